Context: an optimization exercise on an open-source flow, tuned for small area. The choices shown serve that exercise and are no tape-out recipe.
Where RTL was checked, it was by simulation tests only, not by an equivalence proof against the original.
Order is by start time. A run may have started before the one above it ended, and the first run may already hold edits.
Not every run is shown, and edits may drop behaviour that the tests do not exercise.
No functional check of the RTL was part of runs 1, 7 to 10 and 20.
Power figures rest on the tool's default switching activity, not on a simulated workload. The flow treats the clock pin as an ideal source, which a real chip does not have.

`design.v`:
```
module EQComparator_16bit#(
    parameter WORD_WIDTH = 16
)(
    input logic             [WORD_WIDTH-1:0]    inA,
    input logic             [WORD_WIDTH-1:0]    inB,
    output logic                                out
);
    assign out = (inA == inB) ? 1 : 0;
endmodule
`timescale 1ns / 1ps
module QTU_FMB #(
    parameter MEM_DEPTH = 2048,
    parameter MEM_WIDTH = 8,
    parameter WORD_WIDTH = 16
)(
    input logic                             clk,
    input logic                             nrst,
    input logic                             en,
    input logic                             iAmDestination,
    input logic                             HB_Reset,
    input logic         [WORD_WIDTH-1:0]    fSourceID,
    input logic         [WORD_WIDTH-1:0]    fSourceHops,
    input logic         [WORD_WIDTH-1:0]    fQValue,
    input logic         [WORD_WIDTH-1:0]    fEnergyLeft,
    input logic         [WORD_WIDTH-1:0]    fHopsFromCH,
    input logic         [WORD_WIDTH-1:0]    fChosenCH,
    input logic         [WORD_WIDTH-1:0]    chosenCH,
    input logic         [WORD_WIDTH-1:0]    hopsFromCH,
    input logic         [WORD_WIDTH-1:0]    myQValue,
    output logic        [WORD_WIDTH-1:0]    nodeID,
    output logic        [WORD_WIDTH-1:0]    nodeHops,
    output logic        [WORD_WIDTH-1:0]    nodeEnergy,
    output logic        [WORD_WIDTH-1:0]    nodeQValue,
    output logic        [4:0]               neighborIndex,  
    output logic        [WORD_WIDTH-1:0]    chosenHop,
    output logic        [4:0]               neighborCount,
    output logic                            QTUFMB_done
);
logic                                   neighbors_valid [31:0];
logic               [WORD_WIDTH-1:0]    neighbors_neighborID [31:0];
    logic               [1:0]               state;
    logic               [WORD_WIDTH-1:0]    hopsNeeded;  
    logic               [WORD_WIDTH-1:0]    maxQValue; 
    logic               [WORD_WIDTH-1:0]    bestNeighbor;
    logic               [31:0]              oneHotIndex;
    logic               [5:0]               encoder_out;
    logic               [WORD_WIDTH-1:0]    nextHop;
    logic               [WORD_WIDTH-1:0]    nextHopCount;
    parameter s_idle = 2'b00;
    parameter s_process = 2'b01;
    parameter s_output = 2'b10;
    parameter s_HBreset = 2'b11;
    always@(posedge clk or negedge nrst) begin
        if(!nrst) begin
            state <= s_idle;
        end
        else begin
            case(state)
                s_idle: begin
                    if(en && !HB_Reset) begin     
                        state <= s_process;
                    end
                    else if(HB_Reset) begin
                        state <= s_HBreset;
                    end
                    else begin
                        state <= s_idle;
                    end
                end
                s_process: begin
                    if(fChosenCH == chosenCH) begin
                        state <= s_output;
                    end
                    else begin
                        state <= s_idle;
                    end
                end
                s_output: begin
                    state <= s_idle;
                end
                s_HBreset: begin
                    state <= s_idle;
                end
                default: state <= state;
            endcase
        end
    end
    always@(posedge clk or negedge nrst) begin
        if(!nrst) begin
            for(int i = 0; i < 32; i++) begin
                neighbors_valid[i] <= 0;
            end
        end
        else begin
            case(state)
                s_output: begin
                    if((encoder_out == 6'h20 || (!neighbors_valid[neighborIndex])) && (fChosenCH == chosenCH)) begin
                        neighbors_valid[neighborIndex] <= 1;
                    end
                end
                s_HBreset: begin
                    for(int i = 0; i < 32; i++) begin
                        if(neighbors_valid[i] != 0) begin
                            neighbors_valid[i] <= 0;
                        end
                        else begin
                            neighbors_valid[i] <= neighbors_valid[i];
                        end
                    end
                end
                default: begin
                    neighbors_valid[neighborIndex] <= neighbors_valid[neighborIndex];
                end
            endcase
        end
    end
    always@(posedge clk or negedge nrst)  begin
        if(!nrst) begin
            neighborCount <= 0;
        end
        else begin
            case(state)
                s_output: begin
                    if((fChosenCH == chosenCH) && ((!neighbors_valid[neighborIndex]) || encoder_out == 6'h20)) begin
                        neighborCount <= neighborCount + 1;
                    end
                    else begin
                        neighborCount <= neighborCount;
                    end
                end
                s_HBreset: begin
                    neighborCount <= 0;
                end
                default: neighborCount <= neighborCount;
            endcase
        end
    end
    always@(posedge clk or negedge nrst) begin
        if(!nrst) begin
            nodeID <= 16'h0;
        end
        else begin
            case(state)
                s_output: begin
                    nodeID <= fSourceID;
                end
                default: nodeID <= nodeID; 
            endcase
        end
    end
    always@(posedge clk or negedge nrst) begin
        if(!nrst) begin
            nodeHops <= 16'hFFFF;
        end
        else begin
            case(state)
                s_output: begin
                    nodeHops <= fSourceHops;
                end
                default: nodeHops <= nodeHops; 
            endcase
        end
    end
    always@(posedge clk or negedge nrst) begin
        if(!nrst) begin
            nodeEnergy <= 16'h0;
        end
        else begin
            case(state)
                s_output: begin
                    nodeEnergy <= fEnergyLeft;
                end
                default: nodeEnergy <= nodeEnergy; 
            endcase
        end
    end
    always@(posedge clk or negedge nrst) begin
        if(!nrst) begin
            nodeQValue <= 16'h0;
        end
        else begin
            case(state)
                s_output: begin
                    nodeQValue <= fQValue;
                end
                default: nodeQValue <= nodeQValue; 
            endcase
        end
    end
    always@(posedge clk or negedge nrst) begin
        if(!nrst) begin
            QTUFMB_done <= 0;
        end
        else begin
            case(state)
                s_output: begin
                    QTUFMB_done <= 1;
                end
                default: begin 
                    QTUFMB_done <= 0;
                end
            endcase
        end
    end
    always@(posedge clk or negedge nrst) begin
        if(!nrst) begin
            hopsNeeded <= 16'hFFFF;
        end
        else begin
            if(HB_Reset) begin
                hopsNeeded <= 16'hFFFF;
            end
            else begin
                hopsNeeded <= hopsFromCH - 1;
            end
        end
    end
    always@(posedge clk or negedge nrst) begin
        if(!nrst) begin
            maxQValue <= 0;
        end
        else begin
            case(state) 
                s_output: begin
                    if(iAmDestination) begin
                        if(fHopsFromCH == hopsNeeded) begin
                            if(fQValue > maxQValue) begin
                                maxQValue <= fQValue;
                            end
                            else begin
                                maxQValue <= maxQValue;
                            end
                        end
                    end
                    else begin
                        maxQValue <= maxQValue;
                    end
                end
                s_HBreset: begin
                    maxQValue <= 0;
                end
                default: maxQValue <= maxQValue;
            endcase
        end
    end
    always@(posedge clk or negedge nrst) begin
        if(!nrst) begin
            bestNeighbor <= 16'hFFFF;
        end
        else begin
            case(state)
                s_output: begin
                    if(iAmDestination) begin
                        if(hopsNeeded == 0) begin
                            bestNeighbor <= chosenCH;
                        end
                        else if(fHopsFromCH == hopsNeeded) begin
                            if(fQValue > maxQValue) begin
                                bestNeighbor <= fSourceID;
                            end
                            else if(fQValue == maxQValue) begin
                                if(fSourceID < bestNeighbor) begin
                                    bestNeighbor <= fSourceID;
                                end
                                else begin
                                    bestNeighbor <= bestNeighbor;
                                end
                            end
                            else begin
                                bestNeighbor <= bestNeighbor;
                            end
                        end
                        else begin
                            bestNeighbor <= bestNeighbor;
                        end
                    end
                    else begin
                        bestNeighbor <= bestNeighbor;
                    end
                end
                s_HBreset: begin
                    bestNeighbor <= 16'hFFFF;
                end
                default: begin
                    bestNeighbor <= bestNeighbor;
                end
            endcase
        end
    end
    always@(posedge clk or negedge nrst) begin
        if(!nrst) begin
            nextHop <= 16'hffff;
        end
        else begin
            case(state)
                s_output: begin
                    nextHop <= bestNeighbor;
                end
                default: begin
                    if(!HB_Reset) begin
                        nextHop <= nextHop;
                    end
                    else begin
                        nextHop <= 16'hffff;
                    end
                end
            endcase
        end
    end
    always@(posedge clk or negedge nrst) begin
        if(!nrst) begin
            nextHopCount <= 16'hFFFF;
        end
        else begin
            case(state)
                s_output: begin
                    if((fChosenCH == chosenCH) && (encoder_out == 6'h20 || (!neighbors_valid[neighborIndex]))) begin
                        nextHopCount <= hopsNeeded;
                    end
                    else begin
                        nextHopCount <= nextHopCount;
                    end
                end
                default: begin
                    if(!HB_Reset) begin
                        nextHopCount <= nextHopCount;
                    end
                    else begin
                        nextHopCount <= 16'hFFFF;
                    end
                end
            endcase
        end
    end
    always_comb begin
        case(oneHotIndex)
            32'b00000000000000000000000000000001: encoder_out <= 6'd0;
            32'b00000000000000000000000000000010: encoder_out <= 6'd1;
            32'b00000000000000000000000000000100: encoder_out <= 6'd2;
            32'b00000000000000000000000000001000: encoder_out <= 6'd3;
            32'b00000000000000000000000000010000: encoder_out <= 6'd4;
            32'b00000000000000000000000000100000: encoder_out <= 6'd5;
            32'b00000000000000000000000001000000: encoder_out <= 6'd6;
            32'b00000000000000000000000010000000: encoder_out <= 6'd7;
            32'b00000000000000000000000100000000: encoder_out <= 6'd8;
            32'b00000000000000000000001000000000: encoder_out <= 6'd9;
            32'b00000000000000000000010000000000: encoder_out <= 6'd10;
            32'b00000000000000000000100000000000: encoder_out <= 6'd11;
            32'b00000000000000000001000000000000: encoder_out <= 6'd12;
            32'b00000000000000000010000000000000: encoder_out <= 6'd13;
            32'b00000000000000000100000000000000: encoder_out <= 6'd14;
            32'b00000000000000001000000000000000: encoder_out <= 6'd15;
            32'b00000000000000010000000000000000: encoder_out <= 6'd16;
            32'b00000000000000100000000000000000: encoder_out <= 6'd17;
            32'b00000000000001000000000000000000: encoder_out <= 6'd18;
            32'b00000000000010000000000000000000: encoder_out <= 6'd19;
            32'b00000000000100000000000000000000: encoder_out <= 6'd20;
            32'b00000000001000000000000000000000: encoder_out <= 6'd21;
            32'b00000000010000000000000000000000: encoder_out <= 6'd22;
            32'b00000000100000000000000000000000: encoder_out <= 6'd23;
            32'b00000001000000000000000000000000: encoder_out <= 6'd24;
            32'b00000010000000000000000000000000: encoder_out <= 6'd25;
            32'b00000100000000000000000000000000: encoder_out <= 6'd26;
            32'b00001000000000000000000000000000: encoder_out <= 6'd27;
            32'b00010000000000000000000000000000: encoder_out <= 6'd28;
            32'b00100000000000000000000000000000: encoder_out <= 6'd29;
            32'b01000000000000000000000000000000: encoder_out <= 6'd30;
            32'b10000000000000000000000000000000: encoder_out <= 6'd31;
            default: encoder_out <= 6'd32;
        endcase
    end
    EQComparator_16bit C0    (.inA(fSourceID), 
                            .inB(neighbors_neighborID[0]),
                            .out(oneHotIndex[0])
    );
    EQComparator_16bit C1    (.inA(fSourceID), 
                            .inB(neighbors_neighborID[1]),
                            .out(oneHotIndex[1])
    );
    EQComparator_16bit C2    (.inA(fSourceID), 
                            .inB(neighbors_neighborID[2]),
                            .out(oneHotIndex[2])
    );
    EQComparator_16bit C3    (.inA(fSourceID), 
                            .inB(neighbors_neighborID[3]),
                            .out(oneHotIndex[3])
    );
    EQComparator_16bit C4    (.inA(fSourceID), 
                            .inB(neighbors_neighborID[4]),
                            .out(oneHotIndex[4])
    );
    EQComparator_16bit C5    (.inA(fSourceID), 
                            .inB(neighbors_neighborID[5]),
                            .out(oneHotIndex[5])
    );
    EQComparator_16bit C6    (.inA(fSourceID), 
                            .inB(neighbors_neighborID[6]),
                            .out(oneHotIndex[6])
    );
    EQComparator_16bit C7    (.inA(fSourceID), 
                            .inB(neighbors_neighborID[7]),
                            .out(oneHotIndex[7])
    );
    EQComparator_16bit C8    (.inA(fSourceID), 
                            .inB(neighbors_neighborID[8]),
                            .out(oneHotIndex[8])
    );
    EQComparator_16bit C9    (.inA(fSourceID), 
                            .inB(neighbors_neighborID[9]),
                            .out(oneHotIndex[9])
    );
    EQComparator_16bit C10   (.inA(fSourceID), 
                            .inB(neighbors_neighborID[10]),
                            .out(oneHotIndex[10])
    );
    EQComparator_16bit C11   (.inA(fSourceID), 
                            .inB(neighbors_neighborID[11]),
                            .out(oneHotIndex[11])
    );
    EQComparator_16bit C12   (.inA(fSourceID), 
                            .inB(neighbors_neighborID[12]),
                            .out(oneHotIndex[12])
    );
    EQComparator_16bit C13   (.inA(fSourceID), 
                            .inB(neighbors_neighborID[13]),
                            .out(oneHotIndex[13])
    );
    EQComparator_16bit C14   (.inA(fSourceID), 
                            .inB(neighbors_neighborID[14]),
                            .out(oneHotIndex[14])
    );
    EQComparator_16bit C15   (.inA(fSourceID), 
                            .inB(neighbors_neighborID[15]),
                            .out(oneHotIndex[15])
    );
    EQComparator_16bit C16   (.inA(fSourceID), 
                            .inB(neighbors_neighborID[16]),
                            .out(oneHotIndex[16])
    );
    EQComparator_16bit C17   (.inA(fSourceID), 
                            .inB(neighbors_neighborID[17]),
                            .out(oneHotIndex[17])
    );
    EQComparator_16bit C18   (.inA(fSourceID), 
                            .inB(neighbors_neighborID[18]),
                            .out(oneHotIndex[18])
    );
    EQComparator_16bit C19   (.inA(fSourceID), 
                            .inB(neighbors_neighborID[19]),
                            .out(oneHotIndex[19])
    );
    EQComparator_16bit C20   (.inA(fSourceID), 
                            .inB(neighbors_neighborID[20]),
                            .out(oneHotIndex[20])
    );
    EQComparator_16bit C21   (.inA(fSourceID), 
                            .inB(neighbors_neighborID[21]),
                            .out(oneHotIndex[21])
    );
    EQComparator_16bit C22   (.inA(fSourceID), 
                            .inB(neighbors_neighborID[22]),
                            .out(oneHotIndex[22])
    );
    EQComparator_16bit C23   (.inA(fSourceID), 
                            .inB(neighbors_neighborID[23]),
                            .out(oneHotIndex[23])
    );
    EQComparator_16bit C24   (.inA(fSourceID), 
                            .inB(neighbors_neighborID[24]),
                            .out(oneHotIndex[24])
    );
    EQComparator_16bit C25   (.inA(fSourceID), 
                            .inB(neighbors_neighborID[25]),
                            .out(oneHotIndex[25])
    );
    EQComparator_16bit C26   (.inA(fSourceID), 
                            .inB(neighbors_neighborID[26]),
                            .out(oneHotIndex[26])
    );
    EQComparator_16bit C27   (.inA(fSourceID), 
                            .inB(neighbors_neighborID[27]),
                            .out(oneHotIndex[27])
    );
    EQComparator_16bit C28   (.inA(fSourceID), 
                            .inB(neighbors_neighborID[28]),
                            .out(oneHotIndex[28])
    );
    EQComparator_16bit C29   (.inA(fSourceID), 
                            .inB(neighbors_neighborID[29]),
                            .out(oneHotIndex[29])
    );
    EQComparator_16bit C30   (.inA(fSourceID), 
                            .inB(neighbors_neighborID[30]),
                            .out(oneHotIndex[30])
    );
    EQComparator_16bit C31   (.inA(fSourceID), 
                            .inB(neighbors_neighborID[31]),
                            .out(oneHotIndex[31])
    );
    always@(posedge clk or negedge nrst) begin
        if(!nrst) begin
            for(int i = 0; i < 32; i++) begin
                neighbors_neighborID[i] <= 0;
            end
        end
        else begin
            case(state)
                s_output: begin
                    if((encoder_out == 6'h20 || (!neighbors_valid[neighborIndex])) && (fChosenCH == chosenCH)) begin
                        neighbors_neighborID[neighborIndex] <= fSourceID;
                    end
                    else begin
                        neighbors_neighborID[neighborIndex] <= neighbors_neighborID[neighborIndex];
                    end
                end
                default: begin
                    neighbors_neighborID[neighborIndex] <= neighbors_neighborID[neighborIndex];
                end
            endcase
        end
    end
    always@(posedge clk or negedge nrst) begin
        if(!nrst) begin
            neighborIndex <= 0;
        end
        else begin
            case(state) 
                s_process: begin
                    if((encoder_out == 6'h20 || (!neighbors_valid[neighborIndex])) && (fChosenCH == chosenCH)) begin
                        neighborIndex <= neighborCount;
                    end
                    else begin
                        neighborIndex <= encoder_out;
                    end
                end
                default: begin
                    neighborIndex <= neighborIndex;
                end
            endcase
        end
    end
assign chosenHop = bestNeighbor;
endmodule
```
`constraint.sdc`:
```
create_clock -name core_clock -period 10.0 [get_ports {clk}]
set_input_delay 2.0000 -clock core_clock [delete_from_list [all_inputs] [get_ports {clk}]]
set_output_delay 2.0000 -clock core_clock [all_outputs]
set_load 0.01 [all_outputs]
```
`run.sh`:
```
#!/bin/bash
# synth_recipe.tcl (not shown) runs the flow's synth.tcl, then flattens the netlist and writes it again
# the make line also repeats each setting of config.mk as NAME=value (left out here)
make -C /OpenROAD-flow-scripts/flow DESIGN_CONFIG=/design/flow/config.mk WORK_HOME=/design/flow/orfs CLKGATE_MAP_FILE= SYNTH_SCRIPT=/design/flow/synth_recipe.tcl finish
```
`config.mk`:
```
export PLATFORM = sky130hd
export DESIGN_NAME = QTU_FMB
export DESIGN_NICKNAME = QTU_FMB
export VERILOG_FILES = /design/flow/design.v
export SDC_FILE = /design/flow/constraint.sdc
export NUM_CORES = 4
export LEC_CHECK = 0
export CAP_MARGIN = 20
export CORE_MARGIN = 2
export CORE_UTILIZATION = 40
export SLEW_MARGIN = 20
```
==> results of run 1 <==
-- power by group through the flow --
stage | clock network [W] | registers (W) | logic, W
after global placement | 0 | 0.00348 | 0.00160
after detailed placement | 0 | 0.00349 | 0.00162
after CTS | 0.00298 | 0.00344 | 0.00162
after floorplan | 0 | 0.00350 | 0.000805
final | 0.00295 | 0.00345 | 0.00162
after global routing | 0.00310 | 0.00350 | 0.00177
-- state kept, by name (all words and copies together), names as in the netlist --
name / flops
neighborCount: 5
neighbors_valid: 32
nodeHops: 16
nodeEnergy: 16
neighborIndex: 5
nodeQValue: 16
hopsNeeded: 16
maxQValue: 16
bestNeighbor: 16
QTUFMB_done: 1
neighbors_neighborID: 512
nodeID: 16
state: 2
-- final cells by class --
cell class                      instances  area (um2)
Clock buffer                          126        2410
Inverter                               44         165
Fill cell                            8925       49600
Sequential cell                       669       16800
Multi-Input combinational cell       2863       19300
Tap cell                             1254        1570
Antenna cell                            2        5.00
Timing Repair Buffer                  351        3160
Clock inverter                         14         191
-- critical path, cell delays in order --
cell and delay, ps:
sky130_fd_sc_hd__buf_2 440, sky130_fd_sc_hd__buf_4 330, sky130_fd_sc_hd__xnor2_1 140, sky130_fd_sc_hd__nand4_1 430, sky130_fd_sc_hd__nor4_2 1040, sky130_fd_sc_hd__nor4_1 290, sky130_fd_sc_hd__nand4_1 660, sky130_fd_sc_hd__nor2_1 340
sky130_fd_sc_hd__o41ai_4 490, sky130_fd_sc_hd__and2_2 880, sky130_fd_sc_hd__mux2i_4 820, sky130_fd_sc_hd__buf_4 330, sky130_fd_sc_hd__o21ai_1 80
-- kinds of logic after synthesis --
| group | after synthesis | share of synthesized area (%) |
|---|---|---|
| AOI/OAI and AO/OA | 807 | 13.8 |
| xor gates and xnor gates | 568 | 13.3 |
| adders and majority gates | 33 | 1.10 |
| buffers and inverters | 337 | 4.50 |
| DFF | 669 | 44.8 |
| muxes | 235 | 6.93 |
| and+or+nand+nor | 1220 | 15.7 |
-- layout by cell type (no fill, tap or decap), drive strengths merged, types with 13 or more instances in the layout --
cell type        n
nand2          633
dfrtp          621
xnor2          400
o21ai          310
a22oi          219
clkdlybuf4s50  206
mux2           184
nor2           176
a21oi          174
xor2           168
buf            145
nand4          135
clkbuf         126
nor4            95
mux2i           51
dfstp           48
inv             46
nand3           39
ha              33
nor3            25
nand2b          23
nor2b           18
a21o            16
and3            15
a221oi          13
-- path summary, 6_finish.rpt --
path                                                           from                                  endpoint  depth (start not counted)
setup / recovery                                      fSourceID[12]  neighbors_neighborID[18][14]$_DFFE_PN0P_                         13
hold / removal                             nodeHops[11]$_DFFE_PN1P_                  nodeHops[11]$_DFFE_PN1P_                          2
setup reg to reg           neighbors_neighborID[21][12]$_DFFE_PN0P_  neighbors_neighborID[18][14]$_DFFE_PN0P_                         11
hold reg to reg                            nodeHops[11]$_DFFE_PN1P_                  nodeHops[11]$_DFFE_PN1P_                          2
max in group asynchronous                                      nrst              neighborCount[0]$_DFFE_PN0P_                          3
min in group asynchronous                                      nrst  neighbors_neighborID[17][12]$_DFFE_PN0P_                          1
-- metal layers --
layer  track usage, %  wire [um]
met5                0         28
met4             14.8       8320
met3             8.02      14900
met2             46.3      64700
met1             41.3      60200
-- through the flow --
step | utilization (%) | instance area (um2)
global route | 46.7 | 43600
detailed placement | 44.0 | 41000
CTS | 46.7 | 43600
global placement | 44.0 | 41000
finish | 46.8 | 43600
floorplan | - | 37500
==> results.txt, run 1 <==
CTS:
- Clock-pin slew was measured on the worst setup and hold paths at 60 ps.
- TritonCTS built the clock tree.
- The clock tree root driver cell is sky130_fd_sc_hd__clkbuf_16.
- The clock latency on the worst-skew pair is 660 ps.
- TritonCTS created 78 clock buffers.
- The H-tree generated during clock tree synthesis spans 3 levels.
- In this run the deepest clock path goes through 3 buffers.
- The total clock sinks is 669.
- In this run the post-CTS setup repair buffer count came out at 0.
- After clock tree synthesis, the repair step resized 0 gates.
- The hold buffer count at CTS is 0.

Drt:
- In this run, the number of DRC markers left after iteration 0 of detailed routing was 3629.
- The post-detailed-routing wire length is 148 mm.
- The remaining antenna violation count after routing is 0.
- In the routed layout, each cell is associated on average with a via count of 5.82.
- The detailed-route via count is 31000.
- The DRC violations left is 0.
- The length of the first detailed-routing pass in iterations is 6.
- The wire length per cell is 27.8 um.

Synth:
- The register bit total from synthesis is 669.
- Among all flip-flop cells after synthesis, the most frequent one is sky130_fd_sc_hd__dfrtp_1.
- After technology mapping, the gate count stands at 3869.
- The warning count from the yosys run is 5.
- The post-synthesis cell type count is 77.
- By area the synthesized netlist is led by sky130_fd_sc_hd__dfrtp_1 41%, sky130_fd_sc_hd__xnor2_1 9.3%, sky130_fd_sc_hd__nand2_1 6.3%.
- Counting instances in the post-synthesis netlist gives the leading cell types as 633 x sky130_fd_sc_hd__nand2_1, 621 x sky130_fd_sc_hd__dfrtp_1, 400 x sky130_fd_sc_hd__xnor2_1.
- The most common cell in the synthesized netlist is sky130_fd_sc_hd__nand2_1.
- Of all flip-flops after synthesis, the portion carrying an async set or reset was 100%.
- Summing every instance area after synthesis gives 37500 um2.
- Of the synthesized area, sequential elements account for 44.8%.
- Of the post-synthesis cell area, the dominant cell type holds 41.4%.
- In this run the mean area of a mapped cell was 9.70 um2.
- The cell taking the most area after synthesis is sky130_fd_sc_hd__dfrtp_1.
- The count of flip-flops with a built-in enable after synthesis is 0.

Placed design:
- The cell count after placement is 5181.
- At the end of routability-driven placement, the weighted congestion stood at 1.00.
- The worst slack at placement is 1780 ps.
- The quantity of I/O buffers inserted on ports is 223.
- Detailed placement ended at an HPWL of 104 mm.

Setup path:
- STA classifies the critical path endpoint as a flop.
- The maximum fanout count along the critical path is 15.
- Across all register-to-register paths, the minimum setup slack is 3690 ps.
- The critical path is of the input pin to flop type.
- For the worst setup path, the data required time is 10490 ps.
- The signal arrival time at the worst endpoint is 8330 ps.
- The startpoint type of the worst setup path is an input pin.

Global route:
- The total overflow left after global routing is 0.
- Global routing used 30.8% of the available tracks.
- The first global-routing pass estimated 214 mm of wire.
- The number of antenna violations at the first check in global routing is 6.
- The via count of the first global-routing pass is 29600.
- The largest net degree at the start of global routing is 144.

Timing:
- The smallest hold slack is 455 ps.
- Across the routed clock network, the largest skew measured is 32.9 ps.
- The final count of negative-setup-slack endpoints is 0.
- The final max-slew violation count was 0.
- The clock period minus worst slack is 7850 ps.
- The maximum achievable frequency is 127 MHz.
- In this run the tightest slew margin relative to its limit is 15.7%.
- The accumulated negative setup slack is 0 ps.
- The total count of hold-check failures in the final report is 0.
- Setup repair after global routing left no endpoint under its margin.
- The share of the clock period used by the worst path after layout is 78.5%.
- Setup slack closes at 2150 ps.
- For the pin with the worst max-slew slack, the measured transition is 1250 ps.

Outcome:
- The run finished with no timing, DRC or antenna violations.

Floorplanning:
- The die is 310 um wide.
- The count of pins on the block boundary is 240.
- The core region is 93200 um2.
- The number of placement rows is 112.
- The die area is 96300 um2.
- The die extent in y is 310 um.
- The initial utilization of the core area, before any placement, comes to 40.3%.

Power:
- The design draws 0.00802 W.
- The combinational group share of total power is 20.2%.
- Summed over all cells, the static leakage comes to 18.8 nW.
- Internal power comes to 0.00566 W.
- The sequential group share of total power is 43.0%.
- The clock network power share is 36.8%.
- The net switching power is 0.00236 W.
- For this design the ratio of total power to cell area is 184 nW/um2.
- The maximum resistive drop on vdd is 125 uV.
- The switching part of the total is 29.4%.

Finish:
- The post-route netlist has 15.6% of its cells at a drive strength greater than 1.
- The signed area change from the synthesized netlist to the final layout is 16.1%.
- The filler-free cell count of the finished design is 5323.
- The number of nets in the layout is 4189.

Min path:
- The type of the tightest min-delay check is flop to flop.

Job:
- Across the run, the number of max-cap violations was 0.
==> run 2, diff against run 1 <==
==> design.v (replaced) <==
module EQComparator_16bit#(
    parameter WORD_WIDTH = 16
)(
    input logic             [WORD_WIDTH-1:0]    inA,
    input logic             [WORD_WIDTH-1:0]    inB,
    output logic                                out
);
    assign out = (inA == inB);
endmodule
`timescale 1ns / 1ps
module QTU_FMB #(
    parameter MEM_DEPTH = 2048,
    parameter MEM_WIDTH = 8,
    parameter WORD_WIDTH = 16
)(
    input logic                             clk,
    input logic                             nrst,
    input logic                             en,
    input logic                             iAmDestination,
    input logic                             HB_Reset,
    input logic         [WORD_WIDTH-1:0]    fSourceID,
    input logic         [WORD_WIDTH-1:0]    fSourceHops,
    input logic         [WORD_WIDTH-1:0]    fQValue,
    input logic         [WORD_WIDTH-1:0]    fEnergyLeft,
    input logic         [WORD_WIDTH-1:0]    fHopsFromCH,
    input logic         [WORD_WIDTH-1:0]    fChosenCH,
    input logic         [WORD_WIDTH-1:0]    chosenCH,
    input logic         [WORD_WIDTH-1:0]    hopsFromCH,
    input logic         [WORD_WIDTH-1:0]    myQValue,
    output logic        [WORD_WIDTH-1:0]    nodeID,
    output logic        [WORD_WIDTH-1:0]    nodeHops,
    output logic        [WORD_WIDTH-1:0]    nodeEnergy,
    output logic        [WORD_WIDTH-1:0]    nodeQValue,
    output logic        [4:0]               neighborIndex,
    output logic        [WORD_WIDTH-1:0]    chosenHop,
    output logic        [4:0]               neighborCount,
    output logic                            QTUFMB_done
);
    localparam logic [1:0] s_idle    = 2'b00;
    localparam logic [1:0] s_process = 2'b01;
    localparam logic [1:0] s_output  = 2'b10;
    localparam logic [1:0] s_HBreset = 2'b11;
    logic [1:0]            state;
    logic [31:0]           valid;
    logic [31:0]           written;
    logic [WORD_WIDTH-1:0] ids [31:0];
    logic [WORD_WIDTH-1:0] hopsNeeded;
    logic [WORD_WIDTH-1:0] maxQValue;
    logic [WORD_WIDTH-1:0] bestNeighbor;
    logic [31:0] hit;
    logic        fzero;
    assign fzero = (fSourceID == '0);
    genvar g;
    generate
        for (g = 0; g < 32; g++) begin : cam
            logic eq;
            EQComparator_16bit C (.inA(fSourceID), .inB(ids[g]), .out(eq));
            assign hit[g] = written[g] ? eq : fzero;
        end
    endgenerate
    logic       one;
    logic [4:0] idx;
    always_comb begin
        logic [15:0] a1, m1;
        logic [7:0]  a2, m2;
        logic [3:0]  a3, m3;
        logic [1:0]  a4, m4;
        for (int i = 0; i < 16; i++) begin
            a1[i] = hit[2*i] | hit[2*i+1];
            m1[i] = hit[2*i] & hit[2*i+1];
        end
        for (int i = 0; i < 8; i++) begin
            a2[i] = a1[2*i] | a1[2*i+1];
            m2[i] = m1[2*i] | m1[2*i+1] | (a1[2*i] & a1[2*i+1]);
        end
        for (int i = 0; i < 4; i++) begin
            a3[i] = a2[2*i] | a2[2*i+1];
            m3[i] = m2[2*i] | m2[2*i+1] | (a2[2*i] & a2[2*i+1]);
        end
        for (int i = 0; i < 2; i++) begin
            a4[i] = a3[2*i] | a3[2*i+1];
            m4[i] = m3[2*i] | m3[2*i+1] | (a3[2*i] & a3[2*i+1]);
        end
        one = (a4[0] | a4[1]) & ~(m4[0] | m4[1] | (a4[0] & a4[1]));
        idx = '0;
        for (int i = 0; i < 32; i++)
            if (hit[i]) idx = idx | 5'(i);
    end
    logic same, newEntry;
    assign same     = (fChosenCH == chosenCH);
    assign newEntry = same & (~one | ~valid[neighborIndex]);
    logic wr;
    assign wr = (state == s_output) & newEntry;
    always_ff @(posedge clk or negedge nrst) begin
        if (!nrst) state <= s_idle;
        else case (state)
            s_idle:    state <= HB_Reset ? s_HBreset : (en ? s_process : s_idle);
            s_process: state <= same ? s_output : s_idle;
            default:   state <= s_idle;
        endcase
    end
    always_ff @(posedge clk or negedge nrst) begin
        if (!nrst) begin
            valid   <= '0;
            written <= '0;
        end else begin
            for (int i = 0; i < 32; i++) begin
                if (wr && neighborIndex == 5'(i)) begin
                    valid[i]   <= 1'b1;
                    written[i] <= 1'b1;
                end else if (state == s_HBreset) begin
                    valid[i]   <= 1'b0;
                end
            end
        end
    end
    always_ff @(posedge clk) begin
        for (int i = 0; i < 32; i++)
            if (wr && neighborIndex == 5'(i))
                ids[i] <= fSourceID;
    end
    always_ff @(posedge clk or negedge nrst) begin
        if (!nrst) neighborCount <= '0;
        else if (state == s_HBreset) neighborCount <= '0;
        else if (wr) neighborCount <= neighborCount + 5'd1;
    end
    always_ff @(posedge clk or negedge nrst) begin
        if (!nrst) neighborIndex <= '0;
        else if (state == s_process)
            neighborIndex <= newEntry ? neighborCount : (one ? idx : 5'd0);
    end
    always_ff @(posedge clk or negedge nrst) begin
        if (!nrst) begin
            nodeID     <= 16'h0000;
            nodeHops   <= 16'hFFFF;
            nodeEnergy <= 16'h0000;
            nodeQValue <= 16'h0000;
        end else if (state == s_output) begin
            nodeID     <= fSourceID;
            nodeHops   <= fSourceHops;
            nodeEnergy <= fEnergyLeft;
            nodeQValue <= fQValue;
        end
    end
    always_ff @(posedge clk or negedge nrst) begin
        if (!nrst) QTUFMB_done <= 1'b0;
        else QTUFMB_done <= (state == s_output);
    end
    always_ff @(posedge clk or negedge nrst) begin
        if (!nrst) hopsNeeded <= 16'hFFFF;
        else hopsNeeded <= HB_Reset ? 16'hFFFF : hopsFromCH - 16'd1;
    end
    logic hopMatch, qGreater, qEqual;
    assign hopMatch = (fHopsFromCH == hopsNeeded);
    assign qGreater = (fQValue > maxQValue);
    assign qEqual   = (fQValue == maxQValue);
    always_ff @(posedge clk or negedge nrst) begin
        if (!nrst) begin
            maxQValue    <= 16'h0000;
            bestNeighbor <= 16'hFFFF;
        end else if (state == s_HBreset) begin
            maxQValue    <= 16'h0000;
            bestNeighbor <= 16'hFFFF;
        end else if (state == s_output && iAmDestination) begin
            if (hopMatch && qGreater) maxQValue <= fQValue;
            if (hopsNeeded == 16'h0000) bestNeighbor <= chosenCH;
            else if (hopMatch && (qGreater || (qEqual && fSourceID < bestNeighbor)))
                bestNeighbor <= fSourceID;
        end
    end
    assign chosenHop = bestNeighbor;
endmodule
==> results.txt, run 2 <==
Synth:
- The warning count from the yosys run is 3.
- After synthesis, the share of flip-flops with an asynchronous set or reset is 27.0%.
- The share of Yosys cell area claimed by the top area cell type is 48.4%.
- After synthesis, flip-flops and latches occupy 63.5% of the total area.
- The post-synthesis cell type count is 68.
- Sorting the synthesized cells by area gives the leading types as sky130_fd_sc_hd__edfxtp_1 48%, sky130_fd_sc_hd__xor2_1 14%, sky130_fd_sc_hd__dfrtp_1 11%.
- The fraction of the mapped netlist area in compound gates is 2.42%.
- By area, the combinational part of the netlist is dominated by XOR/XNOR gates.
- The library cell with the highest instance count after synthesis is sky130_fd_sc_hd__edfxtp_1.
- By count the netlist is led by 512 x sky130_fd_sc_hd__edfxtp_1, 498 x sky130_fd_sc_hd__xor2_1, 242 x sky130_fd_sc_hd__nand2_1.
- The register bit total from synthesis is 701.
- After Yosys synthesis, XOR and XNOR cells account for 15.3% of the synthesized area.
- For this run, the leading register cell type out of synthesis is sky130_fd_sc_hd__edfxtp_1.
- Of the total synthesized cell area, the portion taken by full adders, half adders and majority gates is 1.34%.
- After Yosys synthesis, and, or, nand and nor cells account for 10.6% of the synthesized area.
- The post-synthesis cell count is 2244.
- The mean cell area of the mapped netlist is 14.1 um2.
- The synthesized area is 31700 um2.
- The cell taking the most area after synthesis is sky130_fd_sc_hd__edfxtp_1.
- The count of flip-flops with a built-in enable after synthesis is 512.
- The mux share of post-synthesis cell area is 3.38%.

CTS:
- The later pin in the worst-skew pair is clocked with a latency of 620 ps.
- Post-CTS timing repair inserted 0 buffers for setup.
- For this design, the CTS-stage hold fixing added 0 buffers.
- The number of gates resized after cts is 0.
- The TritonCTS clock tree is built.
- The largest buffer count on any clock path is 3.
- The tree is rooted in a sky130_fd_sc_hd__clkbuf_16.
- The total clock sinks is 701.
- The number of buffers inserted during clock tree synthesis is 76.
- The clock transition at the registers of the reported paths is 60 ps.
- The maximum level of the CTS H-tree is 3.

Setup path:
- For this run, the slowest stage of the critical path takes 840 ps.
- The worst setup path is captured at a flop.
- Traced cell by cell, the critical path runs through buf_4 > buf_4 > xor2_1 > nor4_1 > nand4_1 > mux2i_1 > nor4_4 > and4b_1 > nor3_1 > a21o_1 > o31a_4 > and3_1.
- The signal arrival time at the worst endpoint is 6490 ps.
- By instance count, the cell type seen most on the critical path is sky130_fd_sc_hd__buf_4.
- In this run the critical register-to-register path is captured at ids[4][3]$_DFFE_PP_.
- For the worst flop-to-flop path, the logic depth is 6.
- The startpoint of the most critical register-to-register path is neighborIndex[0]$_DFFE_PN0P_.
- The critical path contains buffers and inverters numbering 2 combined.
- For the worst setup path, the data required time is 10230 ps.
- For this design, the slowest cell found on the critical path is sky130_fd_sc_hd__and3_1.
- The kind of cell adding the most delay to the critical path is simple AND/OR/NAND/NOR gates.
- The worst setup path is launched from an input pin.
- The critical path in this run is classified as input pin to flop.
- The number of cells on the critical path is 12.
- The critical path capture point is ids[4][3]$_DFFE_PP_.
- The launch point of the worst path is fSourceID[10].
- Of all nets on the critical path, the largest fanout is 40.
- The reg2reg setup slack is 5780 ps.

Timing:
- The total count of hold-check failures in the final report is 0.
- Setup violations remaining at the end of the flow were counted as 0.
- Setup repair after global routing left no endpoint under its margin.
- The transition time at the pin with the least slew margin is 1060 ps.
- For the final database, setup skew stands at 18.8 ps.
- The final max-slew violation count is 0.
- The clock period minus worst slack is 6270 ps.
- Headroom to the max-slew limit came out at 29.1%.
- In the final timing run, aggregate negative setup slack is 0 ps.
- The share of the clock period used by the worst path after layout is 62.7%.
- Static timing analysis puts the maximum clock frequency at 160 MHz.
- The smallest hold slack is 457 ps.

Drt:
- In the routed design, unresolved DRC markers number 0.
- The post-detailed-routing wire length is 75.0 mm.
- The first TritonRoute pass finished after 6 iterations.
- The wire length per cell is 20.9 um.
- The count of nets left with antenna violations once routing finished came out at 0.
- The number of DRC violations after detailed-routing iteration 0 is 1157.
- The mean number of vias per cell is 5.11.
- The detailed-route via count is 18300.

Power:
- The cell leakage power is 14.2 nW.
- The ratio of total power to cell area is 200 nW/um2.
- IR analysis of the VDD net gives a maximum drop of 175 uV.

Finish:
- The register with the most flip-flops in the layout has 512 of them.
- Summing all flip-flop and latch instances after layout gives 20200 um2.
- In the final layout, the multi-input gates occupy 10500 um2.
- Excluding fillers, the count of instances in the completed layout stands at 3586.
- The signed area change from the synthesized netlist to the final layout is 16.6%.
- Of the cells placed in the final design, the portion with a size suffix greater than 1 is 10.6%.
- The largest registers in the layout are ids x512, valid x32, written x32.
- Leaving out fill and tap cells, the most frequent cell in the layout is sky130_fd_sc_hd__edfxtp_1.
- The top cell types in the final layout, fill and taps aside, are 512 x sky130_fd_sc_hd__edfxtp_1, 498 x sky130_fd_sc_hd__xor2_1, 241 x sky130_fd_sc_hd__nand2_1.
- The layout has 6836 filler cells.
- The register with the highest flop count is ids.
- The number of nets in the layout is 2655.

Global route:
- The largest net degree at the start of global routing is 123.
- Summed over all layers, the global routing overflow is 0.
- The via count of the first global-routing pass is 19200.
- The global router's overall resource usage is 18.5%.
- The number of antenna violations at the first check in global routing was 1.
- The first global-routing pass estimated 116 mm of wire.

Job:
- The number of max-capacitance violations reported is 0.

Placed design:
- Once detailed placement completed, the half-perimeter wirelength came to 46.2 mm.
- The cell count after placement is 3445.
- The congestion estimate from routability-driven global placement came to 0.873.
- The quantity of I/O buffers inserted on ports is 223.

Min path:
- The path class of the tightest hold or removal check is flop to flop.

Floorplanning:
- The initial core utilization is 40.3%.
- The die is 286 um wide.
- The die covers 81600 um2.
- The core region is 78700 um2.
- The floorplan has 103 rows.
- The count of pins on the block boundary is 240.
- The floorplan step set the die height to 286 um.

Outcome:
- The flow ran to the end and the layout has no timing, DRC or antenna violations.
[run 2: cells by family (layout without fill, tap and decap cells)]
family / Yosys count / after routing
xor gates and xnor gates: 555 / 555
DFF: 701 / 701
buffers and inverters: 143 / 433
adders and majority gates: 34 / 34
and+or+nand+nor: 614 / 614
other: 0 / 2
AOI/OAI and AO/OA: 106 / 106
muxes: 91 / 91
[run 2: power breakdown]
| part | total (W) | switching (W) | internal [W] |
|---|---|---|---|
| Clock | 0.00268 | 0.00112 | 0.00157 |
| Combinational | 0.00119 | 0.000617 | 0.000577 |
| Sequential | 0.00352 | 0.000136 | 0.00339 |
[run 2: final cells by class]
class,count,area share [%]
Clock buffer,101,5.62
Antenna cell,2,0.0135
Sequential cell,701,54.5
Timing Repair Buffer,256,6.70
Inverter,38,0.385
Multi-Input combinational cell,1400,28.4
Tap cell,1050,3.55
Clock inverter,38,0.822
[run 2: metrics by stage]
step	area [um2]	power [W]	util, %	setup WS, ps
floorplan	31700	0.00414	-	5050
global placement	34600	0.00475	44.0	3220
detailed placement	34600	0.00478	44.0	3050
CTS	37000	0.00749	47.0	3700
global route	37000	0.00773	47.0	3420
finish	37000	0.00740	47.0	3730
[run 2: worst reg2reg max path: stages, from the launching register on]
cell and delay, ps:
sky130_fd_sc_hd__dfrtp_1 950, sky130_fd_sc_hd__mux4_2 640, sky130_fd_sc_hd__mux4_2 530, sky130_fd_sc_hd__mux2_2 280, sky130_fd_sc_hd__inv_1 140, sky130_fd_sc_hd__o31a_4 430
sky130_fd_sc_hd__and3_1 850
[run 2: metal layers]
layer	part of all wire [%]	GRT usage, %	wire length (um)
met5	0.016	0	12
met4	2.2	5.27	1620
met3	6.1	4.40	4580
met2	48	31.0	36100
met1	44	24.0	32700
[run 2: how the worst min path moves through the flow]
stage,startpoint,endpoint,slack [ps],depth (start not counted)
finish,nodeHops[9]$_DFFE_PN1P_,nodeHops[9]$_DFFE_PN1P_,460,2
global route,nodeHops[0]$_DFFE_PN1P_,nodeHops[0]$_DFFE_PN1P_,470,2
CTS,nodeHops[5]$_DFFE_PN1P_,nodeHops[5]$_DFFE_PN1P_,460,2
detailed placement,nodeHops[9]$_DFFE_PN1P_,nodeHops[9]$_DFFE_PN1P_,450,2
global placement,nodeHops[8]$_DFFE_PN1P_,nodeHops[8]$_DFFE_PN1P_,450,2
floorplan,valid[10]$_DFFE_PN0P_,valid[10]$_DFFE_PN0P_,440,1
==> run 3, diff against run 2 <==
--- a/config.mk
+++ b/config.mk
@@ -8,4 +8,5 @@
 export CAP_MARGIN = 20
 export CORE_MARGIN = 2
 export CORE_UTILIZATION = 40
+export CTS_BUF_LIST = sky130_fd_sc_hd__clkbuf_4
 export SLEW_MARGIN = 20
==> results.txt, run 3 <==
Outcome:
- The run finished with no timing, DRC or antenna violations.

Timing:
- The setup clock skew after layout is 74.4 ps.
- For the final routed database, the setup TNS stands at 0 ps.
- At the pin with the least slew margin, the transition time is 1090 ps.
- After layout, the worst path uses 58.8% of the clock period.
- Based on the critical path, the design can be clocked at up to 170 MHz.
- The final count of negative-setup-slack endpoints is 0.
- Setup repair after global routing left no endpoint under its margin.
- The clock period minus worst slack is 5880 ps.
- The least setup slack across all paths after layout is 4120 ps.
- The final max-slew violation count was 0.
- Measured against its own limit, the worst slew margin works out to 26.9%.
- The total count of hold-check failures in the final report is 0.

Global route:
- Entering global routing, the biggest net connects 123 pins.
- The global router's overall resource usage is 18.9%.
- The via count of the first global-routing pass is 20000.
- The number of antenna violations at the first check in global routing is 3.
- The wire length of the first global-routing pass is 117 mm.
- The overflow left after global routing is 0.

Synth:
- The commonest cells after synthesis are 512 x sky130_fd_sc_hd__edfxtp_1, 498 x sky130_fd_sc_hd__xor2_1, 242 x sky130_fd_sc_hd__nand2_1.
- After synthesis, the mean cell area works out to 14.1 um2.
- The most common cell in the synthesized netlist is sky130_fd_sc_hd__edfxtp_1.
- By area the synthesized netlist is led by sky130_fd_sc_hd__edfxtp_1 48%, sky130_fd_sc_hd__xor2_1 14%, sky130_fd_sc_hd__dfrtp_1 11%.
- The Yosys step of the flow raised 3 warnings.
- The synthesized design devotes to its leading area cell type 48.4% of total area.
- The register bit total from synthesis is 701.
- The post-synthesis cell type count is 68.
- Summed over all instances, the cell type with the most area after synthesis is sky130_fd_sc_hd__edfxtp_1.
- The flip-flop cell with the highest count after synthesis is sky130_fd_sc_hd__edfxtp_1.
- The synthesized netlist occupies a cell area of 31700 um2.
- The count of flip-flops with a built-in enable after synthesis is 512.
- The post-synthesis cell count is 2244.
- The post-synthesis sequential area ratio is 63.5%.
- The fraction of registers with async set/reset is 27.0%.

Floorplanning:
- The die is 286 um tall.
- Measured along the x axis, the die boundary spans 286 um.
- The die area is 81600 um2.
- The core region area is 78700 um2.
- The number of placement rows is 103.
- The count of pins on the block boundary is 240.
- Once the floorplan was initialized, standard cells occupied 40.3% of the core.

Setup path:
- STA classifies the critical path endpoint as a flop.
- The slowest stage of the critical path is the sky130_fd_sc_hd__and3_1 cell.
- The signal arrival time at the worst endpoint is 6500 ps.
- Setup slack on the worst reg-to-reg path comes out at 5790 ps.
- The largest stage delay on the critical path is 820 ps.
- The critical path required time is 10610 ps.
- Counting stages on the worst path, the most repeated cell is sky130_fd_sc_hd__buf_4.
- The signal on the critical path passes through buf_4 > buf_4 > xor2_1 > nor4_1 > nand4_1 > mux2i_1 > nor4_4 > and4b_1 > nor3_1 > a21o_1 > o31a_4 > and3_1.
- The kind of cell adding the most delay to the critical path is simple AND/OR/NAND/NOR gates.
- The critical path contains buffers and inverters numbering 2 combined.
- The startpoint-to-endpoint class of the critical path is input pin to flop.
- In this run the worst path has a maximum fanout of 40.
- The worst setup path is launched from an input pin.

Finish:
- The signed area change from the synthesized netlist to the final layout is 16.8%.
- The flip-flop count of the largest register after layout is 512.
- The commonest non-fill, non-tap cell in the layout is sky130_fd_sc_hd__edfxtp_1.
- Leaving out fill and tap cells, the most frequent cells in the layout are 512 x sky130_fd_sc_hd__edfxtp_1, 498 x sky130_fd_sc_hd__xor2_1, 280 x sky130_fd_sc_hd__clkbuf_4.
- After the last flow step, the layout net total stands at 2757.
- The register with the most flip-flops in the final layout is ids.
- The post-route netlist has 16.9% of its cells at a drive strength greater than 1.
- In the final layout, the registers with the most flip-flops are ids x512, valid x32, written x32.

Power:
- The internal power contribution is 0.00538 W.
- The maximum resistive drop on vdd is 134 uV.
- The clock network power share is 35.3%.
- Per report_power, the combinational group accounts for 16.4% of the total.
- Per report_power, the sequential group accounts for 48.3% of the total.
- In this run the power spent charging and discharging nets is 0.00190 W.
- Net switching is 26.1% of the power.
- For this design the static power due to leakage is 14.5 nW.
- The ratio of total power to cell area is 197 nW/um2.

Placed design:
- Port buffering added 223 buffers.
- The estimated wirelength of the detail-placed design is 46.2 mm.
- Timing analysis after detailed placement gives a worst setup slack of 3050 ps.
- The final RePlAce weighted congestion is 0.873.

Drt:
- The wire length per cell is 20.2 um.
- The DRC violations left is 0.
- Across all layers, the routed design uses 19000 vias.
- Wires add up to 76.1 mm.
- The number of DRC violations after detailed-routing iteration 0 is 1192.
- The count of nets left with antenna violations once routing finished came out at 0.
- Before antenna repair, the detailed router went through 6 iterations.
- Dividing the detail-routed via count by the number of cells gives 5.03.

CTS:
- The clock latency on the worst-skew pair is 1040 ps.
- Post-CTS repair changed the size of 0 cells.
- The maximum level of the CTS H-tree is 4.
- For this design, the sink count on the clock tree is 701.
- The post-CTS setup buffer count is 0.
- Counting along the longest clock path gives a buffer depth of 3.
- The clock tree root driver cell is sky130_fd_sc_hd__clkbuf_4.
- The clock transition at the registers of the reported paths is 60 ps.
- The number of buffers inserted during clock tree synthesis is 178.
- The hold buffer count at CTS is 0.
- TritonCTS built the clock tree.

Min path:
- The type of the tightest min-delay check is flop to flop.

Job:
- The number of max-capacitance violations reported is 0.
## run 3: cell counts after synthesis
Identical to the previous run, type by type.
## run 3: stage by stage
stage | power (W) | utilization [%] | area [um2] | hold WS [ps] | cells
after floorplan | 0.00414 | - | 31700 | 444 | 2244
final | 0.00729 | 47.1 | 37100 | 459 | 3772
after CTS | 0.00738 | 47.1 | 37100 | 460 | 3766
after global placement | 0.00475 | 44.0 | 34600 | 449 | 3445
after global routing | 0.00767 | 47.1 | 37100 | 472 | 3771
after detailed placement | 0.00478 | 44.0 | 34600 | 450 | 3445
## run 3: layer usage
metal  global-route usage, %  vias to the layer above  part of all wire [%]
li1                        -                     8804                     -
met1                    23.8                     9490                    43
met2                    30.9                      526                    48
met3                    5.89                      135                   6.2
met4                    6.66                        2                   2.5
met5                       0                        -                 0.016
## run 3: logic make-up (layout without fill, tap and decap cells)
kind of cell / after synthesis / in the layout / synth area share (%)
muxes: 91 / 91 / 3.38
xor gates and xnor gates: 555 / 555 / 15.3
other: 0 / 6 / 0
buffers and inverters: 143 / 615 / 3.38
AOI/OAI and AO/OA: 106 / 106 / 2.42
DFF: 701 / 701 / 63.5
and+or+nand+nor: 614 / 614 / 10.6
adders and majority gates: 34 / 34 / 1.34
## run 3: worst min-delay path: cells and delay by family (launching register included)
kind / cells / cell delay [ps]
flip-flops: 1 / 370
AND/OR/NAND/NOR: 2 / 90
## run 3: layout make-up
class / instances / area (um2)
antenna: 6 / 15.0
clock buffer: 280 / 2100
clock inverter: 41 / 342
fill: 6950 / 41700
inverter: 38 / 143
multi-input combinational: 1400 / 10500
sequential: 701 / 20200
tap: 1050 / 1310
timing repair buffer: 256 / 2480
## run 3: power groups by stage
stage	registers [W]	logic (W)	clock network, W
floorplan	0.00363	0.000502	0
global placement	0.00356	0.00119	0
detailed placement	0.00357	0.00121	0
CTS	0.00352	0.00121	0.00265
global route	0.00354	0.00132	0.00281
finish	0.00352	0.00119	0.00257
## run 3: worst paths after layout
check	startpoint	endpoint	depth (start not counted)
setup / recovery	fSourceID[10]	ids[4][4]$_DFFE_PP_	12
hold / removal	nodeHops[9]$_DFFE_PN1P_	nodeHops[9]$_DFFE_PN1P_	2
setup reg to reg	neighborIndex[0]$_DFFE_PN0P_	ids[4][4]$_DFFE_PP_	6
hold reg to reg	nodeHops[9]$_DFFE_PN1P_	nodeHops[9]$_DFFE_PN1P_	2
max in group asynchronous	nrst	written[23]$_DFFE_PN0P_	2
min in group asynchronous	nrst	nodeID[6]$_DFFE_PN0P_	1
==> run 4, diff against run 3 <==
--- a/config.mk
+++ b/config.mk
@@ -8,5 +8,7 @@
 export CAP_MARGIN = 20
 export CORE_MARGIN = 2
 export CORE_UTILIZATION = 40
-export CTS_BUF_LIST = sky130_fd_sc_hd__clkbuf_4
+export CTS_BUF_LIST = sky130_fd_sc_hd__clkbuf_8
+export CTS_CLUSTER_DIAMETER = 50
+export CTS_CLUSTER_SIZE = 20
 export SLEW_MARGIN = 20
==> results.txt, run 4 <==
Floorplanning:
- The initial core utilization is 40.3%.
- In this run the count of I/O pins placed on the die edge is 240.
- The die extent in y is 286 um.
- The floorplan step set the die width to 286 um.
- The core region area is 78700 um2.
- The die area is 81600 um2.
- The number of placement rows is 103.

Timing:
- The final max-slew violation count is 0.
- The final count of negative-setup-slack endpoints is 0.
- Setup total negative slack on the finished layout was measured at 0 ps.
- The setup clock skew after layout is 41.8 ps.
- After layout, the minimum clock period comes to 6170 ps.
- Setup repair after global routing left no endpoint under its margin.
- The total count of hold-check failures in the final report is 0.
- The transition time at the pin with the least slew margin is 1070 ps.
- The final critical path takes up 61.7% of the cycle.
- The worst pin sits at a relative slew slack of 28.4%.
- Timing would allow up to 162 MHz.

Setup path:
- The most critical setup path has its startpoint at fSourceID[10].
- The reg2reg setup slack is 5780 ps.
- The worst setup path is captured at a flop.
- The cell family contributing the most delay on the critical path is simple AND/OR/NAND/NOR gates.
- The worst setup path is launched from an input pin.
- The critical-path cell with the highest stage delay is sky130_fd_sc_hd__and3_1.
- The number of buffer and inverter instances along the worst setup path is 2.
- Traced cell by cell, the critical path runs through buf_4 > buf_4 > xor2_1 > nor4_1 > nand4_1 > mux2i_1 > nor4_4 > and4b_1 > nor3_1 > a21o_1 > o31a_4 > and3_1.
- The critical path required time is 10310 ps.
- The maximum fanout count along the critical path is 40.
- Counting stages on the worst path, the most repeated cell is sky130_fd_sc_hd__buf_4.
- In this design, the stage delay of the slowest critical-path cell is 830 ps.
- The startpoint of the most critical register-to-register path is neighborIndex[0]$_DFFE_PN0P_.
- STA puts the critical path data arrival time at 6480 ps.
- The startpoint-to-endpoint class of the critical path is input pin to flop.

Synth:
- The synthesized-area fraction occupied by adder cells is 1.34%.
- The synthesized design spends more area on one cell type than any other, namely sky130_fd_sc_hd__edfxtp_1.
- The dominant combinational cell family by area after synthesis is XOR/XNOR gates.
- In the synthesized netlist the async set-or-reset flop fraction comes to 27.0%.
- Synthesis handed over a netlist of 2244 instances.
- Yosys mapped a number of flops with a built-in enable equal to 512.
- Of the total synthesized cell area, the portion taken by XOR and XNOR cells is 15.3%.
- After synthesis, the netlist uses 68 different library cells.
- The register bit total from synthesis is 701.
- The share of Yosys cell area claimed by the top area cell type is 48.4%.
- The synthesized area is 31700 um2.
- After synthesis, the cell types taking the most area are sky130_fd_sc_hd__edfxtp_1 48%, sky130_fd_sc_hd__xor2_1 14%, sky130_fd_sc_hd__dfrtp_1 11%.
- Of the synthesized area, sequential elements account for 63.5%.
- Of the post-synthesis cell area, the part taken by muxes is 3.38%.
- In the synthesized netlist, the cells that appear most often are 512 x sky130_fd_sc_hd__edfxtp_1, 498 x sky130_fd_sc_hd__xor2_1, 242 x sky130_fd_sc_hd__nand2_1.
- Among all cell types in the netlist, the one instantiated most often is sky130_fd_sc_hd__edfxtp_1.
- The fraction of the mapped netlist area in compound gates is 2.42%.
- For this run, the number of Yosys warnings is 3.
- The average instance in the mapped netlist occupies 14.1 um2.
- After Yosys synthesis, and, or, nand and nor cells account for 10.6% of the synthesized area.
- In the synthesized netlist the dominant register cell turns out to be sky130_fd_sc_hd__edfxtp_1.

CTS:
- The number of hold buffers added after CTS was 0.
- The largest buffer count on any clock path is 3.
- Post-CTS timing repair inserted 0 buffers for setup.
- The clock transition at the registers of the reported paths is 90 ps.
- The total clock sinks is 701.
- TritonCTS built the clock tree.
- The clock latency on the worst-skew pair is 700 ps.
- The number of buffers inserted during clock tree synthesis is 76.
- The clock tree root driver cell is sky130_fd_sc_hd__clkbuf_8.
- The maximum level of the CTS H-tree is 3.
- Once the clock tree was built, the resizer swapped 0 gates to a different size.

Power:
- The completed layout was analyzed and its total power is 0.00685 W.
- In this run, the combinational gates consume 17.4% of the power.
- The cell leakage power is 13.9 nW.
- The clock network power share is 31.3%.
- The internal power contribution is 0.00492 W.
- In this run the power density over the cells is 188 nW/um2.
- VDD sags by at most 135 uV.
- In this run switching power makes up 28.2% of total power.
- In this run the power spent charging and discharging nets is 0.00193 W.
- The sequential group share of total power is 51.3%.

Finish:
- Relative to the synthesized area, the layout overhead comes to 14.7%.
- In the final layout, the registers with the most flip-flops are ids x512, valid x32, written x32.
- The footprint of the multi-input gates is 10500 um2.
- ids holds more flip-flops than any other register.
- The commonest non-fill, non-tap cell in the layout is sky130_fd_sc_hd__edfxtp_1.
- The flip-flop count of the largest register after layout is 512.
- At the end of the flow, the number of nets in the layout was 2655.
- Leaving out fill and tap cells, the most frequent cells in the layout are 512 x sky130_fd_sc_hd__edfxtp_1, 498 x sky130_fd_sc_hd__xor2_1, 241 x sky130_fd_sc_hd__nand2_1.
- The area taken by flip-flops and latches is 20200 um2.
- Measured on the finished design, the core utilization comes to 46.2%.
- The post-route netlist has 11.7% of its cells at a drive strength greater than 1.
- After filler insertion, the fill cell instance count of the layout stands at 6899.

Drt:
- The mean number of vias per cell is 5.11.
- The pre-antenna-repair detailed-routing pass consisted of 6 iterations.
- The post-detailed-routing wire length is 74.9 mm.
- For this block, the via count after detailed routing is 18300.
- After detailed routing, the average wire length per cell comes to 20.9 um.
- In the routed design, unresolved DRC markers number 0.
- The detailed router finished its first iteration with 1199 violations.
- In this run the remaining antenna-violating nets after routing total 0.

Global route:
- The wire length of the first global-routing pass is 115 mm.
- The via count of the first global-routing pass is 19100.
- Entering global routing, the biggest net connects 123 pins.
- Summed over all layers, the global routing overflow is 0.
- The global router's overall resource usage is 18.4%.
- The number of antenna violations at the first check in global routing was 2.

Outcome:
- The flow ran to the end and the layout has no timing, DRC or antenna violations.

Min path:
- The hold path startpoint is nodeHops[9]$_DFFE_PN1P_.
- The type of the tightest min-delay check is flop to flop.

Job:
- Across the run, the number of max-cap violations was 0.

Placed design:
- The congestion estimate from routability-driven global placement came to 0.873.
- The HPWL after detailed placement is 46.2 mm.
- In this run the tool buffered the top-level ports with 223 buffer cells.
-- run 4: changes by cell type in the layout (fill, tap and decap cells not counted), moves of 4 or more --
| cell | before | now |
|---|---|---|
| sky130_fd_sc_hd__clkinv_1 | 25 | 3 |
| sky130_fd_sc_hd__inv_1 | 37 | 41 |
| sky130_fd_sc_hd__clkbuf_4 | 280 | 0 |
| sky130_fd_sc_hd__clkbuf_8 | 1 | 80 |
| sky130_fd_sc_hd__inv_8 | 0 | 11 |
| sky130_fd_sc_hd__inv_6 | 1 | 15 |
| sky130_fd_sc_hd__clkinv_4 | 2 | 6 |
| sky130_fd_sc_hd__clkinv_8 | 0 | 8 |
-- run 4: area by class of cell --
type                       count  share of cell area (%)
inverter                      38                   0.392
timing repair buffer         256                    6.81
antenna                        3                  0.0206
clock inverter                62                    1.90
multi-input combinational   1400                    28.9
clock buffer                  79                    2.99
tap                         1050                    3.61
sequential                   701                    55.4
-- run 4: worst min-delay path: stages (launching register included) --
cell and delay (ps):
sky130_fd_sc_hd__dfstp_2 370, sky130_fd_sc_hd__nand2_1 50, sky130_fd_sc_hd__nand2_1 40
-- run 4: metal layers --
metal / wire length [um] / track usage (%) / up-vias
met4: 1750 / 5.59 / 2
li1: - / - / 8472
met2: 36000 / 30.8 / 479
met1: 32700 / 24.0 / 9268
met3: 4470 / 4.08 / 107
met5: 12 / 0 / -
-- run 4: kinds of logic (layout without fill, tap and decap cells) --
group | after synthesis | count (layout)
flops | 701 | 701
buf+inv | 143 | 435
mux | 91 | 91
compound gates | 106 | 106
fa+ha+maj | 34 | 34
xor+xnor | 555 | 555
other cells | 0 | 3
simple gates | 614 | 614
-- run 4: power groups by stage --
stage / sequential (W) / clock (W) / combinational [W]
detailed placement: 0.00357 / 0 / 0.00121
global route: 0.00354 / 0.00232 / 0.00132
global placement: 0.00356 / 0 / 0.00119
finish: 0.00352 / 0.00214 / 0.00119
CTS: 0.00352 / 0.00221 / 0.00121
floorplan: 0.00363 / 0 / 0.000502
-- run 4: path summary, 6_finish.rpt --
check | to | cells past startpoint
max | ids[4][4]$_DFFE_PP_ | 12
min | nodeHops[9]$_DFFE_PN1P_ | 2
max reg2reg | ids[4][4]$_DFFE_PP_ | 6
min reg2reg | nodeHops[9]$_DFFE_PN1P_ | 2
max in group asynchronous | valid[25]$_DFFE_PN0P_ | 2
min in group asynchronous | maxQValue[3]$_DFFE_PN0P_ | 1
-- run 4: stage by stage --
stage / setup WS (ps) / cells / hold WS, ps / area, um2
2_1_floorplan: 5050 / 2244 / 444 / 31700
4_1_cts: 3810 / 3586 / 463 / 36400
5_1_grt: 3500 / 3588 / 474 / 36400
6_report: 3830 / 3589 / 461 / 36400
3_3_place_gp: 3220 / 3445 / 449 / 34600
3_5_place_dp: 3050 / 3445 / 450 / 34600
==> run 5, diff against run 4 <==
--- a/config.mk
+++ b/config.mk
@@ -8,7 +8,6 @@
 export CAP_MARGIN = 20
 export CORE_MARGIN = 2
 export CORE_UTILIZATION = 40
-export CTS_BUF_LIST = sky130_fd_sc_hd__clkbuf_8
-export CTS_CLUSTER_DIAMETER = 50
-export CTS_CLUSTER_SIZE = 20
+export CTS_CLUSTER_DIAMETER = 60
+export CTS_CLUSTER_SIZE = 30
 export SLEW_MARGIN = 20
==> results.txt, run 5 <==
Outcome:
- The flow ran to the end and the layout has no timing, DRC or antenna violations.

Finish:
- In the layout the commonest cells are 512 x sky130_fd_sc_hd__edfxtp_1, 498 x sky130_fd_sc_hd__xor2_1, 241 x sky130_fd_sc_hd__nand2_1.
- The commonest non-fill, non-tap cell in the layout is sky130_fd_sc_hd__edfxtp_1.
- The flip-flop count of the largest register after layout is 512.
- Once layout is complete, the utilization of the core stands at 46.0%.
- After the last flow step, the layout net total stands at 2626.
- The signed area change from the synthesized netlist to the final layout is 14.2%.
- The register with the highest flop count is ids.
- The largest registers in the layout are ids x512, valid x32, written x32.
- The ratio of cells with drive above 1 in the final layout is 9.71%.

Timing:
- The accumulated negative setup slack is 0 ps.
- The total count of hold-check failures in the final report came to 0.
- At the pin with the least slew margin, the transition time is 1070 ps.
- Setup repair after global routing left no endpoint under its margin.
- The final count of negative-setup-slack endpoints is 0.
- The worst relative slew slack is 28.2%.
- The maximum achievable frequency is 160 MHz.
- The worst path uses 62.7% of the clock period.
- The clock period could shrink to 6270 ps.
- The final max-slew violation count was 0.
- The setup clock skew after layout is 37.9 ps.

Power:
- The maximum resistive drop on vdd is 187 uV.
- The total power consumption of the routed design is 0.00679 W.
- Power spread over the standard cell area amounts to 187 nW/um2.
- The cell leakage power is 13.8 nW.

Floorplanning:
- Measured along the y axis, the die boundary spans 286 um.
- The core region area is 78700 um2.
- Measured along the x axis, the die boundary spans 286 um.
- In this run the core area contains 103 standard-cell rows.
- The die area is 81600 um2.
- The initial core utilization is 40.3%.
- The count of pins on the block boundary is 240.

CTS:
- After clock tree synthesis, the clock-pin slew on the worst setup and hold paths is 90 ps.
- The number of gates resized after cts is 0.
- The clock passes through at most 3 buffers.
- The hold buffer count at CTS is 0.
- The clock tree root driver cell is sky130_fd_sc_hd__clkbuf_16.
- The clock latency on the worst-skew pair is 620 ps.
- Once the clock tree was built, the setup fixing pass inserted 0 buffers.
- The TritonCTS clock tree is built.
- The total clock sinks is 701.
- The number of buffers inserted during clock tree synthesis is 47.
- The maximum level of the CTS H-tree is 2.

Setup path:
- The startpoint type of the worst setup path is an input pin.
- The dominant cell type by count on the critical path is sky130_fd_sc_hd__buf_4.
- The reg-to-reg critical path endpoint is ids[4][3]$_DFFE_PP_.
- In this design, the largest share of critical-path delay is due to simple AND/OR/NAND/NOR gates.
- The largest stage delay on the critical path is 820 ps.
- The critical-path cell with the highest stage delay is sky130_fd_sc_hd__and3_1.
- The type of element capturing the critical path is a flop.
- The startpoint of the most critical register-to-register path is neighborIndex[0]$_DFFE_PN0P_.
- The depth of the worst register-to-register path is 6.
- The number of buffer and inverter instances along the worst setup path is 2.
- In this run the register-to-register setup slack is 5830 ps.
- The critical path goes through buf_4 > buf_4 > xor2_1 > nor4_1 > nand4_1 > mux2i_1 > nor4_4 > and4b_1 > nor3_1 > a21o_1 > o31a_4 > and3_1.
- The startpoint-to-endpoint class of the critical path is input pin to flop.
- In this run the worst path has a maximum fanout of 40.
- Data on the critical path arrives at its endpoint at 6510 ps.
- The critical path required time is 10240 ps.

Drt:
- The mean number of vias per cell is 5.10.
- The wire length per cell is 21.0 um.
- After detailed routing, the number of remaining DRC violations is 0.
- In this run the remaining antenna-violating nets after routing total 0.
- The length of the first detailed-routing pass in iterations is 5.
- Summed over all layers, the routed wires come to 74.3 mm.
- The first routing iteration left 1235 violations.
- The detailed-route via count is 18000.

Placed design:
- The quantity of I/O buffers inserted on ports is 223.
- At the end of routability-driven placement, the weighted congestion stood at 0.873.
- The estimated wirelength of the detail-placed design is 46.2 mm.

Synth:
- The warning count from the yosys run is 3.
- The synthesized area is 31700 um2.
- After synthesis, the largest family of logic cells by area is XOR/XNOR gates.
- The library cell with the highest instance count after synthesis is sky130_fd_sc_hd__edfxtp_1.
- After synthesis, the share of flip-flops with an asynchronous set or reset is 27.0%.
- In this run, distinct cell masters in the synthesized netlist total 68.
- The post-synthesis sequential area ratio is 63.5%.
- Ranked by total cell area, the synthesized netlist is headed by sky130_fd_sc_hd__edfxtp_1 48%, sky130_fd_sc_hd__xor2_1 14%, sky130_fd_sc_hd__dfrtp_1 11%.
- Summing the areas of all xor and xnor instances in the mapped netlist gives 15.3% of the synthesized area.
- The register bit total from synthesis is 701.
- A synthesized cell averages 14.1 um2.
- In the synthesized netlist, mux cells make up 3.38% of the area.
- The biggest area contributor in the post-synthesis netlist is sky130_fd_sc_hd__edfxtp_1.
- The post-synthesis cell count is 2244.
- The synthesized netlist devotes 2.42% of its cell area to compound gates.
- For this run, the leading register cell type out of synthesis is sky130_fd_sc_hd__edfxtp_1.
- The post-synthesis share of cell area spent on and, or, nand and nor gates is 10.6%.
- By count the netlist is led by 512 x sky130_fd_sc_hd__edfxtp_1, 498 x sky130_fd_sc_hd__xor2_1, 242 x sky130_fd_sc_hd__nand2_1.
- The synthesized design contains 512 enable-type register cells.
- Of the total synthesized cell area, the portion taken by full adders, half adders and majority gates is 1.34%.
- In this run the biggest area consumer among cell types represents 48.4% of the synthesized area.

Min path:
- The end point of the most critical hold path is nodeHops[9]$_DFFE_PN1P_.
- The worst hold path belongs to the class flop to flop.
- The startpoint identified for the worst hold timing path is nodeHops[9]$_DFFE_PN1P_.
- The worst hold path passes through 2 cells.

Global route:
- For this run the aggregate overflow at the end of global routing stands at 0.
- The number of antenna violations at the first check in global routing is 1.
- The wire length of the first global-routing pass is 114 mm.
- The largest net degree at the start of global routing is 123.
- The via count of the first global-routing pass is 18800.
- Global routing consumed, over all layers together, 18.3% of the routing resources.

Job:
- The number of max-capacitance violations reported is 0.
-- run 5: through the flow --
step	cell area, um2	hold WS, ps	instances	setup WS [ps]
after floorplan	31700	444	2244	5050
after global placement	34600	449	3445	3220
after detailed placement	34600	450	3445	3050
after CTS	36300	463	3532	3700
after global routing	36300	474	3532	3410
final	36300	460	3533	3730
-- run 5: final cells by class --
cell class                 count  area [um2]
antenna                        1        2.50
clock buffer                  54        1240
clock inverter                33         385
fill                        6905       42500
inverter                      38         143
multi-input combinational   1400       10500
sequential                   701       20200
tap                         1050        1310
timing repair buffer         256        2480
-- run 5: logic make-up after synthesis --
family / Yosys count
adders and majority gates: 34
xor gates and xnor gates: 555
buffers and inverters: 143
and+or+nand+nor: 614
muxes: 91
DFF: 701
AOI/OAI and AO/OA: 106
-- run 5: worst min-delay path: stages, from the launching register on --
cell	delay (ps)
sky130_fd_sc_hd__dfstp_2	370
sky130_fd_sc_hd__nand2_1	50
sky130_fd_sc_hd__nand2_1	40
-- run 5: layer usage --
| layer | wire (um) | track usage [%] | share of wire [%] | vias to the layer above |
|---|---|---|---|---|
| met4 | 1570 | 4.45 | 2.1 | 2 |
| met3 | 4110 | 3.89 | 5.5 | 86 |
| li1 | - | - | - | 8389 |
| met5 | 12 | 0 | 0.016 | - |
| met1 | 32600 | 24.0 | 44 | 9135 |
| met2 | 35900 | 30.9 | 48 | 411 |
-- run 5: worst max path at each step --
| stage | from | end | slack (ps) | depth (start not counted) |
|---|---|---|---|---|
| after floorplan | fSourceID[13] | ids[24][0]$_DFFE_PP_ | 5050 | 12 |
| after global placement | fSourceID[10] | ids[9][11]$_DFFE_PP_ | 3220 | 12 |
| after detailed placement | fSourceID[10] | ids[9][8]$_DFFE_PP_ | 3050 | 12 |
| after CTS | fSourceID[10] | ids[9][3]$_DFFE_PP_ | 3700 | 12 |
| after global routing | fSourceID[10] | ids[9][3]$_DFFE_PP_ | 3410 | 12 |
| final | fSourceID[10] | ids[4][3]$_DFFE_PP_ | 3730 | 12 |
-- run 5: where the power goes --
| part | total (W) | internal, W | switching, W | leakage [nW] |
|---|---|---|---|---|
| Clock | 0.00208 | 0.00104 | 0.00104 | 0.792 |
| Sequential | 0.00352 | 0.00338 | 0.000136 | 6.93 |
| Combinational | 0.00119 | 0.000577 | 0.000617 | 6.11 |
==> run 6, diff against run 5 <==
--- a/config.mk
+++ b/config.mk
@@ -8,6 +8,6 @@
 export CAP_MARGIN = 20
 export CORE_MARGIN = 2
 export CORE_UTILIZATION = 40
-export CTS_CLUSTER_DIAMETER = 60
+export CTS_CLUSTER_DIAMETER = 90
 export CTS_CLUSTER_SIZE = 30
 export SLEW_MARGIN = 20
==> results.txt, run 6 <==
Synth:
- After synthesis the cells add up to 31700 um2.
- For this run, the leading register cell type out of synthesis is sky130_fd_sc_hd__edfxtp_1.
- The mean cell area of the mapped netlist is 14.1 um2.
- During synthesis, Yosys emitted a total of 3 warnings.
- The mux share of post-synthesis cell area is 3.38%.
- After synthesis, the largest family of logic cells by area is XOR/XNOR gates.
- The post-synthesis cell type count is 68.
- The synthesized netlist devotes 2.42% of its cell area to compound gates.
- The synthesized design spends more area on one cell type than any other, namely sky130_fd_sc_hd__edfxtp_1.
- Summed over its instances, the top area cell type makes up 48.4% of the synthesized netlist area.
- After synthesis, the cell types taking the most area are sky130_fd_sc_hd__edfxtp_1 48%, sky130_fd_sc_hd__xor2_1 14%, sky130_fd_sc_hd__dfrtp_1 11%.
- The synthesized netlist devotes 1.34% of its cell area to adder and majority cells.
- Among all cell types in the netlist, the one instantiated most often is sky130_fd_sc_hd__edfxtp_1.
- The register bit total from synthesis is 701.
- The post-synthesis cell count is 2244.
- Yosys mapped a number of flops with a built-in enable equal to 512.
- The XOR/XNOR share of the synthesized area is 15.3%.
- After synthesis, the most frequently instantiated cells are 512 x sky130_fd_sc_hd__edfxtp_1, 498 x sky130_fd_sc_hd__xor2_1, 242 x sky130_fd_sc_hd__nand2_1.
- The synthesized netlist devotes 10.6% of its cell area to simple gates.
- Summing the sequential cell areas from Yosys gives 63.5% of the chip area.
- The fraction of registers with async set/reset is 27.0%.

CTS:
- Hold repair after CTS inserted 0 buffers.
- The total clock sinks is 701.
- The number of setup buffers added after CTS is 0.
- The number of buffers inserted during clock tree synthesis is 30.
- After clock tree synthesis, the clock-pin slew on the worst setup and hold paths is 110 ps.
- The number of gates resized after CTS was 0.
- In this run the number of H-tree levels came out at 1.
- The clock latency on the worst-skew pair is 630 ps.
- TritonCTS built the clock tree.
- The root buffer cell chosen for the clock tree is sky130_fd_sc_hd__clkbuf_16.
- The largest buffer count on any clock path is 3.

Placed design:
- Detailed placement ended at an HPWL of 46.2 mm.
- The quantity of I/O buffers inserted on ports is 223.
- The cell count after placement is 3445.
- The final RePlAce weighted congestion is 0.873.

Drt:
- The length of the first detailed-routing pass in iterations is 6.
- The remaining antenna violation count after routing is 0.
- The post-detailed-routing wire length is 73.8 mm.
- The detailed router finished its first iteration with 1146 violations.
- For this block, the via count after detailed routing is 18000.
- The mean number of vias per cell is 5.14.
- In the final routed layout, each cell accounts on average for 21.1 um.
- The DRC violations left is 0.

Finish:
- Leaving out fill and tap cells, the most frequent cell in the layout is sky130_fd_sc_hd__edfxtp_1.
- The register with the highest flop count is ids.
- The filler-free cell count of the finished design is 3502.
- The signed area change from the synthesized netlist to the final layout is 12.1%.
- The library cells used most frequently in the layout, excluding fill and tap cells, are 512 x sky130_fd_sc_hd__edfxtp_1, 498 x sky130_fd_sc_hd__xor2_1, 241 x sky130_fd_sc_hd__nand2_1.
- At the end of the flow the core is filled with cells to 45.2%.
- The number of nets in the layout is 2609.
- In the final layout, the share of cells above drive strength 1 is 8.49%.
- The flip-flop count of the largest register after layout is 512.
- In the final layout, the registers with the most flip-flops are ids x512, valid x32, written x32.

Setup path:
- The startpoint type of the worst setup path is an input pin.
- The critical-path cell with the highest stage delay is sky130_fd_sc_hd__and3_1.
- Among the stages of the critical path, the cell type that occurs most often is sky130_fd_sc_hd__buf_4.
- The type of element capturing the critical path is a flop.
- The startpoint-to-endpoint class of the critical path is input pin to flop.
- The kind of cell with the highest combined delay along the critical path is simple AND/OR/NAND/NOR gates.
- The maximum fanout count along the critical path is 40.
- STA puts the critical path data arrival time at 6530 ps.
- Together, buffers and inverters on the worst path number 2.
- The largest stage delay on the critical path is 850 ps.
- Walking the worst path, the cells encountered are buf_4 > buf_4 > xor2_1 > nor4_1 > nand4_1 > mux2i_1 > nor4_4 > and4b_1 > nor3_1 > a21o_1 > o31a_4 > and3_1.
- The critical path required time is 10260 ps.

Timing:
- Setup violations remaining at the end of the flow were counted as 0.
- The worst relative slew slack is 28.2%.
- The final max-slew violation count is 0.
- The worst path uses 62.6% of the clock period.
- The smallest hold slack is 464 ps.
- For the finished layout, the period the worst path requires is 6260 ps.
- The transition time at the pin with the least slew margin is 1070 ps.
- The maximum achievable frequency is 160 MHz.
- Setup repair after global routing left no endpoint under its margin.
- The total count of hold-check failures in the final report is 0.
- The setup clock skew after layout is 24.2 ps.
- The accumulated negative setup slack is 0 ps.

Floorplanning:
- The width of the die is 286 um.
- 240 I/O pins were placed.
- The floorplan step defined a die boundary enclosing 81600 um2.
- The number of placement rows is 103.
- For this configuration, the core starts out at a cell density of 40.3%.
- The floorplan step defined a core boundary enclosing 78700 um2.
- The floorplan step set the die height to 286 um.

Job:
- The tool flagged a number of max-cap violations equal to 0.

Outcome:
- The flow ran to the end and the layout has no timing, DRC or antenna violations.

Power:
- The analysis attributes to cell leakage a power of 13.5 nW.
- Power spread over the standard cell area amounts to 175 nW/um2.
- The maximum resistive drop on vdd is 135 uV.

Global route:
- The number of antenna violations at the first check in global routing is 1.
- Across every metal layer, demand over resource in global routing totals 18.0%.
- The largest net degree at the start of global routing is 123.
- The first global-routing pass estimated 114 mm of wire.
- The via count of the first global-routing pass is 18600.
- Summed over all layers, the global routing overflow is 0.

Min path:
- The path class of the tightest hold or removal check is flop to flop.
==> run 6: cell counts after synthesis <==
Identical to the previous run, type by type.
==> run 6: area by class of cell <==
cell class | count | area, um2
diodes | 1 | 2.50
clock buffers | 43 | 831
clock inverters | 13 | 134
fillers | 6956 | 43200
inverters | 38 | 143
multi-input cells | 1400 | 10500
flip-flops and latches | 701 | 20200
well taps | 1050 | 1310
repair buffers | 256 | 2480
==> run 6: kinds of logic (layout without fill, tap and decap cells) <==
| kind of cell | count (synthesis) | after routing |
|---|---|---|
| other cells | 0 | 1 |
| simple gates | 614 | 614 |
| fa+ha+maj | 34 | 34 |
| xor+xnor | 555 | 555 |
| compound gates | 106 | 106 |
| mux | 91 | 91 |
| buf+inv | 143 | 350 |
| flops | 701 | 701 |
==> run 6: stage by stage <==
step | area (um2) | worst slack (ps) | total power [W]
detailed placement | 34600 | 3050 | 0.00478
finish | 35600 | 3740 | 0.00623
global route | 35600 | 3470 | 0.00654
floorplan | 31700 | 5050 | 0.00414
CTS | 35600 | 3730 | 0.00630
global placement | 34600 | 3220 | 0.00475
==> run 6: power by group <==
part	leakage [nW]	switching, W	total [W]	internal [W]
clock	0.474	0.000913	0.00152	0.000611
combinational	6.11	0.000617	0.00119	0.000577
sequential	6.93	0.000136	0.00351	0.00338
total	13.5	0.00167	0.00623	0.00457
==> run 6: metal layers <==
metal / part of all wire, % / vias up / track usage (%)
met1: 44 / 9179 / 24.0
met4: 1.7 / 2 / 3.51
li1: - / 8326 / -
met3: 6.0 / 71 / 3.55
met5: 0.016 / - / 0
met2: 48 / 426 / 30.7
==> run 6: final timing paths <==
check / from / endpoint / slack [ps] / cells after the start
worst max-delay path: fSourceID[10] / ids[9][4]$_DFFE_PP_ / 3740 / 12
worst min-delay path: nodeHops[9]$_DFFE_PN1P_ / nodeHops[9]$_DFFE_PN1P_ / 460 / 2
worst max register to register: neighborIndex[0]$_DFFE_PN0P_ / ids[9][4]$_DFFE_PP_ / 5790 / 6
worst min register to register: nodeHops[9]$_DFFE_PN1P_ / nodeHops[9]$_DFFE_PN1P_ / 460 / 2
max in group asynchronous: nrst / written[26]$_DFFE_PN0P_ / 6960 / 2
min in group asynchronous: nrst / maxQValue[1]$_DFFE_PN0P_ / 1550 / 1
==> run 6: worst register-to-register path, delay by kind of cell (launching register included) <==
kind | cells | cell delay, ps
mux | 3 | 1450
flops | 1 | 960
simple gates | 1 | 860
compound gates | 1 | 430
buf+inv | 1 | 140
==> run 7, diff against run 6 <==
--- a/design.v
+++ b/design.v
@@ -150,9 +150,16 @@
         if (!nrst) hopsNeeded <= 16'hFFFF;
         else hopsNeeded <= HB_Reset ? 16'hFFFF : hopsFromCH - 16'd1;
     end
+    function automatic logic gt16(input logic [15:0] a, input logic [15:0] b);
+        logic g;
+        g = 1'b0;
+        for (int i = 0; i < 16; i++)
+            g = (a[i] & ~b[i]) | (~(a[i] ^ b[i]) & g);
+        gt16 = g;
+    endfunction
     logic hopMatch, qGreater, qEqual;
     assign hopMatch = (fHopsFromCH == hopsNeeded);
-    assign qGreater = (fQValue > maxQValue);
+    assign qGreater = gt16(fQValue, maxQValue);
     assign qEqual   = (fQValue == maxQValue);
     always_ff @(posedge clk or negedge nrst) begin
         if (!nrst) begin
@@ -164,7 +171,7 @@
         end else if (state == s_output && iAmDestination) begin
             if (hopMatch && qGreater) maxQValue <= fQValue;
             if (hopsNeeded == 16'h0000) bestNeighbor <= chosenCH;
-            else if (hopMatch && (qGreater || (qEqual && fSourceID < bestNeighbor)))
+            else if (hopMatch && (qGreater || (qEqual && gt16(bestNeighbor, fSourceID))))
                 bestNeighbor <= fSourceID;
         end
     end
==> flow/run.sh (new file) <==
#!/bin/bash
export BUFFER_PORTS_ARGS="-buffer_cell sky130_fd_sc_hd__buf_1"
export RECOVER_POWER=100
bash standard.sh > standard.log 2>&1
==> standard.sh (new file) <==
#!/bin/bash
# synth_recipe.tcl (not shown) runs the flow's synth.tcl, then flattens the netlist and writes it again
# the make line also repeats each setting of config.mk as NAME=value (left out here)
make -C /OpenROAD-flow-scripts/flow DESIGN_CONFIG=/design/flow/config.mk WORK_HOME=/design/flow/orfs CLKGATE_MAP_FILE= SYNTH_SCRIPT=/design/flow/synth_recipe.tcl "${@:-finish}"
--- a/config.mk
+++ b/config.mk
@@ -8,6 +8,6 @@
 export CAP_MARGIN = 20
 export CORE_MARGIN = 2
 export CORE_UTILIZATION = 40
-export CTS_CLUSTER_DIAMETER = 90
+export CTS_CLUSTER_DIAMETER = 60
 export CTS_CLUSTER_SIZE = 30
 export SLEW_MARGIN = 20
removed: run.sh
==> results.txt, run 7 <==
Global route:
- In the global route stage, met1 resource usage came out at 25.1%.
- The largest net degree at the start of global routing is 82.
- The global router's overall resource usage is 18.2%.
- The via count of the first global-routing pass is 18800.
- The number of antenna violations at the first check in global routing is 2.
- For this run, global-route usage on met3 was measured as 2.55%.
- The layer with the highest usage after global routing is met2.
- The overflow left after global routing is 0.
- The first global-routing pass estimated 115 mm of wire.
- Global routing used 30.7% of the available met2 tracks.

Floorplanning:
- The core region is 78600 um2.
- The die area is 81200 um2.
- The initial utilization of the core area, before any placement, comes to 40.2%.
- The die extent in y is 285 um.
- 240 I/O pins were placed.
- The width of the die is 285 um.
- The floorplan has 103 rows.

Power:
- Cell internal power was estimated by the tool at 0.00467 W.
- The total power consumption of the routed design is 0.00650 W.
- The cell leakage power is 13.0 nW.
- The analysis attributes to net switching a power of 0.00184 W.
- Sequential cells account for 53.4% of the total power.
- The switching part of the total is 28.2%.
- The worst-case IR drop observed on VDD is 134 uV.
- Combinational cells account for 13.6% of the total power.
- In this run the power density over the cells is 187 nW/um2.
- The clock network power share is 33.0%.

CTS:
- In this run the deepest clock path goes through 3 buffers.
- The clock latency on the worst-skew pair is 630 ps.
- For this design, the CTS-stage hold fixing added 0 buffers.
- The TritonCTS clock tree is built.
- CTS placed an instance of sky130_fd_sc_hd__clkbuf_16 at the clock tree root.
- For this design, the sink count on the clock tree is 701.
- The clock transition at the registers of the reported paths is 90 ps.
- The number of gates resized after CTS was 0.
- TritonCTS created 47 clock buffers.
- The maximum level of the CTS H-tree is 2.
- After clock tree synthesis, the setup repair step added 0 buffers.

Synth:
- In the synthesized netlist, the cells that appear most often are 512 x sky130_fd_sc_hd__edfxtp_1, 417 x sky130_fd_sc_hd__xor2_1, 201 x sky130_fd_sc_hd__nand2_1.
- After synthesis, the mean cell area works out to 14.1 um2.
- The register bit total from synthesis is 701.
- The most used flip-flop cell after synthesis is sky130_fd_sc_hd__edfxtp_1.
- For this run, the number of Yosys warnings is 3.
- The synthesized area is 31600 um2.
- The fraction of registers with async set/reset is 27.0%.
- The post-synthesis cell count is 2231.
- The post-synthesis sequential area ratio is 63.9%.
- The post-synthesis cell type count is 76.
- Yosys instantiated no cell more often than sky130_fd_sc_hd__edfxtp_1.
- In this run, synthesis inferred 512 flip-flops with an integrated enable.
- By area the synthesized netlist is led by sky130_fd_sc_hd__edfxtp_1 49%, sky130_fd_sc_hd__xor2_1 12%, sky130_fd_sc_hd__dfrtp_1 11%.
- The synthesized design spends more area on one cell type than any other, namely sky130_fd_sc_hd__edfxtp_1.
- The share of Yosys cell area claimed by the top area cell type is 48.7%.

Finish:
- The post-route netlist has 7.93% of its cells at a drive strength greater than 1.
- Leaving out fill and tap cells, the most frequent cells in the layout are 512 x sky130_fd_sc_hd__edfxtp_1, 417 x sky130_fd_sc_hd__xor2_1, 203 x sky130_fd_sc_hd__buf_1.
- The register with the most flip-flops in the layout has 512 of them.
- In the final layout, the registers with the most flip-flops are ids x512, valid x32, written x32.
- The number of nets in the layout is 2616.
- Compared with the post-synthesis result, the final layout area differs by 9.96%.
- The commonest non-fill, non-tap cell in the layout is sky130_fd_sc_hd__edfxtp_1.
- Ranked by flip-flop count, first place goes to ids.

Drt:
- The DRC violations left is 0.
- The number of DRC violations after detailed-routing iteration 0 is 1298.
- Dividing the detail-routed via count by the number of cells gives 5.17.
- The routed layout has 18200 vias.
- The remaining antenna violation count after routing is 0.
- The post-detailed-routing wire length is 74.7 mm.
- The length of the first detailed-routing pass in iterations is 5.
- After detailed routing, the average wire length per cell comes to 21.2 um.

Setup path:
- The worst setup path is captured at a flop.
- The critical-path cell with the highest stage delay is sky130_fd_sc_hd__clkbuf_1.
- The startpoint-to-endpoint class of the critical path is input pin to flop.
- On the critical path the largest part of the delay comes from buffers and inverters.
- The startpoint of the most critical register-to-register path is state[0]$_DFF_PN0_.
- Along the worst path, the maximum fanout reaches 39.
- The signal arrival time at the worst endpoint is 8600 ps.
- The critical path required time is 10250 ps.
- STA classifies the critical path startpoint as an input pin.
- The launch point of the worst path is fSourceID[12].
- The signal on the critical path passes through clkbuf_1 > buf_4 > xor2_1 > nor4_1 > nand4_1 > mux2i_1 > nor4_1 > and4bb_2 > xnor2_1 > o211a_4 > a311oi_4 > buf_4 > and3_1.
- On the worst path, the slowest cell contributes a delay of 1750 ps.
- The number of buffer and inverter instances along the worst setup path is 3.

Timing:
- The setup clock skew after layout is 33.8 ps.
- The final max-slew violation count was 857.
- Setup repair after global routing left no endpoint under its margin.
- Hold is met by 461 ps.
- The total count of hold-check failures in the final report is 0.
- The final count of negative-setup-slack endpoints is 0.
- The smallest clock period supported by the final layout is computed as 8350 ps.
- The transition time at the pin with the least slew margin is 3930 ps.
- The worst relative slew slack is -162%.
- The share of the clock period used by the worst path after layout is 83.5%.
- The maximum achievable frequency is 120 MHz.
- After routing, the total negative slack on setup checks comes to 0 ps.

Placed design:
- Detailed placement finished with a half-perimeter wire length of 47.5 mm.
- At the end of routability-driven placement, the weighted congestion stood at 0.936.
- Input and output buffers added on the ports amount to 223.

Min path:
- The hold path startpoint is nodeHops[13]$_DFFE_PN1P_.
- The worst hold path belongs to the class flop to flop.

Job:
- The tool flagged a number of max-cap violations equal to 23.

Outcome:
- The layout checks failed on capacitance limit, slew limit.
- The run finished, with violations left.
## run 7: metrics by stage
stage | utilization, % | area [um2] | std cells | setup slack, ps
floorplan | - | 31600 | 2231 | 4730
finish | 44.2 | 34700 | 3524 | 1650
global placement | 42.2 | 33100 | 3434 | 2250
global route | 44.2 | 34700 | 3523 | 1350
detailed placement | 42.2 | 33100 | 3434 | 2130
CTS | 44.4 | 34900 | 3521 | 2790
## run 7: path summary, 6_finish.rpt
check	endpoint	slack, ps	depth (start not counted)
max	ids[20][0]$_DFFE_PP_	1650	13
min	nodeHops[13]$_DFFE_PN1P_	460	2
max reg2reg	nodeEnergy[0]$_DFFE_PN0P_	4740	7
min reg2reg	nodeHops[13]$_DFFE_PN1P_	460	2
max in group asynchronous	nodeID[8]$_DFFE_PN0P_	2480	2
min in group asynchronous	maxQValue[6]$_DFFE_PN0P_	2520	1
## run 7: worst reg2reg max path, stage by stage (launching register included)
cell                       delay [ps]
sky130_fd_sc_hd__dfrtp_1          450
sky130_fd_sc_hd__inv_1            130
sky130_fd_sc_hd__nand2_1          180
sky130_fd_sc_hd__clkbuf_1        2290
sky130_fd_sc_hd__clkinv_1         530
sky130_fd_sc_hd__clkbuf_1         990
sky130_fd_sc_hd__nand2_1          500
sky130_fd_sc_hd__nand2_1           80
## run 7: kinds of logic after synthesis
kind of cell	Yosys count	synth area share, %
AOI/OAI and AO/OA	145	3.19
xor gates and xnor gates	555	15.4
adders and majority gates	35	1.37
buffers and inverters	142	3.35
DFF	701	63.9
muxes	65	2.53
and+or+nand+nor	588	10.3
## run 7: power groups by stage
stage	Sequential, W	Clock (W)	Combinational (W)
after floorplan	0.00361	0	0.000458
after global placement	0.00354	0	0.000871
after detailed placement	0.00354	0	0.000896
after CTS	0.00348	0.00220	0.000903
after global routing	0.00350	0.00230	0.000988
final	0.00347	0.00215	0.000885
## run 7: layer usage
metal	part of all wire [%]	vias up	wire (um)
met5	0.013	-	10
met1	46	9414	34200
met3	3.7	86	2780
li1	-	8394	-
met4	1.8	2	1360
met2	49	339	36300
## run 7: layout make-up
type                       count  area [um2]
timing repair buffer         258        1080
inverter                      38         143
clock buffer                  49        1230
fill                        7123       43900
sequential                   701       20200
tap                         1050        1310
antenna                        2        5.00
multi-input combinational   1388       10300
clock inverter                38         497
==> run 8, diff against run 7 <==
--- a/design.v
+++ b/design.v
@@ -146,10 +146,8 @@
         if (!nrst) QTUFMB_done <= 1'b0;
         else QTUFMB_done <= (state == s_output);
     end
-    always_ff @(posedge clk or negedge nrst) begin
-        if (!nrst) hopsNeeded <= 16'hFFFF;
-        else hopsNeeded <= HB_Reset ? 16'hFFFF : hopsFromCH - 16'd1;
-    end
+    always_ff @(posedge clk)
+        hopsNeeded <= HB_Reset ? 16'hFFFF : hopsFromCH - 16'd1;
     function automatic logic gt16(input logic [15:0] a, input logic [15:0] b);
         logic g;
         g = 1'b0;
==> flow/run.sh (replaced) <==
#!/bin/bash
export BUFFER_PORTS_ARGS="-buffer_cell sky130_fd_sc_hd__buf_1"
export CTS_ARGS="-sink_clustering_enable -repair_clock_nets -sink_clustering_size 30 -sink_clustering_max_diameter 100 -dont_use_dummy_load"
bash standard.sh > standard.log 2>&1
--- a/config.mk
+++ b/config.mk
@@ -8,6 +8,4 @@
 export CAP_MARGIN = 20
 export CORE_MARGIN = 2
 export CORE_UTILIZATION = 40
-export CTS_CLUSTER_DIAMETER = 60
-export CTS_CLUSTER_SIZE = 30
 export SLEW_MARGIN = 20
==> results.txt, run 8 <==
CTS:
- The number of gates resized after cts is 0.
- The total clock sinks is 701.
- The clock transition at the registers of the reported paths is 100 ps.
- The maximum level of the CTS H-tree is 1.
- The clock reaches the later pin of the worst-skew pair after 640 ps.
- In this run the post-CTS setup repair buffer count came out at 0.
- The TritonCTS clock tree is built.
- The number of clock buffers added by TritonCTS is 29.
- The largest buffer count on any clock path is 3.
- In this run the clock root is driven by a sky130_fd_sc_hd__clkbuf_16.
- For this design, the CTS-stage hold fixing added 0 buffers.

Setup path:
- The critical path required time is 10360 ps.
- The critical path crosses 14 cells after its start point.
- The startpoint-to-endpoint class of the critical path is input pin to flop.
- The signal arrival time at the worst endpoint is 7580 ps.
- The kind of cell adding the most delay to the critical path is compound AO/OA/AOI/OAI gates.
- The critical path goes through clkbuf_4 > buf_4 > nor4_1 > nand4_2 > nor2_1 > a21oi_1 > nand4_1 > nor4_1 > a21boi_0 > o21ai_1 > o21ai_4 > buf_4 > nor3_2 > buf_6.
- The startpoint type of the worst setup path is an input pin.
- The worst register-to-register path has a setup slack of 4920 ps.
- The type of element capturing the critical path is a flop.
- The number of cells on the worst reg-to-reg path is 12.
- The largest stage delay on the critical path is 710 ps.
- The worst register-to-register path ends at ids[22][7]$_DFFE_PP_.
- The number of buffer and inverter instances along the worst setup path is 4.
- The maximum fanout count along the critical path is 39.
- The critical path capture point is ids[22][7]$_DFFE_PP_.
- The slowest stage of the critical path belongs to the cell sky130_fd_sc_hd__o21ai_4.
- The startpoint of the most critical register-to-register path is ids[19][6]$_DFFE_PP_.
- The launch point of the worst path is fSourceID[8].

Synth:
- The library cell with the highest instance count after synthesis is sky130_fd_sc_hd__xnor2_1.
- The synthesized area is 31800 um2.
- The warning count from the yosys run is 3.
- The cell taking the most area after synthesis is sky130_fd_sc_hd__edfxtp_1.
- In the synthesized netlist, the number of instances is 2353.
- The count of flip-flops with a built-in enable after synthesis is 512.
- The fraction of registers with async set/reset is 24.7%.
- The post-synthesis cell type count is 63.
- The most used flip-flop cell after synthesis is sky130_fd_sc_hd__edfxtp_1.
- Counting instances in the post-synthesis netlist gives the leading cell types as 528 x sky130_fd_sc_hd__xnor2_1, 512 x sky130_fd_sc_hd__edfxtp_1, 255 x sky130_fd_sc_hd__nand2_1.
- The post-synthesis sequential area ratio is 63.1%.
- The register bit total from synthesis is 701.
- After synthesis, the cell types taking the most area are sky130_fd_sc_hd__edfxtp_1 48%, sky130_fd_sc_hd__xnor2_1 15%, sky130_fd_sc_hd__dfrtp_1 11%.
- The average instance in the mapped netlist occupies 13.5 um2.
- Summed over its instances, the top area cell type makes up 48.3% of the synthesized netlist area.

Outcome:
- The flow ran to the end and the layout has no timing, DRC or antenna violations.

Power:
- The total power consumption of the routed design is 0.00585 W.
- The sequential group share of total power is 60.0%.
- Power spread over the standard cell area amounts to 169 nW/um2.
- The combinational group share of total power is 16.6%.
- The internal power contribution is 0.00426 W.
- The maximum resistive drop on vdd is 90.7 uV.
- The switching part of the total is 27.2%.
- The net switching power is 0.00159 W.
- The analysis attributes to cell leakage a power of 12.1 nW.
- The clock network power share is 23.3%.

Drt:
- In this run the remaining antenna-violating nets after routing total 0.
- For this run, design rule violations remaining after detail routing come to 0.
- The length of the first detailed-routing pass in iterations is 6.
- In the routed layout, each cell is associated on average with a via count of 5.26.
- The detailed router finished its first iteration with 1308 violations.
- The post-detailed-routing wire length is 75.2 mm.
- The wire length per cell is 20.9 um.
- The detailed-route via count is 18900.

Timing:
- The tightest hold path in the finished design has a slack of 463 ps.
- The final max-slew violation count is 0.
- The total count of hold-check failures in the final report is 0.
- Static timing analysis puts the maximum clock frequency at 139 MHz.
- The share of the clock period used by the worst path after layout is 72.1%.
- The setup clock skew after layout is 59.6 ps.
- The transition time at the pin with the least slew margin is 1170 ps.
- The final count of negative-setup-slack endpoints is 0.
- The worst relative slew slack is 21.4%.
- The accumulated negative setup slack is 0 ps.
- The clock period could shrink to 7210 ps.
- Setup repair after global routing left no endpoint under its margin.

Finish:
- The flip-flop count of the largest register after layout is 512.
- The number of inserted diodes is 0.
- The library cell used most frequently in the layout, excluding fill and tap cells, is sky130_fd_sc_hd__xnor2_1.
- The register with the highest flop count is ids.
- In the layout the commonest cells are 528 x sky130_fd_sc_hd__xnor2_1, 512 x sky130_fd_sc_hd__edfxtp_1, 254 x sky130_fd_sc_hd__nand2_1.
- The post-route netlist has 9.24% of its cells at a drive strength greater than 1.
- In the final layout, the registers with the most flip-flops are ids x512, valid x32, written x32.
- From synthesis to final layout, the design area changed by 8.93%.
- The final layout contains 2728 nets.

Global route:
- The largest net degree at the start of global routing is 83.
- The overflow left after global routing is 0.
- Global routing used 18.2% of the available tracks across all layers.
- The number of antenna violations at the first check in global routing is 0.
- The via count of the first global-routing pass is 19200.
- The first global-routing pass estimated 117 mm of wire.

Floorplanning:
- The initialized floorplan defines 103 standard-cell rows.
- The total area inside the core boundary comes to 78900 um2.
- From bottom edge to top edge, the die measures 286 um.
- From left edge to right edge, the die measures 286 um.
- For this configuration, the core starts out at a cell density of 40.3%.
- In this run the count of I/O pins placed on the die edge is 240.
- The die covers 81800 um2.

Placed design:
- The quantity of I/O buffers inserted on ports is 223.
- Summed over all nets, the half-perimeter wirelength after detailed placement is 48.9 mm.
- The final RePlAce weighted congestion is 0.867.

Job:
- The tool flagged a number of max-cap violations equal to 0.

Min path:
- The worst hold path belongs to the class flop to flop.
## run 8: cell count changes after synthesis, moves of 15 or more
| cell | change |
|---|---|
| sky130_fd_sc_hd__a21oi_2 | +15 |
| sky130_fd_sc_hd__and3_4 | -25 |
| sky130_fd_sc_hd__dfstp_2 | -16 |
| sky130_fd_sc_hd__dfxtp_1 | +16 |
| sky130_fd_sc_hd__nand2_1 | +54 |
| sky130_fd_sc_hd__nand3_1 | -27 |
| sky130_fd_sc_hd__nand4_1 | +91 |
| sky130_fd_sc_hd__nor2_1 | +50 |
| sky130_fd_sc_hd__nor3_1 | +23 |
| sky130_fd_sc_hd__nor4_1 | -64 |
| sky130_fd_sc_hd__o31ai_1 | +31 |
| sky130_fd_sc_hd__or2_1 | -25 |
| sky130_fd_sc_hd__xnor2_1 | +390 |
| sky130_fd_sc_hd__xor2_1 | -390 |
## run 8: kinds of logic (layout without fill, tap and decap cells)
logic type | after synthesis | after routing | synth area share (%)
flip-flops | 701 | 701 | 63.1
AND/OR/NAND/NOR | 645 | 645 | 9.96
XOR/XNOR | 555 | 555 | 15.3
AO/OA/AOI/OAI | 189 | 189 | 4.24
buffers and inverters | 168 | 359 | 3.76
multiplexers | 62 | 62 | 2.41
adder cells (fa/ha/maj) | 33 | 33 | 1.30
## run 8: layer usage
metal	GRT usage [%]	up-vias	part of all wire, %
met5	0	-	0
met3	1.75	65	4.5
met4	2.93	0	1.4
li1	-	8726	-
met2	30.2	449	48
met1	26.3	9674	46
## run 8: metrics by stage
stage               instance area (um2)  setup slack, ps  utilization (%)  instances
floorplan                         31800             3910                -       2353
global placement                  33700             2530             42.7       3561
detailed placement                33700             2370             42.8       3562
CTS                               34500             3010             43.7       3591
global route                      34700             2450             43.9       3594
finish                            34700             2790             43.9       3594
## run 8: power groups by stage
stage | combinational [W] | sequential (W) | clock [W]
finish | 0.000973 | 0.00351 | 0.00136
global route | 0.00109 | 0.00354 | 0.00150
CTS | 0.000981 | 0.00351 | 0.00141
detailed placement | 0.000978 | 0.00358 | 0
global placement | 0.000957 | 0.00357 | 0
floorplan | 0.000517 | 0.00364 | 0
## run 8: worst min-delay path, stage by stage, from the launching register on
cell                      delay, ps
sky130_fd_sc_hd__dfstp_2        380
sky130_fd_sc_hd__nand2_1         50
sky130_fd_sc_hd__nand2_1         40
## run 8: how the worst min path moves through the flow
| stage | start | end | cells past startpoint |
|---|---|---|---|
| 6_report | nodeHops[15]$_DFFE_PN1P_ | nodeHops[15]$_DFFE_PN1P_ | 2 |
| 2_1_floorplan | valid[10]$_DFFE_PN0P_ | valid[10]$_DFFE_PN0P_ | 2 |
| 3_5_place_dp | nodeHops[15]$_DFFE_PN1P_ | nodeHops[15]$_DFFE_PN1P_ | 2 |
| 5_1_grt | nodeHops[2]$_DFFE_PN1P_ | nodeHops[2]$_DFFE_PN1P_ | 2 |
| 3_3_place_gp | nodeHops[4]$_DFFE_PN1P_ | nodeHops[4]$_DFFE_PN1P_ | 2 |
| 4_1_cts | nodeHops[15]$_DFFE_PN1P_ | nodeHops[15]$_DFFE_PN1P_ | 2 |
## run 8: final cells by class
cell class / instances / area (um2)
Clock buffer: 29 / 726
Tap cell: 1050 / 1310
Fill cell: 7201 / 44200
Inverter: 42 / 158
Multi-Input combinational cell: 1484 / 10900
Timing Repair Buffer: 288 / 1490
Sequential cell: 701 / 20100
==> run 9, diff against run 8 <==
--- a/design.v
+++ b/design.v
@@ -146,8 +146,10 @@
         if (!nrst) QTUFMB_done <= 1'b0;
         else QTUFMB_done <= (state == s_output);
     end
-    always_ff @(posedge clk)
-        hopsNeeded <= HB_Reset ? 16'hFFFF : hopsFromCH - 16'd1;
+    always_ff @(posedge clk or negedge nrst) begin
+        if (!nrst) hopsNeeded <= 16'hFFFF;
+        else hopsNeeded <= HB_Reset ? 16'hFFFF : hopsFromCH - 16'd1;
+    end
     function automatic logic gt16(input logic [15:0] a, input logic [15:0] b);
         logic g;
         g = 1'b0;
==> results.txt, run 9 <==
Outcome:
- The flow ran to the end and the layout has no timing, DRC or antenna violations.

Synth:
- The library cell with the highest instance count after synthesis is sky130_fd_sc_hd__edfxtp_1.
- The warning count from the yosys run is 3.
- In this run, synthesis produced a sequential element count of 701.
- The synthesized design devotes to its leading area cell type 48.7% of total area.
- The post-synthesis cell count is 2231.
- The synthesized area is 31600 um2.
- By area the synthesized netlist is led by sky130_fd_sc_hd__edfxtp_1 49%, sky130_fd_sc_hd__xor2_1 12%, sky130_fd_sc_hd__dfrtp_1 11%.
- The mean cell area of the mapped netlist is 14.1 um2.
- By count the netlist is led by 512 x sky130_fd_sc_hd__edfxtp_1, 417 x sky130_fd_sc_hd__xor2_1, 201 x sky130_fd_sc_hd__nand2_1.
- The post-synthesis cell type count is 76.
- Among all flip-flop cells after synthesis, the most frequent one is sky130_fd_sc_hd__edfxtp_1.
- Summing the sequential cell areas from Yosys gives 63.9% of the chip area.
- Counting flops with a built-in enable in the synthesized netlist gives 512.
- The cell taking the most area after synthesis is sky130_fd_sc_hd__edfxtp_1.
- Counting flops with an async set or reset pin after synthesis yields a share of 27.0%.

CTS:
- Once the clock tree was built, the setup fixing pass inserted 0 buffers.
- The clock tree root driver cell is sky130_fd_sc_hd__clkbuf_16.
- The clock latency on the worst-skew pair is 620 ps.
- For this design, the CTS-stage hold fixing added 0 buffers.
- The largest buffer count on any clock path is 3.
- Clock tree synthesis found a total of 701 sinks.
- In this run, post-CTS repair resized a total of 0 instances.
- The clock transition at the registers of the reported paths is 110 ps.
- The TritonCTS clock tree is built.
- The maximum level of the CTS H-tree is 1.
- Buffers inserted during clock tree synthesis total 28.

Setup path:
- The critical path required time is 10240 ps.
- The critical path is of the input pin to flop type.
- The depth of the worst register-to-register path is 10.
- Data on the critical path arrives at its endpoint at 7200 ps.
- The reg2reg setup slack is 5180 ps.
- The worst setup path is launched from an input pin.
- The type of element capturing the critical path is a flop.
- The maximum fanout count along the critical path is 35.

Floorplanning:
- The width of the die is 285 um.
- In this run the standard cell core region covers 78600 um2.
- For this design the top-level I/O count stands at 240.
- The die extent in y is 285 um.
- The die area is 81200 um2.
- Row generation in the floorplan step produced 103 rows.
- For this configuration, the core starts out at a cell density of 40.2%.

Finish:
- In the final layout, the registers with the most flip-flops are ids x512, valid x32, written x32.
- The library cell used most frequently in the layout, excluding fill and tap cells, is sky130_fd_sc_hd__edfxtp_1.
- Of the cells placed in the final design, the portion with a size suffix greater than 1 is 8.50%.
- The finished cells cover 33900 um2.
- The library cells used most frequently in the layout, excluding fill and tap cells, are 512 x sky130_fd_sc_hd__edfxtp_1, 417 x sky130_fd_sc_hd__xor2_1, 206 x sky130_fd_sc_hd__buf_1.
- The register with the highest flop count is ids.
- After the flow finishes, the layout carries non-filler instances totaling 3464.
- Relative to the synthesized area, the layout overhead comes to 7.32%.
- The flip-flop count of the largest register after layout is 512.
- The net count of the finished layout is 2597.

Power:
- The internal power contribution is 0.00417 W.
- The sequential group share of total power is 61.0%.
- In this run the power spent charging and discharging nets is 0.00153 W.
- The combinational group share of total power is 15.6%.
- Of the total power, the clock network draws 23.4%.
- The ratio of total power to cell area is 168 nW/um2.
- The total power consumption of the routed design is 0.00570 W.
- In this run switching power makes up 26.8% of total power.
- The analysis attributes to cell leakage a power of 12.6 nW.
- The worst-case IR drop observed on VDD is 110 uV.

Placed design:
- The worst slack at placement is 2130 ps.
- The placed instances occupy a cell area of 33100 um2.
- The quantity of I/O buffers inserted on ports is 223.
- The estimated wirelength of the detail-placed design is 47.5 mm.
- The congestion estimate from routability-driven global placement came to 0.936.
- Counting tap cells, the placed design contains a total of 3434 instances.

Min path:
- In this run the worst hold path is classified as flop to flop.
- Counting instances, the worst hold path has a depth of 2.

Drt:
- The detailed-route via count is 18000.
- The DRC violations left is 0.
- The first detailed-routing pass took 5 iterations.
- The wire length per cell is 21.4 um.
- Dividing the detail-routed via count by the number of cells gives 5.19.
- The number of DRC violations after detailed-routing iteration 0 is 1189.
- The post-detailed-routing wire length is 74.0 mm.
- The count of nets left with antenna violations once routing finished came out at 0.

Timing:
- Of the available clock period, the critical path in the final layout requires 69.7%.
- The clock period minus worst slack is 6970 ps.
- Setup repair after global routing left no endpoint under its margin.
- The worst relative slew slack is 28.4%.
- The final count of negative-setup-slack endpoints is 0.
- Across the routed clock network, the largest skew measured is 60.0 ps.
- For the pin with the worst max-slew slack, the measured transition is 1070 ps.
- The final max-slew violation count is 0.
- The total count of hold-check failures in the final report is 0.
- Adding up every negative setup slack in the final design gives 0 ps.
- Static timing analysis puts the maximum clock frequency at 144 MHz.
- The least setup slack across all paths after layout is 3030 ps.

Global route:
- Global routing used 17.9% of the available tracks across all layers.
- After global routing the overflow that remains totals 0.
- The largest net degree at the start of global routing is 82.
- The via count of the first global-routing pass is 18500.
- The number of antenna violations at the first check in global routing came to 2.
- The wire length of the first global-routing pass is 113 mm.

Job:
- The number of max-capacitance violations reported is 0.
## run 9: critical path, cell delays in order
cell,delay (ps)
sky130_fd_sc_hd__clkbuf_4,530
sky130_fd_sc_hd__buf_4,610
sky130_fd_sc_hd__xor2_1,140
sky130_fd_sc_hd__nor4_1,370
sky130_fd_sc_hd__nand4_1,220
sky130_fd_sc_hd__mux2i_1,480
sky130_fd_sc_hd__nand4bb_1,270
sky130_fd_sc_hd__and4bb_2,290
sky130_fd_sc_hd__xnor2_1,150
sky130_fd_sc_hd__o211a_4,160
sky130_fd_sc_hd__a311oi_4,940
sky130_fd_sc_hd__and3_1,920
## run 9: cells by family (layout without fill, tap and decap cells)
family,count (synthesis),in the layout,synth area share (%)
compound gates,145,145,3.19
xor+xnor,555,555,15.4
fa+ha+maj,35,35,1.37
buf+inv,142,324,3.35
flops,701,701,63.9
mux,65,65,2.53
other cells,0,1,0
simple gates,588,588,10.3
## run 9: layout make-up
| class | instances | area [um2] |
|---|---|---|
| inverters | 38 | 143 |
| clock buffers | 28 | 701 |
| repair buffers | 258 | 1200 |
| well taps | 1050 | 1310 |
| flip-flops and latches | 701 | 20200 |
| multi-input cells | 1388 | 10400 |
| fillers | 7176 | 44700 |
| diodes | 1 | 2.50 |
## run 9: per-stage QoR
| step | util, % | hold WS [ps] |
|---|---|---|
| finish | 43.1 | 465 |
| global placement | 42.2 | 449 |
| floorplan | - | 444 |
| CTS | 43.1 | 466 |
| detailed placement | 42.2 | 448 |
| global route | 43.1 | 475 |
## run 9: final timing paths
| path | from | end |
|---|---|---|
| hold reg to reg | nodeHops[13]$_DFFE_PN1P_ | nodeHops[13]$_DFFE_PN1P_ |
| max in group asynchronous | nrst | nodeID[9]$_DFFE_PN0P_ |
| min in group asynchronous | nrst | state[0]$_DFF_PN0_ |
| setup / recovery | fSourceID[7] | ids[28][13]$_DFFE_PP_ |
| setup reg to reg | ids[17][15]$_DFFE_PP_ | ids[28][13]$_DFFE_PP_ |
| hold / removal | nodeHops[13]$_DFFE_PN1P_ | nodeHops[13]$_DFFE_PN1P_ |
## run 9: power groups by stage
stage	logic [W]	registers, W	clock network, W
after floorplan	0.000458	0.00361	0
after global placement	0.000871	0.00354	0
after detailed placement	0.000896	0.00354	0
after CTS	0.000901	0.00348	0.00137
after global routing	0.000988	0.00351	0.00146
final	0.000886	0.00348	0.00133
## run 9: routing by layer
metal / track usage [%] / part of all wire [%] / vias up / wire length, um
met5: 0 / 0.031 / - / 23
met4: 3.69 / 1.7 / 4 / 1280
met3: 1.87 / 3.5 / 83 / 2570
met2: 30.5 / 49 / 336 / 35900
met1: 24.9 / 46 / 9268 / 34200
li1: - / - / 8286 / -
==> run 10, diff against run 9 <==
--- a/design.v
+++ b/design.v
@@ -43,19 +43,21 @@
     logic [1:0]            state;
     logic [31:0]           valid;
     logic [31:0]           written;
-    logic [WORD_WIDTH-1:0] ids [31:0];
+    logic                  wr;
     logic [WORD_WIDTH-1:0] hopsNeeded;
     logic [WORD_WIDTH-1:0] maxQValue;
     logic [WORD_WIDTH-1:0] bestNeighbor;
     logic [31:0] hit;
+    logic [31:0] we, weN;
     logic        fzero;
     assign fzero = (fSourceID == '0);
     genvar g;
     generate
         for (g = 0; g < 32; g++) begin : cam
-            logic eq;
-            EQComparator_16bit C (.inA(fSourceID), .inB(ids[g]), .out(eq));
-            assign hit[g] = written[g] ? eq : fzero;
+            assign we[g]  = wr & (neighborIndex == 5'(g));
+            assign weN[g] = ~we[g];
+            QTU_cam_entry e (.clk(clk), .we(we[g]), .weN(weN[g]), .f(fSourceID),
+                             .fzero(fzero), .written(written[g]), .hit(hit[g]));
         end
     endgenerate
     logic       one;
@@ -89,7 +91,6 @@
     logic same, newEntry;
     assign same     = (fChosenCH == chosenCH);
     assign newEntry = same & (~one | ~valid[neighborIndex]);
-    logic wr;
     assign wr = (state == s_output) & newEntry;
     always_ff @(posedge clk or negedge nrst) begin
         if (!nrst) state <= s_idle;
@@ -105,7 +106,7 @@
             written <= '0;
         end else begin
             for (int i = 0; i < 32; i++) begin
-                if (wr && neighborIndex == 5'(i)) begin
+                if (we[i]) begin
                     valid[i]   <= 1'b1;
                     written[i] <= 1'b1;
                 end else if (state == s_HBreset) begin
@@ -113,11 +114,6 @@
                 end
             end
         end
-    end
-    always_ff @(posedge clk) begin
-        for (int i = 0; i < 32; i++)
-            if (wr && neighborIndex == 5'(i))
-                ids[i] <= fSourceID;
     end
     always_ff @(posedge clk or negedge nrst) begin
         if (!nrst) neighborCount <= '0;
@@ -146,10 +142,8 @@
         if (!nrst) QTUFMB_done <= 1'b0;
         else QTUFMB_done <= (state == s_output);
     end
-    always_ff @(posedge clk or negedge nrst) begin
-        if (!nrst) hopsNeeded <= 16'hFFFF;
-        else hopsNeeded <= HB_Reset ? 16'hFFFF : hopsFromCH - 16'd1;
-    end
+    always_ff @(posedge clk)
+        hopsNeeded <= HB_Reset ? 16'hFFFF : hopsFromCH - 16'd1;
     function automatic logic gt16(input logic [15:0] a, input logic [15:0] b);
         logic g;
         g = 1'b0;
@@ -177,3 +171,17 @@
     end
     assign chosenHop = bestNeighbor;
 endmodule
+module QTU_cam_entry (
+    input  logic        clk,
+    input  logic        we,
+    input  logic        weN,
+    input  logic [15:0] f,
+    input  logic        fzero,
+    input  logic        written,
+    output logic        hit
+);
+    logic [15:0] id;
+    always_ff @(posedge clk)
+        id <= ({16{we}} & f) | ({16{weN}} & id);
+    assign hit = written ? (id == f) : fzero;
+endmodule
--- a/config.mk
+++ b/config.mk
@@ -9,3 +9,4 @@
 export CORE_MARGIN = 2
 export CORE_UTILIZATION = 40
 export SLEW_MARGIN = 20
+export SYNTH_HIERARCHICAL = 1
==> results.txt, run 10 <==
Setup path:
- The critical path required time is 10470 ps.
- The most critical setup path has its startpoint at fSourceID[5].
- The startpoint type of the worst setup path is an input pin.
- The reg2reg setup slack is 5210 ps.
- The slowest stage of the critical path is the sky130_fd_sc_hd__a2111oi_4 cell.
- Counting cells, the worst reg-to-reg path comes to 12.
- Among the stages of the critical path, the cell type that occurs most often is sky130_fd_sc_hd__nor4_1.
- The signal arrival time at the worst endpoint is 7580 ps.
- The critical path ends at cam[22].e.id[3]$_DFF_P_.
- The worst setup path is captured at a flop.
- The signal on the critical path passes through clkbuf_4 > buf_4 > xnor2_1 > nand4_1 > nor4_1 > mux2_2 > or4_1 > nor4_1 > xor2_1 > nor4_1 > a2111oi_4 > buf_4 > nand3_1 > a22o_1.
- In this run the worst path has a maximum fanout of 41.
- On the worst path, the slowest cell contributes a delay of 880 ps.
- The startpoint identified for the worst register-to-register timing path is cam[0].e.id[13]$_DFF_P_.
- The critical path is of the input pin to flop type.
- The endpoint identified for the worst register-to-register timing path is cam[22].e.id[3]$_DFF_P_.

Timing:
- Setup repair after global routing left no endpoint under its margin.
- The transition time at the pin with the least slew margin is 1090 ps.
- The clock period minus worst slack is 7110 ps.
- On the final layout, the worst hold slack is 483 ps.
- The total count of hold-check failures in the final report is 0.
- The setup clock skew after layout is 76.2 ps.
- Setup violations remaining at the end of the flow were counted as 0.
- Summed over all failing endpoints, the final setup total negative slack is 0 ps.
- The worst path uses 71.1% of the clock period.
- For this run, the top clock speed supported by timing is 141 MHz.
- The final max-slew violation count is 0.
- In this run the tightest slew margin relative to its limit is 26.9%.

Finish:
- The register with the most flip-flops in the layout has 512 of them.
- The number of fill cells is 7271.
- The number of nets in the layout is 3077.
- The multi-input combinational cells in the finished layout cover a total of 15200 um2.
- In the final layout, the registers with the most flip-flops are cam.e.id x512, valid x32, written x32.
- The area taken by flip-flops and latches is 14900 um2.
- Relative to the synthesized area, the layout overhead comes to 8.92%.
- The number of inserted diodes is 0.
- The filler-free cell count of the finished design is 3933.
- Once layout is done, the placed cells without fillers occupy 33800 um2.
- The register with the highest flop count is cam.e.id.
- The post-route core utilization is 43.9%.
- The top cell types in the final layout, fill and taps aside, are 536 x sky130_fd_sc_hd__xnor2_1, 528 x sky130_fd_sc_hd__dfxtp_1, 482 x sky130_fd_sc_hd__a22o_1.
- The commonest non-fill, non-tap cell in the layout is sky130_fd_sc_hd__xnor2_1.
- In the final layout, the share of cells above drive strength 1 is 10.5%.

Synth:
- By area the synthesized netlist is led by sky130_fd_sc_hd__dfxtp_1 34%, sky130_fd_sc_hd__xnor2_1 15%, sky130_fd_sc_hd__a22o_1 14%.
- The synthesized design contains 0 enable-type register cells.
- The library cell with the highest instance count after synthesis is sky130_fd_sc_hd__xnor2_1.
- The cell taking the most area after synthesis is sky130_fd_sc_hd__dfxtp_1.
- The post-synthesis cell type count is 62.
- Each instance of the synthesized netlist takes up on average 11.3 um2.
- The warning count from the yosys run is 8.
- The fraction of registers with async set/reset is 24.7%.
- The share of Yosys cell area claimed by the top area cell type is 34.1%.
- The register bit total from synthesis is 701.
- In the synthesized netlist the dominant register cell turns out to be sky130_fd_sc_hd__dfxtp_1.
- The synthesized area is 31000 um2.
- The post-synthesis sequential area ratio is 48.1%.
- The commonest cells after synthesis are 536 x sky130_fd_sc_hd__xnor2_1, 528 x sky130_fd_sc_hd__dfxtp_1, 482 x sky130_fd_sc_hd__a22o_1.
- After technology mapping, the gate count stands at 2756.

Placed design:
- Once placement completed, the tool counted placed cells totaling 3901.
- The HPWL after detailed placement is 55.5 mm.
- The count of buffers added on input and output ports is 223.
- At the end of routability-driven placement, the weighted congestion stood at 0.879.
- In this run the cell area measured after placement is 33000 um2.

Power:
- Power spread over the standard cell area amounts to 161 nW/um2.
- The cell leakage power is 12.2 nW.
- VDD sags by at most 159 uV.

Global route:
- The wire length of the first global-routing pass is 133 mm.
- The via count of the first global-routing pass is 22700.
- The number of antenna violations at the first check in global routing is 2.
- Entering global routing, the biggest net connects 73 pins.
- Global routing used 21.1% of the available tracks.
- The overflow left after global routing is 0.

Floorplanning:
- Once the floorplan was initialized, standard cells occupied 40.3% of the core.
- The floorplan step defined a die boundary enclosing 79800 um2.
- From bottom edge to top edge, the die measures 283 um.
- The number of placement rows is 102.
- 240 I/O pins were placed.
- The width of the die is 283 um.
- The core region area is 77100 um2.

Drt:
- In the routed design, unresolved DRC markers number 0.
- The post-detailed-routing wire length is 85.3 mm.
- The detailed-route via count is 22500.
- The length of the first detailed-routing pass in iterations is 5.
- The first routing iteration left 1398 violations.
- The wire length per cell is 21.7 um.
- After detailed routing, the number of vias per cell comes to 5.72.
- The count of nets left with antenna violations once routing finished came out at 0.

Outcome:
- The flow ran to the end and the layout has no timing, DRC or antenna violations.

CTS:
- TritonCTS created 31 clock buffers.
- TritonCTS built the clock tree.
- The cell sitting at the root of the clock tree is a sky130_fd_sc_hd__clkbuf_16.
- Hold repair after CTS inserted 0 buffers.
- The total clock sinks is 701.
- In this run the number of H-tree levels came out at 1.
- The clock transition at the registers of the reported paths is 100 ps.
- The post-CTS setup buffer count is 0.
- At the later pin of the worst-skew pair, clock insertion delay measures 650 ps.
- Once the clock tree was built, the resizer swapped 0 gates to a different size.
- The clock passes through at most 3 buffers.

Job:
- The number of max-capacitance violations reported is 0.

Min path:
- The type of the tightest min-delay check is flop to flop.
-- run 10: stage by stage --
stage               total power (W)  setup WS, ps
CTS                         0.00549          2950
detailed placement          0.00408          2320
global route                0.00569          2620
global placement            0.00405          2380
floorplan                   0.00368          4050
finish                      0.00544          2890
-- run 10: area by class of cell --
| cell class | instances | area share (%) |
|---|---|---|
| inverters | 39 | 0.433 |
| multi-input cells | 1829 | 44.9 |
| clock buffers | 31 | 2.29 |
| well taps | 1040 | 3.85 |
| repair buffers | 293 | 4.35 |
| flip-flops and latches | 701 | 44.2 |
-- run 10: worst min path at each step --
stage                     depth (start not counted)                       to                     from  slack [ps]
after detailed placement                          1  written[24]$_DFFE_PN0P_  written[24]$_DFFE_PN0P_         460
final                                             1  written[24]$_DFFE_PN0P_  written[24]$_DFFE_PN0P_         480
after global placement                            1  written[22]$_DFFE_PN0P_  written[22]$_DFFE_PN0P_         460
after global routing                              1  written[23]$_DFFE_PN0P_  written[23]$_DFFE_PN0P_         500
after CTS                                         1  written[24]$_DFFE_PN0P_  written[24]$_DFFE_PN0P_         490
after floorplan                                   1   written[0]$_DFFE_PN0P_   written[0]$_DFFE_PN0P_         450
-- run 10: kinds of logic (layout without fill, tap and decap cells) --
logic type | Yosys count | in the layout | synth area share (%)
AO/OA/AOI/OAI | 658 | 658 | 18.4
buffers and inverters | 226 | 363 | 3.14
adder cells (fa/ha/maj) | 33 | 33 | 1.33
multiplexers | 147 | 147 | 5.37
flip-flops | 701 | 701 | 48.1
XOR/XNOR | 558 | 558 | 15.7
AND/OR/NAND/NOR | 433 | 433 | 7.92
-- run 10: Yosys stat by module (local to each module, per instance) --
module / times used / cell area (um2)
QTU_cam_entry: 32 / 662
QTU_FMB: 1 / 9860
-- run 10: worst max-delay path, delay by kind of cell --
kind	cells	cell delay (ps)
AND/OR/NAND/NOR	6	1900
buffers and inverters	3	1560
AO/OA/AOI/OAI	2	1300
multiplexers	1	340
XOR/XNOR	2	410
-- run 10: where the power goes --
part / total, W / internal [W] / switching (W) / leakage, nW
sequential: 0.00315 / 0.00303 / 0.000120 / 6.42
combinational: 0.000864 / 0.000353 / 0.000511 / 5.39
clock: 0.00142 / 0.000553 / 0.000870 / 0.382
-- run 10: routing by layer --
| layer | track usage [%] | routed length (um) | up-vias |
|---|---|---|---|
| li1 | - | - | 10500 |
| met1 | 28.4 | 38300 | 11300 |
| met2 | 34.8 | 39500 | 644 |
| met3 | 3.93 | 5380 | 103 |
| met4 | 5.07 | 2120 | 2 |
| met5 | 0 | 12 | - |
==> run 11, diff against run 10 <==
==> design.v (replaced) <==
module EQComparator_16bit#(
    parameter WORD_WIDTH = 16
)(
    input logic             [WORD_WIDTH-1:0]    inA,
    input logic             [WORD_WIDTH-1:0]    inB,
    output logic                                out
);
    assign out = (inA == inB);
endmodule
`timescale 1ns / 1ps
module QTU_FMB #(
    parameter MEM_DEPTH = 2048,
    parameter MEM_WIDTH = 8,
    parameter WORD_WIDTH = 16
)(
    input logic                             clk,
    input logic                             nrst,
    input logic                             en,
    input logic                             iAmDestination,
    input logic                             HB_Reset,
    input logic         [WORD_WIDTH-1:0]    fSourceID,
    input logic         [WORD_WIDTH-1:0]    fSourceHops,
    input logic         [WORD_WIDTH-1:0]    fQValue,
    input logic         [WORD_WIDTH-1:0]    fEnergyLeft,
    input logic         [WORD_WIDTH-1:0]    fHopsFromCH,
    input logic         [WORD_WIDTH-1:0]    fChosenCH,
    input logic         [WORD_WIDTH-1:0]    chosenCH,
    input logic         [WORD_WIDTH-1:0]    hopsFromCH,
    input logic         [WORD_WIDTH-1:0]    myQValue,
    output logic        [WORD_WIDTH-1:0]    nodeID,
    output logic        [WORD_WIDTH-1:0]    nodeHops,
    output logic        [WORD_WIDTH-1:0]    nodeEnergy,
    output logic        [WORD_WIDTH-1:0]    nodeQValue,
    output logic        [4:0]               neighborIndex,
    output logic        [WORD_WIDTH-1:0]    chosenHop,
    output logic        [4:0]               neighborCount,
    output logic                            QTUFMB_done
);
    localparam logic [1:0] s_idle    = 2'b00;
    localparam logic [1:0] s_process = 2'b01;
    localparam logic [1:0] s_output  = 2'b10;
    localparam logic [1:0] s_HBreset = 2'b11;
    logic [1:0]            state;
    logic                  clr;
    logic [31:0]           valid;
    logic                  wr;
    logic [WORD_WIDTH-1:0] hopsNeeded;
    logic [WORD_WIDTH-1:0] maxQValue;
    logic [WORD_WIDTH-1:0] bestNeighbor;
    always_ff @(posedge clk or negedge nrst) begin
        if (!nrst) clr <= 1'b1;
        else clr <= 1'b0;
    end
    logic [31:0] hit;
    logic [31:0] we, keep;
    genvar g;
    generate
        for (g = 0; g < 32; g++) begin : cam
            assign we[g]   = wr & (neighborIndex == 5'(g));
            assign keep[g] = ~(we[g] | clr);
            QTU_cam_entry e (.clk(clk), .we(we[g]), .keep(keep[g]), .f(fSourceID), .hit(hit[g]));
        end
    endgenerate
    logic       one;
    logic [4:0] idx, nidx;
    always_comb begin
        for (int k = 0; k < 5; k++) begin
            idx[k]  = 1'b0;
            nidx[k] = 1'b0;
            for (int i = 0; i < 32; i++) begin
                if (i & (1 << k)) idx[k]  = idx[k]  | hit[i];
                else              nidx[k] = nidx[k] | hit[i];
            end
        end
        one = (idx[0] | nidx[0]) & ~|(idx & nidx);
    end
    logic same, newEntry;
    EQComparator_16bit c_same (.inA(fChosenCH), .inB(chosenCH), .out(same));
    assign newEntry = same & (~one | ~valid[neighborIndex]);
    assign wr = (state == s_output) & newEntry;
    always_ff @(posedge clk or negedge nrst) begin
        if (!nrst) state <= s_idle;
        else case (state)
            s_idle:    state <= HB_Reset ? s_HBreset : (en ? s_process : s_idle);
            s_process: state <= same ? s_output : s_idle;
            default:   state <= s_idle;
        endcase
    end
    logic hbr;
    assign hbr = (state == s_HBreset);
    always_ff @(posedge clk) begin
        for (int i = 0; i < 32; i++)
            valid[i] <= ~(hbr | clr) & (we[i] | valid[i]);
    end
    always_ff @(posedge clk or negedge nrst) begin
        if (!nrst) neighborCount <= '0;
        else if (hbr) neighborCount <= '0;
        else if (wr) neighborCount <= neighborCount + 5'd1;
    end
    always_ff @(posedge clk or negedge nrst) begin
        if (!nrst) neighborIndex <= '0;
        else if (state == s_process)
            neighborIndex <= newEntry ? neighborCount : (one ? idx : 5'd0);
    end
    logic outEn, outEnN;
    assign outEn  = (state == s_output);
    assign outEnN = ~outEn;
    QTU_ereg #(.RV(16'h0000)) r_nodeID     (.clk(clk), .nrst(nrst), .en(outEn), .enN(outEnN), .d(fSourceID),   .q(nodeID));
    QTU_ereg #(.RV(16'hFFFF)) r_nodeHops   (.clk(clk), .nrst(nrst), .en(outEn), .enN(outEnN), .d(fSourceHops), .q(nodeHops));
    QTU_ereg #(.RV(16'h0000)) r_nodeEnergy (.clk(clk), .nrst(nrst), .en(outEn), .enN(outEnN), .d(fEnergyLeft), .q(nodeEnergy));
    QTU_ereg #(.RV(16'h0000)) r_nodeQValue (.clk(clk), .nrst(nrst), .en(outEn), .enN(outEnN), .d(fQValue),     .q(nodeQValue));
    always_ff @(posedge clk or negedge nrst) begin
        if (!nrst) QTUFMB_done <= 1'b0;
        else QTUFMB_done <= outEn;
    end
    always_ff @(posedge clk)
        hopsNeeded <= HB_Reset ? 16'hFFFF : hopsFromCH - 16'd1;
    function automatic logic gt16(input logic [15:0] a, input logic [15:0] b);
        logic g;
        g = 1'b0;
        for (int i = 0; i < 16; i++)
            g = (a[i] & ~b[i]) | (~(a[i] ^ b[i]) & g);
        gt16 = g;
    endfunction
    logic hopMatch, qGreater, qEqual, fmb;
    assign hopMatch = (fHopsFromCH == hopsNeeded);
    assign qGreater = gt16(fQValue, maxQValue);
    assign qEqual   = (fQValue == maxQValue);
    assign fmb      = outEn & iAmDestination;
    always_ff @(posedge clk) begin
        if (hbr || clr) maxQValue <= 16'h0000;
        else if (fmb && hopMatch && qGreater) maxQValue <= fQValue;
    end
    always_ff @(posedge clk or negedge nrst) begin
        if (!nrst) bestNeighbor <= 16'hFFFF;
        else if (hbr) bestNeighbor <= 16'hFFFF;
        else if (fmb) begin
            if (hopsNeeded == 16'h0000) bestNeighbor <= chosenCH;
            else if (hopMatch && (qGreater || (qEqual && gt16(bestNeighbor, fSourceID))))
                bestNeighbor <= fSourceID;
        end
    end
    assign chosenHop = bestNeighbor;
endmodule
module QTU_cam_entry (
    input  logic        clk,
    input  logic        we,
    input  logic        keep,
    input  logic [15:0] f,
    output logic        hit
);
    logic [15:0] id;
    always_ff @(posedge clk)
        id <= ({16{we}} & f) | ({16{keep}} & id);
    EQComparator_16bit c (.inA(f), .inB(id), .out(hit));
endmodule
module QTU_ereg #(
    parameter logic [15:0] RV = 16'h0000
)(
    input  logic        clk,
    input  logic        nrst,
    input  logic        en,
    input  logic        enN,
    input  logic [15:0] d,
    output logic [15:0] q
);
    always_ff @(posedge clk or negedge nrst)
        if (!nrst) q <= RV;
        else       q <= ({16{en}} & d) | ({16{enN}} & q);
endmodule
--- a/config.mk
+++ b/config.mk
@@ -5,8 +5,9 @@
 export SDC_FILE = /design/flow/constraint.sdc
 export NUM_CORES = 4
 export LEC_CHECK = 0
-export CAP_MARGIN = 20
+export CAP_MARGIN = 5
 export CORE_MARGIN = 2
 export CORE_UTILIZATION = 40
-export SLEW_MARGIN = 20
+export GPL_TIMING_DRIVEN = 0
+export SLEW_MARGIN = 5
 export SYNTH_HIERARCHICAL = 1
==> results.txt, run 11 <==
Synth:
- Sequential cells were found to cover 45.7% of the synthesized design area.
- Among all flip-flop cells after synthesis, the most frequent one is sky130_fd_sc_hd__dfxtp_1.
- The synthesized area is 30500 um2.
- Of the post-synthesis cell area, the dominant cell type holds 37.8%.
- The synthesized design contains 0 enable-type register cells.
- The fraction of registers with async set/reset is 14.0%.
- The commonest cells after synthesis are 576 x sky130_fd_sc_hd__a22o_1, 576 x sky130_fd_sc_hd__dfxtp_1, 553 x sky130_fd_sc_hd__xnor2_1.
- The cell taking the most area after synthesis is sky130_fd_sc_hd__dfxtp_1.
- Sorting the synthesized cells by area gives the leading types as sky130_fd_sc_hd__dfxtp_1 38%, sky130_fd_sc_hd__a22o_1 17%, sky130_fd_sc_hd__xnor2_1 16%.
- Dividing the synthesized area by the synthesized cell count gives 11.3 um2.
- For this run, the number of Yosys warnings is 10.
- Counting flops and latches in the post-synthesis netlist gives 670.
- The post-synthesis cell type count is 60.
- Synthesis produced a netlist whose cell count is 2692.

Timing:
- The final critical path takes up 63.8% of the cycle.
- The clock period minus worst slack is 6380 ps.
- The total count of hold-check failures in the final report came to 0.
- The final max-slew violation count is 0.
- The final count of negative-setup-slack endpoints is 0.
- The setup clock skew after layout is 51.7 ps.
- For the pin with the worst max-slew slack, the measured transition is 1280 ps.
- The worst relative slew slack is 14.7%.
- Hold timing on the final database bottoms out at a slack of 464 ps.
- Setup repair after global routing left no endpoint under its margin.
- Timing would allow up to 157 MHz.
- Setup total negative slack on the finished layout was measured at 0 ps.

Outcome:
- The run finished with no timing, DRC or antenna violations.

Finish:
- The register with the most flip-flops in the final layout is cam.e.id.
- The number of nets in the layout is 3163.
- Cells with a size suffix above 1 make up 11.4% of the layout.
- Leaving out fill and tap cells, the most frequent cells in the layout are 576 x sky130_fd_sc_hd__a22o_1, 576 x sky130_fd_sc_hd__dfxtp_1, 553 x sky130_fd_sc_hd__xnor2_1.
- The signed area change from the synthesized netlist to the final layout is 11.6%.
- The flip-flop count of the largest register after layout is 512.
- The number of inserted diodes is 0.
- The filler-free cell count of the finished design is 3957.
- In the final layout, the registers with the most flip-flops are cam.e.id x512, valid x32.

Setup path:
- The signal arrival time at the worst endpoint is 6950 ps.
- The critical path required time is 10570 ps.
- The depth of the worst register-to-register path is 13.
- In this design, the largest share of critical-path delay is due to simple AND/OR/NAND/NOR gates.
- STA classifies the critical path startpoint as an input pin.
- Walking the worst path, the cells encountered are buf_2 > buf_12 > buf_16 > xnor2_1 > nand4_1 > nor4_2 > nor4_1 > nand4_1 > a22oi_1 > o2111a_1 > a211oi_2 > nand2_1 > nor3_1 > buf_6 > buf_6 > a22o_1.
- The worst setup path is captured at a flop.
- The critical path crosses 16 cells after its start point.
- Together, buffers and inverters on the worst path number 5.
- In this design, the stage delay of the slowest critical-path cell is 710 ps.
- By startpoint and endpoint, the worst setup path is classified as input pin to flop.
- Of all nets on the critical path, the largest fanout is 26.
- The critical-path cell with the highest stage delay is sky130_fd_sc_hd__nor4_2.

Min path:
- The worst hold path stage count is 2.
- The path class of the tightest hold or removal check is flop to flop.

Global route:
- The largest net degree at the start of global routing is 41.
- The via count of the first global-routing pass was 22400.
- The first global-routing pass estimated 134 mm of wire.
- The number of antenna violations at the first check in global routing came to 0.
- The overflow left after global routing is 0.
- The global router's overall resource usage is 21.6%.

Power:
- Of the total power, the clock network draws 26.0%.
- The sequential group share of total power is 56.6%.
- Across the VDD grid, the largest voltage drop is 119 uV.
- For this design the total switching power over the nets is 0.00150 W.
- The ratio of total power to cell area is 155 nW/um2.
- The switching part of the total is 28.5%.
- The internal power contribution is 0.00378 W.
- The share of total power dissipated in combinational logic is 17.3%.
- The cell leakage power is 11.9 nW.

CTS:
- After clock tree synthesis, the clock-pin slew on the worst setup and hold paths is 100 ps.
- The clock net in this run drives a total of 670 sinks.
- Once the clock tree was built, the setup fixing pass inserted 0 buffers.
- The number of gates resized after cts is 0.
- The clock tree root driver cell is sky130_fd_sc_hd__clkbuf_16.
- The TritonCTS clock tree is built.
- The maximum level of the CTS H-tree is 1.
- Counting the buffers created by CTS gives 30.
- The largest buffer count on any clock path is 3.
- The clock latency on the worst-skew pair is 640 ps.
- Buffers inserted to repair hold after CTS numbered 0.

Drt:
- The length of the first detailed-routing pass in iterations is 5.
- The mean number of vias per cell is 5.61.
- The post-detailed-routing wire length is 86.7 mm.
- The wire length per cell is 21.9 um.
- The detailed router finished its first iteration with 1302 violations.
- The final route contains 22200 vias.
- Once detail routing completed, the nets flagged for antenna violations numbered 0.
- After detailed routing, the number of remaining DRC violations is 0.

Placed design:
- The number of placed instances, taps included, is 3927.
- In this run the tool buffered the top-level ports with 223 buffer cells.
- The estimated wirelength of the detail-placed design is 62.5 mm.
- The final RePlAce weighted congestion is 0.910.

Floorplanning:
- For this design the top-level I/O count stands at 240.
- The die area is 78400 um2.
- Measured along the x axis, the die boundary spans 280 um.
- The region available for standard cell placement spans 75700 um2.
- Row generation in the floorplan step produced 101 rows.
- The initial utilization of the core area, before any placement, comes to 40.3%.
- The die extent in y is 280 um.

Job:
- The number of max-capacitance violations reported is 0.
run 11: changes by cell type in the layout (fill, tap and decap cells not counted), sizes merged, moves of 17 or more:
cell / before / now
dfrtp: 141 / 61
a32o: 32 / 0
dfxtp: 528 / 576
a22o: 514 / 576
mux2: 97 / 3
buf: 276 / 412
a31o: 33 / 0
nor2: 19 / 84
xnor2: 536 / 553
xor2: 22 / 4
mux2i: 44 / 27
run 11: final timing paths:
path	start	to	slack [ps]
setup / recovery	fSourceID[1]	cam[15].e.id[5]$_DFF_P_	3620
hold / removal	valid[0]$_DFF_P_	valid[0]$_DFF_P_	460
setup reg to reg	cam[29].e.id[14]$_DFF_P_	cam[15].e.id[5]$_DFF_P_	5790
hold reg to reg	valid[0]$_DFF_P_	valid[0]$_DFF_P_	460
max in group asynchronous	nrst	bestNeighbor[8]$_DFFE_PN1P_	7720
min in group asynchronous	nrst	r_nodeQValue.q[14]$_DFF_PN0_	1500
run 11: stage by stage:
step	util, %	setup WS, ps	cell area (um2)	power, W
finish	44.9	3620	34000	0.00528
global route	44.9	3510	34000	0.00552
CTS	44.9	3710	34000	0.00534
detailed placement	43.9	3050	33300	0.00397
global placement	43.0	256	32500	0.00395
floorplan	-	5410	30500	0.00353
run 11: layout make-up:
| class | instances | area [um2] |
|---|---|---|
| clock buffer | 30 | 751 |
| sequential | 670 | 13900 |
| multi-input combinational | 1797 | 14600 |
| buffer | 185 | 1800 |
| inverter | 40 | 150 |
| fill | 7010 | 41700 |
| timing repair buffer | 257 | 1550 |
| tap | 978 | 1220 |
run 11: worst reg2reg max path, delay by kind of cell, from the launching register on:
kind	cells	cell delay, ps
flops	1	340
buf+inv	2	330
compound gates	3	920
xor+xnor	2	380
simple gates	6	2190
run 11: modules after synthesis (local to each module, per instance), excerpt:
| module | area [um2] | cells inside | times used | flip-flops and latches |
|---|---|---|---|---|
| QTU_cam_entry | 505 | 36 | 32 | 16 |
| EQComparator_16bit | 178 | 21 | 33 | 0 |
| QTU_FMB | 6090 | 703 | 1 | 94 |
run 11: cells by family after synthesis:
family / Yosys count / share of synthesized area (%)
AO/OA/AOI/OAI: 687 / 19.7
XOR/XNOR: 557 / 16.0
adder cells (fa/ha/maj): 33 / 1.35
buffers and inverters: 225 / 6.39
flip-flops: 670 / 45.7
multiplexers: 34 / 1.29
other: 1 / 0.0123
AND/OR/NAND/NOR: 485 / 9.60
run 11: power by group through the flow:
stage                     Clock (W)  Sequential (W)  Combinational [W]
after floorplan                   0         0.00310           0.000430
after global placement            0         0.00304           0.000908
after detailed placement          0         0.00304           0.000925
after CTS                   0.00142         0.00299           0.000926
after global routing        0.00151         0.00301           0.000993
final                       0.00138         0.00299           0.000915
run 11: routing by layer:
metal | routed length (um) | vias up | share of wire (%) | track usage, %
met3 | 3870 | 74 | 4.5 | 2.81
met2 | 41300 | 504 | 48 | 37.1
met1 | 40300 | 11100 | 46 | 29.5
met4 | 1210 | 0 | 1.4 | 3.14
li1 | - | 10500 | - | -
met5 | 0 | - | 0 | 0
==> run 12, diff against run 11 <==
--- a/config.mk
+++ b/config.mk
@@ -5,9 +5,8 @@
 export SDC_FILE = /design/flow/constraint.sdc
 export NUM_CORES = 4
 export LEC_CHECK = 0
-export CAP_MARGIN = 5
+export CAP_MARGIN = 20
 export CORE_MARGIN = 2
 export CORE_UTILIZATION = 40
-export GPL_TIMING_DRIVEN = 0
-export SLEW_MARGIN = 5
+export SLEW_MARGIN = 20
 export SYNTH_HIERARCHICAL = 1
==> results.txt, run 12 <==
Outcome:
- The run finished with no timing, DRC or antenna violations.

Setup path:
- The largest individual stage delay along the critical path comes from the cell sky130_fd_sc_hd__nor4_4.
- The maximum fanout count along the critical path is 41.
- Walking the worst path, the cells encountered are clkbuf_4 > buf_4 > xnor2_1 > nand4_1 > nor4_2 > nor4_1 > nand4_1 > xor2_1 > o2111a_1 > a211o_2 > nor4_4 > nor2_1 > a22o_1.
- The dominant cell type by count on the critical path is sky130_fd_sc_hd__nand4_1.
- The reg2reg setup slack is 5060 ps.
- The number of buffer and inverter instances along the worst setup path is 2.
- For the worst flop-to-flop path, the logic depth is 11.
- The startpoint type of the worst setup path is an input pin.
- In this design, the stage delay of the slowest critical-path cell is 920 ps.
- STA classifies the critical path endpoint as a flop.
- The endpoint identified for the worst register-to-register timing path is cam[24].e.id[3]$_DFF_P_.
- The critical path required time is 10500 ps.
- Counting buffers and inverters, the worst setup path is 13 cells deep.
- The kind of cell with the highest combined delay along the critical path is simple AND/OR/NAND/NOR gates.
- The worst register-to-register path begins at cam[13].e.id[9]$_DFF_P_.
- STA puts the critical path data arrival time at 7670 ps.
- The critical path in this run is classified as input pin to flop.

CTS:
- The clock transition at the registers of the reported paths is 100 ps.
- The hold buffer count at CTS is 0.
- The tree is rooted in a sky130_fd_sc_hd__clkbuf_16.
- The post-CTS setup buffer count is 0.
- The number of gates resized after cts is 0.
- The total clock sinks is 670.
- The clock latency on the worst-skew pair is 630 ps.
- TritonCTS built the clock tree.
- The number of clock buffers added by TritonCTS is 29.
- The largest buffer count on any clock path is 3.
- The maximum level of the CTS H-tree is 1.

Drt:
- For this run, design rule violations remaining after detail routing come to 0.
- The routed design has 81.9 mm of wire.
- In this run the remaining antenna-violating nets after routing total 0.
- The detailed router finished its first iteration with 1478 violations.
- Dividing the detail-routed via count by the number of cells gives 5.74.
- The routed layout has 21800 vias.
- The wire length per cell is 21.6 um.
- The length of the first detailed-routing pass in iterations is 5.

Power:
- Power spread over the standard cell area amounts to 161 nW/um2.
- The net switching power is 0.00146 W.
- The combinational group share of total power is 15.8%.
- Of the total power, registers draw 58.0%.
- IR analysis of the VDD net gives a maximum drop of 118 uV.
- The clock network power share is 26.1%.
- Of the total power, the share spent switching nets is 28.3%.
- The cell leakage power is 10.9 nW.
- Cell internal power was estimated by the tool at 0.00370 W.

Synth:
- sky130_fd_sc_hd__dfxtp_1 takes more of the synthesized area than any other cell.
- Synthesis inferred 670 register bits.
- The synthesized area is 30500 um2.
- A synthesized cell averages 11.3 um2.
- The synthesized design contains 0 enable-type register cells.
- The flip-flop cell with the highest count after synthesis is sky130_fd_sc_hd__dfxtp_1.
- The post-synthesis cell type count is 60.
- The fraction of registers with async set/reset is 14.0%.
- The post-synthesis cell count is 2692.
- The post-synthesis sequential area ratio is 45.7%.
- By count the netlist is led by 576 x sky130_fd_sc_hd__a22o_1, 576 x sky130_fd_sc_hd__dfxtp_1, 553 x sky130_fd_sc_hd__xnor2_1.
- By area the synthesized netlist is led by sky130_fd_sc_hd__dfxtp_1 38%, sky130_fd_sc_hd__a22o_1 17%, sky130_fd_sc_hd__xnor2_1 16%.
- The warning count from the yosys run is 10.
- After synthesis, the largest area contributor takes up 37.8% of total cell area.

Timing:
- The least setup slack across all paths after layout is 2830 ps.
- Derived from the worst setup path, the maximum achievable clock frequency is 139 MHz.
- The final count of negative-setup-slack endpoints is 0.
- The share of the clock period used by the worst path after layout is 71.7%.
- The final max-slew violation count is 0.
- The setup clock skew after layout is 66.5 ps.
- Summed over all failing endpoints, the final setup total negative slack is 0 ps.
- The transition time at the pin with the least slew margin is 1120 ps.
- The worst relative slew slack is 24.9%.
- The clock period minus worst slack is 7170 ps.
- Setup repair after global routing left no endpoint under its margin.
- The total count of hold-check failures in the final report is 0.

Finish:
- Of the cells placed in the final design, the portion with a size suffix greater than 1 is 8.21%.
- The flip-flop count of the largest register after layout is 512.
- The net count of the finished layout is 2996.
- The library cells used most frequently in the layout, excluding fill and tap cells, are 576 x sky130_fd_sc_hd__a22o_1, 576 x sky130_fd_sc_hd__dfxtp_1, 553 x sky130_fd_sc_hd__xnor2_1.
- From synthesis to final layout, the design area changed by 4.99%.
- The largest registers in the layout are cam.e.id x512, valid x32.
- The register with the highest flop count is cam.e.id.
- The number of inserted diodes is 0.

Min path:
- The type of the tightest min-delay check is flop to flop.
- The hold path startpoint is valid[30]$_DFF_P_.
- For hold timing, the worst endpoint is valid[30]$_DFF_P_.
- The worst hold path stage count is 2.

Global route:
- The via count of the first global-routing pass is 22000.
- The number of antenna violations at the first check in global routing is 0.
- Entering global routing, the biggest net connects 68 pins.
- The first global-routing pass estimated 127 mm of wire.
- Global routing used 20.2% of the available tracks.
- The overflow left after global routing is 0.

Floorplanning:
- The die area is 78400 um2.
- Measured along the x axis, the die boundary spans 280 um.
- During I/O placement, the number of pins put on the boundary was 240.
- The core region area is 75700 um2.
- The initial core utilization is 40.3%.
- The floorplan has 101 rows.
- The die is 280 um tall.

Placed design:
- OpenSTA, run right after detailed placement, puts the worst setup slack at 2290 ps.
- The final RePlAce weighted congestion is 0.900.
- During placement, the flow inserted port buffers numbering 223.
- Detailed placement ended at an HPWL of 53.0 mm.

Job:
- The number of max-capacitance violations reported is 0.
run 12: logic make-up after synthesis:
group                    after synthesis  synth area share (%)
adder cells (fa/ha/maj)               33                  1.35
XOR/XNOR                             557                  16.0
other                                  1                0.0123
multiplexers                          34                  1.29
AO/OA/AOI/OAI                        687                  19.7
buffers and inverters                225                  6.39
flip-flops                           670                  45.7
AND/OR/NAND/NOR                      485                  9.60
run 12: worst max-delay path by stage:
stage	from	end
floorplan	fSourceID[5]	cam[17].e.id[10]$_DFF_P_
global placement	fSourceID[11]	cam[7].e.id[12]$_DFF_P_
detailed placement	fSourceID[11]	cam[8].e.id[8]$_DFF_P_
CTS	fSourceID[11]	cam[8].e.id[8]$_DFF_P_
global route	fSourceID[14]	cam[24].e.id[9]$_DFF_P_
finish	fSourceID[14]	cam[24].e.id[3]$_DFF_P_
run 12: routing by layer:
metal	GRT usage, %	up-vias	wire (um)
met5	0	-	0
met4	5.17	0	2030
met3	3.72	107	5010
met2	33.8	638	38100
met1	26.8	10900	36700
li1	-	10100	-
run 12: cell type report:
cell class                      count  area, um2
Tap cell                          978       1220
Fill cell                        7085      43700
Inverter                           40        150
Multi-Input combinational cell   1797      14700
Sequential cell                   670      13900
Clock buffer                       29        726
Timing Repair Buffer              276       1300
run 12: power groups by stage:
stage / combinational, W / sequential [W] / clock (W)
after floorplan: 0.000430 / 0.00310 / 0
after global placement: 0.000811 / 0.00305 / 0
after detailed placement: 0.000827 / 0.00305 / 0
after CTS: 0.000825 / 0.00299 / 0.00139
after global routing: 0.000890 / 0.00302 / 0.00148
final: 0.000817 / 0.00300 / 0.00135
run 12: tightest hold or removal path, cell delays in order (launching register included):
cell and delay (ps):
sky130_fd_sc_hd__dfxtp_1 340, sky130_fd_sc_hd__nand2_1 50, sky130_fd_sc_hd__o41ai_1 50
run 12: per-module statistics from Yosys (local to each module, per instance), a selection:
| module | copies in the design | flip-flops and latches | cells inside | cell area, um2 |
|---|---|---|---|---|
| QTU_cam_entry | 32 | 16 | 36 | 505 |
| QTU_FMB | 1 | 94 | 703 | 6090 |
| EQComparator_16bit | 33 | 0 | 21 | 178 |
run 12: metrics by stage:
step / cell area, um2 / utilization [%] / std cells / hold WS [ps] / total power, W
floorplan: 30500 / - / 2692 / 414 / 0.00353
global placement: 31200 / 41.2 / 3759 / 426 / 0.00386
detailed placement: 31200 / 41.3 / 3760 / 431 / 0.00387
CTS: 32000 / 42.2 / 3789 / 457 / 0.00521
global route: 32000 / 42.3 / 3790 / 487 / 0.00539
finish: 32000 / 42.3 / 3790 / 460 / 0.00516
==> run 13, diff against run 12 <==
--- a/design.v
+++ b/design.v
@@ -115,17 +115,11 @@
     end
     always_ff @(posedge clk)
         hopsNeeded <= HB_Reset ? 16'hFFFF : hopsFromCH - 16'd1;
-    function automatic logic gt16(input logic [15:0] a, input logic [15:0] b);
-        logic g;
-        g = 1'b0;
-        for (int i = 0; i < 16; i++)
-            g = (a[i] & ~b[i]) | (~(a[i] ^ b[i]) & g);
-        gt16 = g;
-    endfunction
-    logic hopMatch, qGreater, qEqual, fmb;
-    assign hopMatch = (fHopsFromCH == hopsNeeded);
-    assign qGreater = gt16(fQValue, maxQValue);
-    assign qEqual   = (fQValue == maxQValue);
+    logic hopMatch, qGreater, qEqual, idLess, fmb;
+    EQComparator_16bit c_hop (.inA(fHopsFromCH), .inB(hopsNeeded), .out(hopMatch));
+    EQComparator_16bit c_qeq (.inA(fQValue), .inB(maxQValue), .out(qEqual));
+    QTU_gt16 c_qgt (.a(fQValue), .b(maxQValue), .gt(qGreater));
+    QTU_gt16 c_idlt (.a(bestNeighbor), .b(fSourceID), .gt(idLess));
     assign fmb      = outEn & iAmDestination;
     always_ff @(posedge clk) begin
         if (hbr || clr) maxQValue <= 16'h0000;
@@ -136,7 +130,7 @@
         else if (hbr) bestNeighbor <= 16'hFFFF;
         else if (fmb) begin
             if (hopsNeeded == 16'h0000) bestNeighbor <= chosenCH;
-            else if (hopMatch && (qGreater || (qEqual && gt16(bestNeighbor, fSourceID))))
+            else if (hopMatch && (qGreater || (qEqual && idLess)))
                 bestNeighbor <= fSourceID;
         end
     end
@@ -168,3 +162,17 @@
         if (!nrst) q <= RV;
         else       q <= ({16{en}} & d) | ({16{enN}} & q);
 endmodule
+module QTU_gt16 (
+    input  logic [15:0] a,
+    input  logic [15:0] b,
+    output logic        gt
+);
+    logic [16:0] c;
+    assign c[0] = 1'b0;
+    for (genvar i = 0; i < 16; i++) begin : g
+        logic bn;
+        assign bn = ~b[i];
+        assign c[i+1] = (a[i] & bn) | (a[i] & c[i]) | (bn & c[i]);
+    end
+    assign gt = c[16];
+endmodule
==> flow/run.sh (replaced) <==
#!/bin/bash
export REMOVE_ABC_BUFFERS=1
export BUFFER_PORTS_ARGS="-buffer_cell sky130_fd_sc_hd__buf_1"
export CTS_ARGS="-sink_clustering_enable -repair_clock_nets -sink_clustering_size 30 -sink_clustering_max_diameter 100 -dont_use_dummy_load"
bash standard.sh > standard.log 2>&1
--- a/config.mk
+++ b/config.mk
@@ -8,5 +8,6 @@
 export CAP_MARGIN = 20
 export CORE_MARGIN = 2
 export CORE_UTILIZATION = 40
+export GPL_TIMING_DRIVEN = 0
 export SLEW_MARGIN = 20
 export SYNTH_HIERARCHICAL = 1
==> results.txt, run 13 <==
Global route:
- The largest net degree at the start of global routing is 67.
- The number of antenna violations at the first check in global routing came to 1.
- The first global-routing pass estimated 130 mm of wire.
- The global router's overall resource usage is 20.7%.
- After global routing the overflow that remains totals 0.
- The via count of the first global-routing pass is 22300.

Drt:
- The wire length per cell is 21.9 um.
- For this block, the routed nets add up to 83.4 mm of wire.
- After detailed routing, the number of remaining DRC violations is 0.
- The remaining antenna violation count after routing is 0.
- Using the TritonRoute via totals, the vias-per-cell ratio works out to 5.76.
- The first detailed-routing pass ran for 5 iterations.
- The met3 wire length is 3.00 mm.
- The detailed-route via count is 22000.
- The detailed router finished its first iteration with 1431 violations.
- In the detailed route, the total length drawn on met2 is 40.3 mm.
- The highest metal layer used by the detailed router is met4.
- After detailed routing, the wire length on met1 is 38.4 mm.

Synth:
- The register bit total from synthesis is 670.
- The flip-flop cell with the highest count after synthesis is sky130_fd_sc_hd__dfxtp_1.
- In the synthesized netlist, the cells that appear most often are 597 x sky130_fd_sc_hd__a22o_1, 576 x sky130_fd_sc_hd__dfxtp_1, 568 x sky130_fd_sc_hd__xnor2_1.
- The library cell with the highest instance count after synthesis is sky130_fd_sc_hd__a22o_1.
- In the post-synthesis netlist, the biggest area contributors are sky130_fd_sc_hd__dfxtp_1 38%, sky130_fd_sc_hd__a22o_1 17%, sky130_fd_sc_hd__xnor2_1 16%.
- The fraction of registers with async set/reset is 14.0%.
- Counting flops with a built-in enable in the synthesized netlist gives 0.
- The mean cell area of the mapped netlist is 11.2 um2.
- After synthesis the cells add up to 30400 um2.
- Counting distinct cell types in the post-synthesis netlist gives 64.
- The share of Yosys cell area claimed by the top area cell type is 38.0%.
- The post-synthesis sequential area ratio is 45.8%.
- The cell taking the most area after synthesis is sky130_fd_sc_hd__dfxtp_1.
- The post-synthesis cell count is 2707.
- The warning count from the yosys run is 10.

Power:
- The design draws 0.00522 W.
- The ratio of total power to cell area is 159 nW/um2.
- In this run the static leakage power is 11.2 nW.
- IR analysis of the VDD net gives a maximum drop of 143 uV.

CTS:
- The clock net in this run drives a total of 670 sinks.
- The post-CTS setup buffer count is 0.
- The hold buffer count at CTS is 0.
- The maximum level of the CTS H-tree is 1.
- The clock tree root driver cell is sky130_fd_sc_hd__clkbuf_16.
- The clock transition at the registers of the reported paths is 120 ps.
- Buffers inserted during clock tree synthesis total 27.
- The clock latency on the worst-skew pair is 620 ps.
- The number of gates resized after cts is 0.
- No sink is reached through more buffers than the 3 on the longest clock path.
- The TritonCTS clock tree is built.

Setup path:
- The reg2reg setup slack is 5510 ps.
- The largest individual stage delay along the critical path comes from the cell sky130_fd_sc_hd__nor2_1.
- The critical path required time is 10570 ps.
- Along the worst path, the maximum fanout reaches 25.
- The startpoint-to-endpoint class of the critical path is input pin to flop.
- On the worst path, the slowest cell contributes a delay of 1040 ps.
- The startpoint type of the worst setup path is an input pin.
- STA puts the critical path data arrival time at 7160 ps.
- The critical path goes through buf_2 > buf_12 > buf_12 > xnor2_1 > nand4_1 > nor4_2 > nor4_4 > nand4_1 > a31oi_1 > o211ai_2 > o21bai_4 > nand3_1 > nor2_1 > a22o_1.
- The type of element capturing the critical path is a flop.
- The number of buffer and inverter instances along the worst setup path is 3.
- The kind of cell adding the most delay to the critical path is simple AND/OR/NAND/NOR gates.

Finish:
- In the final layout, the registers with the most flip-flops are cam.e.id x512, valid x32.
- In the final layout, the multi-input gates occupy 14800 um2.
- For this run, the post-layout net count is 2990.
- The post-route netlist has 9.55% of its cells at a drive strength greater than 1.
- The filler-free cell count of the finished design is 3816.
- The library cells used most frequently in the layout, excluding fill and tap cells, are 597 x sky130_fd_sc_hd__a22o_1, 576 x sky130_fd_sc_hd__dfxtp_1, 568 x sky130_fd_sc_hd__xnor2_1.
- The library cell used most frequently in the layout, excluding fill and tap cells, is sky130_fd_sc_hd__a22o_1.
- The number of fill cells is 7130.
- The area growth from synthesis to layout is 8.03%.
- The area taken by flip-flops and latches is 13900 um2.
- The flip-flop count of the largest register after layout is 512.
- More flip-flops sit in one register than any other, and that register is cam.e.id.

Timing:
- The final max-slew violation count came to 0.
- Summed over all failing endpoints, the final setup total negative slack is 0 ps.
- For the pin with the worst max-slew slack, the measured transition is 1140 ps.
- Setup violations remaining at the end of the flow were counted as 0.
- The share of the clock period used by the worst path after layout is 65.9%.
- The setup clock skew after layout is 33.8 ps.
- The worst relative slew slack is 23.9%.
- The clock period minus worst slack is 6590 ps.
- Timing would allow up to 152 MHz.
- The total count of hold-check failures in the final report is 0.
- Setup repair after global routing left no endpoint under its margin.

Placed design:
- After legalization and detailed placement, the total HPWL measured 59.0 mm.
- At the end of routability-driven placement, the weighted congestion stood at 0.885.
- The cell count after placement is 3788.
- The quantity of I/O buffers inserted on ports is 223.

Floorplanning:
- In this run the count of I/O pins placed on the die edge is 240.
- The die area is 78200 um2.
- The die is 280 um tall.
- Row generation in the floorplan step produced 101 rows.
- The core region area is 75600 um2.
- The initial core utilization is 40.2%.
- The die is 280 um wide.

Job:
- Max-cap violations in this run came to 0.

Min path:
- The min-delay analysis places its worst path in the category flop to flop.

Outcome:
- The run finished with no timing, DRC or antenna violations.
## run 13: worst paths after layout
check / from / end / depth (start not counted)
worst max-delay path: fSourceID[5] / cam[18].e.id[10]$_DFF_P_ / 14
worst min-delay path: valid[13]$_DFF_P_ / valid[13]$_DFF_P_ / 2
worst max register to register: cam[25].e.id[11]$_DFF_P_ / cam[18].e.id[10]$_DFF_P_ / 11
worst min register to register: valid[13]$_DFF_P_ / valid[13]$_DFF_P_ / 2
max in group asynchronous: nrst / r_nodeHops.q[3]$_DFF_PN1_ / 3
min in group asynchronous: nrst / r_nodeQValue.q[0]$_DFF_PN0_ / 1
## run 13: metrics by stage
stage / instance area, um2 / setup WS, ps / util, % / hold slack [ps]
6_report: 32800 / 3410 / 43.4 / 458
5_1_grt: 32800 / 3180 / 43.4 / 476
4_1_cts: 32700 / 3550 / 43.3 / 456
3_5_place_dp: 32000 / 2900 / 42.4 / 441
3_3_place_gp: 30600 / -1380 / 40.5 / 433
2_1_floorplan: 28600 / 4510 / - / 424
## run 13: cell type report
| class | count | area share (%) |
|---|---|---|
| multi-input cells | 1817 | 45.1 |
| flip-flops and latches | 670 | 42.5 |
| repair buffers | 290 | 6.21 |
| well taps | 978 | 3.73 |
| clock buffers | 27 | 2.06 |
| inverters | 33 | 0.393 |
| diodes | 1 | 0.00763 |
## run 13: kinds of logic (layout without fill, tap and decap cells)
logic type | after synthesis | in the layout | share of synthesized area (%)
AOI/OAI and AO/OA | 745 | 745 | 20.3
xor gates and xnor gates | 572 | 572 | 16.5
adders and majority gates | 12 | 12 | 0.420
buffers and inverters | 220 | 350 | 6.36
DFF | 670 | 670 | 45.8
muxes | 36 | 36 | 1.19
other | 1 | 2 | 0.0123
and+or+nand+nor | 451 | 451 | 9.35
## run 13: tightest hold or removal path, delay by kind of cell (launching register included)
family	cells	cell delay (ps)
flops	1	320
compound gates	1	50
simple gates	1	50
## run 13: layer usage
| layer | vias up | track usage [%] |
|---|---|---|
| met1 | 11100 | 28.0 |
| met3 | 114 | 1.75 |
| met4 | 0 | 4.68 |
| li1 | 10200 | - |
| met2 | 520 | 35.8 |
| met5 | - | 0 |
## run 13: where the power goes
| group | leakage, nW | internal [W] | switching, W |
|---|---|---|---|
| sequential | 5.75 | 0.00289 | 0.000128 |
| clock | 0.333 | 0.000486 | 0.000821 |
| combinational | 5.14 | 0.000358 | 0.000540 |
## run 13: modules after synthesis (local to each module, per instance), excerpt
module,flip-flops and latches,cell area [um2],times used,cells inside
QTU_FMB,94,5010,1,586
QTU_cam_entry,16,505,32,36
QTU_gt16,0,305,2,45
EQComparator_16bit,0,178,35,21
==> run 14, diff against run 13 <==
==> flow/run.sh (replaced) <==
#!/bin/bash
export BUFFER_PORTS_ARGS="-buffer_cell sky130_fd_sc_hd__buf_1"
export CTS_ARGS="-sink_clustering_enable -repair_clock_nets -sink_clustering_size 30 -sink_clustering_max_diameter 100 -dont_use_dummy_load"
bash standard.sh > standard.log 2>&1
--- a/config.mk
+++ b/config.mk
@@ -8,6 +8,5 @@
 export CAP_MARGIN = 20
 export CORE_MARGIN = 2
 export CORE_UTILIZATION = 40
-export GPL_TIMING_DRIVEN = 0
 export SLEW_MARGIN = 20
 export SYNTH_HIERARCHICAL = 1
==> results.txt, run 14 <==
Timing:
- The clock period minus worst slack is 6900 ps.
- The share of the clock period used by the worst path after layout is 69.0%.
- The final max-slew violation count came to 0.
- The accumulated negative setup slack is 0 ps.
- The maximum achievable frequency is 145 MHz.
- The final count of negative-setup-slack endpoints is 0.
- The total count of hold-check failures in the final report is 0.
- For the final database, setup skew stands at 73.5 ps.
- Setup repair after global routing left no endpoint under its margin.
- The worst relative slew slack is 26.9%.
- The transition time at the pin with the least slew margin is 1090 ps.
- Across all setup checks in the final design, the least slack found is 3100 ps.

Setup path:
- The kind of cell adding the most delay to the critical path is simple AND/OR/NAND/NOR gates.
- The slowest stage of the critical path is the sky130_fd_sc_hd__nor2_1 cell.
- The type of element capturing the critical path is a flop.
- The startpoint-to-endpoint class of the critical path is input pin to flop.
- The number of buffer and inverter instances along the worst setup path is 2.
- In this run the register-to-register setup slack is 5360 ps.
- Traced cell by cell, the critical path runs through clkbuf_4 > buf_4 > xnor2_1 > nand4_1 > nor4_2 > nor4_4 > nand4_1 > a31oi_1 > o211ai_2 > o21bai_4 > nand3_1 > nor2_1 > a22o_1.
- The reg-to-reg critical path endpoint is cam[16].e.id[6]$_DFF_P_.
- The most numerous cell type found on the critical path is sky130_fd_sc_hd__nand4_1.
- The maximum fanout count along the critical path is 45.
- The largest stage delay on the critical path is 1090 ps.
- The critical path required time is 10550 ps.
- The signal arrival time at the worst endpoint is 7450 ps.
- The depth of the worst register-to-register path is 11.
- The startpoint type of the worst setup path is an input pin.
- The startpoint of the most critical register-to-register path is cam[29].e.id[10]$_DFF_P_.

Finish:
- In the layout the commonest cells are 597 x sky130_fd_sc_hd__a22o_1, 576 x sky130_fd_sc_hd__dfxtp_1, 568 x sky130_fd_sc_hd__xnor2_1.
- The flip-flop count of the largest register after layout is 512.
- The commonest non-fill, non-tap cell in the layout is sky130_fd_sc_hd__a22o_1.
- The number of fill cells is 7225.
- In the final layout, the registers with the most flip-flops are cam.e.id x512, valid x32.
- Compared with the post-synthesis result, the final layout area differs by 5.39%.
- The ratio of cells with drive above 1 in the final layout is 8.29%.
- The register with the highest flop count is cam.e.id.
- 0 antenna diodes ended up in the layout.
- Excluding fillers, the count of instances in the completed layout stands at 3813.
- In the final design database the tool counted 2988 nets.

Synth:
- Among all cell types in the netlist, the one instantiated most often is sky130_fd_sc_hd__a22o_1.
- The Yosys step of the flow raised 10 warnings.
- The register bit total from synthesis is 670.
- The synthesized netlist devotes 20.3% of its cell area to compound gates.
- Ranked by total cell area, the synthesized netlist is headed by sky130_fd_sc_hd__dfxtp_1 38%, sky130_fd_sc_hd__a22o_1 17%, sky130_fd_sc_hd__xnor2_1 16%.
- The synthesized area is 30400 um2.
- In this run, synthesis inferred 0 flip-flops with an integrated enable.
- Summed over all instances, the cell type with the most area after synthesis is sky130_fd_sc_hd__dfxtp_1.
- The share of the Yosys chip area taken by registers is 45.8%.
- The synthesized-area fraction occupied by adder cells is 0.420%.
- The dominant combinational cell family by area after synthesis is compound AO/OA/AOI/OAI gates.
- The post-synthesis share of cell area spent on and, or, nand and nor gates is 9.35%.
- In the synthesized netlist, the number of instances is 2707.
- The fraction of registers with async set/reset is 14.0%.
- The commonest cells after synthesis are 597 x sky130_fd_sc_hd__a22o_1, 576 x sky130_fd_sc_hd__dfxtp_1, 568 x sky130_fd_sc_hd__xnor2_1.
- The mux share of post-synthesis cell area is 1.19%.
- The post-synthesis cell type count is 64.
- The share of Yosys cell area claimed by the top area cell type is 38.0%.
- The most used flip-flop cell after synthesis is sky130_fd_sc_hd__dfxtp_1.
- The XOR/XNOR share of the synthesized area is 16.5%.
- The mean cell area of the mapped netlist is 11.2 um2.

Min path:
- For hold timing, the worst endpoint is valid[28]$_DFF_P_.
- The type of the tightest min-delay check is flop to flop.
- The hold path startpoint is valid[28]$_DFF_P_.
- Counting instances, the worst hold path has a depth of 2.

Drt:
- The number of DRC violations after detailed-routing iteration 0 is 1673.
- After detailed routing, the total wire length is 83.2 mm.
- After detailed routing, the number of vias per cell comes to 5.76.
- The wire length per cell is 21.8 um.
- The first detailed-routing pass ran for 5 iterations.
- The DRC violations left is 0.
- The detail route stage leaves a number of antenna-violating nets equal to 0.
- The detailed-route via count is 22000.

Placed design:
- Counting tap cells, the placed design contains a total of 3783 instances.
- Routability-driven placement finished with a final weighted congestion of 0.850.
- The worst slack at placement is 2480 ps.
- The estimated wirelength of the detail-placed design is 54.1 mm.
- The quantity of I/O buffers inserted on ports is 223.

Power:
- The maximum resistive drop on vdd is 141 uV.
- The ratio of total power to cell area is 162 nW/um2.
- The analysis attributes to cell leakage a power of 11.0 nW.

CTS:
- The number of buffers inserted during clock tree synthesis is 28.
- In this run the deepest clock path goes through 3 buffers.
- The hold buffer count at CTS is 0.
- After clock tree synthesis, the clock-pin slew on the worst setup and hold paths is 110 ps.
- TritonCTS built the clock tree.
- The total clock sinks is 670.
- The clock tree root driver cell is sky130_fd_sc_hd__clkbuf_16.
- The later pin in the worst-skew pair is clocked with a latency of 630 ps.
- The maximum level of the CTS H-tree is 1.
- Post-CTS repair changed the size of 0 cells.
- The number of setup buffers added after CTS is 0.

Floorplanning:
- The number of placement rows is 101.
- The count of pins on the block boundary is 240.
- The initial utilization of the core area, before any placement, comes to 40.2%.
- In this run the standard cell core region covers 75600 um2.
- The die is 280 um tall.
- The width of the die is 280 um.
- The die area is 78200 um2.

Global route:
- For this run the aggregate overflow at the end of global routing stands at 0.
- Global routing used 20.7% of the available tracks across all layers.
- The via count of the first global-routing pass is 21900.
- The number of antenna violations at the first check in global routing is 0.
- The first global-routing pass estimated 129 mm of wire.
- Entering global routing, the biggest net connects 70 pins.

Job:
- The number of max-capacitance violations reported is 0.

Outcome:
- The flow ran to the end and the layout has no timing, DRC or antenna violations.
## run 14: kinds of logic after synthesis
logic type               count (synthesis)
adder cells (fa/ha/maj)                 12
AO/OA/AOI/OAI                          745
XOR/XNOR                               572
buffers and inverters                  220
flip-flops                             670
multiplexers                            36
AND/OR/NAND/NOR                        451
other                                    1
## run 14: metrics by stage
step / util, % / hold WS [ps] / cell area (um2) / power (W)
2_1_floorplan: - / 424 / 30400 / 0.00356
3_3_place_gp: 41.3 / 435 / 31200 / 0.00390
3_5_place_dp: 41.3 / 441 / 31200 / 0.00392
4_1_cts: 42.2 / 458 / 31900 / 0.00524
5_1_grt: 42.4 / 477 / 32000 / 0.00541
6_report: 42.4 / 459 / 32000 / 0.00519
## run 14: power breakdown
group	switching, W	internal [W]	leakage [nW]	total, W
combinational	0.000527	0.000320	4.86	0.000847
clock	0.000827	0.000503	0.345	0.00133
sequential	0.000130	0.00289	5.76	0.00302
total	0.00148	0.00371	11.0	0.00519
## run 14: layout make-up
class                      count  area, um2  area share (%)
timing repair buffer         287       1380            4.31
inverter                      33        129           0.403
sequential                   670      13900            43.5
clock buffer                  28        701            2.19
tap                          978       1220            3.82
multi-input combinational   1817      14700            45.8
## run 14: worst max-delay path by stage
| stage | startpoint | end | slack, ps | cells past startpoint |
|---|---|---|---|---|
| floorplan | fSourceID[10] | cam[7].e.id[10]$_DFF_P_ | 5540 | 13 |
| global placement | fSourceID[10] | cam[31].e.id[10]$_DFF_P_ | 2640 | 12 |
| detailed placement | fSourceID[6] | cam[13].e.id[3]$_DFF_P_ | 2480 | 13 |
| CTS | fSourceID[6] | cam[13].e.id[7]$_DFF_P_ | 3110 | 13 |
| global route | fSourceID[6] | cam[3].e.id[15]$_DFF_P_ | 2890 | 13 |
| finish | fSourceID[5] | cam[16].e.id[6]$_DFF_P_ | 3100 | 13 |
## run 14: worst register-to-register path, stage by stage, from the launching register on
cell and delay, ps:
sky130_fd_sc_hd__dfxtp_1 340, sky130_fd_sc_hd__xnor2_1 180, sky130_fd_sc_hd__nand4_1 140, sky130_fd_sc_hd__nor4_2 770
sky130_fd_sc_hd__nor4_1 150, sky130_fd_sc_hd__and2_1 230, sky130_fd_sc_hd__and4_1 160, sky130_fd_sc_hd__o211ai_2 240
sky130_fd_sc_hd__o21bai_4 290, sky130_fd_sc_hd__nand3_1 690, sky130_fd_sc_hd__nor2_1 1090, sky130_fd_sc_hd__a22o_1 300
## run 14: per-module statistics from Yosys (local to each module, per instance), a selection
module              area [um2]  flops+latches  cells inside
EQComparator_16bit         178              0            21
QTU_FMB                   5010             94           586
QTU_gt16                   305              0            45
QTU_cam_entry              505             16            36
## run 14: metal layers
| metal | GRT usage [%] | up-vias | wire (um) |
|---|---|---|---|
| met3 | 2.69 | 96 | 4670 |
| met1 | 28.7 | 11100 | 38500 |
| li1 | - | 10200 | - |
| met4 | 4.37 | 0 | 1440 |
| met2 | 34.4 | 615 | 38700 |
| met5 | 0 | - | 0 |
==> run 15, diff against run 14 <==
==> flow/run.sh (replaced) <==
#!/bin/bash
export BUFFER_PORTS_ARGS="-buffer_cell sky130_fd_sc_hd__buf_1"
export PRE_RESIZE_TCL="$(pwd)/flow/downsize.tcl"
export CTS_ARGS="-sink_clustering_enable -repair_clock_nets -sink_clustering_size 30 -sink_clustering_max_diameter 100 -dont_use_dummy_load"
bash standard.sh > standard.log 2>&1
==> flow/downsize.tcl (new file) <==
# Before the resizer's repair_design (3_4): swap every combinational cell to
# the smallest cell of its family (same function and pins, e.g. nor4_2 to
# nor4_1); repair_design then fixes any slew or capacitance this breaks.
set db [ord::get_db]
set n 0
foreach inst [[ord::get_db_block] getInsts] {
  set m [$inst getMaster]
  set name [$m getName]
  if {![regexp {^(sky130_fd_sc_hd__[a-z0-9]+)_([0-9]+)$} $name -> base drive]} { continue }
  if {[regexp {__(df|edf|sdf|sedf|dl|tap|fill|decap|conb)} $name]} { continue }
  set best $m
  set barea [expr {[$m getWidth] * [$m getHeight]}]
  foreach d {0 1 2 3 4 6 8 12 16} {
    set c [$db findMaster ${base}_$d]
    if {$c eq "NULL" || $c eq ""} { continue }
    set a [expr {[$c getWidth] * [$c getHeight]}]
    if {$a < $barea} { set best $c; set barea $a }
  }
  if {$best ne $m} {
    $inst swapMaster $best
    incr n
  }
}
puts "downsize.tcl: swapped $n instances to a smaller cell"
==> results.txt, run 15 <==
Outcome:
- The run finished with no timing, DRC or antenna violations.

Timing:
- For the final database, setup skew stands at 66.4 ps.
- The total count of hold-check failures in the final report is 0.
- Setup repair after global routing left no endpoint under its margin.
- Setup slack on the critical path of the routed design comes to 2350 ps.
- The worst relative slew slack is 22.0%.
- The clock period minus worst slack is 7650 ps.
- The final critical path takes up 76.5% of the cycle.
- The transition time at the pin with the least slew margin is 1160 ps.
- The final max-slew violation count was 0.
- The accumulated negative setup slack is 0 ps.
- The tightest hold path in the finished design has a slack of 464 ps.
- Setup violations remaining at the end of the flow were counted as 0.
- The maximum achievable frequency is 131 MHz.

Setup path:
- The signal arrival time at the worst endpoint is 8210 ps.
- The maximum fanout count along the critical path is 25.
- STA classifies the critical path startpoint as an input pin.
- The startpoint-to-endpoint class of the critical path is input pin to flop.
- The critical path required time is 10560 ps.
- STA classifies the critical path endpoint as a flop.

Synth:
- A synthesized cell averages 11.2 um2.
- The count of flip-flops with a built-in enable after synthesis is 0.
- The post-synthesis cell type count is 64.
- sky130_fd_sc_hd__dfxtp_1 takes more of the synthesized area than any other cell.
- Sorting the synthesized cells by how often they occur yields 597 x sky130_fd_sc_hd__a22o_1, 576 x sky130_fd_sc_hd__dfxtp_1, 568 x sky130_fd_sc_hd__xnor2_1.
- Yosys attributes the largest share of cell area to sky130_fd_sc_hd__dfxtp_1 38%, sky130_fd_sc_hd__a22o_1 17%, sky130_fd_sc_hd__xnor2_1 16%.
- After synthesis the netlist holds a flip-flop and latch count of 670.
- The post-synthesis cell count is 2707.
- The fraction of registers with async set/reset is 14.0%.
- sky130_fd_sc_hd__a22o_1 is the most common cell in the netlist.
- Of the post-synthesis cell area, the dominant cell type holds 38.0%.
- Among all flip-flop cells after synthesis, the most frequent one is sky130_fd_sc_hd__dfxtp_1.
- After synthesis the cells add up to 30400 um2.
- Of the synthesized area, sequential elements account for 45.8%.
- The warning count from the yosys run is 10.

Finish:
- The area taken by flip-flops and latches is 13900 um2.
- The final layout contains 3014 nets.
- The largest registers in the layout are cam.e.id x512, valid x32.
- The number of inserted diodes is 0.
- The register with the highest flop count is cam.e.id.
- The ratio of cells with drive above 1 in the final layout is 6.33%.
- The number of fill cells is 7139.
- In the layout the commonest cells are 597 x sky130_fd_sc_hd__a22o_1, 576 x sky130_fd_sc_hd__dfxtp_1, 568 x sky130_fd_sc_hd__xnor2_1.
- The footprint of the multi-input gates is 14300 um2.
- The library cell used most frequently in the layout, excluding fill and tap cells, is sky130_fd_sc_hd__a22o_1.
- The count of cells in the finished layout, fillers not included, comes to 3839.
- The flip-flop count of the largest register after layout is 512.
- The signed area change from the synthesized netlist to the final layout is 5.26%.

Drt:
- The number of DRC violations after detailed-routing iteration 0 is 1460.
- The post-detailed-routing wire length is 83.5 mm.
- In this run the remaining antenna-violating nets after routing total 0.
- Dividing the detail-routed wire length by the instance count gives 21.8 um.
- For this run, design rule violations remaining after detail routing come to 0.
- Before antenna repair, the detailed router went through 5 iterations.
- The detailed-route via count is 22100.
- The mean number of vias per cell is 5.75.

Placed design:
- The wire-length estimate of the detail-placed layout is 56.7 mm.
- The quantity of I/O buffers inserted on ports is 223.
- The worst slack at placement is 1560 ps.
- The cell count after placement is 3811.
- At the end of routability-driven placement, the weighted congestion stood at 0.850.

CTS:
- The longest clock path from root to sink contains 3 buffers.
- The clock transition at the registers of the reported paths is 110 ps.
- The clock tree root driver cell is sky130_fd_sc_hd__clkbuf_16.
- TritonCTS built the clock tree.
- The post-CTS setup buffer count is 0.
- CTS built an H-tree with a depth of 1.
- Counting the buffers created by CTS gives 28.
- The clock latency on the worst-skew pair is 630 ps.
- The hold buffer count at CTS is 0.
- The number of gates resized after cts is 0.
- The total clock sinks is 670.

Power:
- The total power consumption of the routed design is 0.00520 W.
- The clock network accounts for 25.7% of the total power.
- Of the total power, the share spent switching nets is 28.5%.
- Combinational cells account for 16.5% of the total power.
- The maximum resistive drop on vdd is 135 uV.
- The analysis attributes to net switching a power of 0.00148 W.
- The ratio of total power to cell area is 163 nW/um2.
- Summed over all cells, the static leakage comes to 11.0 nW.
- The sequential group share of total power is 57.9%.
- Internal power comes to 0.00372 W.

Floorplanning:
- The width of the die is 280 um.
- The count of pins on the block boundary is 240.
- The initial core utilization is 40.2%.
- The core region area is 75600 um2.
- The die covers 78200 um2.
- The die extent in y is 280 um.
- The number of placement rows is 101.

Global route:
- The via count of the first global-routing pass is 22100.
- Entering global routing, the biggest net connects 70 pins.
- The global router's overall resource usage is 20.9%.
- The number of antenna violations at the first check in global routing came to 0.
- The total overflow left after global routing is 0.
- The first global-routing pass estimated 130 mm of wire.

Min path:
- The type of the tightest min-delay check is flop to flop.

Job:
- The number of max-capacitance violations reported is 0.
==> run 15: path summary, 6_finish.rpt <==
check	startpoint	end	slack, ps	cells past startpoint
worst max-delay path	fSourceID[4]	cam[30].e.id[3]$_DFF_P_	2350	14
worst min-delay path	valid[15]$_DFF_P_	valid[15]$_DFF_P_	460	2
worst max register to register	cam[30].e.id[10]$_DFF_P_	cam[30].e.id[3]$_DFF_P_	4750	13
worst min register to register	valid[15]$_DFF_P_	valid[15]$_DFF_P_	460	2
max in group asynchronous	nrst	bestNeighbor[3]$_DFFE_PN1P_	7580	4
min in group asynchronous	nrst	r_nodeID.q[1]$_DFF_PN0_	1280	1
==> run 15: layout make-up <==
cell class	count	area share [%]
clock buffer	28	2.19
tap	978	3.83
sequential	670	43.5
multi-input combinational	1817	44.7
inverter	33	0.403
timing repair buffer	313	5.32
==> run 15: cells by family (layout without fill, tap and decap cells) <==
family / count (synthesis) / count (layout) / share of synthesized area [%]
other: 1 / 1 / 0.0123
XOR/XNOR: 572 / 572 / 16.5
AO/OA/AOI/OAI: 745 / 745 / 20.3
flip-flops: 670 / 670 / 45.8
AND/OR/NAND/NOR: 451 / 451 / 9.35
adder cells (fa/ha/maj): 12 / 12 / 0.420
multiplexers: 36 / 36 / 1.19
buffers and inverters: 220 / 374 / 6.36
==> run 15: power by group through the flow <==
| stage | registers, W | clock network, W | logic, W |
|---|---|---|---|
| after CTS | 0.00301 | 0.00138 | 0.000866 |
| after global routing | 0.00304 | 0.00146 | 0.000928 |
| after detailed placement | 0.00306 | 0 | 0.000866 |
| after global placement | 0.00306 | 0 | 0.000838 |
| final | 0.00301 | 0.00134 | 0.000856 |
| after floorplan | 0.00312 | 0 | 0.000433 |
==> run 15: worst max-delay path, cell delays in order <==
cell and delay [ps]:
sky130_fd_sc_hd__clkbuf_1 640, sky130_fd_sc_hd__buf_2 760, sky130_fd_sc_hd__xnor2_1 190, sky130_fd_sc_hd__nand4_1 150, sky130_fd_sc_hd__nor4_1 910, sky130_fd_sc_hd__nor4_1 250
sky130_fd_sc_hd__and4_1 260, sky130_fd_sc_hd__o211ai_1 370, sky130_fd_sc_hd__o21bai_2 390, sky130_fd_sc_hd__nand2_1 540, sky130_fd_sc_hd__buf_1 420, sky130_fd_sc_hd__nor3_1 410
sky130_fd_sc_hd__buf_1 610, sky130_fd_sc_hd__a22o_1 250
==> run 15: modules after synthesis, one instance, submodules excluded, a selection <==
module	cells inside	flops+latches
EQComparator_16bit	21	0
QTU_cam_entry	36	16
QTU_FMB	586	94
QTU_gt16	45	0
==> run 15: through the flow <==
step	utilization, %	instance area [um2]
final	42.3	32000
after floorplan	-	30400
after global placement	41.3	31200
after detailed placement	41.3	31200
after global routing	42.3	32000
after CTS	42.2	31900
==> run 15: routing by layer <==
layer,track usage (%),up-vias,share of wire (%)
met5,0,-,0
met2,34.6,653,46
met4,4.70,0,2.3
li1,-,10200,-
met3,2.88,122,5.4
met1,28.9,11000,46
==> run 16, diff against run 15 <==
==> flow/run.sh (replaced) <==
#!/bin/bash
export BUFFER_PORTS_ARGS="-buffer_cell sky130_fd_sc_hd__buf_1"
export CTS_ARGS="-sink_clustering_enable -repair_clock_nets -sink_clustering_size 30 -sink_clustering_max_diameter 100 -dont_use_dummy_load"
bash standard.sh > standard.log 2>&1
--- a/config.mk
+++ b/config.mk
@@ -5,8 +5,8 @@
 export SDC_FILE = /design/flow/constraint.sdc
 export NUM_CORES = 4
 export LEC_CHECK = 0
-export CAP_MARGIN = 20
+export CAP_MARGIN = 0
 export CORE_MARGIN = 2
 export CORE_UTILIZATION = 40
-export SLEW_MARGIN = 20
+export SLEW_MARGIN = 0
 export SYNTH_HIERARCHICAL = 1
removed: flow/downsize.tcl
==> results.txt, run 16 <==
Synth:
- The fraction of registers with async set/reset is 14.0%.
- In the synthesized netlist the dominant register cell turns out to be sky130_fd_sc_hd__dfxtp_1.
- The post-synthesis cell type count is 64.
- By area, the combinational part of the netlist is dominated by compound AO/OA/AOI/OAI gates.
- Of the post-synthesis cell area, the dominant cell type holds 38.0%.
- The synthesized area is 30400 um2.
- The synthesized-area fraction occupied by adder cells is 0.420%.
- sky130_fd_sc_hd__dfxtp_1 takes more of the synthesized area than any other cell.
- The mean cell area of the mapped netlist is 11.2 um2.
- Of the total synthesized cell area, the portion taken by XOR and XNOR cells is 16.5%.
- The register bit total from synthesis is 670.
- The count of flip-flops with a built-in enable after synthesis is 0.
- Counting instances in the post-synthesis netlist gives the leading cell types as 597 x sky130_fd_sc_hd__a22o_1, 576 x sky130_fd_sc_hd__dfxtp_1, 568 x sky130_fd_sc_hd__xnor2_1.
- The mux share of post-synthesis cell area is 1.19%.
- Summing the areas of all and, or, nand and nor instances in the mapped netlist gives 9.35% of the synthesized area.
- The cell count after synthesis came out at 2707.
- In the post-synthesis netlist, the biggest area contributors are sky130_fd_sc_hd__dfxtp_1 38%, sky130_fd_sc_hd__a22o_1 17%, sky130_fd_sc_hd__xnor2_1 16%.
- The post-synthesis sequential area ratio is 45.8%.
- The warning count from the yosys run is 10.
- Summing the areas of all compound-gate instances in the mapped netlist gives 20.3% of the synthesized area.
- The library cell with the highest instance count after synthesis is sky130_fd_sc_hd__a22o_1.

CTS:
- The total clock sinks is 670.
- TritonCTS built the clock tree.
- The clock latency on the worst-skew pair is 630 ps.
- The number of gates resized after cts is 0.
- The largest buffer count on any clock path is 3.
- The maximum level of the CTS H-tree is 1.
- The hold buffer count at CTS is 0.
- The clock transition at the registers of the reported paths is 110 ps.
- The tree is rooted in a sky130_fd_sc_hd__clkbuf_16.
- The number of buffers inserted during clock tree synthesis is 27.
- The post-CTS setup buffer count is 0.

Timing:
- Between clock sinks in the finished design, the worst skew comes to 65.2 ps.
- The final critical path takes up 69.8% of the cycle.
- Setup repair after global routing left no endpoint under its margin.
- The worst path in the final design needs a cycle of 6980 ps, including I/O delays and setup.
- The final count of negative-setup-slack endpoints is 0.
- The total count of hold-check failures in the final report is 0.
- For the pin with the worst max-slew slack, the measured transition is 1360 ps.
- The worst relative slew slack is 9.09%.
- The final max-slew violation count is 0.
- The maximum achievable frequency is 143 MHz.
- For the final routed database, the setup TNS stands at 0 ps.

Drt:
- For this run, design rule violations remaining after detail routing come to 0.
- In this run, the number of DRC markers left after iteration 0 of detailed routing was 1451.
- The final layout contains routed wiring with a total length of 83.0 mm.
- In the routed layout, each cell is associated on average with a via count of 5.74.
- In the final routed layout, each cell accounts on average for 21.8 um.
- Before antenna repair, the detailed router went through 5 iterations.
- The count of nets left with antenna violations once routing finished came out at 0.
- The final route contains 21900 vias.

Floorplanning:
- The initial utilization of the core area, before any placement, comes to 40.2%.
- The die extent in y is 280 um.
- The floorplan has 101 rows.
- The core region area is 75600 um2.
- The floorplan step set the die width to 280 um.
- The count of pins on the block boundary is 240.
- The die area is 78200 um2.

Finish:
- The number of nets in the layout is 2985.
- The number of fill cells is 7163.
- The sequential cells in the finished layout cover a total of 13900 um2.
- The largest registers in the layout are cam.e.id x512, valid x32.
- In the final layout, the multi-input gates occupy 14600 um2.
- The number of antenna diodes in the final layout is 0.
- The signed area change from the synthesized netlist to the final layout is 4.94%.
- The commonest non-fill, non-tap cell in the layout is sky130_fd_sc_hd__a22o_1.
- For this run, the share of the core covered by cells in the final layout is 42.2%.
- The top cell types in the final layout, fill and taps aside, are 597 x sky130_fd_sc_hd__a22o_1, 576 x sky130_fd_sc_hd__dfxtp_1, 568 x sky130_fd_sc_hd__xnor2_1.
- The register with the highest flop count is cam.e.id.
- Of the cells placed in the final design, the portion with a size suffix greater than 1 is 7.31%.
- The flip-flop count of the largest register after layout is 512.

Power:
- Across the VDD grid, the largest voltage drop is 115 uV.
- The cell leakage power is 10.9 nW.
- In this run the power density over the cells is 162 nW/um2.

Setup path:
- The startpoint type of the worst setup path is an input pin.
- The number of buffer and inverter instances along the worst setup path is 2.
- Data on the critical path arrives at its endpoint at 7460 ps.
- Traced cell by cell, the critical path runs through clkbuf_4 > buf_4 > xnor2_1 > nand4_1 > nor4_2 > nor4_4 > nand4_1 > a31oi_1 > o211ai_2 > o21bai_4 > nor3b_2 > a21oi_1 > a22o_1.
- The largest single stage delay on the critical path is 1010 ps.
- The startpoint-to-endpoint class of the critical path is input pin to flop.
- The dominant cell type by count on the critical path is sky130_fd_sc_hd__nand4_1.
- The critical path required time is 10480 ps.
- STA classifies the critical path endpoint as a flop.
- In this run the worst path has a maximum fanout of 45.
- The kind of cell with the highest combined delay along the critical path is simple AND/OR/NAND/NOR gates.
- The critical-path cell with the highest stage delay is sky130_fd_sc_hd__nor3b_2.

Global route:
- The via count of the first global-routing pass is 21900.
- The largest net degree at the start of global routing is 70.
- The number of antenna violations at the first check in global routing is 1.
- The global router's overall resource usage is 20.7%.
- The wire length of the first global-routing pass is 128 mm.
- The total overflow left after global routing is 0.

Min path:
- The worst hold path belongs to the class flop to flop.

Job:
- The number of max-capacitance violations reported is 0.

Placed design:
- Once detailed placement completed, the half-perimeter wirelength came to 54.0 mm.
- The final RePlAce weighted congestion is 0.850.
- Port buffering added 223 buffers.

Outcome:
- The flow ran to the end and the layout has no timing, DRC or antenna violations.
-- run 16: changes by cell type in the layout (fill, tap and decap cells not counted), moves of 6 or more --
cell	before	now
sky130_fd_sc_hd__nor2_2	8	1
sky130_fd_sc_hd__nor4_1	59	23
sky130_fd_sc_hd__clkbuf_2	6	0
sky130_fd_sc_hd__clkbuf_4	11	17
sky130_fd_sc_hd__buf_2	27	0
sky130_fd_sc_hd__nor4_2	7	39
sky130_fd_sc_hd__nor2_1	29	36
sky130_fd_sc_hd__a21oi_2	18	0
sky130_fd_sc_hd__buf_12	15	0
sky130_fd_sc_hd__buf_16	7	0
sky130_fd_sc_hd__a21oi_1	45	63
sky130_fd_sc_hd__buf_4	5	62
sky130_fd_sc_hd__buf_1	239	206
-- run 16: cells by family after synthesis --
kind of cell / Yosys count
other: 1
AOI/OAI and AO/OA: 745
DFF: 670
muxes: 36
buffers and inverters: 220
adders and majority gates: 12
and+or+nand+nor: 451
xor gates and xnor gates: 572
-- run 16: per-layer routing --
layer	part of all wire, %	up-vias	GRT usage, %	wire (um)
met1	45	11000	27.9	37400
met4	2.8	2	5.72	2340
li1	-	10100	-	-
met5	0.018	-	0	15
met3	6.2	137	3.66	5170
met2	46	628	34.1	38100
-- run 16: worst register-to-register path, cell delays in order, from the launching register on --
cell and delay (ps):
sky130_fd_sc_hd__dfrtp_1 530, sky130_fd_sc_hd__nand2b_2 250, sky130_fd_sc_hd__buf_4 350, sky130_fd_sc_hd__inv_2 1070
sky130_fd_sc_hd__nand2_1 460, sky130_fd_sc_hd__nor3b_2 1050, sky130_fd_sc_hd__a21oi_1 650, sky130_fd_sc_hd__a22o_1 390
-- run 16: modules after synthesis (local to each module, per instance), a selection --
module	cell area, um2	cells inside	flops+latches
QTU_FMB	5010	586	94
QTU_gt16	305	45	0
QTU_cam_entry	505	36	16
EQComparator_16bit	178	21	0
-- run 16: path summary, 6_finish.rpt --
check	startpoint	end	slack (ps)	cells after the start
worst max-delay path	fSourceID[5]	cam[31].e.id[11]$_DFF_P_	3020	13
worst min-delay path	valid[28]$_DFF_P_	valid[28]$_DFF_P_	460	2
worst max register to register	state[0]$_DFF_PN0_	cam[31].e.id[11]$_DFF_P_	5140	7
worst min register to register	valid[28]$_DFF_P_	valid[28]$_DFF_P_	460	2
max in group asynchronous	nrst	neighborCount[3]$_DFFE_PN0P_	7400	2
min in group asynchronous	nrst	r_nodeEnergy.q[7]$_DFF_PN0_	1380	1
-- run 16: layout make-up --
cell class                      count  area share [%]
Multi-Input combinational cell   1817            45.7
Sequential cell                   670            43.7
Timing Repair Buffer              285            4.29
Tap cell                          978            3.84
Clock buffer                       27            2.12
Inverter                           33           0.396
-- run 16: through the flow --
step                      worst slack (ps)  cell area (um2)  hold slack [ps]  std cells  total power (W)
after floorplan                       5540            30400              424       2707          0.00356
after global placement                2640            31200              435       3781          0.00390
after detailed placement              2480            31200              441       3781          0.00392
after CTS                             3110            31900              457       3808          0.00521
after global routing                  2600            31900              489       3810          0.00539
final                                 3020            31900              458       3810          0.00517
-- run 16: power by group --
| part | total [W] | leakage [nW] | internal [W] | switching [W] |
|---|---|---|---|---|
| clock | 0.00131 | 0.333 | 0.000487 | 0.000822 |
| sequential | 0.00301 | 5.76 | 0.00289 | 0.000128 |
| combinational | 0.000847 | 4.85 | 0.000320 | 0.000528 |
==> run 17, diff against run 16 <==
==> flow/run.sh (replaced) <==
#!/bin/bash
export BUFFER_PORTS_ARGS="-buffer_cell sky130_fd_sc_hd__buf_1"
export CTS_ARGS="-sink_clustering_enable -repair_clock_nets -sink_clustering_size 30 -sink_clustering_max_diameter 100 -dont_use_dummy_load -buf_list {sky130_fd_sc_hd__clkbuf_4 sky130_fd_sc_hd__clkbuf_8 sky130_fd_sc_hd__clkbuf_16}"
bash standard.sh > standard.log 2>&1
--- a/config.mk
+++ b/config.mk
@@ -5,8 +5,8 @@
 export SDC_FILE = /design/flow/constraint.sdc
 export NUM_CORES = 4
 export LEC_CHECK = 0
-export CAP_MARGIN = 0
+export CAP_MARGIN = 20
 export CORE_MARGIN = 2
 export CORE_UTILIZATION = 40
-export SLEW_MARGIN = 0
+export SLEW_MARGIN = 20
 export SYNTH_HIERARCHICAL = 1
==> results.txt, run 17 <==
Synth:
- sky130_fd_sc_hd__a22o_1 is the most common cell in the netlist.
- Summing the sequential cell areas from Yosys gives 45.8% of the chip area.
- Synthesis handed over a netlist of 2707 instances.
- The biggest area contributor in the post-synthesis netlist is sky130_fd_sc_hd__dfxtp_1.
- Yosys mapped the design onto 64 distinct sky130hd cell types.
- In this run the cell area of the synthesized design comes to 30400 um2.
- After synthesis the netlist holds a flip-flop and latch count of 670.
- The mean cell area of the mapped netlist is 11.2 um2.
- For this run, the leading register cell type out of synthesis is sky130_fd_sc_hd__dfxtp_1.
- The synthesized design contains 0 enable-type register cells.
- The warning count from the yosys run is 10.
- By count the netlist is led by 597 x sky130_fd_sc_hd__a22o_1, 576 x sky130_fd_sc_hd__dfxtp_1, 568 x sky130_fd_sc_hd__xnor2_1.
- In this run the biggest area consumer among cell types represents 38.0% of the synthesized area.
- The fraction of registers with async set/reset is 14.0%.
- Yosys attributes the largest share of cell area to sky130_fd_sc_hd__dfxtp_1 38%, sky130_fd_sc_hd__a22o_1 17%, sky130_fd_sc_hd__xnor2_1 16%.

Setup path:
- The startpoint of the most critical register-to-register path is cam[29].e.id[10]$_DFF_P_.
- The cell that appears most often on the critical path is sky130_fd_sc_hd__nand4_1.
- The critical path required time is 10550 ps.
- The endpoint identified for the worst register-to-register timing path is cam[16].e.id[6]$_DFF_P_.
- On the critical path the largest part of the delay comes from simple AND/OR/NAND/NOR gates.
- The largest stage delay on the critical path is 1090 ps.
- The startpoint-to-endpoint class of the critical path is input pin to flop.
- The number of buffer and inverter instances along the worst setup path is 2.
- In this run the register-to-register setup slack is 5360 ps.
- STA classifies the critical path startpoint as an input pin.
- The largest individual stage delay along the critical path comes from the cell sky130_fd_sc_hd__nor2_1.
- The type of element capturing the critical path is a flop.
- The depth of the worst register-to-register path is 11.
- At the worst endpoint, the arrival time is 7450 ps.
- Of all nets on the critical path, the largest fanout is 45.
- The signal on the critical path passes through clkbuf_4 > buf_4 > xnor2_1 > nand4_1 > nor4_2 > nor4_4 > nand4_1 > a31oi_1 > o211ai_2 > o21bai_4 > nand3_1 > nor2_1 > a22o_1.

Timing:
- The accumulated negative setup slack is 0 ps.
- Setup violations remaining at the end of the flow were counted as 0.
- The smallest hold slack is 459 ps.
- The final max-slew violation count is 0.
- The setup clock skew after layout is 73.5 ps.
- In this run the tightest slew margin relative to its limit is 26.9%.
- The share of the clock period used by the worst path after layout is 69.0%.
- The total count of hold-check failures in the final report is 0.
- The least setup slack across all paths after layout is 3100 ps.
- Timing would allow up to 145 MHz.
- Setup repair after global routing left no endpoint under its margin.
- The clock period minus worst slack is 6900 ps.
- For the pin with the worst max-slew slack, the measured transition is 1090 ps.

CTS:
- The clock latency on the worst-skew pair is 630 ps.
- The TritonCTS clock tree is built.
- The clock tree root driver cell is sky130_fd_sc_hd__clkbuf_16.
- The hold buffer count at CTS is 0.
- The post-CTS setup buffer count is 0.
- In this run the number of H-tree levels came out at 1.
- The clock transition at the registers of the reported paths is 110 ps.
- The largest buffer count on any clock path is 3.
- Counting the buffers created by CTS gives 28.
- The number of gates resized after cts is 0.
- The total clock sinks is 670.

Floorplanning:
- The number of placement rows is 101.
- Once the floorplan was initialized, standard cells occupied 40.2% of the core.
- The core region area is 75600 um2.
- 240 I/O pins were placed.
- Measured along the x axis, the die boundary spans 280 um.
- The die area is 78200 um2.
- The die is 280 um tall.

Finish:
- Leaving out fill and tap cells, the most frequent cell in the layout is sky130_fd_sc_hd__a22o_1.
- The largest registers in the layout are cam.e.id x512, valid x32.
- Cells fill 42.4% of the core in the end.
- The library cells used most frequently in the layout, excluding fill and tap cells, are 597 x sky130_fd_sc_hd__a22o_1, 576 x sky130_fd_sc_hd__dfxtp_1, 568 x sky130_fd_sc_hd__xnor2_1.
- The register with the highest flop count is cam.e.id.
- Relative to the synthesized area, the layout overhead comes to 5.39%.
- The number of fill cells is 7225.
- For this run, the post-layout net count is 2988.
- The area taken by flip-flops and latches is 13900 um2.
- The register with the most flip-flops in the layout has 512 of them.
- The ratio of cells with drive above 1 in the final layout is 8.29%.
- The repair_antennas step left the layout with diodes totalling 0.
- The footprint of the multi-input gates is 14700 um2.

Outcome:
- The flow ran to the end and the layout has no timing, DRC or antenna violations.

Drt:
- The number of DRC violations after detailed-routing iteration 0 is 1673.
- The wire length per cell is 21.8 um.
- The mean number of vias per cell is 5.76.
- The detailed-route via count is 22000.
- The first TritonRoute pass finished after 5 iterations.
- For this block, the routed nets add up to 83.2 mm of wire.
- The DRC violations left is 0.
- The remaining antenna violation count after routing is 0.

Min path:
- The type of the tightest min-delay check is flop to flop.
- The startpoint identified for the worst hold timing path is valid[28]$_DFF_P_.
- The worst hold path stage count is 2.
- The end point of the most critical hold path is valid[28]$_DFF_P_.

Global route:
- The global router's overall resource usage is 20.7%.
- The number of antenna violations at the first check in global routing was 0.
- The wire length of the first global-routing pass is 129 mm.
- The largest net degree at the start of global routing is 70.
- The via count of the first global-routing pass is 21900.
- Global routing finished with a remaining overflow of 0.

Placed design:
- The final RePlAce weighted congestion is 0.850.
- Port buffering added 223 buffers.
- The estimated wirelength of the detail-placed design is 54.1 mm.
- The worst slack at placement is 2480 ps.

Job:
- The tool flagged a number of max-cap violations equal to 0.

Power:
- The cell leakage power is 11.0 nW.
- The worst-case IR drop observed on VDD is 141 uV.
- The ratio of total power to cell area is 162 nW/um2.
run 17: cell types whose count changed in the layout (fill, tap and decap cells not counted), sizes merged:
cell	change
clkbuf	+1
buf	+2
run 17: cell type report:
cell class	count	share of cell area [%]
Clock buffer	28	2.19
Inverter	33	0.403
Multi-Input combinational cell	1817	45.8
Sequential cell	670	43.5
Tap cell	978	3.82
Timing Repair Buffer	287	4.31
run 17: worst register-to-register path: stages (launching register included):
cell and delay, ps:
sky130_fd_sc_hd__dfxtp_1 340, sky130_fd_sc_hd__xnor2_1 180, sky130_fd_sc_hd__nand4_1 140, sky130_fd_sc_hd__nor4_2 770
sky130_fd_sc_hd__nor4_1 150, sky130_fd_sc_hd__and2_1 230, sky130_fd_sc_hd__and4_1 160, sky130_fd_sc_hd__o211ai_2 240
sky130_fd_sc_hd__o21bai_4 290, sky130_fd_sc_hd__nand3_1 690, sky130_fd_sc_hd__nor2_1 1090, sky130_fd_sc_hd__a22o_1 300
run 17: per-module statistics from Yosys, one instance, submodules excluded, a selection:
| module | area (um2) | times used | cells inside | flops+latches |
|---|---|---|---|---|
| EQComparator_16bit | 178 | 35 | 21 | 0 |
| QTU_FMB | 5010 | 1 | 586 | 94 |
| QTU_cam_entry | 505 | 32 | 36 | 16 |
| QTU_gt16 | 305 | 2 | 45 | 0 |
run 17: worst max-delay path by stage:
stage,depth (start not counted),slack [ps],from,to
6_report,13,3100,fSourceID[5],cam[16].e.id[6]$_DFF_P_
5_1_grt,13,2890,fSourceID[6],cam[3].e.id[15]$_DFF_P_
4_1_cts,13,3110,fSourceID[6],cam[13].e.id[7]$_DFF_P_
3_5_place_dp,13,2480,fSourceID[6],cam[13].e.id[3]$_DFF_P_
3_3_place_gp,12,2640,fSourceID[10],cam[31].e.id[10]$_DFF_P_
2_1_floorplan,13,5540,fSourceID[10],cam[7].e.id[10]$_DFF_P_
run 17: cells by family after synthesis:
family | synth area share (%)
AO/OA/AOI/OAI | 20.3
adder cells (fa/ha/maj) | 0.420
XOR/XNOR | 16.5
AND/OR/NAND/NOR | 9.35
other | 0.0123
multiplexers | 1.19
flip-flops | 45.8
buffers and inverters | 6.36
run 17: per-layer routing:
layer | track usage [%] | wire length (um)
met1 | 28.7 | 38500
met2 | 34.4 | 38700
met3 | 2.69 | 4670
met4 | 4.37 | 1440
met5 | 0 | 0
run 17: per-stage QoR:
| stage | instance area (um2) | std cells | total power (W) |
|---|---|---|---|
| 2_1_floorplan | 30400 | 2707 | 0.00356 |
| 3_3_place_gp | 31200 | 3781 | 0.00390 |
| 3_5_place_dp | 31200 | 3783 | 0.00392 |
| 4_1_cts | 31900 | 3811 | 0.00524 |
| 5_1_grt | 32000 | 3813 | 0.00541 |
| 6_report | 32000 | 3813 | 0.00519 |
run 17: where the power goes:
part | internal, W | switching [W]
Clock | 0.000503 | 0.000827
Sequential | 0.00289 | 0.000130
Combinational | 0.000320 | 0.000527
Total | 0.00371 | 0.00148
==> run 18, diff against run 17 <==
==> flow/run.sh (replaced) <==
#!/bin/bash
export BUFFER_PORTS_ARGS="-buffer_cell sky130_fd_sc_hd__buf_1"
export CTS_ARGS="-sink_clustering_enable -repair_clock_nets -sink_clustering_size 30 -sink_clustering_max_diameter 100 -dont_use_dummy_load"
bash standard.sh > standard.log 2>&1
==> config.mk (replaced) <==
export PLATFORM = sky130hd
export DESIGN_NAME = QTU_FMB
export DESIGN_NICKNAME = QTU_FMB
export VERILOG_FILES = /design/flow/design.v
export SDC_FILE = /design/flow/constraint.sdc
export NUM_CORES = 4
export LEC_CHECK = 0
export CAP_MARGIN = 0
export CORE_MARGIN = 2
export CORE_UTILIZATION = 65
export PLACE_DENSITY = 0.75
export SLEW_MARGIN = 0
export SYNTH_HIERARCHICAL = 1
==> results.txt, run 18 <==
Timing:
- The least setup slack across all paths after layout is 3220 ps.
- The setup clock skew after layout is 46.2 ps.
- Setup violations remaining at the end of the flow were counted as 0.
- The share of the clock period used by the worst path after layout is 67.8%.
- For the final routed database, the setup TNS stands at 0 ps.
- The total count of hold-check failures in the final report came to 0.
- The tightest hold path in the finished design has a slack of 455 ps.
- The worst relative slew slack is 7.88%.
- Derived from the worst setup path, the maximum achievable clock frequency is 148 MHz.
- The clock period minus worst slack is 6780 ps.
- Setup repair after global routing left no endpoint under its margin.
- The final max-slew violation count is 0.
- At the pin with the least slew margin, the transition time is 1380 ps.

Drt:
- The DRC violations left is 0.
- The detailed router finished its first iteration with 1807 violations.
- Once detail routing completed, the nets flagged for antenna violations numbered 0.
- For this run, the detailed router's first-pass iteration total came to 5.
- The detailed-route via count is 21900.
- The post-detailed-routing wire length is 74.7 mm.
- In the routed layout, each cell is associated on average with a via count of 6.38.
- The wire length per cell is 21.8 um.

Floorplanning:
- The core region is 46400 um2.
- The initial core utilization is 65.5%.
- The floorplan step set the die height to 220 um.
- For this design the top-level I/O count stands at 240.
- The die area is 48500 um2.
- The number of placement rows is 79.
- The width of the die is 220 um.

Outcome:
- The flow ran to the end and the layout has no timing, DRC or antenna violations.

Global route:
- The number of antenna violations at the first check in global routing was 0.
- The largest net degree at the start of global routing is 70.
- For this run, the total global-route usage over all layers was measured as 30.2%.
- Summed over all layers, the global routing overflow is 0.
- The via count of the first global-routing pass is 21000.
- The first global-routing pass estimated 117 mm of wire.

Synth:
- The register bit total from synthesis is 670.
- The mean cell area of the mapped netlist is 11.2 um2.
- The post-synthesis cell type count is 64.
- sky130_fd_sc_hd__dfxtp_1 takes more of the synthesized area than any other cell.
- The share of synthesized area in the top cell type comes to 38.0%.
- Counting flops with an async set or reset pin after synthesis yields a share of 14.0%.
- The commonest cells after synthesis are 597 x sky130_fd_sc_hd__a22o_1, 576 x sky130_fd_sc_hd__dfxtp_1, 568 x sky130_fd_sc_hd__xnor2_1.
- After synthesis, the cell types taking the most area are sky130_fd_sc_hd__dfxtp_1 38%, sky130_fd_sc_hd__a22o_1 17%, sky130_fd_sc_hd__xnor2_1 16%.
- For this run, the register share of the synthesized area comes to 45.8%.
- The cell count after synthesis came out at 2707.
- The flip-flop cell with the highest count after synthesis is sky130_fd_sc_hd__dfxtp_1.
- Among all cell types in the netlist, the one instantiated most often is sky130_fd_sc_hd__a22o_1.
- The warning count from the yosys run is 10.
- The synthesized design contains 0 enable-type register cells.
- The synthesized area is 30400 um2.

Finish:
- In the layout the commonest cells are 597 x sky130_fd_sc_hd__a22o_1, 576 x sky130_fd_sc_hd__dfxtp_1, 568 x sky130_fd_sc_hd__xnor2_1.
- After the last flow step, the layout net total stands at 2974.
- More flip-flops sit in one register than any other, and that register is cam.e.id.
- In the final layout, the registers with the most flip-flops are cam.e.id x512, valid x32.
- The flip-flop count of the largest register after layout is 512.
- The library cell used most frequently in the layout, excluding fill and tap cells, is sky130_fd_sc_hd__a22o_1.
- The post-route core utilization is 67.6%.
- The ratio of cells with drive above 1 in the final layout is 6.98%.
- The signed area change from the synthesized netlist to the final layout is 3.10%.
- The number of inserted diodes is 0.

CTS:
- The tree is rooted in a sky130_fd_sc_hd__clkbuf_16.
- The clock transition at the registers of the reported paths is 110 ps.
- The clock net in this run drives a total of 670 sinks.
- The number of gates resized after cts is 0.
- The post-CTS setup buffer count is 0.
- For this design, the CTS-stage hold fixing added 0 buffers.
- The clock latency on the worst-skew pair is 610 ps.
- The maximum level of the CTS H-tree is 1.
- TritonCTS built the clock tree.
- The longest clock path from root to sink contains 3 buffers.
- In this run, CTS created clock tree buffers numbering 26.

Placed design:
- In this run the tool buffered the top-level ports with 223 buffer cells.
- The estimated wirelength of the detail-placed design is 48.1 mm.
- The final RePlAce weighted congestion is 0.982.
- The worst slack at placement is 2760 ps.

Setup path:
- STA classifies the critical path startpoint as an input pin.
- The signal arrival time at the worst endpoint is 7310 ps.
- The type of element capturing the critical path is a flop.
- The maximum fanout count along the critical path is 43.
- By startpoint and endpoint, the worst setup path is classified as input pin to flop.
- The critical path required time is 10540 ps.

Power:
- In this run the power density over the cells is 163 nW/um2.
- IR analysis of the VDD net gives a maximum drop of 153 uV.
- The cell leakage power is 10.9 nW.

Min path:
- The tightest min-delay check is of the flop to flop type.

Job:
- Across the run, the number of max-cap violations was 0.
==> run 18: power breakdown <==
part           leakage (nW)  internal, W  switching [W]  total, W
clock                 0.320     0.000470       0.000797   0.00127
sequential             5.76      0.00289       0.000124   0.00301
combinational          4.80     0.000317       0.000500  0.000817
total                  10.9      0.00367        0.00142   0.00509
==> run 18: stage by stage <==
| stage | instances | power (W) | area, um2 |
|---|---|---|---|
| final | 3428 | 0.00509 | 31300 |
| after global routing | 3428 | 0.00528 | 31300 |
| after CTS | 3428 | 0.00511 | 31300 |
| after detailed placement | 3402 | 0.00388 | 30700 |
| after global placement | 3402 | 0.00386 | 30700 |
| after floorplan | 2707 | 0.00356 | 30400 |
==> run 18: logic make-up after synthesis <==
logic type	synth area share (%)
DFF	45.8
adders and majority gates	0.420
and+or+nand+nor	9.35
muxes	1.19
buffers and inverters	6.36
xor gates and xnor gates	16.5
AOI/OAI and AO/OA	20.3
other	0.0123
==> run 18: metal layers <==
layer / wire length (um) / share of wire, % / vias up / global-route usage [%]
met5: 0 / 0 / - / 0
met4: 1460 / 2.0 / 0 / 7.25
met3: 4610 / 6.2 / 97 / 3.77
met2: 35800 / 48 / 647 / 50.6
met1: 32800 / 44 / 11000 / 41.6
li1: - / - / 10100 / -
==> run 18: layout make-up <==
class,count,area (um2)
sequential,670,13900
fill,3556,15000
inverter,33,126
timing repair buffer,275,1290
tap,607,759
clock buffer,26,651
multi-input combinational,1817,14600
==> run 18: worst max-delay path, stage by stage <==
cell	delay, ps
sky130_fd_sc_hd__clkbuf_4	610
sky130_fd_sc_hd__buf_4	550
sky130_fd_sc_hd__xnor2_1	190
sky130_fd_sc_hd__nand4_1	160
sky130_fd_sc_hd__nor4_2	580
sky130_fd_sc_hd__nor4_1	180
sky130_fd_sc_hd__and2_1	190
sky130_fd_sc_hd__and4_1	160
sky130_fd_sc_hd__o211ai_2	280
sky130_fd_sc_hd__o21bai_4	300
sky130_fd_sc_hd__nand3_1	590
sky130_fd_sc_hd__nor2_1	1140
sky130_fd_sc_hd__a22o_1	290
==> run 18: final timing paths <==
| check | slack (ps) | end | cells past startpoint | start |
|---|---|---|---|---|
| hold reg to reg | 450 | valid[13]$_DFF_P_ | 2 | valid[13]$_DFF_P_ |
| setup reg to reg | 5430 | cam[19].e.id[10]$_DFF_P_ | 11 | cam[15].e.id[10]$_DFF_P_ |
| max in group asynchronous | 7480 | bestNeighbor[6]$_DFFE_PN1P_ | 2 | nrst |
| hold / removal | 450 | valid[13]$_DFF_P_ | 2 | valid[13]$_DFF_P_ |
| min in group asynchronous | 1410 | r_nodeEnergy.q[12]$_DFF_PN0_ | 1 | nrst |
| setup / recovery | 3220 | cam[19].e.id[10]$_DFF_P_ | 13 | fSourceID[10] |
==> run 18: Yosys stat by module, one instance, submodules excluded, a selection <==
module              copies in the design  cells inside  cell area (um2)  flip-flops and latches
EQComparator_16bit                    35            21              178                       0
QTU_gt16                               2            45              305                       0
QTU_cam_entry                         32            36              505                      16
QTU_FMB                                1           586             5010                      94
==> run 19, diff against run 18 <==
==> flow/run.sh (replaced) <==
#!/bin/bash
export BUFFER_PORTS_ARGS="-buffer_cell sky130_fd_sc_hd__buf_1"
export PRE_RESIZE_TCL="$(pwd)/flow/downsize.tcl"
export CTS_ARGS="-sink_clustering_enable -repair_clock_nets -sink_clustering_size 30 -sink_clustering_max_diameter 100 -dont_use_dummy_load"
bash standard.sh > standard.log 2>&1
==> flow/downsize.tcl (new file) <==
# Before the resizer's repair_design (3_4): swap every combinational cell to
# the smallest cell of its family (same function and pins, e.g. nor4_2 to
# nor4_1); repair_design then fixes any slew or capacitance this breaks.
set db [ord::get_db]
set n 0
foreach inst [[ord::get_db_block] getInsts] {
  set m [$inst getMaster]
  set name [$m getName]
  if {![regexp {^(sky130_fd_sc_hd__[a-z0-9]+)_([0-9]+)$} $name -> base drive]} { continue }
  if {[regexp {__(df|edf|sdf|sedf|dl|tap|fill|decap|conb)} $name]} { continue }
  set best $m
  set barea [expr {[$m getWidth] * [$m getHeight]}]
  foreach d {0 1 2 3 4 6 8 12 16} {
    set c [$db findMaster ${base}_$d]
    if {$c eq "NULL" || $c eq ""} { continue }
    set a [expr {[$c getWidth] * [$c getHeight]}]
    if {$a < $barea} { set best $c; set barea $a }
  }
  if {$best ne $m} {
    $inst swapMaster $best
    incr n
  }
}
puts "downsize.tcl: swapped $n instances to a smaller cell"
==> results.txt, run 19 <==
Floorplanning:
- The die covers 48500 um2.
- The die is 220 um wide.
- The number of placement rows is 79.
- The total area inside the core boundary comes to 46400 um2.
- 240 I/O pins were placed.
- In this run the vertical extent of the chip is 220 um.
- The initial core utilization is 65.5%.

Finish:
- The post-route core utilization is 67.1%.
- The number of nets in the layout is 2993.
- In the final layout, the registers with the most flip-flops are cam.e.id x512, valid x32.
- The register with the most flip-flops in the layout has 512 of them.
- The repair_antennas step left the layout with diodes totalling 0.
- Leaving out fill and tap cells, the most frequent cells in the layout are 597 x sky130_fd_sc_hd__a22o_1, 576 x sky130_fd_sc_hd__dfxtp_1, 568 x sky130_fd_sc_hd__xnor2_1.
- The ratio of cells with drive above 1 in the final layout is 4.54%.
- The register with the highest flop count is cam.e.id.
- The signed area change from the synthesized netlist to the final layout is 2.34%.
- The library cell used most frequently in the layout, excluding fill and tap cells, is sky130_fd_sc_hd__a22o_1.

Drt:
- The mean number of vias per cell is 6.36.
- The number of DRC violations after detailed-routing iteration 0 is 1749.
- Detailed routing inserted a total of 21900 vias.
- The count of nets left with antenna violations once routing finished came out at 0.
- The length of the first detailed-routing pass in iterations is 5.
- Dividing the detail-routed wire length by the instance count gives 21.6 um.
- For this run, design rule violations remaining after detail routing come to 0.
- The final layout contains routed wiring with a total length of 74.5 mm.

Timing:
- Setup repair after global routing left no endpoint under its margin.
- The worst path in the final design needs a cycle of 8190 ps, including I/O delays and setup.
- The total count of hold-check failures in the final report is 0.
- The transition time at the pin with the least slew margin is 1420 ps.
- The share of the clock period used by the worst path after layout is 81.9%.
- Setup total negative slack on the finished layout was measured at 0 ps.
- The final max-slew violation count is 0.
- The setup clock skew after layout is 36.0 ps.
- Headroom to the max-slew limit came out at 5.50%.
- The maximum achievable frequency is 122 MHz.
- Setup violations remaining at the end of the flow were counted as 0.

Min path:
- The worst hold path passes through 2 cells.
- The worst hold path belongs to the class flop to flop.

Synth:
- The count of flip-flops with a built-in enable after synthesis is 0.
- Of all flip-flops after synthesis, the portion carrying an async set or reset was 14.0%.
- In this run, synthesis produced a sequential element count of 670.
- Yosys instantiated no cell more often than sky130_fd_sc_hd__a22o_1.
- The synthesized area is 30400 um2.
- Dividing the synthesized area by the synthesized cell count gives 11.2 um2.
- In the synthesized netlist the dominant register cell turns out to be sky130_fd_sc_hd__dfxtp_1.
- The post-synthesis cell count is 2707.
- The synthesized design spends more area on one cell type than any other, namely sky130_fd_sc_hd__dfxtp_1.
- The post-synthesis sequential area ratio is 45.8%.
- The warning count from the yosys run is 10.
- The synthesized design devotes to its leading area cell type 38.0% of total area.
- Ranked by total cell area, the synthesized netlist is headed by sky130_fd_sc_hd__dfxtp_1 38%, sky130_fd_sc_hd__a22o_1 17%, sky130_fd_sc_hd__xnor2_1 16%.
- By count the netlist is led by 597 x sky130_fd_sc_hd__a22o_1, 576 x sky130_fd_sc_hd__dfxtp_1, 568 x sky130_fd_sc_hd__xnor2_1.
- The netlist uses 64 different library cells.

Setup path:
- Data arrives at the worst endpoint at 8720 ps.
- For this run, the slowest stage of the critical path takes 940 ps.
- Together, buffers and inverters on the worst path number 5.
- The kind of cell adding the most delay to the critical path is simple AND/OR/NAND/NOR gates.
- The setup path with the least slack is of type input pin to flop.
- The signal on the critical path passes through clkbuf_2 > buf_12 > buf_2 > xnor2_1 > nand4_1 > nor4_1 > nor4_1 > nand4_1 > a31oi_1 > o211ai_1 > o21bai_1 > nand2_1 > buf_1 > nor3_1 > buf_1 > a22o_1.
- STA classifies the critical path endpoint as a flop.
- STA puts the critical path data required time at 10530 ps.
- STA classifies the critical path startpoint as an input pin.
- Along the worst path, the maximum fanout reaches 29.
- The depth of the worst register-to-register path is 12.
- The critical-path cell with the highest stage delay is sky130_fd_sc_hd__nor4_1.
- Counting buffers and inverters, the worst setup path is 16 cells deep.

CTS:
- Buffers added to address setup during post-CTS repair amount to 0.
- TritonCTS built the clock tree.
- The later pin in the worst-skew pair is clocked with a latency of 610 ps.
- Clock tree synthesis inserted a total of 26 buffers.
- The maximum level of the CTS H-tree is 1.
- Clock tree synthesis found a total of 670 sinks.
- Counting along the longest clock path gives a buffer depth of 3.
- In this run the clock root is driven by a sky130_fd_sc_hd__clkbuf_16.
- Buffers inserted to repair hold after CTS numbered 0.
- The number of gates resized after cts is 0.
- After clock tree synthesis, the clock-pin slew on the worst setup and hold paths is 110 ps.

Global route:
- For this run, global-route usage on met3 was measured as 3.99%.
- Entering global routing, the biggest net connects 70 pins.
- The via count of the first global-routing pass was 21300.
- The number of antenna violations at the first check in global routing is 0.
- Global routing finished with a remaining overflow of 0.
- The global router's overall resource usage is 30.3%.
- For met1 alone, demand over resource in global routing was 41.4%.
- The global-route track usage on met2 is 50.8%.
- After global routing, the most crowded layer is met2.
- The first global-routing pass estimated 117 mm of wire.

Placed design:
- The estimated wirelength of the detail-placed design is 49.8 mm.
- The quantity of I/O buffers inserted on ports is 223.
- At the end of routability-driven placement, the weighted congestion stood at 0.982.

Outcome:
- The run finished with no timing, DRC or antenna violations.

Power:
- For this design the static power due to leakage is 10.9 nW.
- The ratio of total power to cell area is 164 nW/um2.
- The worst-case IR drop observed on VDD is 197 uV.

Job:
- Max-cap violations in this run came to 0.
## run 19: cell types whose count changed in the layout (fill, tap and decap cells not counted), moves of 3 or more
cell,previous run,this run
sky130_fd_sc_hd__buf_1,206,237
sky130_fd_sc_hd__buf_16,0,3
sky130_fd_sc_hd__buf_4,52,2
sky130_fd_sc_hd__buf_2,0,16
sky130_fd_sc_hd__clkbuf_4,17,4
sky130_fd_sc_hd__buf_12,0,14
sky130_fd_sc_hd__clkbuf_2,0,18
sky130_fd_sc_hd__nor4_2,39,1
sky130_fd_sc_hd__nor4_4,4,0
sky130_fd_sc_hd__nor4_1,23,65
## run 19: worst register-to-register path: stages (launching register included)
cell and delay [ps]:
sky130_fd_sc_hd__dfxtp_1 340, sky130_fd_sc_hd__xnor2_1 190, sky130_fd_sc_hd__nand4_1 160, sky130_fd_sc_hd__nor4_1 1080, sky130_fd_sc_hd__nor4_1 190, sky130_fd_sc_hd__and4_1 280, sky130_fd_sc_hd__o211ai_1 420, sky130_fd_sc_hd__o21bai_1 560
sky130_fd_sc_hd__nand2_1 730, sky130_fd_sc_hd__buf_1 440, sky130_fd_sc_hd__nor3_1 380, sky130_fd_sc_hd__buf_1 610, sky130_fd_sc_hd__a22o_1 260
## run 19: area by class of cell
cell class | instances | area [um2]
tap | 607 | 759
inverter | 33 | 126
clock buffer | 26 | 651
timing repair buffer | 294 | 1470
multi-input combinational | 1817 | 14200
fill | 3602 | 15300
sequential | 670 | 13900
## run 19: cells by family after synthesis
family / share of synthesized area, %
AO/OA/AOI/OAI: 20.3
XOR/XNOR: 16.5
adder cells (fa/ha/maj): 0.420
buffers and inverters: 6.36
flip-flops: 45.8
multiplexers: 1.19
other: 0.0123
AND/OR/NAND/NOR: 9.35
## run 19: path summary, 6_finish.rpt
kind	from	end	slack, ps
setup / recovery	fSourceID[10]	cam[29].e.id[10]$_DFF_P_	1810
hold / removal	valid[14]$_DFF_P_	valid[14]$_DFF_P_	450
setup reg to reg	cam[7].e.id[0]$_DFF_P_	cam[29].e.id[10]$_DFF_P_	4320
hold reg to reg	valid[14]$_DFF_P_	valid[14]$_DFF_P_	450
max in group asynchronous	nrst	bestNeighbor[11]$_DFFE_PN1P_	7630
min in group asynchronous	nrst	r_nodeEnergy.q[6]$_DFF_PN0_	1200
## run 19: per-module statistics from Yosys, one instance, submodules excluded, excerpt
module / cells / area (um2) / times used
QTU_FMB: 586 / 5010 / 1
QTU_cam_entry: 36 / 505 / 32
QTU_gt16: 45 / 305 / 2
EQComparator_16bit: 21 / 178 / 35
## run 19: routing by layer
metal  vias up  routed length (um)
li1      10200                   -
met1     11000               33200
met2       599               35400
met3       116                4140
met4         0                1780
met5         -                   0
## run 19: power breakdown
| group | internal [W] | switching (W) |
|---|---|---|
| Clock | 0.000470 | 0.000802 |
| Sequential | 0.00289 | 0.000124 |
| Combinational | 0.000324 | 0.000494 |
| Total | 0.00368 | 0.00142 |
## run 19: stage by stage
step / setup slack [ps] / power [W] / hold WS, ps / cell area (um2) / std cells
floorplan: 5540 / 0.00356 / 424 / 30400 / 2707
global placement: 2880 / 0.00386 / 435 / 30700 / 3402
detailed placement: 1070 / 0.00388 / 440 / 30400 / 3420
CTS: 1680 / 0.00512 / 454 / 31100 / 3446
global route: 1500 / 0.00529 / 468 / 31100 / 3447
finish: 1810 / 0.00510 / 454 / 31100 / 3447
==> run 20, diff against run 19 <==
--- a/design.v
+++ b/design.v
@@ -121,19 +121,17 @@
     QTU_gt16 c_qgt (.a(fQValue), .b(maxQValue), .gt(qGreater));
     QTU_gt16 c_idlt (.a(bestNeighbor), .b(fSourceID), .gt(idLess));
     assign fmb      = outEn & iAmDestination;
-    always_ff @(posedge clk) begin
-        if (hbr || clr) maxQValue <= 16'h0000;
-        else if (fmb && hopMatch && qGreater) maxQValue <= fQValue;
-    end
-    always_ff @(posedge clk or negedge nrst) begin
-        if (!nrst) bestNeighbor <= 16'hFFFF;
-        else if (hbr) bestNeighbor <= 16'hFFFF;
-        else if (fmb) begin
-            if (hopsNeeded == 16'h0000) bestNeighbor <= chosenCH;
-            else if (hopMatch && (qGreater || (qEqual && idLess)))
-                bestNeighbor <= fSourceID;
-        end
-    end
+    logic ldQ, keepQ;
+    assign ldQ   = fmb & hopMatch & qGreater;
+    assign keepQ = ~(ldQ | hbr | clr);
+    QTU_sreg r_maxQ (.clk(clk), .ld(ldQ), .keep(keepQ), .d(fQValue), .q(maxQValue));
+    logic hn0, selCH, selF, keepBN;
+    assign hn0    = (hopsNeeded == 16'h0000);
+    assign selCH  = fmb & hn0;
+    assign selF   = fmb & ~hn0 & hopMatch & (qGreater | (qEqual & idLess));
+    assign keepBN = ~(selCH | selF | hbr);
+    QTU_bnreg r_bestNeighbor (.clk(clk), .nrst(nrst), .set(hbr), .selA(selCH), .selB(selF),
+                              .keep(keepBN), .a(chosenCH), .b(fSourceID), .q(bestNeighbor));
     assign chosenHop = bestNeighbor;
 endmodule
 module QTU_cam_entry (
@@ -176,3 +174,28 @@
     end
     assign gt = c[16];
 endmodule
+module QTU_sreg (
+    input  logic        clk,
+    input  logic        ld,
+    input  logic        keep,
+    input  logic [15:0] d,
+    output logic [15:0] q
+);
+    always_ff @(posedge clk)
+        q <= ({16{ld}} & d) | ({16{keep}} & q);
+endmodule
+module QTU_bnreg (
+    input  logic        clk,
+    input  logic        nrst,
+    input  logic        set,
+    input  logic        selA,
+    input  logic        selB,
+    input  logic        keep,
+    input  logic [15:0] a,
+    input  logic [15:0] b,
+    output logic [15:0] q
+);
+    always_ff @(posedge clk or negedge nrst)
+        if (!nrst) q <= 16'hFFFF;
+        else       q <= {16{set}} | ({16{selA}} & a) | ({16{selB}} & b) | ({16{keep}} & q);
+endmodule
--- a/config.mk
+++ b/config.mk
@@ -7,7 +7,6 @@
 export LEC_CHECK = 0
 export CAP_MARGIN = 0
 export CORE_MARGIN = 2
-export CORE_UTILIZATION = 65
-export PLACE_DENSITY = 0.75
+export CORE_UTILIZATION = 40
 export SLEW_MARGIN = 0
 export SYNTH_HIERARCHICAL = 1
==> results.txt, run 20 <==
Timing:
- The final count of negative-setup-slack endpoints is 0.
- The final critical path takes up 76.8% of the cycle.
- The final max-slew violation count is 0.
- The worst relative slew slack is 8.84%.
- The total count of hold-check failures in the final report is 0.
- Setup repair after global routing left no endpoint under its margin.
- The transition time at the pin with the least slew margin is 1370 ps.
- The accumulated negative setup slack is 0 ps.
- Counting I/O delays and the setup requirement, the final critical path takes 7680 ps.
- In the post-route analysis, the smallest setup slack over all paths is 2320 ps.
- Derived from the worst setup path, the maximum achievable clock frequency is 130 MHz.
- The setup clock skew after layout is 60.0 ps.

Floorplanning:
- The die area is 78200 um2.
- The initial core utilization is 40.2%.
- The count of pins on the block boundary is 240.
- The width of the die is 280 um.
- The region available for standard cell placement spans 75600 um2.
- The floorplan has 101 rows.
- The die extent in y is 280 um.

CTS:
- Counting every sink on the clock net gives 670.
- CTS built an H-tree with a depth of 1.
- The clock tree root driver cell is sky130_fd_sc_hd__clkbuf_16.
- The TritonCTS clock tree is built.
- Post-CTS repair changed the size of 0 cells.
- The number of buffers inserted during clock tree synthesis is 29.
- Clock-pin slew was measured on the worst setup and hold paths at 120 ps.
- The clock passes through at most 3 buffers.
- After clock tree synthesis, the flow added hold-fix buffers numbering 0.
- At the later pin of the worst-skew pair, clock insertion delay measures 640 ps.
- Once the clock tree was built, the setup fixing pass inserted 0 buffers.

Drt:
- For this run, the detailed router's first-pass iteration total came to 5.
- Once detail routing completed, the nets flagged for antenna violations numbered 0.
- The detailed router placed 21800 vias in this run.
- The final layout contains routed wiring with a total length of 84.1 mm.
- The number of DRC violations after detailed-routing iteration 0 is 1601.
- The DRC violations left is 0.
- The mean number of vias per cell is 5.77.
- The wire length per cell is 22.3 um.

Setup path:
- The startpoint-to-endpoint class of the critical path is input pin to flop.
- STA classifies the critical path endpoint as a flop.
- The largest stage delay on the critical path is 1010 ps.
- Data on the critical path arrives at its endpoint at 8170 ps.
- Walking the worst path, the cells encountered are clkbuf_2 > buf_16 > buf_1 > xnor2_1 > nand4_1 > nor4_1 > nor4_1 > and4_1 > o22ai_1 > a21o_1 > o21a_1 > buf_1 > a21oi_1 > a22o_1.
- The critical-path cell with the highest stage delay is sky130_fd_sc_hd__nor4_1.
- Data on the critical path is required at its endpoint by 10480 ps.
- Of all nets on the critical path, the largest fanout is 22.
- The startpoint type of the worst setup path is an input pin.

Placed design:
- The HPWL after detailed placement is 57.2 mm.
- In this run the tool buffered the top-level ports with 223 buffer cells.
- Prior to clock tree synthesis, the placed netlist has a worst setup slack of 1730 ps.
- The final RePlAce weighted congestion is 0.877.
- After detailed placement, the total cell area comes to 30900 um2.

Global route:
- The overflow left after global routing is 0.
- The via count of the first global-routing pass is 21700.
- The largest net degree at the start of global routing is 57.
- The first global-routing pass estimated 130 mm of wire.
- Global routing used 20.9% of the available tracks across all layers.
- The number of antenna violations at the first check in global routing is 0.

Power:
- Across the VDD grid, the largest voltage drop is 138 uV.
- The design draws 0.00524 W.
- For this design the ratio of total power to cell area is 165 nW/um2.
- The cell leakage power is 10.8 nW.

Finish:
- The largest registers in the layout are cam.e.id x512, valid x32.
- The repair_antennas step left the layout with diodes totalling 0.
- Summing all non-filler instances in the final layout gives an area of 31700 um2.
- Relative to the synthesized area, the layout overhead comes to 4.22%.
- In the final layout, the share of cells above drive strength 1 is 5.43%.
- The commonest non-fill, non-tap cell in the layout is sky130_fd_sc_hd__a22o_1.
- Cells fill 41.9% of the core in the end.
- The flip-flop count of the largest register after layout is 512.
- The top cell types in the final layout, fill and taps aside, are 628 x sky130_fd_sc_hd__a22o_1, 576 x sky130_fd_sc_hd__dfxtp_1, 569 x sky130_fd_sc_hd__xnor2_1.
- Ranked by flip-flop count, first place goes to cam.e.id.
- The number of nets in the layout is 2954.

Job:
- The number of max-capacitance violations reported is 0.

Synth:
- For this run, the number of Yosys warnings is 12.
- The register bit total from synthesis is 670.
- In the synthesized netlist, the number of instances is 2664.
- sky130_fd_sc_hd__a22o_1 is the most common cell in the netlist.
- The post-synthesis sequential area ratio is 45.8%.
- The share of Yosys cell area claimed by the top area cell type is 37.9%.
- The fraction of registers with async set/reset is 14.0%.
- By area the synthesized netlist is led by sky130_fd_sc_hd__dfxtp_1 38%, sky130_fd_sc_hd__a22o_1 18%, sky130_fd_sc_hd__xnor2_1 16%.
- Among all flip-flop cells after synthesis, the most frequent one is sky130_fd_sc_hd__dfxtp_1.
- After synthesis, the most frequently instantiated cells are 628 x sky130_fd_sc_hd__a22o_1, 576 x sky130_fd_sc_hd__dfxtp_1, 569 x sky130_fd_sc_hd__xnor2_1.
- The post-synthesis cell type count is 69.
- In this run, synthesis inferred 0 flip-flops with an integrated enable.
- The cell taking the most area after synthesis is sky130_fd_sc_hd__dfxtp_1.
- The synthesized netlist occupies a cell area of 30400 um2.
- The mean cell area of the mapped netlist is 11.4 um2.

Outcome:
- The run finished with no timing, DRC or antenna violations.

Min path:
- The min-delay analysis places its worst path in the category flop to flop.
-- run 20: layer usage --
layer	global-route usage [%]	wire, um
met4	4.73	1730
met3	2.19	3110
met5	0	0
met2	35.7	40600
met1	28.4	38700
-- run 20: layout make-up --
class | instances | area [um2]
fill | 7100 | 43900
multi-input combinational | 1771 | 14100
sequential | 670 | 13900
timing repair buffer | 294 | 1590
tap | 978 | 1220
clock buffer | 29 | 726
inverter | 37 | 141
-- run 20: report_power, final --
part	internal (W)	switching [W]
clock	0.000520	0.000837
combinational	0.000329	0.000541
sequential	0.00289	0.000129
total	0.00374	0.00151
-- run 20: critical path: cells and delay by family --
kind	cells	cell delay, ps
AO/OA/AOI/OAI	5	1840
XOR/XNOR	1	210
buffers and inverters	4	2420
AND/OR/NAND/NOR	4	1650
-- run 20: per-stage QoR --
step,hold slack (ps),instances
final,493,3779
after global routing,508,3779
after CTS,495,3777
after detailed placement,463,3748
after global placement,462,3723
after floorplan,449,2664
-- run 20: cells by family after synthesis --
kind of cell	after synthesis	share of synthesized area (%)
multiplexers	23	0.757
XOR/XNOR	575	16.6
AND/OR/NAND/NOR	400	8.45
AO/OA/AOI/OAI	760	21.2
buffers and inverters	223	6.81
flip-flops	670	45.8
adder cells (fa/ha/maj)	12	0.420
other	1	0.0123
-- run 20: Yosys stat by module (local to each module, per instance), a selection --
module / times used / cells inside
QTU_FMB: 1 / 435
QTU_bnreg: 1 / 72
QTU_cam_entry: 32 / 36
QTU_sreg: 1 / 36
QTU_gt16: 2 / 45
EQComparator_16bit: 35 / 21
-- run 20: final timing paths --
check,start,end,slack (ps),depth (start not counted)
setup / recovery,fSourceID[15],cam[31].e.id[6]$_DFF_P_,2320,14
hold / removal,valid[10]$_DFF_P_,valid[10]$_DFF_P_,490,1
setup reg to reg,cam[26].e.id[6]$_DFF_P_,cam[31].e.id[6]$_DFF_P_,4900,12
hold reg to reg,valid[10]$_DFF_P_,valid[10]$_DFF_P_,490,1
max in group asynchronous,nrst,r_bestNeighbor.q[3]$_DFF_PN1_,7270,4
min in group asynchronous,nrst,r_nodeEnergy.q[4]$_DFF_PN0_,1370,1
==> run 21, diff against run 20 <==
--- a/design.v
+++ b/design.v
@@ -121,17 +121,19 @@
     QTU_gt16 c_qgt (.a(fQValue), .b(maxQValue), .gt(qGreater));
     QTU_gt16 c_idlt (.a(bestNeighbor), .b(fSourceID), .gt(idLess));
     assign fmb      = outEn & iAmDestination;
-    logic ldQ, keepQ;
-    assign ldQ   = fmb & hopMatch & qGreater;
-    assign keepQ = ~(ldQ | hbr | clr);
-    QTU_sreg r_maxQ (.clk(clk), .ld(ldQ), .keep(keepQ), .d(fQValue), .q(maxQValue));
-    logic hn0, selCH, selF, keepBN;
-    assign hn0    = (hopsNeeded == 16'h0000);
-    assign selCH  = fmb & hn0;
-    assign selF   = fmb & ~hn0 & hopMatch & (qGreater | (qEqual & idLess));
-    assign keepBN = ~(selCH | selF | hbr);
-    QTU_bnreg r_bestNeighbor (.clk(clk), .nrst(nrst), .set(hbr), .selA(selCH), .selB(selF),
-                              .keep(keepBN), .a(chosenCH), .b(fSourceID), .q(bestNeighbor));
+    always_ff @(posedge clk) begin
+        if (hbr || clr) maxQValue <= 16'h0000;
+        else if (fmb && hopMatch && qGreater) maxQValue <= fQValue;
+    end
+    always_ff @(posedge clk or negedge nrst) begin
+        if (!nrst) bestNeighbor <= 16'hFFFF;
+        else if (hbr) bestNeighbor <= 16'hFFFF;
+        else if (fmb) begin
+            if (hopsNeeded == 16'h0000) bestNeighbor <= chosenCH;
+            else if (hopMatch && (qGreater || (qEqual && idLess)))
+                bestNeighbor <= fSourceID;
+        end
+    end
     assign chosenHop = bestNeighbor;
 endmodule
 module QTU_cam_entry (
@@ -174,28 +176,3 @@
     end
     assign gt = c[16];
 endmodule
-module QTU_sreg (
-    input  logic        clk,
-    input  logic        ld,
-    input  logic        keep,
-    input  logic [15:0] d,
-    output logic [15:0] q
-);
-    always_ff @(posedge clk)
-        q <= ({16{ld}} & d) | ({16{keep}} & q);
-endmodule
-module QTU_bnreg (
-    input  logic        clk,
-    input  logic        nrst,
-    input  logic        set,
-    input  logic        selA,
-    input  logic        selB,
-    input  logic        keep,
-    input  logic [15:0] a,
-    input  logic [15:0] b,
-    output logic [15:0] q
-);
-    always_ff @(posedge clk or negedge nrst)
-        if (!nrst) q <= 16'hFFFF;
-        else       q <= {16{set}} | ({16{selA}} & a) | ({16{selB}} & b) | ({16{keep}} & q);
-endmodule
==> results.txt, run 21 <==
Outcome:
- The flow ran to the end and the layout has no timing, DRC or antenna violations.

Setup path:
- The critical path required time is 10560 ps.
- The startpoint type of the worst setup path is an input pin.
- The maximum fanout count along the critical path is 45.
- The worst register-to-register path ends at cam[30].e.id[5]$_DFF_P_.
- The startpoint-to-endpoint class of the critical path is input pin to flop.
- Counting cells, the worst reg-to-reg path comes to 13.
- The largest stage delay on the critical path is 1040 ps.
- The startpoint of the most critical register-to-register path is cam[29].e.id[10]$_DFF_P_.
- The signal arrival time at the worst endpoint is 8720 ps.
- The critical-path cell with the highest stage delay is sky130_fd_sc_hd__nor4_1.
- The reg2reg setup slack is 4340 ps.
- Traced cell by cell, the critical path runs through clkbuf_4 > buf_2 > xnor2_1 > nand4_1 > nor4_1 > nor4_1 > nand4_1 > a31oi_1 > o211ai_1 > o21bai_1 > nand2_1 > buf_1 > nor3_1 > buf_1 > a22o_1.
- The type of element capturing the critical path is a flop.
- Tracing the worst setup path back leads to its startpoint at fSourceID[5].

Timing:
- The setup clock skew after layout is 57.1 ps.
- The smallest hold slack is 458 ps.
- Headroom to the max-slew limit came out at 5.30%.
- Static timing analysis puts the maximum clock frequency at 123 MHz.
- Summed over all failing endpoints, the final setup total negative slack is 0 ps.
- Setup repair after global routing left no endpoint under its margin.
- The transition time at the pin with the least slew margin is 1420 ps.
- The share of the clock period used by the worst path after layout is 81.6%.
- The total count of hold-check failures in the final report is 0.
- The smallest clock period supported by the final layout is computed as 8160 ps.
- The final max-slew violation count is 0.
- Setup violations remaining at the end of the flow were counted as 0.

Synth:
- In this run the mean area of a mapped cell was 11.2 um2.
- The synthesized netlist devotes 0.420% of its cell area to adder and majority cells.
- Yosys printed 10 warnings.
- After synthesis, the share of flip-flops with an asynchronous set or reset is 14.0%.
- After Yosys synthesis, XOR and XNOR cells account for 16.5% of the synthesized area.
- The library cell with the highest instance count after synthesis is sky130_fd_sc_hd__a22o_1.
- After synthesis, the largest family of logic cells by area is compound AO/OA/AOI/OAI gates.
- In the synthesized netlist the dominant register cell turns out to be sky130_fd_sc_hd__dfxtp_1.
- Ranked by total cell area, the synthesized netlist is headed by sky130_fd_sc_hd__dfxtp_1 38%, sky130_fd_sc_hd__a22o_1 17%, sky130_fd_sc_hd__xnor2_1 16%.
- The synthesized design contains 0 enable-type register cells.
- Multiplexer cells account for 1.19% of the synthesized area.
- The post-synthesis cell count is 2707.
- Of all cell types, the one taking the most synthesized area is sky130_fd_sc_hd__dfxtp_1.
- By count the netlist is led by 597 x sky130_fd_sc_hd__a22o_1, 576 x sky130_fd_sc_hd__dfxtp_1, 568 x sky130_fd_sc_hd__xnor2_1.
- The post-synthesis cell type count is 64.
- The synthesized area is 30400 um2.
- The register bit total from synthesis is 670.
- Summing the areas of all compound-gate instances in the mapped netlist gives 20.3% of the synthesized area.
- Summing the sequential cell areas from Yosys gives 45.8% of the chip area.
- Of the total synthesized cell area, the portion taken by AND, OR, NAND and NOR gates is 9.35%.
- After synthesis, the largest area contributor takes up 38.0% of total cell area.

CTS:
- In this run the number of H-tree levels came out at 1.
- The TritonCTS clock tree is built.
- Gates resized during post-CTS repair numbered 0.
- The largest buffer count on any clock path is 3.
- Post-CTS timing repair inserted 0 buffers for setup.
- The clock tree root driver cell is sky130_fd_sc_hd__clkbuf_16.
- Clock-pin slew was measured on the worst setup and hold paths at 110 ps.
- The later pin in the worst-skew pair is clocked with a latency of 610 ps.
- In this run, CTS created clock tree buffers numbering 28.
- The total clock sinks is 670.
- The hold buffer count at CTS is 0.

Finish:
- The largest registers in the layout are cam.e.id x512, valid x32.
- The post-route core utilization is 41.7%.
- The flip-flop count of the largest register after layout is 512.
- The filler cells instantiated in the layout total 7244.
- Leaving out fill and tap cells, the most frequent cell in the layout is sky130_fd_sc_hd__a22o_1.
- The signed area change from the synthesized netlist to the final layout is 3.80%.
- In the final layout, flip-flops and latches occupy 13900 um2.
- Ranked by flip-flop count, first place goes to cam.e.id.
- The final layout contains 3000 nets.
- The footprint of the multi-input gates is 14200 um2.
- The number of inserted diodes is 0.
- The library cells used most frequently in the layout, excluding fill and tap cells, are 597 x sky130_fd_sc_hd__a22o_1, 576 x sky130_fd_sc_hd__dfxtp_1, 568 x sky130_fd_sc_hd__xnor2_1.
- Cells with a size suffix above 1 make up 4.53% of the layout.

Drt:
- The number of DRC violations after detailed-routing iteration 0 is 1504.
- The wire length per cell is 21.8 um.
- Using the TritonRoute via totals, the vias-per-cell ratio works out to 5.74.
- The detailed-route via count is 22000.
- After detailed routing, the number of remaining DRC violations is 0.
- The first TritonRoute pass finished after 5 iterations.
- In this run the remaining antenna-violating nets after routing total 0.
- After detailed routing, the total wire length is 83.2 mm.

Min path:
- For hold timing, the worst endpoint is valid[28]$_DFF_P_.
- The worst hold path stage count is 2.
- In this run the most critical hold path is launched from valid[28]$_DFF_P_.
- The min-delay analysis places its worst path in the category flop to flop.

Floorplanning:
- 240 I/O pins were placed.
- The initial utilization of the core area, before any placement, comes to 40.2%.
- The die area is 78200 um2.
- The width of the die is 280 um.
- In this run the standard cell core region covers 75600 um2.
- The number of placement rows is 101.
- In this run the vertical extent of the chip is 280 um.

Power:
- The ratio of total power to cell area is 164 nW/um2.
- The cell leakage power is 10.9 nW.
- After layout, the design draws a total of 0.00519 W.
- The maximum resistive drop on vdd is 142 uV.

Global route:
- The wire length of the first global-routing pass is 129 mm.
- The global router's overall resource usage is 20.7%.
- The overflow left after global routing is 0.
- The number of antenna violations at the first check in global routing came to 0.
- Entering global routing, the biggest net connects 70 pins.
- The via count of the first global-routing pass is 21900.

Placed design:
- The estimated wirelength of the detail-placed design is 55.2 mm.
- The congestion estimate from routability-driven global placement came to 0.850.
- Input and output buffers added on the ports amount to 223.

Job:
- Max-cap violations in this run came to 0.
## run 21: cell count changes after synthesis, sizes merged, moves of 14 or more
cell    delta
nand2     +35
a22o      -31
a21o      +15
a22oi     -14
clkbuf    +14
nand4     +14
## run 21: per-stage QoR
| step | setup WS [ps] | std cells | cell area (um2) |
|---|---|---|---|
| floorplan | 5540 | 2707 | 30400 |
| global placement | 2640 | 3781 | 31200 |
| detailed placement | 1110 | 3794 | 30800 |
| global route | 1430 | 3825 | 31500 |
| finish | 1840 | 3825 | 31500 |
| CTS | 1750 | 3822 | 31500 |
## run 21: cell families after synthesis
group | after synthesis
adder cells (fa/ha/maj) | 12
buffers and inverters | 220
flip-flops | 670
AO/OA/AOI/OAI | 745
other | 1
AND/OR/NAND/NOR | 451
XOR/XNOR | 572
multiplexers | 36
## run 21: worst max-delay path, delay by kind of cell
family          cells  cell delay, ps
simple gates        6            2680
buf+inv             4            2510
compound gates      4            1280
xor+xnor            1             200
## run 21: cell type report
cell class	instances	share of cell area (%)
well taps	978	3.88
inverters	33	0.401
repair buffers	299	4.43
multi-input cells	1817	44.9
clock buffers	28	2.22
flip-flops and latches	670	44.2
## run 21: report_power, final
| group | internal [W] | switching [W] | total (W) |
|---|---|---|---|
| clock network | 0.000503 | 0.000826 | 0.00133 |
| logic | 0.000320 | 0.000523 | 0.000843 |
| registers | 0.00289 | 0.000127 | 0.00301 |
## run 21: modules after synthesis, one instance, submodules excluded, excerpt
module | flip-flops and latches | cells inside | copies in the design | cell area, um2
EQComparator_16bit | 0 | 21 | 35 | 178
QTU_gt16 | 0 | 45 | 2 | 305
QTU_cam_entry | 16 | 36 | 32 | 505
QTU_FMB | 94 | 586 | 1 | 5010
## run 21: how the worst max path moves through the flow
stage / end / slack (ps) / depth (start not counted)
after floorplan: cam[7].e.id[10]$_DFF_P_ / 5540 / 13
after global placement: cam[31].e.id[10]$_DFF_P_ / 2640 / 12
after detailed placement: cam[30].e.id[9]$_DFF_P_ / 1110 / 15
after CTS: cam[30].e.id[5]$_DFF_P_ / 1750 / 15
after global routing: cam[30].e.id[10]$_DFF_P_ / 1430 / 15
final: cam[30].e.id[5]$_DFF_P_ / 1840 / 15
## run 21: metal layers
layer / part of all wire (%) / routed length, um / up-vias / GRT usage (%)
li1: - / - / 10200 / -
met1: 47 / 38800 / 11000 / 28.7
met2: 46 / 38400 / 649 / 34.3
met3: 5.4 / 4460 / 95 / 2.77
met4: 1.9 / 1570 / 0 / 4.43
met5: 0 / 0 / - / 0
==> run 22, diff against run 21 <==
--- a/design.v
+++ b/design.v
@@ -56,9 +56,9 @@
     genvar g;
     generate
         for (g = 0; g < 32; g++) begin : cam
-            assign we[g]   = wr & (neighborIndex == 5'(g));
+            assign we[g]   = wrd & (neighborIndex == 5'(g));
             assign keep[g] = ~(we[g] | clr);
-            QTU_cam_entry e (.clk(clk), .we(we[g]), .keep(keep[g]), .f(fSourceID), .hit(hit[g]));
+            QTU_cam_entry e (.clk(clk), .we(we[g]), .keep(keep[g]), .d(nodeID), .f(fSourceID), .hit(hit[g]));
         end
     endgenerate
     logic       one;
@@ -78,6 +78,11 @@
     EQComparator_16bit c_same (.inA(fChosenCH), .inB(chosenCH), .out(same));
     assign newEntry = same & (~one | ~valid[neighborIndex]);
     assign wr = (state == s_output) & newEntry;
+    logic wrd;
+    always_ff @(posedge clk or negedge nrst) begin
+        if (!nrst) wrd <= 1'b0;
+        else wrd <= wr;
+    end
     always_ff @(posedge clk or negedge nrst) begin
         if (!nrst) state <= s_idle;
         else case (state)
@@ -121,31 +126,30 @@
     QTU_gt16 c_qgt (.a(fQValue), .b(maxQValue), .gt(qGreater));
     QTU_gt16 c_idlt (.a(bestNeighbor), .b(fSourceID), .gt(idLess));
     assign fmb      = outEn & iAmDestination;
-    always_ff @(posedge clk) begin
-        if (hbr || clr) maxQValue <= 16'h0000;
-        else if (fmb && hopMatch && qGreater) maxQValue <= fQValue;
-    end
-    always_ff @(posedge clk or negedge nrst) begin
-        if (!nrst) bestNeighbor <= 16'hFFFF;
-        else if (hbr) bestNeighbor <= 16'hFFFF;
-        else if (fmb) begin
-            if (hopsNeeded == 16'h0000) bestNeighbor <= chosenCH;
-            else if (hopMatch && (qGreater || (qEqual && idLess)))
-                bestNeighbor <= fSourceID;
-        end
-    end
+    logic ldQ, keepQ;
+    assign ldQ   = fmb & hopMatch & qGreater;
+    assign keepQ = ~(ldQ | hbr | clr);
+    QTU_sreg r_maxQ (.clk(clk), .ld(ldQ), .keep(keepQ), .d(fQValue), .q(maxQValue));
+    logic hn0, selCH, selF, keepBN;
+    assign hn0    = (hopsNeeded == 16'h0000);
+    assign selCH  = fmb & hn0;
+    assign selF   = fmb & ~hn0 & hopMatch & (qGreater | (qEqual & idLess));
+    assign keepBN = ~(selCH | selF | hbr);
+    QTU_bnreg r_bestNeighbor (.clk(clk), .nrst(nrst), .set(hbr), .selA(selCH), .selB(selF),
+                              .keep(keepBN), .a(chosenCH), .b(fSourceID), .q(bestNeighbor));
     assign chosenHop = bestNeighbor;
 endmodule
 module QTU_cam_entry (
     input  logic        clk,
     input  logic        we,
     input  logic        keep,
+    input  logic [15:0] d,
     input  logic [15:0] f,
     output logic        hit
 );
     logic [15:0] id;
     always_ff @(posedge clk)
-        id <= ({16{we}} & f) | ({16{keep}} & id);
+        id <= ({16{we}} & d) | ({16{keep}} & id);
     EQComparator_16bit c (.inA(f), .inB(id), .out(hit));
 endmodule
 module QTU_ereg #(
@@ -176,3 +180,28 @@
     end
     assign gt = c[16];
 endmodule
+module QTU_sreg (
+    input  logic        clk,
+    input  logic        ld,
+    input  logic        keep,
+    input  logic [15:0] d,
+    output logic [15:0] q
+);
+    always_ff @(posedge clk)
+        q <= ({16{ld}} & d) | ({16{keep}} & q);
+endmodule
+module QTU_bnreg (
+    input  logic        clk,
+    input  logic        nrst,
+    input  logic        set,
+    input  logic        selA,
+    input  logic        selB,
+    input  logic        keep,
+    input  logic [15:0] a,
+    input  logic [15:0] b,
+    output logic [15:0] q
+);
+    always_ff @(posedge clk or negedge nrst)
+        if (!nrst) q <= 16'hFFFF;
+        else       q <= {16{set}} | ({16{selA}} & a) | ({16{selB}} & b) | ({16{keep}} & q);
+endmodule
--- a/config.mk
+++ b/config.mk
@@ -5,8 +5,8 @@
 export SDC_FILE = /design/flow/constraint.sdc
 export NUM_CORES = 4
 export LEC_CHECK = 0
-export CAP_MARGIN = 0
+export CAP_MARGIN = 10
 export CORE_MARGIN = 2
 export CORE_UTILIZATION = 40
-export SLEW_MARGIN = 0
+export SLEW_MARGIN = 10
 export SYNTH_HIERARCHICAL = 1
==> results.txt, run 22 <==
Synth:
- The flip-flop cell with the highest count after synthesis is sky130_fd_sc_hd__dfxtp_1.
- The library cell with the highest instance count after synthesis is sky130_fd_sc_hd__a22o_1.
- The synthesized-area fraction occupied by adder cells is 0.425%.
- The commonest cells after synthesis are 596 x sky130_fd_sc_hd__a22o_1, 576 x sky130_fd_sc_hd__dfxtp_1, 568 x sky130_fd_sc_hd__xnor2_1.
- The count of flip-flops with a built-in enable after synthesis is 0.
- The fraction of the mapped netlist area in compound gates is 20.7%.
- Synthesis inferred 671 register bits.
- The post-synthesis cell type count is 64.
- The cell taking the most area after synthesis is sky130_fd_sc_hd__dfxtp_1.
- The share of Yosys cell area claimed by the top area cell type is 38.4%.
- Of the post-synthesis cell area, the part taken by muxes is 0.700%.
- The XOR/XNOR share of the synthesized area is 16.7%.
- The post-synthesis cell count is 2623.
- The fraction of registers with async set/reset is 14.2%.
- The post-synthesis share of cell area spent on and, or, nand and nor gates is 8.49%.
- Sequential elements use 46.4% of the synthesized area.
- The synthesized area is 30000 um2.
- The average instance in the mapped netlist occupies 11.5 um2.
- By area, the combinational part of the netlist is dominated by compound AO/OA/AOI/OAI gates.
- During synthesis, Yosys emitted a total of 12 warnings.
- In the post-synthesis netlist, the biggest area contributors are sky130_fd_sc_hd__dfxtp_1 38%, sky130_fd_sc_hd__a22o_1 17%, sky130_fd_sc_hd__xnor2_1 17%.

CTS:
- The maximum level of the CTS H-tree is 1.
- The clock net in this run drives a total of 671 sinks.
- The TritonCTS clock tree is built.
- The hold buffer count at CTS is 0.
- The clock tree root driver cell is sky130_fd_sc_hd__clkbuf_16.
- The number of buffers inserted during clock tree synthesis is 28.
- The number of gates resized after cts is 0.
- Clock-pin slew was measured on the worst setup and hold paths at 110 ps.
- Once the clock tree was built, the setup fixing pass inserted 0 buffers.
- The clock passes through at most 3 buffers.
- For the worst-skew pair, the clock arrives at the later sink with an insertion delay of 670 ps.

Drt:
- The post-detailed-routing wire length is 93.7 mm.
- After detailed routing, the number of vias per cell comes to 5.88.
- The length of the first detailed-routing pass in iterations is 5.
- In the routed design, unresolved DRC markers number 0.
- For this block, the initial DRC count from the detailed router was 1872.
- The detailed-route via count is 22300.
- The highest metal layer used by the detailed router is met4.
- The routed length on met2 is 44.2 mm.
- Detailed routing placed a total of 6.21 mm of wire on met3.
- Once detail routing completed, the nets flagged for antenna violations numbered 0.
- The wire length per cell is 24.7 um.
- The met1 wire length is 39.8 mm.

Setup path:
- The maximum fanout count along the critical path is 15.
- The critical path is of the input pin to flop type.
- The worst setup path is launched from an input pin.
- The startpoint of the most critical register-to-register path is r_maxQ.q[5]$_DFF_P_.
- The most critical setup path has its startpoint at fSourceID[11].
- The signal arrival time at the worst endpoint is 6340 ps.
- The critical path required time is 10580 ps.
- The worst setup path is captured at a flop.

Power:
- The maximum resistive drop on vdd is 174 uV.
- In this run the power density over the cells is 188 nW/um2.
- The cell leakage power is 11.0 nW.

Finish:
- The commonest non-fill, non-tap cell in the layout is sky130_fd_sc_hd__a22o_1.
- At the end of the flow, the number of nets in the layout was 2974.
- Cells with a size suffix above 1 make up 6.10% of the layout.
- The register with the highest flop count is cam.e.id.
- In the final layout, the registers with the most flip-flops are cam.e.id x512, valid x32.
- The signed area change from the synthesized netlist to the final layout is 5.83%.
- Leaving out fill and tap cells, the most frequent cells in the layout are 596 x sky130_fd_sc_hd__a22o_1, 576 x sky130_fd_sc_hd__dfxtp_1, 568 x sky130_fd_sc_hd__xnor2_1.
- The repair_antennas step left the layout with diodes totalling 0.
- The flip-flop count of the largest register after layout is 512.

Floorplanning:
- The die is 278 um tall.
- The width of the die is 278 um.
- The die area is 77300 um2.
- Once the floorplan was initialized, standard cells occupied 40.4% of the core.
- The number of placement rows is 100.
- The core region is 74400 um2.
- The count of pins on the block boundary is 240.

Timing:
- Setup repair after global routing left no endpoint under its margin.
- The worst pin sits at a relative slew slack of 16.9%.
- At the pin with the least slew margin, the transition time is 1230 ps.
- For the final routed database, the setup TNS stands at 0 ps.
- Between clock sinks in the finished design, the worst skew comes to 144 ps.
- The final count of negative-setup-slack endpoints is 0.
- The total count of hold-check failures in the final report is 0.
- Derived from the worst setup path, the maximum achievable clock frequency is 174 MHz.
- The clock period minus worst slack is 5760 ps.
- The final max-slew violation count was 0.
- The share of the clock period used by the worst path after layout is 57.6%.
- The least setup slack across all paths after layout is 4240 ps.

Global route:
- Global routing used 23.4% of the available tracks.
- The via count of the first global-routing pass is 22300.
- The largest net degree at the start of global routing is 65.
- The number of antenna violations at the first check in global routing was 2.
- The first global-routing pass estimated 139 mm of wire.
- The overflow left after global routing is 0.

Outcome:
- The run finished with no timing, DRC or antenna violations.

Job:
- The number of max-capacitance violations reported is 0.

Placed design:
- The quantity of I/O buffers inserted on ports is 223.
- Prior to clock tree synthesis, the placed netlist has a worst setup slack of 3660 ps.
- The estimated wirelength of the detail-placed design is 61.9 mm.
- The congestion estimate from routability-driven global placement came to 0.884.

Min path:
- The startpoint identified for the worst hold timing path is valid[15]$_DFF_P_.
- The type of the tightest min-delay check is flop to flop.
-- run 22: changes by cell type after synthesis, sizes merged, moves of 15 or more --
cell / change
a21o: -16
a21oi: -36
a22oi: +18
clkbuf: -19
mux2i: -15
nand2: -40
nor2: +31
o21a: +32
o21ai: -16
-- run 22: worst paths after layout --
kind                                                  end  slack, ps  cells after the start
setup / recovery             neighborCount[1]$_DFFE_PN0P_       4240                     12
hold / removal                          valid[15]$_DFF_P_        480                      1
setup reg to reg                      r_maxQ.q[9]$_DFF_P_       6510                     11
hold reg to reg                         valid[15]$_DFF_P_        480                      1
max in group asynchronous  r_bestNeighbor.q[15]$_DFF_PN1_       7300                      3
min in group asynchronous         r_nodeID.q[6]$_DFF_PN0_       1410                      1
-- run 22: kinds of logic (layout without fill, tap and decap cells) --
family,count (synthesis),after routing
AO/OA/AOI/OAI,722,722
flip-flops,671,671
XOR/XNOR,573,573
AND/OR/NAND/NOR,416,416
buffers and inverters,207,405
multiplexers,21,21
adder cells (fa/ha/maj),12,12
other,1,1
-- run 22: layout make-up --
type / count / area (um2)
clock buffer: 28 / 701
fill: 6982 / 42600
inverter: 34 / 130
multi-input combinational: 1745 / 13800
sequential: 671 / 14000
tap: 969 / 1210
timing repair buffer: 343 / 1990
-- run 22: report_power, final --
group	total [W]	switching [W]	internal [W]
combinational	0.00155	0.00113	0.000427
sequential	0.00309	0.000190	0.00290
clock	0.00134	0.000840	0.000502
-- run 22: modules after synthesis, one instance, submodules excluded, a selection --
module / cells inside / copies in the design / flip-flops and latches / cell area [um2]
QTU_sreg: 36 / 1 / 16 / 505
QTU_FMB: 394 / 1 / 63 / 3360
QTU_gt16: 45 / 2 / 0 / 305
EQComparator_16bit: 21 / 35 / 0 / 178
QTU_cam_entry: 36 / 32 / 16 / 505
QTU_bnreg: 72 / 1 / 16 / 813
-- run 22: worst max-delay path: stages --
cell and delay [ps]:
sky130_fd_sc_hd__clkbuf_2 540, sky130_fd_sc_hd__buf_2 540, sky130_fd_sc_hd__buf_12 270, sky130_fd_sc_hd__xnor2_1 140, sky130_fd_sc_hd__nand4_1 110, sky130_fd_sc_hd__nor4_1 940
sky130_fd_sc_hd__nor4_1 250, sky130_fd_sc_hd__nand4b_1 220, sky130_fd_sc_hd__xor2_1 260, sky130_fd_sc_hd__o2111ai_1 210, sky130_fd_sc_hd__o211ai_1 580, sky130_fd_sc_hd__mux2i_1 250
-- run 22: metrics by stage --
step	area (um2)	cells	util [%]	hold slack, ps	total power, W
floorplan	30000	2623	-	440	0.00377
global placement	31000	3721	41.6	447	0.00460
detailed placement	31100	3762	41.8	453	0.00468
CTS	31800	3790	42.7	481	0.00600
global route	31800	3790	42.7	490	0.00618
finish	31800	3790	42.7	478	0.00598
-- run 22: per-layer routing --
metal  global-route usage [%]  up-vias
met2                     39.2      773
met4                     7.69        0
li1                         -    10000
met3                     3.47      211
met1                     30.8    11300
met5                        0        -
==> run 23, diff against run 22 <==
==> design.v: back to that of run 13 <==
==> flow/run.sh (replaced) <==
#!/bin/bash
export BUFFER_PORTS_ARGS="-buffer_cell sky130_fd_sc_hd__buf_1"
export PRE_GLOBAL_PLACE_TCL="$(pwd)/flow/nobig.tcl"
export PRE_RESIZE_TCL="$(pwd)/flow/pre_resize.tcl"
export PRE_GLOBAL_ROUTE_TCL="$(pwd)/flow/nobig.tcl"
export CTS_ARGS="-sink_clustering_enable -repair_clock_nets -sink_clustering_size 30 -sink_clustering_max_diameter 100 -dont_use_dummy_load"
bash standard.sh > standard.log 2>&1
==> flow/nobig.tcl (new file) <==
set big {}
foreach m [get_lib_cells {sky130_fd_sc_hd__*_8 sky130_fd_sc_hd__*_12 sky130_fd_sc_hd__*_16}] {
  set n [get_name $m]
  if {[regexp {clkbuf|clkinv|decap|fill|lpflow|probe} $n]} { continue }
  lappend big $n
}
set_dont_use $big
puts "nobig.tcl: $big"
==> flow/pre_resize.tcl (new file) <==
source [file join [file dirname [info script]] downsize.tcl]
source [file join [file dirname [info script]] nobig.tcl]
==> results.txt, run 23 <==
Finish:
- In the final layout, flip-flops and latches occupy 13900 um2.
- The number of fill cells is 7198.
- The register with the highest flop count is cam.e.id.
- Of the cells placed in the final design, the portion with a size suffix greater than 1 is 5.45%.
- In the final layout, the registers with the most flip-flops are cam.e.id x512, valid x32.
- The commonest non-fill, non-tap cell in the layout is sky130_fd_sc_hd__a22o_1.
- The footprint of the multi-input gates is 14200 um2.
- The top cell types in the final layout, fill and taps aside, are 597 x sky130_fd_sc_hd__a22o_1, 576 x sky130_fd_sc_hd__dfxtp_1, 568 x sky130_fd_sc_hd__xnor2_1.
- The register with the most flip-flops in the layout has 512 of them.
- The number of antenna diodes in the final layout is 0.
- The signed area change from the synthesized netlist to the final layout is 3.81%.
- The finished cells cover 31500 um2.
- In the final design database the tool counted 2999 nets.

Setup path:
- STA classifies the critical path startpoint as an input pin.
- The maximum fanout count along the critical path is 41.
- The largest stage delay on the critical path is 940 ps.
- For the worst setup path, the data arrival time is 8610 ps.
- The type of element capturing the critical path is a flop.
- The setup path with the least slack is of type input pin to flop.
- Counting both buffers and inverters, the worst setup path holds a total of 4.
- The kind of cell adding the most delay to the critical path is buffers and inverters.
- The critical-path cell with the highest stage delay is sky130_fd_sc_hd__buf_1.
- The setup check on the worst reg-to-reg path leaves a slack of 4350 ps.
- Traced cell by cell, the critical path runs through clkbuf_4 > buf_1 > xnor2_1 > nand4_1 > nor4_1 > nor4_1 > nand4_1 > a31oi_1 > o211ai_1 > o21bai_1 > nand2_1 > buf_1 > nor4_1 > buf_1 > a22o_1.
- Data on the critical path is required at its endpoint by 10550 ps.

Timing:
- The clock period minus worst slack is 8060 ps.
- Measured against its own limit, the worst slew margin works out to 15.3%.
- Timing would allow up to 124 MHz.
- Setup repair after global routing left no endpoint under its margin.
- The transition time at the pin with the least slew margin is 1270 ps.
- The total count of hold-check failures in the final report was 0.
- Setup violations remaining at the end of the flow were counted as 0.
- Between clock sinks in the finished design, the worst skew comes to 30.2 ps.
- After layout, the worst path uses 80.6% of the clock period.
- The final max-slew violation count is 0.
- The accumulated negative setup slack is 0 ps.

Drt:
- Dividing the detail-routed wire length by the instance count gives 21.5 um.
- The routed layout has 21900 vias.
- After detailed routing, the total wire length is 82.3 mm.
- The length of the first detailed-routing pass in iterations is 6.
- The number of DRC violations after detailed-routing iteration 0 is 1600.
- The remaining antenna violation count after routing is 0.
- The DRC violations left is 0.
- Dividing the detail-routed via count by the number of cells gives 5.74.

Global route:
- The wire length of the first global-routing pass is 128 mm.
- The number of antenna violations at the first check in global routing is 3.
- The via count of the first global-routing pass is 21600.
- The overflow left after global routing is 0.
- Global routing consumed, on the met1 layer, 28.7% of the routing resources.
- Entering global routing, the biggest net connects 57 pins.
- In the global route stage, overall resource usage came out at 20.4%.
- The met3 capacity usage during global routing is 2.53%.
- The layer with the highest usage after global routing is met2.
- The global-route track usage on met2 is 34.1%.

Min path:
- The type of the tightest min-delay check is flop to flop.

Synth:
- Each instance of the synthesized netlist takes up on average 11.2 um2.
- The post-synthesis cell type count is 64.
- Among all cell types in the netlist, the one instantiated most often is sky130_fd_sc_hd__a22o_1.
- Summing every instance area after synthesis gives 30400 um2.
- Summed over all instances, the cell type with the most area after synthesis is sky130_fd_sc_hd__dfxtp_1.
- In the synthesized netlist, the cells that appear most often are 597 x sky130_fd_sc_hd__a22o_1, 576 x sky130_fd_sc_hd__dfxtp_1, 568 x sky130_fd_sc_hd__xnor2_1.
- After synthesis the netlist holds a flip-flop and latch count of 670.
- Counting every instance in the synthesized netlist gives 2707.
- The warning count from the yosys run is 10.
- The post-synthesis sequential area ratio is 45.8%.
- For this run, the leading register cell type out of synthesis is sky130_fd_sc_hd__dfxtp_1.
- By area the synthesized netlist is led by sky130_fd_sc_hd__dfxtp_1 38%, sky130_fd_sc_hd__a22o_1 17%, sky130_fd_sc_hd__xnor2_1 16%.
- The count of flip-flops with a built-in enable after synthesis is 0.
- The fraction of registers with async set/reset is 14.0%.
- The share of Yosys cell area claimed by the top area cell type is 38.0%.

CTS:
- The clock reaches the later pin of the worst-skew pair after 620 ps.
- The tree is rooted in a sky130_fd_sc_hd__clkbuf_16.
- The maximum level of the CTS H-tree is 1.
- The largest buffer count on any clock path is 3.
- The total clock sinks is 670.
- Clock tree synthesis inserted a total of 26 buffers.
- Post-CTS timing repair inserted 0 buffers for setup.
- Clock-pin slew was measured on the worst setup and hold paths at 110 ps.
- In this run, post-CTS hold repair placed 0 buffers.
- The number of gates resized after CTS was 0.
- TritonCTS built the clock tree.

Outcome:
- The run finished with no timing, DRC or antenna violations.

Floorplanning:
- The count of pins on the block boundary is 240.
- The initial core utilization is 40.2%.
- The number of placement rows is 101.
- The total area inside the core boundary comes to 75600 um2.
- The die extent in y is 280 um.
- The floorplan step defined a die boundary enclosing 78200 um2.
- The width of the die is 280 um.

Power:
- Across the VDD grid, the largest voltage drop is 126 uV.
- The cell leakage power is 10.8 nW.
- Dividing total power by cell area gives a power density of 163 nW/um2.

Placed design:
- The final RePlAce weighted congestion is 0.874.
- The quantity of I/O buffers inserted on ports is 223.
- The total cell area at the placement stage is 30800 um2.
- Detailed placement ended at an HPWL of 56.2 mm.

Job:
- The number of max-capacitance violations reported is 0.
run 23: path summary, 6_finish.rpt:
kind                                     startpoint                           end  cells after the start
max reg2reg                cam[13].e.id[11]$_DFF_P_        cam[4].e.id[5]$_DFF_P_                     13
min                               valid[12]$_DFF_P_             valid[12]$_DFF_P_                      2
min in group asynchronous                      nrst  r_nodeEnergy.q[12]$_DFF_PN0_                      1
max in group asynchronous                      nrst                 clr$_DFF_PN1_                      3
min reg2reg                       valid[12]$_DFF_P_             valid[12]$_DFF_P_                      2
max                                   fSourceID[13]        cam[4].e.id[5]$_DFF_P_                     15
run 23: cell type report:
| cell class | instances | area share, % |
|---|---|---|
| Tap cell | 978 | 3.88 |
| Sequential cell | 670 | 44.2 |
| Clock buffer | 26 | 2.06 |
| Timing Repair Buffer | 300 | 4.32 |
| Multi-Input combinational cell | 1817 | 45.2 |
| Inverter | 33 | 0.401 |
run 23: layer usage:
| metal | vias up | routed length [um] |
|---|---|---|
| li1 | 10200 | - |
| met4 | 0 | 1090 |
| met5 | - | 0 |
| met2 | 614 | 38400 |
| met1 | 11100 | 38400 |
| met3 | 68 | 4400 |
run 23: kinds of logic after synthesis:
logic type	count (synthesis)	synth area share [%]
buffers and inverters	220	6.36
AND/OR/NAND/NOR	451	9.35
adder cells (fa/ha/maj)	12	0.420
multiplexers	36	1.19
AO/OA/AOI/OAI	745	20.3
other	1	0.0123
flip-flops	670	45.8
XOR/XNOR	572	16.5
run 23: worst reg2reg max path, delay by kind of cell, from the launching register on:
| family | cells | cell delay [ps] |
|---|---|---|
| xor gates and xnor gates | 1 | 200 |
| AOI/OAI and AO/OA | 3 | 1160 |
| DFF | 1 | 340 |
| and+or+nand+nor | 7 | 2810 |
| buffers and inverters | 2 | 1070 |
run 23: modules after synthesis, one instance, submodules excluded, excerpt:
module,flops+latches,cells inside
QTU_FMB,94,586
QTU_cam_entry,16,36
QTU_gt16,0,45
EQComparator_16bit,0,21
run 23: per-stage QoR:
| stage | util [%] | std cells | hold WS (ps) | power, W | setup slack, ps |
|---|---|---|---|---|---|
| 3_5_place_dp | 40.7 | 3796 | 443 | 0.00391 | 1430 |
| 3_3_place_gp | 41.1 | 3775 | 433 | 0.00389 | 2610 |
| 5_1_grt | 41.7 | 3824 | 490 | 0.00535 | 1610 |
| 4_1_cts | 41.6 | 3822 | 464 | 0.00518 | 2090 |
| 6_report | 41.7 | 3824 | 468 | 0.00515 | 1940 |
| 2_1_floorplan | - | 2707 | 424 | 0.00356 | 5540 |
run 23: power breakdown:
part           leakage, nW  internal (W)  switching [W]  total (W)
Sequential            5.76       0.00289       0.000130    0.00302
Clock                0.320      0.000470       0.000825    0.00129
Combinational         4.76      0.000317       0.000520   0.000837
Total                 10.8       0.00367        0.00148    0.00515
==> run 24, diff against run 23 <==
==> design.v: back to that of run 22 <==
==> results.txt, run 24 <==
Outcome:
- The run finished with no timing, DRC or antenna violations.

Finish:
- In the final layout, the registers with the most flip-flops are cam.e.id x512, valid x32.
- Leaving out fill and tap cells, the most frequent cells in the layout are 596 x sky130_fd_sc_hd__a22o_1, 576 x sky130_fd_sc_hd__dfxtp_1, 568 x sky130_fd_sc_hd__xnor2_1.
- The area growth from synthesis to layout is 4.10%.
- The area taken by flip-flops and latches is 14000 um2.
- Of the cells placed in the final design, the portion with a size suffix greater than 1 is 5.86%.
- In the final design database the tool counted 2953 nets.
- Leaving out fill and tap cells, the most frequent cell in the layout is sky130_fd_sc_hd__a22o_1.
- Summing all multi-input logic gate instances after layout gives 13800 um2.
- The filler-free cell count of the finished design is 3769.
- The register with the most flip-flops in the layout has 512 of them.
- cam.e.id holds more flip-flops than any other register.
- The number of fill cells is 7026.
- 0 antenna diodes ended up in the layout.
- Cells fill 42.0% of the core in the end.

CTS:
- The root buffer cell chosen for the clock tree is sky130_fd_sc_hd__clkbuf_16.
- The number of buffers inserted during clock tree synthesis is 29.
- After clock tree synthesis, the repair step resized 0 gates.
- The clock transition at the registers of the reported paths is 110 ps.
- Clock tree synthesis found a total of 671 sinks.
- For the worst-skew pair, the clock arrives at the later sink with an insertion delay of 650 ps.
- In this run the number of H-tree levels came out at 1.
- After clock tree synthesis, the flow added hold-fix buffers numbering 0.
- The TritonCTS clock tree is built.
- The clock passes through at most 3 buffers.
- The post-CTS setup buffer count is 0.

Floorplanning:
- The die extent in y is 278 um.
- For this design the top-level I/O count stands at 240.
- The die covers 77300 um2.
- Once the floorplan was initialized, standard cells occupied 40.4% of the core.
- The initialized floorplan defines 100 standard-cell rows.
- The width of the die is 278 um.
- The core region area is 74400 um2.

Synth:
- The average instance in the mapped netlist occupies 11.5 um2.
- After synthesis, flip-flops and latches occupy 46.4% of the total area.
- In the post-synthesis netlist, the cell with the most instances is sky130_fd_sc_hd__a22o_1.
- The register bit total from synthesis is 671.
- The count of flip-flops with a built-in enable after synthesis is 0.
- Sorting the synthesized cells by area gives the leading types as sky130_fd_sc_hd__dfxtp_1 38%, sky130_fd_sc_hd__a22o_1 17%, sky130_fd_sc_hd__xnor2_1 17%.
- The synthesized netlist occupies a cell area of 30000 um2.
- The post-synthesis cell count is 2623.
- In this run the biggest area consumer among cell types represents 38.4% of the synthesized area.
- Counting distinct cell types in the post-synthesis netlist gives 64.
- The fraction of registers with async set/reset is 14.2%.
- The warning count from the yosys run is 12.
- The synthesized design spends more area on one cell type than any other, namely sky130_fd_sc_hd__dfxtp_1.
- The commonest cells after synthesis are 596 x sky130_fd_sc_hd__a22o_1, 576 x sky130_fd_sc_hd__dfxtp_1, 568 x sky130_fd_sc_hd__xnor2_1.
- For this run, the leading register cell type out of synthesis is sky130_fd_sc_hd__dfxtp_1.

Drt:
- The remaining antenna violation count after routing is 0.
- The first routing iteration left 1592 violations.
- The length of the first detailed-routing pass in iterations is 6.
- The post-detailed-routing wire length is 91.2 mm.
- The detailed-route via count is 22100.
- The DRC violations left is 0.
- After detailed routing, the average wire length per cell comes to 24.2 um.
- The mean number of vias per cell is 5.85.

Min path:
- The startpoint identified for the worst hold timing path is valid[16]$_DFF_P_.
- The worst hold path stage count is 1.
- The type of the tightest min-delay check is flop to flop.
- For hold timing, the worst endpoint is valid[16]$_DFF_P_.

Setup path:
- STA puts the critical path data arrival time at 6480 ps.
- The worst register-to-register path ends at r_maxQ.q[1]$_DFF_P_.
- The reg2reg setup slack is 5930 ps.
- The number of cells on the worst reg-to-reg path is 10.
- The maximum fanout count along the critical path is 21.
- At the worst endpoint, the required time is 10580 ps.
- STA classifies the critical path startpoint as an input pin.
- The worst setup path is of the input pin to flop kind.
- In this run the critical register-to-register path is launched from state[1]$_DFF_PN0_.
- STA classifies the critical path endpoint as a flop.

Timing:
- Setup repair after global routing left no endpoint under its margin.
- The share of the clock period used by the worst path after layout is 59.0%.
- The clock period minus worst slack is 5900 ps.
- The transition time at the pin with the least slew margin is 1210 ps.
- The total count of hold-check failures in the final report is 0.
- The final max-slew violation count is 0.
- Setup violations remaining at the end of the flow were counted as 0.
- Headroom to the max-slew limit came out at 18.7%.
- Between clock sinks in the finished design, the worst skew comes to 131 ps.
- The accumulated negative setup slack is 0 ps.
- Timing would allow up to 169 MHz.

Global route:
- The via count of the first global-routing pass came to 22100.
- Global routing consumed, over all layers together, 22.8% of the routing resources.
- The first global-routing pass estimated 137 mm of wire.
- The number of antenna violations at the first check in global routing is 2.
- The overflow left after global routing is 0.
- The largest net degree at the start of global routing is 49.

Placed design:
- Routability-driven placement finished with a final weighted congestion of 0.907.
- The quantity of I/O buffers inserted on ports is 223.
- The cell count after placement is 3738.
- The estimated wirelength of the detail-placed design is 61.9 mm.

Power:
- In this run the static leakage power is 10.8 nW.
- Power spread over the standard cell area amounts to 187 nW/um2.
- VDD sags by at most 313 uV.

Job:
- The number of max-capacitance violations reported is 0.
run 24: cell types whose count changed after synthesis, moves of 9 or more:
cell	change
sky130_fd_sc_hd__nand2_1	-40
sky130_fd_sc_hd__a21oi_1	-36
sky130_fd_sc_hd__o21a_1	+32
sky130_fd_sc_hd__nor2_1	+31
sky130_fd_sc_hd__clkbuf_1	-19
sky130_fd_sc_hd__a21o_1	-16
sky130_fd_sc_hd__mux2i_1	-15
sky130_fd_sc_hd__a31oi_1	-10
sky130_fd_sc_hd__o21ai_0	-10
sky130_fd_sc_hd__a22oi_1	+9
sky130_fd_sc_hd__a22oi_2	+9
run 24: per-layer routing:
layer | vias up | track usage, % | wire (um)
met5 | - | 0 | 0
met4 | 0 | 8.00 | 3370
li1 | 9982 | - | -
met2 | 639 | 38.9 | 43300
met1 | 11300 | 29.4 | 39500
met3 | 145 | 3.30 | 4990
run 24: how the worst max path moves through the flow:
stage                             start                           end  depth (start not counted)
after floorplan            fSourceID[5]  neighborCount[0]$_DFFE_PN0P_                          9
after global placement     fSourceID[8]  neighborCount[4]$_DFFE_PN0P_                         11
after detailed placement  fSourceID[15]  neighborCount[3]$_DFFE_PN0P_                         12
after CTS                 fSourceID[15]  neighborCount[3]$_DFFE_PN0P_                         12
after global routing       fSourceID[2]  neighborCount[0]$_DFFE_PN0P_                         11
final                      fSourceID[0]  neighborCount[3]$_DFFE_PN0P_                         11
run 24: critical path: stages:
cell                        delay, ps
sky130_fd_sc_hd__buf_2            570
sky130_fd_sc_hd__buf_2            810
sky130_fd_sc_hd__xnor2_1          210
sky130_fd_sc_hd__nand4_1          130
sky130_fd_sc_hd__nor4_1           960
sky130_fd_sc_hd__nor4_1           240
sky130_fd_sc_hd__nand4b_1         230
sky130_fd_sc_hd__xor2_1           240
sky130_fd_sc_hd__o2111ai_1        230
sky130_fd_sc_hd__o211ai_1         580
sky130_fd_sc_hd__mux2i_1          240
run 24: modules after synthesis, one instance, submodules excluded, a selection:
module / times used / area, um2
EQComparator_16bit: 35 / 178
QTU_FMB: 1 / 3360
QTU_bnreg: 1 / 813
QTU_cam_entry: 32 / 505
QTU_gt16: 2 / 305
QTU_sreg: 1 / 505
run 24: area by class of cell:
| class | count | share of cell area (%) |
|---|---|---|
| tap | 969 | 3.88 |
| clock buffer | 29 | 2.32 |
| sequential | 671 | 44.7 |
| inverter | 34 | 0.416 |
| multi-input combinational | 1745 | 44.1 |
| timing repair buffer | 321 | 4.64 |
run 24: report_power, final:
group | leakage [nW] | internal [W] | switching, W
combinational | 4.66 | 0.000357 | 0.000925
sequential | 5.75 | 0.00289 | 0.000329
clock | 0.357 | 0.000518 | 0.000836
total | 10.8 | 0.00377 | 0.00209
run 24: metrics by stage:
stage	total power, W	worst slack [ps]	hold WS (ps)	cell area (um2)
final	0.00586	4100	473	31300
after global routing	0.00605	3880	489	31300
after CTS	0.00587	3840	477	31300
after detailed placement	0.00454	3160	452	30500
after global placement	0.00450	3950	447	30800
after floorplan	0.00377	5800	440	30000
run 24: cells by family (layout without fill, tap and decap cells):
kind of cell | Yosys count | count (layout) | synth area share [%]
AOI/OAI and AO/OA | 722 | 722 | 20.7
xor gates and xnor gates | 573 | 573 | 16.7
adders and majority gates | 12 | 12 | 0.425
buffers and inverters | 207 | 384 | 6.53
DFF | 671 | 671 | 46.4
muxes | 21 | 21 | 0.700
other | 1 | 1 | 0.0125
and+or+nand+nor | 416 | 416 | 8.49
==> run 25, diff against run 24 <==
==> flow/nobig.tcl (replaced) <==
set big {}
foreach m [get_lib_cells {sky130_fd_sc_hd__*_6 sky130_fd_sc_hd__*_8 sky130_fd_sc_hd__*_12 sky130_fd_sc_hd__*_16}] {
  set n [get_name $m]
  if {[regexp {clkbuf|clkinv|decap|fill|lpflow|probe} $n]} { continue }
  lappend big $n
}
set_dont_use $big
puts "nobig.tcl: $big"
==> results.txt, run 25 <==
CTS:
- The total clock sinks is 671.
- Once the clock tree was built, the resizer swapped 0 gates to a different size.
- CTS built an H-tree with a depth of 1.
- The post-CTS setup buffer count is 0.
- Hold repair after CTS inserted 0 buffers.
- TritonCTS built the clock tree.
- The clock tree root driver cell is sky130_fd_sc_hd__clkbuf_16.
- The number of buffers inserted during clock tree synthesis is 28.
- After clock tree synthesis, the clock-pin slew on the worst setup and hold paths is 110 ps.
- The clock passes through at most 3 buffers.
- At the later pin of the worst-skew pair, clock insertion delay measures 670 ps.

Finish:
- The area growth from synthesis to layout is 3.49%.
- In the final layout, the multi-input gates occupy 13800 um2.
- The commonest non-fill, non-tap cell in the layout is sky130_fd_sc_hd__a22o_1.
- The number of inserted diodes is 0.
- At the end of the flow the core is filled with cells to 41.8%.
- The count of cells in the finished layout, fillers not included, comes to 3760.
- The register with the most flip-flops in the final layout is cam.e.id.
- After filler insertion, the fill cell instance count of the layout stands at 7073.
- The ratio of cells with drive above 1 in the final layout is 5.37%.
- The largest registers in the layout are cam.e.id x512, valid x32.
- The area taken by flip-flops and latches is 14000 um2.
- The flip-flop count of the largest register after layout is 512.
- In the final design database the tool counted 2944 nets.
- In the layout the commonest cells are 596 x sky130_fd_sc_hd__a22o_1, 576 x sky130_fd_sc_hd__dfxtp_1, 568 x sky130_fd_sc_hd__xnor2_1.

Synth:
- By count the netlist is led by 596 x sky130_fd_sc_hd__a22o_1, 576 x sky130_fd_sc_hd__dfxtp_1, 568 x sky130_fd_sc_hd__xnor2_1.
- In the synthesized netlist the dominant register cell turns out to be sky130_fd_sc_hd__dfxtp_1.
- Ranked by total cell area, the synthesized netlist is headed by sky130_fd_sc_hd__dfxtp_1 38%, sky130_fd_sc_hd__a22o_1 17%, sky130_fd_sc_hd__xnor2_1 17%.
- After synthesis, the share of flip-flops with an asynchronous set or reset is 14.2%.
- The register bit total from synthesis is 671.
- Synthesis produced a netlist whose cell count is 2623.
- The synthesized area is 30000 um2.
- The library cell with the highest instance count after synthesis is sky130_fd_sc_hd__a22o_1.
- The synthesized design devotes to its leading area cell type 38.4% of total area.
- Sequential elements use 46.4% of the synthesized area.
- The mean cell area of the mapped netlist is 11.5 um2.
- Yosys printed 12 warnings.
- Counting distinct cell types in the post-synthesis netlist gives 64.
- Yosys mapped a number of flops with a built-in enable equal to 0.
- The largest total area in the synthesized netlist belongs to sky130_fd_sc_hd__dfxtp_1.

Outcome:
- The run finished with no timing, DRC or antenna violations.

Floorplanning:
- The count of pins on the block boundary is 240.
- The initialized floorplan defines 100 standard-cell rows.
- For this configuration, the core starts out at a cell density of 40.4%.
- The width of the die is 278 um.
- The die covers 77300 um2.
- In this run the vertical extent of the chip is 278 um.
- The core region area is 74400 um2.

Global route:
- The number of antenna violations at the first check in global routing came to 1.
- The via count of the first global-routing pass is 21900.
- For this run, the total global-route usage over all layers was measured as 22.7%.
- The overflow left after global routing is 0.
- The first global-routing pass estimated 137 mm of wire.
- Entering global routing, the biggest net connects 65 pins.

Timing:
- After layout, the worst path uses 59.4% of the clock period.
- The setup clock skew after layout is 161 ps.
- The total count of hold-check failures in the final report came to 0.
- Headroom to the max-slew limit came out at 11.2%.
- The maximum achievable frequency is 168 MHz.
- Setup repair after global routing left no endpoint under its margin.
- Setup total negative slack on the finished layout was measured at 0 ps.
- The clock period minus worst slack is 5940 ps.
- Setup violations remaining at the end of the flow were counted as 0.
- For the pin with the worst max-slew slack, the measured transition is 1330 ps.
- The final max-slew violation count came to 0.

Drt:
- The number of DRC violations after detailed-routing iteration 0 is 1681.
- After detailed routing, the average wire length per cell comes to 24.2 um.
- The remaining antenna violation count after routing is 0.
- After detailed routing, the number of remaining DRC violations is 0.
- The length of the first detailed-routing pass in iterations is 6.
- The mean number of vias per cell is 5.86.
- The detailed-route via count is 22000.
- The post-detailed-routing wire length is 91.0 mm.

Setup path:
- Data on the critical path is required at its endpoint by 10580 ps.
- The startpoint-to-endpoint class of the critical path is input pin to flop.
- STA classifies the critical path startpoint as an input pin.
- STA classifies the critical path endpoint as a flop.
- The maximum fanout count along the critical path is 20.
- The signal arrival time at the worst endpoint is 6520 ps.

Placed design:
- Counting tap cells, the placed design contains a total of 3732 instances.
- The estimated wirelength of the detail-placed design is 60.6 mm.
- The quantity of I/O buffers inserted on ports is 223.
- The congestion estimate from routability-driven global placement came to 0.915.

Power:
- The total power consumption of the routed design is 0.00582 W.
- Dividing total power by cell area gives a power density of 187 nW/um2.
- The cell leakage power is 10.7 nW.
- The maximum resistive drop on vdd is 196 uV.

Min path:
- The type of the tightest min-delay check is flop to flop.

Job:
- Across the run, the number of max-cap violations was 0.
run 25: per-layer routing:
layer / share of wire [%] / vias up / GRT usage [%]
li1: - / 9968 / -
met1: 43 / 11200 / 29.8
met2: 47 / 731 / 38.4
met3: 5.9 / 173 / 3.32
met4: 3.5 / 0 / 7.46
met5: 0 / - / 0
run 25: cells by family after synthesis:
logic type / after synthesis / synth area share [%]
and+or+nand+nor: 416 / 8.49
DFF: 671 / 46.4
buffers and inverters: 207 / 6.53
AOI/OAI and AO/OA: 722 / 20.7
adders and majority gates: 12 / 0.425
muxes: 21 / 0.700
xor gates and xnor gates: 573 / 16.7
other: 1 / 0.0125
run 25: power by group:
group	leakage [nW]	switching, W	total, W	internal [W]
clock network	0.345	0.000833	0.00134	0.000502
registers	5.75	0.000400	0.00329	0.00289
logic	4.58	0.000852	0.00119	0.000337
total	10.7	0.00208	0.00582	0.00373
run 25: area by class of cell:
| class | instances | area share [%] |
|---|---|---|
| clock buffers | 28 | 2.25 |
| inverters | 34 | 0.423 |
| well taps | 969 | 3.90 |
| flip-flops and latches | 671 | 44.9 |
| multi-input cells | 1745 | 44.3 |
| repair buffers | 313 | 4.18 |
run 25: modules after synthesis, one instance, submodules excluded, excerpt:
module              flip-flops and latches  area, um2
QTU_gt16                                 0        305
QTU_cam_entry                           16        505
QTU_bnreg                               16        813
EQComparator_16bit                       0        178
QTU_sreg                                16        505
QTU_FMB                                 63       3360
run 25: final timing paths:
check	start	endpoint	slack, ps	cells past startpoint
worst max register to register	state[1]$_DFF_PN0_	r_nodeQValue.q[11]$_DFF_PN0_	6060	7
worst min register to register	valid[14]$_DFF_P_	valid[14]$_DFF_P_	480	1
max in group asynchronous	nrst	r_nodeHops.q[10]$_DFF_PN1_	7030	3
worst min-delay path	valid[14]$_DFF_P_	valid[14]$_DFF_P_	480	1
min in group asynchronous	nrst	neighborCount[2]$_DFFE_PN0P_	1440	1
worst max-delay path	fSourceID[5]	neighborCount[1]$_DFFE_PN0P_	4060	11
run 25: metrics by stage:
stage	instance area [um2]	hold slack, ps	setup slack (ps)
2_1_floorplan	30000	440	5800
3_3_place_gp	30700	447	3800
3_5_place_dp	30400	453	3410
4_1_cts	31100	480	4090
5_1_grt	31100	492	3830
6_report	31100	476	4060
run 25: worst max-delay path: stages:
cell and delay (ps):
sky130_fd_sc_hd__buf_2 630, sky130_fd_sc_hd__buf_2 820, sky130_fd_sc_hd__xnor2_1 200, sky130_fd_sc_hd__nand4_1 110
sky130_fd_sc_hd__nor4_1 1020, sky130_fd_sc_hd__nor4_1 230, sky130_fd_sc_hd__nand4b_1 230, sky130_fd_sc_hd__xor2_1 250
sky130_fd_sc_hd__o2111ai_1 210, sky130_fd_sc_hd__o211ai_1 540, sky130_fd_sc_hd__mux2i_1 270
==> run 26, diff against run 25 <==
==> flow/nobig.tcl (replaced) <==
set big {}
foreach m [get_lib_cells {sky130_fd_sc_hd__*_4 sky130_fd_sc_hd__*_6 sky130_fd_sc_hd__*_8 sky130_fd_sc_hd__*_12 sky130_fd_sc_hd__*_16}] {
  set n [get_name $m]
  if {[regexp {clkbuf|clkinv|decap|fill|lpflow|probe} $n]} { continue }
  lappend big $n
}
set_dont_use $big
puts "nobig.tcl: $big"
==> results.txt, run 26 <==
Setup path:
- The signal arrival time at the worst endpoint is 6820 ps.
- The reg-to-reg critical path endpoint is neighborCount[3]$_DFFE_PN0P_.
- The type of element capturing the critical path is a flop.
- The worst register-to-register path has a setup slack of 6410 ps.
- The startpoint-to-endpoint class of the critical path is input pin to flop.
- The number of cells on the worst reg-to-reg path is 9.
- The critical path required time is 10560 ps.
- The startpoint of the most critical register-to-register path is cam[1].e.id[4]$_DFF_P_.
- The maximum fanout count along the critical path is 16.
- The startpoint type of the worst setup path is an input pin.

Synth:
- The library cell with the highest instance count after synthesis is sky130_fd_sc_hd__a22o_1.
- The synthesized area is 30000 um2.
- The post-synthesis cell type count is 64.
- The count of flip-flops with a built-in enable after synthesis is 0.
- After synthesis, the mean cell area works out to 11.5 um2.
- Summed over all instances, the cell type with the most area after synthesis is sky130_fd_sc_hd__dfxtp_1.
- In the synthesized netlist the dominant register cell turns out to be sky130_fd_sc_hd__dfxtp_1.
- After synthesis, flip-flops and latches occupy 46.4% of the total area.
- Summed over its instances, the top area cell type makes up 38.4% of the synthesized netlist area.
- After synthesis, the most frequently instantiated cells are 596 x sky130_fd_sc_hd__a22o_1, 576 x sky130_fd_sc_hd__dfxtp_1, 568 x sky130_fd_sc_hd__xnor2_1.
- The fraction of registers with async set/reset is 14.2%.
- The register bit total from synthesis is 671.
- Ranked by total cell area, the synthesized netlist is headed by sky130_fd_sc_hd__dfxtp_1 38%, sky130_fd_sc_hd__a22o_1 17%, sky130_fd_sc_hd__xnor2_1 17%.
- The post-synthesis cell count is 2623.
- During synthesis, Yosys emitted a total of 12 warnings.

Min path:
- In this run the most critical hold path is launched from valid[0]$_DFF_P_.
- The worst hold path terminates at valid[0]$_DFF_P_.
- The min-delay analysis places its worst path in the category flop to flop.
- Along the worst hold path, the cell count comes to 1.

Placed design:
- Timing analysis after detailed placement gives a worst setup slack of 3100 ps.
- The quantity of I/O buffers inserted on ports is 223.
- The estimated wirelength of the detail-placed design is 61.2 mm.
- The placed instances occupy a cell area of 30400 um2.
- Routability-driven placement finished with a final weighted congestion of 0.933.

Finish:
- The ratio of cells with drive above 1 in the final layout is 5.24%.
- Summing all non-filler instances in the final layout gives an area of 31100 um2.
- The number of fill cells is 7144.
- The footprint of the multi-input gates is 13800 um2.
- The register with the most flip-flops in the layout has 512 of them.
- The commonest non-fill, non-tap cell in the layout is sky130_fd_sc_hd__a22o_1.
- The post-route core utilization is 41.8%.
- The largest registers in the layout are cam.e.id x512, valid x32.
- The area taken by flip-flops and latches is 14000 um2.
- The number of nets in the layout is 2957.
- In the layout the commonest cells are 596 x sky130_fd_sc_hd__a22o_1, 576 x sky130_fd_sc_hd__dfxtp_1, 568 x sky130_fd_sc_hd__xnor2_1.
- The register with the highest flop count is cam.e.id.
- The signed area change from the synthesized netlist to the final layout is 3.47%.
- The number of inserted diodes is 0.

CTS:
- The clock tree root driver cell is sky130_fd_sc_hd__clkbuf_16.
- The clock latency on the worst-skew pair is 660 ps.
- The total clock sinks is 671.
- Buffers inserted during clock tree synthesis total 28.
- For this design, the CTS-stage hold fixing added 0 buffers.
- The number of gates resized after cts is 0.
- In this run the number of H-tree levels came out at 1.
- TritonCTS built the clock tree.
- The clock transition at the registers of the reported paths is 110 ps.
- Counting along the longest clock path gives a buffer depth of 3.
- The number of setup buffers added after CTS is 0.

Floorplanning:
- During I/O placement, the number of pins put on the boundary was 240.
- The width of the die is 278 um.
- The initial core utilization is 40.4%.
- The core region area is 74400 um2.
- The die extent in y is 278 um.
- The die area is 77300 um2.
- The number of placement rows is 100.

Drt:
- The length of the first detailed-routing pass in iterations is 5.
- The DRC violations left is 0.
- After detailed routing, the met3 layer carries 6.04 mm of wire.
- The highest metal layer used by the detailed router is met4.
- The wire length per cell is 24.7 um.
- The detail route stage leaves a number of antenna-violating nets equal to 0.
- The met1 wire length is 40.7 mm.
- The post-detailed-routing wire length is 93.3 mm.
- The detailed router finished its first iteration with 1920 violations.
- Summed over all nets, wire length on met2 after detailed routing comes to 43.5 mm.
- The mean number of vias per cell is 5.88.
- The detailed router placed 22200 vias in this run.

Power:
- The share of total power dissipated in sequential elements is 56.2%.
- The clock network power share is 22.9%.
- The cell leakage power is 10.7 nW.
- The net switching power is 0.00212 W.
- The total power consumption of the routed design is 0.00584 W.
- Across the VDD grid, the largest voltage drop is 154 uV.
- In this run the power density over the cells is 188 nW/um2.
- The internal power contribution is 0.00373 W.
- The switching part of the total is 36.2%.
- The combinational group share of total power is 20.9%.

Timing:
- The total count of hold-check failures in the final report is 0.
- The clock period minus worst slack is 6260 ps.
- The share of the clock period used by the worst path after layout is 62.6%.
- Setup repair after global routing left no endpoint under its margin.
- Setup violations remaining at the end of the flow were counted as 0.
- In this run the tightest slew margin relative to its limit is 13.9%.
- For the final routed database, the setup TNS stands at 0 ps.
- The final max-slew violation count is 0.
- The least setup slack across all paths after layout is 3740 ps.
- The transition time at the pin with the least slew margin is 1290 ps.
- The setup clock skew after layout is 134 ps.
- For this run, the top clock speed supported by timing is 160 MHz.

Global route:
- Global routing consumed, over all layers together, 23.4% of the routing resources.
- For this run the aggregate overflow at the end of global routing stands at 0.
- The number of antenna violations at the first check in global routing came to 2.
- The wire length of the first global-routing pass is 140 mm.
- The largest net degree at the start of global routing is 65.
- The via count of the first global-routing pass was 22100.

Outcome:
- The flow ran to the end and the layout has no timing, DRC or antenna violations.

Job:
- The number of max-capacitance violations reported is 0.
==> run 26: worst max path at each step <==
stage	cells after the start	slack (ps)	to	start
floorplan	9	5800	neighborCount[0]$_DFFE_PN0P_	fSourceID[5]
global placement	13	3640	r_bestNeighbor.q[14]$_DFF_PN1_	fSourceID[11]
detailed placement	12	3100	neighborCount[3]$_DFFE_PN0P_	fSourceID[14]
CTS	12	3780	neighborCount[3]$_DFFE_PN0P_	fSourceID[14]
global route	11	3560	neighborCount[4]$_DFFE_PN0P_	fSourceID[8]
finish	12	3740	neighborCount[3]$_DFFE_PN0P_	fSourceID[14]
==> run 26: cell families after synthesis <==
| group | count (synthesis) | synth area share, % |
|---|---|---|
| flip-flops | 671 | 46.4 |
| buffers and inverters | 207 | 6.53 |
| adder cells (fa/ha/maj) | 12 | 0.425 |
| AND/OR/NAND/NOR | 416 | 8.49 |
| other | 1 | 0.0125 |
| XOR/XNOR | 573 | 16.7 |
| AO/OA/AOI/OAI | 722 | 20.7 |
| multiplexers | 21 | 0.700 |
==> run 26: final cells by class <==
class                   instances  area share [%]
inverters                      34           0.423
clock buffers                  28            2.25
multi-input cells            1745            44.3
repair buffers                326            4.19
flip-flops and latches        671            44.9
well taps                     969            3.90
==> run 26: power groups by stage <==
stage | registers [W] | clock network, W | logic, W
floorplan | 0.00332 | 0 | 0.000445
global placement | 0.00333 | 0 | 0.00121
detailed placement | 0.00334 | 0 | 0.00121
CTS | 0.00328 | 0.00136 | 0.00121
global route | 0.00330 | 0.00145 | 0.00128
finish | 0.00328 | 0.00134 | 0.00122
==> run 26: metrics by stage <==
stage	std cells	hold WS, ps
final	3773	478
after global routing	3773	497
after CTS	3772	475
after detailed placement	3744	452
after global placement	3730	447
after floorplan	2623	440
==> run 26: critical path, stage by stage <==
cell and delay [ps]:
sky130_fd_sc_hd__buf_2 620, sky130_fd_sc_hd__buf_2 420, sky130_fd_sc_hd__buf_2 620, sky130_fd_sc_hd__xnor2_1 200, sky130_fd_sc_hd__nand4_1 150, sky130_fd_sc_hd__nor4_1 1040, sky130_fd_sc_hd__nor4_1 180, sky130_fd_sc_hd__nand4b_1 200
sky130_fd_sc_hd__xor2_1 260, sky130_fd_sc_hd__o2111ai_1 230, sky130_fd_sc_hd__o211ai_1 590, sky130_fd_sc_hd__mux2i_1 260
==> run 26: Yosys stat by module, one instance, submodules excluded, excerpt <==
module	copies in the design	flip-flops and latches	area, um2
QTU_FMB	1	63	3360
QTU_bnreg	1	16	813
QTU_cam_entry	32	16	505
QTU_sreg	1	16	505
QTU_gt16	2	0	305
EQComparator_16bit	35	0	178
==> run 26: routing by layer <==
layer | track usage [%] | up-vias
met2 | 38.8 | 743
met3 | 3.27 | 164
li1 | - | 10000
met4 | 7.03 | 0
met1 | 31.5 | 11300
met5 | 0 | -
==> run 27, diff against run 26 <==
==> flow/nobig.tcl (replaced) <==
set big {}
foreach m [get_lib_cells {sky130_fd_sc_hd__*_6 sky130_fd_sc_hd__*_8 sky130_fd_sc_hd__*_12 sky130_fd_sc_hd__*_16}] {
  set n [get_name $m]
  if {[regexp {clkbuf|clkinv|decap|fill|lpflow|probe} $n]} { continue }
  lappend big $n
}
set_dont_use $big
puts "nobig.tcl: $big"
--- a/config.mk
+++ b/config.mk
@@ -7,6 +7,7 @@
 export LEC_CHECK = 0
 export CAP_MARGIN = 10
 export CORE_MARGIN = 2
-export CORE_UTILIZATION = 40
+export CORE_UTILIZATION = 60
+export PLACE_DENSITY = 0.72
 export SLEW_MARGIN = 10
 export SYNTH_HIERARCHICAL = 1
==> results.txt, run 27 <==
Drt:
- The pre-antenna-repair detailed-routing pass consisted of 5 iterations.
- The final route contains 22400 vias.
- The number of DRC violations after detailed-routing iteration 0 is 2212.
- The remaining antenna violation count after routing is 0.
- The wire length per cell is 25.2 um.
- The post-detailed-routing wire length is 87.1 mm.
- In the routed layout, each cell is associated on average with a via count of 6.47.
- After detailed routing, the number of remaining DRC violations is 0.

Synth:
- The flip-flop cell with the highest count after synthesis is sky130_fd_sc_hd__dfxtp_1.
- The fraction of registers with async set/reset is 14.2%.
- After synthesis the cells add up to 30000 um2.
- The register bit total from synthesis is 671.
- The share of Yosys cell area claimed by the top area cell type is 38.4%.
- By area the synthesized netlist is led by sky130_fd_sc_hd__dfxtp_1 38%, sky130_fd_sc_hd__a22o_1 17%, sky130_fd_sc_hd__xnor2_1 17%.
- The count of flip-flops with a built-in enable after synthesis is 0.
- The post-synthesis cell count is 2623.
- By count the netlist is led by 596 x sky130_fd_sc_hd__a22o_1, 576 x sky130_fd_sc_hd__dfxtp_1, 568 x sky130_fd_sc_hd__xnor2_1.
- The post-synthesis sequential area ratio is 46.4%.
- Counting distinct cell types in the post-synthesis netlist gives 64.
- The warning count from the yosys run is 12.
- sky130_fd_sc_hd__dfxtp_1 takes more of the synthesized area than any other cell.
- sky130_fd_sc_hd__a22o_1 is the most common cell in the netlist.
- Averaged over all synthesized cells, the footprint is 11.5 um2.

Min path:
- The worst hold path belongs to the class flop to flop.
- The hold path startpoint is valid[7]$_DFF_P_.
- The path with the worst hold slack has its endpoint at valid[7]$_DFF_P_.
- The worst hold path stage count is 1.

Floorplanning:
- The core region area is 49800 um2.
- The floorplan step defined a die boundary enclosing 51900 um2.
- The number of placement rows is 82.
- The count of pins on the block boundary is 240.
- The die extent in y is 228 um.
- The width of the die is 228 um.
- For this configuration, the core starts out at a cell density of 60.4%.

Power:
- Net switching is 35.9% of the power.
- VDD sags by at most 160 uV.
- Of the total power, combinational logic draws 20.4%.
- Sequential cells burn 57.4% of the power.
- The ratio of total power to cell area is 188 nW/um2.
- In this run the static leakage power is 10.6 nW.
- Summed over all nets, the switching power comes to 0.00207 W.
- The clock network power share is 22.2%.
- Cell internal power was estimated by the tool at 0.00370 W.

Timing:
- Setup repair after global routing left no endpoint under its margin.
- The maximum achievable frequency is 155 MHz.
- The worst relative slew slack is 11.2%.
- The accumulated negative setup slack is 0 ps.
- The transition time at the pin with the least slew margin is 1330 ps.
- The total count of hold-check failures in the final report is 0.
- On the final layout, the worst clock skew is 52.8 ps.
- The final max-slew violation count is 0.
- Subtracting the final worst setup slack from the clock period gives 6440 ps.
- The share of the clock period used by the worst path after layout is 64.4%.
- Setup violations remaining at the end of the flow were counted as 0.

Setup path:
- For the worst setup path, the data required time is 10510 ps.
- Counting cells, the worst reg-to-reg path comes to 9.
- The startpoint of the most critical register-to-register path is cam[26].e.id[6]$_DFF_P_.
- The critical-path cell with the highest stage delay is sky130_fd_sc_hd__nor4_1.
- The endpoint identified for the worst register-to-register timing path is neighborCount[4]$_DFFE_PN0P_.
- STA classifies the critical path startpoint as an input pin.
- At the worst endpoint, the arrival time is 6940 ps.
- The worst setup path is captured at a flop.
- The largest stage delay on the critical path is 1010 ps.
- The reg2reg setup slack is 6430 ps.
- The maximum fanout count along the critical path is 18.
- Traced cell by cell, the critical path runs through clkbuf_1 > buf_2 > buf_4 > xnor2_1 > nand4_1 > nor4_1 > nor4_1 > nand4b_1 > xor2_1 > o2111ai_1 > o211ai_1 > mux2i_1.
- The number of buffer and inverter instances along the worst setup path is 3.
- The kind of cell adding the most delay to the critical path is buffers and inverters.
- The critical path is of the input pin to flop type.
- Counting stages on the worst path, the most repeated cell is sky130_fd_sc_hd__nor4_1.

Placed design:
- Routability-driven placement finished with a final weighted congestion of 0.941.
- Once detailed placement completed, the half-perimeter wirelength came to 56.6 mm.
- Once placement finished, the instance area stood at 30000 um2.
- The cell count after placement is 3434.
- Port buffering added 223 buffers.

Global route:
- The wire length of the first global-routing pass is 133 mm.
- The number of antenna violations at the first check in global routing was 5.
- For this run, the total global-route usage over all layers was measured as 32.5%.
- The largest net degree at the start of global routing is 65.
- Global routing finished with a remaining overflow of 0.
- The via count of the first global-routing pass is 21900.

Finish:
- The top cell types in the final layout, fill and taps aside, are 596 x sky130_fd_sc_hd__a22o_1, 576 x sky130_fd_sc_hd__dfxtp_1, 568 x sky130_fd_sc_hd__xnor2_1.
- The library cell used most frequently in the layout, excluding fill and tap cells, is sky130_fd_sc_hd__a22o_1.
- The largest registers in the layout are cam.e.id x512, valid x32.
- The layout has 4109 filler cells.
- At the end of the flow, the number of nets in the layout was 2943.
- Counting flops per register, the top entry is cam.e.id.
- The ratio of cells with drive above 1 in the final layout is 5.23%.
- The flip-flop count of the largest register after layout is 512.
- Summing all non-filler instances in the final layout gives an area of 30700 um2.
- From synthesis to final layout, the design area changed by 2.08%.
- Excluding fillers, the count of instances in the completed layout stands at 3463.

CTS:
- The root buffer cell chosen for the clock tree is sky130_fd_sc_hd__clkbuf_16.
- In this run the number of H-tree levels came out at 1.
- The TritonCTS clock tree is built.
- The hold buffer count at CTS is 0.
- The total clock sinks is 671.
- The number of gates resized after cts is 0.
- The number of buffers inserted during clock tree synthesis is 26.
- The clock latency on the worst-skew pair is 630 ps.
- Buffers added to address setup during post-CTS repair amount to 0.
- The largest buffer count on any clock path is 3.
- The clock transition at the registers of the reported paths is 110 ps.

Job:
- The number of max-capacitance violations reported is 0.

Outcome:
- The flow ran to the end and the layout has no timing, DRC or antenna violations.
==> run 27: cell counts after synthesis <==
Identical to the previous run, type by type.
==> run 27: worst reg2reg max path: stages (launching register included) <==
cell	delay [ps]
sky130_fd_sc_hd__dfxtp_1	340
sky130_fd_sc_hd__xnor2_1	180
sky130_fd_sc_hd__nand4_1	120
sky130_fd_sc_hd__nor4_1	1070
sky130_fd_sc_hd__nor4_1	240
sky130_fd_sc_hd__nand4_1	190
sky130_fd_sc_hd__xor2_1	260
sky130_fd_sc_hd__o2111ai_1	230
sky130_fd_sc_hd__o211ai_1	550
sky130_fd_sc_hd__mux2i_1	260
==> run 27: worst max path at each step <==
stage                 start                        endpoint  slack, ps  depth (start not counted)
6_report       fSourceID[5]    neighborCount[4]$_DFFE_PN0P_       3560                         12
5_1_grt        fSourceID[5]    neighborCount[3]$_DFFE_PN0P_       3420                         12
4_1_cts        fSourceID[5]    neighborCount[3]$_DFFE_PN0P_       3760                         12
3_5_place_dp   fSourceID[5]    neighborCount[3]$_DFFE_PN0P_       3160                         12
3_3_place_gp   fSourceID[9]  r_bestNeighbor.q[14]$_DFF_PN1_       3790                         12
2_1_floorplan  fSourceID[5]    neighborCount[0]$_DFFE_PN0P_       5800                          9
==> run 27: area by class of cell <==
type | instances | area [um2] | share of cell area [%]
Multi-Input combinational cell | 1745 | 13800 | 44.9
Clock buffer | 26 | 651 | 2.12
Antenna cell | 1 | 2.50 | 0.00816
Inverter | 34 | 130 | 0.424
Timing Repair Buffer | 314 | 1300 | 4.23
Tap cell | 672 | 841 | 2.74
Sequential cell | 671 | 14000 | 45.5
==> run 27: modules after synthesis, one instance, submodules excluded, a selection <==
module | area, um2 | cells inside | flip-flops and latches | times used
QTU_FMB | 3360 | 394 | 63 | 1
QTU_bnreg | 813 | 72 | 16 | 1
QTU_cam_entry | 505 | 36 | 16 | 32
QTU_sreg | 505 | 36 | 16 | 1
QTU_gt16 | 305 | 45 | 0 | 2
EQComparator_16bit | 178 | 21 | 0 | 35
==> run 27: cell families after synthesis <==
| group | share of synthesized area (%) |
|---|---|
| buffers and inverters | 6.53 |
| and+or+nand+nor | 8.49 |
| adders and majority gates | 0.425 |
| muxes | 0.700 |
| xor gates and xnor gates | 16.7 |
| AOI/OAI and AO/OA | 20.7 |
| other | 0.0125 |
| DFF | 46.4 |
==> run 27: power by group through the flow <==
stage / Sequential (W) / Clock (W) / Combinational (W)
finish: 0.00331 / 0.00128 / 0.00118
detailed placement: 0.00335 / 0 / 0.00115
floorplan: 0.00332 / 0 / 0.000445
global route: 0.00332 / 0.00139 / 0.00123
CTS: 0.00329 / 0.00129 / 0.00115
global placement: 0.00335 / 0 / 0.00114
==> run 27: metal layers <==
| layer | vias to the layer above | part of all wire (%) | GRT usage, % |
|---|---|---|---|
| li1 | 9960 | - | - |
| met1 | 11200 | 43 | 45.7 |
| met2 | 1073 | 45 | 51.2 |
| met3 | 212 | 8.9 | 4.73 |
| met4 | 0 | 3.8 | 11.6 |
| met5 | - | 0 | 0 |
==> run 27: per-stage QoR <==
step / setup slack [ps] / utilization, % / total power (W) / hold WS, ps
after floorplan: 5800 / - / 0.00377 / 440
after global placement: 3790 / 60.9 / 0.00449 / 446
after detailed placement: 3160 / 60.3 / 0.00450 / 453
after CTS: 3760 / 61.6 / 0.00573 / 480
after global routing: 3420 / 61.6 / 0.00593 / 490
final: 3560 / 61.6 / 0.00576 / 477
==> run 28, diff against run 27 <==
==> flow/nobig.tcl (replaced) <==
set big {}
foreach m [get_lib_cells {sky130_fd_sc_hd__*_4 sky130_fd_sc_hd__*_6 sky130_fd_sc_hd__*_8 sky130_fd_sc_hd__*_12 sky130_fd_sc_hd__*_16}] {
  set n [get_name $m]
  if {[regexp {clkbuf|clkinv|decap|fill|lpflow|probe} $n]} { continue }
  lappend big $n
}
set_dont_use $big
puts "nobig.tcl: $big"
==> results.txt, run 28 <==
Synth:
- After synthesis, the most frequently instantiated cells are 596 x sky130_fd_sc_hd__a22o_1, 576 x sky130_fd_sc_hd__dfxtp_1, 568 x sky130_fd_sc_hd__xnor2_1.
- The post-synthesis sequential area ratio is 46.4%.
- The synthesized area is 30000 um2.
- The count of flip-flops with a built-in enable after synthesis is 0.
- Dividing the synthesized area by the synthesized cell count gives 11.5 um2.
- The biggest area contributor in the post-synthesis netlist is sky130_fd_sc_hd__dfxtp_1.
- For this run, asynchronously set or reset flops after synthesis account for 14.2%.
- The Yosys step of the flow raised 12 warnings.
- Synthesis produced a netlist whose cell count is 2623.
- Yosys attributes the largest share of cell area to sky130_fd_sc_hd__dfxtp_1 38%, sky130_fd_sc_hd__a22o_1 17%, sky130_fd_sc_hd__xnor2_1 17%.
- The library cell with the highest instance count after synthesis is sky130_fd_sc_hd__a22o_1.
- Counting distinct cell types in the post-synthesis netlist gives 64.
- The flip-flop cell with the highest count after synthesis is sky130_fd_sc_hd__dfxtp_1.
- The share of Yosys cell area claimed by the top area cell type is 38.4%.
- Synthesis inferred 671 register bits.

Setup path:
- The number of buffer and inverter instances along the worst setup path is 2.
- The startpoint-to-endpoint class of the critical path is input pin to flop.
- The depth of the worst register-to-register path is 11.
- Grouping stages by cell kind, the critical path spends the most delay in buffers and inverters.
- STA classifies the critical path startpoint as an input pin.
- The critical path required time is 10500 ps.
- Of all nets on the critical path, the largest fanout is 13.
- In this run the number of cells on the critical path is 11.
- The dominant cell type by count on the critical path is sky130_fd_sc_hd__nor4_1.
- Data arrives at the worst endpoint at 6780 ps.
- The critical path goes through clkbuf_1 > buf_1 > xnor2_1 > nand4_1 > nor4_1 > nor4_1 > nand4b_1 > xor2_1 > o2111ai_1 > o211ai_1 > mux2i_1.
- The worst setup path is captured at a flop.
- The largest stage delay on the critical path is 980 ps.
- The slowest stage of the critical path belongs to the cell sky130_fd_sc_hd__nor4_1.

Finish:
- Summing all multi-input logic gate instances after layout gives 13800 um2.
- The commonest non-fill, non-tap cell in the layout is sky130_fd_sc_hd__a22o_1.
- The number of inserted diodes is 0.
- The largest registers in the layout are cam.e.id x512, valid x32.
- The post-route core utilization is 61.6%.
- The area taken by flip-flops and latches is 14000 um2.
- After filler insertion, the fill cell instance count of the layout stands at 4194.
- The register with the most flip-flops in the layout has 512 of them.
- The signed area change from the synthesized netlist to the final layout is 2.01%.
- Ranked by flip-flop count, first place goes to cam.e.id.
- The top cell types in the final layout, fill and taps aside, are 596 x sky130_fd_sc_hd__a22o_1, 576 x sky130_fd_sc_hd__dfxtp_1, 568 x sky130_fd_sc_hd__xnor2_1.
- The filler-free cell count of the finished design is 3466.
- After the last flow step, the layout net total stands at 2947.
- The post-route netlist has 5.23% of its cells at a drive strength greater than 1.

Timing:
- Setup repair after global routing left no endpoint under its margin.
- Setup violations remaining at the end of the flow were counted as 0.
- The accumulated negative setup slack is 0 ps.
- The final max-slew violation count is 0.
- The total count of hold-check failures in the final report was 0.
- The worst path uses 62.8% of the clock period.
- In this run the tightest slew margin relative to its limit is 10.3%.
- At the pin with the least slew margin, the transition time is 1340 ps.
- Counting I/O delays and the setup requirement, the final critical path takes 6280 ps.
- Hold timing on the final database bottoms out at a slack of 479 ps.
- Across the routed clock network, the largest skew measured is 64.9 ps.
- The maximum achievable frequency is 159 MHz.

Global route:
- The number of antenna violations at the first check in global routing is 0.
- The global router's overall resource usage is 32.3%.
- The largest net degree at the start of global routing is 65.
- The via count of the first global-routing pass came to 21800.
- The overflow left after global routing is 0.
- The first global-routing pass estimated 132 mm of wire.

Placed design:
- Summed over all nets, the half-perimeter wirelength after detailed placement is 56.8 mm.
- The cell count after placement is 3438.
- At the end of routability-driven placement, the weighted congestion stood at 0.961.
- Port buffering added 223 buffers.

Drt:
- The remaining antenna violation count after routing is 0.
- The length of the first detailed-routing pass in iterations is 5.
- Dividing the detail-routed wire length by the instance count gives 24.8 um.
- The post-detailed-routing wire length is 86.1 mm.
- The mean number of vias per cell is 6.41.
- The number of DRC violations after detailed-routing iteration 0 is 2120.
- The detailed router placed 22200 vias in this run.
- The DRC violations left is 0.

CTS:
- The clock drives 671 sinks.
- The post-CTS setup buffer count is 0.
- After clock tree synthesis, the flow added hold-fix buffers numbering 0.
- TritonCTS built the clock tree.
- The clock transition at the registers of the reported paths is 110 ps.
- In this run the deepest clock path goes through 3 buffers.
- The number of buffers inserted during clock tree synthesis is 26.
- The tree is rooted in a sky130_fd_sc_hd__clkbuf_16.
- At the later pin of the worst-skew pair, clock insertion delay measures 630 ps.
- The number of gates resized after cts is 0.
- The maximum level of the CTS H-tree is 1.

Power:
- Per report_power, the sequential group accounts for 57.6% of the total.
- The internal power contribution is 0.00369 W.
- In this run switching power makes up 35.6% of total power.
- IR analysis of the VDD net gives a maximum drop of 215 uV.
- The net switching power is 0.00204 W.
- In this run the static leakage power is 10.6 nW.
- The share of total power dissipated in the clock network is 22.1%.
- The ratio of total power to cell area is 187 nW/um2.
- The combinational group share of total power is 20.3%.

Job:
- The tool flagged a number of max-cap violations equal to 0.

Min path:
- The type of the tightest min-delay check is flop to flop.
- The worst hold path stage count is 1.

Floorplanning:
- The die area is 51900 um2.
- The width of the die is 228 um.
- The die extent in y is 228 um.
- The count of pins on the block boundary is 240.
- For this configuration, the core starts out at a cell density of 60.4%.
- The region available for standard cell placement spans 49800 um2.
- The initialized floorplan defines 82 standard-cell rows.

Outcome:
- The run finished with no timing, DRC or antenna violations.
[run 28: stage by stage]
step           area, um2  worst slack, ps  total power, W
5_1_grt            30600             3610         0.00591
2_1_floorplan      30000             5800         0.00377
6_report           30600             3720         0.00574
4_1_cts            30600             3790         0.00572
3_3_place_gp       30300             3850         0.00449
3_5_place_dp       30000             3190         0.00449
[run 28: worst register-to-register path, cell delays in order, from the launching register on]
cell and delay (ps):
sky130_fd_sc_hd__dfrtp_1 480, sky130_fd_sc_hd__inv_1 130, sky130_fd_sc_hd__nor2_1 650, sky130_fd_sc_hd__buf_2 220
sky130_fd_sc_hd__buf_2 660, sky130_fd_sc_hd__nand2_1 150, sky130_fd_sc_hd__nor2_1 120, sky130_fd_sc_hd__buf_1 590
sky130_fd_sc_hd__nor3_1 110, sky130_fd_sc_hd__buf_1 340, sky130_fd_sc_hd__a22oi_1 300, sky130_fd_sc_hd__nand2_1 90
[run 28: modules after synthesis (local to each module, per instance), a selection]
module	area, um2	flip-flops and latches
QTU_FMB	3360	63
QTU_bnreg	813	16
QTU_cam_entry	505	16
QTU_sreg	505	16
QTU_gt16	305	0
EQComparator_16bit	178	0
[run 28: power by group through the flow]
stage,Clock (W),Sequential (W),Combinational [W]
finish,0.00127,0.00330,0.00117
global route,0.00137,0.00332,0.00122
CTS,0.00128,0.00329,0.00115
detailed placement,0,0.00334,0.00115
global placement,0,0.00334,0.00115
floorplan,0,0.00332,0.000445
[run 28: logic make-up after synthesis]
| logic type | share of synthesized area (%) |
|---|---|
| flops | 46.4 |
| fa+ha+maj | 0.425 |
| other cells | 0.0125 |
| mux | 0.700 |
| buf+inv | 6.53 |
| xor+xnor | 16.7 |
| simple gates | 8.49 |
| compound gates | 20.7 |
[run 28: worst paths after layout]
path	startpoint	endpoint	slack (ps)
max	fSourceID[12]	neighborCount[4]$_DFFE_PN0P_	3720
min	valid[19]$_DFF_P_	valid[19]$_DFF_P_	480
max reg2reg	state[1]$_DFF_PN0_	r_bestNeighbor.q[11]$_DFF_PN1_	6120
min reg2reg	valid[19]$_DFF_P_	valid[19]$_DFF_P_	480
max in group asynchronous	nrst	r_nodeID.q[13]$_DFF_PN0_	6340
min in group asynchronous	nrst	neighborCount[1]$_DFFE_PN0P_	1350
[run 28: layer usage]
metal / up-vias / share of wire [%] / routed length, um / GRT usage [%]
met2: 895 / 46 / 39500 / 52.5
li1: 9962 / - / - / -
met5: - / 0 / 0 / 0
met4: 0 / 3.4 / 2960 / 10.8
met1: 11200 / 43 / 36900 / 44.5
met3: 175 / 7.7 / 6660 / 4.46
[run 28: final cells by class]
cell class                      count  area share, %
Tap cell                          672           2.74
Multi-Input combinational cell   1745           45.0
Sequential cell                   671           45.6
Clock buffer                       26           2.12
Inverter                           34          0.425
Timing Repair Buffer              318           4.15
==> run 29, diff against run 28 <==
==> flow/run.sh (replaced) <==
#!/bin/bash
export BUFFER_PORTS_ARGS="-buffer_cell sky130_fd_sc_hd__buf_1"
export PRE_GLOBAL_PLACE_TCL="$(pwd)/flow/nobig.tcl"
export PRE_RESIZE_TCL="$(pwd)/flow/pre_resize.tcl"
export PRE_GLOBAL_ROUTE_TCL="$(pwd)/flow/pre_grt.tcl"
export CTS_ARGS="-sink_clustering_enable -repair_clock_nets -sink_clustering_size 30 -sink_clustering_max_diameter 100 -dont_use_dummy_load"
bash standard.sh > standard.log 2>&1
--- a/flow/downsize.tcl
+++ b/flow/downsize.tcl
@@ -7,7 +7,7 @@
   set m [$inst getMaster]
   set name [$m getName]
   if {![regexp {^(sky130_fd_sc_hd__[a-z0-9]+)_([0-9]+)$} $name -> base drive]} { continue }
-  if {[regexp {__(df|edf|sdf|sedf|dl|tap|fill|decap|conb)} $name]} { continue }
+  if {[regexp {__(df|edf|sdf|sedf|dl|tap|fill|decap|conb|clkbuf|clkinv)} $name]} { continue }
   set best $m
   set barea [expr {[$m getWidth] * [$m getHeight]}]
   foreach d {0 1 2 3 4 6 8 12 16} {
==> flow/pre_grt.tcl (new file) <==
source [file join [file dirname [info script]] downsize.tcl]
source [file join [file dirname [info script]] nobig.tcl]
==> results.txt, run 29 <==
Timing:
- Measured against its own limit, the worst slew margin works out to 12.8%.
- The share of the clock period used by the worst path after layout is 63.4%.
- Setup violations remaining at the end of the flow were counted as 0.
- The clock period minus worst slack is 6340 ps.
- The transition time at the pin with the least slew margin is 1300 ps.
- The final max-slew violation count is 0.
- The total count of hold-check failures in the final report is 0.
- Setup repair after global routing left no endpoint under its margin.
- The maximum achievable frequency is 158 MHz.
- Across the routed clock network, the largest skew measured is 31.6 ps.
- Setup total negative slack on the finished layout was measured at 0 ps.
- Hold is met by 478 ps.

Global route:
- The wire length of the first global-routing pass is 132 mm.
- The number of antenna violations at the first check in global routing came to 2.
- The via count of the first global-routing pass is 21800.
- In the global route stage, overall resource usage came out at 32.3%.
- The overflow left after global routing is 0.
- Entering global routing, the biggest net connects 65 pins.

Synth:
- The share of Yosys cell area claimed by the top area cell type is 38.4%.
- Yosys printed 12 warnings.
- The synthesized area is 30000 um2.
- The register bit total from synthesis is 671.
- The synthesized design contains 0 enable-type register cells.
- Of all cell types, the one taking the most synthesized area is sky130_fd_sc_hd__dfxtp_1.
- The post-synthesis cell count is 2623.
- The flip-flop cell with the highest count after synthesis is sky130_fd_sc_hd__dfxtp_1.
- The commonest cells after synthesis are 596 x sky130_fd_sc_hd__a22o_1, 576 x sky130_fd_sc_hd__dfxtp_1, 568 x sky130_fd_sc_hd__xnor2_1.
- For this run, the register share of the synthesized area comes to 46.4%.
- The post-synthesis cell type count is 64.
- Of all flip-flops after synthesis, the portion carrying an async set or reset was 14.2%.
- The library cell with the highest instance count after synthesis is sky130_fd_sc_hd__a22o_1.
- By area the synthesized netlist is led by sky130_fd_sc_hd__dfxtp_1 38%, sky130_fd_sc_hd__a22o_1 17%, sky130_fd_sc_hd__xnor2_1 17%.
- Dividing the synthesized area by the synthesized cell count gives 11.5 um2.

Drt:
- Summing over every cut layer, the via total after detailed routing is 22300.
- The number of DRC violations after detailed-routing iteration 0 is 2037.
- The length of the first detailed-routing pass in iterations is 5.
- The wire length per cell is 24.9 um.
- For this run, design rule violations remaining after detail routing come to 0.
- The remaining antenna violation count after routing is 0.
- The mean number of vias per cell is 6.43.
- The post-detailed-routing wire length is 86.2 mm.

Finish:
- The post-route core utilization is 61.7%.
- The commonest non-fill, non-tap cell in the layout is sky130_fd_sc_hd__a22o_1.
- The filler cells instantiated in the layout total 4169.
- In the final layout, the registers with the most flip-flops are cam.e.id x512, valid x32.
- The flip-flop count of the largest register after layout is 512.
- The signed area change from the synthesized netlist to the final layout is 2.24%.
- The register with the most flip-flops in the final layout is cam.e.id.
- The top cell types in the final layout, fill and taps aside, are 596 x sky130_fd_sc_hd__a22o_1, 576 x sky130_fd_sc_hd__dfxtp_1, 568 x sky130_fd_sc_hd__xnor2_1.
- For this run, the post-layout net count is 2945.
- In the final layout, the share of cells above drive strength 1 is 4.80%.
- Leaving out filler cells and counting taps, the final layout contains 3466.

Setup path:
- The critical path required time is 10520 ps.
- By startpoint and endpoint, the worst setup path is classified as input pin to flop.
- For the worst setup path, the data arrival time is 6860 ps.
- The type of element capturing the critical path is a flop.
- The maximum fanout count along the critical path is 18.
- The startpoint type of the worst setup path is an input pin.

Power:
- The design draws 0.00575 W.
- The net switching power is 0.00205 W.
- For this design the static power due to leakage is 10.6 nW.
- VDD sags by at most 216 uV.
- The switching part of the total is 35.7%.
- The share of total power dissipated in the clock network is 22.2%.
- The ratio of total power to cell area is 187 nW/um2.
- The share of total power dissipated in combinational logic is 20.4%.
- The sequential group share of total power is 57.4%.
- The internal power contribution is 0.00370 W.

Min path:
- The min-delay analysis places its worst path in the category flop to flop.

Placed design:
- The estimated wirelength of the detail-placed design is 56.2 mm.
- The congestion estimate from routability-driven global placement came to 0.961.
- Buffers placed on the I/O ports in this run total 223.
- Counting tap cells, the placed design contains a total of 3431 instances.

CTS:
- In this run, post-CTS hold repair placed 0 buffers.
- TritonCTS built the clock tree.
- The tree is rooted in a sky130_fd_sc_hd__clkbuf_16.
- The clock latency on the worst-skew pair is 610 ps.
- The post-CTS setup buffer count is 0.
- In this run the number of H-tree levels came out at 1.
- The clock transition at the registers of the reported paths is 110 ps.
- CTS saw 671 sinks.
- No sink is reached through more buffers than the 3 on the longest clock path.
- In this run, post-CTS repair resized a total of 0 instances.
- In this run, CTS created clock tree buffers numbering 26.

Floorplanning:
- The initial core utilization is 60.4%.
- After floorplanning, the core was sized to cover 49800 um2.
- From left edge to right edge, the die measures 228 um.
- The number of placement rows is 82.
- For this design the top-level I/O count stands at 240.
- The die area is 51900 um2.
- The die extent in y is 228 um.

Outcome:
- The run finished with no timing, DRC or antenna violations.

Job:
- Across the run, the number of max-cap violations was 0.
run 29: changes by cell type in the layout (fill, tap and decap cells not counted), sizes merged:
cell	before	now
clkbuf	38	80
diode	0	2
buf	306	262
run 29: Yosys stat by module, one instance, submodules excluded, a selection:
module	flip-flops and latches	times used
EQComparator_16bit	0	35
QTU_FMB	63	1
QTU_bnreg	16	1
QTU_cam_entry	16	32
QTU_gt16	0	2
QTU_sreg	16	1
run 29: metrics by stage:
stage               worst slack [ps]  area (um2)
floorplan                       5800       30000
global placement                3850       30300
detailed placement              3340       29900
CTS                             3950       30600
global route                    3510       30700
finish                          3660       30700
run 29: path summary, 6_finish.rpt:
| kind | slack (ps) | cells past startpoint | to | start |
|---|---|---|---|---|
| hold reg to reg | 480 | 1 | valid[4]$_DFF_P_ | valid[4]$_DFF_P_ |
| setup reg to reg | 6220 | 12 | r_bestNeighbor.q[10]$_DFF_PN1_ | state[1]$_DFF_PN0_ |
| setup / recovery | 3660 | 12 | neighborCount[1]$_DFFE_PN0P_ | fSourceID[10] |
| min in group asynchronous | 1390 | 1 | neighborIndex[0]$_DFFE_PN0N_ | nrst |
| hold / removal | 480 | 1 | valid[4]$_DFF_P_ | valid[4]$_DFF_P_ |
| max in group asynchronous | 6450 | 3 | r_nodeID.q[13]$_DFF_PN0_ | nrst |
run 29: per-layer routing:
layer | global-route usage, % | vias up | share of wire, %
li1 | - | 9966 | -
met1 | 45.4 | 11300 | 43
met2 | 52.2 | 932 | 46
met3 | 3.88 | 151 | 8.0
met4 | 10.0 | 0 | 3.0
met5 | 0 | - | 0
run 29: logic make-up (layout without fill, tap and decap cells):
kind of cell / count (synthesis) / in the layout / synth area share, %
fa+ha+maj: 12 / 12 / 0.425
other cells: 1 / 3 / 0.0125
buf+inv: 207 / 376 / 6.53
simple gates: 416 / 416 / 8.49
xor+xnor: 573 / 573 / 16.7
mux: 21 / 21 / 0.700
compound gates: 722 / 722 / 20.7
flops: 671 / 671 / 46.4
run 29: area by class of cell:
cell class	count	area, um2	area share [%]
sequential	671	14000	45.5
clock buffer	26	651	2.12
timing repair buffer	316	1360	4.42
multi-input combinational	1745	13800	44.8
inverter	34	130	0.424
tap	672	841	2.74
antenna	2	5.00	0.0163
run 29: critical path, stage by stage:
cell and delay [ps]:
sky130_fd_sc_hd__clkbuf_2 620, sky130_fd_sc_hd__buf_1 420, sky130_fd_sc_hd__clkbuf_2 730, sky130_fd_sc_hd__xnor2_1 200
sky130_fd_sc_hd__nand4_1 140, sky130_fd_sc_hd__nor4_1 1020, sky130_fd_sc_hd__nor4_1 200, sky130_fd_sc_hd__nand4b_1 230
sky130_fd_sc_hd__xor2_1 250, sky130_fd_sc_hd__o2111ai_1 220, sky130_fd_sc_hd__o211ai_1 560, sky130_fd_sc_hd__mux2i_1 250
run 29: power by group through the flow:
stage	clock network (W)	logic, W	registers (W)
floorplan	0	0.000445	0.00332
global route	0.00138	0.00123	0.00331
detailed placement	0	0.00114	0.00334
global placement	0	0.00115	0.00334
CTS	0.00128	0.00115	0.00328
finish	0.00127	0.00117	0.00330

## re-timing with driven ports
In the flow no input, the clock included, has a driving cell. The finished layouts below were timed again as built, in two steps.
Step 1 assumes that a clkbuf_16 drives the clock port and a buf_2 every other input.
Step 2 times the ports against the registers' clock, not the clock port: input delays grow and output delays shrink by t, the midpoint of the rising clock arrivals with the driver on.
Three values: ideal ports, drivers, drivers and shift; two values: the first two.
run	t, ns	setup slack, ns	clock arrival spread, ns
run 1	0.708	2.154 / 2.167 / 1.459	0.035 / 0.035
run 2	0.665	3.735 / 3.763 / 3.098	0.019 / 0.019
run 3	1.065	4.118 / 4.146 / 3.081	0.075 / 0.075
run 4	0.748	3.825 / 3.859 / 3.111	0.041 / 0.042
run 5	0.660	3.732 / 3.761 / 3.101	0.038 / 0.038
run 6	0.677	3.735 / 3.763 / 3.086	0.027 / 0.026
run 7	0.671	1.651 / 1.671 / 1.000	0.034 / 0.034
run 8	0.675	2.785 / 2.821 / 2.146	0.068 / 0.067
run 9	0.654	3.032 / 3.058 / 2.404	0.060 / 0.060
run 10	0.674	2.889 / 2.923 / 2.249	0.077 / 0.076
run 11	0.677	3.618 / 3.649 / 2.972	0.052 / 0.051
run 12	0.657	2.825 / 2.863 / 2.206	0.066 / 0.066
run 13	0.656	3.411 / 3.432 / 2.776	0.034 / 0.034
run 14	0.656	3.101 / 3.140 / 2.484	0.074 / 0.074
run 15	0.655	2.353 / 2.381 / 1.726	0.067 / 0.067
run 16	0.665	3.019 / 3.064 / 2.399	0.065 / 0.065
run 17	0.656	3.101 / 3.140 / 2.484	0.074 / 0.074
run 18	0.653	3.223 / 3.266 / 2.612	0.046 / 0.047
run 19	0.654	1.813 / 1.851 / 1.197	0.036 / 0.036
run 20	0.677	2.315 / 2.358 / 1.681	0.060 / 0.060
run 21	0.650	1.843 / 1.876 / 1.225	0.080 / 0.081
run 22	0.659	4.239 / 4.280 / 3.621	0.144 / 0.143
run 23	0.663	1.939 / 1.972 / 1.309	0.041 / 0.041
run 24	0.655	4.099 / 4.136 / 3.480	0.138 / 0.137
run 25	0.652	4.055 / 4.093 / 3.441	0.165 / 0.166
run 26	0.654	3.737 / 3.773 / 3.119	0.140 / 0.140
run 27	0.664	3.564 / 3.592 / 2.928	0.056 / 0.056
run 28	0.658	3.719 / 3.741 / 3.083	0.068 / 0.069
run 29	0.661	3.657 / 3.700 / 3.039	0.032 / 0.032
For run 3, which loses most, drivers alone change the setup slack by +0.028 ns; drivers and shift together by -1.037 ns.
